Source: an optimization exercise on an open RTL-to-GDS flow (aim: small area, a short achievable clock period and few clock cycles). Production flows keep margins and buffers that such runs may drop. RTL that was checked went through simulation tests only; none was proved equivalent to the original. Runs are listed by start time; runs that overlapped did not see each other's results, and the first one shown may already differ from the original design. Not every run is shown, and edits may drop behaviour that the tests do not exercise. No functional check of the RTL was part of runs 2 to 10, 13, 15 to 19 and 30. Power figures rest on the tool's default switching activity, not on a simulated workload.

==> config.mk <==
export PLATFORM = sky130hd
export DESIGN_NAME = matrix_mult_pipelined_10
export DESIGN_NICKNAME = matrix_mult_pipelined_10
export VERILOG_FILES = /design/flow/design.v
export SDC_FILE = /design/flow/constraint.sdc
export NUM_CORES = 4
export LEC_CHECK = 0
export CAP_MARGIN = 20
export CORE_MARGIN = 2
export CORE_UTILIZATION = 40
export PLACE_DENSITY = 0.6
export SLEW_MARGIN = 20
==> constraint.sdc <==
create_clock -name core_clock -period 10.0 [get_ports {clk}]
set_input_delay 2.0000 -clock core_clock [delete_from_list [all_inputs] [get_ports {clk}]]
set_output_delay 2.0000 -clock core_clock [all_outputs]
set_load 0.01 [all_outputs]
==> design.v <==
module matrix_mult_pipelined_10 #(parameter DATA_WIDTH = 8)(
    input clk,                         
    input rst,                         
    input in_valid,                    
    input [7:0] in_data,               
    output reg in_ready,               
    output reg out_valid,              
    output reg [2*DATA_WIDTH-1:0] out_data   
);
    reg [DATA_WIDTH-1:0] A_matrix [0:99];
    reg [DATA_WIDTH-1:0] B_matrix [0:99];
    reg [2*DATA_WIDTH-1:0] partial_product [0:9];  
    reg [2*DATA_WIDTH-1:0] accum_stage;           
    reg [6:0] calc_index;                         
    reg [6:0] j;                                  
    reg [1:0] cc;                                 
    reg write_done;                               
    reg [7:0] rx_count;                           
    reg load_done;                                
    integer i;
    wire [6:0] j_row = j / 10;
    wire [6:0] j_col = j % 10;
    reg [DATA_WIDTH-1:0] a_sel [0:9];
    reg [DATA_WIDTH-1:0] b_sel [0:9];
    integer r, k;
    always @(*) begin
        for (k = 0; k < 10; k = k + 1) begin
            a_sel[k] = 0;
            b_sel[k] = 0;
            for (r = 0; r < 10; r = r + 1) begin
                if (j_row == r) a_sel[k] = A_matrix[r*10+k];
                if (j_col == r) b_sel[k] = B_matrix[k*10+r];
            end
        end
    end
    always @(posedge clk) begin
        if (in_valid && in_ready) begin
            if (rx_count < 100)
                A_matrix[rx_count[6:0]] <= in_data;
            else
                B_matrix[rx_count - 100] <= in_data;
        end
    end
    always @(posedge clk or posedge rst) begin
        if (rst) begin
            accum_stage <= 0;
            for (i = 0; i < 10; i = i + 1) partial_product[i] <= 0;
            out_valid <= 0;
            out_data <= 0;
            calc_index <= 0;
            j <= 0;
            cc <= 0;
            write_done <= 0;
            rx_count <= 0;
            load_done <= 0;
            in_ready <= 1;
        end
        else if (!load_done) begin
            out_valid <= 0;
            if (in_valid && in_ready) begin
                rx_count <= rx_count + 1;
                if (rx_count == 199) begin
                    load_done <= 1;
                    in_ready <= 0;
                end
            end
        end
        else begin
            out_valid <= 0;
            if (calc_index < 100) begin
                for (i = 0; i < 10; i = i + 1)
                    partial_product[i] <= a_sel[i] * b_sel[i];
                accum_stage <= partial_product[0] + partial_product[1] + partial_product[2] +
                               partial_product[3] + partial_product[4] + partial_product[5] +
                               partial_product[6] + partial_product[7] + partial_product[8] +
                               partial_product[9];
                if (cc >= 2 || write_done) begin
                    out_data <= accum_stage;
                    out_valid <= 1;
                    calc_index <= calc_index + 1;
                    write_done <= 1;  
                end
                cc <= cc + 1;
                j <= j + 1;  
            end
            else begin
                calc_index <= 0;
                j <= 0;
                cc <= 0;
                write_done <= 0;
                rx_count <= 0;
                load_done <= 0;
                in_ready <= 1;
            end
        end
    end
endmodule
==> run.sh <==
#!/bin/bash
# synth_recipe.tcl (not shown) runs the flow's synth.tcl, then flattens the netlist and writes it again
# the make line also repeats each setting of config.mk as NAME=value (left out here)
make -C /OpenROAD-flow-scripts/flow DESIGN_CONFIG=/design/flow/config.mk WORK_HOME=/design/flow/orfs CLKGATE_MAP_FILE= SYNTH_SCRIPT=/design/flow/synth_recipe.tcl finish
==> run notes, run 1 <==
Ports=29; CTS tree=yes; first-pass detailed-route iteration total=8; Post-Synth XOR/XNOR Area=0.0108; FF-to-FF setup slack=0.41 ns; most frequent cells in the layout=edfxtp_1 (1600), nand2_1 (887), inv_1 (630), nor2_1 (492), fa_1 (474); HP Start=accum_stage[3]$_DFFE_PP0P_; yosys synthesis warning count=4; Synth Cell Area=approximately 0.095 mm^2; Buffers on Ports=28; CORE AREA=roughly 0.24 mm^2; Nets=8761; crit path kind=reg -> reg; DR WL met2=around 140000 um; hold_buf cts=0; initial antenna violation count=9; CP most frequent cell=inv_1; clock sinks=about 1800; most common cell after layout, fill and taps aside=edfxtp_1; layout cells sized above 1=0.0949; hold path cells=2; R2R Path End=partial_product[7][15]$_DFFE_PP0P_; die area=0.242 mm^2; Clock transition at path regs=roughly 0.070 ns; 1st-iter DRT viols=7548; relative max-transition margin=0.208; Residual DRC=0; DR vias/cell=5.70; Post-DRT Antenna Nets=0; Hold/Removal Path Class=reg -> reg; average size of a mapped cell=12.3 um^2; die extent in y=roughly 500 um; number of synthesized register bits=~1800; final core utilization=0.450; Post-synth EDFFs=1600; total CTS buffers=roughly 190; Hold EP=out_data[3]$_DFFE_PP0P_; final worst path period share=0.959; Met1 Wirelength=roughly 120000 um; total length of routed wires=between 300000 and 400000 um; vias post-DR=63900; Setup violations, final=0; simple-gate share of the synthesized area=0.111; largest net degree at the start of global routing=around 130; crit-path max cell delay=around 0.77 ns; Final Hold Violating Endpoints=0; die width=roughly 490 um; critical path's slowest cell=a2111oi_1; vias in the first global route=about 64000; num rows=179; WP data arrival=about 10 ns; FILL cells=around 21000; largest family of logic cells by synthesized area=adder cells; Synth async-reset ratio=0.121; critical path data required time=~11 ns; Area growth syn-to-layout=12.3%; Post-Synthesis Cells=7712; gr usage total=0.249; Main synth FF type=edfxtp_1; Worst setup SP type=flip-flop; Final GP Congestion=~0.94; FF-to-FF path depth=34; Final Skew=just under 0.05 ns; first-pass GRT wire length=about 440000 um; post-layout min period=9.59 ns; Crit. End Element=flip-flop; Synth Net Count=around 8600; clock root cell=clkbuf_16; Synth Area in Adders=0.151; Netlist cell types=between 100 and 150; Worst-Margin Slew=approximately 1.2 ns; Fmax=104 MHz; register area share after synthesis=0.563; clk latency of the worst-skew pair=approximately 0.87 ns; top layer in use=met4; met3 wire length=29400 um; critical-path maximum fanout=43; Initial Utilization=0.401; Max Buffers Root-to-Sink=3; FF-to-FF Start=j[4]$_DFFE_PP0P_; setup TNS=0 ns; Compound-Gate Fraction of Synth Area=0.110; Overflow after GRT=0; status=no timing/DRC/antenna violations; CTS H-tree depth=4; post-DP HPWL=roughly 210000 um; mux contribution to synthesized area=0.0115; Maximum Capacitance Violations=0; Slew Limit Fails=0; routed len/inst=27.0 um
cells in the mapped netlist (22+ instances only):
library cell / instances / area, um^2
xor2_1: 34 / 298
and3_1: 118 / 738
a21boi_0: 42 / 315
o21ai_0: 288 / 1440
a32oi_1: 33 / 289
buf_1: 24 / 90.1
a21o_1: 48 / 360
a211o_1: 32 / 280
buf_2: 98 / 490
a311oi_1: 29 / 254
inv_1: 631 / 2370
nor2b_1: 157 / 982
a2bb2oi_1: 22 / 193
and2_1: 193 / 1210
a221o_1: 41 / 410
o31ai_1: 46 / 345
o21a_1: 36 / 270
ha_1: 389 / 4870
o32ai_1: 30 / 263
edfxtp_1: 1600 / 48000
nor3_1: 66 / 330
or3_1: 41 / 257
nand2b_1: 43 / 269
o311ai_1: 26 / 228
fa_1: 474 / 9490
a21oi_1: 380 / 1900
a31oi_1: 48 / 300
xnor2_1: 83 / 727
a222oi_1: 60 / 601
o22ai_1: 62 / 388
a21oi_2: 24 / 210
nand3_1: 173 / 866
nand2_1: 892 / 3350
clkbuf_1: 226 / 848
o211ai_1: 47 / 353
nor2_1: 502 / 1880
mux2i_1: 95 / 951
buf_4: 23 / 173
a211oi_1: 27 / 203
a22oi_1: 33 / 248
dfrtp_1: 219 / 5480
stage by stage:
step / hold slack, ns / cell area (um^2) / instances / setup WS, ns
after CTS: 0.462 / 107000 / 11200 / 0.132
after global routing: 0.497 / 107000 / 11200 / -0.0699
after floorplan: 0.439 / 95100 / 7712 / 1.37
after global placement: 0.451 / 101000 / 10900 / 0.119
after detailed placement: 0.449 / 101000 / 10900 / 0.183
final: 0.456 / 107000 / 11200 / 0.415
metal layers:
metal  global-route usage  up-vias
met1                0.341    32500
met2                0.389     2938
met3               0.0529      479
met5                    0        -
li1                     -    28000
met4               0.0901        0
area by class of cell:
class	count	area [um^2]	share of cell area
clock inverters	109	1020	0.00957
diodes	2	5.00	0.0000469
multi-input cells	4878	37800	0.354
flip-flops and latches	1820	53600	0.501
well taps	3167	3960	0.0371
clock buffers	233	4890	0.0458
repair buffers	366	3140	0.0294
inverters	634	2390	0.0224
flip-flops by register name, summed over array words and instances, names as in the netlist:
register,count
A_matrix,800
cc,2
write_done,1
partial_product,160
j,7
load_done,1
out_valid,1
rx_count,8
in_ready,1
calc_index,7
out_data,16
B_matrix,800
accum_stage,16
worst max-delay path by stage:
| stage | from | to | cells past startpoint |
|---|---|---|---|
| 2_1_floorplan | j[4]$_DFFE_PP0P_ | partial_product[6][15]$_DFFE_PP0P_ | 37 |
| 3_3_place_gp | j[4]$_DFFE_PP0P_ | partial_product[2][15]$_DFFE_PP0P_ | 33 |
| 3_5_place_dp | j[4]$_DFFE_PP0P_ | partial_product[9][15]$_DFFE_PP0P_ | 35 |
| 4_1_cts | j[4]$_DFFE_PP0P_ | partial_product[9][15]$_DFFE_PP0P_ | 35 |
| 5_1_grt | j[4]$_DFFE_PP0P_ | partial_product[7][15]$_DFFE_PP0P_ | 34 |
| 6_report | j[4]$_DFFE_PP0P_ | partial_product[7][15]$_DFFE_PP0P_ | 34 |
timing repair:
item,CTS,global route
hold endpoints to repair,0,0
gates resized for setup,0,31
buffers inserted,0,8
endpoints found under the setup margin,0,29
cell families (layout without fill, tap and decap cells):
kind of cell | after synthesis | in the layout
AOI/OAI and AO/OA | 1511 | 1512
xor gates and xnor gates | 117 | 117
adders and majority gates | 863 | 863
buffers and inverters | 1015 | 1342
DFF | 1820 | 1820
muxes | 107 | 107
other | 0 | 2
and+or+nand+nor | 2279 | 2279
worst max-delay path, delay by kind of cell (launching register included):
family	cells	cell delay, ns
AND/OR/NAND/NOR	8	1.72
AO/OA/AOI/OAI	13	3.78
adder cells (fa/ha/maj)	6	2.74
flip-flops	1	0.38
buffers and inverters	7	0.81
Testbench counts, summed over its fixed seeds: cycles 14,544.
Power of run 1 is not shown: the default activity estimate is doubtful for this run.
==> inputs of run 2 (changes only) <==
==> design.v (replaced) <==
module matrix_mult_pipelined_10 #(parameter DATA_WIDTH = 8)(
    input clk,
    input rst,
    input in_valid,
    input [7:0] in_data,
    output reg in_ready,
    output reg out_valid,
    output reg [2*DATA_WIDTH-1:0] out_data
);
    integer x, k;
    reg [3:0] ph_t, ph_u;      
    reg [3:0] ix_t, ix_u;      
    reg       half;            
    reg       cact;            
    reg       wr_a;            
    reg       wr_b;            
    reg       wr_last;         
    reg [7:0] din_r;
    wire fire = in_valid & in_ready;
    wire ph_u9 = (ph_u == 4'd9);
    wire ph_t9 = (ph_t == 4'd9);
    wire ph99  = ph_u9 & ph_t9;
    wire ix_u9 = (ix_u == 4'd9);
    wire ix_t9 = (ix_t == 4'd9);
    wire ix0   = (ix_u == 4'd0) & (ix_t == 4'd0);
    wire cact_n = wr_last | (cact & ~ph99);
    wire idle_nf = ix0 & ~half & ~cact_n;
    wire [3:0] p1_u = ph_u9 ? 4'd0 : ph_u + 4'd1;
    wire [3:0] p1_t = ph_u9 ? (ph_t9 ? 4'd0 : ph_t + 4'd1) : ph_t;
    wire       p1_u9 = (p1_u == 4'd9);
    wire       p1_t9 = (p1_t == 4'd9);
    wire [3:0] p2_u = p1_u9 ? 4'd0 : p1_u + 4'd1;
    wire [3:0] p2_t = p1_u9 ? (p1_t9 ? 4'd0 : p1_t + 4'd1) : p1_t;
    wire aligned_nf = (p2_u == ix_u) & (p2_t == ix_t);
    wire rdy_nf = idle_nf | aligned_nf;
    always @(posedge clk or posedge rst) begin
        if (rst) begin
            ph_t <= 4'd9; ph_u <= 4'd9;
            ix_t <= 4'd0; ix_u <= 4'd0;
            half <= 1'b0;
            cact <= 1'b0;
            wr_a <= 1'b0; wr_b <= 1'b0; wr_last <= 1'b0;
            in_ready <= 1'b1;
        end else begin
            in_ready <= fire | rdy_nf;
            if (~fire & idle_nf) begin
                ph_t <= 4'd9; ph_u <= 4'd9;
            end else begin
                ph_t <= p1_t; ph_u <= p1_u;
            end
            wr_a <= fire & ~half;
            wr_b <= fire & half;
            wr_last <= fire & half & ix_u9 & ix_t9;
            if (fire) begin
                if (ix_u9) begin
                    ix_u <= 4'd0;
                    if (ix_t9) begin
                        ix_t <= 4'd0;
                        half <= ~half;
                    end else
                        ix_t <= ix_t + 4'd1;
                end else
                    ix_u <= ix_u + 4'd1;
            end
            cact <= cact_n;
        end
    end
    always @(posedge clk) din_r <= in_data;
    reg [7:0] ra [0:99];
    always @(posedge clk) begin
        for (x = 99; x > 0; x = x - 1) ra[x] <= ra[x-1];
        ra[0] <= wr_a ? din_r : ra[99];
    end
    reg [7:0] rb [0:99];    
    always @(posedge clk) begin
        for (k = 0; k < 10; k = k + 1) begin
            for (x = 9; x > 0; x = x - 1) rb[10*k+x] <= rb[10*k+x-1];
            rb[10*k] <= (wr_b && ph_t == k) ? din_r : rb[10*k+9];
        end
    end
    reg [7:0] ah [0:9];
    wire ld_row = cact & (ph_u == 4'd0);
    always @(posedge clk) begin
        if (ld_row)
            for (k = 0; k < 10; k = k + 1) ah[k] <= ra[99-k];
    end
    reg        pv, pv2;
    reg [15:0] pr [0:9];
    reg [15:0] sum;
    always @(*) begin
        sum = 16'd0;
        for (k = 0; k < 10; k = k + 1) sum = sum + pr[k];
    end
    always @(posedge clk) begin
        for (k = 0; k < 10; k = k + 1) pr[k] <= ah[k] * rb[10*k];
        out_data <= sum;
    end
    always @(posedge clk or posedge rst) begin
        if (rst) begin
            pv <= 1'b0; pv2 <= 1'b0; out_valid <= 1'b0;
        end else begin
            pv <= cact;
            pv2 <= pv;
            out_valid <= pv2;
        end
    end
endmodule
==> run notes, run 2 <==
area share of the largest cell type after synthesis=0.555 (was 0.505); largest net degree at the start of global routing=49 (was 127); post-DP HPWL=82700 um (was 210000 um); Final Skew=0.0585 ns (was 0.0480 ns); Area growth syn-to-layout=14.7% (was 12.3%); average size of a mapped cell=13.2 um^2 (was 12.3 um^2); routed len/inst=15.9 um (was 27.0 um); peak supply drop=between 0.15 and 0.2 mV; Ports=29 (unchanged); final worst path period share=0.498 (was 0.959); Post-Synthesis Cells=4863 (was 7712); post-layout min period=4.98 ns (was 9.59 ns); Final Power=between 15 and 20 mW; Placed Instances=7027 (was 10900); die width=405 um (was 492 um); design area=0.0738 mm^2 (was 0.107 mm^2); Slew Limit Fails=0 (unchanged); Synth Cell Area=0.0643 mm^2 (was 0.0951 mm^2); most common cell after layout, fill and taps aside=dfxtp_1 (was edfxtp_1); Fmax=201 MHz (was 104 MHz); Hold/Removal Path Class=reg -> reg (unchanged); Main synth FF type=dfxtp_1 (was edfxtp_1); Power Density=between 200 and 250 mW/mm^2; die area=0.164 mm^2 (was 0.242 mm^2); non-filler instance count after layout=7367 (was 11200); Setup violations, final=0 (unchanged); CORE AREA=0.160 mm^2 (was 0.237 mm^2); Initial Utilization=0.402 (was 0.401); clk latency of the worst-skew pair=0.83 ns (was 0.87 ns); Final Hold Violating Endpoints=0 (unchanged); Overflow after GRT=0 (unchanged); status=no timing/DRC/antenna violations (unchanged); initial antenna violation count=13 (was 9); WP data arrival=5.66 ns (was 10.35 ns); Final GP Congestion=0.819 (was 0.942); first-pass detailed-route iteration total=5 (was 8); Netlist cell types=64 (was 106); Storage cell area=0.0388 mm^2 (was 0.0536 mm^2); num rows=147 (was 179); vias post-DR=32100 (was 63900); Worst-Margin Slew=1.13 ns (was 1.18 ns); Residual DRC=0 (unchanged); Nets=5921 (was 8761); dpl cell area=0.0673 mm^2 (was 0.101 mm^2); Post-synth EDFFs=80 (was 1600); setup TNS=0 ns (unchanged); Post-DRT Antenna Nets=0 (unchanged); critical path data required time=10.68 ns (was 10.76 ns); total length of routed wires=117000 um (was 303000 um); total CTS buffers=183 (was 187); CTS tree=yes (unchanged); CTS H-tree depth=4 (unchanged); RSZ-0062 raised after global routing=false; leading area contributor after synthesis=dfxtp_1 (was edfxtp_1); most frequent cells in the layout=dfxtp_1 (1776), inv_1 (655), fa_1 (474), ha_1 (384), nand2_1 (356) (was edfxtp_1 (1600), nand2_1 (887), inv_1 (630), nor2_1 (492), fa_1 (474)); multi-input logic area=0.0230 mm^2 (was 0.0378 mm^2); number of synthesized register bits=1889 (was 1820); leading cell type by number of instances after synthesis=dfxtp_1 (was edfxtp_1); yosys synthesis warning count=5 (was 4); Maximum Capacitance Violations=0 (unchanged); Post-CTS Setup Bufs=0 (unchanged); register area share after synthesis=0.602 (was 0.563); Buffers on Ports=28 (unchanged); vias in the first global route=33200 (was 63800); Crit. End Element=flip-flop (unchanged); clock root cell=clkbuf_16 (unchanged); Max Buffers Root-to-Sink=3 (unchanged); relative max-transition margin=0.245 (was 0.208); FILL cells=14200 (was 21400); Synth async-reset ratio=0.0132 (was 0.121); Area contributors post-synth=dfxtp_1 (56%), fa_1 (15%), ha_1 (7.5%), inv_1 (3.8%), edfxtp_1 (3.7%) (was edfxtp_1 (51%), fa_1 (10%), dfrtp_1 (5.8%), ha_1 (5.1%), nand2_1 (3.5%)); layout cells sized above 1=0.0834 (was 0.0949); die extent in y=405 um (was 492 um); DR vias/cell=4.35 (was 5.70); first-pass GRT wire length=187000 um (was 442000 um); crit path kind=reg -> reg (unchanged); hold_buf cts=0 (unchanged); leakage=approximately 33 nW; Clock transition at path regs=0.06 ns (was 0.07 ns); Worst setup SP type=flip-flop (unchanged); clock sinks=1889 (was 1820); post_cts resized=0 (unchanged); most instantiated cells after synthesis=dfxtp_1 (1784), inv_1 (656), fa_1 (474) (was edfxtp_1 (1600), nand2_1 (892), inv_1 (631)); critical-path maximum fanout=4 (was 43); Synth Net Count=5732 (was 8586); gr usage total=0.149 (was 0.249); 1st-iter DRT viols=1813 (was 7548)
[run 2: cell types whose count changed after synthesis, moves of 199 or more]
cell / before / now
edfxtp_1: 1600 / 80
dfxtp_1: 0 / 1784
nand2_1: 892 / 356
clkbuf_1: 226 / 25
nor2_1: 502 / 111
dfrtp_1: 219 / 20
o21ai_0: 288 / 44
a21oi_1: 380 / 59
[run 2: kinds of logic after synthesis]
kind of cell / Yosys count / share of synthesized area
DFF: 1889 / 0.602
and+or+nand+nor: 958 / 0.0749
adders and majority gates: 858 / 0.222
buffers and inverters: 684 / 0.0400
AOI/OAI and AO/OA: 239 / 0.0252
xor gates and xnor gates: 143 / 0.0195
muxes: 92 / 0.0160
[run 2: final timing paths]
| check | to | startpoint | slack [ns] | depth (start not counted) |
|---|---|---|---|---|
| max | out_data[15]$_DFF_P_ | pr[0][3]$_DFF_P_ | 5.02 | 17 |
| min | ra[7][5]$_DFF_P_ | ra[6][5]$_DFF_P_ | 0.27 | 0 |
| max reg2reg | out_data[15]$_DFF_P_ | pr[0][3]$_DFF_P_ | 5.02 | 17 |
| min reg2reg | ra[7][5]$_DFF_P_ | ra[6][5]$_DFF_P_ | 0.27 | 0 |
| max in group asynchronous | ph_u[1]$_DFF_PP0_ | rst | 7.99 | 2 |
| min in group asynchronous | ph_u[2]$_DFF_PP0_ | rst | 1.57 | 2 |
[run 2: final cells by class]
class,instances,share of cell area
Timing Repair Buffer,32,0.00420
Sequential cell,1889,0.525
Tap cell,2160,0.0366
Clock inverter,97,0.0194
Multi-Input combinational cell,2290,0.312
Antenna cell,5,0.000170
Clock buffer,238,0.0692
Inverter,656,0.0334
[run 2: per-layer routing]
metal / wire (um) / up-vias / GRT usage / share of wire
li1: - / 15500 / - / -
met1: 56600 / 15800 / 0.211 / 0.48
met2: 50600 / 571 / 0.222 / 0.43
met3: 6230 / 172 / 0.0346 / 0.053
met4: 3370 / 2 / 0.0547 / 0.029
met5: 13 / - / 0 / 0.00011
[run 2: critical path, stage by stage, from the launching register on]
cell      delay [ns]
dfxtp_1         0.32
inv_1           0.05
fa_1            0.54
inv_1           0.05
fa_1            0.51
fa_1            0.43
fa_1            0.49
inv_1           0.05
fa_1            0.47
inv_1           0.04
ha_1            0.32
nor2b_1         0.16
o31a_1          0.30
o41ai_1         0.49
nand4b_1        0.16
o211ai_1        0.16
o21ai_0         0.15
xnor2_1         0.14
[run 2: per-stage QoR]
stage	utilization	hold slack, ns	worst slack [ns]
finish	0.461	0.268	5.02
detailed placement	0.420	0.312	5.04
CTS	0.461	0.260	4.99
floorplan	-	0.310	5.52
global placement	0.420	0.309	5.09
global route	0.461	0.263	4.68
[run 2: report_power, final]
part	total (mW)	switching (mW)	leakage [nW]	internal (mW)
logic	0.224	0.118	14.7	0.106
clock network	7.18	2.96	3.18	4.22
registers	7.89	0.119	15.3	7.77
## Run 3: large edit since run 2, in outline
design.v: 107 -> 3245 lines; modules unchanged: 0
  matrix_mult_pipelined_10: edited, 107 -> 3245 lines, shown in part
==> module matrix_mult_pipelined_10, changes in run 3, first 41 of 3238 lines <==
@@ -23,16 +23,22 @@
     wire ix_u9 = (ix_u == 4'd9);
     wire ix_t9 = (ix_t == 4'd9);
     wire ix0   = (ix_u == 4'd0) & (ix_t == 4'd0);
-    wire cact_n = wr_last | (cact & ~ph99);
-    wire idle_nf = ix0 & ~half & ~cact_n;
-    wire [3:0] p1_u = ph_u9 ? 4'd0 : ph_u + 4'd1;
+    wire cact_n  = wr_last | (cact & ~ph99);
+    wire idle_nf = ix0 & ~half & ~cact_n;           
+    wire [3:0] p1_u = ph_u9 ? 4'd0 : ph_u + 4'd1;   
     wire [3:0] p1_t = ph_u9 ? (ph_t9 ? 4'd0 : ph_t + 4'd1) : ph_t;
     wire       p1_u9 = (p1_u == 4'd9);
     wire       p1_t9 = (p1_t == 4'd9);
-    wire [3:0] p2_u = p1_u9 ? 4'd0 : p1_u + 4'd1;
+    wire [3:0] p2_u = p1_u9 ? 4'd0 : p1_u + 4'd1;   
     wire [3:0] p2_t = p1_u9 ? (p1_t9 ? 4'd0 : p1_t + 4'd1) : p1_t;
     wire aligned_nf = (p2_u == ix_u) & (p2_t == ix_t);
-    wire rdy_nf = idle_nf | aligned_nf;
+    wire rdy_nf = idle_nf | aligned_nf;             
+    wire [3:0] pn_u = idle_nf ? 4'd9 : p1_u;        
+    wire [3:0] pn_t = idle_nf ? 4'd9 : p1_t;
+    wire [3:0] i1_u = ix_u9 ? 4'd0 : ix_u + 4'd1;   
+    wire [3:0] i1_t = ix_u9 ? (ix_t9 ? 4'd0 : ix_t + 4'd1) : ix_t;
+    wire       i1_h = (ix_u9 & ix_t9) ? ~half : half;
+    wire       last = half & ix_u9 & ix_t9;
     always @(posedge clk or posedge rst) begin
         if (rst) begin
             ph_t <= 4'd9; ph_u <= 4'd9;
@@ -43,24 +49,13 @@
             in_ready <= 1'b1;
         end else begin
             in_ready <= fire | rdy_nf;
-            if (~fire & idle_nf) begin
-                ph_t <= 4'd9; ph_u <= 4'd9;
-            end else begin
-                ph_t <= p1_t; ph_u <= p1_u;
-            end
+            ph_t <= fire ? p1_t : pn_t;
+            ph_u <= fire ? p1_u : pn_u;
             wr_a <= fire & ~half;
             wr_b <= fire & half;
==> run notes, run 3 <==
status=no timing/DRC/antenna violations (unchanged); Switching Share=0.202 (was 0.209); Synth Cell Area=0.0630 mm^2 (was 0.0643 mm^2); Clock power frac=0.467 (was 0.469); met3 wire length=7190 um (was 6230 um); gr usage total=0.160 (was 0.149); Final Hold Violating Endpoints=0 (unchanged); Synth Net Count=4904 (was 5732); post_cts resized=0 (unchanged); vias post-DR=28500 (was 32100); Power Density=221 mW/mm^2 (was 207 mW/mm^2); Setup violations, final=0 (unchanged); CTS H-tree depth=4 (unchanged); design area=0.0727 mm^2 (was 0.0738 mm^2); Nets=5121 (was 5921); Post-CTS Setup Bufs=0 (unchanged); peak supply drop=0.172 mV (was 0.169 mV); Crit. End Element=output pin (was flip-flop); FF-to-FF path depth=9 (was 17); Residual DRC=0 (unchanged); most instantiated cells after synthesis=dfxtp_1 (1962), fa_1 (593), inv_1 (587) (was dfxtp_1 (1784), inv_1 (656), fa_1 (474)); HP Start=ra[83][0]$_DFF_P_ (was ra[6][5]$_DFF_P_); Sequential Power Share=0.522 (was 0.516); final worst path period share=0.390 (was 0.498); hold path cells=0 (unchanged); critical-path maximum fanout=5 (was 4); crit-path max cell delay=0.56 ns (was 0.54 ns); Internal=12.8 mW (was 12.1 mW); CP Depth=1 (was 17); 1st-iter DRT viols=1587 (was 1813); largest net degree at the start of global routing=56 (was 49); Netlist cell types=59 (was 64); relative max-transition margin=0.333 (was 0.245); die area=0.161 mm^2 (was 0.164 mm^2); critical path's slowest cell=dfstp_2 (was fa_1); yosys synthesis warning count=4 (was 5); first-pass GRT wire length=188000 um (was 187000 um); Ports=29 (unchanged); routed len/inst=18.5 um (was 15.9 um); leading area contributor after synthesis=dfxtp_1 (unchanged); first-pass detailed-route iteration total=6 (was 5); most frequent cells in the layout=dfxtp_1 (1962), fa_1 (593), inv_1 (586), and2_1 (446), nand2_1 (221) (was dfxtp_1 (1776), inv_1 (655), fa_1 (474), ha_1 (384), nand2_1 (356)); Overflow after GRT=0 (unchanged); DR WL met2=57400 um (was 50600 um); Final Skew=0.0600 ns (was 0.0585 ns); clk latency of the worst-skew pair=0.82 ns (was 0.83 ns); Hold/Removal Path Class=reg -> reg (unchanged); initial antenna violation count=12 (was 13); worst setup path startpoint=in_ready$_DFF_PP1_ (was pr[0][3]$_DFF_P_); DR vias/cell=4.24 (was 4.35); number of synthesized register bits=2068 (was 1889); layout cells sized above 1=0.0944 (was 0.0834); crit-path cells=clkdlybuf4s50_1 (was inv_1, fa_1, inv_1, fa_1, fa_1, fa_1, inv_1, fa_1, inv_1, ha_1, nor2b_1, o31a_1, o41ai_1, nand4b_1, o211ai_1, o21ai_0, xnor2_1); Synth async-reset ratio=0.0126 (was 0.0132); die extent in y=401 um (was 405 um); total CTS buffers=190 (was 183); Clock transition at path regs=0.06 ns (about the same); leakage=31.4 nW (was 33.1 nW); CORE AREA=0.156 mm^2 (was 0.160 mm^2); Area growth syn-to-layout=15.4% (was 14.7%); total length of routed wires=124000 um (was 117000 um); Area contributors post-synth=dfxtp_1 (62%), fa_1 (19%), and2_1 (4.4%), edfxtp_1 (3.8%), inv_1 (3.5%) (was dfxtp_1 (56%), fa_1 (15%), ha_1 (7.5%), inv_1 (3.8%), edfxtp_1 (3.7%)); most common cell after layout, fill and taps aside=dfxtp_1 (unchanged); FF-to-FF Start=q1474$_DFF_P_ (was pr[0][3]$_DFF_P_); Max Buffers Root-to-Sink=3 (unchanged); Main synth FF type=dfxtp_1 (unchanged); Fmax=256 MHz (was 201 MHz); non-filler instance count after layout=6706 (was 7367); die width=401 um (was 405 um); family with the most delay on the worst path=flip-flops (was adder cells); Placed Instances=6342 (was 7027); WP data arrival=1.90 ns (was 5.66 ns); Post-synth EDFFs=80 (unchanged); Slew Limit Fails=0 (unchanged); Initial Utilization=0.403 (was 0.402); Worst setup SP type=flip-flop (unchanged); post-layout min period=3.90 ns (was 4.98 ns); Final GP Congestion=0.899 (was 0.819); num rows=145 (was 147); leading cell type by number of instances after synthesis=dfxtp_1 (unchanged); area share of the largest cell type after synthesis=0.624 (was 0.555); RSZ-0062 raised after global routing=false (unchanged); top layer in use=met5 (unchanged); Comb power frac=0.011 (was 0.015); P_sw=3.25 mW (was 3.19 mW); vias in the first global route=30500 (was 33200); Met1 Wirelength=54800 um (was 56600 um); CP bufs+invs=1 (was 4); Worst-Margin Slew=0.999 ns (was 1.13 ns); critical path data required time=8.00 ns (was 10.68 ns); dpl cell area=0.0659 mm^2 (was 0.0673 mm^2); Post-Synthesis Cells=4259 (was 4863); Buffers on Ports=28 (unchanged); average size of a mapped cell=14.8 um^2 (was 13.2 um^2); clock root cell=clkbuf_16 (unchanged); clock sinks=2068 (was 1889); register area share after synthesis=0.672 (was 0.602); Maximum Capacitance Violations=0 (unchanged); crit path kind=reg -> out (was reg -> reg); CTS tree=yes (unchanged); post-DP HPWL=90300 um (was 82700 um); setup TNS=0 ns (unchanged); Post-DRT Antenna Nets=0 (unchanged); hold_buf cts=0 (unchanged)
## run 3: cell families after synthesis
kind of cell	share of synthesized area
AND/OR/NAND/NOR	0.0652
AO/OA/AOI/OAI	0.00717
adder cells (fa/ha/maj)	0.197
flip-flops	0.672
multiplexers	0.0164
XOR/XNOR	0.00584
buffers and inverters	0.0362
## run 3: metrics by stage
stage | hold slack [ns] | setup slack (ns) | util | total power [mW]
final | 0.279 | 6.10 | 0.465 | 16.1
after global routing | 0.288 | 6.02 | 0.465 | 16.6
after CTS | 0.277 | 6.02 | 0.465 | 16.3
after detailed placement | 0.312 | 6.32 | 0.422 | 8.74
after global placement | 0.310 | 6.35 | 0.422 | 8.74
after floorplan | 0.310 | 1.00 | - | 8.68
## run 3: path summary, 6_finish.rpt
| check | endpoint | slack (ns) |
|---|---|---|
| max | in_ready | 6.10 |
| min | ra[84][0]$_DFF_P_ | 0.28 |
| max reg2reg | out_data[15]$_DFF_P_ | 6.76 |
| min reg2reg | ra[84][0]$_DFF_P_ | 0.28 |
| max in group asynchronous | wr_last$_DFF_PP0_ | 8.04 |
| min in group asynchronous | out_valid$_DFF_PP0_ | 1.57 |
## run 3: power by group through the flow
stage / Clock (mW) / Combinational, mW / Sequential, mW
floorplan: 0 / 0.149 / 8.53
global placement: 0 / 0.169 / 8.57
detailed placement: 0 / 0.171 / 8.57
CTS: 7.71 / 0.172 / 8.39
global route: 8.03 / 0.191 / 8.39
finish: 7.51 / 0.171 / 8.39
## run 3: per-layer routing
layer | vias up | GRT usage
li1 | 13200 | -
met1 | 14400 | 0.210
met2 | 626 | 0.257
met3 | 207 | 0.0361
met4 | 10 | 0.0615
met5 | - | 0
## run 3: cell type report
cell class,instances,area [um^2]
Fill cell,13600,83500
Sequential cell,2068,42300
Multi-Input combinational cell,1586,18400
Clock buffer,283,5830
Tap cell,2058,2570
Inverter,587,2200
Clock inverter,72,926
Timing Repair Buffer,43,393
Antenna cell,9,22.5
## Run 4: large edit since run 3, in outline
design.v: 3245 -> 2835 lines; modules unchanged: 0
  matrix_mult_pipelined_10: edited, 3245 -> 2835 lines, shown in part
==> module matrix_mult_pipelined_10 as of run 4, first 47 of 2835 lines <==
module matrix_mult_pipelined_10 #(parameter DATA_WIDTH = 8)(
    input clk,
    input rst,
    input in_valid,
    input [7:0] in_data,
    output reg in_ready,
    output reg out_valid,
    output reg [2*DATA_WIDTH-1:0] out_data
);
    integer x, k;
    reg [3:0] ph_t, ph_u;      
    reg [3:0] ix_t, ix_u;      
    reg       half;            
    reg       cact;            
    reg       wr_a;            
    reg       wr_b;            
    reg       wr_last;         
    reg [7:0] din_r;
    wire fire = in_valid & in_ready;
    wire ph_u9 = (ph_u == 4'd9);
    wire ph_t9 = (ph_t == 4'd9);
    wire ph99  = ph_u9 & ph_t9;
    wire ix_u9 = (ix_u == 4'd9);
    wire ix_t9 = (ix_t == 4'd9);
    wire ix0   = (ix_u == 4'd0) & (ix_t == 4'd0);
    wire cact_n  = wr_last | (cact & ~ph99);
    wire idle_nf = ix0 & ~half & ~cact_n;           
    wire [3:0] p1_u = ph_u9 ? 4'd0 : ph_u + 4'd1;   
    wire [3:0] p1_t = ph_u9 ? (ph_t9 ? 4'd0 : ph_t + 4'd1) : ph_t;
    wire       p1_u9 = (p1_u == 4'd9);
    wire       p1_t9 = (p1_t == 4'd9);
    wire [3:0] p2_u = p1_u9 ? 4'd0 : p1_u + 4'd1;   
    wire [3:0] p2_t = p1_u9 ? (p1_t9 ? 4'd0 : p1_t + 4'd1) : p1_t;
    wire aligned_nf = (p2_u == ix_u) & (p2_t == ix_t);
    wire rdy_nf = idle_nf | aligned_nf;             
    wire [3:0] pn_u = idle_nf ? 4'd9 : p1_u;        
    wire [3:0] pn_t = idle_nf ? 4'd9 : p1_t;
    wire [3:0] i1_u = ix_u9 ? 4'd0 : ix_u + 4'd1;   
    wire [3:0] i1_t = ix_u9 ? (ix_t9 ? 4'd0 : ix_t + 4'd1) : ix_t;
    wire       i1_h = (ix_u9 & ix_t9) ? ~half : half;
    wire       last = half & ix_u9 & ix_t9;
    always @(posedge clk or posedge rst) begin
        if (rst) begin
            ph_t <= 4'd9; ph_u <= 4'd9;
            ix_t <= 4'd0; ix_u <= 4'd0;
            half <= 1'b0;
            cact <= 1'b0;
==> run notes, run 4 <==
P_sw=3.08 mW (was 3.25 mW); average size of a mapped cell=14.5 um^2 (was 14.8 um^2); gr usage total=0.166 (was 0.160); leading area contributor after synthesis=dfxtp_1 (unchanged); RSZ-0062 raised after global routing=false (unchanged); Maximum Capacitance Violations=0 (unchanged); number of synthesized register bits=1865 (was 2068); dpl cell area=0.0616 mm^2 (was 0.0659 mm^2); design area=0.0678 mm^2 (was 0.0727 mm^2); CORE AREA=0.146 mm^2 (was 0.156 mm^2); Max Buffers Root-to-Sink=3 (unchanged); most instantiated cells after synthesis=dfxtp_1 (1760), inv_1 (619), fa_1 (593) (was dfxtp_1 (1962), fa_1 (593), inv_1 (587)); Fmax=223 MHz (was 256 MHz); Clock power frac=0.462 (was 0.467); post_cts resized=0 (unchanged); Synth async-reset ratio=0.0134 (was 0.0126); total length of routed wires=119000 um (was 124000 um); vias post-DR=27200 (was 28500); Area contributors post-synth=dfxtp_1 (60%), fa_1 (20%), and2_1 (4.6%), edfxtp_1 (4.1%), inv_1 (3.9%) (was dfxtp_1 (62%), fa_1 (19%), and2_1 (4.4%), edfxtp_1 (3.8%), inv_1 (3.5%)); Comb power frac=0.015 (was 0.011); clock root cell=clkbuf_16 (unchanged); post-DP HPWL=88100 um (was 90300 um); Final Hold Violating Endpoints=0 (unchanged); leading cell type by number of instances after synthesis=dfxtp_1 (unchanged); WP data arrival=5.18 ns (was 1.90 ns); Post-CTS Setup Bufs=0 (unchanged); clock sinks=1865 (was 2068); critical path data required time=10.70 ns (was 8.00 ns); Hold/Removal Path Class=reg -> reg (unchanged); DR vias/cell=4.29 (was 4.24); clk latency of the worst-skew pair=0.82 ns (about the same); setup TNS=0 ns (unchanged); first-pass GRT wire length=185000 um (was 188000 um); Worst-Margin Slew=1.09 ns (was 0.999 ns); Overflow after GRT=0 (unchanged); post-layout min period=4.48 ns (was 3.90 ns); Post-synth EDFFs=80 (unchanged); Synth Net Count=4721 (was 4904); Sequential Power Share=0.523 (was 0.522); die area=0.150 mm^2 (was 0.161 mm^2); Main synth FF type=dfxtp_1 (unchanged); relative max-transition margin=0.270 (was 0.333); Residual DRC=0 (unchanged); Post-DRT Antenna Nets=0 (unchanged); vias in the first global route=29700 (was 30500); Crit. End Element=flip-flop (was output pin); Internal=11.8 mW (was 12.8 mW); initial antenna violation count=8 (was 12); peak supply drop=0.163 mV (was 0.172 mV); Initial Utilization=0.404 (was 0.403); yosys synthesis warning count=4 (unchanged); die extent in y=388 um (was 401 um); Final GP Congestion=0.929 (was 0.899); status=no timing/DRC/antenna violations (unchanged); CTS tree=yes (unchanged); Buffers on Ports=28 (unchanged); crit path kind=reg -> reg (was reg -> out); 1st-iter DRT viols=1409 (was 1587); most common cell after layout, fill and taps aside=dfxtp_1 (unchanged); leakage=28.5 nW (was 31.4 nW); Setup violations, final=0 (unchanged); Switching Share=0.207 (was 0.202); Area growth syn-to-layout=15.1% (was 15.4%); register area share after synthesis=0.650 (was 0.672); most frequent cells in the layout=dfxtp_1 (1760), inv_1 (618), fa_1 (593), and2_1 (430), nand2_1 (235) (was dfxtp_1 (1962), fa_1 (593), inv_1 (586), and2_1 (446), nand2_1 (221)); final worst path period share=0.448 (was 0.390); hold_buf cts=0 (unchanged); largest net degree at the start of global routing=60 (was 56); Post-Synthesis Cells=4076 (was 4259); routed len/inst=18.8 um (was 18.5 um); critical-path maximum fanout=4 (was 5); Worst setup SP type=flip-flop (unchanged); CTS H-tree depth=4 (unchanged); Netlist cell types=53 (was 59); Ports=29 (unchanged); area share of the largest cell type after synthesis=0.598 (was 0.624); total CTS buffers=167 (was 190); Power Density=220 mW/mm^2 (was 221 mW/mm^2); die width=388 um (was 401 um); Final Skew=0.0421 ns (was 0.0600 ns); layout cells sized above 1=0.0921 (was 0.0944); Synth Cell Area=0.0589 mm^2 (was 0.0630 mm^2); FF-to-FF setup slack=5.52 ns (was 6.76 ns); num rows=140 (was 145); Clock transition at path regs=0.07 ns (was 0.06 ns); Nets=4911 (was 5121); first-pass detailed-route iteration total=5 (was 6); Slew Limit Fails=0 (unchanged)
run 4: cells by family after synthesis:
kind of cell | synth area share
flip-flops | 0.650
AND/OR/NAND/NOR | 0.0686
buffers and inverters | 0.0410
adder cells (fa/ha/maj) | 0.210
multiplexers | 0.0179
AO/OA/AOI/OAI | 0.00563
XOR/XNOR | 0.00714
run 4: layout make-up:
cell class | instances | area [um^2]
multi-input combinational | 1572 | 18200
timing repair buffer | 41 | 398
fill | 12800 | 78100
sequential | 1865 | 38300
antenna | 5 | 12.5
clock buffer | 220 | 4720
clock inverter | 93 | 1430
tap | 1917 | 2400
inverter | 619 | 2320
run 4: critical path, stage by stage, from the launching register on:
cell      delay (ns)
dfxtp_1         0.32
inv_1           0.06
fa_1            0.54
inv_1           0.06
fa_1            0.49
fa_1            0.50
inv_1           0.05
fa_1            0.47
inv_1           0.04
ha_1            0.30
nor2b_1         0.14
o21ai_0         0.12
a21boi_1        0.31
o21ai_0         0.23
a31oi_1         0.35
nor4_1          0.08
a311o_1         0.31
run 4: per-stage QoR:
step	hold WS (ns)	utilization	std cells	power (mW)	worst slack (ns)
4_1_cts	0.299	0.464	6326	15.1	5.47
2_1_floorplan	0.310	-	4076	8.09	0.990
5_1_grt	0.309	0.465	6328	15.4	5.18
6_report	0.305	0.465	6332	14.9	5.52
3_3_place_gp	0.310	0.422	6013	8.18	5.51
3_5_place_dp	0.312	0.422	6013	8.17	5.49
run 4: power by group through the flow:
| stage | sequential, mW | combinational (mW) | clock, mW |
|---|---|---|---|
| floorplan | 7.89 | 0.207 | 0 |
| global placement | 7.95 | 0.223 | 0 |
| detailed placement | 7.95 | 0.226 | 0 |
| CTS | 7.79 | 0.228 | 7.07 |
| global route | 7.81 | 0.254 | 7.37 |
| finish | 7.79 | 0.226 | 6.88 |
run 4: path summary, 6_finish.rpt:
check,start,to,cells after the start
max,q1043$_DFF_P_,out_data[14]$_DFF_P_,16
min,rb[46][1]$_DFF_P_,rb[47][1]$_DFF_P_,0
max reg2reg,q1043$_DFF_P_,out_data[14]$_DFF_P_,16
min reg2reg,rb[46][1]$_DFF_P_,rb[47][1]$_DFF_P_,0
max in group asynchronous,rst,ph_u[3]$_DFF_PP1_,3
min in group asynchronous,rst,ph_u[1]$_DFF_PP0_,2
run 4: per-layer routing:
layer	global-route usage	up-vias	share of wire	wire length (um)
met2	0.267	573	0.47	55700
met4	0.0558	0	0.026	3100
li1	-	12600	-	-
met3	0.0285	159	0.047	5600
met5	0	-	0	0
met1	0.229	13900	0.46	54900
==> inputs of run 5 (changes only) <==
==> design.v: back to that of run 3 <==
==> flow/run.sh (new file) <==
#!/bin/bash
# Standard layout (standard.sh, unchanged synthesis and steps), with
# repair_timing asked to keep a larger setup slack than the default, so the
# resizer also works on paths that already meet the 10 ns clock.
bash standard.sh SETUP_SLACK_MARGIN=7.2 finish > standard.log 2>&1
==> standard.sh (new file) <==
#!/bin/bash
# synth_recipe.tcl (not shown) runs the flow's synth.tcl, then flattens the netlist and writes it again
# the make line also repeats each setting of config.mk as NAME=value (left out here)
make -C /OpenROAD-flow-scripts/flow DESIGN_CONFIG=/design/flow/config.mk WORK_HOME=/design/flow/orfs CLKGATE_MAP_FILE= SYNTH_SCRIPT=/design/flow/synth_recipe.tcl "${@:-finish}"
removed: run.sh
==> run notes, run 5 <==
FF-to-FF Start=q1454$_DFF_P_ (was q1043$_DFF_P_); die area=0.161 mm^2 (was 0.150 mm^2); leakage=31.6 nW (was 28.5 nW); hold path cells=0 (unchanged); met3 wire length=6340 um (was 5600 um); dpl cell area=0.0659 mm^2 (was 0.0616 mm^2); most instantiated cells after synthesis=dfxtp_1 (1962), fa_1 (593), inv_1 (587) (was dfxtp_1 (1760), inv_1 (619), fa_1 (593)); Post-synth EDFFs=80 (unchanged); num rows=145 (was 140); routed len/inst=18.7 um (was 18.8 um); CORE AREA=0.156 mm^2 (was 0.146 mm^2); critical-path maximum fanout=2 (was 4); clk latency of the worst-skew pair=0.84 ns (was 0.82 ns); WP data arrival=1.45 ns (was 5.18 ns); critical path data required time=8.00 ns (was 10.70 ns); clock root cell=clkbuf_16 (unchanged); yosys synthesis warning count=4 (unchanged); Worst-Margin Slew=1.11 ns (was 1.09 ns); Synth async-reset ratio=0.0126 (was 0.0134); Setup violations, final=0 (unchanged); status=no timing/DRC/antenna violations (unchanged); R2R Path End=out_data[13]$_DFF_P_ (was out_data[14]$_DFF_P_); Power Density=217 mW/mm^2 (was 220 mW/mm^2); Slew Limit Fails=0 (unchanged); initial antenna violation count=7 (was 8); vias in the first global route=31300 (was 29700); Met1 Wirelength=56900 um (was 54900 um); register area share after synthesis=0.672 (was 0.650); 1st-iter DRT viols=1817 (was 1409); largest net degree at the start of global routing=53 (was 60); Maximum Capacitance Violations=0 (unchanged); Fmax=290 MHz (was 223 MHz); Final Skew=0.0559 ns (was 0.0421 ns); DR WL met2=59700 um (was 55700 um); post-DP HPWL=90900 um (was 88100 um); most common cell after layout, fill and taps aside=dfxtp_1 (unchanged); crit-path cells=buf_6 (was inv_1, fa_1, inv_1, fa_1, fa_1, inv_1, fa_1, inv_1, ha_1, nor2b_1, o21ai_0, a21boi_1, o21ai_0, a31oi_1, nor4_1, a311o_1); Synth Net Count=4904 (was 4721); Area growth syn-to-layout=16.6% (was 15.1%); critical path's slowest cell=dfstp_2 (was fa_1); Synth Cell Area=0.0630 mm^2 (was 0.0589 mm^2); Crit. End Element=output pin (was flip-flop); Main synth FF type=dfxtp_1 (unchanged); Hold EP=ra[82][0]$_DFF_P_ (was rb[47][1]$_DFF_P_); DR vias/cell=4.29 (about the same); Buffers on Ports=28 (unchanged); die width=401 um (was 388 um); setup TNS=0 ns (unchanged); average size of a mapped cell=14.8 um^2 (was 14.5 um^2); Nets=5181 (was 4911); Residual DRC=0 (unchanged); hold_buf cts=0 (unchanged); HP Start=ra[81][0]$_DFF_P_ (was rb[46][1]$_DFF_P_); Post-DRT Antenna Nets=0 (unchanged); crit-path max cell delay=0.54 ns (about the same); first-pass detailed-route iteration total=5 (unchanged); crit path kind=reg -> out (was reg -> reg); Hold/Removal Path Class=reg -> reg (unchanged); clock sinks=2068 (was 1865); CTS H-tree depth=4 (unchanged); Worst setup SP type=flip-flop (unchanged); top layer in use=met4 (unchanged); gr usage total=0.162 (was 0.166); vias post-DR=29000 (was 27200); most frequent cells in the layout=dfxtp_1 (1921), inv_1 (555), fa_1 (555), and2_1 (416), nand2_1 (213) (was dfxtp_1 (1760), inv_1 (618), fa_1 (593), and2_1 (430), nand2_1 (235)); layout cells sized above 1=0.146 (was 0.0921); final worst path period share=0.345 (was 0.448); peak supply drop=0.177 mV (was 0.163 mV); RSZ-0062 raised after global routing=true (was false); Overflow after GRT=0 (unchanged); Initial Utilization=0.403 (was 0.404); FF-to-FF setup slack=6.86 ns (was 5.52 ns); FF-to-FF path depth=11 (was 16); design area=0.0734 mm^2 (was 0.0678 mm^2); area share of the largest cell type after synthesis=0.624 (was 0.598); Max Buffers Root-to-Sink=3 (unchanged); leading cell type by number of instances after synthesis=dfxtp_1 (unchanged); Final GP Congestion=0.882 (was 0.929); number of synthesized register bits=2068 (was 1865); Post-Synthesis Cells=4259 (was 4076); total CTS buffers=190 (was 167); leading area contributor after synthesis=dfxtp_1 (unchanged); Clock transition at path regs=0.06 ns (was 0.07 ns); CTS tree=yes (unchanged); relative max-transition margin=0.257 (was 0.270); Area contributors post-synth=dfxtp_1 (62%), fa_1 (19%), and2_1 (4.4%), edfxtp_1 (3.8%), inv_1 (3.5%) (was dfxtp_1 (60%), fa_1 (20%), and2_1 (4.6%), edfxtp_1 (4.1%), inv_1 (3.9%)); family with the most delay on the worst path=flip-flops (was adder cells); Final Hold Violating Endpoints=0 (unchanged); CP bufs+invs=1 (was 4); Netlist cell types=59 (was 53); total length of routed wires=127000 um (was 119000 um); die extent in y=401 um (was 388 um); Final Power=15.9 mW (was 14.9 mW); first-pass GRT wire length=192000 um (was 185000 um); post-layout min period=3.45 ns (was 4.48 ns); Ports=29 (unchanged)
==> run 5: layer usage <==
metal | GRT usage | vias up
li1 | - | 13400
met1 | 0.216 | 14800
met2 | 0.267 | 614
met3 | 0.0331 | 213
met4 | 0.0517 | 0
met5 | 0 | -
==> run 5: what timing repair did <==
item                       4_1_cts  5_1_grt
setup endpoints to repair       59       55
buffers inserted                50       12
pin swaps                       58       50
gates resized for setup        202       65
cloned                           0        0
==> run 5: kinds of logic (layout without fill, tap and decap cells) <==
family                   Yosys count  count (layout)  share of synthesized area
AO/OA/AOI/OAI                     65              65                    0.00717
other                              0               1                          0
buffers and inverters            605            1047                     0.0362
XOR/XNOR                          42              42                    0.00584
AND/OR/NAND/NOR                  753             753                     0.0652
adder cells (fa/ha/maj)          634             634                      0.197
multiplexers                      92              92                     0.0164
flip-flops                      2068            2068                      0.672
==> run 5: through the flow <==
step | util | cells | hold WS, ns | setup WS [ns]
after floorplan | - | 4259 | 0.310 | 6.34
after global routing | 0.470 | 6759 | 0.276 | 6.49
after CTS | 0.468 | 6746 | 0.274 | 6.49
after detailed placement | 0.422 | 6339 | 0.312 | 6.54
after global placement | 0.422 | 6339 | 0.310 | 6.58
final | 0.470 | 6760 | 0.284 | 6.55
==> run 5: worst max path at each step <==
stage,from,to,slack [ns],cells after the start
2_1_floorplan,ph_u[1]$_DFF_PP0_,ah[0][0]$_DFFE_PP_,6.34,3
3_3_place_gp,in_valid,ix_t[1]$_DFFE_PP0P_,6.58,5
3_5_place_dp,in_valid,ix_t[1]$_DFFE_PP0P_,6.54,5
4_1_cts,in_ready$_DFF_PP1_,in_ready,6.49,1
5_1_grt,in_ready$_DFF_PP1_,in_ready,6.49,1
6_report,in_ready$_DFF_PP1_,in_ready,6.55,1
==> run 5: report_power, final <==
part | internal, mW | leakage (nW) | switching (mW)
Sequential | 8.32 | 16.7 | 0.0621
Combinational | 0.0812 | 11.7 | 0.0951
Clock | 4.22 | 3.23 | 3.15
Total | 12.6 | 31.6 | 3.31
==> run 5: worst register-to-register path, cell delays in order (launching register included) <==
cell	delay, ns
dfxtp_2	0.32
fa_1	0.52
inv_1	0.04
fa_1	0.52
inv_2	0.06
ha_4	0.27
a21oi_4	0.06
o211ai_1	0.26
nand4b_1	0.31
a211o_1	0.43
o21bai_1	0.18
xor2_1	0.14
==> run 5: cell type report <==
class	count	area, um^2
well taps	2058	2570
flip-flops and latches	2068	42400
diodes	1	2.50
fillers	13700	82800
clock buffers	276	5610
inverters	587	2200
multi-input cells	1586	18800
repair buffers	103	875
clock inverters	81	962
==> inputs of run 6 (changes only) <==
==> flow/run.sh (replaced) <==
#!/bin/bash
# Standard layout (standard.sh, unchanged synthesis and steps), with
# repair_timing asked to keep a larger setup slack than the default, so the
# resizer also works on paths that already meet the 10 ns clock.
bash standard.sh SETUP_SLACK_MARGIN=6.5 finish > standard.log 2>&1
==> run notes, run 6 <==
Clock transition at path regs=0.07 ns (was 0.06 ns); Max Buffers Root-to-Sink=3 (unchanged); peak supply drop=0.171 mV (was 0.177 mV); CORE AREA=0.156 mm^2 (unchanged); DR vias/cell=4.28 (was 4.29); largest family of logic cells by synthesized area=adder cells (unchanged); clock sinks=2068 (unchanged); most instantiated cells after synthesis=dfxtp_1 (1962), fa_1 (593), inv_1 (587) (unchanged); 1st-iter DRT viols=1532 (was 1817); Residual DRC=0 (unchanged); total CTS buffers=189 (was 190); Area growth syn-to-layout=15.2% (was 16.6%); Synth async-reset ratio=0.0126 (unchanged); die width=401 um (unchanged); most frequent cells in the layout=dfxtp_1 (1962), fa_1 (593), inv_1 (584), and2_1 (446), nand2_1 (221) (was dfxtp_1 (1921), inv_1 (555), fa_1 (555), and2_1 (416), nand2_1 (213)); Synth Net Count=4904 (unchanged); clk latency of the worst-skew pair=0.83 ns (was 0.84 ns); Place WS=6.35 ns (was 6.54 ns); most common cell after layout, fill and taps aside=dfxtp_1 (unchanged); Final Hold Violating Endpoints=0 (unchanged); Maximum Capacitance Violations=0 (unchanged); Post-Synthesis Cells=4259 (unchanged); Buffers on Ports=28 (unchanged); Hold/Removal Path Class=reg -> reg (unchanged); setup TNS=0 ns (unchanged); Worst-Margin Slew=1.01 ns (was 1.11 ns); Post-synth EDFFs=80 (unchanged); Synth Cell Area=0.0630 mm^2 (unchanged); critical-path maximum fanout=2 (unchanged); first-pass detailed-route iteration total=5 (unchanged); crit-path cells=clkbuf_2 (was buf_6); leakage=31.4 nW (was 31.6 nW); simple-gate share of the synthesized area=0.0652 (unchanged); fin worst setup slack=6.52 ns (was 6.55 ns); number of synthesized register bits=2068 (unchanged); leading cell type by number of instances after synthesis=dfxtp_1 (unchanged); vias in the first global route=30900 (was 31300); RSZ-0062 raised after global routing=true (unchanged); Final Skew=0.0515 ns (was 0.0559 ns); critical path's slowest cell=dfstp_2 (unchanged); top layer in use=met5 (was met4); largest net degree at the start of global routing=52 (was 53); yosys synthesis warning count=4 (unchanged); DR WL met2=57800 um (was 59700 um); final worst path period share=0.348 (was 0.345); num rows=145 (unchanged); gr usage total=0.161 (was 0.162); family with the most delay on the worst path=flip-flops (unchanged); Netlist cell types=59 (unchanged); multi-input logic area=0.0184 mm^2 (was 0.0188 mm^2); average size of a mapped cell=14.8 um^2 (unchanged); Overflow after GRT=0 (unchanged); WP data arrival=1.48 ns (was 1.45 ns); Crit. End Element=output pin (unchanged); Post-Synth XOR/XNOR Area=0.00584 (unchanged); Nets=5126 (was 5181); die area=0.161 mm^2 (unchanged); post-layout min period=3.48 ns (was 3.45 ns); Met1 Wirelength=54500 um (was 56900 um); Final GP Congestion=0.879 (was 0.882); Main synth FF type=dfxtp_1 (unchanged); CTS H-tree depth=4 (unchanged); first-pass GRT wire length=190000 um (was 192000 um); layout cells sized above 1=0.0943 (was 0.146); mux contribution to synthesized area=0.0164 (unchanged); area share of the largest cell type after synthesis=0.624 (unchanged); post-DP HPWL=91200 um (was 90900 um); crit path kind=reg -> out (unchanged); Area contributors post-synth=dfxtp_1 (62%), fa_1 (19%), and2_1 (4.4%), edfxtp_1 (3.8%), inv_1 (3.5%) (unchanged); total length of routed wires=124000 um (was 127000 um); met3 wire length=6930 um (was 6340 um); die extent in y=401 um (unchanged); Setup violations, final=0 (unchanged); CTS tree=yes (unchanged); final core utilization=0.464 (was 0.470); Initial Utilization=0.403 (unchanged); initial antenna violation count=7 (unchanged); Storage cell area=0.0423 mm^2 (was 0.0424 mm^2); Compound-Gate Fraction of Synth Area=0.00717 (unchanged); leading area contributor after synthesis=dfxtp_1 (unchanged); WHS=0.296 ns (was 0.284 ns); Ports=29 (unchanged); FILL cells=13600 (was 13700); Worst setup SP type=flip-flop (unchanged); status=no timing/DRC/antenna violations (unchanged); relative max-transition margin=0.323 (was 0.257); Fmax=288 MHz (was 290 MHz); Synth Area in Adders=0.197 (unchanged); Slew Limit Fails=0 (unchanged); vias post-DR=28700 (was 29000); Post-DRT Antenna Nets=0 (unchanged); hold_buf cts=0 (unchanged); crit-path max cell delay=0.53 ns (was 0.54 ns); Power Density=219 mW/mm^2 (was 217 mW/mm^2); register area share after synthesis=0.672 (unchanged); CP bufs+invs=1 (unchanged); clock root cell=clkbuf_16 (unchanged); critical path data required time=8.00 ns (about the same); routed len/inst=18.6 um (was 18.7 um)
-- run 6: final timing paths --
| path | start | endpoint | slack (ns) | depth (start not counted) |
|---|---|---|---|---|
| max | in_ready$_DFF_PP1_ | in_ready | 6.52 | 1 |
| min | rb[35][2]$_DFF_P_ | rb[36][2]$_DFF_P_ | 0.30 | 0 |
| max reg2reg | q1474$_DFF_P_ | out_data[15]$_DFF_P_ | 6.76 | 10 |
| min reg2reg | rb[35][2]$_DFF_P_ | rb[36][2]$_DFF_P_ | 0.30 | 0 |
| max in group asynchronous | rst | ph_u[3]$_DFF_PP1_ | 8.15 | 3 |
| min in group asynchronous | rst | out_valid$_DFF_PP0_ | 1.40 | 2 |
-- run 6: routing by layer --
| metal | GRT usage | vias up |
|---|---|---|
| li1 | - | 13200 |
| met1 | 0.209 | 14600 |
| met2 | 0.259 | 623 |
| met3 | 0.0368 | 244 |
| met4 | 0.0708 | 4 |
| met5 | 0 | - |
-- run 6: logic make-up after synthesis --
family                     Yosys count
adders and majority gates          634
buffers and inverters              605
muxes                               92
AOI/OAI and AO/OA                   65
xor gates and xnor gates            42
and+or+nand+nor                    753
DFF                               2068
-- run 6: stage by stage --
step           power [mW]  cells  area [um^2]
2_1_floorplan        8.68   4259        63000
3_3_place_gp         8.73   6345        65900
3_5_place_dp         8.74   6345        65900
4_1_cts              16.1   6699        72500
5_1_grt              16.4   6702        72500
6_report             15.9   6707        72500
-- run 6: power by group --
| part | total (mW) | internal, mW | switching, mW | leakage [nW] |
|---|---|---|---|---|
| Combinational | 0.171 | 0.0815 | 0.0896 | 11.5 |
| Sequential | 8.38 | 8.32 | 0.0590 | 16.7 |
| Clock | 7.33 | 4.19 | 3.14 | 3.22 |
| Total | 15.9 | 12.6 | 3.29 | 31.4 |
-- run 6: what timing repair did --
item,4_1_cts,5_1_grt
buffers inserted,0,2
cloned,0,0
resized for setup,23,2
endpoints found under the setup margin,18,2
pin swaps,0,1
endpoints found under the hold margin,0,0
-- run 6: cell type report --
class,count,share of cell area
Antenna cell,5,0.000173
Clock buffer,275,0.0768
Clock inverter,79,0.0139
Inverter,587,0.0304
Multi-Input combinational cell,1586,0.253
Sequential cell,2068,0.584
Tap cell,2058,0.0355
Timing Repair Buffer,49,0.00604
--- run 7: outline of the changes from run 6 ---
design.v: 3245 -> 2687 lines; modules unchanged: 0
  matrix_mult_pipelined_10: edited, 3245 -> 2683 lines, shown in part
  mm10_fa: new, 4 lines
==> module matrix_mult_pipelined_10 as of run 7, first 47 of 2683 lines <==
module matrix_mult_pipelined_10 #(parameter DATA_WIDTH = 8)(
    input clk,
    input rst,
    input in_valid,
    input [7:0] in_data,
    output reg in_ready,
    output reg out_valid,
    output reg [2*DATA_WIDTH-1:0] out_data
);
    integer x, k;
    reg [3:0] ph_t, ph_u;      
    reg [3:0] ix_t, ix_u;      
    reg       half;            
    reg       cact;            
    reg       wr_a;            
    reg       wr_b;            
    reg       wr_last;         
    reg [7:0] din_r;
    wire fire = in_valid & in_ready;
    wire ph_u9 = (ph_u == 4'd9);
    wire ph_t9 = (ph_t == 4'd9);
    wire ph99  = ph_u9 & ph_t9;
    wire ix_u9 = (ix_u == 4'd9);
    wire ix_t9 = (ix_t == 4'd9);
    wire ix0   = (ix_u == 4'd0) & (ix_t == 4'd0);
    wire cact_n  = wr_last | (cact & ~ph99);
    wire idle_nf = ix0 & ~half & ~cact_n;           
    wire [3:0] p1_u = ph_u9 ? 4'd0 : ph_u + 4'd1;   
    wire [3:0] p1_t = ph_u9 ? (ph_t9 ? 4'd0 : ph_t + 4'd1) : ph_t;
    wire       p1_u9 = (p1_u == 4'd9);
    wire       p1_t9 = (p1_t == 4'd9);
    wire [3:0] p2_u = p1_u9 ? 4'd0 : p1_u + 4'd1;   
    wire [3:0] p2_t = p1_u9 ? (p1_t9 ? 4'd0 : p1_t + 4'd1) : p1_t;
    wire aligned_nf = (p2_u == ix_u) & (p2_t == ix_t);
    wire rdy_nf = idle_nf | aligned_nf;             
    wire [3:0] pn_u = idle_nf ? 4'd9 : p1_u;        
    wire [3:0] pn_t = idle_nf ? 4'd9 : p1_t;
    wire [3:0] i1_u = ix_u9 ? 4'd0 : ix_u + 4'd1;   
    wire [3:0] i1_t = ix_u9 ? (ix_t9 ? 4'd0 : ix_t + 4'd1) : ix_t;
    wire       i1_h = (ix_u9 & ix_t9) ? ~half : half;
    wire       last = half & ix_u9 & ix_t9;
    always @(posedge clk or posedge rst) begin
        if (rst) begin
            ph_t <= 4'd9; ph_u <= 4'd9;
            ix_t <= 4'd0; ix_u <= 4'd0;
            half <= 1'b0;
            cact <= 1'b0;
==> module mm10_fa as of run 7 <==
module mm10_fa(input a, input b, input c, output s, output co);
    assign s = a ^ b ^ c;
    assign co = (a & b) | (a & c) | (b & c);
endmodule
==> flow/run.sh (replaced) <==
#!/bin/bash
# Standard layout (standard.sh: unchanged synthesis and steps), with
# repair_timing asked to keep a larger setup slack than the default, so the
# resizer also speeds up paths that already meet the 10 ns clock.
bash standard.sh SETUP_SLACK_MARGIN=6.5 finish > standard.log 2>&1
--- a/config.mk
+++ b/config.mk
@@ -10,3 +10,5 @@
 export CORE_UTILIZATION = 40
 export PLACE_DENSITY = 0.6
 export SLEW_MARGIN = 20
+export SYNTH_HIERARCHICAL = 1
+export SYNTH_MINIMUM_KEEP_SIZE = 0
==> run notes, run 7 <==
status=no timing/DRC/antenna violations (unchanged); 1st-iter DRT viols=1732 (was 1532); Final GP Congestion=0.901 (was 0.879); Final Hold Violating Endpoints=0 (unchanged); largest net degree at the start of global routing=54 (was 52); crit-path cells=fa_1, fa_1, inv_1, fa_1, a21o_1, a21o_1, a2111oi_2, o311ai_0, a21oi_1, xnor2_1 (was clkbuf_2); first-pass detailed-route iteration total=8 (was 5); R2R Path End=out_data[12]$_DFF_P_ (was out_data[15]$_DFF_P_); dpl cell area=0.0631 mm^2 (was 0.0659 mm^2); Post-Synthesis Cells=3959 (was 4259); Post-synth EDFFs=80 (unchanged); leading cell type by number of instances after synthesis=dfxtp_1 (unchanged); final worst path period share=0.340 (was 0.348); clk latency of the worst-skew pair=0.83 ns (about the same); area share of the largest cell type after synthesis=0.646 (was 0.624); Max Buffers Root-to-Sink=3 (unchanged); average size of a mapped cell=15.4 um^2 (was 14.8 um^2); CTS H-tree depth=4 (unchanged); Ports=29 (unchanged); Final Skew=0.0550 ns (was 0.0515 ns); critical path data required time=10.74 ns (was 8.00 ns); critical path's slowest cell=fa_1 (was dfstp_2); clock root cell=clkbuf_16 (unchanged); register area share after synthesis=0.696 (was 0.672); Initial Utilization=0.401 (was 0.403); setup TNS=0 ns (unchanged); Post-DRT Antenna Nets=0 (unchanged); Synth Net Count=4604 (was 4904); first-pass GRT wire length=181000 um (was 190000 um); hold path cells=0 (unchanged); total CTS buffers=189 (unchanged); Clock transition at path regs=0.06 ns (was 0.07 ns); CORE AREA=0.152 mm^2 (was 0.156 mm^2); total length of routed wires=118000 um (was 124000 um); yosys synthesis warning count=10 (was 4); layout cells sized above 1=0.108 (was 0.0943); gr usage total=0.158 (was 0.161); die width=394 um (was 401 um); met3 Use GR=0.0378 (was 0.0368); WP data arrival=4.14 ns (was 1.48 ns); Residual DRC=0 (unchanged); number of synthesized register bits=2068 (unchanged); Synth Cell Area=0.0608 mm^2 (was 0.0630 mm^2); CTS tree=yes (unchanged); Overflow after GRT=0 (unchanged); Maximum Capacitance Violations=0 (unchanged); Main synth FF type=dfxtp_1 (unchanged); vias in the first global route=29100 (was 30900); FILL cells=13200 (was 13600); most common cell after layout, fill and taps aside=dfxtp_1 (unchanged); crit path kind=reg -> reg (was reg -> out); crit-path max cell delay=0.55 ns (was 0.53 ns); initial antenna violation count=4 (was 7); final core utilization=0.460 (was 0.464); Area growth syn-to-layout=14.6% (was 15.2%); CP most frequent cell=fa_1; most frequent cells in the layout=dfxtp_1 (1961), nand2_1 (647), fa_1 (593), clkbuf_16 (193), inv_1 (106) (was dfxtp_1 (1962), fa_1 (593), inv_1 (584), and2_1 (446), nand2_1 (221)); RSZ-0062 raised after global routing=true (unchanged); Top Usage Layer GRT=met2 (unchanged); post-DP HPWL=85700 um (was 91200 um); design area=0.0697 mm^2 (was 0.0725 mm^2); relative max-transition margin=0.243 (was 0.323); Hold/Removal Path Class=reg -> reg (unchanged); clock sinks=2068 (unchanged); die extent in y=394 um (was 401 um); Worst setup SP type=flip-flop (unchanged); FF-to-FF path depth=10 (unchanged); grt met2 use=0.253 (was 0.259); Synth async-reset ratio=0.0126 (unchanged); critical-path maximum fanout=2 (unchanged); Setup violations, final=0 (unchanged); leading area contributor after synthesis=dfxtp_1 (unchanged); Nets=4667 (was 5126); Worst-Margin Slew=1.14 ns (was 1.01 ns); FF-to-FF setup slack=6.60 ns (was 6.76 ns); Fmax=294 MHz (was 288 MHz); hold_buf cts=0 (unchanged); HP Start=rb[73][4]$_DFF_P_ (was rb[35][2]$_DFF_P_); num rows=143 (was 145); Area contributors post-synth=dfxtp_1 (65%), fa_1 (20%), nand2_1 (4.0%), edfxtp_1 (3.9%), mux2_2 (1.6%) (was dfxtp_1 (62%), fa_1 (19%), and2_1 (4.4%), edfxtp_1 (3.8%), inv_1 (3.5%)); die area=0.155 mm^2 (was 0.161 mm^2); # diodes=0 (was 5); Netlist cell types=64 (was 59); vias post-DR=27200 (was 28700); post-layout min period=3.40 ns (was 3.48 ns); Slew Limit Fails=0 (unchanged); DR vias/cell=4.37 (was 4.28); met1 Track Usage GR=0.209 (about the same); Hold EP=rb[74][4]$_DFF_P_ (was rb[36][2]$_DFF_P_); Crit. End Element=flip-flop (was output pin); Buffers on Ports=28 (unchanged); FF-to-FF Start=q2094$_DFF_P_ (was q1474$_DFF_P_); most instantiated cells after synthesis=dfxtp_1 (1962), nand2_1 (647), fa_1 (593) (was dfxtp_1 (1962), fa_1 (593), inv_1 (587)); routed len/inst=19.0 um (was 18.6 um)
-- run 7: changes by cell type after synthesis, sizes merged, moves of 3 or more --
| cell | previous run | this run |
|---|---|---|
| inv | 587 | 106 |
| and2 | 446 | 17 |
| nand2 | 221 | 647 |
| clkbuf | 16 | 176 |
| nand3 | 13 | 21 |
| a21o | 6 | 12 |
| o21ai | 13 | 19 |
| a21oi | 17 | 21 |
| buf | 2 | 6 |
| xnor2 | 37 | 33 |
| a211o | 5 | 2 |
| and3 | 3 | 6 |
| nand2b | 8 | 5 |
| o311ai | 1 | 4 |
-- run 7: per-module statistics from Yosys, one instance, submodules excluded --
module | cells | cell area, um^2 | flops+latches | times used
matrix_mult_pipelined_10 | 3367 | 49000 | 2068 | 1
mm10_fa | 1 | 20.0 | 0 | 592
-- run 7: stage by stage --
| stage | cells | setup WS, ns | hold slack [ns] |
|---|---|---|---|
| after floorplan | 3959 | 6.87 | 0.310 |
| after global placement | 5859 | 6.32 | 0.309 |
| after detailed placement | 5859 | 6.31 | 0.312 |
| after CTS | 6211 | 6.45 | 0.287 |
| after global routing | 6212 | 6.46 | 0.302 |
| final | 6212 | 6.60 | 0.297 |
-- run 7: final cells by class --
type                    instances  area (um^2)  share of cell area
flip-flops and latches       2068        42300               0.607
clock buffers                 262         5420              0.0777
repair buffers                 54          472             0.00676
inverters                     106          398             0.00571
well taps                    2030         2540              0.0364
clock inverters                89         1180              0.0169
multi-input cells            1603        17400               0.249
-- run 7: worst max-delay path, delay by kind of cell, from the launching register on --
kind,cells,cell delay [ns]
xor+xnor,1,0.13
flops,1,0.31
fa+ha+maj,3,1.51
compound gates,5,1.34
buf+inv,1,0.07
-- run 7: worst max path at each step --
stage | startpoint | to | slack [ns] | cells after the start
6_report | q2094$_DFF_P_ | out_data[12]$_DFF_P_ | 6.60 | 10
5_1_grt | q2094$_DFF_P_ | out_data[12]$_DFF_P_ | 6.46 | 10
4_1_cts | in_ready$_DFF_PP0_ | in_ready | 6.45 | 1
3_5_place_dp | q2094$_DFF_P_ | out_data[12]$_DFF_P_ | 6.31 | 10
3_3_place_gp | q2094$_DFF_P_ | out_data[12]$_DFF_P_ | 6.32 | 10
2_1_floorplan | q2094$_DFF_P_ | out_data[14]$_DFF_P_ | 6.87 | 10
-- run 7: repair_timing --
action,in CTS,in global routing
resized for setup,34,4
buffers inserted,1,0
endpoints found under the setup margin,20,4
endpoints found under the hold margin,0,0
cloned,0,0
-- run 7: kinds of logic (layout without fill, tap and decap cells) --
kind of cell             after synthesis  after routing  synth area share
buffers and inverters                288            511            0.0185
AO/OA/AOI/OAI                         81             81           0.00889
flip-flops                          2068           2068             0.696
multiplexers                          91             91            0.0168
AND/OR/NAND/NOR                      757            757            0.0505
XOR/XNOR                              40             40           0.00576
adder cells (fa/ha/maj)              634            634             0.204
-- run 7: layer usage --
layer | vias up | wire length [um]
li1 | 12300 | -
met1 | 13900 | 52300
met2 | 771 | 55500
met3 | 195 | 6870
met4 | 0 | 3700
met5 | - | 0
Power of run 7 is not shown: the default activity estimate is doubtful for this run.
==> inputs of run 8 (changes only) <==
--- a/config.mk
+++ b/config.mk
@@ -7,8 +7,8 @@
 export LEC_CHECK = 0
 export CAP_MARGIN = 20
 export CORE_MARGIN = 2
-export CORE_UTILIZATION = 40
-export PLACE_DENSITY = 0.6
+export CORE_UTILIZATION = 65
+export PLACE_DENSITY = 0.75
 export SLEW_MARGIN = 20
 export SYNTH_HIERARCHICAL = 1
 export SYNTH_MINIMUM_KEEP_SIZE = 0
==> run notes, run 8 <==
status=no timing/DRC/antenna violations (unchanged); clock root cell=clkbuf_16 (unchanged); Residual DRC=0 (unchanged); RSZ-0062 raised after global routing=true (unchanged); leading area contributor after synthesis=dfxtp_1 (unchanged); simple-gate share of the synthesized area=0.0505 (unchanged); multi-input logic area=0.0174 mm^2 (about the same); vias in the first global route=30100 (was 29100); first-pass GRT wire length=185000 um (was 181000 um); Post-DRT Antenna Nets=0 (unchanged); hold_buf cts=0 (unchanged); first-pass detailed-route iteration total=7 (was 8); Synth async-reset ratio=0.0126 (unchanged); layout cells sized above 1=0.0978 (was 0.108); Fmax=291 MHz (was 294 MHz); leading cell type by number of instances after synthesis=dfxtp_1 (unchanged); family with the most delay on the worst path=flip-flops (was adder cells); crit path kind=reg -> out (was reg -> reg); Final Skew=0.0420 ns (was 0.0550 ns); FILL cells=5563 (was 13200); post-layout min period=3.44 ns (was 3.40 ns); Storage cell area=0.0423 mm^2 (about the same); Clock transition at path regs=0.06 ns (about the same); total length of routed wires=123000 um (was 118000 um); largest family of logic cells by synthesized area=adder cells (unchanged); Final GP Congestion=0.943 (was 0.901); CORE AREA=0.0930 mm^2 (was 0.152 mm^2); Overflow after GRT=0 (unchanged); die width=310 um (was 394 um); Main synth FF type=dfxtp_1 (unchanged); clk latency of the worst-skew pair=0.80 ns (was 0.83 ns); average size of a mapped cell=15.4 um^2 (unchanged); Compound-Gate Fraction of Synth Area=0.00889 (unchanged); Ports=29 (unchanged); FF-to-FF Start=q2094$_DFF_P_ (unchanged); die extent in y=310 um (was 394 um); crit-path max cell delay=0.37 ns (was 0.55 ns); CTS tree=yes (unchanged); Post-Synthesis Cells=3959 (unchanged); Hold EP=rb[16][0]$_DFF_P_ (was rb[74][4]$_DFF_P_); FF-to-FF path depth=10 (unchanged); post-DP HPWL=82500 um (was 85700 um); Crit. End Element=output pin (was flip-flop); die area=0.0961 mm^2 (was 0.155 mm^2); CTS H-tree depth=4 (unchanged); gr usage total=0.268 (was 0.158); yosys synthesis warning count=10 (unchanged); total CTS buffers=178 (was 189); Nets=4639 (was 4667); area share of the largest cell type after synthesis=0.646 (unchanged); register area share after synthesis=0.696 (unchanged); Synth Net Count=4604 (unchanged); crit-path cells=dlygate4sd2_1 (was fa_1, fa_1, inv_1, fa_1, a21o_1, a21o_1, a2111oi_2, o311ai_0, a21oi_1, xnor2_1); most instantiated cells after synthesis=dfxtp_1 (1962), nand2_1 (647), fa_1 (593) (unchanged); Setup violations, final=0 (unchanged); critical-path maximum fanout=2 (unchanged); HP Start=rb[15][0]$_DFF_P_ (was rb[73][4]$_DFF_P_); mux contribution to synthesized area=0.0168 (unchanged); Initial Utilization=0.654 (was 0.401); Netlist cell types=64 (unchanged); number of synthesized register bits=2068 (unchanged); clock sinks=2068 (unchanged); Max Buffers Root-to-Sink=3 (unchanged); FF-to-FF setup slack=6.61 ns (was 6.60 ns); relative max-transition margin=0.211 (was 0.243); WP data arrival=1.44 ns (was 4.14 ns); initial antenna violation count=4 (unchanged); final worst path period share=0.344 (was 0.340); Worst-Margin Slew=1.18 ns (was 1.14 ns); Synth Cell Area=0.0608 mm^2 (unchanged); largest net degree at the start of global routing=54 (unchanged); hold path cells=0 (unchanged); Area growth syn-to-layout=12.0% (was 14.6%); Maximum Capacitance Violations=0 (unchanged); CP bufs+invs=1 (unchanged); critical path's slowest cell=dfrtp_1 (was fa_1); Slew Limit Fails=0 (unchanged); R2R Path End=out_data[12]$_DFF_P_ (unchanged); most frequent cells in the layout=dfxtp_1 (1962), nand2_1 (647), fa_1 (593), clkbuf_16 (188), inv_1 (105) (was dfxtp_1 (1961), nand2_1 (647), fa_1 (593), clkbuf_16 (193), inv_1 (106)); DR vias/cell=5.16 (was 4.37); setup TNS=0 ns (unchanged); worst setup path startpoint=in_ready$_DFF_PP0_ (was q2094$_DFF_P_); 1st-iter DRT viols=2242 (was 1732); Worst setup SP type=flip-flop (unchanged); Final Hold Violating Endpoints=0 (unchanged); Synth Area in Adders=0.204 (unchanged); Area contributors post-synth=dfxtp_1 (65%), fa_1 (20%), nand2_1 (4.0%), edfxtp_1 (3.9%), mux2_2 (1.6%) (unchanged); # diodes=0 (unchanged); vias post-DR=27800 (was 27200); critical path data required time=8.00 ns (was 10.74 ns); num rows=112 (was 143); Hold/Removal Path Class=reg -> reg (unchanged); routed len/inst=22.8 um (was 19.0 um); Post-synth EDFFs=80 (unchanged); most common cell after layout, fill and taps aside=dfxtp_1 (unchanged); Post-Synth XOR/XNOR Area=0.00576 (unchanged); Buffers on Ports=28 (unchanged)
## run 8: cell counts after synthesis
No cell type changed its count.
## run 8: timing repair
action                     CTS  global route
resized for setup           19             5
setup buffers                0             1
setup endpoints to repair   19             5
## run 8: worst max-delay path by stage
stage | slack (ns) | to | cells past startpoint
finish | 6.56 | in_ready | 1
floorplan | 6.87 | out_data[14]$_DFF_P_ | 10
global placement | 6.42 | ix_t[3]$_DFFE_PP0P_ | 7
detailed placement | 6.42 | half$_DFFE_PP0P_ | 6
CTS | 6.45 | in_ready | 1
global route | 6.44 | out_data[12]$_DFF_P_ | 10
## run 8: final cells by class
| type | count | area share |
|---|---|---|
| inverters | 106 | 0.00584 |
| clock inverters | 68 | 0.0121 |
| well taps | 1254 | 0.0230 |
| clock buffers | 259 | 0.0773 |
| flip-flops and latches | 2068 | 0.621 |
| multi-input cells | 1603 | 0.255 |
| repair buffers | 37 | 0.00507 |
## run 8: cell families after synthesis
kind of cell / after synthesis
fa+ha+maj: 634
flops: 2068
buf+inv: 288
xor+xnor: 40
simple gates: 757
mux: 91
compound gates: 81
## run 8: through the flow
step	instance area, um^2	utilization	cells	hold slack [ns]	setup slack, ns
after CTS	68100	0.732	5393	0.297	6.45
after global routing	68200	0.732	5395	0.294	6.44
final	68200	0.732	5395	0.304	6.56
after floorplan	60800	-	3959	0.310	6.87
after global placement	62000	0.667	5066	0.309	6.42
after detailed placement	62000	0.667	5066	0.312	6.42
## run 8: per-module statistics from Yosys (local to each module, per instance)
module / cell area (um^2) / flops+latches
matrix_mult_pipelined_10: 49000 / 2068
mm10_fa: 20.0 / 0
## run 8: metal layers
layer,vias up,GRT usage,wire (um)
li1,12300,-,-
met1,14300,0.342,48800
met2,1051,0.445,60300
met3,245,0.0552,8070
met4,0,0.121,5550
met5,-,0,0
Power of run 8 is not shown: the default activity estimate is doubtful for this run.
==> inputs of run 9 (changes only) <==
--- a/config.mk
+++ b/config.mk
@@ -8,6 +8,8 @@
 export CAP_MARGIN = 20
 export CORE_MARGIN = 2
 export CORE_UTILIZATION = 65
+export CTS_CLUSTER_DIAMETER = 100
+export CTS_CLUSTER_SIZE = 30
 export PLACE_DENSITY = 0.75
 export SLEW_MARGIN = 20
 export SYNTH_HIERARCHICAL = 1
==> run notes, run 9 <==
status=no timing/DRC/antenna violations (unchanged); first-pass GRT wire length=172000 um (was 185000 um); HP Start=rb[58][5]$_DFF_P_ (was rb[15][0]$_DFF_P_); WP data arrival=1.37 ns (was 1.44 ns); DR vias/cell=5.12 (was 5.16); FF-to-FF setup slack=6.64 ns (was 6.61 ns); routed len/inst=22.0 um (was 22.8 um); die area=0.0961 mm^2 (unchanged); Clock transition at path regs=0.11 ns (was 0.06 ns); largest family of logic cells by synthesized area=adder cells (unchanged); post-DP HPWL=82500 um (unchanged); hold_buf cts=0 (unchanged); family with the most delay on the worst path=flip-flops (unchanged); crit path kind=reg -> out (unchanged); grt met2 use=0.411 (was 0.445); Synth Area in Adders=0.204 (unchanged); Compound-Gate Fraction of Synth Area=0.00889 (unchanged); critical path data required time=8.00 ns (about the same); clock root cell=clkbuf_16 (unchanged); Hold/Removal Path Class=reg -> reg (unchanged); crit-path cells=dlygate4sd2_1 (unchanged); most common cell after layout, fill and taps aside=dfxtp_1 (unchanged); Synth Cell Area=0.0608 mm^2 (unchanged); Main synth FF type=dfxtp_1 (unchanged); final worst path period share=0.337 (was 0.344); FF-to-FF path depth=10 (unchanged); Setup violations, final=0 (unchanged); Residual DRC=0 (unchanged); Post-Synth XOR/XNOR Area=0.00576 (unchanged); relative max-transition margin=0.214 (was 0.211); Final Hold Violating Endpoints=0 (unchanged); Netlist cell types=64 (unchanged); R2R Path End=out_data[12]$_DFF_P_ (unchanged); Max Buffers Root-to-Sink=3 (unchanged); Fmax=297 MHz (was 291 MHz); Area contributors post-synth=dfxtp_1 (65%), fa_1 (20%), nand2_1 (4.0%), edfxtp_1 (3.9%), mux2_2 (1.6%) (unchanged); total CTS buffers=80 (was 178); most frequent cells in the layout=dfxtp_1 (1962), nand2_1 (647), fa_1 (593), inv_1 (105), mux2_2 (88) (was dfxtp_1 (1962), nand2_1 (647), fa_1 (593), clkbuf_16 (188), inv_1 (105)); Nets=4541 (was 4639); worst setup path startpoint=in_ready$_DFF_PP0_ (unchanged); vias in the first global route=27900 (was 30100); gr usage total=0.247 (was 0.268); num rows=112 (unchanged); crit-path max cell delay=0.39 ns (was 0.37 ns); Ports=29 (unchanged); FILL cells=6082 (was 5563); average size of a mapped cell=15.4 um^2 (unchanged); register area share after synthesis=0.696 (unchanged); Overflow after GRT=0 (unchanged); critical-path maximum fanout=2 (unchanged); leading cell type by number of instances after synthesis=dfxtp_1 (unchanged); Synth async-reset ratio=0.0126 (unchanged); # diodes=0 (unchanged); Slew Limit Fails=0 (unchanged); number of synthesized register bits=2068 (unchanged); Buffers on Ports=28 (unchanged); most instantiated cells after synthesis=dfxtp_1 (1962), nand2_1 (647), fa_1 (593) (unchanged); area share of the largest cell type after synthesis=0.646 (unchanged); clk latency of the worst-skew pair=0.71 ns (was 0.80 ns); largest net degree at the start of global routing=54 (unchanged); Crit. End Element=output pin (unchanged); mux contribution to synthesized area=0.0168 (unchanged); 1st-iter DRT viols=2142 (was 2242); Post-DRT Antenna Nets=0 (unchanged); yosys synthesis warning count=10 (unchanged); met1 Track Usage GR=0.330 (was 0.342); initial antenna violation count=2 (was 4); FF-to-FF Start=q2094$_DFF_P_ (unchanged); CORE AREA=0.0930 mm^2 (unchanged); Top Usage Layer GRT=met2 (unchanged); Synth Net Count=4604 (unchanged); simple-gate share of the synthesized area=0.0505 (unchanged); Post-synth EDFFs=80 (unchanged); Maximum Capacitance Violations=0 (unchanged); clock sinks=2068 (unchanged); die width=310 um (unchanged); Final Skew=0.0467 ns (was 0.0420 ns); layout cells sized above 1=0.0544 (was 0.0978); vias post-DR=26500 (was 27800); leading area contributor after synthesis=dfxtp_1 (unchanged); Hold EP=rb[59][5]$_DFF_P_ (was rb[16][0]$_DFF_P_); CTS tree=yes (unchanged); RSZ-0062 raised after global routing=true (unchanged); setup TNS=0 ns (unchanged); Worst setup SP type=flip-flop (unchanged); die extent in y=310 um (unchanged); first-pass detailed-route iteration total=8 (was 7); Area growth syn-to-layout=5.85% (was 12.0%); total length of routed wires=114000 um (was 123000 um); critical path's slowest cell=dfrtp_1 (unchanged); Post-Synthesis Cells=3959 (unchanged); post-layout min period=3.37 ns (was 3.44 ns); hold path cells=0 (unchanged); Worst-Margin Slew=1.18 ns (about the same); Final GP Congestion=0.943 (unchanged); Initial Utilization=0.654 (unchanged); met3 Use GR=0.0428 (was 0.0552); CP bufs+invs=1 (unchanged); CTS H-tree depth=3 (was 4)
[run 9: cell count changes in the layout (fill, tap and decap cells not counted), sizes merged]
cell      previous run  this run
clkinv              38         7
bufinv               8         0
inv                118       112
clkinvlp            10         0
clkbuf             259       105
[run 9: stage by stage]
step                area [um^2]   util  setup WS [ns]  hold slack (ns)  std cells
global route              64400  0.692           6.46            0.312       5186
finish                    64400  0.692           6.63            0.308       5186
global placement          62000  0.667           6.42            0.309       5066
detailed placement        62000  0.667           6.42            0.312       5066
floorplan                 60800      -           6.87            0.310       3959
CTS                       64300  0.691           6.55            0.302       5185
[run 9: cell type report]
| class | instances | area [um^2] | area share |
|---|---|---|---|
| clock buffer | 105 | 2100 | 0.0325 |
| clock inverter | 13 | 239 | 0.00371 |
| inverter | 106 | 398 | 0.00618 |
| multi-input combinational | 1603 | 17400 | 0.270 |
| sequential | 2068 | 42300 | 0.658 |
| tap | 1254 | 1570 | 0.0244 |
| timing repair buffer | 37 | 345 | 0.00536 |
[run 9: worst reg2reg max path, delay by kind of cell, from the launching register on]
kind | cells | cell delay, ns
xor+xnor | 1 | 0.13
buf+inv | 1 | 0.07
flops | 1 | 0.33
compound gates | 5 | 1.27
fa+ha+maj | 3 | 1.50
[run 9: worst max-delay path by stage]
stage / depth (start not counted) / endpoint
finish: 1 / in_ready
detailed placement: 6 / half$_DFFE_PP0P_
CTS: 10 / out_data[12]$_DFF_P_
floorplan: 10 / out_data[14]$_DFF_P_
global route: 10 / out_data[12]$_DFF_P_
global placement: 7 / ix_t[3]$_DFFE_PP0P_
[run 9: metal layers]
metal	vias up	share of wire
met5	-	0
met4	0	0.039
met3	192	0.060
met2	871	0.49
met1	13500	0.42
li1	11900	-
[run 9: cells by family (layout without fill, tap and decap cells)]
logic type | after synthesis | after routing
muxes | 91 | 91
and+or+nand+nor | 757 | 757
xor gates and xnor gates | 40 | 40
buffers and inverters | 288 | 261
adders and majority gates | 634 | 634
AOI/OAI and AO/OA | 81 | 81
DFF | 2068 | 2068
[run 9: per-module statistics from Yosys (local to each module, per instance)]
module | times used | cells inside
mm10_fa | 592 | 1
matrix_mult_pipelined_10 | 1 | 3367
[run 9: timing repair]
item | in CTS | in global routing
resized for setup | 19 | 4
buffers inserted | 1 | 0
endpoints found under the setup margin | 19 | 3
hold endpoints to repair | 0 | 0
Power of run 9 is not shown: the default activity estimate is doubtful for this run.
==> inputs of run 10 (changes only) <==
--- a/config.mk
+++ b/config.mk
@@ -8,8 +8,7 @@
 export CAP_MARGIN = 20
 export CORE_MARGIN = 2
 export CORE_UTILIZATION = 65
-export CTS_CLUSTER_DIAMETER = 100
-export CTS_CLUSTER_SIZE = 30
+export CTS_BUF_LIST = sky130_fd_sc_hd__clkbuf_4 sky130_fd_sc_hd__clkbuf_8
 export PLACE_DENSITY = 0.75
 export SLEW_MARGIN = 20
 export SYNTH_HIERARCHICAL = 1
==> run notes, run 10 <==
post-layout min period=3.43 ns (was 3.37 ns); yosys synthesis warning count=10 (unchanged); family with the most delay on the worst path=flip-flops (unchanged); Synth Net Count=4604 (unchanged); Worst-Margin Slew=1.19 ns (was 1.18 ns); Crit. End Element=output pin (unchanged); 1st-iter DRT viols=1931 (was 2142); Synth Cell Area=0.0608 mm^2 (unchanged); CP bufs+invs=1 (unchanged); vias post-DR=28200 (was 26500); clock sinks=2068 (unchanged); final worst path period share=0.343 (was 0.337); die area=0.0961 mm^2 (unchanged); total length of routed wires=119000 um (was 114000 um); average size of a mapped cell=15.4 um^2 (unchanged); Netlist cell types=64 (unchanged); crit path kind=reg -> out (unchanged); Overflow after GRT=0 (unchanged); critical path's slowest cell=dfrtp_1 (unchanged); hold_buf cts=0 (unchanged); most frequent cells in the layout=dfxtp_1 (1959), nand2_1 (647), fa_1 (593), clkbuf_8 (367), inv_1 (105) (was dfxtp_1 (1962), nand2_1 (647), fa_1 (593), inv_1 (105), mux2_2 (88)); routed len/inst=21.4 um (was 22.0 um); Final Hold Violating Endpoints=0 (unchanged); die width=310 um (unchanged); leading cell type by number of instances after synthesis=dfxtp_1 (unchanged); Nets=4773 (was 4541); crit-path max cell delay=0.37 ns (was 0.39 ns); Buffers on Ports=28 (unchanged); Ports=29 (unchanged); Main synth FF type=dfxtp_1 (unchanged); num rows=112 (unchanged); Final GP Congestion=0.943 (unchanged); setup TNS=0 ns (unchanged); Area contributors post-synth=dfxtp_1 (65%), fa_1 (20%), nand2_1 (4.0%), edfxtp_1 (3.9%), mux2_2 (1.6%) (unchanged); CORE AREA=0.0930 mm^2 (unchanged); critical path data required time=8.00 ns (about the same); most instantiated cells after synthesis=dfxtp_1 (1962), nand2_1 (647), fa_1 (593) (unchanged); clock root cell=clkbuf_8 (was clkbuf_16); Fmax=291 MHz (was 297 MHz); vias in the first global route=30500 (was 27900); area share of the largest cell type after synthesis=0.646 (unchanged); Slew Limit Fails=0 (unchanged); CTS tree=yes (unchanged); crit-path cells=buf_2 (was dlygate4sd2_1); layout cells sized above 1=0.151 (was 0.0544); Clock transition at path regs=0.06 ns (was 0.11 ns); first-pass detailed-route iteration total=8 (unchanged); Residual DRC=0 (unchanged); Max Buffers Root-to-Sink=4 (was 3); Initial Utilization=0.654 (unchanged); clk latency of the worst-skew pair=0.97 ns (was 0.71 ns); Setup violations, final=0 (unchanged); largest net degree at the start of global routing=54 (unchanged); Post-synth EDFFs=80 (unchanged); DR vias/cell=5.04 (was 5.12); post-DP HPWL=82500 um (unchanged); Area growth syn-to-layout=12.2% (was 5.85%); Post-DRT Antenna Nets=0 (unchanged); most common cell after layout, fill and taps aside=dfxtp_1 (unchanged); RSZ-0062 raised after global routing=true (unchanged); WHS=0.274 ns (was 0.308 ns); first-pass GRT wire length=180000 um (was 172000 um); total CTS buffers=312 (was 80); Post-Synthesis Cells=3959 (unchanged); Place WS=6.42 ns (unchanged); initial antenna violation count=4 (was 2); Synth async-reset ratio=0.0126 (unchanged); leading area contributor after synthesis=dfxtp_1 (unchanged); Hold/Removal Path Class=reg -> reg (unchanged); CTS H-tree depth=5 (was 3); die extent in y=310 um (unchanged); Final Skew=0.0854 ns (was 0.0467 ns); WP data arrival=1.43 ns (was 1.37 ns); status=no timing/DRC/antenna violations (unchanged); register area share after synthesis=0.696 (unchanged); relative max-transition margin=0.205 (was 0.214); final core utilization=0.733 (was 0.692); gr usage total=0.260 (was 0.247); Worst setup SP type=flip-flop (unchanged); critical-path maximum fanout=2 (unchanged); Maximum Capacitance Violations=0 (unchanged); number of synthesized register bits=2068 (unchanged); fin worst setup slack=6.57 ns (was 6.63 ns)
==> run 10: per-stage QoR <==
stage	instance area, um^2	cells
finish	68200	5591
global route	68200	5591
CTS	68200	5586
detailed placement	62000	5066
global placement	62000	5066
floorplan	60800	3959
==> run 10: worst paths after layout <==
kind	cells past startpoint	to	slack, ns	startpoint
max in group asynchronous	3	ph_u[3]$_DFF_PP1_	8.19	rst
worst max-delay path	1	in_ready	6.57	in_ready$_DFF_PP0_
worst min-delay path	0	rb[39][7]$_DFF_P_	0.27	rb[38][7]$_DFF_P_
worst min register to register	0	rb[39][7]$_DFF_P_	0.27	rb[38][7]$_DFF_P_
worst max register to register	10	out_data[12]$_DFF_P_	6.60	q2094$_DFF_P_
min in group asynchronous	2	ph_t[2]$_DFF_PP0_	1.34	rst
==> run 10: kinds of logic (layout without fill, tap and decap cells) <==
family | count (synthesis) | after routing | synth area share
flops | 2068 | 2068 | 0.696
simple gates | 757 | 757 | 0.0505
fa+ha+maj | 634 | 634 | 0.204
buf+inv | 288 | 662 | 0.0185
mux | 91 | 91 | 0.0168
compound gates | 81 | 81 | 0.00889
xor+xnor | 40 | 40 | 0.00576
other cells | 0 | 4 | 0
==> run 10: final cells by class <==
cell class	count	area (um^2)
fill	5613	24800
clock buffer	461	5760
clock inverter	58	475
tap	1254	1570
antenna	4	10.0
inverter	106	398
timing repair buffer	37	278
multi-input combinational	1603	17400
sequential	2068	42300
==> run 10: per-module statistics from Yosys, one instance, submodules excluded <==
module	cells	flops+latches	times used
matrix_mult_pipelined_10	3367	2068	1
mm10_fa	1	0	592
==> run 10: metal layers <==
| metal | track usage | part of all wire |
|---|---|---|
| met4 | 0.133 | 0.048 |
| met2 | 0.425 | 0.49 |
| met5 | 0 | 0 |
| met3 | 0.0587 | 0.066 |
| met1 | 0.329 | 0.40 |
==> run 10: repair_timing <==
item / CTS / global route
gates resized for setup: 76 / 3
endpoints found under the setup margin: 19 / 3
buffers inserted: 1 / 0
Power of run 10 is not shown: the default activity estimate is doubtful for this run.
--- run 11: outline of the changes from run 10 ---
design.v: 2687 -> 2420 lines; modules unchanged: 1
  matrix_mult_pipelined_10: edited, 2683 -> 2416 lines, shown in part
==> module matrix_mult_pipelined_10 as of run 11, first 47 of 2416 lines <==
module matrix_mult_pipelined_10 #(parameter DATA_WIDTH = 8)(
    input clk,
    input rst,
    input in_valid,
    input [7:0] in_data,
    output reg in_ready,
    output reg out_valid,
    output reg [2*DATA_WIDTH-1:0] out_data
);
    integer x, k;
    reg [3:0] ph_t, ph_u;      
    reg [3:0] ix_t, ix_u;      
    reg       half;            
    reg       cact;            
    reg       wr_a;            
    reg       wr_b;            
    reg       wr_last;         
    reg [7:0] din_r;
    wire fire = in_valid & in_ready;
    wire ph_u9 = (ph_u == 4'd9);
    wire ph_t9 = (ph_t == 4'd9);
    wire ph99  = ph_u9 & ph_t9;
    wire ix_u9 = (ix_u == 4'd9);
    wire ix_t9 = (ix_t == 4'd9);
    wire ix0   = (ix_u == 4'd0) & (ix_t == 4'd0);
    wire cact_n  = wr_last | (cact & ~ph99);
    wire idle_nf = ix0 & ~half & ~cact_n;           
    wire [3:0] p1_u = ph_u9 ? 4'd0 : ph_u + 4'd1;   
    wire [3:0] p1_t = ph_u9 ? (ph_t9 ? 4'd0 : ph_t + 4'd1) : ph_t;
    wire       p1_u9 = (p1_u == 4'd9);
    wire       p1_t9 = (p1_t == 4'd9);
    wire [3:0] p2_u = p1_u9 ? 4'd0 : p1_u + 4'd1;   
    wire [3:0] p2_t = p1_u9 ? (p1_t9 ? 4'd0 : p1_t + 4'd1) : p1_t;
    wire aligned_nf = (p2_u == ix_u) & (p2_t == ix_t);
    wire rdy_nf = idle_nf | aligned_nf;             
    wire [3:0] pn_u = idle_nf ? 4'd9 : p1_u;        
    wire [3:0] pn_t = idle_nf ? 4'd9 : p1_t;
    wire [3:0] i1_u = ix_u9 ? 4'd0 : ix_u + 4'd1;   
    wire [3:0] i1_t = ix_u9 ? (ix_t9 ? 4'd0 : ix_t + 4'd1) : ix_t;
    wire       i1_h = (ix_u9 & ix_t9) ? ~half : half;
    wire       last = half & ix_u9 & ix_t9;
    always @(posedge clk or posedge rst) begin
        if (rst) begin
            ph_t <= 4'd9; ph_u <= 4'd9;
            ix_t <= 4'd0; ix_u <= 4'd0;
            half <= 1'b0;
            cact <= 1'b0;
==> flow/run.sh (replaced) <==
#!/bin/bash
# Standard layout (standard.sh: unchanged synthesis and steps), with
# repair_timing asked to keep a larger setup slack than the default, so the
# resizer also speeds up paths that already meet the 10 ns clock.
bash standard.sh SETUP_SLACK_MARGIN=7.0 finish > standard.log 2>&1
--- a/config.mk
+++ b/config.mk
@@ -8,7 +8,8 @@
 export CAP_MARGIN = 20
 export CORE_MARGIN = 2
 export CORE_UTILIZATION = 65
-export CTS_BUF_LIST = sky130_fd_sc_hd__clkbuf_4 sky130_fd_sc_hd__clkbuf_8
+export CTS_CLUSTER_DIAMETER = 100
+export CTS_CLUSTER_SIZE = 30
 export PLACE_DENSITY = 0.75
 export SLEW_MARGIN = 20
 export SYNTH_HIERARCHICAL = 1
==> run notes, run 11 <==
simple-gate share of the synthesized area=0.0516 (was 0.0505); Post-Synth XOR/XNOR Area=0.00695 (was 0.00576); status=no timing/DRC/antenna violations (unchanged); Nets=4502 (was 4773); Hold/Removal Path Class=reg -> reg (unchanged); P_sw=about 2.6 mW; most instantiated cells after synthesis=dfxtp_1 (1835), nand2_1 (647), fa_1 (593) (was dfxtp_1 (1962), nand2_1 (647), fa_1 (593)); Switching Share=0.211; FILL cells=5415 (was 5613); Main synth FF type=dfxtp_1 (unchanged); fin worst setup slack=6.63 ns (was 6.57 ns); gr usage total=0.276 (was 0.260); largest family of logic cells by synthesized area=adder cells (unchanged); total CTS buffers=76 (was 312); peak supply drop=around 0.22 mV; number of synthesized register bits=1941 (was 2068); dpl cell area=0.0593 mm^2 (was 0.0620 mm^2); DR vias/cell=5.23 (was 5.04); Ports=29 (unchanged); Internal=around 9.6 mW; CP bufs+invs=1 (unchanged); Final Hold Violating Endpoints=0 (unchanged); Clock power frac=0.310; post-layout min period=3.37 ns (was 3.43 ns); crit-path max cell delay=0.60 ns (was 0.37 ns); Worst setup SP type=flip-flop (unchanged); Post-Synthesis Cells=3780 (was 3959); first-pass GRT wire length=180000 um (about the same); layout cells sized above 1=0.186 (was 0.151); first-pass detailed-route iteration total=6 (was 8); Final Skew=0.0602 ns (was 0.0854 ns); die extent in y=303 um (was 310 um); routed len/inst=24.1 um (was 21.4 um); Area growth syn-to-layout=10.1% (was 12.2%); Overflow after GRT=0 (unchanged); Worst-Margin Slew=1.20 ns (was 1.19 ns); WP data arrival=3.91 ns (was 1.43 ns); Netlist cell types=50 (was 64); CTS H-tree depth=3 (was 5); CTS tree=yes (unchanged); relative max-transition margin=0.196 (was 0.205); post-DP HPWL=84900 um (was 82500 um); Setup violations, final=0 (unchanged); critical path data required time=10.54 ns (was 8.00 ns); Synth Area in Adders=0.212 (was 0.204); Synth async-reset ratio=0.0134 (was 0.0126); die width=303 um (was 310 um); area share of the largest cell type after synthesis=0.634 (was 0.646); Power Density=~190 mW/mm^2; crit path kind=reg -> reg (was reg -> out); Residual DRC=0 (unchanged); yosys synthesis warning count=10 (unchanged); 1st-iter DRT viols=1967 (was 1931); largest net degree at the start of global routing=51 (was 54); FF-to-FF path depth=7 (was 10); initial antenna violation count=2 (was 4); hold path cells=0 (unchanged); die area=0.0915 mm^2 (was 0.0961 mm^2); most common cell after layout, fill and taps aside=dfxtp_1 (unchanged); Post-DRT Antenna Nets=0 (unchanged); Area contributors post-synth=dfxtp_1 (63%), fa_1 (20%), nand2_1 (4.2%), edfxtp_1 (4.1%), mux2_2 (1.7%) (was dfxtp_1 (65%), fa_1 (20%), nand2_1 (4.0%), edfxtp_1 (3.9%), mux2_2 (1.6%)); CORE AREA=0.0884 mm^2 (was 0.0930 mm^2); setup TNS=0 ns (unchanged); Crit. End Element=flip-flop (was output pin); clk latency of the worst-skew pair=0.71 ns (was 0.97 ns); average size of a mapped cell=15.3 um^2 (was 15.4 um^2); Post-synth EDFFs=80 (unchanged); total length of routed wires=122000 um (was 119000 um); register area share after synthesis=0.687 (was 0.696); clock sinks=1941 (was 2068); Sequential Power Share=0.668; design area=0.0638 mm^2 (was 0.0682 mm^2); most frequent cells in the layout=dfxtp_1 (1757), nand2_1 (560), fa_1 (414), fa_2 (179), buf_4 (110) (was dfxtp_1 (1959), nand2_1 (647), fa_1 (593), clkbuf_8 (367), inv_1 (105)); Clock transition at path regs=0.11 ns (was 0.06 ns); Fmax=297 MHz (was 291 MHz); Compound-Gate Fraction of Synth Area=0.00771 (was 0.00889); Max Buffers Root-to-Sink=3 (was 4); Final GP Congestion=0.954 (was 0.943); RSZ-0062 raised after global routing=true (unchanged); Synth Net Count=4419 (was 4604); Initial Utilization=0.656 (was 0.654); crit-path cells=buf_12, nand2_2, fa_2, fa_2, fa_2, fa_2, fa_1 (was buf_2); Synth Cell Area=0.0579 mm^2 (was 0.0608 mm^2); CP Depth=7 (was 1); final worst path period share=0.337 (was 0.343); hold_buf cts=0 (unchanged); clock root cell=clkbuf_16 (was clkbuf_8); leading area contributor after synthesis=dfxtp_1 (unchanged); CP most frequent cell=fa_2; Place WS=6.43 ns (was 6.42 ns); leakage=between 20 and 25 nW; Slew Limit Fails=0 (unchanged); num rows=109 (was 112); critical-path maximum fanout=8 (was 2); vias post-DR=26500 (was 28200); mux contribution to synthesized area=0.0173 (was 0.0168); vias in the first global route=28700 (was 30500); critical path's slowest cell=fa_2 (was dfrtp_1); Buffers on Ports=28 (unchanged); leading cell type by number of instances after synthesis=dfxtp_1 (unchanged); family with the most delay on the worst path=adder cells (was flip-flops); Comb power frac=0.022; Maximum Capacitance Violations=0 (unchanged)
-- run 11: cell count changes in the layout (fill, tap and decap cells not counted), sizes merged, moves of 4 or more --
cell      previous run  this run
nand3               21        11
bufinv               5         0
o311ai               4         0
dfxtp             1962      1835
ha                  41        35
inv                112        91
a31oi                2         6
clkinvlp             8         0
clkinv              39         8
clkbuf             461        99
xor2                 7        14
buf                 27       171
-- run 11: logic make-up after synthesis --
logic type | count (synthesis)
DFF | 1941
buffers and inverters | 264
adders and majority gates | 628
AOI/OAI and AO/OA | 67
and+or+nand+nor | 745
muxes | 89
xor gates and xnor gates | 46
-- run 11: power by group through the flow --
| stage | Sequential [mW] | Combinational, mW | Clock [mW] |
|---|---|---|---|
| floorplan | 8.20 | 0.235 | 0 |
| global placement | 8.27 | 0.256 | 0 |
| detailed placement | 8.28 | 0.259 | 0 |
| CTS | 8.11 | 0.263 | 3.81 |
| global route | 8.13 | 0.298 | 4.06 |
| finish | 8.10 | 0.266 | 3.75 |
-- run 11: area by class of cell --
class,count,area (um^2),area share
flip-flops and latches,1941,40000,0.627
inverters,87,327,0.00512
clock inverters,12,262,0.00410
well taps,1165,1460,0.0228
clock buffers,98,2000,0.0314
diodes,2,5.00,0.0000784
repair buffers,182,1740,0.0273
multi-input cells,1575,18000,0.282
-- run 11: modules after synthesis, one instance, submodules excluded --
module,times used,flops+latches,area (um^2)
matrix_mult_pipelined_10,1,1941,46100
mm10_fa,592,0,20.0
-- run 11: layer usage --
metal,global-route usage,up-vias,routed length [um]
met3,0.0448,263,7060
li1,-,11700,-
met4,0.142,0,7260
met1,0.365,13600,49900
met2,0.446,927,57600
met5,0,-,0
-- run 11: per-stage QoR --
step           hold slack (ns)  power, mW  instances  utilization
2_1_floorplan            0.310       8.44       3780            -
3_3_place_gp             0.310       8.53       4805        0.671
3_5_place_dp             0.312       8.54       4805        0.671
4_1_cts                  0.300       12.2       5035        0.716
5_1_grt                  0.308       12.5       5060        0.722
6_report                 0.303       12.1       5062        0.722
-- run 11: final timing paths --
kind	start	to	slack [ns]
setup reg to reg	ah[0][5]$_DFFE_PP_	q1695$_DFF_P_	6.63
min in group asynchronous	rst	cact$_DFF_PP0_	1.67
hold / removal	rb[35][0]$_DFF_P_	rb[36][0]$_DFF_P_	0.30
max in group asynchronous	rst	ph_u[0]$_DFF_PP1_	7.94
hold reg to reg	rb[35][0]$_DFF_P_	rb[36][0]$_DFF_P_	0.30
setup / recovery	ah[0][5]$_DFFE_PP_	q1695$_DFF_P_	6.63
-- run 11: what timing repair did --
action | 4_1_cts | 5_1_grt
setup buffers | 120 | 25
pin swaps | 116 | 102
setup endpoints to repair | 94 | 97
gates resized for setup | 344 | 107
hold endpoints to repair | 0 | 0
Testbench counts for the RTL of run 11, summed over its fixed seeds: cycles 10,440.
==> inputs of run 12 (changes only) <==
==> flow/run.sh (replaced) <==
#!/bin/bash
# Standard layout (standard.sh: unchanged synthesis and steps), with
# repair_timing asked to keep a larger setup slack than the default, so the
# resizer also speeds up paths that already meet the 10 ns clock.
bash standard.sh SETUP_SLACK_MARGIN=6.5 finish > standard.log 2>&1
==> run notes, run 12 <==
die extent in y=303 um (unchanged); routed len/inst=23.2 um (was 24.1 um); Synth Net Count=4419 (unchanged); Slew Limit Fails=0 (unchanged); Synth async-reset ratio=0.0134 (unchanged); die width=303 um (unchanged); setup TNS=0 ns (unchanged); Final Hold Violating Endpoints=0 (unchanged); Main synth FF type=dfxtp_1 (unchanged); Crit. End Element=flip-flop (unchanged); Max Buffers Root-to-Sink=3 (unchanged); Internal=9.58 mW (was 9.57 mW); Final GP Congestion=0.955 (was 0.954); total length of routed wires=115000 um (was 122000 um); 1st-iter DRT viols=1936 (was 1967); most common cell after layout, fill and taps aside=dfxtp_1 (unchanged); leading area contributor after synthesis=dfxtp_1 (unchanged); hold path cells=0 (unchanged); most frequent cells in the layout=dfxtp_1 (1793), nand2_1 (646), fa_1 (590), mux2_2 (88), inv_1 (83) (was dfxtp_1 (1757), nand2_1 (560), fa_1 (414), fa_2 (179), buf_4 (110)); Clock power frac=0.310 (about the same); Clock transition at path regs=0.12 ns (was 0.11 ns); WP data arrival=4.03 ns (was 3.91 ns); Power Density=196 mW/mm^2 (was 190 mW/mm^2); CTS H-tree depth=3 (unchanged); layout cells sized above 1=0.0785 (was 0.186); clk latency of the worst-skew pair=0.72 ns (was 0.71 ns); Switching Share=0.210 (was 0.211); clock root cell=clkbuf_16 (unchanged); initial antenna violation count=5 (was 2); num rows=109 (unchanged); number of synthesized register bits=1941 (unchanged); average size of a mapped cell=15.3 um^2 (unchanged); clock sinks=1941 (unchanged); Post-DRT Antenna Nets=0 (unchanged); register area share after synthesis=0.687 (unchanged); Post-Synthesis Cells=3780 (unchanged); FF-to-FF path depth=6 (was 7); CORE AREA=0.0884 mm^2 (unchanged); leakage=20.4 nW (was 21.3 nW); Final Skew=0.0428 ns (was 0.0602 ns); WHS=0.311 ns (was 0.303 ns); Synth Cell Area=0.0579 mm^2 (unchanged); Maximum Capacitance Violations=0 (unchanged); Ports=29 (unchanged); most instantiated cells after synthesis=dfxtp_1 (1835), nand2_1 (647), fa_1 (593) (unchanged); Post-synth EDFFs=80 (unchanged); largest family of logic cells by synthesized area=adder cells (unchanged); die area=0.0915 mm^2 (unchanged); critical path data required time=10.59 ns (was 10.54 ns); FILL cells=5650 (was 5415); # diodes=0 (was 2); yosys synthesis warning count=10 (unchanged); R2R Path End=q1685$_DFF_P_ (was q1695$_DFF_P_); relative max-transition margin=0.224 (was 0.196); simple-gate share of the synthesized area=0.0516 (unchanged); vias post-DR=25600 (was 26500); Initial Utilization=0.656 (unchanged); Residual DRC=0 (unchanged); DR vias/cell=5.16 (was 5.23); leading cell type by number of instances after synthesis=dfxtp_1 (unchanged); crit path kind=reg -> reg (unchanged); mux contribution to synthesized area=0.0173 (unchanged); worst setup path startpoint=ah[3][4]$_DFFE_PP_ (was ah[0][5]$_DFFE_PP_); Netlist cell types=50 (unchanged); Fmax=290 MHz (was 297 MHz); largest net degree at the start of global routing=57 (was 51); Place WS=6.37 ns (was 6.43 ns); Final Power=12.1 mW (about the same); Post-Synth XOR/XNOR Area=0.00695 (unchanged); peak supply drop=0.255 mV (was 0.220 mV); post-DP HPWL=83400 um (was 84900 um); RSZ-0062 raised after global routing=true (unchanged); Worst-Margin Slew=1.16 ns (was 1.20 ns); Sequential Power Share=0.669 (was 0.668); Area contributors post-synth=dfxtp_1 (63%), fa_1 (20%), nand2_1 (4.2%), edfxtp_1 (4.1%), mux2_2 (1.7%) (unchanged); CTS tree=yes (unchanged); first-pass detailed-route iteration total=5 (was 6); P_sw=2.54 mW (was 2.55 mW); FF-to-FF Start=ah[3][4]$_DFFE_PP_ (was ah[0][5]$_DFFE_PP_); fin worst setup slack=6.56 ns (was 6.63 ns); Setup violations, final=0 (unchanged); final worst path period share=0.344 (was 0.337); critical-path maximum fanout=8 (unchanged); Comb power frac=0.021 (was 0.022); area share of the largest cell type after synthesis=0.634 (unchanged); post-layout min period=3.44 ns (was 3.37 ns); Overflow after GRT=0 (unchanged); FF-to-FF setup slack=6.56 ns (was 6.63 ns); Hold/Removal Path Class=reg -> reg (unchanged); gr usage total=0.262 (was 0.276); status=no timing/DRC/antenna violations (unchanged); first-pass GRT wire length=172000 um (was 180000 um); Critical path destination=q1685$_DFF_P_ (was q1695$_DFF_P_); Buffers on Ports=28 (unchanged); total CTS buffers=76 (unchanged); Worst setup SP type=flip-flop (unchanged); vias in the first global route=27400 (was 28700); Area growth syn-to-layout=6.65% (was 10.1%); Synth Area in Adders=0.212 (unchanged); Nets=4404 (was 4502); Compound-Gate Fraction of Synth Area=0.00771 (unchanged)
run 12: timing repair:
item | 4_1_cts | 5_1_grt
resized for setup | 30 | 34
endpoints found under the setup margin | 32 | 36
hold buffers | 0 | 0
pin swaps | 0 | 4
setup buffers | 2 | 47
run 12: logic make-up after synthesis:
logic type / Yosys count
flops: 1941
simple gates: 745
fa+ha+maj: 628
compound gates: 67
mux: 89
buf+inv: 264
xor+xnor: 46
run 12: worst min path at each step:
| stage | from | to | slack (ns) |
|---|---|---|---|
| final | rb[93][5]$_DFF_P_ | rb[94][5]$_DFF_P_ | 0.31 |
| after global routing | ra[11][6]$_DFF_P_ | ra[12][6]$_DFF_P_ | 0.32 |
| after CTS | rb[93][5]$_DFF_P_ | rb[94][5]$_DFF_P_ | 0.32 |
| after detailed placement | ra[1][6]$_DFF_P_ | ra[2][6]$_DFF_P_ | 0.31 |
| after global placement | ra[64][0]$_DFF_P_ | ra[65][0]$_DFF_P_ | 0.31 |
| after floorplan | q1605$_DFF_P_ | q1997$_DFF_P_ | 0.31 |
run 12: power groups by stage:
stage          Sequential, mW  Combinational (mW)  Clock [mW]
3_3_place_gp             8.27               0.245           0
2_1_floorplan            8.20               0.235           0
4_1_cts                  8.12               0.254        3.84
3_5_place_dp             8.28               0.249           0
6_report                 8.11               0.255        3.76
5_1_grt                  8.14               0.284        4.08
run 12: per-layer routing:
metal | share of wire | global-route usage
met5 | 0 | 0
met4 | 0.045 | 0.110
met3 | 0.051 | 0.0396
met2 | 0.50 | 0.439
met1 | 0.41 | 0.345
run 12: modules after synthesis (local to each module, per instance):
| module | flops+latches | cells inside | cell area [um^2] |
|---|---|---|---|
| matrix_mult_pipelined_10 | 1941 | 3188 | 46100 |
| mm10_fa | 0 | 1 | 20.0 |
run 12: through the flow:
stage	utilization	cell area [um^2]	cells
floorplan	-	58000	3780
global placement	0.669	59100	4803
detailed placement	0.669	59100	4803
CTS	0.694	61300	4916
global route	0.699	61800	4963
finish	0.699	61800	4963
run 12: final cells by class:
cell class,count,area (um^2),share of cell area
tap,1165,1460,0.0236
inverter,87,327,0.00529
sequential,1941,39800,0.645
clock buffer,101,2040,0.0330
clock inverter,10,184,0.00298
timing repair buffer,84,741,0.0120
multi-input combinational,1575,17200,0.278
run 12: worst max-delay path: stages (launching register included):
cell and delay [ns]:
edfxtp_1 0.60, nand2_1 0.15, fa_1 0.52, fa_1 0.53, fa_1 0.49, fa_1 0.60, fa_1 0.43
==> inputs of run 13 (changes only) <==
--- a/design.v
+++ b/design.v
@@ -12,6 +12,8 @@
     reg [3:0] ix_t, ix_u;      
     reg       half;            
     reg       cact;            
+    reg       trl;             
+    reg [3:0] e;               
     reg       wr_a;            
     reg       wr_b;            
     reg       wr_last;         
@@ -23,7 +25,14 @@
     wire ix_u9 = (ix_u == 4'd9);
     wire ix_t9 = (ix_t == 4'd9);
     wire ix0   = (ix_u == 4'd0) & (ix_t == 4'd0);
-    wire cact_n  = wr_last | (cact & ~ph99);
+    wire ph_t9u0 = ph_t9 & (ph_u == 4'd0);
+    wire ph89  = (ph_t == 4'd8) & ph_u9;
+    wire present = ph_u9 ? wr_last : (half & ix_t9 & (ix_u > ph_u));
+    wire start90 = ph_t9u0 & half & ix_t9 & (ix_u != 4'd0);
+    wire okc = ph_t9 & (ph_t9u0 ? start90 : (trl & present));    
+    wire fail = ph_t9 & ~ph_t9u0 & trl & ~present;
+    wire row0_v = okc & (ph_u >= e);                             
+    wire cact_n  = (okc & ph_u9) | (cact & ~ph89);
     wire idle_nf = ix0 & ~half & ~cact_n;           
     wire [3:0] p1_u = ph_u9 ? 4'd0 : ph_u + 4'd1;   
     wire [3:0] p1_t = ph_u9 ? (ph_t9 ? 4'd0 : ph_t + 4'd1) : ph_t;
@@ -45,6 +54,8 @@
             ix_t <= 4'd0; ix_u <= 4'd0;
             half <= 1'b0;
             cact <= 1'b0;
+            trl <= 1'b0;
+            e <= 4'd0;
             wr_a <= 1'b0; wr_b <= 1'b0; wr_last <= 1'b0;
             in_ready <= 1'b0;
         end else begin
@@ -58,6 +69,11 @@
                 ix_t <= i1_t; ix_u <= i1_u; half <= i1_h;
             end
             cact <= cact_n;
+            trl <= okc;
+            if (okc & ph_u9)
+                e <= 4'd0;
+            else if (fail)
+                e <= ph_u;
         end
     end
     always @(posedge clk) din_r <= in_data;
@@ -74,10 +90,10 @@
         end
     end
     reg [7:0] ah [0:9];
-    wire ld_row = cact & (ph_u == 4'd0);
+    wire ld_row = (cact & (ph_u == 4'd0)) | start90;
     always @(posedge clk) begin
         if (ld_row)
-            for (k = 0; k < 10; k = k + 1) ah[k] <= ra[99-k];
+            for (k = 0; k < 10; k = k + 1) ah[k] <= ra[89-k];
     end
     wire [7:0] ah0 = ah[0], ah1 = ah[1], ah2 = ah[2], ah3 = ah[3], ah4 = ah[4],
                ah5 = ah[5], ah6 = ah[6], ah7 = ah[7], ah8 = ah[8], ah9 = ah[9];
@@ -2409,7 +2425,7 @@
         if (rst) begin
             vp <= 0; out_valid <= 1'b0;
         end else begin
-            vp <= {vp[NCUT-1:0], cact};
+            vp <= {vp[NCUT-1:0], cact | row0_v};
             out_valid <= vp[NCUT];
         end
     end
==> run notes, run 13 <==
Post-Synth XOR/XNOR Area=0.00690 (was 0.00695); CP most frequent cell=fa_1 (unchanged); Fmax=289 MHz (was 290 MHz); Post-DRT Antenna Nets=0 (unchanged); Final GP Congestion=0.956 (was 0.955); largest family of logic cells by synthesized area=adder cells (unchanged); first-pass GRT wire length=167000 um (was 172000 um); largest net degree at the start of global routing=55 (was 57); leakage=20.8 nW (was 20.4 nW); routed len/inst=22.0 um (was 23.2 um); Power Density=194 mW/mm^2 (was 196 mW/mm^2); most instantiated cells after synthesis=dfxtp_1 (1835), nand2_1 (653), fa_1 (593) (was dfxtp_1 (1835), nand2_1 (647), fa_1 (593)); RSZ-0062 raised after global routing=false (was true); crit-path max cell delay=0.59 ns (was 0.60 ns); initial antenna violation count=6 (was 5); crit-path cells=buf_4, nand2_1, fa_1, fa_1, fa_1, fa_1, fa_1 (was nand2_1, fa_1, fa_1, fa_1, fa_1, fa_1); Buffers on Ports=28 (unchanged); Maximum Capacitance Violations=0 (unchanged); number of synthesized register bits=1946 (was 1941); Max Buffers Root-to-Sink=3 (unchanged); Area growth syn-to-layout=6.97% (was 6.65%); 1st-iter DRT viols=1880 (was 1936); die width=304 um (was 303 um); total length of routed wires=110000 um (was 115000 um); leading cell type by number of instances after synthesis=dfxtp_1 (unchanged); Post-Synthesis Cells=3818 (was 3780); clk latency of the worst-skew pair=0.69 ns (was 0.72 ns); yosys synthesis warning count=10 (unchanged); Place WS=6.24 ns (was 6.37 ns); Nets=4470 (was 4404); Synth Area in Adders=0.213 (was 0.212); gr usage total=0.246 (was 0.262); num rows=109 (unchanged); status=no timing/DRC/antenna violations (unchanged); Synth Net Count=4466 (was 4419); leading area contributor after synthesis=dfxtp_1 (unchanged); post-DP HPWL=80500 um (was 83400 um); WHS=0.319 ns (was 0.311 ns); Storage cell area=0.0400 mm^2 (was 0.0398 mm^2); average size of a mapped cell=15.3 um^2 (about the same); WP data arrival=4.01 ns (was 4.03 ns); Synth Cell Area=0.0584 mm^2 (was 0.0579 mm^2); vias post-DR=26000 (was 25600); Ports=29 (unchanged); # diodes=0 (unchanged); fin worst setup slack=6.54 ns (was 6.56 ns); Post-synth EDFFs=80 (unchanged); multi-input logic area=0.0175 mm^2 (was 0.0172 mm^2); Crit. End Element=flip-flop (unchanged); critical path data required time=10.56 ns (was 10.59 ns); clock root cell=clkbuf_16 (unchanged); relative max-transition margin=0.293 (was 0.224); CORE AREA=0.0888 mm^2 (was 0.0884 mm^2); simple-gate share of the synthesized area=0.0530 (was 0.0516); Setup violations, final=0 (unchanged); Initial Utilization=0.658 (was 0.656); family with the most delay on the worst path=adder cells (unchanged); Overflow after GRT=0 (unchanged); Hold/Removal Path Class=reg -> reg (unchanged); Final Skew=0.0343 ns (was 0.0428 ns); first-pass detailed-route iteration total=5 (unchanged); Area contributors post-synth=dfxtp_1 (63%), fa_1 (20%), nand2_1 (4.2%), edfxtp_1 (4.1%), mux2_2 (1.7%) (unchanged); area share of the largest cell type after synthesis=0.629 (was 0.634); die area=0.0923 mm^2 (was 0.0915 mm^2); Residual DRC=0 (unchanged); DR vias/cell=5.17 (was 5.16); Slew Limit Fails=0 (unchanged); Compound-Gate Fraction of Synth Area=0.00884 (was 0.00771); CP bufs+invs=1 (was 0); layout cells sized above 1=0.0846 (was 0.0785); crit path kind=reg -> reg (unchanged); most common cell after layout, fill and taps aside=dfxtp_1 (unchanged); final worst path period share=0.346 (was 0.344); Clock transition at path regs=0.11 ns (was 0.12 ns); vias in the first global route=27300 (was 27400); post-layout min period=3.46 ns (was 3.44 ns); setup TNS=0 ns (unchanged); hold_buf cts=0 (unchanged); critical path's slowest cell=fa_1 (was edfxtp_1); CTS tree=yes (unchanged); Final Hold Violating Endpoints=0 (unchanged); peak supply drop=0.179 mV (was 0.255 mV); Final Power=12.1 mW (about the same); clock sinks=1946 (was 1941); critical-path maximum fanout=7 (was 8); total CTS buffers=76 (unchanged); Netlist cell types=67 (was 50); CTS H-tree depth=3 (unchanged); die extent in y=304 um (was 303 um); register area share after synthesis=0.683 (was 0.687); Worst-Margin Slew=1.06 ns (was 1.16 ns); Worst setup SP type=flip-flop (unchanged); Main synth FF type=dfxtp_1 (unchanged); most frequent cells in the layout=dfxtp_1 (1784), nand2_1 (651), fa_1 (591), inv_1 (89), mux2_2 (88) (was dfxtp_1 (1793), nand2_1 (646), fa_1 (590), mux2_2 (88), inv_1 (83)); Synth async-reset ratio=0.0159 (was 0.0134); mux contribution to synthesized area=0.0180 (was 0.0173); FILL cells=5633 (was 5650)
## run 13: cell count changes after synthesis, moves of 5 or more
cell     previous run  this run
nand2_1           647       653
o21a_1              0         6
dfrtp_1            22        27
nor2_1             27        22
ha_1               35        44
mux2i_1             1         6
## run 13: what timing repair did
action                     CTS  global route
setup buffers               16            48
pin swaps                    0             3
resized for setup           55            23
setup endpoints to repair   56            40
## run 13: worst paths after layout
kind / slack, ns / to / depth (start not counted) / start
max in group asynchronous: 7.95 / ph_u[0]$_DFF_PP1_ / 3 / rst
max: 6.54 / q1706$_DFF_P_ / 7 / ah[0][6]$_DFFE_PP_
max reg2reg: 6.54 / q1706$_DFF_P_ / 7 / ah[0][6]$_DFFE_PP_
min in group asynchronous: 1.67 / in_ready$_DFF_PP0_ / 3 / rst
min: 0.32 / rb[25][2]$_DFF_P_ / 0 / rb[24][2]$_DFF_P_
min reg2reg: 0.32 / rb[25][2]$_DFF_P_ / 0 / rb[24][2]$_DFF_P_
## run 13: cells by family (layout without fill, tap and decap cells)
group / Yosys count / after routing
AO/OA/AOI/OAI: 73 / 73
XOR/XNOR: 46 / 46
adder cells (fa/ha/maj): 637 / 637
buffers and inverters: 266 / 303
flip-flops: 1946 / 1946
multiplexers: 94 / 94
AND/OR/NAND/NOR: 756 / 756
## run 13: cell type report
| type | count | share of cell area |
|---|---|---|
| clock buffer | 103 | 0.0332 |
| clock inverter | 8 | 0.00198 |
| inverter | 91 | 0.00547 |
| multi-input combinational | 1606 | 0.280 |
| sequential | 1946 | 0.640 |
| tap | 1165 | 0.0233 |
| timing repair buffer | 101 | 0.0159 |
## run 13: where the power goes
part	leakage [nW]	switching, mW	internal [mW]
sequential	15.8	0.136	7.99
clock	1.06	2.21	1.50
combinational	3.93	0.166	0.135
total	20.8	2.51	9.62
## run 13: stage by stage
| step | utilization | instances | instance area [um^2] |
|---|---|---|---|
| floorplan | - | 3818 | 58400 |
| CTS | 0.697 | 4972 | 61900 |
| finish | 0.704 | 5020 | 62500 |
| detailed placement | 0.671 | 4845 | 59600 |
| global route | 0.704 | 5020 | 62500 |
| global placement | 0.671 | 4845 | 59600 |
## run 13: per-layer routing
layer / share of wire / vias up / GRT usage
met1: 0.43 / 13200 / 0.343
li1: - / 11700 / -
met4: 0.055 / 0 / 0.119
met2: 0.46 / 878 / 0.387
met5: 0 / - / 0
met3: 0.055 / 240 / 0.0353
## run 13: worst reg2reg max path, stage by stage, from the launching register on
cell      delay (ns)
edfxtp_1        0.38
buf_4           0.18
nand2_1         0.09
fa_1            0.58
fa_1            0.47
fa_1            0.59
fa_1            0.56
fa_1            0.51
## run 13: per-module statistics from Yosys, one instance, submodules excluded
module	times used	cells
matrix_mult_pipelined_10	1	3226
mm10_fa	592	1
==> inputs of run 14 (changes only) <==
--- a/design.v
+++ b/design.v
@@ -27,11 +27,12 @@
     wire ix0   = (ix_u == 4'd0) & (ix_t == 4'd0);
     wire ph_t9u0 = ph_t9 & (ph_u == 4'd0);
     wire ph89  = (ph_t == 4'd8) & ph_u9;
-    wire present = ph_u9 ? wr_last : (half & ix_t9 & (ix_u > ph_u));
-    wire start90 = ph_t9u0 & half & ix_t9 & (ix_u != 4'd0);
-    wire okc = ph_t9 & (ph_t9u0 ? start90 : (trl & present));    
+    wire lt_e  = (ph_u < e);                                     
+    wire present = wr_b | lt_e;
+    wire start90 = ph_t9u0 & present;
+    wire okc = ph_t9 & (ph_t9u0 | trl) & present;                
     wire fail = ph_t9 & ~ph_t9u0 & trl & ~present;
-    wire row0_v = okc & (ph_u >= e);                             
+    wire row0_v = okc & ~lt_e;                                   
     wire cact_n  = (okc & ph_u9) | (cact & ~ph89);
     wire idle_nf = ix0 & ~half & ~cact_n;           
     wire [3:0] p1_u = ph_u9 ? 4'd0 : ph_u + 4'd1;   
==> run notes, run 14 <==
Buffers on Ports=28 (unchanged); leakage=20.8 nW (about the same); WP data arrival=4.12 ns (was 4.01 ns); initial antenna violation count=6 (unchanged); Ports=29 (unchanged); peak supply drop=0.230 mV (was 0.179 mV); final core utilization=0.702 (was 0.704); Synth async-reset ratio=0.0154 (was 0.0159); yosys synthesis warning count=10 (unchanged); Synth Net Count=4454 (was 4466); leading area contributor after synthesis=dfxtp_1 (unchanged); area share of the largest cell type after synthesis=0.631 (was 0.629); critical-path maximum fanout=9 (was 7); Main synth FF type=dfxtp_1 (unchanged); CORE AREA=0.0886 mm^2 (was 0.0888 mm^2); Max Buffers Root-to-Sink=3 (unchanged); WHS=0.319 ns (about the same); DR vias/cell=5.19 (was 5.17); die extent in y=303 um (was 304 um); critical path data required time=10.65 ns (was 10.56 ns); clk latency of the worst-skew pair=0.70 ns (was 0.69 ns); Setup violations, final=0 (unchanged); Maximum Capacitance Violations=0 (unchanged); CTS tree=yes (unchanged); total CTS buffers=75 (was 76); Synth Cell Area=0.0583 mm^2 (was 0.0584 mm^2); Final Hold Violating Endpoints=0 (unchanged); most frequent cells in the layout=dfxtp_1 (1782), nand2_1 (657), fa_1 (593), mux2_2 (88), inv_1 (85) (was dfxtp_1 (1784), nand2_1 (651), fa_1 (591), inv_1 (89), mux2_2 (88)); Internal=9.66 mW (was 9.62 mW); vias post-DR=25900 (was 26000); total length of routed wires=111000 um (was 110000 um); status=no timing/DRC/antenna violations (unchanged); most common cell after layout, fill and taps aside=dfxtp_1 (unchanged); Hold/Removal Path Class=reg -> reg (unchanged); Post-DRT Antenna Nets=0 (unchanged); clock sinks=1945 (was 1946); routed len/inst=22.1 um (was 22.0 um); P_sw=2.61 mW (was 2.51 mW); relative max-transition margin=0.312 (was 0.293); Slew Limit Fails=0 (unchanged); first-pass detailed-route iteration total=5 (unchanged); layout cells sized above 1=0.0806 (was 0.0846); Post-Synthesis Cells=3811 (was 3818); setup TNS=0 ns (unchanged); Power Density=197 mW/mm^2 (was 194 mW/mm^2); Residual DRC=0 (unchanged); Post-synth EDFFs=80 (unchanged); Switching Share=0.213 (was 0.207); Netlist cell types=63 (was 67); FILL cells=5723 (was 5633); Clock transition at path regs=0.12 ns (was 0.11 ns); 1st-iter DRT viols=2160 (was 1880); crit path kind=reg -> reg (unchanged); RSZ-0062 raised after global routing=true (was false); Area growth syn-to-layout=6.85% (was 6.97%); register area share after synthesis=0.685 (was 0.683); Overflow after GRT=0 (unchanged); vias in the first global route=27000 (was 27300); hold_buf cts=0 (unchanged); first-pass GRT wire length=165000 um (was 167000 um); Area contributors post-synth=dfxtp_1 (63%), fa_1 (20%), nand2_1 (4.2%), edfxtp_1 (4.1%), mux2_2 (1.7%) (unchanged); Worst setup SP type=flip-flop (unchanged); final worst path period share=0.347 (was 0.346); largest net degree at the start of global routing=56 (was 55); Clock power frac=0.298 (was 0.306); number of synthesized register bits=1945 (was 1946); Initial Utilization=0.657 (was 0.658); Final Skew=0.0345 ns (was 0.0343 ns); post-layout min period=3.47 ns (was 3.46 ns); Worst-Margin Slew=1.03 ns (was 1.06 ns); non-filler instance count after layout=4997 (was 5020); Placed Instances=4837 (was 4845); die width=303 um (was 304 um); CTS H-tree depth=3 (unchanged); most instantiated cells after synthesis=dfxtp_1 (1835), nand2_1 (658), fa_1 (593) (was dfxtp_1 (1835), nand2_1 (653), fa_1 (593)); num rows=109 (unchanged); average size of a mapped cell=15.3 um^2 (about the same); leading cell type by number of instances after synthesis=dfxtp_1 (unchanged); Nets=4446 (was 4470); Final Power=12.3 mW (was 12.1 mW); Fmax=288 MHz (was 289 MHz); Comb power frac=0.031 (was 0.025); gr usage total=0.249 (was 0.246); post-DP HPWL=80000 um (was 80500 um); clock root cell=clkbuf_16 (unchanged); # diodes=0 (unchanged); Final GP Congestion=0.941 (was 0.956); die area=0.0920 mm^2 (was 0.0923 mm^2); Sequential Power Share=0.670 (about the same); Crit. End Element=flip-flop (unchanged)
run 14: cell types whose count changed in the layout (fill, tap and decap cells not counted), sizes merged, moves of 6 or more:
cell    previous run  this run
buf               73        65
inv               95        88
a21o              10         4
clkbuf           103        97
run 14: cells by family after synthesis:
logic type               count (synthesis)  share of synthesized area
buffers and inverters                  263                     0.0171
adder cells (fa/ha/maj)                632                      0.212
AO/OA/AOI/OAI                           69                    0.00818
multiplexers                            92                     0.0177
AND/OR/NAND/NOR                        766                     0.0533
XOR/XNOR                                44                    0.00674
flip-flops                            1945                      0.685
run 14: routing by layer:
metal	vias up	global-route usage	wire [um]	part of all wire
li1	11600	-	-	-
met2	900	0.400	51800	0.47
met4	0	0.111	5740	0.052
met1	13200	0.344	46400	0.42
met3	214	0.0359	6630	0.060
met5	-	0	0	0
run 14: modules after synthesis, one instance, submodules excluded:
module	cells inside	copies in the design	flops+latches
matrix_mult_pipelined_10	3219	1	1945
mm10_fa	1	592	0
run 14: cell type report:
cell class | count | area, um^2 | share of cell area
Clock inverter | 9 | 156 | 0.00251
Inverter | 85 | 319 | 0.00513
Multi-Input combinational cell | 1603 | 17400 | 0.279
Tap cell | 1165 | 1460 | 0.0234
Clock buffer | 97 | 1990 | 0.0320
Timing Repair Buffer | 93 | 983 | 0.0158
Sequential cell | 1945 | 40000 | 0.642
run 14: timing repair:
action / 4_1_cts / 5_1_grt
endpoints found under the setup margin: 63 / 46
resized for setup: 52 / 20
hold endpoints to repair: 0 / 0
setup buffers: 5 / 49
run 14: path summary, 6_finish.rpt:
path,slack [ns],cells after the start,end,start
max in group asynchronous,7.99,3,ph_u[0]$_DFF_PP1_,rst
setup reg to reg,6.53,6,q1673$_DFF_P_,rb[50][4]$_DFF_P_
setup / recovery,6.53,6,q1673$_DFF_P_,rb[50][4]$_DFF_P_
min in group asynchronous,1.67,3,half$_DFFE_PP0P_,rst
hold reg to reg,0.32,0,rb[7][3]$_DFF_P_,rb[6][3]$_DFF_P_
hold / removal,0.32,0,rb[7][3]$_DFF_P_,rb[6][3]$_DFF_P_
run 14: per-stage QoR:
step	cell area (um^2)	worst slack (ns)
2_1_floorplan	58300	6.74
3_3_place_gp	59400	6.22
3_5_place_dp	59400	6.19
4_1_cts	61600	6.50
5_1_grt	62200	6.43
6_report	62200	6.53
run 14: critical path: stages (launching register included):
cell and delay, ns:
dfxtp_1 0.71, nand2_1 0.15, fa_1 0.56, fa_1 0.45, fa_1 0.49, fa_1 0.53
fa_1 0.54
run 14: power by group through the flow:
stage                     sequential (mW)  combinational, mW  clock (mW)
after floorplan                      8.27              0.333           0
after global placement               8.41              0.318           0
after detailed placement             8.41              0.324           0
after CTS                            8.25              0.332        3.74
after global routing                 8.25              0.424        3.99
final                                8.22              0.383        3.66
Testbench counts for the RTL of run 14, summed over its fixed seeds: cycles 10,360.
==> inputs of run 15 (changes only) <==
--- a/design.v
+++ b/design.v
@@ -14,11 +14,9 @@
     reg       cact;            
     reg       trl;             
     reg [3:0] e;               
-    reg       wr_a;            
-    reg       wr_b;            
-    reg       wr_last;         
-    reg [7:0] din_r;
     wire fire = in_valid & in_ready;
+    wire wr_a = fire & ~half;   
+    wire wr_b = fire & half;    
     wire ph_u9 = (ph_u == 4'd9);
     wire ph_t9 = (ph_t == 4'd9);
     wire ph99  = ph_u9 & ph_t9;
@@ -34,38 +32,29 @@
     wire fail = ph_t9 & ~ph_t9u0 & trl & ~present;
     wire row0_v = okc & ~lt_e;                                   
     wire cact_n  = (okc & ph_u9) | (cact & ~ph89);
-    wire idle_nf = ix0 & ~half & ~cact_n;           
+    wire idle_nf = ix0 & ~half & ~(cact & ~ph89);
     wire [3:0] p1_u = ph_u9 ? 4'd0 : ph_u + 4'd1;   
     wire [3:0] p1_t = ph_u9 ? (ph_t9 ? 4'd0 : ph_t + 4'd1) : ph_t;
-    wire       p1_u9 = (p1_u == 4'd9);
-    wire       p1_t9 = (p1_t == 4'd9);
-    wire [3:0] p2_u = p1_u9 ? 4'd0 : p1_u + 4'd1;   
-    wire [3:0] p2_t = p1_u9 ? (p1_t9 ? 4'd0 : p1_t + 4'd1) : p1_t;
-    wire aligned_nf = (p2_u == ix_u) & (p2_t == ix_t);
+    wire aligned_nf = (p1_u == ix_u) & (p1_t == ix_t);
     wire rdy_nf = idle_nf | aligned_nf;             
-    wire [3:0] pn_u = idle_nf ? 4'd9 : p1_u;        
-    wire [3:0] pn_t = idle_nf ? 4'd9 : p1_t;
+    wire [3:0] pn_u = idle_nf ? 4'd0 : p1_u;        
+    wire [3:0] pn_t = idle_nf ? 4'd0 : p1_t;
     wire [3:0] i1_u = ix_u9 ? 4'd0 : ix_u + 4'd1;   
     wire [3:0] i1_t = ix_u9 ? (ix_t9 ? 4'd0 : ix_t + 4'd1) : ix_t;
     wire       i1_h = (ix_u9 & ix_t9) ? ~half : half;
-    wire       last = half & ix_u9 & ix_t9;
     always @(posedge clk or posedge rst) begin
         if (rst) begin
-            ph_t <= 4'd9; ph_u <= 4'd9;
+            ph_t <= 4'd0; ph_u <= 4'd0;
             ix_t <= 4'd0; ix_u <= 4'd0;
             half <= 1'b0;
             cact <= 1'b0;
             trl <= 1'b0;
             e <= 4'd0;
-            wr_a <= 1'b0; wr_b <= 1'b0; wr_last <= 1'b0;
             in_ready <= 1'b0;
         end else begin
             in_ready <= fire | rdy_nf;
             ph_t <= fire ? p1_t : pn_t;
             ph_u <= fire ? p1_u : pn_u;
-            wr_a <= fire & ~half;
-            wr_b <= fire & half;
-            wr_last <= fire & last;
             if (fire) begin
                 ix_t <= i1_t; ix_u <= i1_u; half <= i1_h;
             end
@@ -77,21 +66,20 @@
                 e <= ph_u;
         end
     end
-    always @(posedge clk) din_r <= in_data;
     reg [7:0] ra [0:99];
     always @(posedge clk) begin
         for (x = 99; x > 0; x = x - 1) ra[x] <= ra[x-1];
-        ra[0] <= wr_a ? din_r : ra[99];
+        ra[0] <= wr_a ? in_data : ra[99];
     end
     reg [7:0] rb [0:99];    
     always @(posedge clk) begin
         for (k = 0; k < 10; k = k + 1) begin
             for (x = 9; x > 0; x = x - 1) rb[10*k+x] <= rb[10*k+x-1];
-            rb[10*k] <= (wr_b && ph_t == k) ? din_r : rb[10*k+9];
+            rb[10*k] <= (wr_b && ph_t == k) ? in_data : rb[10*k+9];
         end
     end
     reg [7:0] ah [0:9];
-    wire ld_row = (cact & (ph_u == 4'd0)) | start90;
+    wire ld_row = (cact & (ph_u == 4'd0)) | (ph_t9u0 & half);
     always @(posedge clk) begin
         if (ld_row)
             for (k = 0; k < 10; k = k + 1) ah[k] <= ra[89-k];
==> flow/run.sh (replaced) <==
#!/bin/bash
# Standard layout (standard.sh: unchanged synthesis and steps), with
# repair_timing asked to keep a larger setup slack than the default, so the
# resizer also speeds up paths that already meet the 10 ns clock.
bash standard.sh SETUP_SLACK_MARGIN=6.65 finish > standard.log 2>&1
==> run notes, run 15 <==
status=no timing/DRC/antenna violations (unchanged); Setup violations, final=0 (unchanged); crit path kind=reg -> reg (unchanged); layout cells sized above 1=0.118 (was 0.0806); RSZ-0062 raised after global routing=true (unchanged); CTS tree=yes (unchanged); gr usage total=0.251 (was 0.249); Initial Utilization=0.654 (was 0.657); critical-path maximum fanout=5 (was 9); Hold/Removal Path Class=reg -> reg (unchanged); most instantiated cells after synthesis=dfxtp_1 (1827), nand2_1 (642), fa_1 (593) (was dfxtp_1 (1835), nand2_1 (658), fa_1 (593)); Area growth syn-to-layout=8.32% (was 6.85%); CP bufs+invs=1 (was 0); setup TNS=0 ns (unchanged); hold_buf cts=0 (unchanged); register area share after synthesis=0.687 (was 0.685); leading area contributor after synthesis=dfxtp_1 (unchanged); CORE AREA=0.0882 mm^2 (was 0.0886 mm^2); final worst path period share=0.346 (was 0.347); WP data arrival=4.10 ns (was 4.12 ns); Max Buffers Root-to-Sink=3 (unchanged); vias in the first global route=27000 (about the same); Maximum Capacitance Violations=0 (unchanged); Worst setup SP type=flip-flop (unchanged); num rows=109 (unchanged); Main synth FF type=dfxtp_1 (unchanged); Worst-Margin Slew=0.932 ns (was 1.03 ns); Fmax=289 MHz (was 288 MHz); FF-to-FF setup slack=6.54 ns (was 6.53 ns); die extent in y=302 um (was 303 um); total CTS buffers=75 (unchanged); Final Skew=0.0314 ns (was 0.0345 ns); 1st-iter DRT viols=2225 (was 2160); routed len/inst=22.1 um (about the same); die area=0.0912 mm^2 (was 0.0920 mm^2); critical path data required time=10.64 ns (was 10.65 ns); design area=0.0626 mm^2 (was 0.0622 mm^2); family with the most delay on the worst path=adder cells (unchanged); yosys synthesis warning count=10 (unchanged); clk latency of the worst-skew pair=0.70 ns (about the same); Synth Cell Area=0.0577 mm^2 (was 0.0583 mm^2); Post-Synth XOR/XNOR Area=0.00713 (was 0.00674); Slew Limit Fails=0 (unchanged); Synth Area in Adders=0.213 (was 0.212); total length of routed wires=111000 um (about the same); dpl cell area=0.0589 mm^2 (was 0.0594 mm^2); CP Depth=7 (was 6); Nets=4459 (was 4446); crit-path max cell delay=0.62 ns (was 0.71 ns); largest net degree at the start of global routing=54 (was 56); relative max-transition margin=0.376 (was 0.312); Final Hold Violating Endpoints=0 (unchanged); leading cell type by number of instances after synthesis=dfxtp_1 (unchanged); DR vias/cell=5.17 (was 5.19); R2R Path End=q1662$_DFF_P_ (was q1673$_DFF_P_); largest family of logic cells by synthesized area=adder cells (unchanged); Ports=29 (unchanged); Netlist cell types=46 (was 63); area share of the largest cell type after synthesis=0.633 (was 0.631); FF-to-FF path depth=7 (was 6); Buffers on Ports=28 (unchanged); Overflow after GRT=0 (unchanged); crit-path cells=buf_6, nand2_1, fa_1, fa_1, fa_2, fa_2, fa_2 (was nand2_1, fa_1, fa_1, fa_1, fa_1, fa_1); Residual DRC=0 (unchanged); worst setup path startpoint=ah[3][5]$_DFFE_PP_ (was rb[50][4]$_DFF_P_); Place WS=5.65 ns (was 6.19 ns); number of synthesized register bits=1935 (was 1945); simple-gate share of the synthesized area=0.0513 (was 0.0533); CP most frequent cell=fa_2 (was fa_1); initial antenna violation count=5 (was 6); Clock transition at path regs=0.11 ns (was 0.12 ns); clock root cell=clkbuf_16 (unchanged); FILL cells=5614 (was 5723); die width=302 um (was 303 um); CTS H-tree depth=3 (unchanged); Synth Net Count=4399 (was 4454); average size of a mapped cell=15.4 um^2 (was 15.3 um^2); Area contributors post-synth=dfxtp_1 (63%), fa_1 (21%), nand2_1 (4.2%), edfxtp_1 (4.2%), mux2_2 (1.7%) (was dfxtp_1 (63%), fa_1 (20%), nand2_1 (4.2%), edfxtp_1 (4.1%), mux2_2 (1.7%)); fin worst setup slack=6.54 ns (was 6.53 ns); first-pass GRT wire length=165000 um (about the same); FF-to-FF Start=ah[3][5]$_DFFE_PP_ (was rb[50][4]$_DFF_P_); first-pass detailed-route iteration total=6 (was 5); Post-Synthesis Cells=3761 (was 3811); Synth async-reset ratio=0.0145 (was 0.0154); mux contribution to synthesized area=0.0180 (was 0.0177); most common cell after layout, fill and taps aside=dfxtp_1 (unchanged); critical path's slowest cell=fa_2 (was dfxtp_1); Final GP Congestion=0.932 (was 0.941); clock sinks=1935 (was 1945); vias post-DR=25900 (about the same); Crit. End Element=flip-flop (unchanged); post-layout min period=3.46 ns (was 3.47 ns); Post-DRT Antenna Nets=0 (unchanged); Critical path destination=q1662$_DFF_P_ (was q1673$_DFF_P_); Post-synth EDFFs=80 (unchanged); most frequent cells in the layout=dfxtp_1 (1774), nand2_1 (619), fa_1 (544), buf_4 (108), mux2_2 (89) (was dfxtp_1 (1782), nand2_1 (657), fa_1 (593), mux2_2 (88), inv_1 (85)); post-DP HPWL=78500 um (was 80000 um); Compound-Gate Fraction of Synth Area=0.00659 (was 0.00818)
==> run 15: changes by cell type in the layout (fill, tap and decap cells not counted), sizes merged, moves of 4 or more <==
cell / change
dfxtp: -8
a21o: +6
dfstp: -4
nand3b: -4
ha: -5
nand3: -8
dlygate4sd2: -4
nand2: -16
buf: +64
nor2: +4
==> run 15: final cells by class <==
type,instances,area [um^2],share of cell area
Clock inverter,7,113,0.00180
Inverter,86,323,0.00516
Sequential cell,1935,39900,0.637
Clock buffer,95,1990,0.0319
Multi-Input combinational cell,1566,17400,0.278
Tap cell,1165,1460,0.0233
Antenna cell,1,2.50,0.0000400
Timing Repair Buffer,157,1400,0.0224
==> run 15: stage by stage <==
step / hold WS (ns) / utilization / std cells
floorplan: 0.310 / - / 3761
global placement: 0.309 / 0.668 / 4788
detailed placement: 0.312 / 0.668 / 4788
CTS: 0.312 / 0.702 / 4970
global route: 0.312 / 0.709 / 5011
finish: 0.315 / 0.709 / 5012
==> run 15: Yosys stat by module, one instance, submodules excluded <==
module	cell area [um^2]	copies in the design
matrix_mult_pipelined_10	45900	1
mm10_fa	20.0	592
==> run 15: logic make-up after synthesis <==
group / count (synthesis)
xor+xnor: 47
mux: 93
flops: 1935
simple gates: 738
fa+ha+maj: 627
compound gates: 60
buf+inv: 261
==> run 15: how the worst min path moves through the flow <==
stage,from,to,depth (start not counted)
after floorplan,q1605$_DFF_P_,q1997$_DFF_P_,0
after global placement,ra[61][1]$_DFF_P_,ra[62][1]$_DFF_P_,0
after detailed placement,ra[34][6]$_DFF_P_,ra[35][6]$_DFF_P_,0
after CTS,ra[19][6]$_DFF_P_,ra[20][6]$_DFF_P_,0
after global routing,ra[42][7]$_DFF_P_,ra[43][7]$_DFF_P_,0
final,ra[19][6]$_DFF_P_,ra[20][6]$_DFF_P_,0
==> run 15: what timing repair did <==
action | CTS | global route
gates resized for setup | 123 | 103
cloned | 0 | 1
buffers inserted | 80 | 40
pin swaps | 26 | 56
endpoints found under the setup margin | 141 | 169
==> run 15: worst reg2reg max path, delay by kind of cell, from the launching register on <==
family,cells,cell delay [ns]
adders and majority gates,5,2.63
DFF,1,0.57
buffers and inverters,1,0.16
and+or+nand+nor,1,0.06
==> run 15: metal layers <==
layer  up-vias  track usage  wire [um]
met2      1081        0.390      50800
met5         -      0.00155          0
met4         0        0.112       5650
met1     13000        0.348      46500
met3       264       0.0486       7910
li1      11600            -          -
Power of run 15 is not shown: the default activity estimate is doubtful for this run.
==> inputs of run 16 (changes only) <==
--- a/config.mk
+++ b/config.mk
@@ -9,7 +9,7 @@
 export CORE_MARGIN = 2
 export CORE_UTILIZATION = 65
 export CTS_CLUSTER_DIAMETER = 100
-export CTS_CLUSTER_SIZE = 30
+export CTS_CLUSTER_SIZE = 25
 export PLACE_DENSITY = 0.75
 export SLEW_MARGIN = 20
 export SYNTH_HIERARCHICAL = 1
==> run notes, run 16 <==
status=no timing/DRC/antenna violations (unchanged); Hold/Removal Path Class=reg -> reg (unchanged); Nets=4461 (was 4459); Synth Cell Area=0.0577 mm^2 (unchanged); Setup violations, final=0 (unchanged); Final Hold Violating Endpoints=0 (unchanged); Initial Utilization=0.654 (unchanged); FF-to-FF setup slack=6.53 ns (was 6.54 ns); critical path data required time=10.65 ns (was 10.64 ns); CTS tree=yes (unchanged); Synth Net Count=4399 (unchanged); yosys synthesis warning count=10 (unchanged); Buffers on Ports=28 (unchanged); post-DP HPWL=78500 um (unchanged); CP most frequent cell=fa_1 (was fa_2); relative max-transition margin=0.316 (was 0.376); RSZ-0062 raised after global routing=true (unchanged); Post-DRT Antenna Nets=0 (unchanged); Main synth FF type=dfxtp_1 (unchanged); critical path's slowest cell=fa_1 (was fa_2); worst setup path startpoint=ah[4][1]$_DFFE_PP_ (was ah[3][5]$_DFFE_PP_); Final GP Congestion=0.932 (unchanged); Placed Instances=4788 (unchanged); design area=0.0627 mm^2 (was 0.0626 mm^2); crit-path cells=nand2_1, fa_1, fa_1, fa_1, fa_2, fa_2 (was buf_6, nand2_1, fa_1, fa_1, fa_2, fa_2, fa_2); 1st-iter DRT viols=2229 (was 2225); number of synthesized register bits=1935 (unchanged); Overflow after GRT=0 (unchanged); Worst-Margin Slew=1.02 ns (was 0.932 ns); leading area contributor after synthesis=dfxtp_1 (unchanged); initial antenna violation count=5 (unchanged); die extent in y=302 um (unchanged); routed len/inst=22.2 um (was 22.1 um); die area=0.0912 mm^2 (unchanged); Post-Synthesis Cells=3761 (unchanged); most frequent cells in the layout=dfxtp_1 (1774), nand2_1 (632), fa_1 (560), buf_4 (101), clkbuf_16 (91) (was dfxtp_1 (1774), nand2_1 (619), fa_1 (544), buf_4 (108), mux2_2 (89)); Clock transition at path regs=0.10 ns (was 0.11 ns); Fmax=289 MHz (about the same); total CTS buffers=88 (was 75); average size of a mapped cell=15.4 um^2 (unchanged); num rows=109 (unchanged); CTS H-tree depth=3 (unchanged); dpl cell area=0.0589 mm^2 (unchanged); vias post-DR=26000 (was 25900); family with the most delay on the worst path=adder cells (unchanged); crit-path max cell delay=0.60 ns (was 0.62 ns); critical-path maximum fanout=3 (was 5); post-layout min period=3.47 ns (was 3.46 ns); first-pass GRT wire length=166000 um (was 165000 um); Maximum Capacitance Violations=0 (unchanged); total length of routed wires=111000 um (about the same); final core utilization=0.710 (was 0.709); FF-to-FF Start=ah[4][1]$_DFFE_PP_ (was ah[3][5]$_DFFE_PP_); Ports=29 (unchanged); register area share after synthesis=0.687 (unchanged); final worst path period share=0.347 (was 0.346); most common cell after layout, fill and taps aside=dfxtp_1 (unchanged); CP bufs+invs=0 (was 1); area share of the largest cell type after synthesis=0.633 (unchanged); Netlist cell types=46 (unchanged); Slew Limit Fails=0 (unchanged); Final Skew=0.0208 ns (was 0.0314 ns); setup TNS=0 ns (unchanged); layout cells sized above 1=0.110 (was 0.118); leading cell type by number of instances after synthesis=dfxtp_1 (unchanged); Crit. End Element=flip-flop (unchanged); Residual DRC=0 (unchanged); R2R Path End=q1673$_DFF_P_ (was q1662$_DFF_P_); vias in the first global route=27200 (was 27000); non-filler instance count after layout=5013 (was 5012); CORE AREA=0.0882 mm^2 (unchanged); Post-synth EDFFs=80 (unchanged); Critical path destination=q1673$_DFF_P_ (was q1662$_DFF_P_); Area contributors post-synth=dfxtp_1 (63%), fa_1 (21%), nand2_1 (4.2%), edfxtp_1 (4.2%), mux2_2 (1.7%) (unchanged); clk latency of the worst-skew pair=0.70 ns (about the same); FF-to-FF path depth=6 (was 7); Worst setup SP type=flip-flop (unchanged); Max Buffers Root-to-Sink=3 (unchanged); WP data arrival=4.11 ns (was 4.10 ns); most instantiated cells after synthesis=dfxtp_1 (1827), nand2_1 (642), fa_1 (593) (unchanged); die width=302 um (unchanged); crit path kind=reg -> reg (unchanged); DR vias/cell=5.19 (was 5.17); largest net degree at the start of global routing=54 (unchanged); Area growth syn-to-layout=8.51% (was 8.32%); Synth async-reset ratio=0.0145 (unchanged); clock root cell=clkbuf_16 (unchanged); clock sinks=1935 (unchanged); first-pass detailed-route iteration total=6 (unchanged); gr usage total=0.253 (was 0.251); CP Depth=6 (was 7)
-- run 16: stage by stage --
stage	worst slack [ns]	hold slack (ns)
2_1_floorplan	6.70	0.310
3_3_place_gp	5.72	0.309
3_5_place_dp	5.65	0.312
4_1_cts	6.54	0.324
5_1_grt	6.49	0.330
6_report	6.53	0.320
-- run 16: layout make-up --
type / instances / area, um^2
antenna: 1 / 2.50
clock buffer: 108 / 2340
clock inverter: 6 / 86.3
fill: 5577 / 25600
inverter: 86 / 323
multi-input combinational: 1566 / 17300
sequential: 1935 / 39800
tap: 1165 / 1460
timing repair buffer: 146 / 1310
-- run 16: logic make-up (layout without fill, tap and decap cells) --
kind of cell	Yosys count	in the layout	share of synthesized area
xor+xnor	47	47	0.00713
compound gates	60	60	0.00659
flops	1935	1935	0.687
simple gates	738	739	0.0513
mux	93	93	0.0180
buf+inv	261	346	0.0170
fa+ha+maj	627	627	0.213
other cells	0	1	0
-- run 16: worst min path at each step --
stage | from | end | slack [ns] | cells after the start
6_report | ra[14][3]$_DFF_P_ | ra[15][3]$_DFF_P_ | 0.32 | 0
3_3_place_gp | ra[61][1]$_DFF_P_ | ra[62][1]$_DFF_P_ | 0.31 | 0
4_1_cts | rb[63][4]$_DFF_P_ | rb[64][4]$_DFF_P_ | 0.32 | 0
5_1_grt | ra[70][7]$_DFF_P_ | ra[71][7]$_DFF_P_ | 0.33 | 0
2_1_floorplan | q1605$_DFF_P_ | q1997$_DFF_P_ | 0.31 | 0
3_5_place_dp | ra[34][6]$_DFF_P_ | ra[35][6]$_DFF_P_ | 0.31 | 0
-- run 16: routing by layer --
metal / part of all wire / vias up / wire length (um) / GRT usage
li1: - / 11600 / - / -
met1: 0.42 / 13000 / 46300 / 0.348
met2: 0.46 / 1114 / 50800 / 0.395
met3: 0.074 / 269 / 8230 / 0.0496
met4: 0.053 / 0 / 5950 / 0.117
met5: 0 / - / 0 / 0.00155
-- run 16: modules after synthesis (local to each module, per instance) --
module	flops+latches	copies in the design	cells	area [um^2]
matrix_mult_pipelined_10	1935	1	3169	45900
mm10_fa	0	592	1	20.0
-- run 16: what timing repair did --
item,CTS,global route
pin swaps,35,38
gates cloned,1,0
resized for setup,135,50
setup endpoints to repair,168,157
hold buffers,0,0
setup buffers,72,37
hold endpoints to repair,0,0
Power of run 16 is not shown: the default activity estimate is doubtful for this run.
==> run 17: too many edits to list; what changed since run 16 <==
design.v: 2425 -> 2580 lines; modules unchanged: 1
  matrix_mult_pipelined_10: edited, 2421 -> 2576 lines, shown in part
==> module matrix_mult_pipelined_10, changes in run 17, first 40 of 1644 lines <==
@@ -14,9 +14,11 @@
     reg       cact;            
     reg       trl;             
     reg [3:0] e;               
+    reg       wr_a;            
+    reg       wr_b;            
+    reg       wr_last;         
+    reg [7:0] din_r;
     wire fire = in_valid & in_ready;
-    wire wr_a = fire & ~half;   
-    wire wr_b = fire & half;    
     wire ph_u9 = (ph_u == 4'd9);
     wire ph_t9 = (ph_t == 4'd9);
     wire ph99  = ph_u9 & ph_t9;
@@ -32,29 +34,38 @@
     wire fail = ph_t9 & ~ph_t9u0 & trl & ~present;
     wire row0_v = okc & ~lt_e;                                   
     wire cact_n  = (okc & ph_u9) | (cact & ~ph89);
-    wire idle_nf = ix0 & ~half & ~(cact & ~ph89);
+    wire idle_nf = ix0 & ~half & ~cact_n;           
     wire [3:0] p1_u = ph_u9 ? 4'd0 : ph_u + 4'd1;   
     wire [3:0] p1_t = ph_u9 ? (ph_t9 ? 4'd0 : ph_t + 4'd1) : ph_t;
-    wire aligned_nf = (p1_u == ix_u) & (p1_t == ix_t);
+    wire       p1_u9 = (p1_u == 4'd9);
+    wire       p1_t9 = (p1_t == 4'd9);
+    wire [3:0] p2_u = p1_u9 ? 4'd0 : p1_u + 4'd1;   
+    wire [3:0] p2_t = p1_u9 ? (p1_t9 ? 4'd0 : p1_t + 4'd1) : p1_t;
+    wire aligned_nf = (p2_u == ix_u) & (p2_t == ix_t);
     wire rdy_nf = idle_nf | aligned_nf;             
-    wire [3:0] pn_u = idle_nf ? 4'd0 : p1_u;        
-    wire [3:0] pn_t = idle_nf ? 4'd0 : p1_t;
+    wire [3:0] pn_u = idle_nf ? 4'd9 : p1_u;        
+    wire [3:0] pn_t = idle_nf ? 4'd9 : p1_t;
     wire [3:0] i1_u = ix_u9 ? 4'd0 : ix_u + 4'd1;   
     wire [3:0] i1_t = ix_u9 ? (ix_t9 ? 4'd0 : ix_t + 4'd1) : ix_t;
     wire       i1_h = (ix_u9 & ix_t9) ? ~half : half;
+    wire       last = half & ix_u9 & ix_t9;
     always @(posedge clk or posedge rst) begin
         if (rst) begin
-            ph_t <= 4'd0; ph_u <= 4'd0;
==> run notes, run 17 <==
Clock transition at path regs=0.10 ns (about the same); setup TNS=0 ns (unchanged); HP Start=ra[26][6]$_DFF_P_ (was ra[14][3]$_DFF_P_); Worst setup SP type=flip-flop (unchanged); 1st-iter DRT viols=2049 (was 2229); Post-DRT Antenna Nets=0 (unchanged); Initial Utilization=0.654 (about the same); average size of a mapped cell=15.4 um^2 (about the same); Worst-Margin Slew=1.15 ns (was 1.02 ns); total CTS buffers=91 (was 88); clk latency of the worst-skew pair=0.74 ns (was 0.70 ns); RSZ-0062 raised after global routing=true (unchanged); Residual DRC=0 (unchanged); Final Skew=0.0479 ns (was 0.0208 ns); number of synthesized register bits=2015 (was 1935); Synth Net Count=4522 (was 4399); worst setup path startpoint=q1689$_DFF_P_ (was ah[4][1]$_DFFE_PP_); Area growth syn-to-layout=6.23% (was 8.51%); vias post-DR=26000 (about the same); DR vias/cell=5.15 (was 5.19); FF-to-FF Start=q1689$_DFF_P_ (was ah[4][1]$_DFFE_PP_); Hold/Removal Path Class=reg -> reg (unchanged); multi-input logic area=0.0174 mm^2 (was 0.0173 mm^2); CORE AREA=0.0912 mm^2 (was 0.0882 mm^2); die extent in y=307 um (was 302 um); critical-path maximum fanout=1 (was 3); Synth async-reset ratio=0.0149 (was 0.0145); Post-synth EDFFs=80 (unchanged); FILL cells=5984 (was 5577); Critical path destination=q2115$_DFF_P_ (was q1673$_DFF_P_); FF-to-FF path depth=9 (was 6); Final Hold Violating Endpoints=0 (unchanged); status=no timing/DRC/antenna violations (unchanged); Maximum Capacitance Violations=0 (unchanged); hold_buf cts=0 (unchanged); routed len/inst=22.1 um (was 22.2 um); leading area contributor after synthesis=dfxtp_1 (unchanged); Synth Cell Area=0.0596 mm^2 (was 0.0577 mm^2); CTS tree=yes (unchanged); initial antenna violation count=5 (unchanged); Place WS=6.40 ns (was 5.65 ns); clock root cell=clkbuf_16 (unchanged); post-layout min period=3.41 ns (was 3.47 ns); die area=0.0942 mm^2 (was 0.0912 mm^2); CTS H-tree depth=3 (unchanged); Fmax=294 MHz (was 289 MHz); Overflow after GRT=0 (unchanged); clock sinks=2015 (was 1935); Ports=29 (unchanged); layout cells sized above 1=0.0589 (was 0.110); yosys synthesis warning count=10 (unchanged); fin worst setup slack=6.59 ns (was 6.53 ns); Setup violations, final=0 (unchanged); FF-to-FF setup slack=6.59 ns (was 6.53 ns); R2R Path End=q2115$_DFF_P_ (was q1673$_DFF_P_); first-pass GRT wire length=169000 um (was 166000 um); Storage cell area=0.0413 mm^2 (was 0.0398 mm^2); leading cell type by number of instances after synthesis=dfxtp_1 (unchanged); Buffers on Ports=28 (unchanged); Final GP Congestion=0.934 (was 0.932); critical path data required time=10.65 ns (about the same); first-pass detailed-route iteration total=5 (was 6); final core utilization=0.694 (was 0.710); vias in the first global route=27500 (was 27200); post-DP HPWL=80600 um (was 78500 um); relative max-transition margin=0.231 (was 0.316); area share of the largest cell type after synthesis=0.639 (was 0.633); most frequent cells in the layout=dfxtp_1 (1905), nand2_1 (653), fa_1 (591), clkbuf_16 (91), inv_1 (89) (was dfxtp_1 (1774), nand2_1 (632), fa_1 (560), buf_4 (101), clkbuf_16 (91)); Area contributors post-synth=dfxtp_1 (64%), fa_1 (20%), nand2_1 (4.1%), edfxtp_1 (4.0%), mux2_2 (1.7%) (was dfxtp_1 (63%), fa_1 (21%), nand2_1 (4.2%), edfxtp_1 (4.2%), mux2_2 (1.7%)); Crit. End Element=flip-flop (unchanged); Netlist cell types=58 (was 46); most common cell after layout, fill and taps aside=dfxtp_1 (unchanged); WP data arrival=4.05 ns (was 4.11 ns); Post-Synthesis Cells=3879 (was 3761); Main synth FF type=dfxtp_1 (unchanged); num rows=111 (was 109); most instantiated cells after synthesis=dfxtp_1 (1905), nand2_1 (653), fa_1 (593) (was dfxtp_1 (1827), nand2_1 (642), fa_1 (593)); gr usage total=0.248 (was 0.253); final worst path period share=0.341 (was 0.347); die width=307 um (was 302 um); largest net degree at the start of global routing=56 (was 54); crit path kind=reg -> reg (unchanged); Slew Limit Fails=0 (unchanged); Nets=4476 (was 4461); Max Buffers Root-to-Sink=3 (unchanged); register area share after synthesis=0.692 (was 0.687); total length of routed wires=112000 um (was 111000 um)
## run 17: changes by cell type after synthesis, sizes merged, moves of 3 or more
cell	change
o21a	-3
a211oi	+4
o31ai	+3
a21oi	+4
ha	+5
nand3	+6
dfstp	+4
xor2	-9
inv	+4
xnor2	+7
dfxtp	+78
nand2	+12
buf	+3
## run 17: logic make-up after synthesis
family                     count (synthesis)  share of synthesized area
xor gates and xnor gates                  45                    0.00673
muxes                                     93                     0.0175
DFF                                     2015                      0.692
buffers and inverters                    268                     0.0172
AOI/OAI and AO/OA                         71                    0.00782
adders and majority gates                632                      0.207
and+or+nand+nor                          755                     0.0513
## run 17: worst min path at each step
stage,to,slack (ns),depth (start not counted)
6_report,ra[27][6]$_DFF_P_,0.31,0
4_1_cts,ra[27][6]$_DFF_P_,0.31,0
3_5_place_dp,ra[25][6]$_DFF_P_,0.31,0
2_1_floorplan,q2070$_DFF_P_,0.31,0
5_1_grt,ra[27][6]$_DFF_P_,0.30,0
3_3_place_gp,ra[68][1]$_DFF_P_,0.31,0
## run 17: worst max-delay path: stages, from the launching register on
cell and delay (ns):
dfxtp_1 0.33, fa_1 0.51, fa_1 0.61, fa_1 0.45, fa_1 0.46, fa_2 0.37, xor2_2 0.16, xnor2_1 0.16
xnor2_1 0.15, xnor2_1 0.13
## run 17: final cells by class
type / instances / share of cell area
Antenna cell: 2 / 0.0000790
Clock buffer: 120 / 0.0377
Clock inverter: 10 / 0.00235
Inverter: 90 / 0.00533
Multi-Input combinational cell: 1596 / 0.274
Sequential cell: 2015 / 0.652
Tap cell: 1186 / 0.0234
Timing Repair Buffer: 39 / 0.00543
## run 17: timing repair
action,in CTS,in global routing
setup endpoints to repair,72,42
buffers inserted,1,0
pin swaps,7,3
resized for setup,24,17
hold endpoints to repair,0,0
## run 17: through the flow
| stage | hold WS (ns) | instances | area, um^2 |
|---|---|---|---|
| floorplan | 0.310 | 3879 | 59600 |
| global placement | 0.309 | 4925 | 60800 |
| detailed placement | 0.312 | 4925 | 60800 |
| CTS | 0.306 | 5056 | 63400 |
| global route | 0.302 | 5056 | 63400 |
| finish | 0.308 | 5058 | 63400 |
## run 17: metal layers
layer / share of wire / up-vias / GRT usage
li1: - / 11700 / -
met1: 0.42 / 13200 / 0.340
met4: 0.044 / 0 / 0.100
met3: 0.062 / 220 / 0.0404
met2: 0.47 / 927 / 0.401
met5: 0 / - / 0
## run 17: per-module statistics from Yosys, one instance, submodules excluded
module                    copies in the design  flip-flops and latches  cells
mm10_fa                                    592                       0      1
matrix_mult_pipelined_10                     1                    2015   3287
Power of run 17 is not shown: the default activity estimate is doubtful for this run.
==> inputs of run 18 (changes only) <==
==> flow/run.sh (replaced) <==
#!/bin/bash
# Standard layout (standard.sh: unchanged synthesis and steps), with
# repair_timing asked to keep a larger setup slack than the default, so the
# resizer also speeds up paths that already meet the 10 ns clock.
bash standard.sh SETUP_SLACK_MARGIN=6.8 finish > standard.log 2>&1
==> run notes, run 18 <==
status=no timing/DRC/antenna violations (unchanged); average size of a mapped cell=15.4 um^2 (unchanged); vias in the first global route=27700 (was 27500); register area share after synthesis=0.692 (unchanged); die width=307 um (unchanged); total CTS buffers=91 (unchanged); Crit. End Element=flip-flop (unchanged); Final Hold Violating Endpoints=0 (unchanged); initial antenna violation count=6 (was 5); routed len/inst=22.4 um (was 22.1 um); FILL cells=6000 (was 5984); clk latency of the worst-skew pair=0.70 ns (was 0.74 ns); vias post-DR=26100 (was 26000); clock root cell=clkbuf_16 (unchanged); final worst path period share=0.340 (was 0.341); Post-synth EDFFs=80 (unchanged); setup TNS=0 ns (unchanged); die area=0.0942 mm^2 (unchanged); Fmax=294 MHz (about the same); Nets=4475 (was 4476); Buffers on Ports=28 (unchanged); leading area contributor after synthesis=dfxtp_1 (unchanged); CTS H-tree depth=3 (unchanged); most common cell after layout, fill and taps aside=dfxtp_1 (unchanged); Area growth syn-to-layout=6.26% (was 6.23%); relative max-transition margin=0.330 (was 0.231); hold_buf cts=0 (unchanged); Main synth FF type=dfxtp_1 (unchanged); Maximum Capacitance Violations=0 (unchanged); WP data arrival=4.03 ns (was 4.05 ns); Hold/Removal Path Class=reg -> reg (unchanged); worst setup path startpoint=q1695$_DFF_P_ (was q1689$_DFF_P_); most instantiated cells after synthesis=dfxtp_1 (1905), nand2_1 (653), fa_1 (593) (unchanged); critical path data required time=10.63 ns (was 10.65 ns); layout cells sized above 1=0.0680 (was 0.0589); Ports=29 (unchanged); number of synthesized register bits=2015 (unchanged); clock sinks=2015 (unchanged); most frequent cells in the layout=dfxtp_1 (1886), nand2_1 (653), fa_1 (591), clkbuf_16 (94), inv_1 (89) (was dfxtp_1 (1905), nand2_1 (653), fa_1 (591), clkbuf_16 (91), inv_1 (89)); die extent in y=307 um (unchanged); first-pass detailed-route iteration total=5 (unchanged); post-layout min period=3.40 ns (was 3.41 ns); Worst setup SP type=flip-flop (unchanged); first-pass GRT wire length=170000 um (was 169000 um); Synth Net Count=4522 (unchanged); Post-DRT Antenna Nets=0 (unchanged); Slew Limit Fails=0 (unchanged); gr usage total=0.250 (was 0.248); Initial Utilization=0.654 (unchanged); HP Start=ra[39][5]$_DFF_P_ (was ra[26][6]$_DFF_P_); FF-to-FF Start=q1695$_DFF_P_ (was q1689$_DFF_P_); crit path kind=reg -> reg (unchanged); Overflow after GRT=0 (unchanged); total length of routed wires=113000 um (was 112000 um); Worst-Margin Slew=1.00 ns (was 1.15 ns); RSZ-0062 raised after global routing=true (unchanged); Netlist cell types=58 (unchanged); 1st-iter DRT viols=2285 (was 2049); multi-input logic area=0.0174 mm^2 (about the same); num rows=111 (unchanged); Final Skew=0.0263 ns (was 0.0479 ns); post-DP HPWL=81600 um (was 80600 um); CTS tree=yes (unchanged); Area contributors post-synth=dfxtp_1 (64%), fa_1 (20%), nand2_1 (4.1%), edfxtp_1 (4.0%), mux2_2 (1.7%) (unchanged); Synth async-reset ratio=0.0149 (unchanged); Residual DRC=0 (unchanged); Storage cell area=0.0413 mm^2 (about the same); Clock transition at path regs=0.11 ns (was 0.10 ns); leading cell type by number of instances after synthesis=dfxtp_1 (unchanged); largest net degree at the start of global routing=59 (was 56); DR vias/cell=5.16 (was 5.15); Post-Synthesis Cells=3879 (unchanged); critical-path maximum fanout=1 (unchanged); area share of the largest cell type after synthesis=0.639 (unchanged); CORE AREA=0.0912 mm^2 (unchanged); Max Buffers Root-to-Sink=3 (unchanged); Final GP Congestion=0.914 (was 0.934); yosys synthesis warning count=10 (unchanged); Setup violations, final=0 (unchanged); Synth Cell Area=0.0596 mm^2 (unchanged)
==> run 18: worst max-delay path: stages (launching register included) <==
cell     delay (ns)
dfxtp_2        0.34
fa_1           0.55
fa_1           0.45
fa_1           0.55
fa_1           0.45
fa_2           0.37
xor2_2         0.16
xnor2_1        0.17
xnor2_1        0.16
xnor2_1        0.14
==> run 18: final cells by class <==
class,count,share of cell area
flip-flops and latches,2015,0.652
multi-input cells,1596,0.274
clock buffers,120,0.0388
well taps,1186,0.0234
inverters,90,0.00533
repair buffers,38,0.00438
clock inverters,6,0.00193
diodes,2,0.0000790
==> run 18: layer usage <==
| metal | global-route usage | up-vias | part of all wire |
|---|---|---|---|
| li1 | - | 11700 | - |
| met1 | 0.337 | 13200 | 0.41 |
| met2 | 0.409 | 887 | 0.48 |
| met3 | 0.0409 | 209 | 0.062 |
| met4 | 0.104 | 0 | 0.046 |
| met5 | 0 | - | 0 |
==> run 18: metrics by stage <==
| stage | util | hold WS (ns) | instance area, um^2 | setup slack, ns | std cells |
|---|---|---|---|---|---|
| global placement | 0.666 | 0.309 | 60800 | 6.43 | 4924 |
| global route | 0.695 | 0.327 | 63400 | 6.48 | 5051 |
| detailed placement | 0.666 | 0.312 | 60800 | 6.39 | 4924 |
| CTS | 0.694 | 0.323 | 63300 | 6.59 | 5051 |
| floorplan | - | 0.310 | 59700 | 6.77 | 3879 |
| finish | 0.695 | 0.318 | 63400 | 6.60 | 5053 |
==> run 18: timing repair <==
action	4_1_cts	5_1_grt
pin swaps	2	0
buffers inserted	1	0
endpoints found under the setup margin	78	83
gates resized for setup	78	21
cloned	0	0
==> run 18: worst paths after layout <==
| check | end | slack [ns] | cells past startpoint |
|---|---|---|---|
| worst max-delay path | q2115$_DFF_P_ | 6.60 | 9 |
| worst min-delay path | ra[40][5]$_DFF_P_ | 0.32 | 0 |
| worst max register to register | q2115$_DFF_P_ | 6.60 | 9 |
| worst min register to register | ra[40][5]$_DFF_P_ | 0.32 | 0 |
| max in group asynchronous | in_ready$_DFF_PP0_ | 7.82 | 2 |
| min in group asynchronous | ix_u[3]$_DFFE_PP0P_ | 1.71 | 2 |
==> run 18: per-module statistics from Yosys, one instance, submodules excluded <==
module / flops+latches / copies in the design / cell area (um^2) / cells
mm10_fa: 0 / 592 / 20.0 / 1
matrix_mult_pipelined_10: 2015 / 1 / 47800 / 3287
==> run 18: logic make-up after synthesis <==
logic type,after synthesis,synth area share
DFF,2015,0.692
and+or+nand+nor,755,0.0513
adders and majority gates,632,0.207
buffers and inverters,268,0.0172
muxes,93,0.0175
AOI/OAI and AO/OA,71,0.00782
xor gates and xnor gates,45,0.00673
Power of run 18 is not shown: the default activity estimate is doubtful for this run.
==> inputs of run 19 (changes only) <==
--- a/design.v
+++ b/design.v
@@ -101,140 +101,6 @@
     wire [7:0] bb0 = rb[0],  bb1 = rb[10], bb2 = rb[20], bb3 = rb[30], bb4 = rb[40],
                bb5 = rb[50], bb6 = rb[60], bb7 = rb[70], bb8 = rb[80], bb9 = rb[90];
     localparam NCUT = 2;
-    reg q1463;
-    reg q1464;
-    reg q1465;
-    reg q1466;
-    reg q1467;
-    reg q1468;
-    reg q1469;
-    reg q1470;
-    reg q1471;
-    reg q1472;
-    reg q1473;
-    reg q1474;
-    reg q1475;
-    reg q1476;
-    reg q1477;
-    reg q1478;
-    reg q1479;
-    reg q1480;
-    reg q1481;
-    reg q1482;
-    reg q1483;
-    reg q1484;
-    reg q1485;
-    reg q1486;
-    reg q1487;
-    reg q1488;
-    reg q1489;
-    reg q1490;
-    reg q1491;
-    reg q1492;
-    reg q1493;
-    reg q1494;
-    reg q1495;
-    reg q1496;
-    reg q1497;
-    reg q1498;
-    reg q1499;
-    reg q1500;
-    reg q1501;
-    reg q1502;
-    reg q1503;
-    reg q1504;
-    reg q1505;
-    reg q1506;
-    reg q1507;
-    reg q1508;
-    reg q1509;
-    reg q1510;
-    reg q1511;
-    reg q1512;
-    reg q1513;
-    reg q1514;
-    reg q1515;
-    reg q1516;
-    reg q1517;
-    reg q1518;
-    reg q1519;
-    reg q1520;
-    reg q1521;
-    reg q1522;
-    reg q1523;
-    reg q1524;
-    reg q1525;
-    reg q1526;
-    reg q1527;
-    reg q1528;
-    reg q1529;
-    reg q1530;
-    reg q1531;
-    reg q1532;
-    reg q1533;
-    reg q1534;
-    reg q1535;
-    reg q1536;
-    reg q1537;
-    reg q1538;
-    reg q1539;
-    reg q1540;
-    reg q1541;
-    reg q1542;
-    reg q1543;
-    reg q1544;
-    reg q1545;
-    reg q1546;
-    reg q1547;
-    reg q1548;
-    reg q1549;
-    reg q1550;
-    reg q1551;
-    reg q1552;
-    reg q1553;
-    reg q1554;
-    reg q1555;
-    reg q1556;
-    reg q1557;
-    reg q1558;
-    reg q1559;
-    reg q1560;
-    reg q1561;
-    reg q1562;
-    reg q1563;
-    reg q1564;
-    reg q1565;
-    reg q1566;
-    reg q1567;
-    reg q1568;
-    reg q1569;
-    reg q1570;
-    reg q1571;
-    reg q1572;
-    reg q1573;
-    reg q1574;
-    reg q1575;
-    reg q1576;
-    reg q1577;
-    reg q1578;
-    reg q1579;
-    reg q1580;
-    reg q1581;
-    reg q1582;
-    reg q1583;
-    reg q1584;
-    reg q1585;
-    reg q1586;
-    reg q1587;
-    reg q1588;
-    reg q1589;
-    reg q1590;
-    reg q1591;
-    reg q1592;
-    reg q1593;
-    reg q1594;
-    reg q1595;
-    reg q1596;
     reg q1597;
     reg q1598;
     reg q1599;
@@ -335,53 +201,127 @@
     reg q1694;
     reg q1695;
     reg q1696;
+    reg q1697;
     reg q1698;
-    reg q2069;
-    reg q2070;
-    reg q2071;
-    reg q2072;
-    reg q2073;
-    reg q2074;
-    reg q2075;
-    reg q2076;
-    reg q2077;
-    reg q2078;
-    reg q2079;
-    reg q2080;
-    reg q2081;
-    reg q2082;
-    reg q2083;
-    reg q2084;
-    reg q2085;
-    reg q2086;
-    reg q2087;
-    reg q2088;
-    reg q2089;
-    reg q2090;
-    reg q2091;
-    reg q2092;
-    reg q2093;
-    reg q2094;
-    reg q2095;
-    reg q2096;
-    reg q2097;
-    reg q2098;
-    reg q2099;
-    reg q2100;
-    reg q2101;
-    reg q2102;
-    reg q2103;
-    reg q2104;
-    reg q2105;
-    reg q2106;
-    reg q2107;
-    reg q2108;
-    reg q2109;
-    reg q2110;
-    reg q2111;
-    reg q2112;
-    reg q2113;
-    reg q2115;
+    reg q1699;
+    reg q1700;
+    reg q1701;
+    reg q1702;
+    reg q1703;
+    reg q1704;
+    reg q1705;
+    reg q1706;
+    reg q1707;
+    reg q1708;
+    reg q1709;
+    reg q1710;
+    reg q1711;
+    reg q1712;
+    reg q1713;
+    reg q1714;
+    reg q1715;
+    reg q1716;
+    reg q1717;
+    reg q1718;
+    reg q1719;
+    reg q1720;
+    reg q1721;
+    reg q1722;
+    reg q1723;
+    reg q1724;
+    reg q1725;
+    reg q1726;
+    reg q1727;
+    reg q1728;
+    reg q1729;
+    reg q1730;
+    reg q1731;
+    reg q1732;
+    reg q1733;
+    reg q1734;
+    reg q1735;
+    reg q1736;
+    reg q1737;
+    reg q1738;
+    reg q1739;
+    reg q1740;
+    reg q1741;
+    reg q1742;
+    reg q1743;
+    reg q1744;
+    reg q1745;
+    reg q1746;
+    reg q1747;
+    reg q1748;
+    reg q1749;
+    reg q1750;
+    reg q1751;
+    reg q1752;
+    reg q1753;
+    reg q1754;
+    reg q1755;
+    reg q1756;
+    reg q1757;
+    reg q1758;
+    reg q1759;
+    reg q1760;
+    reg q1761;
+    reg q1762;
+    reg q1763;
+    reg q1764;
+    reg q1765;
+    reg q1766;
+    reg q1767;
+    reg q1768;
+    reg q1769;
+    reg q2007;
+    reg q2008;
+    reg q2009;
+    reg q2010;
+    reg q2011;
+    reg q2012;
+    reg q2013;
+    reg q2014;
+    reg q2015;
+    reg q2016;
+    reg q2017;
+    reg q2018;
+    reg q2019;
+    reg q2020;
+    reg q2021;
+    reg q2022;
+    reg q2023;
+    reg q2024;
+    reg q2025;
+    reg q2026;
+    reg q2027;
+    reg q2028;
+    reg q2029;
+    reg q2030;
+    reg q2031;
+    reg q2032;
+    reg q2033;
+    reg q2034;
+    reg q2035;
+    reg q2036;
+    reg q2037;
+    reg q2038;
+    reg q2039;
+    reg q2040;
+    reg q2041;
+    reg q2042;
+    reg q2043;
+    reg q2044;
+    reg q2045;
+    reg q2046;
+    reg q2047;
+    reg q2048;
+    reg q2049;
+    reg q2050;
+    reg q2051;
+    reg q2052;
+    reg q2053;
+    reg q2054;
     wire p1 = ~(ah0[0] & bb0[0]);
     wire p2 = ~(ah0[0] & bb0[1]);
     wire p3 = ~(ah0[0] & bb0[2]);
@@ -1442,124 +1382,157 @@
     wire s1457, c1458;
     wire s1459, c1460;
     wire s1461, c1462;
-    wire x1697 = c1456 ^ c1458 ^ c1460 ^ c1462;
-    wire s1699, c1700;
-    wire s1701, c1702;
-    wire s1703 = ~(q1479 ^ q1480);
-    wire c1704 = q1479 | q1480;
-    wire s1705, c1706;
-    wire s1707, c1708;
-    wire s1709, c1710;
-    wire s1711, c1712;
-    wire s1713, c1714;
-    wire s1715, c1716;
-    wire s1717, c1718;
-    wire s1719, c1720;
-    wire s1721 = ~(q1517 ^ q1518);
-    wire c1722 = q1517 | q1518;
-    wire s1723, c1724;
-    wire s1725, c1726;
-    wire s1727, c1728;
-    wire s1729, c1730;
-    wire s1731, c1732;
-    wire s1733, c1734;
-    wire s1735, c1736;
-    wire s1737, c1738;
-    wire s1739, c1740;
-    wire s1741, c1742;
-    wire s1743, c1744;
-    wire s1745, c1746;
-    wire s1747, c1748;
-    wire s1749, c1750;
-    wire s1751, c1752;
-    wire s1753, c1754;
-    wire s1755, c1756;
-    wire s1757, c1758;
-    wire s1759, c1760;
-    wire s1761, c1762;
-    wire s1763, c1764;
-    wire s1765, c1766;
-    wire s1767, c1768;
-    wire s1769, c1770;
-    wire s1771, c1772;
-    wire s1773, c1774;
-    wire s1775, c1776;
-    wire s1777, c1778;
-    wire s1779, c1780;
-    wire s1781, c1782;
-    wire s1783, c1784;
-    wire s1785, c1786;
-    wire s1787, c1788;
-    wire s1789, c1790;
-    wire s1791, c1792;
-    wire s1793, c1794;
-    wire s1795, c1796;
-    wire s1797, c1798;
-    wire s1799, c1800;
-    wire s1801, c1802;
-    wire s1803, c1804;
-    wire s1805, c1806;
-    wire s1807, c1808;
-    wire s1809, c1810;
-    wire s1811, c1812;
-    wire s1813, c1814;
-    wire s1815, c1816;
-    wire s1817, c1818;
-    wire s1819, c1820;
-    wire s1821, c1822;
-    wire s1823, c1824;
-    wire s1825, c1826;
-    wire s1827, c1828;
-    wire s1829, c1830;
-    wire s1831, c1832;
-    wire s1833, c1834;
-    wire s1835, c1836;
-    wire s1837, c1838;
-    wire s1839, c1840;
-    wire s1841, c1842;
-    wire s1843 = ~(q1503 ^ q1504);
-    wire c1844 = q1503 | q1504;
-    wire s1845, c1846;
-    wire s1847, c1848;
-    wire s1849, c1850;
-    wire s1851, c1852;
-    wire s1853, c1854;
-    wire s1855, c1856;
-    wire s1857, c1858;
-    wire s1859, c1860;
-    wire s1861, c1862;
-    wire s1863, c1864;
-    wire s1865, c1866;
-    wire s1867, c1868;
-    wire s1869, c1870;
-    wire s1871, c1872;
-    wire s1873, c1874;
-    wire s1875, c1876;
-    wire s1877, c1878;
-    wire s1879, c1880;
-    wire s1881, c1882;
-    wire s1883, c1884;
-    wire s1885, c1886;
-    wire s1887, c1888;
-    wire s1889, c1890;
-    wire s1891, c1892;
-    wire s1893, c1894;
-    wire s1895, c1896;
-    wire s1897, c1898;
-    wire s1899, c1900;
-    wire s1901, c1902;
-    wire s1903, c1904;
-    wire s1905, c1906;
-    wire s1907, c1908;
-    wire s1909, c1910;
-    wire s1911, c1912;
-    wire s1913, c1914;
-    wire s1915, c1916;
-    wire x1917 = q1698 ^ c1824;
+    wire s1463, c1464;
+    wire s1465, c1466;
+    wire s1467 = ~(p322 ^ p329);
+    wire c1468 = p322 | p329;
+    wire s1469, c1470;
+    wire s1471, c1472;
+    wire s1473, c1474;
+    wire s1475, c1476;
+    wire s1477, c1478;
+    wire s1479, c1480;
+    wire s1481, c1482;
+    wire s1483, c1484;
+    wire s1485 = ~(c1274 ^ c1276);
+    wire c1486 = c1274 | c1276;
+    wire s1487, c1488;
+    wire s1489, c1490;
+    wire s1491, c1492;
+    wire s1493, c1494;
+    wire s1495, c1496;
+    wire s1497, c1498;
+    wire s1499, c1500;
+    wire s1501, c1502;
+    wire s1503, c1504;
+    wire s1505, c1506;
+    wire s1507, c1508;
+    wire s1509, c1510;
+    wire s1511, c1512;
+    wire s1513, c1514;
+    wire s1515, c1516;
+    wire s1517, c1518;
+    wire s1519, c1520;
+    wire s1521, c1522;
+    wire s1523, c1524;
+    wire s1525, c1526;
+    wire s1527, c1528;
+    wire s1529, c1530;
+    wire s1531, c1532;
+    wire s1533, c1534;
+    wire s1535, c1536;
+    wire s1537, c1538;
+    wire s1539, c1540;
+    wire s1541, c1542;
+    wire s1543, c1544;
+    wire s1545, c1546;
+    wire s1547, c1548;
+    wire s1549, c1550;
+    wire s1551, c1552;
+    wire s1553, c1554;
+    wire s1555, c1556;
+    wire s1557, c1558;
+    wire s1559, c1560;
+    wire s1561, c1562;
+    wire s1563, c1564;
+    wire s1565, c1566;
+    wire s1567, c1568;
+    wire s1569, c1570;
+    wire s1571, c1572;
+    wire s1573, c1574;
+    wire s1575, c1576;
+    wire s1577, c1578;
+    wire s1579, c1580;
+    wire s1581, c1582;
+    wire s1583, c1584;
+    wire s1585, c1586;
+    wire s1587, c1588;
+    wire s1589, c1590;
+    wire s1591, c1592;
+    wire s1593, c1594;
+    wire s1595, c1596;
+    wire s1770, c1771;
+    wire s1772, c1773;
+    wire s1774, c1775;
+    wire s1776, c1777;
+    wire s1778, c1779;
+    wire s1780 = ~(q1624 ^ q1625);
+    wire c1781 = q1624 | q1625;
+    wire s1782, c1783;
+    wire s1784, c1785;
+    wire s1786, c1787;
+    wire s1788, c1789;
+    wire s1790, c1791;
+    wire s1792, c1793;
+    wire s1794, c1795;
+    wire s1796, c1797;
+    wire s1798, c1799;
+    wire s1800, c1801;
+    wire s1802, c1803;
+    wire s1804, c1805;
+    wire s1806, c1807;
+    wire s1808, c1809;
+    wire s1810, c1811;
+    wire s1812, c1813;
+    wire s1814, c1815;
+    wire s1816, c1817;
+    wire s1818, c1819;
+    wire s1820, c1821;
+    wire s1822, c1823;
+    wire s1824, c1825;
+    wire s1826, c1827;
+    wire s1828, c1829;
+    wire s1830, c1831;
+    wire s1832, c1833;
+    wire s1834, c1835;
+    wire s1836, c1837;
+    wire s1838, c1839;
+    wire s1840, c1841;
+    wire s1842, c1843;
+    wire s1844, c1845;
+    wire s1846, c1847;
+    wire s1848, c1849;
+    wire s1850, c1851;
+    wire s1852, c1853;
+    wire x1854 = q1761 ^ q1762 ^ q1763;
+    wire x1855 = q1764 ^ q1765 ^ q1766;
+    wire s1856, c1857;
+    wire s1858, c1859;
+    wire s1860 = ~(q1614 ^ q1615);
+    wire c1861 = q1614 | q1615;
+    wire s1862, c1863;
+    wire s1864, c1865;
+    wire s1866, c1867;
+    wire s1868, c1869;
+    wire s1870, c1871;
+    wire s1872, c1873;
+    wire s1874, c1875;
+    wire s1876, c1877;
+    wire s1878, c1879;
+    wire s1880, c1881;
+    wire s1882, c1883;
+    wire s1884, c1885;
+    wire s1886, c1887;
+    wire s1888, c1889;
+    wire s1890, c1891;
+    wire s1892, c1893;
+    wire s1894, c1895;
+    wire s1896, c1897;
+    wire s1898, c1899;
+    wire s1900, c1901;
+    wire s1902, c1903;
+    wire s1904, c1905;
+    wire s1906, c1907;
+    wire s1908, c1909;
+    wire s1910, c1911;
+    wire s1912, c1913;
+    wire x1914 = x1854 ^ x1855 ^ q1767;
+    wire x1915 = q1768 ^ q1769 ^ c1849;
+    wire s1916, c1917;
     wire s1918, c1919;
-    wire s1920, c1921;
-    wire s1922 = ~(q1485 ^ q1486);
-    wire c1923 = q1485 | q1486;
+    wire s1920 = ~(q1617 ^ c1771);
+    wire c1921 = q1617 | c1771;
+    wire s1922, c1923;
     wire s1924, c1925;
     wire s1926, c1927;
     wire s1928, c1929;
@@ -1585,13 +1558,13 @@
     wire s1968, c1969;
     wire s1970, c1971;
     wire s1972, c1973;
-    wire s1974, c1975;
-    wire x1976 = x1917 ^ c1826 ^ c1828;
-    wire x1977 = c1830 ^ c1832 ^ c1912;
+    wire x1974 = x1914 ^ x1915 ^ c1851;
+    wire x1975 = c1853 ^ c1911 ^ c1913;
+    wire s1976 = ~(s1916 ^ q1604);
+    wire c1977 = s1916 | q1604;
     wire s1978, c1979;
     wire s1980, c1981;
-    wire s1982 = ~(q1488 ^ c1834);
-    wire c1983 = q1488 | c1834;
+    wire s1982, c1983;
     wire s1984, c1985;
     wire s1986, c1987;
     wire s1988, c1989;
@@ -1603,89 +1576,56 @@
     wire s2000, c2001;
     wire s2002, c2003;
     wire s2004, c2005;
-    wire s2006, c2007;
-    wire s2008, c2009;
-    wire s2010, c2011;
-    wire s2012, c2013;
-    wire s2014, c2015;
-    wire s2016, c2017;
-    wire s2018, c2019;
-    wire s2020, c2021;
-    wire s2022, c2023;
-    wire s2024, c2025;
-    wire s2026, c2027;
-    wire s2028, c2029;
-    wire s2030, c2031;
-    wire s2032, c2033;
-    wire s2034, c2035;
-    wire x2036 = x1976 ^ x1977 ^ c1914;
-    wire x2037 = c1916 ^ c1973 ^ c1975;
-    wire s2038 = ~(s1978 ^ q1470);
-    wire c2039 = s1978 | q1470;
-    wire s2040, c2041;
-    wire s2042, c2043;
-    wire s2044, c2045;
-    wire s2046, c2047;
-    wire s2048, c2049;
-    wire s2050, c2051;
-    wire s2052, c2053;
-    wire s2054, c2055;
-    wire s2056, c2057;
-    wire s2058, c2059;
-    wire s2060, c2061;
-    wire s2062, c2063;
-    wire s2064, c2065;
-    wire s2066, c2067;
-    wire x2068 = x2036 ^ x2037 ^ c2033;
-    wire x2114 = x2068 ^ c2035 ^ c2067;
-    wire s2116 = ~(q2069 ^ q2070);
-    wire c2117 = q2069 | q2070;
-    wire s2118, c2119;
-    wire s2120, c2121;
-    wire s2122, c2123;
-    wire s2124, c2125;
-    wire s2126, c2127;
-    wire s2128, c2129;
-    wire s2130, c2131;
-    wire s2132, c2133;
-    wire s2134, c2135;
-    wire s2136, c2137;
-    wire s2138, c2139;
-    wire s2140, c2141;
-    wire s2142, c2143;
-    wire s2144, c2145;
-    wire v2146 = ~s2116;
-    wire v2147 = ~q2071;
-    wire v2148 = ~s2118;
-    wire v2149 = ~c2117;
-    wire v2150 = ~s2120;
-    wire v2151 = ~c2119;
-    wire v2152 = ~s2122;
-    wire v2153 = ~c2121;
-    wire v2154 = ~s2124;
-    wire v2155 = ~c2123;
-    wire v2156 = ~s2126;
-    wire v2157 = ~c2125;
-    wire v2158 = ~s2128;
-    wire v2159 = ~c2127;
-    wire v2160 = ~s2130;
-    wire v2161 = ~c2129;
-    wire v2162 = ~s2132;
-    wire v2163 = ~c2131;
-    wire v2164 = ~s2134;
-    wire v2165 = ~c2133;
-    wire v2166 = ~s2136;
-    wire v2167 = ~c2135;
-    wire v2168 = ~s2138;
-    wire v2169 = ~c2137;
-    wire v2170 = ~s2140;
-    wire v2171 = ~c2139;
-    wire v2172 = ~s2142;
-    wire v2173 = ~c2141;
-    wire v2174 = ~s2144;
-    wire v2175 = ~c2143;
-    wire v2176 = ~q2115;
-    wire v2177 = ~c2145;
+    wire x2006 = x1974 ^ x1975 ^ c1971;
+    wire s2055 = ~(q2007 ^ q2008);
+    wire c2056 = q2007 | q2008;
+    wire s2057, c2058;
+    wire s2059, c2060;
+    wire s2061, c2062;
+    wire s2063, c2064;
+    wire s2065, c2066;
+    wire s2067, c2068;
+    wire s2069, c2070;
+    wire s2071, c2072;
+    wire s2073, c2074;
+    wire s2075, c2076;
+    wire s2077, c2078;
+    wire s2079, c2080;
+    wire s2081, c2082;
+    wire s2083, c2084;
+    wire x2085 = q2052 ^ q2053 ^ q2054;
+    wire v2086 = ~s2055;
+    wire v2087 = ~q2009;
+    wire v2088 = ~s2057;
+    wire v2089 = ~c2056;
+    wire v2090 = ~s2059;
+    wire v2091 = ~c2058;
+    wire v2092 = ~s2061;
+    wire v2093 = ~c2060;
+    wire v2094 = ~s2063;
+    wire v2095 = ~c2062;
+    wire v2096 = ~s2065;
+    wire v2097 = ~c2064;
+    wire v2098 = ~s2067;
+    wire v2099 = ~c2066;
+    wire v2100 = ~s2069;
+    wire v2101 = ~c2068;
+    wire v2102 = ~s2071;
+    wire v2103 = ~c2070;
+    wire v2104 = ~s2073;
+    wire v2105 = ~c2072;
+    wire v2106 = ~s2075;
+    wire v2107 = ~c2074;
+    wire v2108 = ~s2077;
+    wire v2109 = ~c2076;
+    wire v2110 = ~s2079;
+    wire v2111 = ~c2078;
+    wire v2112 = ~s2081;
+    wire v2113 = ~c2080;
+    wire v2114 = ~s2083;
+    wire v2115 = ~c2082;
+    wire v2116 = ~x2085;
+    wire v2117 = ~c2084;
     mm10_fa u_s641 (.a(p6), .b(p13), .c(p20), .s(s641), .co(c642));
     mm10_fa u_s643 (.a(p27), .b(p34), .c(p41), .s(s643), .co(c644));
     mm10_fa u_s645 (.a(p70), .b(p77), .c(p84), .s(s645), .co(c646));
@@ -2088,481 +2028,421 @@
     mm10_fa u_s1457 (.a(p256), .b(p320), .c(p384), .s(s1457), .co(c1458));
     mm10_fa u_s1459 (.a(p448), .b(p512), .c(p576), .s(s1459), .co(c1460));
     mm10_fa u_s1461 (.a(p640), .b(c1256), .c(c1258), .s(s1461), .co(c1462));
-    mm10_fa u_s1699 (.a(q1473), .b(q1474), .c(q1475), .s(s1699), .co(c1700));
-    mm10_fa u_s1701 (.a(q1476), .b(q1477), .c(q1478), .s(s1701), .co(c1702));
-    mm10_fa u_s1705 (.a(q1489), .b(q1490), .c(q1491), .s(s1705), .co(c1706));
-    mm10_fa u_s1707 (.a(q1492), .b(q1493), .c(q1494), .s(s1707), .co(c1708));
-    mm10_fa u_s1709 (.a(q1495), .b(q1496), .c(q1497), .s(s1709), .co(c1710));
-    mm10_fa u_s1711 (.a(q1498), .b(q1499), .c(q1500), .s(s1711), .co(c1712));
-    mm10_fa u_s1713 (.a(q1505), .b(q1506), .c(q1507), .s(s1713), .co(c1714));
-    mm10_fa u_s1715 (.a(q1508), .b(q1509), .c(q1510), .s(s1715), .co(c1716));
-    mm10_fa u_s1717 (.a(q1511), .b(q1512), .c(q1513), .s(s1717), .co(c1718));
-    mm10_fa u_s1719 (.a(q1514), .b(q1515), .c(q1516), .s(s1719), .co(c1720));
-    mm10_fa u_s1723 (.a(q1521), .b(q1522), .c(q1523), .s(s1723), .co(c1724));
-    mm10_fa u_s1725 (.a(q1524), .b(q1525), .c(q1526), .s(s1725), .co(c1726));
-    mm10_fa u_s1727 (.a(q1527), .b(q1528), .c(q1529), .s(s1727), .co(c1728));
-    mm10_fa u_s1729 (.a(q1530), .b(q1531), .c(q1532), .s(s1729), .co(c1730));
-    mm10_fa u_s1731 (.a(q1533), .b(q1534), .c(q1535), .s(s1731), .co(c1732));
-    mm10_fa u_s1733 (.a(q1537), .b(q1538), .c(q1539), .s(s1733), .co(c1734));
-    mm10_fa u_s1735 (.a(q1540), .b(q1541), .c(q1542), .s(s1735), .co(c1736));
-    mm10_fa u_s1737 (.a(q1543), .b(q1544), .c(q1545), .s(s1737), .co(c1738));
-    mm10_fa u_s1739 (.a(q1546), .b(q1547), .c(q1548), .s(s1739), .co(c1740));
-    mm10_fa u_s1741 (.a(q1549), .b(q1550), .c(q1551), .s(s1741), .co(c1742));
-    mm10_fa u_s1743 (.a(q1553), .b(q1554), .c(q1555), .s(s1743), .co(c1744));
-    mm10_fa u_s1745 (.a(q1556), .b(q1557), .c(q1558), .s(s1745), .co(c1746));
-    mm10_fa u_s1747 (.a(q1559), .b(q1560), .c(q1561), .s(s1747), .co(c1748));
-    mm10_fa u_s1749 (.a(q1562), .b(q1563), .c(q1564), .s(s1749), .co(c1750));
-    mm10_fa u_s1751 (.a(q1565), .b(q1566), .c(q1567), .s(s1751), .co(c1752));
-    mm10_fa u_s1753 (.a(q1569), .b(q1570), .c(q1571), .s(s1753), .co(c1754));
-    mm10_fa u_s1755 (.a(q1572), .b(q1573), .c(q1574), .s(s1755), .co(c1756));
-    mm10_fa u_s1757 (.a(q1575), .b(q1576), .c(q1577), .s(s1757), .co(c1758));
-    mm10_fa u_s1759 (.a(q1578), .b(q1579), .c(q1580), .s(s1759), .co(c1760));
-    mm10_fa u_s1761 (.a(q1581), .b(q1582), .c(q1583), .s(s1761), .co(c1762));
-    mm10_fa u_s1763 (.a(q1585), .b(q1586), .c(q1587), .s(s1763), .co(c1764));
-    mm10_fa u_s1765 (.a(q1588), .b(q1589), .c(q1590), .s(s1765), .co(c1766));
-    mm10_fa u_s1767 (.a(q1591), .b(q1592), .c(q1593), .s(s1767), .co(c1768));
-    mm10_fa u_s1769 (.a(q1594), .b(q1595), .c(q1596), .s(s1769), .co(c1770));
-    mm10_fa u_s1771 (.a(q1597), .b(q1598), .c(q1599), .s(s1771), .co(c1772));
-    mm10_fa u_s1773 (.a(q1601), .b(q1602), .c(q1603), .s(s1773), .co(c1774));
-    mm10_fa u_s1775 (.a(q1604), .b(q1605), .c(q1606), .s(s1775), .co(c1776));
-    mm10_fa u_s1777 (.a(q1607), .b(q1608), .c(q1609), .s(s1777), .co(c1778));
-    mm10_fa u_s1779 (.a(q1610), .b(q1611), .c(q1612), .s(s1779), .co(c1780));
-    mm10_fa u_s1781 (.a(q1613), .b(q1614), .c(q1615), .s(s1781), .co(c1782));
-    mm10_fa u_s1783 (.a(q1617), .b(q1618), .c(q1619), .s(s1783), .co(c1784));
-    mm10_fa u_s1785 (.a(q1620), .b(q1621), .c(q1622), .s(s1785), .co(c1786));
-    mm10_fa u_s1787 (.a(q1623), .b(q1624), .c(q1625), .s(s1787), .co(c1788));
-    mm10_fa u_s1789 (.a(q1626), .b(q1627), .c(q1628), .s(s1789), .co(c1790));
-    mm10_fa u_s1791 (.a(q1629), .b(q1630), .c(q1631), .s(s1791), .co(c1792));
-    mm10_fa u_s1793 (.a(q1633), .b(q1634), .c(q1635), .s(s1793), .co(c1794));
-    mm10_fa u_s1795 (.a(q1636), .b(q1637), .c(q1638), .s(s1795), .co(c1796));
-    mm10_fa u_s1797 (.a(q1639), .b(q1640), .c(q1641), .s(s1797), .co(c1798));
-    mm10_fa u_s1799 (.a(q1642), .b(q1643), .c(q1644), .s(s1799), .co(c1800));
-    mm10_fa u_s1801 (.a(q1645), .b(q1646), .c(q1647), .s(s1801), .co(c1802));
-    mm10_fa u_s1803 (.a(q1649), .b(q1650), .c(q1651), .s(s1803), .co(c1804));
-    mm10_fa u_s1805 (.a(q1652), .b(q1653), .c(q1654), .s(s1805), .co(c1806));
-    mm10_fa u_s1807 (.a(q1655), .b(q1656), .c(q1657), .s(s1807), .co(c1808));
-    mm10_fa u_s1809 (.a(q1658), .b(q1659), .c(q1660), .s(s1809), .co(c1810));
-    mm10_fa u_s1811 (.a(q1661), .b(q1662), .c(q1663), .s(s1811), .co(c1812));
-    mm10_fa u_s1813 (.a(q1665), .b(q1666), .c(q1667), .s(s1813), .co(c1814));
-    mm10_fa u_s1815 (.a(q1668), .b(q1669), .c(q1670), .s(s1815), .co(c1816));
-    mm10_fa u_s1817 (.a(q1671), .b(q1672), .c(q1673), .s(s1817), .co(c1818));
-    mm10_fa u_s1819 (.a(q1674), .b(q1675), .c(q1676), .s(s1819), .co(c1820));
-    mm10_fa u_s1821 (.a(q1677), .b(q1678), .c(q1679), .s(s1821), .co(c1822));
-    mm10_fa u_s1823 (.a(q1681), .b(q1682), .c(q1683), .s(s1823), .co(c1824));
-    mm10_fa u_s1825 (.a(q1684), .b(q1685), .c(q1686), .s(s1825), .co(c1826));
-    mm10_fa u_s1827 (.a(q1687), .b(q1688), .c(q1689), .s(s1827), .co(c1828));
-    mm10_fa u_s1829 (.a(q1690), .b(q1691), .c(q1692), .s(s1829), .co(c1830));
-    mm10_fa u_s1831 (.a(q1693), .b(q1694), .c(q1695), .s(s1831), .co(c1832));
-    mm10_fa u_s1833 (.a(q1463), .b(q1464), .c(q1465), .s(s1833), .co(c1834));
-    mm10_fa u_s1835 (.a(s1699), .b(s1701), .c(s1703), .s(s1835), .co(c1836));
-    mm10_fa u_s1837 (.a(q1481), .b(q1482), .c(q1483), .s(s1837), .co(c1838));
-    mm10_fa u_s1839 (.a(s1705), .b(s1707), .c(s1709), .s(s1839), .co(c1840));
-    mm10_fa u_s1841 (.a(s1711), .b(q1501), .c(q1502), .s(s1841), .co(c1842));
-    mm10_fa u_s1845 (.a(s1713), .b(s1715), .c(s1717), .s(s1845), .co(c1846));
-    mm10_fa u_s1847 (.a(s1719), .b(s1721), .c(q1519), .s(s1847), .co(c1848));
-    mm10_fa u_s1849 (.a(q1520), .b(c1706), .c(c1708), .s(s1849), .co(c1850));
-    mm10_fa u_s1851 (.a(s1723), .b(s1725), .c(s1727), .s(s1851), .co(c1852));
-    mm10_fa u_s1853 (.a(s1729), .b(s1731), .c(q1536), .s(s1853), .co(c1854));
-    mm10_fa u_s1855 (.a(c1714), .b(c1716), .c(c1718), .s(s1855), .co(c1856));
-    mm10_fa u_s1857 (.a(s1733), .b(s1735), .c(s1737), .s(s1857), .co(c1858));
-    mm10_fa u_s1859 (.a(s1739), .b(s1741), .c(q1552), .s(s1859), .co(c1860));
-    mm10_fa u_s1861 (.a(c1724), .b(c1726), .c(c1728), .s(s1861), .co(c1862));
-    mm10_fa u_s1863 (.a(s1743), .b(s1745), .c(s1747), .s(s1863), .co(c1864));
-    mm10_fa u_s1865 (.a(s1749), .b(s1751), .c(q1568), .s(s1865), .co(c1866));
-    mm10_fa u_s1867 (.a(c1734), .b(c1736), .c(c1738), .s(s1867), .co(c1868));
-    mm10_fa u_s1869 (.a(s1753), .b(s1755), .c(s1757), .s(s1869), .co(c1870));
-    mm10_fa u_s1871 (.a(s1759), .b(s1761), .c(q1584), .s(s1871), .co(c1872));
-    mm10_fa u_s1873 (.a(c1744), .b(c1746), .c(c1748), .s(s1873), .co(c1874));
-    mm10_fa u_s1875 (.a(s1763), .b(s1765), .c(s1767), .s(s1875), .co(c1876));
-    mm10_fa u_s1877 (.a(s1769), .b(s1771), .c(q1600), .s(s1877), .co(c1878));
-    mm10_fa u_s1879 (.a(c1754), .b(c1756), .c(c1758), .s(s1879), .co(c1880));
-    mm10_fa u_s1881 (.a(s1773), .b(s1775), .c(s1777), .s(s1881), .co(c1882));
-    mm10_fa u_s1883 (.a(s1779), .b(s1781), .c(q1616), .s(s1883), .co(c1884));
-    mm10_fa u_s1885 (.a(c1764), .b(c1766), .c(c1768), .s(s1885), .co(c1886));
-    mm10_fa u_s1887 (.a(s1783), .b(s1785), .c(s1787), .s(s1887), .co(c1888));
-    mm10_fa u_s1889 (.a(s1789), .b(s1791), .c(q1632), .s(s1889), .co(c1890));
-    mm10_fa u_s1891 (.a(c1774), .b(c1776), .c(c1778), .s(s1891), .co(c1892));
-    mm10_fa u_s1893 (.a(s1793), .b(s1795), .c(s1797), .s(s1893), .co(c1894));
-    mm10_fa u_s1895 (.a(s1799), .b(s1801), .c(q1648), .s(s1895), .co(c1896));
-    mm10_fa u_s1897 (.a(c1784), .b(c1786), .c(c1788), .s(s1897), .co(c1898));
-    mm10_fa u_s1899 (.a(s1803), .b(s1805), .c(s1807), .s(s1899), .co(c1900));
-    mm10_fa u_s1901 (.a(s1809), .b(s1811), .c(q1664), .s(s1901), .co(c1902));
-    mm10_fa u_s1903 (.a(c1794), .b(c1796), .c(c1798), .s(s1903), .co(c1904));
-    mm10_fa u_s1905 (.a(s1813), .b(s1815), .c(s1817), .s(s1905), .co(c1906));
-    mm10_fa u_s1907 (.a(s1819), .b(s1821), .c(q1680), .s(s1907), .co(c1908));
-    mm10_fa u_s1909 (.a(c1804), .b(c1806), .c(c1808), .s(s1909), .co(c1910));
-    mm10_fa u_s1911 (.a(s1823), .b(s1825), .c(s1827), .s(s1911), .co(c1912));
-    mm10_fa u_s1913 (.a(s1829), .b(s1831), .c(q1696), .s(s1913), .co(c1914));
-    mm10_fa u_s1915 (.a(c1814), .b(c1816), .c(c1818), .s(s1915), .co(c1916));
-    mm10_fa u_s1918 (.a(s1833), .b(q1466), .c(q1467), .s(s1918), .co(c1919));
-    mm10_fa u_s1920 (.a(s1835), .b(s1837), .c(q1484), .s(s1920), .co(c1921));
-    mm10_fa u_s1924 (.a(s1839), .b(s1841), .c(s1843), .s(s1924), .co(c1925));
-    mm10_fa u_s1926 (.a(c1700), .b(c1702), .c(c1704), .s(s1926), .co(c1927));
-    mm10_fa u_s1928 (.a(s1845), .b(s1847), .c(s1849), .s(s1928), .co(c1929));
-    mm10_fa u_s1930 (.a(c1710), .b(c1712), .c(c1840), .s(s1930), .co(c1931));
-    mm10_fa u_s1932 (.a(s1851), .b(s1853), .c(s1855), .s(s1932), .co(c1933));
-    mm10_fa u_s1934 (.a(c1720), .b(c1722), .c(c1846), .s(s1934), .co(c1935));
-    mm10_fa u_s1936 (.a(s1857), .b(s1859), .c(s1861), .s(s1936), .co(c1937));
-    mm10_fa u_s1938 (.a(c1730), .b(c1732), .c(c1852), .s(s1938), .co(c1939));
-    mm10_fa u_s1940 (.a(s1863), .b(s1865), .c(s1867), .s(s1940), .co(c1941));
-    mm10_fa u_s1942 (.a(c1740), .b(c1742), .c(c1858), .s(s1942), .co(c1943));
-    mm10_fa u_s1944 (.a(s1869), .b(s1871), .c(s1873), .s(s1944), .co(c1945));
-    mm10_fa u_s1946 (.a(c1750), .b(c1752), .c(c1864), .s(s1946), .co(c1947));
-    mm10_fa u_s1948 (.a(s1875), .b(s1877), .c(s1879), .s(s1948), .co(c1949));
-    mm10_fa u_s1950 (.a(c1760), .b(c1762), .c(c1870), .s(s1950), .co(c1951));
-    mm10_fa u_s1952 (.a(s1881), .b(s1883), .c(s1885), .s(s1952), .co(c1953));
-    mm10_fa u_s1954 (.a(c1770), .b(c1772), .c(c1876), .s(s1954), .co(c1955));
-    mm10_fa u_s1956 (.a(s1887), .b(s1889), .c(s1891), .s(s1956), .co(c1957));
-    mm10_fa u_s1958 (.a(c1780), .b(c1782), .c(c1882), .s(s1958), .co(c1959));
-    mm10_fa u_s1960 (.a(s1893), .b(s1895), .c(s1897), .s(s1960), .co(c1961));
-    mm10_fa u_s1962 (.a(c1790), .b(c1792), .c(c1888), .s(s1962), .co(c1963));
-    mm10_fa u_s1964 (.a(s1899), .b(s1901), .c(s1903), .s(s1964), .co(c1965));
-    mm10_fa u_s1966 (.a(c1800), .b(c1802), .c(c1894), .s(s1966), .co(c1967));
-    mm10_fa u_s1968 (.a(s1905), .b(s1907), .c(s1909), .s(s1968), .co(c1969));
-    mm10_fa u_s1970 (.a(c1810), .b(c1812), .c(c1900), .s(s1970), .co(c1971));
-    mm10_fa u_s1972 (.a(s1911), .b(s1913), .c(s1915), .s(s1972), .co(c1973));
-    mm10_fa u_s1974 (.a(c1820), .b(c1822), .c(c1906), .s(s1974), .co(c1975));
-    mm10_fa u_s1978 (.a(s1918), .b(q1468), .c(q1469), .s(s1978), .co(c1979));
-    mm10_fa u_s1980 (.a(s1920), .b(s1922), .c(q1487), .s(s1980), .co(c1981));
-    mm10_fa u_s1984 (.a(s1924), .b(s1926), .c(c1836), .s(s1984), .co(c1985));
-    mm10_fa u_s1986 (.a(c1838), .b(c1921), .c(c1923), .s(s1986), .co(c1987));
-    mm10_fa u_s1988 (.a(s1928), .b(s1930), .c(c1842), .s(s1988), .co(c1989));
-    mm10_fa u_s1990 (.a(c1844), .b(c1925), .c(c1927), .s(s1990), .co(c1991));
-    mm10_fa u_s1992 (.a(s1932), .b(s1934), .c(c1848), .s(s1992), .co(c1993));
-    mm10_fa u_s1994 (.a(c1850), .b(c1929), .c(c1931), .s(s1994), .co(c1995));
-    mm10_fa u_s1996 (.a(s1936), .b(s1938), .c(c1854), .s(s1996), .co(c1997));
-    mm10_fa u_s1998 (.a(c1856), .b(c1933), .c(c1935), .s(s1998), .co(c1999));
-    mm10_fa u_s2000 (.a(s1940), .b(s1942), .c(c1860), .s(s2000), .co(c2001));
-    mm10_fa u_s2002 (.a(c1862), .b(c1937), .c(c1939), .s(s2002), .co(c2003));
-    mm10_fa u_s2004 (.a(s1944), .b(s1946), .c(c1866), .s(s2004), .co(c2005));
-    mm10_fa u_s2006 (.a(c1868), .b(c1941), .c(c1943), .s(s2006), .co(c2007));
-    mm10_fa u_s2008 (.a(s1948), .b(s1950), .c(c1872), .s(s2008), .co(c2009));
-    mm10_fa u_s2010 (.a(c1874), .b(c1945), .c(c1947), .s(s2010), .co(c2011));
-    mm10_fa u_s2012 (.a(s1952), .b(s1954), .c(c1878), .s(s2012), .co(c2013));
-    mm10_fa u_s2014 (.a(c1880), .b(c1949), .c(c1951), .s(s2014), .co(c2015));
-    mm10_fa u_s2016 (.a(s1956), .b(s1958), .c(c1884), .s(s2016), .co(c2017));
-    mm10_fa u_s2018 (.a(c1886), .b(c1953), .c(c1955), .s(s2018), .co(c2019));
-    mm10_fa u_s2020 (.a(s1960), .b(s1962), .c(c1890), .s(s2020), .co(c2021));
-    mm10_fa u_s2022 (.a(c1892), .b(c1957), .c(c1959), .s(s2022), .co(c2023));
-    mm10_fa u_s2024 (.a(s1964), .b(s1966), .c(c1896), .s(s2024), .co(c2025));
-    mm10_fa u_s2026 (.a(c1898), .b(c1961), .c(c1963), .s(s2026), .co(c2027));
-    mm10_fa u_s2028 (.a(s1968), .b(s1970), .c(c1902), .s(s2028), .co(c2029));
-    mm10_fa u_s2030 (.a(c1904), .b(c1965), .c(c1967), .s(s2030), .co(c2031));
-    mm10_fa u_s2032 (.a(s1972), .b(s1974), .c(c1908), .s(s2032), .co(c2033));
-    mm10_fa u_s2034 (.a(c1910), .b(c1969), .c(c1971), .s(s2034), .co(c2035));
-    mm10_fa u_s2040 (.a(s1980), .b(s1982), .c(c1919), .s(s2040), .co(c2041));
-    mm10_fa u_s2042 (.a(s1984), .b(s1986), .c(c1981), .s(s2042), .co(c2043));
-    mm10_fa u_s2044 (.a(s1988), .b(s1990), .c(c1985), .s(s2044), .co(c2045));
-    mm10_fa u_s2046 (.a(s1992), .b(s1994), .c(c1989), .s(s2046), .co(c2047));
-    mm10_fa u_s2048 (.a(s1996), .b(s1998), .c(c1993), .s(s2048), .co(c2049));
-    mm10_fa u_s2050 (.a(s2000), .b(s2002), .c(c1997), .s(s2050), .co(c2051));
-    mm10_fa u_s2052 (.a(s2004), .b(s2006), .c(c2001), .s(s2052), .co(c2053));
-    mm10_fa u_s2054 (.a(s2008), .b(s2010), .c(c2005), .s(s2054), .co(c2055));
-    mm10_fa u_s2056 (.a(s2012), .b(s2014), .c(c2009), .s(s2056), .co(c2057));
-    mm10_fa u_s2058 (.a(s2016), .b(s2018), .c(c2013), .s(s2058), .co(c2059));
-    mm10_fa u_s2060 (.a(s2020), .b(s2022), .c(c2017), .s(s2060), .co(c2061));
-    mm10_fa u_s2062 (.a(s2024), .b(s2026), .c(c2021), .s(s2062), .co(c2063));
-    mm10_fa u_s2064 (.a(s2028), .b(s2030), .c(c2025), .s(s2064), .co(c2065));
-    mm10_fa u_s2066 (.a(s2032), .b(s2034), .c(c2029), .s(s2066), .co(c2067));
-    mm10_fa u_s2118 (.a(q2072), .b(q2073), .c(q2074), .s(s2118), .co(c2119));
-    mm10_fa u_s2120 (.a(q2075), .b(q2076), .c(q2077), .s(s2120), .co(c2121));
-    mm10_fa u_s2122 (.a(q2078), .b(q2079), .c(q2080), .s(s2122), .co(c2123));
-    mm10_fa u_s2124 (.a(q2081), .b(q2082), .c(q2083), .s(s2124), .co(c2125));
-    mm10_fa u_s2126 (.a(q2084), .b(q2085), .c(q2086), .s(s2126), .co(c2127));
-    mm10_fa u_s2128 (.a(q2087), .b(q2088), .c(q2089), .s(s2128), .co(c2129));
-    mm10_fa u_s2130 (.a(q2090), .b(q2091), .c(q2092), .s(s2130), .co(c2131));
-    mm10_fa u_s2132 (.a(q2093), .b(q2094), .c(q2095), .s(s2132), .co(c2133));
-    mm10_fa u_s2134 (.a(q2096), .b(q2097), .c(q2098), .s(s2134), .co(c2135));
-    mm10_fa u_s2136 (.a(q2099), .b(q2100), .c(q2101), .s(s2136), .co(c2137));
-    mm10_fa u_s2138 (.a(q2102), .b(q2103), .c(q2104), .s(s2138), .co(c2139));
-    mm10_fa u_s2140 (.a(q2105), .b(q2106), .c(q2107), .s(s2140), .co(c2141));
-    mm10_fa u_s2142 (.a(q2108), .b(q2109), .c(q2110), .s(s2142), .co(c2143));
-    mm10_fa u_s2144 (.a(q2111), .b(q2112), .c(q2113), .s(s2144), .co(c2145));
+    mm10_fa u_s1463 (.a(s1267), .b(s1269), .c(p194), .s(s1463), .co(c1464));
+    mm10_fa u_s1465 (.a(p201), .b(p258), .c(p265), .s(s1465), .co(c1466));
+    mm10_fa u_s1469 (.a(s1271), .b(s1273), .c(s1275), .s(s1469), .co(c1470));
+    mm10_fa u_s1471 (.a(s1277), .b(s1279), .c(p451), .s(s1471), .co(c1472));
+    mm10_fa u_s1473 (.a(p458), .b(p465), .c(p515), .s(s1473), .co(c1474));
+    mm10_fa u_s1475 (.a(p522), .b(p529), .c(p579), .s(s1475), .co(c1476));
+    mm10_fa u_s1477 (.a(s1281), .b(s1283), .c(s1285), .s(s1477), .co(c1478));
+    mm10_fa u_s1479 (.a(s1287), .b(s1289), .c(s1291), .s(s1479), .co(c1480));
+    mm10_fa u_s1481 (.a(s1293), .b(p601), .c(c1024), .s(s1481), .co(c1482));
+    mm10_fa u_s1483 (.a(c1026), .b(c1028), .c(c1272), .s(s1483), .co(c1484));
+    mm10_fa u_s1487 (.a(s1295), .b(s1297), .c(s1299), .s(s1487), .co(c1488));
+    mm10_fa u_s1489 (.a(s1301), .b(s1303), .c(s1305), .s(s1489), .co(c1490));
+    mm10_fa u_s1491 (.a(s1307), .b(s1309), .c(c1044), .s(s1491), .co(c1492));
+    mm10_fa u_s1493 (.a(c1282), .b(c1284), .c(c1286), .s(s1493), .co(c1494));
+    mm10_fa u_s1495 (.a(c1288), .b(c1290), .c(c1292), .s(s1495), .co(c1496));
+    mm10_fa u_s1497 (.a(s1311), .b(s1313), .c(s1315), .s(s1497), .co(c1498));
+    mm10_fa u_s1499 (.a(s1317), .b(s1319), .c(s1321), .s(s1499), .co(c1500));
+    mm10_fa u_s1501 (.a(s1323), .b(s1325), .c(c1296), .s(s1501), .co(c1502));
+    mm10_fa u_s1503 (.a(c1298), .b(c1300), .c(c1302), .s(s1503), .co(c1504));
+    mm10_fa u_s1505 (.a(c1304), .b(c1306), .c(c1308), .s(s1505), .co(c1506));
+    mm10_fa u_s1507 (.a(s1327), .b(s1329), .c(s1331), .s(s1507), .co(c1508));
+    mm10_fa u_s1509 (.a(s1333), .b(s1335), .c(s1337), .s(s1509), .co(c1510));
+    mm10_fa u_s1511 (.a(s1339), .b(s1341), .c(c1312), .s(s1511), .co(c1512));
+    mm10_fa u_s1513 (.a(c1314), .b(c1316), .c(c1318), .s(s1513), .co(c1514));
+    mm10_fa u_s1515 (.a(c1320), .b(c1322), .c(c1324), .s(s1515), .co(c1516));
+    mm10_fa u_s1517 (.a(s1343), .b(s1345), .c(s1347), .s(s1517), .co(c1518));
+    mm10_fa u_s1519 (.a(s1349), .b(s1351), .c(s1353), .s(s1519), .co(c1520));
+    mm10_fa u_s1521 (.a(s1355), .b(s1357), .c(c1328), .s(s1521), .co(c1522));
+    mm10_fa u_s1523 (.a(c1330), .b(c1332), .c(c1334), .s(s1523), .co(c1524));
+    mm10_fa u_s1525 (.a(c1336), .b(c1338), .c(c1340), .s(s1525), .co(c1526));
+    mm10_fa u_s1527 (.a(s1359), .b(s1361), .c(s1363), .s(s1527), .co(c1528));
+    mm10_fa u_s1529 (.a(s1365), .b(s1367), .c(s1369), .s(s1529), .co(c1530));
+    mm10_fa u_s1531 (.a(s1371), .b(s1373), .c(c1344), .s(s1531), .co(c1532));
+    mm10_fa u_s1533 (.a(c1346), .b(c1348), .c(c1350), .s(s1533), .co(c1534));
+    mm10_fa u_s1535 (.a(c1352), .b(c1354), .c(c1356), .s(s1535), .co(c1536));
+    mm10_fa u_s1537 (.a(s1375), .b(s1377), .c(s1379), .s(s1537), .co(c1538));
+    mm10_fa u_s1539 (.a(s1381), .b(s1383), .c(s1385), .s(s1539), .co(c1540));
+    mm10_fa u_s1541 (.a(s1387), .b(s1389), .c(c1360), .s(s1541), .co(c1542));
+    mm10_fa u_s1543 (.a(c1362), .b(c1364), .c(c1366), .s(s1543), .co(c1544));
+    mm10_fa u_s1545 (.a(c1368), .b(c1370), .c(c1372), .s(s1545), .co(c1546));
+    mm10_fa u_s1547 (.a(s1391), .b(s1393), .c(s1395), .s(s1547), .co(c1548));
+    mm10_fa u_s1549 (.a(s1397), .b(s1399), .c(s1401), .s(s1549), .co(c1550));
+    mm10_fa u_s1551 (.a(s1403), .b(s1405), .c(c1376), .s(s1551), .co(c1552));
+    mm10_fa u_s1553 (.a(c1378), .b(c1380), .c(c1382), .s(s1553), .co(c1554));
+    mm10_fa u_s1555 (.a(c1384), .b(c1386), .c(c1388), .s(s1555), .co(c1556));
+    mm10_fa u_s1557 (.a(s1407), .b(s1409), .c(s1411), .s(s1557), .co(c1558));
+    mm10_fa u_s1559 (.a(s1413), .b(s1415), .c(s1417), .s(s1559), .co(c1560));
+    mm10_fa u_s1561 (.a(s1419), .b(s1421), .c(c1392), .s(s1561), .co(c1562));
+    mm10_fa u_s1563 (.a(c1394), .b(c1396), .c(c1398), .s(s1563), .co(c1564));
+    mm10_fa u_s1565 (.a(c1400), .b(c1402), .c(c1404), .s(s1565), .co(c1566));
+    mm10_fa u_s1567 (.a(s1423), .b(s1425), .c(s1427), .s(s1567), .co(c1568));
+    mm10_fa u_s1569 (.a(s1429), .b(s1431), .c(s1433), .s(s1569), .co(c1570));
+    mm10_fa u_s1571 (.a(s1435), .b(s1437), .c(c1408), .s(s1571), .co(c1572));
+    mm10_fa u_s1573 (.a(c1410), .b(c1412), .c(c1414), .s(s1573), .co(c1574));
+    mm10_fa u_s1575 (.a(c1416), .b(c1418), .c(c1420), .s(s1575), .co(c1576));
+    mm10_fa u_s1577 (.a(s1439), .b(s1441), .c(s1443), .s(s1577), .co(c1578));
+    mm10_fa u_s1579 (.a(s1445), .b(s1447), .c(s1449), .s(s1579), .co(c1580));
+    mm10_fa u_s1581 (.a(s1451), .b(s1453), .c(c1424), .s(s1581), .co(c1582));
+    mm10_fa u_s1583 (.a(c1426), .b(c1428), .c(c1430), .s(s1583), .co(c1584));
+    mm10_fa u_s1585 (.a(c1432), .b(c1434), .c(c1436), .s(s1585), .co(c1586));
+    mm10_fa u_s1587 (.a(s1455), .b(s1457), .c(s1459), .s(s1587), .co(c1588));
+    mm10_fa u_s1589 (.a(s1461), .b(c1260), .c(c1262), .s(s1589), .co(c1590));
+    mm10_fa u_s1591 (.a(c1264), .b(c1266), .c(c1440), .s(s1591), .co(c1592));
+    mm10_fa u_s1593 (.a(c1442), .b(c1444), .c(c1446), .s(s1593), .co(c1594));
+    mm10_fa u_s1595 (.a(c1448), .b(c1450), .c(c1452), .s(s1595), .co(c1596));
+    mm10_fa u_s1770 (.a(q1597), .b(q1598), .c(q1599), .s(s1770), .co(c1771));
+    mm10_fa u_s1772 (.a(q1607), .b(q1608), .c(q1609), .s(s1772), .co(c1773));
+    mm10_fa u_s1774 (.a(q1610), .b(q1611), .c(q1612), .s(s1774), .co(c1775));
+    mm10_fa u_s1776 (.a(q1618), .b(q1619), .c(q1620), .s(s1776), .co(c1777));
+    mm10_fa u_s1778 (.a(q1621), .b(q1622), .c(q1623), .s(s1778), .co(c1779));
+    mm10_fa u_s1782 (.a(q1629), .b(q1630), .c(q1631), .s(s1782), .co(c1783));
+    mm10_fa u_s1784 (.a(q1632), .b(q1633), .c(q1634), .s(s1784), .co(c1785));
+    mm10_fa u_s1786 (.a(q1635), .b(q1636), .c(q1637), .s(s1786), .co(c1787));
+    mm10_fa u_s1788 (.a(q1640), .b(q1641), .c(q1642), .s(s1788), .co(c1789));
+    mm10_fa u_s1790 (.a(q1643), .b(q1644), .c(q1645), .s(s1790), .co(c1791));
+    mm10_fa u_s1792 (.a(q1646), .b(q1647), .c(q1648), .s(s1792), .co(c1793));
+    mm10_fa u_s1794 (.a(q1651), .b(q1652), .c(q1653), .s(s1794), .co(c1795));
+    mm10_fa u_s1796 (.a(q1654), .b(q1655), .c(q1656), .s(s1796), .co(c1797));
+    mm10_fa u_s1798 (.a(q1657), .b(q1658), .c(q1659), .s(s1798), .co(c1799));
+    mm10_fa u_s1800 (.a(q1662), .b(q1663), .c(q1664), .s(s1800), .co(c1801));
+    mm10_fa u_s1802 (.a(q1665), .b(q1666), .c(q1667), .s(s1802), .co(c1803));
+    mm10_fa u_s1804 (.a(q1668), .b(q1669), .c(q1670), .s(s1804), .co(c1805));
+    mm10_fa u_s1806 (.a(q1673), .b(q1674), .c(q1675), .s(s1806), .co(c1807));
+    mm10_fa u_s1808 (.a(q1676), .b(q1677), .c(q1678), .s(s1808), .co(c1809));
+    mm10_fa u_s1810 (.a(q1679), .b(q1680), .c(q1681), .s(s1810), .co(c1811));
+    mm10_fa u_s1812 (.a(q1684), .b(q1685), .c(q1686), .s(s1812), .co(c1813));
+    mm10_fa u_s1814 (.a(q1687), .b(q1688), .c(q1689), .s(s1814), .co(c1815));
+    mm10_fa u_s1816 (.a(q1690), .b(q1691), .c(q1692), .s(s1816), .co(c1817));
+    mm10_fa u_s1818 (.a(q1695), .b(q1696), .c(q1697), .s(s1818), .co(c1819));
+    mm10_fa u_s1820 (.a(q1698), .b(q1699), .c(q1700), .s(s1820), .co(c1821));
+    mm10_fa u_s1822 (.a(q1701), .b(q1702), .c(q1703), .s(s1822), .co(c1823));
+    mm10_fa u_s1824 (.a(q1706), .b(q1707), .c(q1708), .s(s1824), .co(c1825));
+    mm10_fa u_s1826 (.a(q1709), .b(q1710), .c(q1711), .s(s1826), .co(c1827));
+    mm10_fa u_s1828 (.a(q1712), .b(q1713), .c(q1714), .s(s1828), .co(c1829));
+    mm10_fa u_s1830 (.a(q1717), .b(q1718), .c(q1719), .s(s1830), .co(c1831));
+    mm10_fa u_s1832 (.a(q1720), .b(q1721), .c(q1722), .s(s1832), .co(c1833));
+    mm10_fa u_s1834 (.a(q1723), .b(q1724), .c(q1725), .s(s1834), .co(c1835));
+    mm10_fa u_s1836 (.a(q1728), .b(q1729), .c(q1730), .s(s1836), .co(c1837));
+    mm10_fa u_s1838 (.a(q1731), .b(q1732), .c(q1733), .s(s1838), .co(c1839));
+    mm10_fa u_s1840 (.a(q1734), .b(q1735), .c(q1736), .s(s1840), .co(c1841));
+    mm10_fa u_s1842 (.a(q1739), .b(q1740), .c(q1741), .s(s1842), .co(c1843));
+    mm10_fa u_s1844 (.a(q1742), .b(q1743), .c(q1744), .s(s1844), .co(c1845));
+    mm10_fa u_s1846 (.a(q1745), .b(q1746), .c(q1747), .s(s1846), .co(c1847));
+    mm10_fa u_s1848 (.a(q1750), .b(q1751), .c(q1752), .s(s1848), .co(c1849));
+    mm10_fa u_s1850 (.a(q1753), .b(q1754), .c(q1755), .s(s1850), .co(c1851));
+    mm10_fa u_s1852 (.a(q1756), .b(q1757), .c(q1758), .s(s1852), .co(c1853));
+    mm10_fa u_s1856 (.a(s1770), .b(q1600), .c(q1601), .s(s1856), .co(c1857));
+    mm10_fa u_s1858 (.a(s1772), .b(s1774), .c(q1613), .s(s1858), .co(c1859));
+    mm10_fa u_s1862 (.a(s1776), .b(s1778), .c(s1780), .s(s1862), .co(c1863));
+    mm10_fa u_s1864 (.a(q1626), .b(q1627), .c(q1628), .s(s1864), .co(c1865));
+    mm10_fa u_s1866 (.a(s1782), .b(s1784), .c(s1786), .s(s1866), .co(c1867));
+    mm10_fa u_s1868 (.a(q1638), .b(q1639), .c(c1777), .s(s1868), .co(c1869));
+    mm10_fa u_s1870 (.a(s1788), .b(s1790), .c(s1792), .s(s1870), .co(c1871));
+    mm10_fa u_s1872 (.a(q1649), .b(q1650), .c(c1783), .s(s1872), .co(c1873));
+    mm10_fa u_s1874 (.a(s1794), .b(s1796), .c(s1798), .s(s1874), .co(c1875));
+    mm10_fa u_s1876 (.a(q1660), .b(q1661), .c(c1789), .s(s1876), .co(c1877));
+    mm10_fa u_s1878 (.a(s1800), .b(s1802), .c(s1804), .s(s1878), .co(c1879));
+    mm10_fa u_s1880 (.a(q1671), .b(q1672), .c(c1795), .s(s1880), .co(c1881));
+    mm10_fa u_s1882 (.a(s1806), .b(s1808), .c(s1810), .s(s1882), .co(c1883));
+    mm10_fa u_s1884 (.a(q1682), .b(q1683), .c(c1801), .s(s1884), .co(c1885));
+    mm10_fa u_s1886 (.a(s1812), .b(s1814), .c(s1816), .s(s1886), .co(c1887));
+    mm10_fa u_s1888 (.a(q1693), .b(q1694), .c(c1807), .s(s1888), .co(c1889));
+    mm10_fa u_s1890 (.a(s1818), .b(s1820), .c(s1822), .s(s1890), .co(c1891));
+    mm10_fa u_s1892 (.a(q1704), .b(q1705), .c(c1813), .s(s1892), .co(c1893));
+    mm10_fa u_s1894 (.a(s1824), .b(s1826), .c(s1828), .s(s1894), .co(c1895));
+    mm10_fa u_s1896 (.a(q1715), .b(q1716), .c(c1819), .s(s1896), .co(c1897));
+    mm10_fa u_s1898 (.a(s1830), .b(s1832), .c(s1834), .s(s1898), .co(c1899));
+    mm10_fa u_s1900 (.a(q1726), .b(q1727), .c(c1825), .s(s1900), .co(c1901));
+    mm10_fa u_s1902 (.a(s1836), .b(s1838), .c(s1840), .s(s1902), .co(c1903));
+    mm10_fa u_s1904 (.a(q1737), .b(q1738), .c(c1831), .s(s1904), .co(c1905));
+    mm10_fa u_s1906 (.a(s1842), .b(s1844), .c(s1846), .s(s1906), .co(c1907));
+    mm10_fa u_s1908 (.a(q1748), .b(q1749), .c(c1837), .s(s1908), .co(c1909));
+    mm10_fa u_s1910 (.a(s1848), .b(s1850), .c(s1852), .s(s1910), .co(c1911));
+    mm10_fa u_s1912 (.a(q1759), .b(q1760), .c(c1843), .s(s1912), .co(c1913));
+    mm10_fa u_s1916 (.a(s1856), .b(q1602), .c(q1603), .s(s1916), .co(c1917));
+    mm10_fa u_s1918 (.a(s1858), .b(s1860), .c(q1616), .s(s1918), .co(c1919));
+    mm10_fa u_s1922 (.a(s1862), .b(s1864), .c(c1773), .s(s1922), .co(c1923));
+    mm10_fa u_s1924 (.a(c1775), .b(c1859), .c(c1861), .s(s1924), .co(c1925));
+    mm10_fa u_s1926 (.a(s1866), .b(s1868), .c(c1779), .s(s1926), .co(c1927));
+    mm10_fa u_s1928 (.a(c1781), .b(c1863), .c(c1865), .s(s1928), .co(c1929));
+    mm10_fa u_s1930 (.a(s1870), .b(s1872), .c(c1785), .s(s1930), .co(c1931));
+    mm10_fa u_s1932 (.a(c1787), .b(c1867), .c(c1869), .s(s1932), .co(c1933));
+    mm10_fa u_s1934 (.a(s1874), .b(s1876), .c(c1791), .s(s1934), .co(c1935));
+    mm10_fa u_s1936 (.a(c1793), .b(c1871), .c(c1873), .s(s1936), .co(c1937));
+    mm10_fa u_s1938 (.a(s1878), .b(s1880), .c(c1797), .s(s1938), .co(c1939));
+    mm10_fa u_s1940 (.a(c1799), .b(c1875), .c(c1877), .s(s1940), .co(c1941));
+    mm10_fa u_s1942 (.a(s1882), .b(s1884), .c(c1803), .s(s1942), .co(c1943));
+    mm10_fa u_s1944 (.a(c1805), .b(c1879), .c(c1881), .s(s1944), .co(c1945));
+    mm10_fa u_s1946 (.a(s1886), .b(s1888), .c(c1809), .s(s1946), .co(c1947));
+    mm10_fa u_s1948 (.a(c1811), .b(c1883), .c(c1885), .s(s1948), .co(c1949));
+    mm10_fa u_s1950 (.a(s1890), .b(s1892), .c(c1815), .s(s1950), .co(c1951));
+    mm10_fa u_s1952 (.a(c1817), .b(c1887), .c(c1889), .s(s1952), .co(c1953));
+    mm10_fa u_s1954 (.a(s1894), .b(s1896), .c(c1821), .s(s1954), .co(c1955));
+    mm10_fa u_s1956 (.a(c1823), .b(c1891), .c(c1893), .s(s1956), .co(c1957));
+    mm10_fa u_s1958 (.a(s1898), .b(s1900), .c(c1827), .s(s1958), .co(c1959));
+    mm10_fa u_s1960 (.a(c1829), .b(c1895), .c(c1897), .s(s1960), .co(c1961));
+    mm10_fa u_s1962 (.a(s1902), .b(s1904), .c(c1833), .s(s1962), .co(c1963));
+    mm10_fa u_s1964 (.a(c1835), .b(c1899), .c(c1901), .s(s1964), .co(c1965));
+    mm10_fa u_s1966 (.a(s1906), .b(s1908), .c(c1839), .s(s1966), .co(c1967));
+    mm10_fa u_s1968 (.a(c1841), .b(c1903), .c(c1905), .s(s1968), .co(c1969));
+    mm10_fa u_s1970 (.a(s1910), .b(s1912), .c(c1845), .s(s1970), .co(c1971));
+    mm10_fa u_s1972 (.a(c1847), .b(c1907), .c(c1909), .s(s1972), .co(c1973));
+    mm10_fa u_s1978 (.a(s1918), .b(s1920), .c(c1857), .s(s1978), .co(c1979));
+    mm10_fa u_s1980 (.a(s1922), .b(s1924), .c(c1919), .s(s1980), .co(c1981));
+    mm10_fa u_s1982 (.a(s1926), .b(s1928), .c(c1923), .s(s1982), .co(c1983));
+    mm10_fa u_s1984 (.a(s1930), .b(s1932), .c(c1927), .s(s1984), .co(c1985));
+    mm10_fa u_s1986 (.a(s1934), .b(s1936), .c(c1931), .s(s1986), .co(c1987));
+    mm10_fa u_s1988 (.a(s1938), .b(s1940), .c(c1935), .s(s1988), .co(c1989));
+    mm10_fa u_s1990 (.a(s1942), .b(s1944), .c(c1939), .s(s1990), .co(c1991));
+    mm10_fa u_s1992 (.a(s1946), .b(s1948), .c(c1943), .s(s1992), .co(c1993));
+    mm10_fa u_s1994 (.a(s1950), .b(s1952), .c(c1947), .s(s1994), .co(c1995));
+    mm10_fa u_s1996 (.a(s1954), .b(s1956), .c(c1951), .s(s1996), .co(c1997));
+    mm10_fa u_s1998 (.a(s1958), .b(s1960), .c(c1955), .s(s1998), .co(c1999));
+    mm10_fa u_s2000 (.a(s1962), .b(s1964), .c(c1959), .s(s2000), .co(c2001));
+    mm10_fa u_s2002 (.a(s1966), .b(s1968), .c(c1963), .s(s2002), .co(c2003));
+    mm10_fa u_s2004 (.a(s1970), .b(s1972), .c(c1967), .s(s2004), .co(c2005));
+    mm10_fa u_s2057 (.a(q2010), .b(q2011), .c(q2012), .s(s2057), .co(c2058));
+    mm10_fa u_s2059 (.a(q2013), .b(q2014), .c(q2015), .s(s2059), .co(c2060));
+    mm10_fa u_s2061 (.a(q2016), .b(q2017), .c(q2018), .s(s2061), .co(c2062));
+    mm10_fa u_s2063 (.a(q2019), .b(q2020), .c(q2021), .s(s2063), .co(c2064));
+    mm10_fa u_s2065 (.a(q2022), .b(q2023), .c(q2024), .s(s2065), .co(c2066));
+    mm10_fa u_s2067 (.a(q2025), .b(q2026), .c(q2027), .s(s2067), .co(c2068));
+    mm10_fa u_s2069 (.a(q2028), .b(q2029), .c(q2030), .s(s2069), .co(c2070));
+    mm10_fa u_s2071 (.a(q2031), .b(q2032), .c(q2033), .s(s2071), .co(c2072));
+    mm10_fa u_s2073 (.a(q2034), .b(q2035), .c(q2036), .s(s2073), .co(c2074));
+    mm10_fa u_s2075 (.a(q2037), .b(q2038), .c(q2039), .s(s2075), .co(c2076));
+    mm10_fa u_s2077 (.a(q2040), .b(q2041), .c(q2042), .s(s2077), .co(c2078));
+    mm10_fa u_s2079 (.a(q2043), .b(q2044), .c(q2045), .s(s2079), .co(c2080));
+    mm10_fa u_s2081 (.a(q2046), .b(q2047), .c(q2048), .s(s2081), .co(c2082));
+    mm10_fa u_s2083 (.a(q2049), .b(q2050), .c(q2051), .s(s2083), .co(c2084));
     always @(posedge clk) begin
-        q1463 <= p1;
-        q1464 <= p65;
-        q1465 <= p129;
-        q1466 <= p193;
-        q1467 <= p257;
-        q1468 <= p321;
-        q1469 <= p385;
-        q1470 <= p449;
-        q1471 <= p513;
-        q1472 <= p577;
-        q1473 <= s1267;
-        q1474 <= s1269;
-        q1475 <= p194;
-        q1476 <= p201;
-        q1477 <= p258;
-        q1478 <= p265;
-        q1479 <= p322;
-        q1480 <= p329;
-        q1481 <= p386;
-        q1482 <= p393;
-        q1483 <= p450;
-        q1484 <= p457;
-        q1485 <= p514;
-        q1486 <= p521;
-        q1487 <= p578;
-        q1488 <= p585;
-        q1489 <= s1271;
-        q1490 <= s1273;
-        q1491 <= s1275;
-        q1492 <= s1277;
-        q1493 <= s1279;
-        q1494 <= p451;
-        q1495 <= p458;
-        q1496 <= p465;
-        q1497 <= p515;
-        q1498 <= p522;
-        q1499 <= p529;
-        q1500 <= p579;
-        q1501 <= p586;
-        q1502 <= p593;
-        q1503 <= c1268;
-        q1504 <= c1270;
-        q1505 <= s1281;
-        q1506 <= s1283;
-        q1507 <= s1285;
-        q1508 <= s1287;
-        q1509 <= s1289;
-        q1510 <= s1291;
-        q1511 <= s1293;
-        q1512 <= p601;
-        q1513 <= c1024;
-        q1514 <= c1026;
-        q1515 <= c1028;
-        q1516 <= c1272;
-        q1517 <= c1274;
-        q1518 <= c1276;
-        q1519 <= c1278;
-        q1520 <= c1280;
-        q1521 <= s1295;
-        q1522 <= s1297;
-        q1523 <= s1299;
-        q1524 <= s1301;
-        q1525 <= s1303;
-        q1526 <= s1305;
-        q1527 <= s1307;
-        q1528 <= s1309;
-        q1529 <= c1044;
-        q1530 <= c1282;
-        q1531 <= c1284;
-        q1532 <= c1286;
-        q1533 <= c1288;
-        q1534 <= c1290;
-        q1535 <= c1292;
-        q1536 <= c1294;
-        q1537 <= s1311;
-        q1538 <= s1313;
-        q1539 <= s1315;
-        q1540 <= s1317;
-        q1541 <= s1319;
-        q1542 <= s1321;
-        q1543 <= s1323;
-        q1544 <= s1325;
-        q1545 <= c1296;
-        q1546 <= c1298;
-        q1547 <= c1300;
-        q1548 <= c1302;
-        q1549 <= c1304;
-        q1550 <= c1306;
-        q1551 <= c1308;
-        q1552 <= c1310;
-        q1553 <= s1327;
-        q1554 <= s1329;
-        q1555 <= s1331;
-        q1556 <= s1333;
-        q1557 <= s1335;
-        q1558 <= s1337;
-        q1559 <= s1339;
-        q1560 <= s1341;
-        q1561 <= c1312;
-        q1562 <= c1314;
-        q1563 <= c1316;
-        q1564 <= c1318;
-        q1565 <= c1320;
-        q1566 <= c1322;
-        q1567 <= c1324;
-        q1568 <= c1326;
-        q1569 <= s1343;
-        q1570 <= s1345;
-        q1571 <= s1347;
-        q1572 <= s1349;
-        q1573 <= s1351;
-        q1574 <= s1353;
-        q1575 <= s1355;
-        q1576 <= s1357;
-        q1577 <= c1328;
-        q1578 <= c1330;
-        q1579 <= c1332;
-        q1580 <= c1334;
-        q1581 <= c1336;
-        q1582 <= c1338;
-        q1583 <= c1340;
-        q1584 <= c1342;
-        q1585 <= s1359;
-        q1586 <= s1361;
-        q1587 <= s1363;
-        q1588 <= s1365;
-        q1589 <= s1367;
-        q1590 <= s1369;
-        q1591 <= s1371;
-        q1592 <= s1373;
-        q1593 <= c1344;
-        q1594 <= c1346;
-        q1595 <= c1348;
-        q1596 <= c1350;
-        q1597 <= c1352;
-        q1598 <= c1354;
-        q1599 <= c1356;
-        q1600 <= c1358;
-        q1601 <= s1375;
-        q1602 <= s1377;
-        q1603 <= s1379;
-        q1604 <= s1381;
-        q1605 <= s1383;
-        q1606 <= s1385;
-        q1607 <= s1387;
-        q1608 <= s1389;
-        q1609 <= c1360;
-        q1610 <= c1362;
-        q1611 <= c1364;
-        q1612 <= c1366;
-        q1613 <= c1368;
-        q1614 <= c1370;
-        q1615 <= c1372;
-        q1616 <= c1374;
-        q1617 <= s1391;
-        q1618 <= s1393;
-        q1619 <= s1395;
-        q1620 <= s1397;
-        q1621 <= s1399;
-        q1622 <= s1401;
-        q1623 <= s1403;
-        q1624 <= s1405;
-        q1625 <= c1376;
-        q1626 <= c1378;
-        q1627 <= c1380;
-        q1628 <= c1382;
-        q1629 <= c1384;
-        q1630 <= c1386;
-        q1631 <= c1388;
-        q1632 <= c1390;
-        q1633 <= s1407;
-        q1634 <= s1409;
-        q1635 <= s1411;
-        q1636 <= s1413;
-        q1637 <= s1415;
-        q1638 <= s1417;
-        q1639 <= s1419;
-        q1640 <= s1421;
-        q1641 <= c1392;
-        q1642 <= c1394;
-        q1643 <= c1396;
-        q1644 <= c1398;
-        q1645 <= c1400;
-        q1646 <= c1402;
-        q1647 <= c1404;
-        q1648 <= c1406;
-        q1649 <= s1423;
-        q1650 <= s1425;
-        q1651 <= s1427;
-        q1652 <= s1429;
-        q1653 <= s1431;
-        q1654 <= s1433;
-        q1655 <= s1435;
-        q1656 <= s1437;
-        q1657 <= c1408;
-        q1658 <= c1410;
-        q1659 <= c1412;
-        q1660 <= c1414;
-        q1661 <= c1416;
-        q1662 <= c1418;
-        q1663 <= c1420;
-        q1664 <= c1422;
-        q1665 <= s1439;
-        q1666 <= s1441;
-        q1667 <= s1443;
-        q1668 <= s1445;
-        q1669 <= s1447;
-        q1670 <= s1449;
-        q1671 <= s1451;
-        q1672 <= s1453;
-        q1673 <= c1424;
-        q1674 <= c1426;
-        q1675 <= c1428;
-        q1676 <= c1430;
-        q1677 <= c1432;
-        q1678 <= c1434;
-        q1679 <= c1436;
-        q1680 <= c1438;
-        q1681 <= s1455;
-        q1682 <= s1457;
-        q1683 <= s1459;
-        q1684 <= s1461;
-        q1685 <= c1260;
-        q1686 <= c1262;
-        q1687 <= c1264;
-        q1688 <= c1266;
-        q1689 <= c1440;
-        q1690 <= c1442;
-        q1691 <= c1444;
-        q1692 <= c1446;
-        q1693 <= c1448;
-        q1694 <= c1450;
-        q1695 <= c1452;
-        q1696 <= c1454;
-        q1698 <= x1697;
-        q2069 <= s2038;
-        q2070 <= q1471;
-        q2071 <= q1472;
-        q2072 <= s2040;
-        q2073 <= c1979;
-        q2074 <= c2039;
-        q2075 <= s2042;
-        q2076 <= c1983;
-        q2077 <= c2041;
-        q2078 <= s2044;
-        q2079 <= c1987;
-        q2080 <= c2043;
-        q2081 <= s2046;
-        q2082 <= c1991;
-        q2083 <= c2045;
-        q2084 <= s2048;
-        q2085 <= c1995;
-        q2086 <= c2047;
-        q2087 <= s2050;
-        q2088 <= c1999;
-        q2089 <= c2049;
-        q2090 <= s2052;
-        q2091 <= c2003;
-        q2092 <= c2051;
-        q2093 <= s2054;
-        q2094 <= c2007;
-        q2095 <= c2053;
-        q2096 <= s2056;
-        q2097 <= c2011;
-        q2098 <= c2055;
-        q2099 <= s2058;
-        q2100 <= c2015;
-        q2101 <= c2057;
-        q2102 <= s2060;
-        q2103 <= c2019;
-        q2104 <= c2059;
-        q2105 <= s2062;
-        q2106 <= c2023;
-        q2107 <= c2061;
-        q2108 <= s2064;
-        q2109 <= c2027;
-        q2110 <= c2063;
-        q2111 <= s2066;
-        q2112 <= c2031;
-        q2113 <= c2065;
-        q2115 <= x2114;
+        q1597 <= p1;
+        q1598 <= p65;
+        q1599 <= p129;
+        q1600 <= p193;
+        q1601 <= p257;
+        q1602 <= p321;
+        q1603 <= p385;
+        q1604 <= p449;
+        q1605 <= p513;
+        q1606 <= p577;
+        q1607 <= s1463;
+        q1608 <= s1465;
+        q1609 <= s1467;
+        q1610 <= p386;
+        q1611 <= p393;
+        q1612 <= p450;
+        q1613 <= p457;
+        q1614 <= p514;
+        q1615 <= p521;
+        q1616 <= p578;
+        q1617 <= p585;
+        q1618 <= s1469;
+        q1619 <= s1471;
+        q1620 <= s1473;
+        q1621 <= s1475;
+        q1622 <= p586;
+        q1623 <= p593;
+        q1624 <= c1268;
+        q1625 <= c1270;
+        q1626 <= c1464;
+        q1627 <= c1466;
+        q1628 <= c1468;
+        q1629 <= s1477;
+        q1630 <= s1479;
+        q1631 <= s1481;
+        q1632 <= s1483;
+        q1633 <= s1485;
+        q1634 <= c1278;
+        q1635 <= c1280;
+        q1636 <= c1470;
+        q1637 <= c1472;
+        q1638 <= c1474;
+        q1639 <= c1476;
+        q1640 <= s1487;
+        q1641 <= s1489;
+        q1642 <= s1491;
+        q1643 <= s1493;
+        q1644 <= s1495;
+        q1645 <= c1294;
+        q1646 <= c1478;
+        q1647 <= c1480;
+        q1648 <= c1482;
+        q1649 <= c1484;
+        q1650 <= c1486;
+        q1651 <= s1497;
+        q1652 <= s1499;
+        q1653 <= s1501;
+        q1654 <= s1503;
+        q1655 <= s1505;
+        q1656 <= c1310;
+        q1657 <= c1488;
+        q1658 <= c1490;
+        q1659 <= c1492;
+        q1660 <= c1494;
+        q1661 <= c1496;
+        q1662 <= s1507;
+        q1663 <= s1509;
+        q1664 <= s1511;
+        q1665 <= s1513;
+        q1666 <= s1515;
+        q1667 <= c1326;
+        q1668 <= c1498;
+        q1669 <= c1500;
+        q1670 <= c1502;
+        q1671 <= c1504;
+        q1672 <= c1506;
+        q1673 <= s1517;
+        q1674 <= s1519;
+        q1675 <= s1521;
+        q1676 <= s1523;
+        q1677 <= s1525;
+        q1678 <= c1342;
+        q1679 <= c1508;
+        q1680 <= c1510;
+        q1681 <= c1512;
+        q1682 <= c1514;
+        q1683 <= c1516;
+        q1684 <= s1527;
+        q1685 <= s1529;
+        q1686 <= s1531;
+        q1687 <= s1533;
+        q1688 <= s1535;
+        q1689 <= c1358;
+        q1690 <= c1518;
+        q1691 <= c1520;
+        q1692 <= c1522;
+        q1693 <= c1524;
+        q1694 <= c1526;
+        q1695 <= s1537;
+        q1696 <= s1539;
+        q1697 <= s1541;
+        q1698 <= s1543;
+        q1699 <= s1545;
+        q1700 <= c1374;
+        q1701 <= c1528;
+        q1702 <= c1530;
+        q1703 <= c1532;
+        q1704 <= c1534;
+        q1705 <= c1536;
+        q1706 <= s1547;
+        q1707 <= s1549;
+        q1708 <= s1551;
+        q1709 <= s1553;
+        q1710 <= s1555;
+        q1711 <= c1390;
+        q1712 <= c1538;
+        q1713 <= c1540;
+        q1714 <= c1542;
+        q1715 <= c1544;
+        q1716 <= c1546;
+        q1717 <= s1557;
+        q1718 <= s1559;
+        q1719 <= s1561;
+        q1720 <= s1563;
+        q1721 <= s1565;
+        q1722 <= c1406;
+        q1723 <= c1548;
+        q1724 <= c1550;
+        q1725 <= c1552;
+        q1726 <= c1554;
+        q1727 <= c1556;
+        q1728 <= s1567;
+        q1729 <= s1569;
+        q1730 <= s1571;
+        q1731 <= s1573;
+        q1732 <= s1575;
+        q1733 <= c1422;
+        q1734 <= c1558;
+        q1735 <= c1560;
+        q1736 <= c1562;
+        q1737 <= c1564;
+        q1738 <= c1566;
+        q1739 <= s1577;
+        q1740 <= s1579;
+        q1741 <= s1581;
+        q1742 <= s1583;
+        q1743 <= s1585;
+        q1744 <= c1438;
+        q1745 <= c1568;
+        q1746 <= c1570;
+        q1747 <= c1572;
+        q1748 <= c1574;
+        q1749 <= c1576;
+        q1750 <= s1587;
+        q1751 <= s1589;
+        q1752 <= s1591;
+        q1753 <= s1593;
+        q1754 <= s1595;
+        q1755 <= c1454;
+        q1756 <= c1578;
+        q1757 <= c1580;
+        q1758 <= c1582;
+        q1759 <= c1584;
+        q1760 <= c1586;
+        q1761 <= c1456;
+        q1762 <= c1458;
+        q1763 <= c1460;
+        q1764 <= c1462;
+        q1765 <= c1588;
+        q1766 <= c1590;
+        q1767 <= c1592;
+        q1768 <= c1594;
+        q1769 <= c1596;
+        q2007 <= s1976;
+        q2008 <= q1605;
+        q2009 <= q1606;
+        q2010 <= s1978;
+        q2011 <= c1917;
+        q2012 <= c1977;
+        q2013 <= s1980;
+        q2014 <= c1921;
+        q2015 <= c1979;
+        q2016 <= s1982;
+        q2017 <= c1925;
+        q2018 <= c1981;
+        q2019 <= s1984;
+        q2020 <= c1929;
+        q2021 <= c1983;
+        q2022 <= s1986;
+        q2023 <= c1933;
+        q2024 <= c1985;
+        q2025 <= s1988;
+        q2026 <= c1937;
+        q2027 <= c1987;
+        q2028 <= s1990;
+        q2029 <= c1941;
+        q2030 <= c1989;
+        q2031 <= s1992;
+        q2032 <= c1945;
+        q2033 <= c1991;
+        q2034 <= s1994;
+        q2035 <= c1949;
+        q2036 <= c1993;
+        q2037 <= s1996;
+        q2038 <= c1953;
+        q2039 <= c1995;
+        q2040 <= s1998;
+        q2041 <= c1957;
+        q2042 <= c1997;
+        q2043 <= s2000;
+        q2044 <= c1961;
+        q2045 <= c1999;
+        q2046 <= s2002;
+        q2047 <= c1965;
+        q2048 <= c2001;
+        q2049 <= s2004;
+        q2050 <= c1969;
+        q2051 <= c2003;
+        q2052 <= x2006;
+        q2053 <= c1973;
+        q2054 <= c2005;
     end
-    wire [15:0] s_x = {v2176, v2174, v2172, v2170, v2168, v2166, v2164, v2162, v2160, v2158, v2156, v2154, v2152, v2150, v2148, v2146};
-    wire [15:0] s_y = {v2177, v2175, v2173, v2171, v2169, v2167, v2165, v2163, v2161, v2159, v2157, v2155, v2153, v2151, v2149, v2147};
+    wire [15:0] s_x = {v2116, v2114, v2112, v2110, v2108, v2106, v2104, v2102, v2100, v2098, v2096, v2094, v2092, v2090, v2088, v2086};
+    wire [15:0] s_y = {v2117, v2115, v2113, v2111, v2109, v2107, v2105, v2103, v2101, v2099, v2097, v2095, v2093, v2091, v2089, v2087};
     always @(posedge clk) out_data <= s_x + s_y;
     reg [NCUT:0] vp;
     always @(posedge clk or posedge rst) begin
==> flow/run.sh (replaced) <==
#!/bin/bash
# Standard layout (standard.sh: unchanged synthesis and steps), with
# repair_timing asked to keep a larger setup slack than the default, so the
# resizer also speeds up paths that already meet the 10 ns clock.
bash standard.sh SETUP_SLACK_MARGIN=6.65 finish > standard.log 2>&1
==> run notes, run 19 <==
Final GP Congestion=0.921 (was 0.914); Clock transition at path regs=0.11 ns (about the same); vias post-DR=26300 (was 26100); Post-DRT Antenna Nets=0 (unchanged); Buffers on Ports=28 (unchanged); relative max-transition margin=0.266 (was 0.330); initial antenna violation count=3 (was 6); CP bufs+invs=1 (was 0); clock root cell=clkbuf_16 (unchanged); clock sinks=1955 (was 2015); 1st-iter DRT viols=2050 (was 2285); CP most frequent cell=fa_1 (unchanged); leading area contributor after synthesis=dfxtp_1 (unchanged); total CTS buffers=88 (was 91); register area share after synthesis=0.685 (was 0.692); hold path cells=0 (unchanged); die extent in y=304 um (was 307 um); final worst path period share=0.337 (was 0.340); vias in the first global route=28300 (was 27700); most frequent cells in the layout=dfxtp_1 (1792), nand2_1 (647), fa_1 (570), buf_4 (92), clkbuf_16 (89) (was dfxtp_1 (1886), nand2_1 (653), fa_1 (591), clkbuf_16 (94), inv_1 (89)); family with the most delay on the worst path=adder cells (unchanged); first-pass GRT wire length=174000 um (was 170000 um); die area=0.0925 mm^2 (was 0.0942 mm^2); setup TNS=0 ns (unchanged); Setup violations, final=0 (unchanged); FF-to-FF path depth=7 (was 9); HP Start=rb[97][5]$_DFF_P_ (was ra[39][5]$_DFF_P_); hold_buf cts=0 (unchanged); average size of a mapped cell=15.3 um^2 (was 15.4 um^2); Initial Utilization=0.654 (about the same); Synth Net Count=4464 (was 4522); final core utilization=0.705 (was 0.695); status=no timing/DRC/antenna violations (unchanged); leading cell type by number of instances after synthesis=dfxtp_1 (unchanged); Main synth FF type=dfxtp_1 (unchanged); Post-Synthesis Cells=3826 (was 3879); FILL cells=5711 (was 6000); critical-path maximum fanout=4 (was 1); Slew Limit Fails=0 (unchanged); Post-synth EDFFs=80 (unchanged); Final Hold Violating Endpoints=0 (unchanged); most instantiated cells after synthesis=dfxtp_1 (1845), nand2_1 (655), fa_1 (593) (was dfxtp_1 (1905), nand2_1 (653), fa_1 (593)); Area growth syn-to-layout=7.79% (was 6.26%); most common cell after layout, fill and taps aside=dfxtp_1 (unchanged); clk latency of the worst-skew pair=0.72 ns (was 0.70 ns); first-pass detailed-route iteration total=5 (unchanged); Hold EP=rb[98][5]$_DFF_P_ (was ra[40][5]$_DFF_P_); CORE AREA=0.0896 mm^2 (was 0.0912 mm^2); Max Buffers Root-to-Sink=3 (unchanged); Residual DRC=0 (unchanged); Overflow after GRT=0 (unchanged); post-DP HPWL=81900 um (was 81600 um); RSZ-0062 raised after global routing=true (unchanged); critical path data required time=10.66 ns (was 10.63 ns); WP data arrival=4.03 ns (about the same); Hold/Removal Path Class=reg -> reg (unchanged); CTS tree=yes (unchanged); total length of routed wires=115000 um (was 113000 um); DR vias/cell=5.18 (was 5.16); critical path's slowest cell=fa_1 (unchanged); area share of the largest cell type after synthesis=0.631 (was 0.639); crit-path max cell delay=0.56 ns (was 0.55 ns); yosys synthesis warning count=10 (unchanged); num rows=110 (was 111); Crit. End Element=flip-flop (unchanged); R2R Path End=q1651$_DFF_P_ (was q2115$_DFF_P_); routed len/inst=22.7 um (was 22.4 um); Final Skew=0.0386 ns (was 0.0263 ns); CTS H-tree depth=3 (unchanged); Area contributors post-synth=dfxtp_1 (63%), fa_1 (20%), nand2_1 (4.2%), edfxtp_1 (4.1%), mux2_2 (1.7%) (was dfxtp_1 (64%), fa_1 (20%), nand2_1 (4.1%), edfxtp_1 (4.0%), mux2_2 (1.7%)); layout cells sized above 1=0.102 (was 0.0680); Worst setup SP type=flip-flop (unchanged); Synth async-reset ratio=0.0153 (was 0.0149); Ports=29 (unchanged); FF-to-FF setup slack=6.63 ns (was 6.60 ns); Fmax=296 MHz (was 294 MHz); die width=304 um (was 307 um); post-layout min period=3.37 ns (was 3.40 ns); Nets=4505 (was 4475); Worst-Margin Slew=1.10 ns (was 1.00 ns); number of synthesized register bits=1955 (was 2015); crit-path cells=buf_4, nand2_1, fa_1, fa_1, fa_1, fa_1, fa_1 (was fa_1, fa_1, fa_1, fa_1, fa_2, xor2_2, xnor2_1, xnor2_1, xnor2_1); gr usage total=0.258 (was 0.250); Maximum Capacitance Violations=0 (unchanged); crit path kind=reg -> reg (unchanged); Netlist cell types=72 (was 58); FF-to-FF Start=ah[1][1]$_DFFE_PP_ (was q1695$_DFF_P_); largest net degree at the start of global routing=59 (unchanged); Synth Cell Area=0.0586 mm^2 (was 0.0596 mm^2)
[run 19: changes by cell type in the layout (fill, tap and decap cells not counted), moves of 9 or more]
cell	change
xnor2_1	-10
dlygate4sd2_1	+9
buf_2	-16
buf_4	+83
fa_2	+21
fa_1	-21
dfxtp_4	+31
dfxtp_1	-94
[run 19: stage by stage]
stage          setup slack [ns]  hold slack (ns)  cells  cell area, um^2
5_1_grt                    6.57            0.316   5074            63100
3_5_place_dp               6.32            0.312   4857            59700
2_1_floorplan              6.74            0.310   3826            58600
4_1_cts                    6.56            0.312   5056            62900
3_3_place_gp               6.32            0.310   4857            59700
6_report                   6.63            0.306   5075            63100
[run 19: kinds of logic after synthesis]
family / Yosys count / share of synthesized area
and+or+nand+nor: 759 / 0.0534
adders and majority gates: 627 / 0.210
AOI/OAI and AO/OA: 82 / 0.0103
DFF: 1955 / 0.685
muxes: 95 / 0.0181
xor gates and xnor gates: 39 / 0.00583
buffers and inverters: 269 / 0.0177
[run 19: how the worst max path moves through the flow]
stage | from | endpoint | slack [ns] | cells past startpoint
after global routing | ah[3][4]$_DFFE_PP_ | q1662$_DFF_P_ | 6.57 | 7
after CTS | in_ready$_DFF_PP0_ | in_ready | 6.56 | 1
after floorplan | ah[0][1]$_DFFE_PP_ | q1684$_DFF_P_ | 6.74 | 7
final | ah[1][1]$_DFFE_PP_ | q1651$_DFF_P_ | 6.63 | 7
after global placement | in_valid | half$_DFFE_PP0P_ | 6.32 | 6
after detailed placement | in_valid | half$_DFFE_PP0P_ | 6.32 | 6
[run 19: per-module statistics from Yosys (local to each module, per instance)]
module                    cells inside  flip-flops and latches  cell area (um^2)  times used
matrix_mult_pipelined_10          3234                    1955             46700           1
mm10_fa                              1                       0              20.0         592
[run 19: repair_timing]
item | 4_1_cts | 5_1_grt
pin swaps | 18 | 32
buffers inserted | 78 | 17
gates cloned | 0 | 0
endpoints found under the setup margin | 82 | 105
resized for setup | 99 | 50
[run 19: layout make-up]
class | count | area, um^2 | area share
tap | 1176 | 1470 | 0.0233
clock inverter | 9 | 101 | 0.00161
inverter | 89 | 334 | 0.00529
clock buffer | 112 | 2310 | 0.0366
antenna | 1 | 2.50 | 0.0000396
multi-input combinational | 1602 | 17500 | 0.278
sequential | 1955 | 40200 | 0.637
timing repair buffer | 131 | 1140 | 0.0181
[run 19: routing by layer]
metal,wire [um],vias up,global-route usage
li1,-,11800,-
met1,48500,13400,0.348
met2,54000,893,0.412
met3,6360,255,0.0435
met4,6350,0,0.127
met5,0,-,0
Power of run 19 is not shown: the default activity estimate is doubtful for this run.
==> inputs of run 20 (changes only) <==
==> design.v: back to that of run 14 <==
--- a/config.mk
+++ b/config.mk
@@ -9,7 +9,7 @@
 export CORE_MARGIN = 2
 export CORE_UTILIZATION = 65
 export CTS_CLUSTER_DIAMETER = 100
-export CTS_CLUSTER_SIZE = 25
+export CTS_CLUSTER_SIZE = 30
 export PLACE_DENSITY = 0.75
 export SLEW_MARGIN = 20
 export SYNTH_HIERARCHICAL = 1
==> run notes, run 20 <==
final core utilization=0.707 (was 0.705); final worst path period share=0.340 (was 0.337); peak supply drop=between 0.2 and 0.25 mV; simple-gate share of the synthesized area=0.0533 (was 0.0534); dpl cell area=0.0594 mm^2 (was 0.0597 mm^2); layout cells sized above 1=0.101 (was 0.102); Setup violations, final=0 (unchanged); post-DP HPWL=80000 um (was 81900 um); total length of routed wires=112000 um (was 115000 um); Crit. End Element=flip-flop (unchanged); num rows=109 (was 110); most common cell after layout, fill and taps aside=dfxtp_1 (unchanged); Maximum Capacitance Violations=0 (unchanged); critical path's slowest cell=fa_1 (unchanged); family with the most delay on the worst path=adder cells (unchanged); FF-to-FF Start=ah[4][1]$_DFFE_PP_ (was ah[1][1]$_DFFE_PP_); mux contribution to synthesized area=0.0177 (was 0.0181); FF-to-FF setup slack=6.60 ns (was 6.63 ns); FF-to-FF path depth=6 (was 7); WHS=0.316 ns (was 0.306 ns); Netlist cell types=63 (was 72); Nets=4488 (was 4505); crit-path max cell delay=0.57 ns (was 0.56 ns); Post-synth EDFFs=80 (unchanged); vias post-DR=26100 (was 26300); Residual DRC=0 (unchanged); fin worst setup slack=6.60 ns (was 6.63 ns); Max Buffers Root-to-Sink=3 (unchanged); relative max-transition margin=0.360 (was 0.266); CTS tree=yes (unchanged); Initial Utilization=0.657 (was 0.654); Fmax=294 MHz (was 296 MHz); Place WS=6.19 ns (was 6.32 ns); status=no timing/DRC/antenna violations (unchanged); Synth Cell Area=0.0583 mm^2 (was 0.0586 mm^2); WP data arrival=4.05 ns (was 4.03 ns); leading area contributor after synthesis=dfxtp_1 (unchanged); area share of the largest cell type after synthesis=0.631 (about the same); Final GP Congestion=0.941 (was 0.921); 1st-iter DRT viols=2206 (was 2050); vias in the first global route=27400 (was 28300); crit-path cells=nand2_1, fa_1, fa_1, fa_1, fa_1, fa_1 (was buf_4, nand2_1, fa_1, fa_1, fa_1, fa_1, fa_1); DR vias/cell=5.18 (about the same); routed len/inst=22.2 um (was 22.7 um); Area growth syn-to-layout=7.52% (was 7.79%); Storage cell area=0.0400 mm^2 (was 0.0402 mm^2); setup TNS=0 ns (unchanged); RSZ-0062 raised after global routing=true (unchanged); Main synth FF type=dfxtp_1 (unchanged); Worst setup SP type=flip-flop (unchanged); largest net degree at the start of global routing=56 (was 59); Power Density=roughly 200 mW/mm^2; total CTS buffers=75 (was 88); critical-path maximum fanout=3 (was 4); # diodes=0 (was 1); Post-Synthesis Cells=3811 (was 3826); most frequent cells in the layout=dfxtp_1 (1780), nand2_1 (647), fa_1 (567), buf_4 (96), mux2_2 (88) (was dfxtp_1 (1792), nand2_1 (647), fa_1 (570), buf_4 (92), clkbuf_16 (89)); non-filler instance count after layout=5039 (was 5075); die width=303 um (was 304 um); Final Skew=0.0348 ns (was 0.0386 ns); first-pass detailed-route iteration total=6 (was 5); Hold/Removal Path Class=reg -> reg (unchanged); Synth Net Count=4454 (was 4464); Post-Synth XOR/XNOR Area=0.00674 (was 0.00583); Final Power=around 12 mW; FILL cells=5659 (was 5711); yosys synthesis warning count=10 (unchanged); Ports=29 (unchanged); clock sinks=1945 (was 1955); number of synthesized register bits=1945 (was 1955); R2R Path End=q1673$_DFF_P_ (was q1651$_DFF_P_); initial antenna violation count=8 (was 3); hold_buf cts=0 (unchanged); Placed Instances=4837 (was 4857); HP Start=rb[55][4]$_DFF_P_ (was rb[97][5]$_DFF_P_); Final Hold Violating Endpoints=0 (unchanged); crit path kind=reg -> reg (unchanged); post-layout min period=3.40 ns (was 3.37 ns); CP bufs+invs=0 (was 1); Post-DRT Antenna Nets=0 (unchanged); Compound-Gate Fraction of Synth Area=0.00818 (was 0.0103); Slew Limit Fails=0 (unchanged); Overflow after GRT=0 (unchanged); Worst-Margin Slew=0.957 ns (was 1.10 ns); critical path data required time=10.65 ns (was 10.66 ns); leading cell type by number of instances after synthesis=dfxtp_1 (unchanged); clock root cell=clkbuf_16 (unchanged); leakage=21.0 nW; CP most frequent cell=fa_1 (unchanged); gr usage total=0.254 (was 0.258); Synth async-reset ratio=0.0154 (was 0.0153); multi-input logic area=0.0175 mm^2 (about the same); Synth Area in Adders=0.212 (was 0.210); largest family of logic cells by synthesized area=adder cells (unchanged); hold path cells=0 (unchanged); Buffers on Ports=28 (unchanged); CORE AREA=0.0886 mm^2 (was 0.0896 mm^2); Clock transition at path regs=0.12 ns (was 0.11 ns); most instantiated cells after synthesis=dfxtp_1 (1835), nand2_1 (658), fa_1 (593) (was dfxtp_1 (1845), nand2_1 (655), fa_1 (593)); Hold EP=rb[56][4]$_DFF_P_ (was rb[98][5]$_DFF_P_); average size of a mapped cell=15.3 um^2 (about the same); die area=0.0920 mm^2 (was 0.0925 mm^2); register area share after synthesis=0.685 (about the same); die extent in y=303 um (was 304 um); Area contributors post-synth=dfxtp_1 (63%), fa_1 (20%), nand2_1 (4.2%), edfxtp_1 (4.1%), mux2_2 (1.7%) (unchanged); CTS H-tree depth=3 (unchanged); first-pass GRT wire length=168000 um (was 174000 um); design area=0.0626 mm^2 (was 0.0631 mm^2); clk latency of the worst-skew pair=0.70 ns (was 0.72 ns)
## run 20: power by group
group / leakage (nW) / switching [mW] / internal, mW
Sequential: 16.1 / 0.180 / 8.03
Combinational: 3.92 / 0.225 / 0.180
Clock: 1.03 / 2.22 / 1.45
## run 20: worst max path at each step
stage	from	endpoint	slack, ns	cells after the start
floorplan	ah[0][1]$_DFFE_PP_	q1684$_DFF_P_	6.74	7
global placement	in_valid	half$_DFFE_PP0P_	6.22	6
detailed placement	in_valid	half$_DFFE_PP0P_	6.19	6
CTS	in_ready$_DFF_PP0_	in_ready	6.58	1
global route	ah[3][6]$_DFFE_PP_	q1762$_DFF_P_	6.54	11
finish	ah[4][1]$_DFFE_PP_	q1673$_DFF_P_	6.60	6
## run 20: worst register-to-register path, stage by stage (launching register included)
cell      delay [ns]
edfxtp_1        0.56
nand2_1         0.13
fa_1            0.54
fa_1            0.54
fa_1            0.57
fa_1            0.48
fa_1            0.55
## run 20: cell families (layout without fill, tap and decap cells)
group / count (synthesis) / count (layout)
and+or+nand+nor: 766 / 766
AOI/OAI and AO/OA: 69 / 69
buffers and inverters: 263 / 326
xor gates and xnor gates: 44 / 44
DFF: 1945 / 1945
adders and majority gates: 632 / 632
muxes: 92 / 92
## run 20: timing repair
| action | 4_1_cts | 5_1_grt |
|---|---|---|
| buffers inserted | 73 | 23 |
| pin swaps | 12 | 34 |
| endpoints found under the setup margin | 84 | 105 |
| gates resized for setup | 99 | 51 |
## run 20: final cells by class
class                      count  area share
tap                         1165      0.0233
sequential                  1945       0.639
inverter                      85     0.00509
timing repair buffer         135      0.0188
multi-input combinational   1603       0.279
clock buffer                  97      0.0318
clock inverter                 9     0.00250
## run 20: per-module statistics from Yosys, one instance, submodules excluded
module	times used	cells inside	cell area [um^2]	flip-flops and latches
mm10_fa	592	1	20.0	0
matrix_mult_pipelined_10	1	3219	46400	1945
## run 20: layer usage
layer	vias up	global-route usage	wire [um]
met2	916	0.405	52200
met1	13300	0.349	47000
met4	2	0.110	5420
met5	-	0	13
met3	212	0.0411	7250
li1	11700	-	-
Testbench counts for the RTL of run 20, summed over its fixed seeds: cycles 10,360.
==> inputs of run 21 (changes only) <==
--- a/design.v
+++ b/design.v
@@ -58,9 +58,7 @@
             trl <= 1'b0;
             e <= 4'd0;
             wr_a <= 1'b0; wr_b <= 1'b0; wr_last <= 1'b0;
-            in_ready <= 1'b0;
         end else begin
-            in_ready <= fire | rdy_nf;
             ph_t <= fire ? p1_t : pn_t;
             ph_u <= fire ? p1_u : pn_u;
             wr_a <= fire & ~half;
@@ -78,6 +76,7 @@
         end
     end
     always @(posedge clk) din_r <= in_data;
+    always @(posedge clk) in_ready <= fire | rdy_nf;
     reg [7:0] ra [0:99];
     always @(posedge clk) begin
         for (x = 99; x > 0; x = x - 1) ra[x] <= ra[x-1];
@@ -101,6 +100,140 @@
     wire [7:0] bb0 = rb[0],  bb1 = rb[10], bb2 = rb[20], bb3 = rb[30], bb4 = rb[40],
                bb5 = rb[50], bb6 = rb[60], bb7 = rb[70], bb8 = rb[80], bb9 = rb[90];
     localparam NCUT = 2;
+    reg q1463;
+    reg q1464;
+    reg q1465;
+    reg q1466;
+    reg q1467;
+    reg q1468;
+    reg q1469;
+    reg q1470;
+    reg q1471;
+    reg q1472;
+    reg q1473;
+    reg q1474;
+    reg q1475;
+    reg q1476;
+    reg q1477;
+    reg q1478;
+    reg q1479;
+    reg q1480;
+    reg q1481;
+    reg q1482;
+    reg q1483;
+    reg q1484;
+    reg q1485;
+    reg q1486;
+    reg q1487;
+    reg q1488;
+    reg q1489;
+    reg q1490;
+    reg q1491;
+    reg q1492;
+    reg q1493;
+    reg q1494;
+    reg q1495;
+    reg q1496;
+    reg q1497;
+    reg q1498;
+    reg q1499;
+    reg q1500;
+    reg q1501;
+    reg q1502;
+    reg q1503;
+    reg q1504;
+    reg q1505;
+    reg q1506;
+    reg q1507;
+    reg q1508;
+    reg q1509;
+    reg q1510;
+    reg q1511;
+    reg q1512;
+    reg q1513;
+    reg q1514;
+    reg q1515;
+    reg q1516;
+    reg q1517;
+    reg q1518;
+    reg q1519;
+    reg q1520;
+    reg q1521;
+    reg q1522;
+    reg q1523;
+    reg q1524;
+    reg q1525;
+    reg q1526;
+    reg q1527;
+    reg q1528;
+    reg q1529;
+    reg q1530;
+    reg q1531;
+    reg q1532;
+    reg q1533;
+    reg q1534;
+    reg q1535;
+    reg q1536;
+    reg q1537;
+    reg q1538;
+    reg q1539;
+    reg q1540;
+    reg q1541;
+    reg q1542;
+    reg q1543;
+    reg q1544;
+    reg q1545;
+    reg q1546;
+    reg q1547;
+    reg q1548;
+    reg q1549;
+    reg q1550;
+    reg q1551;
+    reg q1552;
+    reg q1553;
+    reg q1554;
+    reg q1555;
+    reg q1556;
+    reg q1557;
+    reg q1558;
+    reg q1559;
+    reg q1560;
+    reg q1561;
+    reg q1562;
+    reg q1563;
+    reg q1564;
+    reg q1565;
+    reg q1566;
+    reg q1567;
+    reg q1568;
+    reg q1569;
+    reg q1570;
+    reg q1571;
+    reg q1572;
+    reg q1573;
+    reg q1574;
+    reg q1575;
+    reg q1576;
+    reg q1577;
+    reg q1578;
+    reg q1579;
+    reg q1580;
+    reg q1581;
+    reg q1582;
+    reg q1583;
+    reg q1584;
+    reg q1585;
+    reg q1586;
+    reg q1587;
+    reg q1588;
+    reg q1589;
+    reg q1590;
+    reg q1591;
+    reg q1592;
+    reg q1593;
+    reg q1594;
+    reg q1595;
+    reg q1596;
     reg q1597;
     reg q1598;
     reg q1599;
@@ -205,113 +338,54 @@
     reg q1698;
     reg q1699;
     reg q1700;
-    reg q1701;
-    reg q1702;
-    reg q1703;
-    reg q1704;
-    reg q1705;
-    reg q1706;
-    reg q1707;
-    reg q1708;
-    reg q1709;
-    reg q1710;
-    reg q1711;
-    reg q1712;
-    reg q1713;
-    reg q1714;
-    reg q1715;
-    reg q1716;
-    reg q1717;
-    reg q1718;
-    reg q1719;
-    reg q1720;
-    reg q1721;
-    reg q1722;
-    reg q1723;
-    reg q1724;
-    reg q1725;
-    reg q1726;
-    reg q1727;
-    reg q1728;
-    reg q1729;
-    reg q1730;
-    reg q1731;
-    reg q1732;
-    reg q1733;
-    reg q1734;
-    reg q1735;
-    reg q1736;
-    reg q1737;
-    reg q1738;
-    reg q1739;
-    reg q1740;
-    reg q1741;
-    reg q1742;
-    reg q1743;
-    reg q1744;
-    reg q1745;
-    reg q1746;
-    reg q1747;
-    reg q1748;
-    reg q1749;
-    reg q1750;
-    reg q1751;
-    reg q1752;
-    reg q1753;
-    reg q1754;
-    reg q1755;
-    reg q1756;
-    reg q1757;
-    reg q1758;
-    reg q1759;
-    reg q1760;
-    reg q1762;
-    reg q1996;
-    reg q1997;
-    reg q1998;
-    reg q1999;
-    reg q2000;
-    reg q2001;
-    reg q2002;
-    reg q2003;
-    reg q2004;
-    reg q2005;
-    reg q2006;
-    reg q2007;
-    reg q2008;
-    reg q2009;
-    reg q2010;
-    reg q2011;
-    reg q2012;
-    reg q2013;
-    reg q2014;
-    reg q2015;
-    reg q2016;
-    reg q2017;
-    reg q2018;
-    reg q2019;
-    reg q2020;
-    reg q2021;
-    reg q2022;
-    reg q2023;
-    reg q2024;
-    reg q2025;
-    reg q2026;
-    reg q2027;
-    reg q2028;
-    reg q2029;
-    reg q2030;
-    reg q2031;
-    reg q2032;
-    reg q2033;
-    reg q2034;
-    reg q2035;
-    reg q2036;
-    reg q2037;
-    reg q2038;
-    reg q2039;
-    reg q2040;
-    reg q2042;
+    reg q2072;
+    reg q2073;
+    reg q2074;
+    reg q2075;
+    reg q2076;
+    reg q2077;
+    reg q2078;
+    reg q2079;
+    reg q2080;
+    reg q2081;
+    reg q2082;
+    reg q2083;
+    reg q2084;
+    reg q2085;
+    reg q2086;
+    reg q2087;
+    reg q2088;
+    reg q2089;
+    reg q2090;
+    reg q2091;
+    reg q2092;
+    reg q2093;
+    reg q2094;
+    reg q2095;
+    reg q2096;
+    reg q2097;
+    reg q2098;
+    reg q2099;
+    reg q2100;
+    reg q2101;
+    reg q2102;
+    reg q2103;
+    reg q2104;
+    reg q2105;
+    reg q2106;
+    reg q2107;
+    reg q2108;
+    reg q2109;
+    reg q2110;
+    reg q2111;
+    reg q2112;
+    reg q2113;
+    reg q2114;
+    reg q2115;
+    reg q2116;
+    reg q2117;
+    reg q2118;
+    reg q2119;
     wire p1 = ~(ah0[0] & bb0[0]);
     wire p2 = ~(ah0[0] & bb0[1]);
     wire p3 = ~(ah0[0] & bb0[2]);
@@ -1372,83 +1446,45 @@
     wire s1457, c1458;
     wire s1459, c1460;
     wire s1461, c1462;
-    wire s1463, c1464;
-    wire s1465, c1466;
-    wire s1467 = ~(p322 ^ p329);
-    wire c1468 = p322 | p329;
-    wire s1469, c1470;
-    wire s1471, c1472;
-    wire s1473, c1474;
-    wire s1475, c1476;
-    wire s1477, c1478;
-    wire s1479, c1480;
-    wire s1481, c1482;
-    wire s1483, c1484;
-    wire s1485 = ~(c1274 ^ c1276);
-    wire c1486 = c1274 | c1276;
-    wire s1487, c1488;
-    wire s1489, c1490;
-    wire s1491, c1492;
-    wire s1493, c1494;
-    wire s1495, c1496;
-    wire s1497, c1498;
-    wire s1499, c1500;
-    wire s1501, c1502;
-    wire s1503, c1504;
-    wire s1505, c1506;
-    wire s1507, c1508;
-    wire s1509, c1510;
-    wire s1511, c1512;
-    wire s1513, c1514;
-    wire s1515, c1516;
-    wire s1517, c1518;
-    wire s1519, c1520;
-    wire s1521, c1522;
-    wire s1523, c1524;
-    wire s1525, c1526;
-    wire s1527, c1528;
-    wire s1529, c1530;
-    wire s1531, c1532;
-    wire s1533, c1534;
-    wire s1535, c1536;
-    wire s1537, c1538;
-    wire s1539, c1540;
-    wire s1541, c1542;
-    wire s1543, c1544;
-    wire s1545, c1546;
-    wire s1547, c1548;
-    wire s1549, c1550;
-    wire s1551, c1552;
-    wire s1553, c1554;
-    wire s1555, c1556;
-    wire s1557, c1558;
-    wire s1559, c1560;
-    wire s1561, c1562;
-    wire s1563, c1564;
-    wire s1565, c1566;
-    wire s1567, c1568;
-    wire s1569, c1570;
-    wire s1571, c1572;
-    wire s1573, c1574;
-    wire s1575, c1576;
-    wire s1577, c1578;
-    wire s1579, c1580;
-    wire s1581, c1582;
-    wire s1583, c1584;
-    wire s1585, c1586;
-    wire s1587, c1588;
-    wire s1589, c1590;
-    wire s1591, c1592;
-    wire s1593, c1594;
-    wire s1595, c1596;
-    wire x1761 = c1456 ^ c1458 ^ c1460 ^ c1462 ^ c1588 ^ c1590 ^ c1592 ^ c1594 ^ c1596;
+    wire s1701, c1702;
+    wire s1703, c1704;
+    wire s1705 = ~(q1479 ^ q1480);
+    wire c1706 = q1479 | q1480;
+    wire s1707, c1708;
+    wire s1709, c1710;
+    wire s1711, c1712;
+    wire s1713, c1714;
+    wire s1715, c1716;
+    wire s1717, c1718;
+    wire s1719, c1720;
+    wire s1721, c1722;
+    wire s1723 = ~(q1517 ^ q1518);
+    wire c1724 = q1517 | q1518;
+    wire s1725, c1726;
+    wire s1727, c1728;
+    wire s1729, c1730;
+    wire s1731, c1732;
+    wire s1733, c1734;
+    wire s1735, c1736;
+    wire s1737, c1738;
+    wire s1739, c1740;
+    wire s1741, c1742;
+    wire s1743, c1744;
+    wire s1745, c1746;
+    wire s1747, c1748;
+    wire s1749, c1750;
+    wire s1751, c1752;
+    wire s1753, c1754;
+    wire s1755, c1756;
+    wire s1757, c1758;
+    wire s1759, c1760;
+    wire s1761, c1762;
     wire s1763, c1764;
     wire s1765, c1766;
     wire s1767, c1768;
     wire s1769, c1770;
     wire s1771, c1772;
-    wire s1773 = ~(q1624 ^ q1625);
-    wire c1774 = q1624 | q1625;
+    wire s1773, c1774;
     wire s1775, c1776;
     wire s1777, c1778;
     wire s1779, c1780;
@@ -1484,11 +1520,11 @@
     wire s1839, c1840;
     wire s1841, c1842;
     wire s1843, c1844;
-    wire s1845, c1846;
+    wire s1845 = ~(q1503 ^ q1504);
+    wire c1846 = q1503 | q1504;
     wire s1847, c1848;
     wire s1849, c1850;
-    wire s1851 = ~(q1614 ^ q1615);
-    wire c1852 = q1614 | q1615;
+    wire s1851, c1852;
     wire s1853, c1854;
     wire s1855, c1856;
     wire s1857, c1858;
@@ -1517,16 +1553,17 @@
     wire s1903, c1904;
     wire s1905, c1906;
     wire s1907, c1908;
-    wire s1909 = ~(q1617 ^ c1764);
-    wire c1910 = q1617 | c1764;
+    wire s1909, c1910;
     wire s1911, c1912;
     wire s1913, c1914;
     wire s1915, c1916;
     wire s1917, c1918;
-    wire s1919, c1920;
+    wire x1919 = q1697 ^ q1698 ^ q1699;
+    wire x1920 = q1700 ^ c1826 ^ c1828;
     wire s1921, c1922;
     wire s1923, c1924;
-    wire s1925, c1926;
+    wire s1925 = ~(q1485 ^ q1486);
+    wire c1926 = q1485 | q1486;
     wire s1927, c1928;
     wire s1929, c1930;
     wire s1931, c1932;
@@ -1545,28 +1582,51 @@
     wire s1957, c1958;
     wire s1959, c1960;
     wire s1961, c1962;
-    wire x1963 = q1762 ^ c1842 ^ c1844;
-    wire x1964 = c1846 ^ c1902 ^ c1904;
-    wire s1965 = ~(s1905 ^ q1604);
-    wire c1966 = s1905 | q1604;
+    wire s1963, c1964;
+    wire s1965, c1966;
     wire s1967, c1968;
     wire s1969, c1970;
     wire s1971, c1972;
     wire s1973, c1974;
     wire s1975, c1976;
     wire s1977, c1978;
-    wire s1979, c1980;
+    wire x1979 = x1919 ^ x1920 ^ c1830;
+    wire x1980 = c1832 ^ c1834 ^ c1914;
     wire s1981, c1982;
     wire s1983, c1984;
-    wire s1985, c1986;
+    wire s1985 = ~(q1488 ^ c1836);
+    wire c1986 = q1488 | c1836;
     wire s1987, c1988;
     wire s1989, c1990;
     wire s1991, c1992;
     wire s1993, c1994;
-    wire x1995 = x1963 ^ x1964 ^ c1960;
-    wire x2041 = x1995 ^ c1962 ^ c1994;
-    wire s2043 = ~(q1996 ^ q1997);
-    wire c2044 = q1996 | q1997;
+    wire s1995, c1996;
+    wire s1997, c1998;
+    wire s1999, c2000;
+    wire s2001, c2002;
+    wire s2003, c2004;
+    wire s2005, c2006;
+    wire s2007, c2008;
+    wire s2009, c2010;
+    wire s2011, c2012;
+    wire s2013, c2014;
+    wire s2015, c2016;
+    wire s2017, c2018;
+    wire s2019, c2020;
+    wire s2021, c2022;
+    wire s2023, c2024;
+    wire s2025, c2026;
+    wire s2027, c2028;
+    wire s2029, c2030;
+    wire s2031, c2032;
+    wire s2033, c2034;
+    wire s2035, c2036;
+    wire s2037, c2038;
+    wire x2039 = x1979 ^ x1980 ^ c1916;
+    wire x2040 = c1918 ^ c1976 ^ c1978;
+    wire s2041 = ~(s1981 ^ q1470);
+    wire c2042 = s1981 | q1470;
+    wire s2043, c2044;
     wire s2045, c2046;
     wire s2047, c2048;
     wire s2049, c2050;
@@ -1580,39 +1640,56 @@
     wire s2065, c2066;
     wire s2067, c2068;
     wire s2069, c2070;
-    wire s2071, c2072;
-    wire v2073 = ~s2043;
-    wire v2074 = ~q1998;
-    wire v2075 = ~s2045;
-    wire v2076 = ~c2044;
-    wire v2077 = ~s2047;
-    wire v2078 = ~c2046;
-    wire v2079 = ~s2049;
-    wire v2080 = ~c2048;
-    wire v2081 = ~s2051;
-    wire v2082 = ~c2050;
-    wire v2083 = ~s2053;
-    wire v2084 = ~c2052;
-    wire v2085 = ~s2055;
-    wire v2086 = ~c2054;
-    wire v2087 = ~s2057;
-    wire v2088 = ~c2056;
-    wire v2089 = ~s2059;
-    wire v2090 = ~c2058;
-    wire v2091 = ~s2061;
-    wire v2092 = ~c2060;
-    wire v2093 = ~s2063;
-    wire v2094 = ~c2062;
-    wire v2095 = ~s2065;
-    wire v2096 = ~c2064;
-    wire v2097 = ~s2067;
-    wire v2098 = ~c2066;
-    wire v2099 = ~s2069;
-    wire v2100 = ~c2068;
-    wire v2101 = ~s2071;
-    wire v2102 = ~c2070;
-    wire v2103 = ~q2042;
-    wire v2104 = ~c2072;
+    wire x2071 = x2039 ^ x2040 ^ c2036;
+    wire s2120 = ~(q2072 ^ q2073);
+    wire c2121 = q2072 | q2073;
+    wire s2122, c2123;
+    wire s2124, c2125;
+    wire s2126, c2127;
+    wire s2128, c2129;
+    wire s2130, c2131;
+    wire s2132, c2133;
+    wire s2134, c2135;
+    wire s2136, c2137;
+    wire s2138, c2139;
+    wire s2140, c2141;
+    wire s2142, c2143;
+    wire s2144, c2145;
+    wire s2146, c2147;
+    wire s2148, c2149;
+    wire x2150 = q2117 ^ q2118 ^ q2119;
+    wire v2151 = ~s2120;
+    wire v2152 = ~q2074;
+    wire v2153 = ~s2122;
+    wire v2154 = ~c2121;
+    wire v2155 = ~s2124;
+    wire v2156 = ~c2123;
+    wire v2157 = ~s2126;
+    wire v2158 = ~c2125;
+    wire v2159 = ~s2128;
+    wire v2160 = ~c2127;
+    wire v2161 = ~s2130;
+    wire v2162 = ~c2129;
+    wire v2163 = ~s2132;
+    wire v2164 = ~c2131;
+    wire v2165 = ~s2134;
+    wire v2166 = ~c2133;
+    wire v2167 = ~s2136;
+    wire v2168 = ~c2135;
+    wire v2169 = ~s2138;
+    wire v2170 = ~c2137;
+    wire v2171 = ~s2140;
+    wire v2172 = ~c2139;
+    wire v2173 = ~s2142;
+    wire v2174 = ~c2141;
+    wire v2175 = ~s2144;
+    wire v2176 = ~c2143;
+    wire v2177 = ~s2146;
+    wire v2178 = ~c2145;
+    wire v2179 = ~s2148;
+    wire v2180 = ~c2147;
+    wire v2181 = ~x2150;
+    wire v2182 = ~c2149;
     mm10_fa u_s641 (.a(p6), .b(p13), .c(p20), .s(s641), .co(c642));
     mm10_fa u_s643 (.a(p27), .b(p34), .c(p41), .s(s643), .co(c644));
     mm10_fa u_s645 (.a(p70), .b(p77), .c(p84), .s(s645), .co(c646));
@@ -2015,411 +2092,486 @@
     mm10_fa u_s1457 (.a(p256), .b(p320), .c(p384), .s(s1457), .co(c1458));
     mm10_fa u_s1459 (.a(p448), .b(p512), .c(p576), .s(s1459), .co(c1460));
     mm10_fa u_s1461 (.a(p640), .b(c1256), .c(c1258), .s(s1461), .co(c1462));
-    mm10_fa u_s1463 (.a(s1267), .b(s1269), .c(p194), .s(s1463), .co(c1464));
-    mm10_fa u_s1465 (.a(p201), .b(p258), .c(p265), .s(s1465), .co(c1466));
-    mm10_fa u_s1469 (.a(s1271), .b(s1273), .c(s1275), .s(s1469), .co(c1470));
-    mm10_fa u_s1471 (.a(s1277), .b(s1279), .c(p451), .s(s1471), .co(c1472));
-    mm10_fa u_s1473 (.a(p458), .b(p465), .c(p515), .s(s1473), .co(c1474));
-    mm10_fa u_s1475 (.a(p522), .b(p529), .c(p579), .s(s1475), .co(c1476));
-    mm10_fa u_s1477 (.a(s1281), .b(s1283), .c(s1285), .s(s1477), .co(c1478));
-    mm10_fa u_s1479 (.a(s1287), .b(s1289), .c(s1291), .s(s1479), .co(c1480));
-    mm10_fa u_s1481 (.a(s1293), .b(p601), .c(c1024), .s(s1481), .co(c1482));
-    mm10_fa u_s1483 (.a(c1026), .b(c1028), .c(c1272), .s(s1483), .co(c1484));
-    mm10_fa u_s1487 (.a(s1295), .b(s1297), .c(s1299), .s(s1487), .co(c1488));
-    mm10_fa u_s1489 (.a(s1301), .b(s1303), .c(s1305), .s(s1489), .co(c1490));
-    mm10_fa u_s1491 (.a(s1307), .b(s1309), .c(c1044), .s(s1491), .co(c1492));
-    mm10_fa u_s1493 (.a(c1282), .b(c1284), .c(c1286), .s(s1493), .co(c1494));
-    mm10_fa u_s1495 (.a(c1288), .b(c1290), .c(c1292), .s(s1495), .co(c1496));
-    mm10_fa u_s1497 (.a(s1311), .b(s1313), .c(s1315), .s(s1497), .co(c1498));
-    mm10_fa u_s1499 (.a(s1317), .b(s1319), .c(s1321), .s(s1499), .co(c1500));
-    mm10_fa u_s1501 (.a(s1323), .b(s1325), .c(c1296), .s(s1501), .co(c1502));
-    mm10_fa u_s1503 (.a(c1298), .b(c1300), .c(c1302), .s(s1503), .co(c1504));
-    mm10_fa u_s1505 (.a(c1304), .b(c1306), .c(c1308), .s(s1505), .co(c1506));
-    mm10_fa u_s1507 (.a(s1327), .b(s1329), .c(s1331), .s(s1507), .co(c1508));
-    mm10_fa u_s1509 (.a(s1333), .b(s1335), .c(s1337), .s(s1509), .co(c1510));
-    mm10_fa u_s1511 (.a(s1339), .b(s1341), .c(c1312), .s(s1511), .co(c1512));
-    mm10_fa u_s1513 (.a(c1314), .b(c1316), .c(c1318), .s(s1513), .co(c1514));
-    mm10_fa u_s1515 (.a(c1320), .b(c1322), .c(c1324), .s(s1515), .co(c1516));
-    mm10_fa u_s1517 (.a(s1343), .b(s1345), .c(s1347), .s(s1517), .co(c1518));
-    mm10_fa u_s1519 (.a(s1349), .b(s1351), .c(s1353), .s(s1519), .co(c1520));
-    mm10_fa u_s1521 (.a(s1355), .b(s1357), .c(c1328), .s(s1521), .co(c1522));
-    mm10_fa u_s1523 (.a(c1330), .b(c1332), .c(c1334), .s(s1523), .co(c1524));
-    mm10_fa u_s1525 (.a(c1336), .b(c1338), .c(c1340), .s(s1525), .co(c1526));
-    mm10_fa u_s1527 (.a(s1359), .b(s1361), .c(s1363), .s(s1527), .co(c1528));
-    mm10_fa u_s1529 (.a(s1365), .b(s1367), .c(s1369), .s(s1529), .co(c1530));
-    mm10_fa u_s1531 (.a(s1371), .b(s1373), .c(c1344), .s(s1531), .co(c1532));
-    mm10_fa u_s1533 (.a(c1346), .b(c1348), .c(c1350), .s(s1533), .co(c1534));
-    mm10_fa u_s1535 (.a(c1352), .b(c1354), .c(c1356), .s(s1535), .co(c1536));
-    mm10_fa u_s1537 (.a(s1375), .b(s1377), .c(s1379), .s(s1537), .co(c1538));
-    mm10_fa u_s1539 (.a(s1381), .b(s1383), .c(s1385), .s(s1539), .co(c1540));
-    mm10_fa u_s1541 (.a(s1387), .b(s1389), .c(c1360), .s(s1541), .co(c1542));
-    mm10_fa u_s1543 (.a(c1362), .b(c1364), .c(c1366), .s(s1543), .co(c1544));
-    mm10_fa u_s1545 (.a(c1368), .b(c1370), .c(c1372), .s(s1545), .co(c1546));
-    mm10_fa u_s1547 (.a(s1391), .b(s1393), .c(s1395), .s(s1547), .co(c1548));
-    mm10_fa u_s1549 (.a(s1397), .b(s1399), .c(s1401), .s(s1549), .co(c1550));
-    mm10_fa u_s1551 (.a(s1403), .b(s1405), .c(c1376), .s(s1551), .co(c1552));
-    mm10_fa u_s1553 (.a(c1378), .b(c1380), .c(c1382), .s(s1553), .co(c1554));
-    mm10_fa u_s1555 (.a(c1384), .b(c1386), .c(c1388), .s(s1555), .co(c1556));
-    mm10_fa u_s1557 (.a(s1407), .b(s1409), .c(s1411), .s(s1557), .co(c1558));
-    mm10_fa u_s1559 (.a(s1413), .b(s1415), .c(s1417), .s(s1559), .co(c1560));
-    mm10_fa u_s1561 (.a(s1419), .b(s1421), .c(c1392), .s(s1561), .co(c1562));
-    mm10_fa u_s1563 (.a(c1394), .b(c1396), .c(c1398), .s(s1563), .co(c1564));
-    mm10_fa u_s1565 (.a(c1400), .b(c1402), .c(c1404), .s(s1565), .co(c1566));
-    mm10_fa u_s1567 (.a(s1423), .b(s1425), .c(s1427), .s(s1567), .co(c1568));
-    mm10_fa u_s1569 (.a(s1429), .b(s1431), .c(s1433), .s(s1569), .co(c1570));
-    mm10_fa u_s1571 (.a(s1435), .b(s1437), .c(c1408), .s(s1571), .co(c1572));
-    mm10_fa u_s1573 (.a(c1410), .b(c1412), .c(c1414), .s(s1573), .co(c1574));
-    mm10_fa u_s1575 (.a(c1416), .b(c1418), .c(c1420), .s(s1575), .co(c1576));
-    mm10_fa u_s1577 (.a(s1439), .b(s1441), .c(s1443), .s(s1577), .co(c1578));
-    mm10_fa u_s1579 (.a(s1445), .b(s1447), .c(s1449), .s(s1579), .co(c1580));
-    mm10_fa u_s1581 (.a(s1451), .b(s1453), .c(c1424), .s(s1581), .co(c1582));
-    mm10_fa u_s1583 (.a(c1426), .b(c1428), .c(c1430), .s(s1583), .co(c1584));
-    mm10_fa u_s1585 (.a(c1432), .b(c1434), .c(c1436), .s(s1585), .co(c1586));
-    mm10_fa u_s1587 (.a(s1455), .b(s1457), .c(s1459), .s(s1587), .co(c1588));
-    mm10_fa u_s1589 (.a(s1461), .b(c1260), .c(c1262), .s(s1589), .co(c1590));
-    mm10_fa u_s1591 (.a(c1264), .b(c1266), .c(c1440), .s(s1591), .co(c1592));
-    mm10_fa u_s1593 (.a(c1442), .b(c1444), .c(c1446), .s(s1593), .co(c1594));
-    mm10_fa u_s1595 (.a(c1448), .b(c1450), .c(c1452), .s(s1595), .co(c1596));
-    mm10_fa u_s1763 (.a(q1597), .b(q1598), .c(q1599), .s(s1763), .co(c1764));
-    mm10_fa u_s1765 (.a(q1607), .b(q1608), .c(q1609), .s(s1765), .co(c1766));
-    mm10_fa u_s1767 (.a(q1610), .b(q1611), .c(q1612), .s(s1767), .co(c1768));
-    mm10_fa u_s1769 (.a(q1618), .b(q1619), .c(q1620), .s(s1769), .co(c1770));
-    mm10_fa u_s1771 (.a(q1621), .b(q1622), .c(q1623), .s(s1771), .co(c1772));
-    mm10_fa u_s1775 (.a(q1629), .b(q1630), .c(q1631), .s(s1775), .co(c1776));
-    mm10_fa u_s1777 (.a(q1632), .b(q1633), .c(q1634), .s(s1777), .co(c1778));
-    mm10_fa u_s1779 (.a(q1635), .b(q1636), .c(q1637), .s(s1779), .co(c1780));
-    mm10_fa u_s1781 (.a(q1640), .b(q1641), .c(q1642), .s(s1781), .co(c1782));
-    mm10_fa u_s1783 (.a(q1643), .b(q1644), .c(q1645), .s(s1783), .co(c1784));
-    mm10_fa u_s1785 (.a(q1646), .b(q1647), .c(q1648), .s(s1785), .co(c1786));
-    mm10_fa u_s1787 (.a(q1651), .b(q1652), .c(q1653), .s(s1787), .co(c1788));
-    mm10_fa u_s1789 (.a(q1654), .b(q1655), .c(q1656), .s(s1789), .co(c1790));
-    mm10_fa u_s1791 (.a(q1657), .b(q1658), .c(q1659), .s(s1791), .co(c1792));
-    mm10_fa u_s1793 (.a(q1662), .b(q1663), .c(q1664), .s(s1793), .co(c1794));
-    mm10_fa u_s1795 (.a(q1665), .b(q1666), .c(q1667), .s(s1795), .co(c1796));
-    mm10_fa u_s1797 (.a(q1668), .b(q1669), .c(q1670), .s(s1797), .co(c1798));
-    mm10_fa u_s1799 (.a(q1673), .b(q1674), .c(q1675), .s(s1799), .co(c1800));
-    mm10_fa u_s1801 (.a(q1676), .b(q1677), .c(q1678), .s(s1801), .co(c1802));
-    mm10_fa u_s1803 (.a(q1679), .b(q1680), .c(q1681), .s(s1803), .co(c1804));
-    mm10_fa u_s1805 (.a(q1684), .b(q1685), .c(q1686), .s(s1805), .co(c1806));
-    mm10_fa u_s1807 (.a(q1687), .b(q1688), .c(q1689), .s(s1807), .co(c1808));
-    mm10_fa u_s1809 (.a(q1690), .b(q1691), .c(q1692), .s(s1809), .co(c1810));
-    mm10_fa u_s1811 (.a(q1695), .b(q1696), .c(q1697), .s(s1811), .co(c1812));
-    mm10_fa u_s1813 (.a(q1698), .b(q1699), .c(q1700), .s(s1813), .co(c1814));
-    mm10_fa u_s1815 (.a(q1701), .b(q1702), .c(q1703), .s(s1815), .co(c1816));
-    mm10_fa u_s1817 (.a(q1706), .b(q1707), .c(q1708), .s(s1817), .co(c1818));
-    mm10_fa u_s1819 (.a(q1709), .b(q1710), .c(q1711), .s(s1819), .co(c1820));
-    mm10_fa u_s1821 (.a(q1712), .b(q1713), .c(q1714), .s(s1821), .co(c1822));
-    mm10_fa u_s1823 (.a(q1717), .b(q1718), .c(q1719), .s(s1823), .co(c1824));
-    mm10_fa u_s1825 (.a(q1720), .b(q1721), .c(q1722), .s(s1825), .co(c1826));
-    mm10_fa u_s1827 (.a(q1723), .b(q1724), .c(q1725), .s(s1827), .co(c1828));
-    mm10_fa u_s1829 (.a(q1728), .b(q1729), .c(q1730), .s(s1829), .co(c1830));
-    mm10_fa u_s1831 (.a(q1731), .b(q1732), .c(q1733), .s(s1831), .co(c1832));
-    mm10_fa u_s1833 (.a(q1734), .b(q1735), .c(q1736), .s(s1833), .co(c1834));
-    mm10_fa u_s1835 (.a(q1739), .b(q1740), .c(q1741), .s(s1835), .co(c1836));
-    mm10_fa u_s1837 (.a(q1742), .b(q1743), .c(q1744), .s(s1837), .co(c1838));
-    mm10_fa u_s1839 (.a(q1745), .b(q1746), .c(q1747), .s(s1839), .co(c1840));
-    mm10_fa u_s1841 (.a(q1750), .b(q1751), .c(q1752), .s(s1841), .co(c1842));
-    mm10_fa u_s1843 (.a(q1753), .b(q1754), .c(q1755), .s(s1843), .co(c1844));
-    mm10_fa u_s1845 (.a(q1756), .b(q1757), .c(q1758), .s(s1845), .co(c1846));
-    mm10_fa u_s1847 (.a(s1763), .b(q1600), .c(q1601), .s(s1847), .co(c1848));
-    mm10_fa u_s1849 (.a(s1765), .b(s1767), .c(q1613), .s(s1849), .co(c1850));
-    mm10_fa u_s1853 (.a(s1769), .b(s1771), .c(s1773), .s(s1853), .co(c1854));
-    mm10_fa u_s1855 (.a(q1626), .b(q1627), .c(q1628), .s(s1855), .co(c1856));
-    mm10_fa u_s1857 (.a(s1775), .b(s1777), .c(s1779), .s(s1857), .co(c1858));
-    mm10_fa u_s1859 (.a(q1638), .b(q1639), .c(c1770), .s(s1859), .co(c1860));
-    mm10_fa u_s1861 (.a(s1781), .b(s1783), .c(s1785), .s(s1861), .co(c1862));
-    mm10_fa u_s1863 (.a(q1649), .b(q1650), .c(c1776), .s(s1863), .co(c1864));
-    mm10_fa u_s1865 (.a(s1787), .b(s1789), .c(s1791), .s(s1865), .co(c1866));
-    mm10_fa u_s1867 (.a(q1660), .b(q1661), .c(c1782), .s(s1867), .co(c1868));
-    mm10_fa u_s1869 (.a(s1793), .b(s1795), .c(s1797), .s(s1869), .co(c1870));
-    mm10_fa u_s1871 (.a(q1671), .b(q1672), .c(c1788), .s(s1871), .co(c1872));
-    mm10_fa u_s1873 (.a(s1799), .b(s1801), .c(s1803), .s(s1873), .co(c1874));
-    mm10_fa u_s1875 (.a(q1682), .b(q1683), .c(c1794), .s(s1875), .co(c1876));
-    mm10_fa u_s1877 (.a(s1805), .b(s1807), .c(s1809), .s(s1877), .co(c1878));
-    mm10_fa u_s1879 (.a(q1693), .b(q1694), .c(c1800), .s(s1879), .co(c1880));
-    mm10_fa u_s1881 (.a(s1811), .b(s1813), .c(s1815), .s(s1881), .co(c1882));
-    mm10_fa u_s1883 (.a(q1704), .b(q1705), .c(c1806), .s(s1883), .co(c1884));
-    mm10_fa u_s1885 (.a(s1817), .b(s1819), .c(s1821), .s(s1885), .co(c1886));
-    mm10_fa u_s1887 (.a(q1715), .b(q1716), .c(c1812), .s(s1887), .co(c1888));
-    mm10_fa u_s1889 (.a(s1823), .b(s1825), .c(s1827), .s(s1889), .co(c1890));
-    mm10_fa u_s1891 (.a(q1726), .b(q1727), .c(c1818), .s(s1891), .co(c1892));
-    mm10_fa u_s1893 (.a(s1829), .b(s1831), .c(s1833), .s(s1893), .co(c1894));
-    mm10_fa u_s1895 (.a(q1737), .b(q1738), .c(c1824), .s(s1895), .co(c1896));
-    mm10_fa u_s1897 (.a(s1835), .b(s1837), .c(s1839), .s(s1897), .co(c1898));
-    mm10_fa u_s1899 (.a(q1748), .b(q1749), .c(c1830), .s(s1899), .co(c1900));
-    mm10_fa u_s1901 (.a(s1841), .b(s1843), .c(s1845), .s(s1901), .co(c1902));
-    mm10_fa u_s1903 (.a(q1759), .b(q1760), .c(c1836), .s(s1903), .co(c1904));
-    mm10_fa u_s1905 (.a(s1847), .b(q1602), .c(q1603), .s(s1905), .co(c1906));
-    mm10_fa u_s1907 (.a(s1849), .b(s1851), .c(q1616), .s(s1907), .co(c1908));
-    mm10_fa u_s1911 (.a(s1853), .b(s1855), .c(c1766), .s(s1911), .co(c1912));
-    mm10_fa u_s1913 (.a(c1768), .b(c1850), .c(c1852), .s(s1913), .co(c1914));
-    mm10_fa u_s1915 (.a(s1857), .b(s1859), .c(c1772), .s(s1915), .co(c1916));
-    mm10_fa u_s1917 (.a(c1774), .b(c1854), .c(c1856), .s(s1917), .co(c1918));
-    mm10_fa u_s1919 (.a(s1861), .b(s1863), .c(c1778), .s(s1919), .co(c1920));
-    mm10_fa u_s1921 (.a(c1780), .b(c1858), .c(c1860), .s(s1921), .co(c1922));
-    mm10_fa u_s1923 (.a(s1865), .b(s1867), .c(c1784), .s(s1923), .co(c1924));
-    mm10_fa u_s1925 (.a(c1786), .b(c1862), .c(c1864), .s(s1925), .co(c1926));
-    mm10_fa u_s1927 (.a(s1869), .b(s1871), .c(c1790), .s(s1927), .co(c1928));
-    mm10_fa u_s1929 (.a(c1792), .b(c1866), .c(c1868), .s(s1929), .co(c1930));
-    mm10_fa u_s1931 (.a(s1873), .b(s1875), .c(c1796), .s(s1931), .co(c1932));
-    mm10_fa u_s1933 (.a(c1798), .b(c1870), .c(c1872), .s(s1933), .co(c1934));
-    mm10_fa u_s1935 (.a(s1877), .b(s1879), .c(c1802), .s(s1935), .co(c1936));
-    mm10_fa u_s1937 (.a(c1804), .b(c1874), .c(c1876), .s(s1937), .co(c1938));
-    mm10_fa u_s1939 (.a(s1881), .b(s1883), .c(c1808), .s(s1939), .co(c1940));
-    mm10_fa u_s1941 (.a(c1810), .b(c1878), .c(c1880), .s(s1941), .co(c1942));
-    mm10_fa u_s1943 (.a(s1885), .b(s1887), .c(c1814), .s(s1943), .co(c1944));
-    mm10_fa u_s1945 (.a(c1816), .b(c1882), .c(c1884), .s(s1945), .co(c1946));
-    mm10_fa u_s1947 (.a(s1889), .b(s1891), .c(c1820), .s(s1947), .co(c1948));
-    mm10_fa u_s1949 (.a(c1822), .b(c1886), .c(c1888), .s(s1949), .co(c1950));
-    mm10_fa u_s1951 (.a(s1893), .b(s1895), .c(c1826), .s(s1951), .co(c1952));
-    mm10_fa u_s1953 (.a(c1828), .b(c1890), .c(c1892), .s(s1953), .co(c1954));
-    mm10_fa u_s1955 (.a(s1897), .b(s1899), .c(c1832), .s(s1955), .co(c1956));
-    mm10_fa u_s1957 (.a(c1834), .b(c1894), .c(c1896), .s(s1957), .co(c1958));
-    mm10_fa u_s1959 (.a(s1901), .b(s1903), .c(c1838), .s(s1959), .co(c1960));
-    mm10_fa u_s1961 (.a(c1840), .b(c1898), .c(c1900), .s(s1961), .co(c1962));
-    mm10_fa u_s1967 (.a(s1907), .b(s1909), .c(c1848), .s(s1967), .co(c1968));
-    mm10_fa u_s1969 (.a(s1911), .b(s1913), .c(c1908), .s(s1969), .co(c1970));
-    mm10_fa u_s1971 (.a(s1915), .b(s1917), .c(c1912), .s(s1971), .co(c1972));
-    mm10_fa u_s1973 (.a(s1919), .b(s1921), .c(c1916), .s(s1973), .co(c1974));
-    mm10_fa u_s1975 (.a(s1923), .b(s1925), .c(c1920), .s(s1975), .co(c1976));
-    mm10_fa u_s1977 (.a(s1927), .b(s1929), .c(c1924), .s(s1977), .co(c1978));
-    mm10_fa u_s1979 (.a(s1931), .b(s1933), .c(c1928), .s(s1979), .co(c1980));
-    mm10_fa u_s1981 (.a(s1935), .b(s1937), .c(c1932), .s(s1981), .co(c1982));
-    mm10_fa u_s1983 (.a(s1939), .b(s1941), .c(c1936), .s(s1983), .co(c1984));
-    mm10_fa u_s1985 (.a(s1943), .b(s1945), .c(c1940), .s(s1985), .co(c1986));
-    mm10_fa u_s1987 (.a(s1947), .b(s1949), .c(c1944), .s(s1987), .co(c1988));
-    mm10_fa u_s1989 (.a(s1951), .b(s1953), .c(c1948), .s(s1989), .co(c1990));
-    mm10_fa u_s1991 (.a(s1955), .b(s1957), .c(c1952), .s(s1991), .co(c1992));
-    mm10_fa u_s1993 (.a(s1959), .b(s1961), .c(c1956), .s(s1993), .co(c1994));
-    mm10_fa u_s2045 (.a(q1999), .b(q2000), .c(q2001), .s(s2045), .co(c2046));
-    mm10_fa u_s2047 (.a(q2002), .b(q2003), .c(q2004), .s(s2047), .co(c2048));
-    mm10_fa u_s2049 (.a(q2005), .b(q2006), .c(q2007), .s(s2049), .co(c2050));
-    mm10_fa u_s2051 (.a(q2008), .b(q2009), .c(q2010), .s(s2051), .co(c2052));
-    mm10_fa u_s2053 (.a(q2011), .b(q2012), .c(q2013), .s(s2053), .co(c2054));
-    mm10_fa u_s2055 (.a(q2014), .b(q2015), .c(q2016), .s(s2055), .co(c2056));
-    mm10_fa u_s2057 (.a(q2017), .b(q2018), .c(q2019), .s(s2057), .co(c2058));
-    mm10_fa u_s2059 (.a(q2020), .b(q2021), .c(q2022), .s(s2059), .co(c2060));
-    mm10_fa u_s2061 (.a(q2023), .b(q2024), .c(q2025), .s(s2061), .co(c2062));
-    mm10_fa u_s2063 (.a(q2026), .b(q2027), .c(q2028), .s(s2063), .co(c2064));
-    mm10_fa u_s2065 (.a(q2029), .b(q2030), .c(q2031), .s(s2065), .co(c2066));
-    mm10_fa u_s2067 (.a(q2032), .b(q2033), .c(q2034), .s(s2067), .co(c2068));
-    mm10_fa u_s2069 (.a(q2035), .b(q2036), .c(q2037), .s(s2069), .co(c2070));
-    mm10_fa u_s2071 (.a(q2038), .b(q2039), .c(q2040), .s(s2071), .co(c2072));
+    mm10_fa u_s1701 (.a(q1473), .b(q1474), .c(q1475), .s(s1701), .co(c1702));
+    mm10_fa u_s1703 (.a(q1476), .b(q1477), .c(q1478), .s(s1703), .co(c1704));
+    mm10_fa u_s1707 (.a(q1489), .b(q1490), .c(q1491), .s(s1707), .co(c1708));
+    mm10_fa u_s1709 (.a(q1492), .b(q1493), .c(q1494), .s(s1709), .co(c1710));
+    mm10_fa u_s1711 (.a(q1495), .b(q1496), .c(q1497), .s(s1711), .co(c1712));
+    mm10_fa u_s1713 (.a(q1498), .b(q1499), .c(q1500), .s(s1713), .co(c1714));
+    mm10_fa u_s1715 (.a(q1505), .b(q1506), .c(q1507), .s(s1715), .co(c1716));
+    mm10_fa u_s1717 (.a(q1508), .b(q1509), .c(q1510), .s(s1717), .co(c1718));
+    mm10_fa u_s1719 (.a(q1511), .b(q1512), .c(q1513), .s(s1719), .co(c1720));
+    mm10_fa u_s1721 (.a(q1514), .b(q1515), .c(q1516), .s(s1721), .co(c1722));
+    mm10_fa u_s1725 (.a(q1521), .b(q1522), .c(q1523), .s(s1725), .co(c1726));
+    mm10_fa u_s1727 (.a(q1524), .b(q1525), .c(q1526), .s(s1727), .co(c1728));
+    mm10_fa u_s1729 (.a(q1527), .b(q1528), .c(q1529), .s(s1729), .co(c1730));
+    mm10_fa u_s1731 (.a(q1530), .b(q1531), .c(q1532), .s(s1731), .co(c1732));
+    mm10_fa u_s1733 (.a(q1533), .b(q1534), .c(q1535), .s(s1733), .co(c1734));
+    mm10_fa u_s1735 (.a(q1537), .b(q1538), .c(q1539), .s(s1735), .co(c1736));
+    mm10_fa u_s1737 (.a(q1540), .b(q1541), .c(q1542), .s(s1737), .co(c1738));
+    mm10_fa u_s1739 (.a(q1543), .b(q1544), .c(q1545), .s(s1739), .co(c1740));
+    mm10_fa u_s1741 (.a(q1546), .b(q1547), .c(q1548), .s(s1741), .co(c1742));
+    mm10_fa u_s1743 (.a(q1549), .b(q1550), .c(q1551), .s(s1743), .co(c1744));
+    mm10_fa u_s1745 (.a(q1553), .b(q1554), .c(q1555), .s(s1745), .co(c1746));
+    mm10_fa u_s1747 (.a(q1556), .b(q1557), .c(q1558), .s(s1747), .co(c1748));
+    mm10_fa u_s1749 (.a(q1559), .b(q1560), .c(q1561), .s(s1749), .co(c1750));
+    mm10_fa u_s1751 (.a(q1562), .b(q1563), .c(q1564), .s(s1751), .co(c1752));
+    mm10_fa u_s1753 (.a(q1565), .b(q1566), .c(q1567), .s(s1753), .co(c1754));
+    mm10_fa u_s1755 (.a(q1569), .b(q1570), .c(q1571), .s(s1755), .co(c1756));
+    mm10_fa u_s1757 (.a(q1572), .b(q1573), .c(q1574), .s(s1757), .co(c1758));
+    mm10_fa u_s1759 (.a(q1575), .b(q1576), .c(q1577), .s(s1759), .co(c1760));
+    mm10_fa u_s1761 (.a(q1578), .b(q1579), .c(q1580), .s(s1761), .co(c1762));
+    mm10_fa u_s1763 (.a(q1581), .b(q1582), .c(q1583), .s(s1763), .co(c1764));
+    mm10_fa u_s1765 (.a(q1585), .b(q1586), .c(q1587), .s(s1765), .co(c1766));
+    mm10_fa u_s1767 (.a(q1588), .b(q1589), .c(q1590), .s(s1767), .co(c1768));
+    mm10_fa u_s1769 (.a(q1591), .b(q1592), .c(q1593), .s(s1769), .co(c1770));
+    mm10_fa u_s1771 (.a(q1594), .b(q1595), .c(q1596), .s(s1771), .co(c1772));
+    mm10_fa u_s1773 (.a(q1597), .b(q1598), .c(q1599), .s(s1773), .co(c1774));
+    mm10_fa u_s1775 (.a(q1601), .b(q1602), .c(q1603), .s(s1775), .co(c1776));
+    mm10_fa u_s1777 (.a(q1604), .b(q1605), .c(q1606), .s(s1777), .co(c1778));
+    mm10_fa u_s1779 (.a(q1607), .b(q1608), .c(q1609), .s(s1779), .co(c1780));
+    mm10_fa u_s1781 (.a(q1610), .b(q1611), .c(q1612), .s(s1781), .co(c1782));
+    mm10_fa u_s1783 (.a(q1613), .b(q1614), .c(q1615), .s(s1783), .co(c1784));
+    mm10_fa u_s1785 (.a(q1617), .b(q1618), .c(q1619), .s(s1785), .co(c1786));
+    mm10_fa u_s1787 (.a(q1620), .b(q1621), .c(q1622), .s(s1787), .co(c1788));
+    mm10_fa u_s1789 (.a(q1623), .b(q1624), .c(q1625), .s(s1789), .co(c1790));
+    mm10_fa u_s1791 (.a(q1626), .b(q1627), .c(q1628), .s(s1791), .co(c1792));
+    mm10_fa u_s1793 (.a(q1629), .b(q1630), .c(q1631), .s(s1793), .co(c1794));
+    mm10_fa u_s1795 (.a(q1633), .b(q1634), .c(q1635), .s(s1795), .co(c1796));
+    mm10_fa u_s1797 (.a(q1636), .b(q1637), .c(q1638), .s(s1797), .co(c1798));
+    mm10_fa u_s1799 (.a(q1639), .b(q1640), .c(q1641), .s(s1799), .co(c1800));
+    mm10_fa u_s1801 (.a(q1642), .b(q1643), .c(q1644), .s(s1801), .co(c1802));
+    mm10_fa u_s1803 (.a(q1645), .b(q1646), .c(q1647), .s(s1803), .co(c1804));
+    mm10_fa u_s1805 (.a(q1649), .b(q1650), .c(q1651), .s(s1805), .co(c1806));
+    mm10_fa u_s1807 (.a(q1652), .b(q1653), .c(q1654), .s(s1807), .co(c1808));
+    mm10_fa u_s1809 (.a(q1655), .b(q1656), .c(q1657), .s(s1809), .co(c1810));
+    mm10_fa u_s1811 (.a(q1658), .b(q1659), .c(q1660), .s(s1811), .co(c1812));
+    mm10_fa u_s1813 (.a(q1661), .b(q1662), .c(q1663), .s(s1813), .co(c1814));
+    mm10_fa u_s1815 (.a(q1665), .b(q1666), .c(q1667), .s(s1815), .co(c1816));
+    mm10_fa u_s1817 (.a(q1668), .b(q1669), .c(q1670), .s(s1817), .co(c1818));
+    mm10_fa u_s1819 (.a(q1671), .b(q1672), .c(q1673), .s(s1819), .co(c1820));
+    mm10_fa u_s1821 (.a(q1674), .b(q1675), .c(q1676), .s(s1821), .co(c1822));
+    mm10_fa u_s1823 (.a(q1677), .b(q1678), .c(q1679), .s(s1823), .co(c1824));
+    mm10_fa u_s1825 (.a(q1681), .b(q1682), .c(q1683), .s(s1825), .co(c1826));
+    mm10_fa u_s1827 (.a(q1684), .b(q1685), .c(q1686), .s(s1827), .co(c1828));
+    mm10_fa u_s1829 (.a(q1687), .b(q1688), .c(q1689), .s(s1829), .co(c1830));
+    mm10_fa u_s1831 (.a(q1690), .b(q1691), .c(q1692), .s(s1831), .co(c1832));
+    mm10_fa u_s1833 (.a(q1693), .b(q1694), .c(q1695), .s(s1833), .co(c1834));
+    mm10_fa u_s1835 (.a(q1463), .b(q1464), .c(q1465), .s(s1835), .co(c1836));
+    mm10_fa u_s1837 (.a(s1701), .b(s1703), .c(s1705), .s(s1837), .co(c1838));
+    mm10_fa u_s1839 (.a(q1481), .b(q1482), .c(q1483), .s(s1839), .co(c1840));
+    mm10_fa u_s1841 (.a(s1707), .b(s1709), .c(s1711), .s(s1841), .co(c1842));
+    mm10_fa u_s1843 (.a(s1713), .b(q1501), .c(q1502), .s(s1843), .co(c1844));
+    mm10_fa u_s1847 (.a(s1715), .b(s1717), .c(s1719), .s(s1847), .co(c1848));
+    mm10_fa u_s1849 (.a(s1721), .b(s1723), .c(q1519), .s(s1849), .co(c1850));
+    mm10_fa u_s1851 (.a(q1520), .b(c1708), .c(c1710), .s(s1851), .co(c1852));
+    mm10_fa u_s1853 (.a(s1725), .b(s1727), .c(s1729), .s(s1853), .co(c1854));
+    mm10_fa u_s1855 (.a(s1731), .b(s1733), .c(q1536), .s(s1855), .co(c1856));
+    mm10_fa u_s1857 (.a(c1716), .b(c1718), .c(c1720), .s(s1857), .co(c1858));
+    mm10_fa u_s1859 (.a(s1735), .b(s1737), .c(s1739), .s(s1859), .co(c1860));
+    mm10_fa u_s1861 (.a(s1741), .b(s1743), .c(q1552), .s(s1861), .co(c1862));
+    mm10_fa u_s1863 (.a(c1726), .b(c1728), .c(c1730), .s(s1863), .co(c1864));
+    mm10_fa u_s1865 (.a(s1745), .b(s1747), .c(s1749), .s(s1865), .co(c1866));
+    mm10_fa u_s1867 (.a(s1751), .b(s1753), .c(q1568), .s(s1867), .co(c1868));
+    mm10_fa u_s1869 (.a(c1736), .b(c1738), .c(c1740), .s(s1869), .co(c1870));
+    mm10_fa u_s1871 (.a(s1755), .b(s1757), .c(s1759), .s(s1871), .co(c1872));
+    mm10_fa u_s1873 (.a(s1761), .b(s1763), .c(q1584), .s(s1873), .co(c1874));
+    mm10_fa u_s1875 (.a(c1746), .b(c1748), .c(c1750), .s(s1875), .co(c1876));
+    mm10_fa u_s1877 (.a(s1765), .b(s1767), .c(s1769), .s(s1877), .co(c1878));
+    mm10_fa u_s1879 (.a(s1771), .b(s1773), .c(q1600), .s(s1879), .co(c1880));
+    mm10_fa u_s1881 (.a(c1756), .b(c1758), .c(c1760), .s(s1881), .co(c1882));
+    mm10_fa u_s1883 (.a(s1775), .b(s1777), .c(s1779), .s(s1883), .co(c1884));
+    mm10_fa u_s1885 (.a(s1781), .b(s1783), .c(q1616), .s(s1885), .co(c1886));
+    mm10_fa u_s1887 (.a(c1766), .b(c1768), .c(c1770), .s(s1887), .co(c1888));
+    mm10_fa u_s1889 (.a(s1785), .b(s1787), .c(s1789), .s(s1889), .co(c1890));
+    mm10_fa u_s1891 (.a(s1791), .b(s1793), .c(q1632), .s(s1891), .co(c1892));
+    mm10_fa u_s1893 (.a(c1776), .b(c1778), .c(c1780), .s(s1893), .co(c1894));
+    mm10_fa u_s1895 (.a(s1795), .b(s1797), .c(s1799), .s(s1895), .co(c1896));
+    mm10_fa u_s1897 (.a(s1801), .b(s1803), .c(q1648), .s(s1897), .co(c1898));
+    mm10_fa u_s1899 (.a(c1786), .b(c1788), .c(c1790), .s(s1899), .co(c1900));
+    mm10_fa u_s1901 (.a(s1805), .b(s1807), .c(s1809), .s(s1901), .co(c1902));
+    mm10_fa u_s1903 (.a(s1811), .b(s1813), .c(q1664), .s(s1903), .co(c1904));
+    mm10_fa u_s1905 (.a(c1796), .b(c1798), .c(c1800), .s(s1905), .co(c1906));
+    mm10_fa u_s1907 (.a(s1815), .b(s1817), .c(s1819), .s(s1907), .co(c1908));
+    mm10_fa u_s1909 (.a(s1821), .b(s1823), .c(q1680), .s(s1909), .co(c1910));
+    mm10_fa u_s1911 (.a(c1806), .b(c1808), .c(c1810), .s(s1911), .co(c1912));
+    mm10_fa u_s1913 (.a(s1825), .b(s1827), .c(s1829), .s(s1913), .co(c1914));
+    mm10_fa u_s1915 (.a(s1831), .b(s1833), .c(q1696), .s(s1915), .co(c1916));
+    mm10_fa u_s1917 (.a(c1816), .b(c1818), .c(c1820), .s(s1917), .co(c1918));
+    mm10_fa u_s1921 (.a(s1835), .b(q1466), .c(q1467), .s(s1921), .co(c1922));
+    mm10_fa u_s1923 (.a(s1837), .b(s1839), .c(q1484), .s(s1923), .co(c1924));
+    mm10_fa u_s1927 (.a(s1841), .b(s1843), .c(s1845), .s(s1927), .co(c1928));
+    mm10_fa u_s1929 (.a(c1702), .b(c1704), .c(c1706), .s(s1929), .co(c1930));
+    mm10_fa u_s1931 (.a(s1847), .b(s1849), .c(s1851), .s(s1931), .co(c1932));
+    mm10_fa u_s1933 (.a(c1712), .b(c1714), .c(c1842), .s(s1933), .co(c1934));
+    mm10_fa u_s1935 (.a(s1853), .b(s1855), .c(s1857), .s(s1935), .co(c1936));
+    mm10_fa u_s1937 (.a(c1722), .b(c1724), .c(c1848), .s(s1937), .co(c1938));
+    mm10_fa u_s1939 (.a(s1859), .b(s1861), .c(s1863), .s(s1939), .co(c1940));
+    mm10_fa u_s1941 (.a(c1732), .b(c1734), .c(c1854), .s(s1941), .co(c1942));
+    mm10_fa u_s1943 (.a(s1865), .b(s1867), .c(s1869), .s(s1943), .co(c1944));
+    mm10_fa u_s1945 (.a(c1742), .b(c1744), .c(c1860), .s(s1945), .co(c1946));
+    mm10_fa u_s1947 (.a(s1871), .b(s1873), .c(s1875), .s(s1947), .co(c1948));
+    mm10_fa u_s1949 (.a(c1752), .b(c1754), .c(c1866), .s(s1949), .co(c1950));
+    mm10_fa u_s1951 (.a(s1877), .b(s1879), .c(s1881), .s(s1951), .co(c1952));
+    mm10_fa u_s1953 (.a(c1762), .b(c1764), .c(c1872), .s(s1953), .co(c1954));
+    mm10_fa u_s1955 (.a(s1883), .b(s1885), .c(s1887), .s(s1955), .co(c1956));
+    mm10_fa u_s1957 (.a(c1772), .b(c1774), .c(c1878), .s(s1957), .co(c1958));
+    mm10_fa u_s1959 (.a(s1889), .b(s1891), .c(s1893), .s(s1959), .co(c1960));
+    mm10_fa u_s1961 (.a(c1782), .b(c1784), .c(c1884), .s(s1961), .co(c1962));
+    mm10_fa u_s1963 (.a(s1895), .b(s1897), .c(s1899), .s(s1963), .co(c1964));
+    mm10_fa u_s1965 (.a(c1792), .b(c1794), .c(c1890), .s(s1965), .co(c1966));
+    mm10_fa u_s1967 (.a(s1901), .b(s1903), .c(s1905), .s(s1967), .co(c1968));
+    mm10_fa u_s1969 (.a(c1802), .b(c1804), .c(c1896), .s(s1969), .co(c1970));
+    mm10_fa u_s1971 (.a(s1907), .b(s1909), .c(s1911), .s(s1971), .co(c1972));
+    mm10_fa u_s1973 (.a(c1812), .b(c1814), .c(c1902), .s(s1973), .co(c1974));
+    mm10_fa u_s1975 (.a(s1913), .b(s1915), .c(s1917), .s(s1975), .co(c1976));
+    mm10_fa u_s1977 (.a(c1822), .b(c1824), .c(c1908), .s(s1977), .co(c1978));
+    mm10_fa u_s1981 (.a(s1921), .b(q1468), .c(q1469), .s(s1981), .co(c1982));
+    mm10_fa u_s1983 (.a(s1923), .b(s1925), .c(q1487), .s(s1983), .co(c1984));
+    mm10_fa u_s1987 (.a(s1927), .b(s1929), .c(c1838), .s(s1987), .co(c1988));
+    mm10_fa u_s1989 (.a(c1840), .b(c1924), .c(c1926), .s(s1989), .co(c1990));
+    mm10_fa u_s1991 (.a(s1931), .b(s1933), .c(c1844), .s(s1991), .co(c1992));
+    mm10_fa u_s1993 (.a(c1846), .b(c1928), .c(c1930), .s(s1993), .co(c1994));
+    mm10_fa u_s1995 (.a(s1935), .b(s1937), .c(c1850), .s(s1995), .co(c1996));
+    mm10_fa u_s1997 (.a(c1852), .b(c1932), .c(c1934), .s(s1997), .co(c1998));
+    mm10_fa u_s1999 (.a(s1939), .b(s1941), .c(c1856), .s(s1999), .co(c2000));
+    mm10_fa u_s2001 (.a(c1858), .b(c1936), .c(c1938), .s(s2001), .co(c2002));
+    mm10_fa u_s2003 (.a(s1943), .b(s1945), .c(c1862), .s(s2003), .co(c2004));
+    mm10_fa u_s2005 (.a(c1864), .b(c1940), .c(c1942), .s(s2005), .co(c2006));
+    mm10_fa u_s2007 (.a(s1947), .b(s1949), .c(c1868), .s(s2007), .co(c2008));
+    mm10_fa u_s2009 (.a(c1870), .b(c1944), .c(c1946), .s(s2009), .co(c2010));
+    mm10_fa u_s2011 (.a(s1951), .b(s1953), .c(c1874), .s(s2011), .co(c2012));
+    mm10_fa u_s2013 (.a(c1876), .b(c1948), .c(c1950), .s(s2013), .co(c2014));
+    mm10_fa u_s2015 (.a(s1955), .b(s1957), .c(c1880), .s(s2015), .co(c2016));
+    mm10_fa u_s2017 (.a(c1882), .b(c1952), .c(c1954), .s(s2017), .co(c2018));
+    mm10_fa u_s2019 (.a(s1959), .b(s1961), .c(c1886), .s(s2019), .co(c2020));
+    mm10_fa u_s2021 (.a(c1888), .b(c1956), .c(c1958), .s(s2021), .co(c2022));
+    mm10_fa u_s2023 (.a(s1963), .b(s1965), .c(c1892), .s(s2023), .co(c2024));
+    mm10_fa u_s2025 (.a(c1894), .b(c1960), .c(c1962), .s(s2025), .co(c2026));
+    mm10_fa u_s2027 (.a(s1967), .b(s1969), .c(c1898), .s(s2027), .co(c2028));
+    mm10_fa u_s2029 (.a(c1900), .b(c1964), .c(c1966), .s(s2029), .co(c2030));
+    mm10_fa u_s2031 (.a(s1971), .b(s1973), .c(c1904), .s(s2031), .co(c2032));
+    mm10_fa u_s2033 (.a(c1906), .b(c1968), .c(c1970), .s(s2033), .co(c2034));
+    mm10_fa u_s2035 (.a(s1975), .b(s1977), .c(c1910), .s(s2035), .co(c2036));
+    mm10_fa u_s2037 (.a(c1912), .b(c1972), .c(c1974), .s(s2037), .co(c2038));
+    mm10_fa u_s2043 (.a(s1983), .b(s1985), .c(c1922), .s(s2043), .co(c2044));
+    mm10_fa u_s2045 (.a(s1987), .b(s1989), .c(c1984), .s(s2045), .co(c2046));
+    mm10_fa u_s2047 (.a(s1991), .b(s1993), .c(c1988), .s(s2047), .co(c2048));
+    mm10_fa u_s2049 (.a(s1995), .b(s1997), .c(c1992), .s(s2049), .co(c2050));
+    mm10_fa u_s2051 (.a(s1999), .b(s2001), .c(c1996), .s(s2051), .co(c2052));
+    mm10_fa u_s2053 (.a(s2003), .b(s2005), .c(c2000), .s(s2053), .co(c2054));
+    mm10_fa u_s2055 (.a(s2007), .b(s2009), .c(c2004), .s(s2055), .co(c2056));
+    mm10_fa u_s2057 (.a(s2011), .b(s2013), .c(c2008), .s(s2057), .co(c2058));
+    mm10_fa u_s2059 (.a(s2015), .b(s2017), .c(c2012), .s(s2059), .co(c2060));
+    mm10_fa u_s2061 (.a(s2019), .b(s2021), .c(c2016), .s(s2061), .co(c2062));
+    mm10_fa u_s2063 (.a(s2023), .b(s2025), .c(c2020), .s(s2063), .co(c2064));
+    mm10_fa u_s2065 (.a(s2027), .b(s2029), .c(c2024), .s(s2065), .co(c2066));
+    mm10_fa u_s2067 (.a(s2031), .b(s2033), .c(c2028), .s(s2067), .co(c2068));
+    mm10_fa u_s2069 (.a(s2035), .b(s2037), .c(c2032), .s(s2069), .co(c2070));
+    mm10_fa u_s2122 (.a(q2075), .b(q2076), .c(q2077), .s(s2122), .co(c2123));
+    mm10_fa u_s2124 (.a(q2078), .b(q2079), .c(q2080), .s(s2124), .co(c2125));
+    mm10_fa u_s2126 (.a(q2081), .b(q2082), .c(q2083), .s(s2126), .co(c2127));
+    mm10_fa u_s2128 (.a(q2084), .b(q2085), .c(q2086), .s(s2128), .co(c2129));
+    mm10_fa u_s2130 (.a(q2087), .b(q2088), .c(q2089), .s(s2130), .co(c2131));
+    mm10_fa u_s2132 (.a(q2090), .b(q2091), .c(q2092), .s(s2132), .co(c2133));
+    mm10_fa u_s2134 (.a(q2093), .b(q2094), .c(q2095), .s(s2134), .co(c2135));
+    mm10_fa u_s2136 (.a(q2096), .b(q2097), .c(q2098), .s(s2136), .co(c2137));
+    mm10_fa u_s2138 (.a(q2099), .b(q2100), .c(q2101), .s(s2138), .co(c2139));
+    mm10_fa u_s2140 (.a(q2102), .b(q2103), .c(q2104), .s(s2140), .co(c2141));
+    mm10_fa u_s2142 (.a(q2105), .b(q2106), .c(q2107), .s(s2142), .co(c2143));
+    mm10_fa u_s2144 (.a(q2108), .b(q2109), .c(q2110), .s(s2144), .co(c2145));
+    mm10_fa u_s2146 (.a(q2111), .b(q2112), .c(q2113), .s(s2146), .co(c2147));
+    mm10_fa u_s2148 (.a(q2114), .b(q2115), .c(q2116), .s(s2148), .co(c2149));
     always @(posedge clk) begin
-        q1597 <= p1;
-        q1598 <= p65;
-        q1599 <= p129;
-        q1600 <= p193;
-        q1601 <= p257;
-        q1602 <= p321;
-        q1603 <= p385;
-        q1604 <= p449;
-        q1605 <= p513;
-        q1606 <= p577;
-        q1607 <= s1463;
-        q1608 <= s1465;
-        q1609 <= s1467;
-        q1610 <= p386;
-        q1611 <= p393;
-        q1612 <= p450;
-        q1613 <= p457;
-        q1614 <= p514;
-        q1615 <= p521;
-        q1616 <= p578;
-        q1617 <= p585;
-        q1618 <= s1469;
-        q1619 <= s1471;
-        q1620 <= s1473;
-        q1621 <= s1475;
-        q1622 <= p586;
-        q1623 <= p593;
-        q1624 <= c1268;
-        q1625 <= c1270;
-        q1626 <= c1464;
-        q1627 <= c1466;
-        q1628 <= c1468;
-        q1629 <= s1477;
-        q1630 <= s1479;
-        q1631 <= s1481;
-        q1632 <= s1483;
-        q1633 <= s1485;
-        q1634 <= c1278;
-        q1635 <= c1280;
-        q1636 <= c1470;
-        q1637 <= c1472;
-        q1638 <= c1474;
-        q1639 <= c1476;
-        q1640 <= s1487;
-        q1641 <= s1489;
-        q1642 <= s1491;
-        q1643 <= s1493;
-        q1644 <= s1495;
-        q1645 <= c1294;
-        q1646 <= c1478;
-        q1647 <= c1480;
-        q1648 <= c1482;
-        q1649 <= c1484;
-        q1650 <= c1486;
-        q1651 <= s1497;
-        q1652 <= s1499;
-        q1653 <= s1501;
-        q1654 <= s1503;
-        q1655 <= s1505;
-        q1656 <= c1310;
-        q1657 <= c1488;
-        q1658 <= c1490;
-        q1659 <= c1492;
-        q1660 <= c1494;
-        q1661 <= c1496;
-        q1662 <= s1507;
-        q1663 <= s1509;
-        q1664 <= s1511;
-        q1665 <= s1513;
-        q1666 <= s1515;
-        q1667 <= c1326;
-        q1668 <= c1498;
-        q1669 <= c1500;
-        q1670 <= c1502;
-        q1671 <= c1504;
-        q1672 <= c1506;
-        q1673 <= s1517;
-        q1674 <= s1519;
-        q1675 <= s1521;
-        q1676 <= s1523;
-        q1677 <= s1525;
-        q1678 <= c1342;
-        q1679 <= c1508;
-        q1680 <= c1510;
-        q1681 <= c1512;
-        q1682 <= c1514;
-        q1683 <= c1516;
-        q1684 <= s1527;
-        q1685 <= s1529;
-        q1686 <= s1531;
-        q1687 <= s1533;
-        q1688 <= s1535;
-        q1689 <= c1358;
-        q1690 <= c1518;
-        q1691 <= c1520;
-        q1692 <= c1522;
-        q1693 <= c1524;
-        q1694 <= c1526;
-        q1695 <= s1537;
-        q1696 <= s1539;
-        q1697 <= s1541;
-        q1698 <= s1543;
-        q1699 <= s1545;
-        q1700 <= c1374;
-        q1701 <= c1528;
-        q1702 <= c1530;
-        q1703 <= c1532;
-        q1704 <= c1534;
-        q1705 <= c1536;
-        q1706 <= s1547;
-        q1707 <= s1549;
-        q1708 <= s1551;
-        q1709 <= s1553;
-        q1710 <= s1555;
-        q1711 <= c1390;
-        q1712 <= c1538;
-        q1713 <= c1540;
-        q1714 <= c1542;
-        q1715 <= c1544;
-        q1716 <= c1546;
-        q1717 <= s1557;
-        q1718 <= s1559;
-        q1719 <= s1561;
-        q1720 <= s1563;
-        q1721 <= s1565;
-        q1722 <= c1406;
-        q1723 <= c1548;
-        q1724 <= c1550;
-        q1725 <= c1552;
-        q1726 <= c1554;
-        q1727 <= c1556;
-        q1728 <= s1567;
-        q1729 <= s1569;
-        q1730 <= s1571;
-        q1731 <= s1573;
-        q1732 <= s1575;
-        q1733 <= c1422;
-        q1734 <= c1558;
-        q1735 <= c1560;
-        q1736 <= c1562;
-        q1737 <= c1564;
-        q1738 <= c1566;
-        q1739 <= s1577;
-        q1740 <= s1579;
-        q1741 <= s1581;
-        q1742 <= s1583;
-        q1743 <= s1585;
-        q1744 <= c1438;
-        q1745 <= c1568;
-        q1746 <= c1570;
-        q1747 <= c1572;
-        q1748 <= c1574;
-        q1749 <= c1576;
-        q1750 <= s1587;
-        q1751 <= s1589;
-        q1752 <= s1591;
-        q1753 <= s1593;
-        q1754 <= s1595;
-        q1755 <= c1454;
-        q1756 <= c1578;
-        q1757 <= c1580;
-        q1758 <= c1582;
-        q1759 <= c1584;
-        q1760 <= c1586;
-        q1762 <= x1761;
-        q1996 <= s1965;
-        q1997 <= q1605;
-        q1998 <= q1606;
-        q1999 <= s1967;
-        q2000 <= c1906;
-        q2001 <= c1966;
-        q2002 <= s1969;
-        q2003 <= c1910;
-        q2004 <= c1968;
-        q2005 <= s1971;
-        q2006 <= c1914;
-        q2007 <= c1970;
-        q2008 <= s1973;
-        q2009 <= c1918;
-        q2010 <= c1972;
-        q2011 <= s1975;
-        q2012 <= c1922;
-        q2013 <= c1974;
-        q2014 <= s1977;
-        q2015 <= c1926;
-        q2016 <= c1976;
-        q2017 <= s1979;
-        q2018 <= c1930;
-        q2019 <= c1978;
-        q2020 <= s1981;
-        q2021 <= c1934;
-        q2022 <= c1980;
-        q2023 <= s1983;
-        q2024 <= c1938;
-        q2025 <= c1982;
-        q2026 <= s1985;
-        q2027 <= c1942;
-        q2028 <= c1984;
-        q2029 <= s1987;
-        q2030 <= c1946;
-        q2031 <= c1986;
-        q2032 <= s1989;
-        q2033 <= c1950;
-        q2034 <= c1988;
-        q2035 <= s1991;
-        q2036 <= c1954;
-        q2037 <= c1990;
-        q2038 <= s1993;
-        q2039 <= c1958;
-        q2040 <= c1992;
-        q2042 <= x2041;
+        q1463 <= p1;
+        q1464 <= p65;
+        q1465 <= p129;
+        q1466 <= p193;
+        q1467 <= p257;
+        q1468 <= p321;
+        q1469 <= p385;
+        q1470 <= p449;
+        q1471 <= p513;
+        q1472 <= p577;
+        q1473 <= s1267;
+        q1474 <= s1269;
+        q1475 <= p194;
+        q1476 <= p201;
+        q1477 <= p258;
+        q1478 <= p265;
+        q1479 <= p322;
+        q1480 <= p329;
+        q1481 <= p386;
+        q1482 <= p393;
+        q1483 <= p450;
+        q1484 <= p457;
+        q1485 <= p514;
+        q1486 <= p521;
+        q1487 <= p578;
+        q1488 <= p585;
+        q1489 <= s1271;
+        q1490 <= s1273;
+        q1491 <= s1275;
+        q1492 <= s1277;
+        q1493 <= s1279;
+        q1494 <= p451;
+        q1495 <= p458;
+        q1496 <= p465;
+        q1497 <= p515;
+        q1498 <= p522;
+        q1499 <= p529;
+        q1500 <= p579;
+        q1501 <= p586;
+        q1502 <= p593;
+        q1503 <= c1268;
+        q1504 <= c1270;
+        q1505 <= s1281;
+        q1506 <= s1283;
+        q1507 <= s1285;
+        q1508 <= s1287;
+        q1509 <= s1289;
+        q1510 <= s1291;
+        q1511 <= s1293;
+        q1512 <= p601;
+        q1513 <= c1024;
+        q1514 <= c1026;
+        q1515 <= c1028;
+        q1516 <= c1272;
+        q1517 <= c1274;
+        q1518 <= c1276;
+        q1519 <= c1278;
+        q1520 <= c1280;
+        q1521 <= s1295;
+        q1522 <= s1297;
+        q1523 <= s1299;
+        q1524 <= s1301;
+        q1525 <= s1303;
+        q1526 <= s1305;
+        q1527 <= s1307;
+        q1528 <= s1309;
+        q1529 <= c1044;
+        q1530 <= c1282;
+        q1531 <= c1284;
+        q1532 <= c1286;
+        q1533 <= c1288;
+        q1534 <= c1290;
+        q1535 <= c1292;
+        q1536 <= c1294;
+        q1537 <= s1311;
+        q1538 <= s1313;
+        q1539 <= s1315;
+        q1540 <= s1317;
+        q1541 <= s1319;
+        q1542 <= s1321;
+        q1543 <= s1323;
+        q1544 <= s1325;
+        q1545 <= c1296;
+        q1546 <= c1298;
+        q1547 <= c1300;
+        q1548 <= c1302;
+        q1549 <= c1304;
+        q1550 <= c1306;
+        q1551 <= c1308;
+        q1552 <= c1310;
+        q1553 <= s1327;
+        q1554 <= s1329;
+        q1555 <= s1331;
+        q1556 <= s1333;
+        q1557 <= s1335;
+        q1558 <= s1337;
+        q1559 <= s1339;
+        q1560 <= s1341;
+        q1561 <= c1312;
+        q1562 <= c1314;
+        q1563 <= c1316;
+        q1564 <= c1318;
+        q1565 <= c1320;
+        q1566 <= c1322;
+        q1567 <= c1324;
+        q1568 <= c1326;
+        q1569 <= s1343;
+        q1570 <= s1345;
+        q1571 <= s1347;
+        q1572 <= s1349;
+        q1573 <= s1351;
+        q1574 <= s1353;
+        q1575 <= s1355;
+        q1576 <= s1357;
+        q1577 <= c1328;
+        q1578 <= c1330;
+        q1579 <= c1332;
+        q1580 <= c1334;
+        q1581 <= c1336;
+        q1582 <= c1338;
+        q1583 <= c1340;
+        q1584 <= c1342;
+        q1585 <= s1359;
+        q1586 <= s1361;
+        q1587 <= s1363;
+        q1588 <= s1365;
+        q1589 <= s1367;
+        q1590 <= s1369;
+        q1591 <= s1371;
+        q1592 <= s1373;
+        q1593 <= c1344;
+        q1594 <= c1346;
+        q1595 <= c1348;
+        q1596 <= c1350;
+        q1597 <= c1352;
+        q1598 <= c1354;
+        q1599 <= c1356;
+        q1600 <= c1358;
+        q1601 <= s1375;
+        q1602 <= s1377;
+        q1603 <= s1379;
+        q1604 <= s1381;
+        q1605 <= s1383;
+        q1606 <= s1385;
+        q1607 <= s1387;
+        q1608 <= s1389;
+        q1609 <= c1360;
+        q1610 <= c1362;
+        q1611 <= c1364;
+        q1612 <= c1366;
+        q1613 <= c1368;
+        q1614 <= c1370;
+        q1615 <= c1372;
+        q1616 <= c1374;
+        q1617 <= s1391;
+        q1618 <= s1393;
+        q1619 <= s1395;
+        q1620 <= s1397;
+        q1621 <= s1399;
+        q1622 <= s1401;
+        q1623 <= s1403;
+        q1624 <= s1405;
+        q1625 <= c1376;
+        q1626 <= c1378;
+        q1627 <= c1380;
+        q1628 <= c1382;
+        q1629 <= c1384;
+        q1630 <= c1386;
+        q1631 <= c1388;
+        q1632 <= c1390;
+        q1633 <= s1407;
+        q1634 <= s1409;
+        q1635 <= s1411;
+        q1636 <= s1413;
+        q1637 <= s1415;
+        q1638 <= s1417;
+        q1639 <= s1419;
+        q1640 <= s1421;
+        q1641 <= c1392;
+        q1642 <= c1394;
+        q1643 <= c1396;
+        q1644 <= c1398;
+        q1645 <= c1400;
+        q1646 <= c1402;
+        q1647 <= c1404;
+        q1648 <= c1406;
+        q1649 <= s1423;
+        q1650 <= s1425;
+        q1651 <= s1427;
+        q1652 <= s1429;
+        q1653 <= s1431;
+        q1654 <= s1433;
+        q1655 <= s1435;
+        q1656 <= s1437;
+        q1657 <= c1408;
+        q1658 <= c1410;
+        q1659 <= c1412;
+        q1660 <= c1414;
+        q1661 <= c1416;
+        q1662 <= c1418;
+        q1663 <= c1420;
+        q1664 <= c1422;
+        q1665 <= s1439;
+        q1666 <= s1441;
+        q1667 <= s1443;
+        q1668 <= s1445;
+        q1669 <= s1447;
+        q1670 <= s1449;
+        q1671 <= s1451;
+        q1672 <= s1453;
+        q1673 <= c1424;
+        q1674 <= c1426;
+        q1675 <= c1428;
+        q1676 <= c1430;
+        q1677 <= c1432;
+        q1678 <= c1434;
+        q1679 <= c1436;
+        q1680 <= c1438;
+        q1681 <= s1455;
+        q1682 <= s1457;
+        q1683 <= s1459;
+        q1684 <= s1461;
+        q1685 <= c1260;
+        q1686 <= c1262;
+        q1687 <= c1264;
+        q1688 <= c1266;
+        q1689 <= c1440;
+        q1690 <= c1442;
+        q1691 <= c1444;
+        q1692 <= c1446;
+        q1693 <= c1448;
+        q1694 <= c1450;
+        q1695 <= c1452;
+        q1696 <= c1454;
+        q1697 <= c1456;
+        q1698 <= c1458;
+        q1699 <= c1460;
+        q1700 <= c1462;
+        q2072 <= s2041;
+        q2073 <= q1471;
+        q2074 <= q1472;
+        q2075 <= s2043;
+        q2076 <= c1982;
+        q2077 <= c2042;
+        q2078 <= s2045;
+        q2079 <= c1986;
+        q2080 <= c2044;
+        q2081 <= s2047;
+        q2082 <= c1990;
+        q2083 <= c2046;
+        q2084 <= s2049;
+        q2085 <= c1994;
+        q2086 <= c2048;
+        q2087 <= s2051;
+        q2088 <= c1998;
+        q2089 <= c2050;
+        q2090 <= s2053;
+        q2091 <= c2002;
+        q2092 <= c2052;
+        q2093 <= s2055;
+        q2094 <= c2006;
+        q2095 <= c2054;
+        q2096 <= s2057;
+        q2097 <= c2010;
+        q2098 <= c2056;
+        q2099 <= s2059;
+        q2100 <= c2014;
+        q2101 <= c2058;
+        q2102 <= s2061;
+        q2103 <= c2018;
+        q2104 <= c2060;
+        q2105 <= s2063;
+        q2106 <= c2022;
+        q2107 <= c2062;
+        q2108 <= s2065;
+        q2109 <= c2026;
+        q2110 <= c2064;
+        q2111 <= s2067;
+        q2112 <= c2030;
+        q2113 <= c2066;
+        q2114 <= s2069;
+        q2115 <= c2034;
+        q2116 <= c2068;
+        q2117 <= x2071;
+        q2118 <= c2038;
+        q2119 <= c2070;
     end
-    wire [15:0] s_x = {v2103, v2101, v2099, v2097, v2095, v2093, v2091, v2089, v2087, v2085, v2083, v2081, v2079, v2077, v2075, v2073};
-    wire [15:0] s_y = {v2104, v2102, v2100, v2098, v2096, v2094, v2092, v2090, v2088, v2086, v2084, v2082, v2080, v2078, v2076, v2074};
+    wire [15:0] s_x = {v2181, v2179, v2177, v2175, v2173, v2171, v2169, v2167, v2165, v2163, v2161, v2159, v2157, v2155, v2153, v2151};
+    wire [15:0] s_y = {v2182, v2180, v2178, v2176, v2174, v2172, v2170, v2168, v2166, v2164, v2162, v2160, v2158, v2156, v2154, v2152};
     always @(posedge clk) out_data <= s_x + s_y;
     reg [NCUT:0] vp;
     always @(posedge clk or posedge rst) begin
==> flow/run.sh (replaced) <==
#!/bin/bash
# Standard layout (standard.sh: unchanged synthesis and steps), with
# repair_timing asked to keep a larger setup slack than the default, so the
# resizer also speeds up paths that already meet the 10 ns clock.
bash standard.sh SETUP_SLACK_MARGIN=6.8 finish > standard.log 2>&1
--- a/config.mk
+++ b/config.mk
@@ -7,10 +7,10 @@
 export LEC_CHECK = 0
 export CAP_MARGIN = 20
 export CORE_MARGIN = 2
-export CORE_UTILIZATION = 65
+export CORE_UTILIZATION = 72
 export CTS_CLUSTER_DIAMETER = 100
-export CTS_CLUSTER_SIZE = 30
-export PLACE_DENSITY = 0.75
+export CTS_CLUSTER_SIZE = 25
+export PLACE_DENSITY = 0.8
 export SLEW_MARGIN = 20
 export SYNTH_HIERARCHICAL = 1
 export SYNTH_MINIMUM_KEEP_SIZE = 0
==> run notes, run 21 <==
Final Skew=0.0876 ns (was 0.0348 ns); Max Buffers Root-to-Sink=3 (unchanged); crit path kind=reg -> reg (unchanged); leading area contributor after synthesis=dfxtp_1 (unchanged); Setup violations, final=0 (unchanged); num rows=105 (was 109); hold path cells=0 (unchanged); clock root cell=clkbuf_16 (unchanged); post-layout min period=3.57 ns (was 3.40 ns); area share of the largest cell type after synthesis=0.641 (was 0.631); Worst-Margin Slew=1.14 ns (was 0.957 ns); Fmax=280 MHz (was 294 MHz); die extent in y=292 um (was 303 um); largest net degree at the start of global routing=56 (unchanged); die width=292 um (was 303 um); Overflow after GRT=0 (unchanged); Synth async-reset ratio=0.0144 (was 0.0154); total length of routed wires=141000 um (was 112000 um); CTS H-tree depth=3 (unchanged); final worst path period share=0.357 (was 0.340); most instantiated cells after synthesis=dfxtp_1 (1911), nand2_1 (649), fa_1 (593) (was dfxtp_1 (1835), nand2_1 (658), fa_1 (593)); Residual DRC=0 (unchanged); Hold/Removal Path Class=reg -> reg (unchanged); CTS tree=yes (unchanged); Hold EP=rb[82][1]$_DFF_P_ (was rb[56][4]$_DFF_P_); Ports=29 (unchanged); worst setup path startpoint=q1684$_DFF_P_ (was ah[4][1]$_DFFE_PP_); HP Start=rb[81][1]$_DFF_P_ (was rb[55][4]$_DFF_P_); clock sinks=2020 (was 1945); Worst setup SP type=flip-flop (unchanged); WP data arrival=4.17 ns (was 4.05 ns); Initial Utilization=0.727 (was 0.657); Synth Net Count=4511 (was 4454); FILL cells=4297 (was 5659); post-DP HPWL=90900 um (was 80000 um); Final GP Congestion=0.930 (was 0.941); gr usage total=0.337 (was 0.254); Clock transition at path regs=0.11 ns (was 0.12 ns); Slew Limit Fails=0 (unchanged); FF-to-FF setup slack=6.43 ns (was 6.60 ns); Post-synth EDFFs=80 (unchanged); crit-path max cell delay=0.66 ns (was 0.57 ns); FF-to-FF Start=q1684$_DFF_P_ (was ah[4][1]$_DFFE_PP_); average size of a mapped cell=15.4 um^2 (was 15.3 um^2); total CTS buffers=91 (was 75); crit-path cells=fa_2, fa_1, fa_1, fa_2, xnor2_2, xnor2_2, xnor2_4, xnor2_4 (was nand2_1, fa_1, fa_1, fa_1, fa_1, fa_1); critical path data required time=10.60 ns (was 10.65 ns); initial antenna violation count=2 (was 8); CORE AREA=0.0821 mm^2 (was 0.0886 mm^2); Synth Cell Area=0.0597 mm^2 (was 0.0583 mm^2); critical-path maximum fanout=1 (was 3); number of synthesized register bits=2020 (was 1945); Nets=4483 (was 4488); setup TNS=0 ns (unchanged); yosys synthesis warning count=10 (unchanged); Netlist cell types=57 (was 63); layout cells sized above 1=0.0797 (was 0.101); status=no timing/DRC/antenna violations (unchanged); 1st-iter DRT viols=2803 (was 2206); Post-Synthesis Cells=3868 (was 3811); vias in the first global route=31200 (was 27400); vias post-DR=28200 (was 26100); Buffers on Ports=28 (unchanged); critical path's slowest cell=fa_2 (was fa_1); first-pass detailed-route iteration total=6 (unchanged); relative max-transition margin=0.236 (was 0.360); first-pass GRT wire length=204000 um (was 168000 um); Post-DRT Antenna Nets=0 (unchanged); Area growth syn-to-layout=6.43% (was 7.52%); most frequent cells in the layout=dfxtp_1 (1869), nand2_1 (649), fa_1 (588), inv_1 (91), clkbuf_16 (91) (was dfxtp_1 (1780), nand2_1 (647), fa_1 (567), buf_4 (96), mux2_2 (88)); R2R Path End=q2117$_DFF_P_ (was q1673$_DFF_P_); Area contributors post-synth=dfxtp_1 (64%), fa_1 (20%), nand2_1 (4.1%), edfxtp_1 (4.0%), mux2_2 (1.7%) (was dfxtp_1 (63%), fa_1 (20%), nand2_1 (4.2%), edfxtp_1 (4.1%), mux2_2 (1.7%)); most common cell after layout, fill and taps aside=dfxtp_1 (unchanged); routed len/inst=28.5 um (was 22.2 um); Final Hold Violating Endpoints=0 (unchanged); register area share after synthesis=0.694 (was 0.685); die area=0.0852 mm^2 (was 0.0920 mm^2); final core utilization=0.773 (was 0.707); clk latency of the worst-skew pair=0.73 ns (was 0.70 ns); RSZ-0062 raised after global routing=true (unchanged); Main synth FF type=dfxtp_1 (unchanged); DR vias/cell=5.69 (was 5.18); hold_buf cts=0 (unchanged); Crit. End Element=flip-flop (unchanged); Maximum Capacitance Violations=0 (unchanged); FF-to-FF path depth=8 (was 6); leading cell type by number of instances after synthesis=dfxtp_1 (unchanged)
-- run 21: cell count changes after synthesis, moves of 4 or more --
cell      previous run  this run
dfxtp_1           1835      1911
xor2_1              16        11
nand2_1            658       649
xnor2_1             27        35
inv_1               85        92
o211ai_1             4         0
-- run 21: how the worst max path moves through the flow --
stage / cells past startpoint / end / slack, ns
2_1_floorplan: 5 / q2078$_DFF_P_ / 7.08
3_3_place_gp: 6 / ix_t[3]$_DFFE_PP0P_ / 6.31
3_5_place_dp: 5 / half$_DFFE_PP0P_ / 6.31
4_1_cts: 1 / out_valid / 6.74
5_1_grt: 8 / q2117$_DFF_P_ / 6.40
6_report: 8 / q2117$_DFF_P_ / 6.43
-- run 21: critical path: cells and delay by family (launching register included) --
family                   cells  cell delay, ns
adder cells (fa/ha/maj)      4            2.09
XOR/XNOR                     4            1.02
flip-flops                   1            0.34
-- run 21: final cells by class --
type / instances / area [um^2] / area share
multi-input cells: 1578 / 17300 / 0.273
clock buffers: 118 / 2380 / 0.0375
repair buffers: 57 / 447 / 0.00703
diodes: 2 / 5.00 / 0.0000788
clock inverters: 10 / 214 / 0.00337
inverters: 92 / 345 / 0.00544
flip-flops and latches: 2020 / 41400 / 0.653
well taps: 1070 / 1340 / 0.0211
-- run 21: cell families (layout without fill, tap and decap cells) --
logic type | after synthesis | in the layout | synth area share
xor+xnor | 47 | 47 | 0.00702
flops | 2020 | 2020 | 0.694
simple gates | 739 | 739 | 0.0496
other cells | 0 | 2 | 0
mux | 94 | 94 | 0.0176
buf+inv | 270 | 277 | 0.0172
fa+ha+maj | 632 | 632 | 0.207
compound gates | 66 | 66 | 0.00778
-- run 21: metal layers --
layer | routed length (um) | GRT usage | vias up
li1 | - | - | 11700
met1 | 52200 | 0.421 | 14300
met2 | 68500 | 0.561 | 1603
met3 | 10900 | 0.0668 | 517
met4 | 9120 | 0.180 | 2
met5 | 3 | 0 | -
-- run 21: stage by stage --
stage	hold WS (ns)	instance area, um^2	setup WS (ns)	instances
CTS	0.302	63300	6.74	4933
detailed placement	0.312	60700	6.31	4804
global placement	0.309	60700	6.31	4804
floorplan	0.310	59700	7.08	3868
global route	0.303	63500	6.40	4945
finish	0.298	63500	6.43	4947
-- run 21: timing repair --
item | 4_1_cts | 5_1_grt
endpoints found under the setup margin | 84 | 82
pin swaps | 11 | 14
setup buffers | 1 | 12
resized for setup | 94 | 37
-- run 21: per-module statistics from Yosys, one instance, submodules excluded --
| module | times used | flip-flops and latches |
|---|---|---|
| matrix_mult_pipelined_10 | 1 | 2020 |
| mm10_fa | 592 | 0 |
Testbench counts for the RTL of run 21, summed over its fixed seeds: cycles 10,360.
Power of run 21 is not shown: the default activity estimate is doubtful for this run.
==> inputs of run 22 (changes only) <==
--- a/config.mk
+++ b/config.mk
@@ -7,10 +7,10 @@
 export LEC_CHECK = 0
 export CAP_MARGIN = 20
 export CORE_MARGIN = 2
-export CORE_UTILIZATION = 72
+export CORE_UTILIZATION = 65
 export CTS_CLUSTER_DIAMETER = 100
 export CTS_CLUSTER_SIZE = 25
-export PLACE_DENSITY = 0.8
+export PLACE_DENSITY = 0.75
 export SLEW_MARGIN = 20
 export SYNTH_HIERARCHICAL = 1
 export SYNTH_MINIMUM_KEEP_SIZE = 0
==> run notes, run 22 <==
Slew Limit Fails=0 (unchanged); 1st-iter DRT viols=1919 (was 2803); HP Start=rb[11][0]$_DFF_P_ (was rb[81][1]$_DFF_P_); Hold/Removal Path Class=reg -> reg (unchanged); CTS H-tree depth=3 (unchanged); Placed Instances=4912 (was 4804); routed len/inst=22.5 um (was 28.5 um); Fmax=314 MHz (was 280 MHz); vias post-DR=26100 (was 28200); die area=0.0942 mm^2 (was 0.0852 mm^2); Setup violations, final=0 (unchanged); FILL cells=5911 (was 4297); relative max-transition margin=0.313 (was 0.236); Final Skew=0.0285 ns (was 0.0876 ns); leading area contributor after synthesis=dfxtp_1 (unchanged); Overflow after GRT=0 (unchanged); num rows=111 (was 105); status=no timing/DRC/antenna violations (unchanged); clock sinks=2020 (unchanged); Max Buffers Root-to-Sink=3 (unchanged); Area contributors post-synth=dfxtp_1 (64%), fa_1 (20%), nand2_1 (4.1%), edfxtp_1 (4.0%), mux2_2 (1.7%) (unchanged); Synth async-reset ratio=0.0144 (unchanged); initial antenna violation count=3 (was 2); RSZ-0062 raised after global routing=true (unchanged); total length of routed wires=114000 um (was 141000 um); largest net degree at the start of global routing=60 (was 56); Synth Net Count=4511 (unchanged); setup TNS=0 ns (unchanged); register area share after synthesis=0.694 (unchanged); first-pass GRT wire length=172000 um (was 204000 um); critical path data required time=10.54 ns (was 10.60 ns); CORE AREA=0.0914 mm^2 (was 0.0821 mm^2); Clock transition at path regs=0.09 ns (was 0.11 ns); leading cell type by number of instances after synthesis=dfxtp_1 (unchanged); FF-to-FF Start=rb[0][1]$_DFF_P_ (was q1684$_DFF_P_); Initial Utilization=0.653 (was 0.727); crit path kind=reg -> reg (unchanged); Post-DRT Antenna Nets=0 (unchanged); critical-path maximum fanout=9 (was 1); clock root cell=clkbuf_16 (unchanged); Buffers on Ports=28 (unchanged); most frequent cells in the layout=dfxtp_1 (1890), nand2_1 (649), fa_1 (592), inv_1 (91), clkbuf_16 (90) (was dfxtp_1 (1869), nand2_1 (649), fa_1 (588), inv_1 (91), clkbuf_16 (91)); gr usage total=0.252 (was 0.337); WP data arrival=3.73 ns (was 4.17 ns); first-pass detailed-route iteration total=5 (was 6); total CTS buffers=90 (was 91); area share of the largest cell type after synthesis=0.641 (unchanged); Final GP Congestion=0.937 (was 0.930); CTS tree=yes (unchanged); post-DP HPWL=81000 um (was 90900 um); most common cell after layout, fill and taps aside=dfxtp_1 (unchanged); Synth Cell Area=0.0597 mm^2 (unchanged); WHS=0.316 ns (was 0.298 ns); non-filler instance count after layout=5037 (was 4947); average size of a mapped cell=15.4 um^2 (unchanged); vias in the first global route=28000 (was 31200); post-layout min period=3.19 ns (was 3.57 ns); yosys synthesis warning count=10 (unchanged); final core utilization=0.692 (was 0.773); Post-Synthesis Cells=3868 (unchanged); Residual DRC=0 (unchanged); number of synthesized register bits=2020 (unchanged); die width=307 um (was 292 um); worst setup path startpoint=rb[0][1]$_DFF_P_ (was q1684$_DFF_P_); Post-synth EDFFs=80 (unchanged); Ports=29 (unchanged); layout cells sized above 1=0.0673 (was 0.0797); DR vias/cell=5.19 (was 5.69); die extent in y=307 um (was 292 um); most instantiated cells after synthesis=dfxtp_1 (1911), nand2_1 (649), fa_1 (593) (unchanged); Netlist cell types=57 (unchanged); Main synth FF type=dfxtp_1 (unchanged); Area growth syn-to-layout=6.03% (was 6.43%); Final Hold Violating Endpoints=0 (unchanged); Worst-Margin Slew=1.03 ns (was 1.14 ns); clk latency of the worst-skew pair=0.70 ns (was 0.73 ns); Maximum Capacitance Violations=0 (unchanged); final worst path period share=0.319 (was 0.357); Nets=4462 (was 4483); Worst setup SP type=flip-flop (unchanged); Crit. End Element=flip-flop (unchanged)
[run 22: cell type report]
type / count / area (um^2) / area share
Inverter: 92 / 345 / 0.00546
Clock buffer: 118 / 2380 / 0.0376
Clock inverter: 5 / 76.3 / 0.00121
Antenna cell: 1 / 2.50 / 0.0000396
Timing Repair Buffer: 37 / 268 / 0.00423
Sequential cell: 2020 / 41400 / 0.655
Tap cell: 1186 / 1480 / 0.0235
Multi-Input combinational cell: 1578 / 17300 / 0.273
[run 22: through the flow]
stage               cell area (um^2)  worst slack, ns
finish                         63300             6.81
global route                   63300             6.75
CTS                            63200             6.77
detailed placement             60800             6.41
global placement               60800             6.45
floorplan                      59700             7.08
[run 22: Yosys stat by module, one instance, submodules excluded]
module	area, um^2	times used	cells inside
matrix_mult_pipelined_10	47800	1	3276
mm10_fa	20.0	592	1
[run 22: cell families (layout without fill, tap and decap cells)]
group                      after synthesis  after routing  synth area share
other                                    0              1                 0
xor gates and xnor gates                47             47           0.00702
adders and majority gates              632            632             0.207
AOI/OAI and AO/OA                       66             66           0.00778
DFF                                   2020           2020             0.694
and+or+nand+nor                        739            739            0.0496
buffers and inverters                  270            252            0.0172
muxes                                   94             94            0.0176
[run 22: final timing paths]
| path | cells after the start | slack, ns | endpoint |
|---|---|---|---|
| worst max register to register | 5 | 6.81 | q1593$_DFF_P_ |
| worst min-delay path | 0 | 0.32 | rb[12][0]$_DFF_P_ |
| max in group asynchronous | 2 | 7.92 | ix_t[3]$_DFFE_PP0P_ |
| worst max-delay path | 5 | 6.81 | q1593$_DFF_P_ |
| worst min register to register | 0 | 0.32 | rb[12][0]$_DFF_P_ |
| min in group asynchronous | 2 | 1.69 | vp[1]$_DFF_PP0_ |
[run 22: critical path: stages, from the launching register on]
cell and delay, ns:
dfxtp_1 0.74, nand2_1 0.17, fa_1 0.59, fa_1 0.46
fa_1 0.56, fa_1 0.52
[run 22: timing repair]
action	CTS	global route
gates cloned	0	0
setup endpoints to repair	20	77
pin swaps	1	5
hold buffers	0	0
hold endpoints to repair	0	0
resized for setup	78	22
setup buffers	1	0
[run 22: metal layers]
layer | global-route usage | share of wire | up-vias
met2 | 0.408 | 0.47 | 936
li1 | - | - | 11700
met1 | 0.337 | 0.41 | 13300
met4 | 0.114 | 0.054 | 0
met3 | 0.0445 | 0.062 | 255
met5 | 0 | 0 | -
Power of run 22 is not shown: the default activity estimate is doubtful for this run.
==> inputs of run 23 (changes only) <==
--- a/design.v
+++ b/design.v
@@ -58,7 +58,9 @@
             trl <= 1'b0;
             e <= 4'd0;
             wr_a <= 1'b0; wr_b <= 1'b0; wr_last <= 1'b0;
+            in_ready <= 1'b0;
         end else begin
+            in_ready <= fire | rdy_nf;
             ph_t <= fire ? p1_t : pn_t;
             ph_u <= fire ? p1_u : pn_u;
             wr_a <= fire & ~half;
@@ -76,7 +78,6 @@
         end
     end
     always @(posedge clk) din_r <= in_data;
-    always @(posedge clk) in_ready <= fire | rdy_nf;
     reg [7:0] ra [0:99];
     always @(posedge clk) begin
         for (x = 99; x > 0; x = x - 1) ra[x] <= ra[x-1];
==> run notes, run 23 <==
clock sinks=2020 (unchanged); num rows=111 (unchanged); die width=307 um (about the same); most frequent cells in the layout=dfxtp_1 (1886), nand2_1 (647), fa_1 (590), inv_1 (91), clkbuf_16 (90) (was dfxtp_1 (1890), nand2_1 (649), fa_1 (592), inv_1 (91), clkbuf_16 (90)); total CTS buffers=90 (unchanged); DR vias/cell=5.15 (was 5.19); HP Start=ra[77][1]$_DFF_P_ (was rb[11][0]$_DFF_P_); Synth async-reset ratio=0.0149 (was 0.0144); Main synth FF type=dfxtp_1 (unchanged); Crit. End Element=output pin (was flip-flop); Final Hold Violating Endpoints=0 (unchanged); number of synthesized register bits=2020 (unchanged); Post-DRT Antenna Nets=0 (unchanged); clock root cell=clkbuf_16 (unchanged); routed len/inst=22.5 um (about the same); final worst path period share=0.328 (was 0.319); critical path's slowest cell=dfrtp_1 (was dfxtp_1); leading area contributor after synthesis=dfxtp_1 (unchanged); CP bufs+invs=1 (was 0); area share of the largest cell type after synthesis=0.640 (was 0.641); Initial Utilization=0.654 (was 0.653); post-DP HPWL=81900 um (was 81000 um); die area=0.0944 mm^2 (was 0.0942 mm^2); total length of routed wires=114000 um (about the same); Max Buffers Root-to-Sink=3 (unchanged); yosys synthesis warning count=10 (unchanged); leading cell type by number of instances after synthesis=dfxtp_1 (unchanged); critical-path maximum fanout=2 (was 9); vias post-DR=26100 (about the same); hold_buf cts=0 (unchanged); setup TNS=0 ns (unchanged); Hold/Removal Path Class=reg -> reg (unchanged); layout cells sized above 1=0.0686 (was 0.0673); Setup violations, final=0 (unchanged); Overflow after GRT=0 (unchanged); crit path kind=reg -> out (was reg -> reg); CTS tree=yes (unchanged); Maximum Capacitance Violations=0 (unchanged); register area share after synthesis=0.693 (was 0.694); Clock transition at path regs=0.11 ns (was 0.09 ns); critical path data required time=8.00 ns (was 10.54 ns); average size of a mapped cell=15.4 um^2 (about the same); crit-path max cell delay=0.42 ns (was 0.74 ns); Area contributors post-synth=dfxtp_1 (64%), fa_1 (20%), nand2_1 (4.1%), edfxtp_1 (4.0%), mux2_2 (1.7%) (unchanged); Worst-Margin Slew=1.09 ns (was 1.03 ns); FILL cells=5975 (was 5911); Synth Net Count=4531 (was 4511); worst setup path startpoint=in_ready$_DFF_PP0_ (was rb[0][1]$_DFF_P_); Ports=29 (unchanged); Netlist cell types=56 (was 57); Post-synth EDFFs=80 (unchanged); Nets=4488 (was 4462); Slew Limit Fails=0 (unchanged); first-pass GRT wire length=172000 um (about the same); WP data arrival=1.28 ns (was 3.73 ns); Area growth syn-to-layout=6.23% (was 6.03%); gr usage total=0.253 (was 0.252); largest net degree at the start of global routing=55 (was 60); Synth Cell Area=0.0598 mm^2 (was 0.0597 mm^2); Worst setup SP type=flip-flop (unchanged); clk latency of the worst-skew pair=0.71 ns (was 0.70 ns); die extent in y=307 um (about the same); first-pass detailed-route iteration total=7 (was 5); Post-Synthesis Cells=3888 (was 3868); CORE AREA=0.0914 mm^2 (unchanged); crit-path cells=buf_2 (was nand2_1, fa_1, fa_1, fa_1, fa_1); relative max-transition margin=0.271 (was 0.313); CTS H-tree depth=3 (unchanged); most common cell after layout, fill and taps aside=dfxtp_1 (unchanged); 1st-iter DRT viols=2067 (was 1919); RSZ-0062 raised after global routing=true (unchanged); Final GP Congestion=0.918 (was 0.937); status=no timing/DRC/antenna violations (unchanged); FF-to-FF Start=rb[40][6]$_DFF_P_ (was rb[0][1]$_DFF_P_); post-layout min period=3.28 ns (was 3.19 ns); Final Skew=0.0493 ns (was 0.0285 ns); family with the most delay on the worst path=flip-flops (was adder cells); initial antenna violation count=5 (was 3); vias in the first global route=28000 (about the same); Residual DRC=0 (unchanged); Fmax=305 MHz (was 314 MHz); Buffers on Ports=28 (unchanged); most instantiated cells after synthesis=dfxtp_1 (1910), nand2_1 (647), fa_1 (593) (was dfxtp_1 (1911), nand2_1 (649), fa_1 (593))
[run 23: metrics by stage]
stage                     setup slack (ns)  hold WS (ns)  utilization  area, um^2  cells
after floorplan                       6.82         0.310            -       59800   3888
after global placement                6.46         0.310        0.667       61000   4938
after detailed placement              6.49         0.312        0.667       61000   4938
after CTS                             6.70         0.294        0.694       63400   5065
after global routing                  6.69         0.301        0.695       63500   5065
final                                 6.72         0.302        0.695       63500   5066
[run 23: worst paths after layout]
path / to / cells after the start / slack (ns)
worst min register to register: ra[78][1]$_DFF_P_ / 0 / 0.30
min in group asynchronous: ix_u[2]$_DFFE_PP0P_ / 2 / 1.67
worst min-delay path: ra[78][1]$_DFF_P_ / 0 / 0.30
max in group asynchronous: out_valid$_DFF_PP0_ / 2 / 7.90
worst max-delay path: in_ready / 1 / 6.72
worst max register to register: q1589$_DFF_P_ / 5 / 6.85
[run 23: area by class of cell]
type                       count  area (um^2)  area share
multi-input combinational   1596        17400       0.274
sequential                  2020        41400       0.653
timing repair buffer          45          322     0.00507
antenna                        1         2.50   0.0000394
inverter                      92          345     0.00544
clock inverter                 8          178     0.00280
clock buffer                 118         2360      0.0371
tap                         1186         1480      0.0234
[run 23: cell families after synthesis]
group,Yosys count,synth area share
AO/OA/AOI/OAI,70,0.00823
XOR/XNOR,49,0.00718
buffers and inverters,272,0.0172
adder cells (fa/ha/maj),632,0.207
multiplexers,91,0.0171
flip-flops,2020,0.693
AND/OR/NAND/NOR,754,0.0508
[run 23: per-module statistics from Yosys (local to each module, per instance)]
module	cells	flip-flops and latches	area (um^2)
mm10_fa	1	0	20.0
matrix_mult_pipelined_10	3296	2020	47900
[run 23: metal layers]
layer  global-route usage  share of wire
met3               0.0403          0.058
met5                    0              0
met4                0.109          0.047
met1                0.340           0.42
met2                0.413           0.48
[run 23: repair_timing]
item / 4_1_cts / 5_1_grt
setup buffers: 1 / 0
gates resized for setup: 79 / 22
endpoints found under the setup margin: 31 / 22
pin swaps: 4 / 3
Testbench counts for the RTL of run 23, summed over its fixed seeds: cycles 10,360.
Power of run 23 is not shown: the default activity estimate is doubtful for this run.
==> inputs of run 24 (changes only) <==
--- a/design.v
+++ b/design.v
@@ -58,9 +58,7 @@
             trl <= 1'b0;
             e <= 4'd0;
             wr_a <= 1'b0; wr_b <= 1'b0; wr_last <= 1'b0;
-            in_ready <= 1'b0;
         end else begin
-            in_ready <= fire | rdy_nf;
             ph_t <= fire ? p1_t : pn_t;
             ph_u <= fire ? p1_u : pn_u;
             wr_a <= fire & ~half;
@@ -78,6 +76,7 @@
         end
     end
     always @(posedge clk) din_r <= in_data;
+    always @(posedge clk) in_ready <= fire | rdy_nf;
     reg [7:0] ra [0:99];
     always @(posedge clk) begin
         for (x = 99; x > 0; x = x - 1) ra[x] <= ra[x-1];
==> flow/run.sh (replaced) <==
#!/bin/bash
# Standard layout (standard.sh: unchanged synthesis and steps), with
# repair_timing asked to keep a larger setup slack than the default, so the
# resizer also speeds up paths that already meet the 10 ns clock.
bash standard.sh SETUP_SLACK_MARGIN=6.95 finish > standard.log 2>&1
==> run notes, run 24 <==
Clock transition at path regs=0.10 ns (was 0.11 ns); # diodes=0 (was 1); Worst setup SP type=flip-flop (unchanged); Max Buffers Root-to-Sink=3 (unchanged); most common cell after layout, fill and taps aside=dfxtp_1 (unchanged); Overflow after GRT=0 (unchanged); CP bufs+invs=1 (unchanged); WP data arrival=1.19 ns (was 1.28 ns); Main synth FF type=dfxtp_1 (unchanged); Residual DRC=0 (unchanged); die width=307 um (about the same); Post-synth EDFFs=80 (unchanged); Place WS=6.41 ns (was 6.49 ns); largest net degree at the start of global routing=60 (was 55); setup TNS=0 ns (unchanged); crit path kind=reg -> out (unchanged); Buffers on Ports=28 (unchanged); area share of the largest cell type after synthesis=0.641 (was 0.640); CTS H-tree depth=3 (unchanged); status=no timing/DRC/antenna violations (unchanged); CTS tree=yes (unchanged); first-pass GRT wire length=172000 um (about the same); vias in the first global route=28000 (unchanged); Crit. End Element=output pin (unchanged); final worst path period share=0.319 (was 0.328); critical path data required time=8.00 ns (about the same); crit-path cells=buf_2 (unchanged); fin worst setup slack=6.81 ns (was 6.72 ns); Synth async-reset ratio=0.0144 (was 0.0149); Synth Net Count=4511 (was 4531); clk latency of the worst-skew pair=0.70 ns (was 0.71 ns); Slew Limit Fails=0 (unchanged); register area share after synthesis=0.694 (was 0.693); leading area contributor after synthesis=dfxtp_1 (unchanged); critical-path maximum fanout=1 (was 2); FILL cells=5839 (was 5975); Nets=4499 (was 4488); relative max-transition margin=0.316 (was 0.271); DR vias/cell=5.19 (was 5.15); average size of a mapped cell=15.4 um^2 (about the same); Final Hold Violating Endpoints=0 (unchanged); Initial Utilization=0.653 (was 0.654); gr usage total=0.253 (about the same); hold path cells=0 (unchanged); design area=0.0638 mm^2 (was 0.0635 mm^2); Setup violations, final=0 (unchanged); Hold/Removal Path Class=reg -> reg (unchanged); post-DP HPWL=81000 um (was 81900 um); RSZ-0062 raised after global routing=true (unchanged); number of synthesized register bits=2020 (unchanged); Synth Cell Area=0.0597 mm^2 (was 0.0598 mm^2); 1st-iter DRT viols=2167 (was 2067); Netlist cell types=57 (was 56); clock sinks=2020 (unchanged); family with the most delay on the worst path=flip-flops (unchanged); post-layout min period=3.19 ns (was 3.28 ns); Post-DRT Antenna Nets=0 (unchanged); critical path's slowest cell=dfrtp_1 (unchanged); Final Skew=0.0319 ns (was 0.0493 ns); WHS=0.315 ns (was 0.302 ns); CP Depth=1 (unchanged); leading cell type by number of instances after synthesis=dfxtp_1 (unchanged); CORE AREA=0.0914 mm^2 (unchanged); die area=0.0942 mm^2 (was 0.0944 mm^2); crit-path max cell delay=0.37 ns (was 0.42 ns); Area growth syn-to-layout=6.95% (was 6.23%); Final GP Congestion=0.937 (was 0.918); Maximum Capacitance Violations=0 (unchanged); Area contributors post-synth=dfxtp_1 (64%), fa_1 (20%), nand2_1 (4.1%), edfxtp_1 (4.0%), mux2_2 (1.7%) (unchanged); initial antenna violation count=5 (unchanged); most frequent cells in the layout=dfxtp_1 (1843), nand2_1 (649), fa_1 (586), inv_1 (91), clkbuf_16 (90) (was dfxtp_1 (1886), nand2_1 (647), fa_1 (590), inv_1 (91), clkbuf_16 (90)); layout cells sized above 1=0.0903 (was 0.0686); dpl cell area=0.0608 mm^2 (was 0.0610 mm^2); yosys synthesis warning count=10 (unchanged); vias post-DR=26300 (was 26100); FF-to-FF path depth=5 (unchanged); total CTS buffers=90 (unchanged); die extent in y=307 um (about the same); first-pass detailed-route iteration total=5 (was 7); hold_buf cts=0 (unchanged); num rows=111 (unchanged); most instantiated cells after synthesis=dfxtp_1 (1911), nand2_1 (649), fa_1 (593) (was dfxtp_1 (1910), nand2_1 (647), fa_1 (593)); routed len/inst=22.6 um (was 22.5 um); Worst-Margin Slew=1.03 ns (was 1.09 ns); Ports=29 (unchanged); Fmax=314 MHz (was 305 MHz); total length of routed wires=114000 um (about the same); Post-Synthesis Cells=3868 (was 3888); clock root cell=clkbuf_16 (unchanged)
==> run 24: stage by stage <==
| step | utilization | instances |
|---|---|---|
| floorplan | - | 3868 |
| global placement | 0.666 | 4912 |
| detailed placement | 0.666 | 4912 |
| CTS | 0.693 | 5042 |
| global route | 0.698 | 5073 |
| finish | 0.698 | 5073 |
==> run 24: timing repair <==
item                                    CTS  global route
setup buffers                             7            31
hold endpoints to repair                  0             0
pin swaps                                42            56
endpoints found under the setup margin  133           131
gates resized for setup                 119            49
==> run 24: cell type report <==
type	count	area [um^2]	share of cell area
sequential	2020	41500	0.650
multi-input combinational	1578	17300	0.271
clock buffer	118	2380	0.0373
tap	1186	1480	0.0233
timing repair buffer	74	729	0.0114
inverter	92	345	0.00541
clock inverter	5	76.3	0.00120
==> run 24: logic make-up after synthesis <==
family / Yosys count / share of synthesized area
muxes: 94 / 0.0176
and+or+nand+nor: 739 / 0.0496
buffers and inverters: 270 / 0.0172
AOI/OAI and AO/OA: 66 / 0.00778
adders and majority gates: 632 / 0.207
xor gates and xnor gates: 47 / 0.00702
DFF: 2020 / 0.694
==> run 24: per-module statistics from Yosys, one instance, submodules excluded <==
module / copies in the design / flops+latches / area [um^2] / cells
matrix_mult_pipelined_10: 1 / 2020 / 47800 / 3276
mm10_fa: 592 / 0 / 20.0 / 1
==> run 24: layer usage <==
layer,wire length [um],vias up,GRT usage
li1,-,11800,-
met1,47100,13400,0.338
met2,54300,948,0.409
met3,6870,246,0.0416
met4,6240,2,0.118
met5,13,-,0
==> run 24: worst paths after layout <==
check,startpoint,to,slack [ns]
min in group asynchronous,rst,vp[1]$_DFF_PP0_,1.69
worst max-delay path,out_valid$_DFF_PP0_,out_valid,6.81
worst min register to register,rb[7][1]$_DFF_P_,rb[8][1]$_DFF_P_,0.31
worst min-delay path,rb[7][1]$_DFF_P_,rb[8][1]$_DFF_P_,0.31
max in group asynchronous,rst,half$_DFFE_PP0P_,7.91
worst max register to register,q1491$_DFF_P_,q2078$_DFF_P_,6.94
Testbench counts for the RTL of run 24, summed over its fixed seeds: cycles 10,360.
Power of run 24 is not shown: the default activity estimate is doubtful for this run.
==> inputs of run 25 (changes only) <==
--- a/config.mk
+++ b/config.mk
@@ -8,8 +8,8 @@
 export CAP_MARGIN = 20
 export CORE_MARGIN = 2
 export CORE_UTILIZATION = 65
-export CTS_CLUSTER_DIAMETER = 100
-export CTS_CLUSTER_SIZE = 25
+export CTS_CLUSTER_DIAMETER = 60
+export CTS_CLUSTER_SIZE = 32
 export PLACE_DENSITY = 0.75
 export SLEW_MARGIN = 20
 export SYNTH_HIERARCHICAL = 1
==> run notes, run 25 <==
non-filler instance count after layout=5122 (was 5073); Area growth syn-to-layout=8.98% (was 6.95%); Overflow after GRT=0 (unchanged); final core utilization=0.712 (was 0.698); HP Start=rb[46][7]$_DFF_P_ (was rb[7][1]$_DFF_P_); mux contribution to synthesized area=0.0176 (unchanged); Slew Limit Fails=0 (unchanged); setup TNS=0 ns (unchanged); post-layout min period=3.18 ns (was 3.19 ns); Post-Synth XOR/XNOR Area=0.00702 (unchanged); status=no timing/DRC/antenna violations (unchanged); Area contributors post-synth=dfxtp_1 (64%), fa_1 (20%), nand2_1 (4.1%), edfxtp_1 (4.0%), mux2_2 (1.7%) (unchanged); final worst path period share=0.318 (was 0.319); critical path data required time=8.00 ns (about the same); area share of the largest cell type after synthesis=0.641 (unchanged); initial antenna violation count=3 (was 5); Clock transition at path regs=0.10 ns (about the same); Post-synth EDFFs=80 (unchanged); leading cell type by number of instances after synthesis=dfxtp_1 (unchanged); # diodes=0 (unchanged); FF-to-FF setup slack=6.90 ns (was 6.94 ns); most instantiated cells after synthesis=dfxtp_1 (1911), nand2_1 (649), fa_1 (593) (unchanged); Final GP Congestion=0.937 (unchanged); relative max-transition margin=0.319 (was 0.316); first-pass GRT wire length=173000 um (was 172000 um); Placed Instances=4912 (unchanged); largest family of logic cells by synthesized area=adder cells (unchanged); Synth Cell Area=0.0597 mm^2 (unchanged); Hold/Removal Path Class=reg -> reg (unchanged); Fmax=314 MHz (about the same); Compound-Gate Fraction of Synth Area=0.00778 (unchanged); critical path's slowest cell=dfrtp_1 (unchanged); die width=307 um (unchanged); Buffers on Ports=28 (unchanged); crit-path max cell delay=0.36 ns (was 0.37 ns); crit-path cells=buf_2 (unchanged); Netlist cell types=57 (unchanged); vias in the first global route=28000 (about the same); worst setup path startpoint=out_valid$_DFF_PP0_ (unchanged); leading area contributor after synthesis=dfxtp_1 (unchanged); Ports=29 (unchanged); hold_buf cts=0 (unchanged); critical-path maximum fanout=1 (unchanged); clock root cell=clkbuf_16 (unchanged); largest net degree at the start of global routing=60 (unchanged); die extent in y=307 um (unchanged); vias post-DR=26500 (was 26300); post-DP HPWL=81000 um (unchanged); 1st-iter DRT viols=2266 (was 2167); gr usage total=0.254 (was 0.253); Nets=4506 (was 4499); total CTS buffers=99 (was 90); Top Usage Layer GRT=met2 (unchanged); average size of a mapped cell=15.4 um^2 (unchanged); first-pass detailed-route iteration total=5 (unchanged); clk latency of the worst-skew pair=0.70 ns (about the same); num rows=111 (unchanged); Post-DRT Antenna Nets=0 (unchanged); grt met2 use=0.409 (about the same); Synth async-reset ratio=0.0144 (unchanged); number of synthesized register bits=2020 (unchanged); FF-to-FF Start=q1695$_DFF_P_ (was q1491$_DFF_P_); CP bufs+invs=1 (unchanged); RSZ-0062 raised after global routing=true (unchanged); Setup violations, final=0 (unchanged); Maximum Capacitance Violations=0 (unchanged); CTS H-tree depth=3 (unchanged); CTS tree=yes (unchanged); Final Skew=0.0367 ns (was 0.0319 ns); met3 Use GR=0.0461 (was 0.0416); Synth Area in Adders=0.207 (unchanged); FILL cells=5701 (was 5839); clock sinks=2020 (unchanged); yosys synthesis warning count=10 (unchanged); Worst setup SP type=flip-flop (unchanged); Crit. End Element=output pin (unchanged); DR vias/cell=5.17 (was 5.19); WP data arrival=1.18 ns (was 1.19 ns); simple-gate share of the synthesized area=0.0496 (unchanged); family with the most delay on the worst path=flip-flops (unchanged); crit path kind=reg -> out (unchanged); Main synth FF type=dfxtp_1 (unchanged); met1 Track Usage GR=0.339 (was 0.338); routed len/inst=22.6 um (about the same); layout cells sized above 1=0.109 (was 0.0903); Post-Synthesis Cells=3868 (unchanged); Final Hold Violating Endpoints=0 (unchanged); Residual DRC=0 (unchanged); Initial Utilization=0.653 (unchanged); Synth Net Count=4511 (unchanged); CORE AREA=0.0914 mm^2 (unchanged); most frequent cells in the layout=dfxtp_1 (1837), nand2_1 (649), fa_1 (586), clkbuf_16 (102), inv_1 (91) (was dfxtp_1 (1843), nand2_1 (649), fa_1 (586), inv_1 (91), clkbuf_16 (90)); Worst-Margin Slew=1.02 ns (was 1.03 ns); most common cell after layout, fill and taps aside=dfxtp_1 (unchanged); register area share after synthesis=0.694 (unchanged); Max Buffers Root-to-Sink=3 (unchanged); total length of routed wires=116000 um (was 114000 um); die area=0.0942 mm^2 (unchanged)
run 25: cell counts after synthesis:
Identical to the previous run, type by type.
run 25: cells by family after synthesis:
family | Yosys count
AOI/OAI and AO/OA | 66
muxes | 94
adders and majority gates | 632
and+or+nand+nor | 739
DFF | 2020
xor gates and xnor gates | 47
buffers and inverters | 270
run 25: worst paths after layout:
check,cells past startpoint,end
worst min register to register,0,rb[47][7]$_DFF_P_
worst max register to register,8,q2117$_DFF_P_
max in group asynchronous,2,half$_DFFE_PP0P_
min in group asynchronous,2,ix_t[2]$_DFFE_PP0P_
worst min-delay path,0,rb[47][7]$_DFF_P_
worst max-delay path,1,out_valid
run 25: what timing repair did:
action                                  in CTS  in global routing
buffers inserted                             3                 33
gates resized for setup                    129                 46
pin swaps                                   40                 69
endpoints found under the setup margin     141                130
run 25: stage by stage:
| stage | worst slack (ns) | hold slack [ns] | instance area, um^2 |
|---|---|---|---|
| final | 6.82 | 0.293 | 65000 |
| after global routing | 6.76 | 0.306 | 65000 |
| after CTS | 6.77 | 0.294 | 64500 |
| after detailed placement | 6.41 | 0.312 | 60800 |
| after global placement | 6.45 | 0.309 | 60800 |
| after floorplan | 7.08 | 0.310 | 59700 |
run 25: worst reg2reg max path: stages, from the launching register on:
cell and delay (ns):
dfxtp_2 0.34, fa_1 0.55, fa_1 0.44, fa_1 0.53, fa_2 0.41, xnor2_2 0.16, xnor2_2 0.16, xnor2_2 0.17
xnor2_2 0.25
run 25: Yosys stat by module, one instance, submodules excluded:
module,cell area [um^2],copies in the design
matrix_mult_pipelined_10,47800,1
mm10_fa,20.0,592
run 25: area by class of cell:
class | instances | area [um^2] | area share
Sequential cell | 2020 | 41500 | 0.638
Multi-Input combinational cell | 1578 | 17300 | 0.267
Clock buffer | 107 | 2580 | 0.0397
Tap cell | 1186 | 1480 | 0.0228
Clock inverter | 67 | 1080 | 0.0167
Timing Repair Buffer | 72 | 709 | 0.0109
Inverter | 92 | 345 | 0.00531
run 25: routing by layer:
metal  vias up  wire length [um]
met5         -                 0
met4         0              6570
met3       279              7260
met2      1027             54300
met1     13400             47500
li1      11800                 -
Power of run 25 is not shown: the default activity estimate is doubtful for this run.
==> inputs of run 26 (changes only) <==
--- a/config.mk
+++ b/config.mk
@@ -7,10 +7,10 @@
 export LEC_CHECK = 0
 export CAP_MARGIN = 20
 export CORE_MARGIN = 2
-export CORE_UTILIZATION = 65
-export CTS_CLUSTER_DIAMETER = 60
-export CTS_CLUSTER_SIZE = 32
-export PLACE_DENSITY = 0.75
+export CORE_UTILIZATION = 60
+export CTS_CLUSTER_DIAMETER = 100
+export CTS_CLUSTER_SIZE = 28
+export PLACE_DENSITY = 0.7
 export SLEW_MARGIN = 20
 export SYNTH_HIERARCHICAL = 1
 export SYNTH_MINIMUM_KEEP_SIZE = 0
==> run notes, run 26 <==
Worst setup SP type=flip-flop (unchanged); Netlist cell types=57 (unchanged); crit-path max cell delay=0.36 ns (about the same); die width=319 um (was 307 um); leading area contributor after synthesis=dfxtp_1 (unchanged); critical-path maximum fanout=1 (unchanged); Main synth FF type=dfxtp_1 (unchanged); total length of routed wires=113000 um (was 116000 um); num rows=115 (was 111); crit-path cells=buf_2 (unchanged); Final GP Congestion=0.894 (was 0.937); crit path kind=reg -> out (unchanged); Post-DRT Antenna Nets=0 (unchanged); Final Hold Violating Endpoints=0 (unchanged); Clock transition at path regs=0.10 ns (about the same); RSZ-0062 raised after global routing=true (unchanged); CTS H-tree depth=3 (unchanged); register area share after synthesis=0.694 (unchanged); Overflow after GRT=0 (unchanged); setup TNS=0 ns (unchanged); clock root cell=clkbuf_16 (unchanged); clk latency of the worst-skew pair=0.72 ns (was 0.70 ns); Hold/Removal Path Class=reg -> reg (unchanged); gr usage total=0.230 (was 0.254); CORE AREA=0.0984 mm^2 (was 0.0914 mm^2); die extent in y=319 um (was 307 um); Fmax=314 MHz (about the same); routed len/inst=21.8 um (was 22.6 um); family with the most delay on the worst path=flip-flops (unchanged); critical path's slowest cell=dfrtp_1 (unchanged); relative max-transition margin=0.395 (was 0.319); Ports=29 (unchanged); hold_buf cts=0 (unchanged); area share of the largest cell type after synthesis=0.641 (unchanged); 1st-iter DRT viols=1913 (was 2266); first-pass detailed-route iteration total=5 (unchanged); most common cell after layout, fill and taps aside=dfxtp_1 (unchanged); Maximum Capacitance Violations=0 (unchanged); number of synthesized register bits=2020 (unchanged); Post-Synthesis Cells=3868 (unchanged); fin worst setup slack=6.82 ns (about the same); Place WS=6.43 ns (was 6.41 ns); most instantiated cells after synthesis=dfxtp_1 (1911), nand2_1 (649), fa_1 (593) (unchanged); clock sinks=2020 (unchanged); die area=0.102 mm^2 (was 0.0942 mm^2); Setup violations, final=0 (unchanged); post-layout min period=3.18 ns (about the same); Post-synth EDFFs=80 (unchanged); most frequent cells in the layout=dfxtp_1 (1840), nand2_1 (649), fa_1 (587), inv_1 (92), mux2_2 (88) (was dfxtp_1 (1837), nand2_1 (649), fa_1 (586), clkbuf_16 (102), inv_1 (91)); Final Skew=0.0302 ns (was 0.0367 ns); Residual DRC=0 (unchanged); Synth async-reset ratio=0.0144 (unchanged); CTS tree=yes (unchanged); Worst-Margin Slew=0.906 ns (was 1.02 ns); Area growth syn-to-layout=6.81% (was 8.98%); first-pass GRT wire length=170000 um (was 173000 um); Nets=4487 (was 4506); critical path data required time=8.00 ns (about the same); Synth Cell Area=0.0597 mm^2 (unchanged); largest net degree at the start of global routing=56 (was 60); CP bufs+invs=1 (unchanged); Synth Net Count=4511 (unchanged); Max Buffers Root-to-Sink=3 (unchanged); Crit. End Element=output pin (unchanged); # diodes=0 (unchanged); total CTS buffers=83 (was 99); leading cell type by number of instances after synthesis=dfxtp_1 (unchanged); average size of a mapped cell=15.4 um^2 (unchanged); vias in the first global route=27300 (was 28000); yosys synthesis warning count=10 (unchanged); vias post-DR=25900 (was 26500); Initial Utilization=0.606 (was 0.653); initial antenna violation count=6 (was 3); Slew Limit Fails=0 (unchanged); final worst path period share=0.318 (about the same); Buffers on Ports=28 (unchanged); Area contributors post-synth=dfxtp_1 (64%), fa_1 (20%), nand2_1 (4.1%), edfxtp_1 (4.0%), mux2_2 (1.7%) (unchanged); DR vias/cell=5.01 (was 5.17); layout cells sized above 1=0.0884 (was 0.109); status=no timing/DRC/antenna violations (unchanged); post-DP HPWL=81700 um (was 81000 um); WP data arrival=1.18 ns (about the same)
==> run 26: through the flow <==
stage / cell area (um^2) / util / hold slack (ns) / instances
after global routing: 63700 / 0.648 / 0.318 / 5168
final: 63700 / 0.648 / 0.313 / 5168
after detailed placement: 61000 / 0.620 / 0.312 / 5018
after floorplan: 59700 / - / 0.310 / 3868
after CTS: 63500 / 0.645 / 0.322 / 5152
after global placement: 61000 / 0.620 / 0.309 / 5018
==> run 26: path summary, 6_finish.rpt <==
path | startpoint | endpoint | slack (ns) | cells after the start
max reg2reg | q1507$_DFF_P_ | q2081$_DFF_P_ | 6.97 | 5
max | out_valid$_DFF_PP0_ | out_valid | 6.82 | 1
min | ra[70][5]$_DFF_P_ | ra[71][5]$_DFF_P_ | 0.31 | 0
max in group asynchronous | rst | ph_u[3]$_DFF_PP1_ | 8.01 | 3
min in group asynchronous | rst | ix_t[0]$_DFFE_PP0P_ | 1.66 | 3
min reg2reg | ra[70][5]$_DFF_P_ | ra[71][5]$_DFF_P_ | 0.31 | 0
==> run 26: cells by family (layout without fill, tap and decap cells) <==
kind of cell / count (synthesis) / in the layout / synth area share
flops: 2020 / 2020 / 0.694
simple gates: 739 / 739 / 0.0496
fa+ha+maj: 632 / 632 / 0.207
buf+inv: 270 / 283 / 0.0172
mux: 94 / 94 / 0.0176
compound gates: 66 / 66 / 0.00778
xor+xnor: 47 / 47 / 0.00702
==> run 26: layout make-up <==
type,count,area [um^2]
clock buffer,110,2180
clock inverter,12,181
fill,7090,34700
inverter,92,345
multi-input combinational,1578,17300
sequential,2020,41500
tap,1287,1610
timing repair buffer,69,611
==> run 26: layer usage <==
metal	up-vias	wire length, um	track usage	share of wire
li1	11700	-	-	-
met1	13100	48500	0.313	0.43
met2	813	51400	0.363	0.46
met3	229	6420	0.0382	0.057
met4	0	6240	0.111	0.055
met5	-	0	0	0
==> run 26: repair_timing <==
action                                  4_1_cts  5_1_grt
buffers inserted                             12       16
endpoints found under the setup margin      138      111
resized for setup                           130       39
pin swaps                                    44       55
hold endpoints to repair                      0        0
==> run 26: per-module statistics from Yosys (local to each module, per instance) <==
module	times used	area, um^2	flip-flops and latches	cells inside
matrix_mult_pipelined_10	1	47800	2020	3276
mm10_fa	592	20.0	0	1
Power of run 26 is not shown: the default activity estimate is doubtful for this run.
==> inputs of run 27 (changes only) <==
--- a/config.mk
+++ b/config.mk
@@ -7,10 +7,10 @@
 export LEC_CHECK = 0
 export CAP_MARGIN = 20
 export CORE_MARGIN = 2
-export CORE_UTILIZATION = 60
+export CORE_UTILIZATION = 65
 export CTS_CLUSTER_DIAMETER = 100
 export CTS_CLUSTER_SIZE = 28
-export PLACE_DENSITY = 0.7
+export PLACE_DENSITY = 0.75
 export SLEW_MARGIN = 20
 export SYNTH_HIERARCHICAL = 1
 export SYNTH_MINIMUM_KEEP_SIZE = 0
==> run notes, run 27 <==
largest net degree at the start of global routing=60 (was 56); leading cell type by number of instances after synthesis=dfxtp_1 (unchanged); family with the most delay on the worst path=flip-flops (unchanged); Max Buffers Root-to-Sink=3 (unchanged); Final Skew=0.0292 ns (was 0.0302 ns); Initial Utilization=0.653 (was 0.606); critical path data required time=8.00 ns (about the same); Fmax=316 MHz (was 314 MHz); critical path's slowest cell=dfrtp_1 (unchanged); setup TNS=0 ns (unchanged); Slew Limit Fails=0 (unchanged); Residual DRC=0 (unchanged); Worst setup SP type=flip-flop (unchanged); die extent in y=307 um (was 319 um); clock sinks=2020 (unchanged); area share of the largest cell type after synthesis=0.641 (unchanged); WHS=0.312 ns (was 0.313 ns); CP Depth=1 (unchanged); Area growth syn-to-layout=6.62% (was 6.81%); Final Hold Violating Endpoints=0 (unchanged); die width=307 um (was 319 um); CP bufs+invs=1 (unchanged); leading area contributor after synthesis=dfxtp_1 (unchanged); Setup violations, final=0 (unchanged); vias post-DR=26200 (was 25900); CORE AREA=0.0914 mm^2 (was 0.0984 mm^2); FILL cells=5866 (was 7090); Final GP Congestion=0.937 (was 0.894); status=no timing/DRC/antenna violations (unchanged); post-layout min period=3.16 ns (was 3.18 ns); yosys synthesis warning count=10 (unchanged); DR vias/cell=5.17 (was 5.01); Area contributors post-synth=dfxtp_1 (64%), fa_1 (20%), nand2_1 (4.1%), edfxtp_1 (4.0%), mux2_2 (1.7%) (unchanged); post-DP HPWL=81000 um (was 81700 um); crit-path max cell delay=0.36 ns (about the same); hold_buf cts=0 (unchanged); clock root cell=clkbuf_16 (unchanged); Nets=4484 (was 4487); CTS tree=yes (unchanged); relative max-transition margin=0.333 (was 0.395); Crit. End Element=output pin (unchanged); clk latency of the worst-skew pair=0.69 ns (was 0.72 ns); Overflow after GRT=0 (unchanged); Post-DRT Antenna Nets=0 (unchanged); Maximum Capacitance Violations=0 (unchanged); crit-path cells=buf_2 (unchanged); hold path cells=0 (unchanged); Post-synth EDFFs=80 (unchanged); most frequent cells in the layout=dfxtp_1 (1839), nand2_1 (649), fa_1 (585), inv_1 (91), mux2_2 (88) (was dfxtp_1 (1840), nand2_1 (649), fa_1 (587), inv_1 (92), mux2_2 (88)); vias in the first global route=27700 (was 27300); number of synthesized register bits=2020 (unchanged); total CTS buffers=82 (was 83); Netlist cell types=57 (unchanged); average size of a mapped cell=15.4 um^2 (unchanged); Synth Net Count=4511 (unchanged); Post-Synthesis Cells=3868 (unchanged); final worst path period share=0.316 (was 0.318); Ports=29 (unchanged); most instantiated cells after synthesis=dfxtp_1 (1911), nand2_1 (649), fa_1 (593) (unchanged); initial antenna violation count=2 (was 6); Clock transition at path regs=0.10 ns (about the same); most common cell after layout, fill and taps aside=dfxtp_1 (unchanged); Buffers on Ports=28 (unchanged); routed len/inst=22.4 um (was 21.8 um); gr usage total=0.248 (was 0.230); Synth async-reset ratio=0.0144 (unchanged); WP data arrival=1.16 ns (was 1.18 ns); register area share after synthesis=0.694 (unchanged); first-pass GRT wire length=170000 um (about the same); first-pass detailed-route iteration total=5 (unchanged); 1st-iter DRT viols=2175 (was 1913); CTS H-tree depth=3 (unchanged); total length of routed wires=113000 um (about the same); layout cells sized above 1=0.0883 (was 0.0884); Hold/Removal Path Class=reg -> reg (unchanged); num rows=111 (was 115); Synth Cell Area=0.0597 mm^2 (unchanged); Worst-Margin Slew=0.999 ns (was 0.906 ns); crit path kind=reg -> out (unchanged); die area=0.0942 mm^2 (was 0.102 mm^2); critical-path maximum fanout=1 (unchanged); FF-to-FF path depth=5 (unchanged); Main synth FF type=dfxtp_1 (unchanged); RSZ-0062 raised after global routing=true (unchanged)
run 27: cell types whose count changed in the layout (fill, tap and decap cells not counted), sizes merged:
cell	change
clkinv	-3
buf	-2
inv	+2
clkbuf	-2
diode	+1
clkinvlp	-1
run 27: routing by layer:
metal  part of all wire  routed length, um  global-route usage
met1               0.41              46800               0.335
met2               0.47              53200               0.398
met3              0.062               7040              0.0405
met4              0.055               6210               0.121
met5                  0                  0                   0
run 27: layout make-up:
type | count | area, um^2 | share of cell area
Sequential cell | 2020 | 41500 | 0.652
Multi-Input combinational cell | 1578 | 17300 | 0.272
Clock buffer | 108 | 2150 | 0.0338
Tap cell | 1186 | 1480 | 0.0233
Timing Repair Buffer | 67 | 689 | 0.0108
Inverter | 92 | 345 | 0.00543
Clock inverter | 10 | 148 | 0.00232
Antenna cell | 1 | 2.50 | 0.0000393
run 27: worst paths after layout:
kind	from	endpoint	slack, ns
worst max-delay path	out_valid$_DFF_PP0_	out_valid	6.84
worst min-delay path	rb[87][6]$_DFF_P_	rb[88][6]$_DFF_P_	0.31
worst max register to register	ah[1][2]$_DFFE_PP_	q1621$_DFF_P_	6.96
worst min register to register	rb[87][6]$_DFF_P_	rb[88][6]$_DFF_P_	0.31
max in group asynchronous	rst	e[2]$_DFFE_PP0P_	7.90
min in group asynchronous	rst	ix_t[3]$_DFFE_PP0P_	1.70
run 27: cell families (layout without fill, tap and decap cells):
family | count (synthesis) | in the layout | share of synthesized area
compound gates | 66 | 66 | 0.00778
xor+xnor | 47 | 47 | 0.00702
fa+ha+maj | 632 | 632 | 0.207
buf+inv | 270 | 277 | 0.0172
flops | 2020 | 2020 | 0.694
mux | 94 | 94 | 0.0176
other cells | 0 | 1 | 0
simple gates | 739 | 739 | 0.0496
run 27: per-module statistics from Yosys, one instance, submodules excluded:
module,flip-flops and latches,times used,cells
mm10_fa,0,592,1
matrix_mult_pipelined_10,2020,1,3276
run 27: what timing repair did:
item | in CTS | in global routing
buffers inserted | 4 | 27
setup endpoints to repair | 136 | 125
cloned | 0 | 0
pin swaps | 46 | 51
gates resized for setup | 133 | 39
run 27: per-stage QoR:
step                      cells  area, um^2  worst slack (ns)   util
final                      5062       63600              6.84  0.696
after global routing       5061       63600              6.78  0.696
after CTS                  5034       63200              6.79  0.692
after detailed placement   4912       60800              6.41  0.666
after global placement     4912       60800              6.45  0.666
after floorplan            3868       59700              7.08      -
Power of run 27 is not shown: the default activity estimate is doubtful for this run.
==> inputs of run 28 (changes only) <==
--- a/config.mk
+++ b/config.mk
@@ -5,6 +5,7 @@
 export SDC_FILE = /design/flow/constraint.sdc
 export NUM_CORES = 4
 export LEC_CHECK = 0
+export ABC_AREA = 1
 export CAP_MARGIN = 20
 export CORE_MARGIN = 2
 export CORE_UTILIZATION = 65
==> run notes, run 28 <==
leading area contributor after synthesis=dfxtp_1 (unchanged); CP Depth=1 (unchanged); number of synthesized register bits=2020 (unchanged); Buffers on Ports=28 (unchanged); CTS H-tree depth=3 (unchanged); area share of the largest cell type after synthesis=0.642 (was 0.641); Overflow after GRT=0 (unchanged); grt met2 use=0.414 (was 0.398); first-pass GRT wire length=175000 um (was 170000 um); clock sinks=2020 (unchanged); Area growth syn-to-layout=6.57% (was 6.62%); total CTS buffers=83 (was 82); leading cell type by number of instances after synthesis=dfxtp_1 (unchanged); critical path data required time=8.00 ns (about the same); layout cells sized above 1=0.0606 (was 0.0883); family with the most delay on the worst path=flip-flops (unchanged); Worst-Margin Slew=0.951 ns (was 0.999 ns); 1st-iter DRT viols=2354 (was 2175); Nets=4683 (was 4484); total length of routed wires=116000 um (was 113000 um); initial antenna violation count=4 (was 2); relative max-transition margin=0.366 (was 0.333); Residual DRC=0 (unchanged); Post-Synthesis Cells=4073 (was 3868); post-DP HPWL=82800 um (was 81000 um); CTS tree=yes (unchanged); met3 Use GR=0.0352 (was 0.0405); crit-path cells=buf_6 (was buf_2); Initial Utilization=0.653 (about the same); Hold/Removal Path Class=reg -> reg (unchanged); RSZ-0062 raised after global routing=true (unchanged); met1 Track Usage GR=0.348 (was 0.335); post-layout min period=3.19 ns (was 3.16 ns); most frequent cells in the layout=dfxtp_1 (1844), nand2_1 (784), fa_1 (591), inv_1 (144), clkbuf_16 (85) (was dfxtp_1 (1839), nand2_1 (649), fa_1 (585), inv_1 (91), mux2_2 (88)); Post-DRT Antenna Nets=0 (unchanged); Post-synth EDFFs=80 (unchanged); die extent in y=307 um (about the same); clk latency of the worst-skew pair=0.70 ns (was 0.69 ns); hold path cells=0 (unchanged); critical-path maximum fanout=1 (unchanged); CP bufs+invs=1 (unchanged); Ports=29 (unchanged); Top Usage Layer GRT=met2 (unchanged); vias post-DR=27200 (was 26200); most common cell after layout, fill and taps aside=dfxtp_1 (unchanged); register area share after synthesis=0.695 (was 0.694); Crit. End Element=output pin (unchanged); WP data arrival=1.19 ns (was 1.16 ns); crit path kind=reg -> out (unchanged); die width=307 um (about the same); CORE AREA=0.0912 mm^2 (was 0.0914 mm^2); Synth async-reset ratio=0.0144 (unchanged); Main synth FF type=dfxtp_1 (unchanged); die area=0.0941 mm^2 (was 0.0942 mm^2); Max Buffers Root-to-Sink=3 (unchanged); largest net degree at the start of global routing=57 (was 60); Maximum Capacitance Violations=0 (unchanged); Fmax=314 MHz (was 316 MHz); routed len/inst=22.0 um (was 22.4 um); setup TNS=0 ns (unchanged); hold_buf cts=0 (unchanged); crit-path max cell delay=0.38 ns (was 0.36 ns); vias in the first global route=28800 (was 27700); most instantiated cells after synthesis=dfxtp_1 (1911), nand2_1 (787), fa_1 (593) (was dfxtp_1 (1911), nand2_1 (649), fa_1 (593)); Worst setup SP type=flip-flop (unchanged); Slew Limit Fails=0 (unchanged); gr usage total=0.255 (was 0.248); Final GP Congestion=0.915 (was 0.937); Synth Cell Area=0.0596 mm^2 (was 0.0597 mm^2); critical path's slowest cell=dfrtp_1 (unchanged); Final Skew=0.0208 ns (was 0.0292 ns); Synth Net Count=4716 (was 4511); Final Hold Violating Endpoints=0 (unchanged); clock root cell=clkbuf_16 (unchanged); first-pass detailed-route iteration total=5 (unchanged); Area contributors post-synth=dfxtp_1 (64%), fa_1 (20%), nand2_1 (5.0%), edfxtp_1 (4.0%), clkbuf_1 (1.1%) (was dfxtp_1 (64%), fa_1 (20%), nand2_1 (4.1%), edfxtp_1 (4.0%), mux2_2 (1.7%)); yosys synthesis warning count=10 (unchanged); average size of a mapped cell=14.6 um^2 (was 15.4 um^2); FF-to-FF path depth=8 (was 5); Clock transition at path regs=0.11 ns (was 0.10 ns); Netlist cell types=32 (was 57); final worst path period share=0.319 (was 0.316); DR vias/cell=5.17 (about the same); Setup violations, final=0 (unchanged); num rows=111 (unchanged); status=no timing/DRC/antenna violations (unchanged)
[run 28: cell types whose count changed after synthesis, moves of 19 or more]
cell	delta
nand3_1	+27
xnor2_1	-19
inv_1	+53
a21oi_1	+43
nand2_1	+138
nor2_1	+53
o21ai_0	+53
mux2_2	-88
[run 28: area by class of cell]
type	instances	area [um^2]
inverter	147	552
clock buffer	107	2220
antenna	3	7.51
sequential	2020	41500
tap	1186	1480
multi-input combinational	1724	17000
fill	5939	27700
clock inverter	11	166
timing repair buffer	64	602
[run 28: metrics by stage]
stage                util  hold slack [ns]  setup slack [ns]  area [um^2]  cells
floorplan               -            0.310              6.95        59600   4073
CTS                 0.692            0.315              6.77        63200   5236
global placement    0.666            0.310              6.30        60800   5115
global route        0.696            0.326              6.76        63500   5259
detailed placement  0.666            0.312              6.28        60800   5115
finish              0.696            0.316              6.81        63500   5262
[run 28: path summary, 6_finish.rpt]
path	startpoint	slack (ns)	end
worst min register to register	rb[45][0]$_DFF_P_	0.32	rb[46][0]$_DFF_P_
worst min-delay path	rb[45][0]$_DFF_P_	0.32	rb[46][0]$_DFF_P_
worst max-delay path	out_valid$_DFF_PP0_	6.81	out_valid
max in group asynchronous	rst	7.98	ph_u[3]$_DFF_PP1_
worst max register to register	q1683$_DFF_P_	6.89	q2117$_DFF_P_
min in group asynchronous	rst	1.67	ix_u[0]$_DFFE_PP0P_
[run 28: what timing repair did]
action,in CTS,in global routing
resized for setup,122,35
gates cloned,1,0
endpoints found under the setup margin,125,81
pin swaps,39,48
setup buffers,2,23
[run 28: cell families (layout without fill, tap and decap cells)]
group,Yosys count,after routing,synth area share
AO/OA/AOI/OAI,133,134,0.0115
XOR/XNOR,34,34,0.00500
adder cells (fa/ha/maj),632,632,0.207
buffers and inverters,330,329,0.0210
flip-flops,2020,2020,0.695
other,0,3,0
AND/OR/NAND/NOR,924,924,0.0604
[run 28: per-layer routing]
layer	part of all wire	up-vias
li1	-	12300
met1	0.41	13800
met2	0.48	928
met3	0.057	226
met4	0.050	0
met5	0	-
[run 28: modules after synthesis, one instance, submodules excluded]
module / cells / copies in the design
matrix_mult_pipelined_10: 3481 / 1
mm10_fa: 1 / 592
Power of run 28 is not shown: the default activity estimate is doubtful for this run.
==> inputs of run 29 (changes only) <==
==> flow/run.sh (replaced) <==
#!/bin/bash
# Standard layout (standard.sh: unchanged synthesis and steps), with
# repair_timing asked to keep a larger setup slack than the default, so the
# resizer also speeds up paths that already meet the 10 ns clock.
bash standard.sh SETUP_SLACK_MARGIN=7.1 finish > standard.log 2>&1
--- a/config.mk
+++ b/config.mk
@@ -5,7 +5,6 @@
 export SDC_FILE = /design/flow/constraint.sdc
 export NUM_CORES = 4
 export LEC_CHECK = 0
-export ABC_AREA = 1
 export CAP_MARGIN = 20
 export CORE_MARGIN = 2
 export CORE_UTILIZATION = 65
==> run notes, run 29 <==
status=no timing/DRC/antenna violations (unchanged); first-pass GRT wire length=171000 um (was 175000 um); post-layout min period=3.19 ns (about the same); Buffers on Ports=28 (unchanged); Area contributors post-synth=dfxtp_1 (64%), fa_1 (20%), nand2_1 (4.1%), edfxtp_1 (4.0%), mux2_2 (1.7%) (was dfxtp_1 (64%), fa_1 (20%), nand2_1 (5.0%), edfxtp_1 (4.0%), clkbuf_1 (1.1%)); CTS H-tree depth=3 (unchanged); register area share after synthesis=0.694 (was 0.695); DR vias/cell=5.17 (about the same); 1st-iter DRT viols=2318 (was 2354); first-pass detailed-route iteration total=7 (was 5); gr usage total=0.252 (was 0.255); Initial Utilization=0.653 (about the same); crit-path max cell delay=0.38 ns (about the same); Crit. End Element=output pin (unchanged); Synth async-reset ratio=0.0144 (unchanged); clk latency of the worst-skew pair=0.70 ns (about the same); Area growth syn-to-layout=8.38% (was 6.57%); die area=0.0942 mm^2 (was 0.0941 mm^2); FILL cells=5778 (was 5939); HP Start=rb[57][7]$_DFF_P_ (was rb[45][0]$_DFF_P_); crit path kind=reg -> out (unchanged); CTS tree=yes (unchanged); Worst-Margin Slew=1.08 ns (was 0.951 ns); Worst setup SP type=flip-flop (unchanged); Synth Cell Area=0.0597 mm^2 (was 0.0596 mm^2); Netlist cell types=57 (was 32); CP Depth=1 (unchanged); Fmax=313 MHz (was 314 MHz); FF-to-FF path depth=8 (unchanged); leading cell type by number of instances after synthesis=dfxtp_1 (unchanged); post-DP HPWL=81700 um (was 82800 um); hold path cells=0 (unchanged); Final GP Congestion=0.925 (was 0.915); largest net degree at the start of global routing=56 (was 57); setup TNS=0 ns (unchanged); clock sinks=2020 (unchanged); family with the most delay on the worst path=flip-flops (unchanged); WP data arrival=1.19 ns (about the same); CORE AREA=0.0914 mm^2 (was 0.0912 mm^2); clock root cell=clkbuf_16 (unchanged); Final Skew=0.0275 ns (was 0.0208 ns); Ports=29 (unchanged); non-filler instance count after layout=5133 (was 5262); Clock transition at path regs=0.11 ns (about the same); relative max-transition margin=0.280 (was 0.366); critical path data required time=8.00 ns (about the same); most common cell after layout, fill and taps aside=dfxtp_1 (unchanged); crit-path cells=buf_2 (was buf_6); initial antenna violation count=6 (was 4); vias post-DR=26500 (was 27200); total CTS buffers=82 (was 83); Slew Limit Fails=0 (unchanged); Synth Net Count=4511 (was 4716); die extent in y=307 um (about the same); die width=307 um (about the same); hold_buf cts=0 (unchanged); CP bufs+invs=1 (unchanged); yosys synthesis warning count=10 (unchanged); FF-to-FF Start=q1682$_DFF_P_ (was q1683$_DFF_P_); Final Hold Violating Endpoints=0 (unchanged); Post-synth EDFFs=80 (unchanged); layout cells sized above 1=0.129 (was 0.0606); final worst path period share=0.319 (about the same); Overflow after GRT=0 (unchanged); Main synth FF type=dfxtp_1 (unchanged); Post-DRT Antenna Nets=0 (unchanged); total length of routed wires=116000 um (about the same); vias in the first global route=28000 (was 28800); RSZ-0062 raised after global routing=true (unchanged); critical-path maximum fanout=1 (unchanged); Setup violations, final=0 (unchanged); worst setup path startpoint=out_valid$_DFF_PP0_ (unchanged); most frequent cells in the layout=dfxtp_1 (1805), nand2_1 (640), fa_1 (545), inv_1 (90), mux2_2 (88) (was dfxtp_1 (1844), nand2_1 (784), fa_1 (591), inv_1 (144), clkbuf_16 (85)); area share of the largest cell type after synthesis=0.641 (was 0.642); Nets=4557 (was 4683); Max Buffers Root-to-Sink=3 (unchanged); Placed Instances=4911 (was 5115); num rows=111 (unchanged); routed len/inst=22.6 um (was 22.0 um); Residual DRC=0 (unchanged); most instantiated cells after synthesis=dfxtp_1 (1911), nand2_1 (649), fa_1 (593) (was dfxtp_1 (1911), nand2_1 (787), fa_1 (593)); # diodes=0 (was 3); number of synthesized register bits=2020 (unchanged); Hold/Removal Path Class=reg -> reg (unchanged); leading area contributor after synthesis=dfxtp_1 (unchanged); Post-Synthesis Cells=3868 (was 4073); average size of a mapped cell=15.4 um^2 (was 14.6 um^2); critical path's slowest cell=dfrtp_1 (unchanged); Maximum Capacitance Violations=0 (unchanged)
## run 29: cells by family after synthesis
kind of cell | Yosys count | share of synthesized area
AO/OA/AOI/OAI | 66 | 0.00778
AND/OR/NAND/NOR | 739 | 0.0496
XOR/XNOR | 47 | 0.00702
multiplexers | 94 | 0.0176
adder cells (fa/ha/maj) | 632 | 0.207
flip-flops | 2020 | 0.694
buffers and inverters | 270 | 0.0172
## run 29: final timing paths
path	end	slack, ns
setup reg to reg	q2117$_DFF_P_	6.84
min in group asynchronous	ix_u[1]$_DFFE_PP0P_	1.71
hold reg to reg	rb[58][7]$_DFF_P_	0.31
max in group asynchronous	e[0]$_DFFE_PP0P_	7.86
hold / removal	rb[58][7]$_DFF_P_	0.31
setup / recovery	out_valid	6.81
## run 29: final cells by class
| class | count | area (um^2) | share of cell area |
|---|---|---|---|
| clock buffer | 109 | 2200 | 0.0340 |
| clock inverter | 8 | 135 | 0.00209 |
| inverter | 92 | 345 | 0.00534 |
| multi-input combinational | 1579 | 17500 | 0.271 |
| sequential | 2020 | 41600 | 0.644 |
| tap | 1186 | 1480 | 0.0229 |
| timing repair buffer | 139 | 1360 | 0.0210 |
## run 29: modules after synthesis, one instance, submodules excluded
module	flops+latches	area, um^2	cells inside
matrix_mult_pipelined_10	2020	47800	3276
mm10_fa	0	20.0	1
## run 29: what timing repair did
action                     4_1_cts  5_1_grt
gates resized for setup        201      111
pin swaps                       91       81
buffers inserted                59       45
cloned                           0        1
setup endpoints to repair      182      145
## run 29: routing by layer
layer / part of all wire / wire length, um / global-route usage
met1: 0.41 / 47600 / 0.343
met2: 0.48 / 55100 / 0.408
met3: 0.062 / 7180 / 0.0393
met4: 0.052 / 6070 / 0.113
met5: 0.00015 / 17 / 0
## run 29: stage by stage
stage	setup slack, ns	util	hold WS (ns)	area [um^2]
6_report	6.81	0.708	0.314	64700
5_1_grt	6.75	0.708	0.324	64700
4_1_cts	6.77	0.698	0.323	63800
3_5_place_dp	6.43	0.665	0.312	60800
3_3_place_gp	6.40	0.665	0.309	60800
2_1_floorplan	7.12	-	0.310	59700
Power of run 29 is not shown: the default activity estimate is doubtful for this run.
==> inputs of run 30 (changes only) <==
--- a/design.v
+++ b/design.v
@@ -14,11 +14,9 @@
     reg       cact;            
     reg       trl;             
     reg [3:0] e;               
-    reg       wr_a;            
-    reg       wr_b;            
-    reg       wr_last;         
-    reg [7:0] din_r;
     wire fire = in_valid & in_ready;
+    wire wr_a = fire & ~half;   
+    wire wr_b = fire & half;    
     wire ph_u9 = (ph_u == 4'd9);
     wire ph_t9 = (ph_t == 4'd9);
     wire ph99  = ph_u9 & ph_t9;
@@ -34,36 +32,27 @@
     wire fail = ph_t9 & ~ph_t9u0 & trl & ~present;
     wire row0_v = okc & ~lt_e;                                   
     wire cact_n  = (okc & ph_u9) | (cact & ~ph89);
-    wire idle_nf = ix0 & ~half & ~cact_n;           
+    wire idle_nf = ix0 & ~half & ~(cact & ~ph89);
     wire [3:0] p1_u = ph_u9 ? 4'd0 : ph_u + 4'd1;   
     wire [3:0] p1_t = ph_u9 ? (ph_t9 ? 4'd0 : ph_t + 4'd1) : ph_t;
-    wire       p1_u9 = (p1_u == 4'd9);
-    wire       p1_t9 = (p1_t == 4'd9);
-    wire [3:0] p2_u = p1_u9 ? 4'd0 : p1_u + 4'd1;   
-    wire [3:0] p2_t = p1_u9 ? (p1_t9 ? 4'd0 : p1_t + 4'd1) : p1_t;
-    wire aligned_nf = (p2_u == ix_u) & (p2_t == ix_t);
+    wire aligned_nf = (p1_u == ix_u) & (p1_t == ix_t);
     wire rdy_nf = idle_nf | aligned_nf;             
-    wire [3:0] pn_u = idle_nf ? 4'd9 : p1_u;        
-    wire [3:0] pn_t = idle_nf ? 4'd9 : p1_t;
+    wire [3:0] pn_u = idle_nf ? 4'd0 : p1_u;        
+    wire [3:0] pn_t = idle_nf ? 4'd0 : p1_t;
     wire [3:0] i1_u = ix_u9 ? 4'd0 : ix_u + 4'd1;   
     wire [3:0] i1_t = ix_u9 ? (ix_t9 ? 4'd0 : ix_t + 4'd1) : ix_t;
     wire       i1_h = (ix_u9 & ix_t9) ? ~half : half;
-    wire       last = half & ix_u9 & ix_t9;
     always @(posedge clk or posedge rst) begin
         if (rst) begin
-            ph_t <= 4'd9; ph_u <= 4'd9;
+            ph_t <= 4'd0; ph_u <= 4'd0;
             ix_t <= 4'd0; ix_u <= 4'd0;
             half <= 1'b0;
             cact <= 1'b0;
             trl <= 1'b0;
             e <= 4'd0;
-            wr_a <= 1'b0; wr_b <= 1'b0; wr_last <= 1'b0;
         end else begin
             ph_t <= fire ? p1_t : pn_t;
             ph_u <= fire ? p1_u : pn_u;
-            wr_a <= fire & ~half;
-            wr_b <= fire & half;
-            wr_last <= fire & last;
             if (fire) begin
                 ix_t <= i1_t; ix_u <= i1_u; half <= i1_h;
             end
@@ -75,22 +64,21 @@
                 e <= ph_u;
         end
     end
-    always @(posedge clk) din_r <= in_data;
     always @(posedge clk) in_ready <= fire | rdy_nf;
     reg [7:0] ra [0:99];
     always @(posedge clk) begin
         for (x = 99; x > 0; x = x - 1) ra[x] <= ra[x-1];
-        ra[0] <= wr_a ? din_r : ra[99];
+        ra[0] <= wr_a ? in_data : ra[99];
     end
     reg [7:0] rb [0:99];    
     always @(posedge clk) begin
         for (k = 0; k < 10; k = k + 1) begin
             for (x = 9; x > 0; x = x - 1) rb[10*k+x] <= rb[10*k+x-1];
-            rb[10*k] <= (wr_b && ph_t == k) ? din_r : rb[10*k+9];
+            rb[10*k] <= (wr_b && ph_t == k) ? in_data : rb[10*k+9];
         end
     end
     reg [7:0] ah [0:9];
-    wire ld_row = (cact & (ph_u == 4'd0)) | start90;
+    wire ld_row = (cact & (ph_u == 4'd0)) | (ph_t9u0 & half);
     always @(posedge clk) begin
         if (ld_row)
             for (k = 0; k < 10; k = k + 1) ah[k] <= ra[89-k];
==> flow/run.sh (replaced) <==
#!/bin/bash
# Standard layout (standard.sh: unchanged synthesis and steps), with
# repair_timing asked to keep a larger setup slack than the default, so the
# resizer also speeds up paths that already meet the 10 ns clock.
bash standard.sh SETUP_SLACK_MARGIN=6.95 finish > standard.log 2>&1
==> run notes, run 30 <==
status=no timing/DRC/antenna violations (unchanged); Area contributors post-synth=dfxtp_1 (64%), fa_1 (20%), nand2_1 (4.1%), edfxtp_1 (4.1%), mux2_2 (1.5%) (was dfxtp_1 (64%), fa_1 (20%), nand2_1 (4.1%), edfxtp_1 (4.0%), mux2_2 (1.7%)); clock sinks=2010 (was 2020); relative max-transition margin=0.360 (was 0.280); largest family of logic cells by synthesized area=adder cells (unchanged); leading area contributor after synthesis=dfxtp_1 (unchanged); post-DP HPWL=81700 um (about the same); register area share after synthesis=0.694 (about the same); total CTS buffers=82 (unchanged); average size of a mapped cell=15.4 um^2 (about the same); Slew Limit Fails=0 (unchanged); Fmax=311 MHz (was 313 MHz); initial antenna violation count=7 (was 6); Post-Synth XOR/XNOR Area=0.00680 (was 0.00702); Hold EP=ra[73][6]$_DFF_P_ (was rb[58][7]$_DFF_P_); Compound-Gate Fraction of Synth Area=0.00629 (was 0.00778); clock root cell=clkbuf_16 (unchanged); CORE AREA=0.0901 mm^2 (was 0.0914 mm^2); Ports=29 (unchanged); FF-to-FF setup slack=6.95 ns (was 6.84 ns); die extent in y=306 um (was 307 um); Hold/Removal Path Class=reg -> reg (unchanged); Post-synth EDFFs=80 (unchanged); mux contribution to synthesized area=0.0179 (was 0.0176); Initial Utilization=0.658 (was 0.653); FILL cells=5706 (was 5778); vias post-DR=26200 (was 26500); critical-path maximum fanout=1 (unchanged); Crit. End Element=output pin (unchanged); Residual DRC=0 (unchanged); Synth async-reset ratio=0.0134 (was 0.0144); Worst setup SP type=flip-flop (unchanged); num rows=110 (was 111); Overflow after GRT=0 (unchanged); yosys synthesis warning count=10 (unchanged); vias in the first global route=27800 (was 28000); FF-to-FF path depth=5 (was 8); layout cells sized above 1=0.0934 (was 0.129); crit-path max cell delay=0.38 ns (about the same); simple-gate share of the synthesized area=0.0500 (was 0.0496); Synth Cell Area=0.0593 mm^2 (was 0.0597 mm^2); HP Start=ra[72][6]$_DFF_P_ (was rb[57][7]$_DFF_P_); FF-to-FF Start=q1673$_DFF_P_ (was q1682$_DFF_P_); Buffers on Ports=28 (unchanged); multi-input logic area=0.0173 mm^2 (was 0.0175 mm^2); Storage cell area=0.0413 mm^2 (was 0.0416 mm^2); die area=0.0936 mm^2 (was 0.0942 mm^2); setup TNS=0 ns (unchanged); crit path kind=reg -> out (unchanged); Clock transition at path regs=0.10 ns (was 0.11 ns); family with the most delay on the worst path=flip-flops (unchanged); crit-path cells=buf_2 (unchanged); Max Buffers Root-to-Sink=3 (unchanged); Final GP Congestion=0.907 (was 0.925); routed len/inst=22.4 um (was 22.6 um); Post-Synthesis Cells=3841 (was 3868); DR vias/cell=5.17 (about the same); first-pass detailed-route iteration total=5 (was 7); leading cell type by number of instances after synthesis=dfxtp_1 (unchanged); Setup violations, final=0 (unchanged); critical path's slowest cell=dfrtp_1 (unchanged); critical path data required time=8.00 ns (about the same); most instantiated cells after synthesis=dfxtp_1 (1903), nand2_1 (651), fa_1 (593) (was dfxtp_1 (1911), nand2_1 (649), fa_1 (593)); Worst-Margin Slew=0.959 ns (was 1.08 ns); total length of routed wires=114000 um (was 116000 um); Maximum Capacitance Violations=0 (unchanged); post-layout min period=3.21 ns (was 3.19 ns); number of synthesized register bits=2010 (was 2020); CTS tree=yes (unchanged); final worst path period share=0.321 (was 0.319); 1st-iter DRT viols=2320 (was 2318); Main synth FF type=dfxtp_1 (unchanged); R2R Path End=q2111$_DFF_P_ (was q2117$_DFF_P_); Synth Net Count=4479 (was 4511); most common cell after layout, fill and taps aside=dfxtp_1 (unchanged); Final Hold Violating Endpoints=0 (unchanged); Synth Area in Adders=0.207 (about the same); Final Skew=0.0262 ns (was 0.0275 ns); RSZ-0062 raised after global routing=true (unchanged); Area growth syn-to-layout=7.66% (was 8.38%); clk latency of the worst-skew pair=0.71 ns (was 0.70 ns); CTS H-tree depth=3 (unchanged); most frequent cells in the layout=dfxtp_1 (1839), nand2_1 (648), fa_1 (588), inv_1 (87), clkbuf_16 (82) (was dfxtp_1 (1805), nand2_1 (640), fa_1 (545), inv_1 (90), mux2_2 (88)); Netlist cell types=49 (was 57); die width=306 um (was 307 um); Post-DRT Antenna Nets=0 (unchanged); first-pass GRT wire length=171000 um (about the same); gr usage total=0.251 (was 0.252); Nets=4496 (was 4557); CP bufs+invs=1 (unchanged); WP data arrival=1.21 ns (was 1.19 ns); largest net degree at the start of global routing=54 (was 56); area share of the largest cell type after synthesis=0.643 (was 0.641); hold path cells=0 (unchanged)
[run 30: cell types whose count changed in the layout (fill, tap and decap cells not counted), moves of 9 or more]
cell and delta:
dfxtp_2 -15, buf_4 -32, dfxtp_4 -27, buf_6 -9, mux2_4 +9, dfxtp_1 +34, fa_2 -43, mux2_2 -16
fa_1 +43
[run 30: timing repair]
item,4_1_cts,5_1_grt
gates cloned,1,0
setup endpoints to repair,223,68
pin swaps,32,47
resized for setup,140,29
hold buffers,0,0
buffers inserted,22,46
[run 30: layer usage]
layer  up-vias  GRT usage  share of wire
li1      11700          -              -
met1     13200      0.347           0.42
met2      1045      0.393           0.46
met3       236     0.0484          0.075
met4         0      0.113          0.049
met5         -          0              0
[run 30: area by class of cell]
type	count	share of cell area
sequential	2010	0.647
multi-input combinational	1566	0.270
clock buffer	103	0.0334
tap	1176	0.0231
timing repair buffer	110	0.0181
inverter	88	0.00517
clock inverter	10	0.00302
antenna	5	0.000196
[run 30: logic make-up (layout without fill, tap and decap cells)]
group,count (synthesis),after routing
AOI/OAI and AO/OA,56,56
xor gates and xnor gates,46,46
adders and majority gates,627,627
buffers and inverters,266,311
DFF,2010,2010
muxes,95,95
other,0,5
and+or+nand+nor,741,742
[run 30: worst max-delay path by stage]
| stage | start | end | slack [ns] | cells after the start |
|---|---|---|---|---|
| floorplan | in_valid | rb[30][0]$_DFF_P_ | 6.70 | 5 |
| global placement | in_valid | rb[0][4]$_DFF_P_ | 5.72 | 6 |
| detailed placement | in_valid | rb[0][4]$_DFF_P_ | 5.72 | 6 |
| CTS | out_valid$_DFF_PP0_ | out_valid | 6.74 | 1 |
| global route | out_valid$_DFF_PP0_ | out_valid | 6.74 | 1 |
| finish | out_valid$_DFF_PP0_ | out_valid | 6.79 | 1 |
[run 30: through the flow]
| stage | hold slack [ns] | instance area [um^2] | worst slack (ns) | instances | utilization |
|---|---|---|---|---|---|
| 2_1_floorplan | 0.310 | 59400 | 6.70 | 3841 | - |
| 3_3_place_gp | 0.310 | 60600 | 5.72 | 4881 | 0.672 |
| 3_5_place_dp | 0.312 | 60600 | 5.72 | 4881 | 0.672 |
| 4_1_cts | 0.318 | 63100 | 6.74 | 5017 | 0.700 |
| 5_1_grt | 0.320 | 63800 | 6.74 | 5063 | 0.708 |
| 6_report | 0.317 | 63800 | 6.79 | 5068 | 0.708 |
[run 30: modules after synthesis, one instance, submodules excluded]
module                    flip-flops and latches  area (um^2)  cells inside
mm10_fa                                        0         20.0             1
matrix_mult_pipelined_10                    2010        47400          3249
Power of run 30 is not shown: the default activity estimate is doubtful for this run.
==> inputs of run 31 (changes only) <==
==> design.v: back to that of run 21 <==
--- a/config.mk
+++ b/config.mk
@@ -10,7 +10,7 @@
 export CORE_UTILIZATION = 65
 export CTS_CLUSTER_DIAMETER = 100
 export CTS_CLUSTER_SIZE = 28
-export PLACE_DENSITY = 0.75
+export PLACE_DENSITY = 0.68
 export SLEW_MARGIN = 20
 export SYNTH_HIERARCHICAL = 1
 export SYNTH_MINIMUM_KEEP_SIZE = 0
==> run notes, run 31 <==
total CTS buffers=84 (was 82); Max Buffers Root-to-Sink=3 (unchanged); die width=307 um (was 306 um); RSZ-0062 raised after global routing=true (unchanged); Residual DRC=0 (unchanged); status=no timing/DRC/antenna violations (unchanged); DR vias/cell=5.18 (was 5.17); 1st-iter DRT viols=1810 (was 2320); leading cell type by number of instances after synthesis=dfxtp_1 (unchanged); Area contributors post-synth=dfxtp_1 (64%), fa_1 (20%), nand2_1 (4.1%), edfxtp_1 (4.0%), mux2_2 (1.7%) (was dfxtp_1 (64%), fa_1 (20%), nand2_1 (4.1%), edfxtp_1 (4.1%), mux2_2 (1.5%)); final core utilization=0.700 (was 0.708); Slew Limit Fails=0 (unchanged); num rows=111 (was 110); die area=0.0942 mm^2 (was 0.0936 mm^2); vias in the first global route=28700 (was 27800); crit-path cells=fa_1, fa_1, fa_1, fa_2, xnor2_2, xnor2_2, xnor2_1, xnor2_1 (was buf_2); leading area contributor after synthesis=dfxtp_1 (unchanged); Post-Synthesis Cells=3868 (was 3841); CP most frequent cell=fa_1; Hold/Removal Path Class=reg -> reg (unchanged); yosys synthesis warning count=10 (unchanged); Fmax=306 MHz (was 311 MHz); Overflow after GRT=0 (unchanged); largest net degree at the start of global routing=56 (was 54); Buffers on Ports=28 (unchanged); crit path kind=reg -> reg (was reg -> out); clock sinks=2020 (was 2010); routed len/inst=23.8 um (was 22.4 um); CP bufs+invs=0 (was 1); critical-path maximum fanout=1 (unchanged); relative max-transition margin=0.248 (was 0.360); setup TNS=0 ns (unchanged); crit-path max cell delay=0.60 ns (was 0.38 ns); critical path's slowest cell=fa_1 (was dfrtp_1); Synth async-reset ratio=0.0144 (was 0.0134); Post-synth EDFFs=80 (unchanged); gr usage total=0.262 (was 0.251); vias post-DR=26300 (was 26200); Post-DRT Antenna Nets=0 (unchanged); area share of the largest cell type after synthesis=0.641 (was 0.643); family with the most delay on the worst path=adder cells (was flip-flops); first-pass GRT wire length=179000 um (was 171000 um); clk latency of the worst-skew pair=0.73 ns (was 0.71 ns); total length of routed wires=121000 um (was 114000 um); Synth Cell Area=0.0597 mm^2 (was 0.0593 mm^2); WP data arrival=3.85 ns (was 1.21 ns); clock root cell=clkbuf_16 (unchanged); Main synth FF type=dfxtp_1 (unchanged); Setup violations, final=0 (unchanged); Initial Utilization=0.653 (was 0.658); Final GP Congestion=0.897 (was 0.907); Nets=4504 (was 4496); Crit. End Element=flip-flop (was output pin); CTS H-tree depth=3 (unchanged); Worst-Margin Slew=1.12 ns (was 0.959 ns); final worst path period share=0.327 (was 0.321); CORE AREA=0.0914 mm^2 (was 0.0901 mm^2); layout cells sized above 1=0.0937 (was 0.0934); most instantiated cells after synthesis=dfxtp_1 (1911), nand2_1 (649), fa_1 (593) (was dfxtp_1 (1903), nand2_1 (651), fa_1 (593)); first-pass detailed-route iteration total=5 (unchanged); register area share after synthesis=0.694 (about the same); Final Skew=0.0414 ns (was 0.0262 ns); FILL cells=5826 (was 5706); most frequent cells in the layout=dfxtp_1 (1841), nand2_1 (649), fa_1 (585), inv_1 (92), mux2_2 (88) (was dfxtp_1 (1839), nand2_1 (648), fa_1 (588), inv_1 (87), clkbuf_16 (82)); Synth Net Count=4511 (was 4479); die extent in y=307 um (was 306 um); Area growth syn-to-layout=7.26% (was 7.66%); CTS tree=yes (unchanged); number of synthesized register bits=2020 (was 2010); most common cell after layout, fill and taps aside=dfxtp_1 (unchanged); Ports=29 (unchanged); average size of a mapped cell=15.4 um^2 (about the same); Clock transition at path regs=0.11 ns (was 0.10 ns); Maximum Capacitance Violations=0 (unchanged); Worst setup SP type=flip-flop (unchanged); post-layout min period=3.27 ns (was 3.21 ns); initial antenna violation count=2 (was 7); Final Hold Violating Endpoints=0 (unchanged); critical path data required time=10.59 ns (was 8.00 ns); post-DP HPWL=86600 um (was 81700 um); Netlist cell types=57 (was 49)
run 31: per-stage QoR:
stage	worst slack (ns)	instance area, um^2	hold WS, ns	instances
after floorplan	7.08	59700	0.310	3868
after global placement	6.32	60900	0.309	4920
after detailed placement	6.41	60900	0.312	4921
after CTS	6.73	63500	0.307	5052
after global routing	6.72	64000	0.316	5083
final	6.73	64000	0.315	5084
run 31: area by class of cell:
class	count	area [um^2]	area share
flip-flops and latches	2020	41500	0.648
multi-input cells	1578	17300	0.271
clock buffers	108	2210	0.0346
well taps	1186	1480	0.0232
repair buffers	85	901	0.0141
inverters	92	345	0.00540
clock inverters	14	264	0.00412
diodes	1	2.50	0.0000391
run 31: timing repair:
item / in CTS / in global routing
hold endpoints to repair: 0 / 0
hold buffers: 0 / 0
pin swaps: 51 / 41
buffers inserted: 9 / 31
endpoints found under the setup margin: 136 / 114
resized for setup: 146 / 23
run 31: path summary, 6_finish.rpt:
| check | from | to | slack, ns | depth (start not counted) |
|---|---|---|---|---|
| setup reg to reg | q1682$_DFF_P_ | q2117$_DFF_P_ | 6.73 | 8 |
| min in group asynchronous | rst | ix_t[2]$_DFFE_PP0P_ | 1.60 | 2 |
| hold / removal | ra[33][2]$_DFF_P_ | ra[34][2]$_DFF_P_ | 0.31 | 0 |
| max in group asynchronous | rst | ph_t[0]$_DFF_PP1_ | 7.83 | 3 |
| hold reg to reg | ra[33][2]$_DFF_P_ | ra[34][2]$_DFF_P_ | 0.31 | 0 |
| setup / recovery | q1682$_DFF_P_ | q2117$_DFF_P_ | 6.73 | 8 |
run 31: layer usage:
metal	global-route usage	vias up	wire length (um)
met5	0	-	0
met2	0.430	867	58400
met3	0.0378	212	6170
met1	0.356	13500	51100
li1	-	11800	-
met4	0.109	0	5470
run 31: per-module statistics from Yosys (local to each module, per instance):
module | times used | flip-flops and latches
mm10_fa | 592 | 0
matrix_mult_pipelined_10 | 1 | 2020
run 31: kinds of logic after synthesis:
kind of cell	share of synthesized area
multiplexers	0.0176
buffers and inverters	0.0172
AO/OA/AOI/OAI	0.00778
XOR/XNOR	0.00702
AND/OR/NAND/NOR	0.0496
flip-flops	0.694
adder cells (fa/ha/maj)	0.207
run 31: worst reg2reg max path, cell delays in order (launching register included):
cell and delay (ns):
dfxtp_1 0.34, fa_1 0.51, fa_1 0.60, fa_1 0.45, fa_2 0.38, xnor2_2 0.25, xnor2_2 0.16, xnor2_1 0.13
xnor2_1 0.31
Testbench counts for the RTL of run 31, summed over its fixed seeds: cycles 10,360.
Power of run 31 is not shown: the default activity estimate is doubtful for this run.
==> inputs of run 32 (changes only) <==
--- a/config.mk
+++ b/config.mk
@@ -10,7 +10,7 @@
 export CORE_UTILIZATION = 65
 export CTS_CLUSTER_DIAMETER = 100
 export CTS_CLUSTER_SIZE = 28
-export PLACE_DENSITY = 0.68
+export PLACE_DENSITY = 0.82
 export SLEW_MARGIN = 20
 export SYNTH_HIERARCHICAL = 1
 export SYNTH_MINIMUM_KEEP_SIZE = 0
==> run notes, run 32 <==
total CTS buffers=82 (was 84); crit path kind=reg -> out (was reg -> reg); design area=0.0637 mm^2 (was 0.0640 mm^2); die extent in y=307 um (unchanged); Overflow after GRT=0 (unchanged); dpl cell area=0.0608 mm^2 (was 0.0609 mm^2); Area growth syn-to-layout=6.80% (was 7.26%); Crit. End Element=output pin (was flip-flop); most common cell after layout, fill and taps aside=dfxtp_1 (unchanged); status=no timing/DRC/antenna violations (unchanged); die width=307 um (unchanged); Final Hold Violating Endpoints=0 (unchanged); Main synth FF type=dfxtp_1 (unchanged); gr usage total=0.256 (was 0.262); number of synthesized register bits=2020 (unchanged); Worst-Margin Slew=1.00 ns (was 1.12 ns); Fmax=314 MHz (was 306 MHz); Initial Utilization=0.653 (unchanged); Max Buffers Root-to-Sink=3 (unchanged); post-layout min period=3.18 ns (was 3.27 ns); Area contributors post-synth=dfxtp_1 (64%), fa_1 (20%), nand2_1 (4.1%), edfxtp_1 (4.0%), mux2_2 (1.7%) (unchanged); critical path's slowest cell=dfrtp_1 (was fa_1); register area share after synthesis=0.694 (unchanged); Clock transition at path regs=0.11 ns (about the same); area share of the largest cell type after synthesis=0.641 (unchanged); initial antenna violation count=5 (was 2); Post-synth EDFFs=80 (unchanged); Synth async-reset ratio=0.0144 (unchanged); clk latency of the worst-skew pair=0.70 ns (was 0.73 ns); DR vias/cell=5.26 (was 5.18); largest net degree at the start of global routing=56 (unchanged); Hold/Removal Path Class=reg -> reg (unchanged); critical-path maximum fanout=1 (unchanged); routed len/inst=23.3 um (was 23.8 um); clock sinks=2020 (unchanged); WP data arrival=1.18 ns (was 3.85 ns); Worst setup SP type=flip-flop (unchanged); Netlist cell types=57 (unchanged); yosys synthesis warning count=10 (unchanged); Placed Instances=4911 (was 4921); hold_buf cts=0 (unchanged); CP bufs+invs=1 (was 0); layout cells sized above 1=0.0902 (was 0.0937); CTS H-tree depth=3 (unchanged); Synth Net Count=4511 (unchanged); most instantiated cells after synthesis=dfxtp_1 (1911), nand2_1 (649), fa_1 (593) (unchanged); final worst path period share=0.318 (was 0.327); Residual DRC=0 (unchanged); first-pass detailed-route iteration total=6 (was 5); family with the most delay on the worst path=flip-flops (was adder cells); Slew Limit Fails=0 (unchanged); Buffers on Ports=28 (unchanged); die area=0.0942 mm^2 (unchanged); Synth Cell Area=0.0597 mm^2 (unchanged); Final Skew=0.0277 ns (was 0.0414 ns); relative max-transition margin=0.331 (was 0.248); Final GP Congestion=0.971 (was 0.897); total length of routed wires=118000 um (was 121000 um); Post-DRT Antenna Nets=0 (unchanged); RSZ-0062 raised after global routing=true (unchanged); setup TNS=0 ns (unchanged); Maximum Capacitance Violations=0 (unchanged); first-pass GRT wire length=175000 um (was 179000 um); leading area contributor after synthesis=dfxtp_1 (unchanged); Ports=29 (unchanged); vias in the first global route=28700 (about the same); most frequent cells in the layout=dfxtp_1 (1842), nand2_1 (649), fa_1 (584), inv_1 (91), mux2_2 (88) (was dfxtp_1 (1841), nand2_1 (649), fa_1 (585), inv_1 (92), mux2_2 (88)); FILL cells=5690 (was 5826); final core utilization=0.697 (was 0.700); CORE AREA=0.0914 mm^2 (unchanged); non-filler instance count after layout=5067 (was 5084); 1st-iter DRT viols=2322 (was 1810); clock root cell=clkbuf_16 (unchanged); Nets=4492 (was 4504); average size of a mapped cell=15.4 um^2 (unchanged); Post-Synthesis Cells=3868 (unchanged); CTS tree=yes (unchanged); num rows=111 (unchanged); crit-path cells=buf_2 (was fa_1, fa_1, fa_1, fa_2, xnor2_2, xnor2_2, xnor2_1, xnor2_1); crit-path max cell delay=0.37 ns (was 0.60 ns); vias post-DR=26700 (was 26300); post-DP HPWL=82400 um (was 86600 um); critical path data required time=8.00 ns (was 10.59 ns); leading cell type by number of instances after synthesis=dfxtp_1 (unchanged); Setup violations, final=0 (unchanged)
==> run 32: cell counts after synthesis <==
Identical to the previous run, type by type.
==> run 32: path summary, 6_finish.rpt <==
kind                                          end           startpoint  slack [ns]  cells after the start
worst max-delay path                    out_valid  out_valid$_DFF_PP0_        6.82                      1
worst min-delay path            ra[21][7]$_DFF_P_    ra[20][7]$_DFF_P_        0.31                      0
worst max register to register      q2117$_DFF_P_        q1690$_DFF_P_        6.94                      8
worst min register to register  ra[21][7]$_DFF_P_    ra[20][7]$_DFF_P_        0.31                      0
max in group asynchronous        e[2]$_DFFE_PP0P_                  rst        7.88                      2
min in group asynchronous          wr_a$_DFF_PP0_                  rst        1.70                      2
==> run 32: modules after synthesis (local to each module, per instance) <==
module                    times used  cell area (um^2)
matrix_mult_pipelined_10           1             47800
mm10_fa                          592              20.0
==> run 32: logic make-up after synthesis <==
group / Yosys count / synth area share
muxes: 94 / 0.0176
AOI/OAI and AO/OA: 66 / 0.00778
adders and majority gates: 632 / 0.207
and+or+nand+nor: 739 / 0.0496
buffers and inverters: 270 / 0.0172
DFF: 2020 / 0.694
xor gates and xnor gates: 47 / 0.00702
==> run 32: layout make-up <==
cell class | count | area [um^2] | share of cell area
diodes | 1 | 2.50 | 0.0000393
clock buffers | 108 | 2180 | 0.0342
clock inverters | 7 | 141 | 0.00222
inverters | 92 | 345 | 0.00542
multi-input cells | 1578 | 17300 | 0.272
flip-flops and latches | 2020 | 41500 | 0.651
well taps | 1186 | 1480 | 0.0233
repair buffers | 75 | 743 | 0.0117
==> run 32: per-layer routing <==
layer	track usage	part of all wire	vias to the layer above
met5	0	0	-
li1	-	-	11700
met1	0.331	0.39	13500
met2	0.423	0.49	1147
met3	0.0482	0.070	261
met4	0.122	0.053	0
==> run 32: timing repair <==
item,4_1_cts,5_1_grt
gates cloned,0,0
pin swaps,42,68
resized for setup,129,45
buffers inserted,10,30
endpoints found under the setup margin,143,125
endpoints found under the hold margin,0,0
==> run 32: stage by stage <==
step	setup WS [ns]	hold slack [ns]
floorplan	7.08	0.310
global placement	6.43	0.310
detailed placement	6.46	0.312
CTS	6.78	0.324
global route	6.78	0.323
finish	6.82	0.313
Power of run 32 is not shown: the default activity estimate is doubtful for this run.

separate check: timing with driven ports:
Ports are ideal in the flow. The routed layouts listed here were re-timed in OpenROAD.
Step 1 assumes that a clkbuf_16 drives the clock port and a buf_2 every other input.
Step 2, shift: input delay + t, output delay - t, t = (earliest + latest rising clock arrival at the registers) / 2. This alone moves slack from input paths to output paths.
Three values: no drivers, after step 1, after step 2; two values: the first two.
| run | t, ns | setup slack, ns | worst setup path after step 2 | pins driven straight from the clock port |
|---|---|---|---|---|
| run 1 | 0.950 | 0.415 / 0.415 / 0.415 | register to register | 1 |
| run 2 | 0.883 | 5.024 / 5.024 / 5.024 | register to register | 1 |
| run 3 | 0.860 | 6.097 / 6.026 / 6.332 | input to register | 1 |
| run 4 | 0.867 | 5.519 / 5.519 / 5.519 | register to register | 1 |
| run 5 | 0.881 | 6.553 / 6.477 / 6.544 | input to register | 1 |
| run 6 | 0.877 | 6.524 / 6.453 / 6.355 | input to register | 1 |
| run 7 | 0.871 | 6.599 / 6.540 / 6.358 | input to register | 1 |
| run 8 | 0.851 | 6.563 / 6.491 / 6.395 | input to register | 1 |
| run 9 | 0.754 | 6.633 / 6.567 / 6.410 | input to register | 1 |
| run 10 | 1.006 | 6.566 / 6.495 / 6.387 | input to register | 1 |
| run 11 | 0.748 | 6.631 / 6.631 / 6.533 | input to register | 1 |
| run 12 | 0.770 | 6.555 / 6.545 / 6.555 | register to register | 1 |
| run 13 | 0.743 | 6.545 / 6.545 / 6.269 | input to register | 1 |
| run 14 | 0.750 | 6.531 / 6.531 / 6.190 | input to register | 1 |
| run 15 | 0.736 | 6.539 / 6.539 / 5.921 | input to register | 1 |
| run 16 | 0.758 | 6.534 / 6.534 / 5.990 | input to register | 1 |
| run 17 | 0.780 | 6.595 / 6.595 / 6.395 | input to register | 1 |
| run 18 | 0.748 | 6.599 / 6.599 / 6.376 | input to register | 1 |
| run 19 | 0.768 | 6.626 / 6.626 / 6.314 | input to register | 1 |
| run 20 | 0.748 | 6.601 / 6.601 / 6.195 | input to register | 1 |
| run 21 | 0.760 | 6.427 / 6.427 / 6.286 | input to register | 1 |
| run 22 | 0.756 | 6.811 / 6.741 / 6.395 | input to register | 1 |
| run 23 | 0.758 | 6.719 / 6.649 / 6.527 | input to register | 1 |
| run 24 | 0.755 | 6.812 / 6.743 / 6.399 | input to register | 1 |
| run 25 | 0.759 | 6.818 / 6.746 / 6.405 | input to register | 1 |
| run 26 | 0.770 | 6.820 / 6.750 / 6.420 | input to register | 1 |
| run 27 | 0.744 | 6.839 / 6.771 / 6.410 | input to register | 1 |
| run 28 | 0.760 | 6.814 / 6.744 / 6.317 | input to register | 1 |
| run 29 | 0.756 | 6.808 / 6.739 / 6.720 | input to register | 1 |
| run 30 | 0.772 | 6.785 / 6.713 / 6.271 | input to register | 1 |
| run 31 | 0.782 | 6.735 / 6.710 / 6.411 | input to register | 1 |
| run 32 | 0.761 | 6.820 / 6.747 / 6.469 | input to register | 1 |
After both steps every run listed still meets setup and hold. For run 15, which loses most, drivers alone change the setup slack by 0.000 ns; drivers and shift together by -0.618 ns.
